Background: an optimization exercise with open tools, aiming at small area. Do not read the settings as production practice. Where RTL was checked, it was by simulation tests only, not by an equivalence proof against the original. Runs are listed by start time; runs that overlapped did not see each other's results, and the first one shown may already differ from the original design. Not every run is shown, and edits may drop behaviour that the tests do not exercise. Only the layout flow was run in runs 7 and 8; the RTL was not checked for function there. Power is estimated from default activity; no workload was simulated.

<file path="flow/config.mk">
export PLATFORM = sky130hd
export DESIGN_NAME = fft_core
export DESIGN_NICKNAME = fft_core
export VERILOG_FILES = /design/flow/design.v
export SDC_FILE = /design/flow/constraint.sdc
export NUM_CORES = 4
export LEC_CHECK = 0
export CAP_MARGIN = 20
export CORE_MARGIN = 2
export CORE_UTILIZATION = 40
export SLEW_MARGIN = 20
export SYNTH_MEMORY_MAX_BITS = 65536
</file>
<file path="flow/constraint.sdc">
create_clock -name core_clock -period 20.0 [get_ports {clk}]
set_input_delay 4.0000 -clock core_clock [delete_from_list [all_inputs] [get_ports {clk}]]
set_output_delay 4.0000 -clock core_clock [all_outputs]
set_load 0.01 [all_outputs]
</file>
<file path="flow/design.v">
typedef struct packed {
   logic signed  [16 - 1 : 0] data_r;
   logic signed  [16 - 1 : 0] data_i;
} DATA_SAMPLE;
typedef struct packed {
   DATA_SAMPLE                  data;
   logic                        valid;
} DATA_BUS;
typedef struct packed {
   logic                        valid;
} RX_TO_CONT;
typedef struct packed {
   logic                        valid;
} TX_TO_CONT;
typedef struct packed {
   logic  [3:0]                 point;
   logic  [17:0]                scaling;
   logic                        ifft;
} CONT_TO_COMP;
typedef struct packed {
   logic  [3:0]                 point;
   logic  [4:0]                final_shift;
   logic                        ifft;
} CONT_TO_TX;
module sat_16(
   input         [16     : 0]  result_pre,
   output logic  [16 - 1 : 0]  result
);
  logic trigger;
   assign trigger = result_pre[16] ^ result_pre[16 - 1];
   always_comb begin
      if (trigger == 1) begin
         if (result_pre[16] == 0) begin
            result = 16'h7fff;
         end
         else begin
            result = 16'h8000;
         end
      end
      else begin
         result = result_pre;
      end
   end
endmodule
module sat_32 (
   input [32   : 0] in,
   output logic [16 - 1 : 0] out
);
   logic trig_0;
   assign trig_0 = (in[32 - 1 : 16 - 1] == 0) || (in[32 - 1 : 16 - 1] == 17'h1ffff);
   always_comb begin
      if (in == 33'h100000000) begin
         out = 16'h7fff;
      end
      else begin
      if (trig_0 == 1) begin
         out = in[15:0];
      end
      else begin
         if (in[31] == 0) begin
            out = 16'h7fff;
         end
         else begin
            out = 16'h8000;
         end
      end
      end
   end
endmodule
module cadd(
    input  DATA_SAMPLE              opa,
    input  DATA_SAMPLE              opb,
    output DATA_SAMPLE              out
    );
    logic signed [16  - 1  : 0] aR, bR, aI, bI;
    logic signed [16     : 0] result_pre_R, result_pre_I;
    assign  aR = opa.data_r;
    assign  aI = opa.data_i;
    assign  bR = opb.data_r;
    assign  bI = opb.data_i;
    assign  result_pre_R = aR + bR;
    assign  result_pre_I = aI + bI;
   sat_16 sr(
      .result_pre(result_pre_R),
      .result(out.data_r)
   );
   sat_16 si(
      .result_pre(result_pre_I),
      .result(out.data_i)
   );
endmodule
module csub (
    input  DATA_SAMPLE              opa,
    input  DATA_SAMPLE              opb,
    output DATA_SAMPLE              out
    );
    logic signed [16  - 1  : 0] aR, bR, aI, bI;
    logic signed [16     : 0] result_pre_R, result_pre_I;
    assign  aR = opa.data_r;
    assign  aI = opa.data_i;
    assign  bR = opb.data_r;
    assign  bI = opb.data_i;
    assign  result_pre_R = aR - bR;
    assign  result_pre_I = aI - bI;
   sat_16 sr(
      .result_pre(result_pre_R),
      .result(out.data_r)
   );
   sat_16 si(
      .result_pre(result_pre_I),
      .result(out.data_i)
   );
endmodule
module cmult(
    input  DATA_SAMPLE              opa,
    input  DATA_SAMPLE              opb,
    output DATA_SAMPLE              out
    );
    logic signed [16  - 1  : 0] aR, bR, aI, bI;
    logic signed [2*16 - 1 : 0] aRbR, aRbI, aIbR, aIbI;
    logic signed [2*16     : 0] result_pre_R, result_pre_I;
    logic signed [2*16     : 0] result_pre_R_t, result_pre_I_t;
    assign  aR = opa.data_r;
    assign  aI = opa.data_i;
    assign  bR = opb.data_r;
    assign  bI = opb.data_i;
    assign  result_pre_R_t = result_pre_R >>> 14;
    assign  result_pre_I_t = result_pre_I >>> 14;
    assign  aRbR = aR * bR;
    assign  aRbI = aR * bI;
    assign  aIbR = aI * bR;
    assign  aIbI = aI * bI;
    assign  result_pre_R = aRbR - aIbI;
    assign  result_pre_I = aIbR + aRbI;
   sat_32 sr(
      .in(result_pre_R_t),
      .out(out.data_r)
   );
   sat_32 si(
      .in(result_pre_I_t),
      .out(out.data_i)
   );
endmodule
module butterfly (
   input   DATA_BUS      add_up,
   input   DATA_BUS      add_down,
   input   DATA_BUS      sub_up,
   input   DATA_BUS      sub_down,
   input   DATA_BUS      twiddle,
   input                 clk,
   input                 rst_n,
   output  DATA_BUS   add_out,
   output  DATA_BUS   mult_out
);
   DATA_SAMPLE add_opa, add_opb, sub_opa, sub_opb, mult_opa, mult_opb;
   DATA_SAMPLE add_out_pre, sub_out_pre, mult_out_pre, sub_out;
   logic mult_valid;
   assign add_opa = (add_up.valid == 1) ? add_up.data   : 0;
   assign add_opb = (add_down.valid == 1) ? add_down.data : 0;
   assign sub_opa = (sub_up.valid == 1) ? sub_up.data   : 0;
   assign sub_opb = (sub_down.valid == 1) ? sub_down.data : 0;
   assign mult_opa = (mult_valid == 1)? sub_out : 0;
   assign mult_opb = (twiddle.valid == 1)? twiddle.data : 0;
   cmult m1 (
      .opa(mult_opa),
      .opb(mult_opb),
      .out(mult_out_pre)
   ); 
   cadd a1 (
      .opa(add_opa),
      .opb(add_opb),
      .out(add_out_pre)
   ); 
   csub s1 (
      .opa(sub_opa),
      .opb(sub_opb),
      .out(sub_out_pre)
   ); 
   always_ff @(posedge clk) begin
      if (rst_n == 0) begin
         mult_out.data <= 0;
         sub_out  <= 0;
         add_out.data  <= 0;
         add_out.valid <= 0;
         mult_out.valid <= 0;
         mult_valid <= 0;
      end
      else begin
         mult_out.data <= mult_out_pre;
         sub_out  <= sub_out_pre;
         add_out.data  <= add_out_pre;
         add_out.valid <= (add_up.valid && add_down.valid);
         mult_out.valid <= (mult_valid && twiddle.valid);
         mult_valid <= (sub_up.valid && sub_down.valid);
      end
   end 
endmodule
module lut (
   input       clk,
   input       rst_n,
   input  [$clog2(512) - 1 - 1 : 0] index,
   input               valid,
   output  DATA_BUS twiddle
);
   logic [7:0] idx;
   assign idx = index;
   logic [15:0] twidI, twidQ;
   logic  [31:0] twiddle_w;
   assign  twiddle_w = (valid == 0) ? {1'b0,1'b1, 14'b0, 16'b0} : {twidI, twidQ};
	always_comb begin
		case (idx)
			8'd0: begin
				twidI = 16'd16384;
				twidQ = 16'd0;
			end
			8'd1: begin
				twidI = 16'd16382;
				twidQ = -16'd202;
			end
			8'd2: begin
				twidI = 16'd16379;
				twidQ = -16'd403;
			end
			8'd3: begin
				twidI = 16'd16372;
				twidQ = -16'd604;
			end
			8'd4: begin
				twidI = 16'd16364;
				twidQ = -16'd804;
			end
			8'd5: begin
				twidI = 16'd16353;
				twidQ = -16'd1005;
			end
			8'd6: begin
				twidI = 16'd16339;
				twidQ = -16'd1206;
			end
			8'd7: begin
				twidI = 16'd16323;
				twidQ = -16'd1406;
			end
			8'd8: begin
				twidI = 16'd16305;
				twidQ = -16'd1606;
			end
			8'd9: begin
				twidI = 16'd16284;
				twidQ = -16'd1806;
			end
			8'd10: begin
				twidI = 16'd16260;
				twidQ = -16'd2006;
			end
			8'd11: begin
				twidI = 16'd16234;
				twidQ = -16'd2205;
			end
			8'd12: begin
				twidI = 16'd16206;
				twidQ = -16'd2405;
			end
			8'd13: begin
				twidI = 16'd16175;
				twidQ = -16'd2603;
			end
			8'd14: begin
				twidI = 16'd16142;
				twidQ = -16'd2802;
			end
			8'd15: begin
				twidI = 16'd16107;
				twidQ = -16'd2999;
			end
			8'd16: begin
				twidI = 16'd16069;
				twidQ = -16'd3197;
			end
			8'd17: begin
				twidI = 16'd16028;
				twidQ = -16'd3394;
			end
			8'd18: begin
				twidI = 16'd15985;
				twidQ = -16'd3590;
			end
			8'd19: begin
				twidI = 16'd15940;
				twidQ = -16'd3786;
			end
			8'd20: begin
				twidI = 16'd15892;
				twidQ = -16'd3981;
			end
			8'd21: begin
				twidI = 16'd15842;
				twidQ = -16'd4176;
			end
			8'd22: begin
				twidI = 16'd15790;
				twidQ = -16'd4370;
			end
			8'd23: begin
				twidI = 16'd15735;
				twidQ = -16'd4564;
			end
			8'd24: begin
				twidI = 16'd15678;
				twidQ = -16'd4757;
			end
			8'd25: begin
				twidI = 16'd15618;
				twidQ = -16'd4949;
			end
			8'd26: begin
				twidI = 16'd15557;
				twidQ = -16'd5140;
			end
			8'd27: begin
				twidI = 16'd15492;
				twidQ = -16'd5330;
			end
			8'd28: begin
				twidI = 16'd15426;
				twidQ = -16'd5520;
			end
			8'd29: begin
				twidI = 16'd15357;
				twidQ = -16'd5709;
			end
			8'd30: begin
				twidI = 16'd15286;
				twidQ = -16'd5897;
			end
			8'd31: begin
				twidI = 16'd15212;
				twidQ = -16'd6084;
			end
			8'd32: begin
				twidI = 16'd15136;
				twidQ = -16'd6270;
			end
			8'd33: begin
				twidI = 16'd15058;
				twidQ = -16'd6456;
			end
			8'd34: begin
				twidI = 16'd14978;
				twidQ = -16'd6640;
			end
			8'd35: begin
				twidI = 16'd14895;
				twidQ = -16'd6823;
			end
			8'd36: begin
				twidI = 16'd14810;
				twidQ = -16'd7006;
			end
			8'd37: begin
				twidI = 16'd14723;
				twidQ = -16'd7187;
			end
			8'd38: begin
				twidI = 16'd14634;
				twidQ = -16'd7367;
			end
			8'd39: begin
				twidI = 16'd14543;
				twidQ = -16'd7546;
			end
			8'd40: begin
				twidI = 16'd14449;
				twidQ = -16'd7724;
			end
			8'd41: begin
				twidI = 16'd14353;
				twidQ = -16'd7901;
			end
			8'd42: begin
				twidI = 16'd14255;
				twidQ = -16'd8076;
			end
			8'd43: begin
				twidI = 16'd14155;
				twidQ = -16'd8250;
			end
			8'd44: begin
				twidI = 16'd14053;
				twidQ = -16'd8424;
			end
			8'd45: begin
				twidI = 16'd13948;
				twidQ = -16'd8595;
			end
			8'd46: begin
				twidI = 16'd13842;
				twidQ = -16'd8766;
			end
			8'd47: begin
				twidI = 16'd13733;
				twidQ = -16'd8935;
			end
			8'd48: begin
				twidI = 16'd13622;
				twidQ = -16'd9103;
			end
			8'd49: begin
				twidI = 16'd13510;
				twidQ = -16'd9269;
			end
			8'd50: begin
				twidI = 16'd13395;
				twidQ = -16'd9435;
			end
			8'd51: begin
				twidI = 16'd13278;
				twidQ = -16'd9598;
			end
			8'd52: begin
				twidI = 16'd13159;
				twidQ = -16'd9760;
			end
			8'd53: begin
				twidI = 16'd13038;
				twidQ = -16'd9921;
			end
			8'd54: begin
				twidI = 16'd12916;
				twidQ = -16'd10080;
			end
			8'd55: begin
				twidI = 16'd12791;
				twidQ = -16'd10238;
			end
			8'd56: begin
				twidI = 16'd12665;
				twidQ = -16'd10394;
			end
			8'd57: begin
				twidI = 16'd12536;
				twidQ = -16'd10549;
			end
			8'd58: begin
				twidI = 16'd12406;
				twidQ = -16'd10702;
			end
			8'd59: begin
				twidI = 16'd12273;
				twidQ = -16'd10854;
			end
			8'd60: begin
				twidI = 16'd12139;
				twidQ = -16'd11003;
			end
			8'd61: begin
				twidI = 16'd12003;
				twidQ = -16'd11151;
			end
			8'd62: begin
				twidI = 16'd11866;
				twidQ = -16'd11298;
			end
			8'd63: begin
				twidI = 16'd11726;
				twidQ = -16'd11443;
			end
			8'd64: begin
				twidI = 16'd11585;
				twidQ = -16'd11586;
			end
			8'd65: begin
				twidI = 16'd11442;
				twidQ = -16'd11727;
			end
			8'd66: begin
				twidI = 16'd11297;
				twidQ = -16'd11867;
			end
			8'd67: begin
				twidI = 16'd11150;
				twidQ = -16'd12004;
			end
			8'd68: begin
				twidI = 16'd11002;
				twidQ = -16'd12140;
			end
			8'd69: begin
				twidI = 16'd10853;
				twidQ = -16'd12274;
			end
			8'd70: begin
				twidI = 16'd10701;
				twidQ = -16'd12407;
			end
			8'd71: begin
				twidI = 16'd10548;
				twidQ = -16'd12537;
			end
			8'd72: begin
				twidI = 16'd10393;
				twidQ = -16'd12666;
			end
			8'd73: begin
				twidI = 16'd10237;
				twidQ = -16'd12792;
			end
			8'd74: begin
				twidI = 16'd10079;
				twidQ = -16'd12917;
			end
			8'd75: begin
				twidI = 16'd9920;
				twidQ = -16'd13039;
			end
			8'd76: begin
				twidI = 16'd9759;
				twidQ = -16'd13160;
			end
			8'd77: begin
				twidI = 16'd9597;
				twidQ = -16'd13279;
			end
			8'd78: begin
				twidI = 16'd9434;
				twidQ = -16'd13396;
			end
			8'd79: begin
				twidI = 16'd9268;
				twidQ = -16'd13511;
			end
			8'd80: begin
				twidI = 16'd9102;
				twidQ = -16'd13623;
			end
			8'd81: begin
				twidI = 16'd8934;
				twidQ = -16'd13734;
			end
			8'd82: begin
				twidI = 16'd8765;
				twidQ = -16'd13843;
			end
			8'd83: begin
				twidI = 16'd8594;
				twidQ = -16'd13949;
			end
			8'd84: begin
				twidI = 16'd8423;
				twidQ = -16'd14054;
			end
			8'd85: begin
				twidI = 16'd8249;
				twidQ = -16'd14156;
			end
			8'd86: begin
				twidI = 16'd8075;
				twidQ = -16'd14256;
			end
			8'd87: begin
				twidI = 16'd7900;
				twidQ = -16'd14354;
			end
			8'd88: begin
				twidI = 16'd7723;
				twidQ = -16'd14450;
			end
			8'd89: begin
				twidI = 16'd7545;
				twidQ = -16'd14544;
			end
			8'd90: begin
				twidI = 16'd7366;
				twidQ = -16'd14635;
			end
			8'd91: begin
				twidI = 16'd7186;
				twidQ = -16'd14724;
			end
			8'd92: begin
				twidI = 16'd7005;
				twidQ = -16'd14811;
			end
			8'd93: begin
				twidI = 16'd6822;
				twidQ = -16'd14896;
			end
			8'd94: begin
				twidI = 16'd6639;
				twidQ = -16'd14979;
			end
			8'd95: begin
				twidI = 16'd6455;
				twidQ = -16'd15059;
			end
			8'd96: begin
				twidI = 16'd6269;
				twidQ = -16'd15137;
			end
			8'd97: begin
				twidI = 16'd6083;
				twidQ = -16'd15213;
			end
			8'd98: begin
				twidI = 16'd5896;
				twidQ = -16'd15287;
			end
			8'd99: begin
				twidI = 16'd5708;
				twidQ = -16'd15358;
			end
			8'd100: begin
				twidI = 16'd5519;
				twidQ = -16'd15427;
			end
			8'd101: begin
				twidI = 16'd5329;
				twidQ = -16'd15493;
			end
			8'd102: begin
				twidI = 16'd5139;
				twidQ = -16'd15558;
			end
			8'd103: begin
				twidI = 16'd4948;
				twidQ = -16'd15619;
			end
			8'd104: begin
				twidI = 16'd4756;
				twidQ = -16'd15679;
			end
			8'd105: begin
				twidI = 16'd4563;
				twidQ = -16'd15736;
			end
			8'd106: begin
				twidI = 16'd4369;
				twidQ = -16'd15791;
			end
			8'd107: begin
				twidI = 16'd4175;
				twidQ = -16'd15843;
			end
			8'd108: begin
				twidI = 16'd3980;
				twidQ = -16'd15893;
			end
			8'd109: begin
				twidI = 16'd3785;
				twidQ = -16'd15941;
			end
			8'd110: begin
				twidI = 16'd3589;
				twidQ = -16'd15986;
			end
			8'd111: begin
				twidI = 16'd3393;
				twidQ = -16'd16029;
			end
			8'd112: begin
				twidI = 16'd3196;
				twidQ = -16'd16070;
			end
			8'd113: begin
				twidI = 16'd2998;
				twidQ = -16'd16108;
			end
			8'd114: begin
				twidI = 16'd2801;
				twidQ = -16'd16143;
			end
			8'd115: begin
				twidI = 16'd2602;
				twidQ = -16'd16176;
			end
			8'd116: begin
				twidI = 16'd2404;
				twidQ = -16'd16207;
			end
			8'd117: begin
				twidI = 16'd2204;
				twidQ = -16'd16235;
			end
			8'd118: begin
				twidI = 16'd2005;
				twidQ = -16'd16261;
			end
			8'd119: begin
				twidI = 16'd1805;
				twidQ = -16'd16285;
			end
			8'd120: begin
				twidI = 16'd1605;
				twidQ = -16'd16306;
			end
			8'd121: begin
				twidI = 16'd1405;
				twidQ = -16'd16324;
			end
			8'd122: begin
				twidI = 16'd1205;
				twidQ = -16'd16340;
			end
			8'd123: begin
				twidI = 16'd1004;
				twidQ = -16'd16354;
			end
			8'd124: begin
				twidI = 16'd803;
				twidQ = -16'd16365;
			end
			8'd125: begin
				twidI = 16'd603;
				twidQ = -16'd16373;
			end
			8'd126: begin
				twidI = 16'd402;
				twidQ = -16'd16380;
			end
			8'd127: begin
				twidI = 16'd201;
				twidQ = -16'd16383;
			end
			8'd128: begin
				twidI = 16'd0;
				twidQ = -16'd16384;
			end
			8'd129: begin
				twidI = -16'd202;
				twidQ = -16'd16383;
			end
			8'd130: begin
				twidI = -16'd403;
				twidQ = -16'd16380;
			end
			8'd131: begin
				twidI = -16'd604;
				twidQ = -16'd16373;
			end
			8'd132: begin
				twidI = -16'd804;
				twidQ = -16'd16365;
			end
			8'd133: begin
				twidI = -16'd1005;
				twidQ = -16'd16354;
			end
			8'd134: begin
				twidI = -16'd1206;
				twidQ = -16'd16340;
			end
			8'd135: begin
				twidI = -16'd1406;
				twidQ = -16'd16324;
			end
			8'd136: begin
				twidI = -16'd1606;
				twidQ = -16'd16306;
			end
			8'd137: begin
				twidI = -16'd1806;
				twidQ = -16'd16285;
			end
			8'd138: begin
				twidI = -16'd2006;
				twidQ = -16'd16261;
			end
			8'd139: begin
				twidI = -16'd2205;
				twidQ = -16'd16235;
			end
			8'd140: begin
				twidI = -16'd2405;
				twidQ = -16'd16207;
			end
			8'd141: begin
				twidI = -16'd2603;
				twidQ = -16'd16176;
			end
			8'd142: begin
				twidI = -16'd2802;
				twidQ = -16'd16143;
			end
			8'd143: begin
				twidI = -16'd2999;
				twidQ = -16'd16108;
			end
			8'd144: begin
				twidI = -16'd3197;
				twidQ = -16'd16070;
			end
			8'd145: begin
				twidI = -16'd3394;
				twidQ = -16'd16029;
			end
			8'd146: begin
				twidI = -16'd3590;
				twidQ = -16'd15986;
			end
			8'd147: begin
				twidI = -16'd3786;
				twidQ = -16'd15941;
			end
			8'd148: begin
				twidI = -16'd3981;
				twidQ = -16'd15893;
			end
			8'd149: begin
				twidI = -16'd4176;
				twidQ = -16'd15843;
			end
			8'd150: begin
				twidI = -16'd4370;
				twidQ = -16'd15791;
			end
			8'd151: begin
				twidI = -16'd4564;
				twidQ = -16'd15736;
			end
			8'd152: begin
				twidI = -16'd4757;
				twidQ = -16'd15679;
			end
			8'd153: begin
				twidI = -16'd4949;
				twidQ = -16'd15619;
			end
			8'd154: begin
				twidI = -16'd5140;
				twidQ = -16'd15558;
			end
			8'd155: begin
				twidI = -16'd5330;
				twidQ = -16'd15493;
			end
			8'd156: begin
				twidI = -16'd5520;
				twidQ = -16'd15427;
			end
			8'd157: begin
				twidI = -16'd5709;
				twidQ = -16'd15358;
			end
			8'd158: begin
				twidI = -16'd5897;
				twidQ = -16'd15287;
			end
			8'd159: begin
				twidI = -16'd6084;
				twidQ = -16'd15213;
			end
			8'd160: begin
				twidI = -16'd6270;
				twidQ = -16'd15137;
			end
			8'd161: begin
				twidI = -16'd6456;
				twidQ = -16'd15059;
			end
			8'd162: begin
				twidI = -16'd6640;
				twidQ = -16'd14979;
			end
			8'd163: begin
				twidI = -16'd6823;
				twidQ = -16'd14896;
			end
			8'd164: begin
				twidI = -16'd7006;
				twidQ = -16'd14811;
			end
			8'd165: begin
				twidI = -16'd7187;
				twidQ = -16'd14724;
			end
			8'd166: begin
				twidI = -16'd7367;
				twidQ = -16'd14635;
			end
			8'd167: begin
				twidI = -16'd7546;
				twidQ = -16'd14544;
			end
			8'd168: begin
				twidI = -16'd7724;
				twidQ = -16'd14450;
			end
			8'd169: begin
				twidI = -16'd7901;
				twidQ = -16'd14354;
			end
			8'd170: begin
				twidI = -16'd8076;
				twidQ = -16'd14256;
			end
			8'd171: begin
				twidI = -16'd8250;
				twidQ = -16'd14156;
			end
			8'd172: begin
				twidI = -16'd8424;
				twidQ = -16'd14054;
			end
			8'd173: begin
				twidI = -16'd8595;
				twidQ = -16'd13949;
			end
			8'd174: begin
				twidI = -16'd8766;
				twidQ = -16'd13843;
			end
			8'd175: begin
				twidI = -16'd8935;
				twidQ = -16'd13734;
			end
			8'd176: begin
				twidI = -16'd9103;
				twidQ = -16'd13623;
			end
			8'd177: begin
				twidI = -16'd9269;
				twidQ = -16'd13511;
			end
			8'd178: begin
				twidI = -16'd9435;
				twidQ = -16'd13396;
			end
			8'd179: begin
				twidI = -16'd9598;
				twidQ = -16'd13279;
			end
			8'd180: begin
				twidI = -16'd9760;
				twidQ = -16'd13160;
			end
			8'd181: begin
				twidI = -16'd9921;
				twidQ = -16'd13039;
			end
			8'd182: begin
				twidI = -16'd10080;
				twidQ = -16'd12917;
			end
			8'd183: begin
				twidI = -16'd10238;
				twidQ = -16'd12792;
			end
			8'd184: begin
				twidI = -16'd10394;
				twidQ = -16'd12666;
			end
			8'd185: begin
				twidI = -16'd10549;
				twidQ = -16'd12537;
			end
			8'd186: begin
				twidI = -16'd10702;
				twidQ = -16'd12407;
			end
			8'd187: begin
				twidI = -16'd10854;
				twidQ = -16'd12274;
			end
			8'd188: begin
				twidI = -16'd11003;
				twidQ = -16'd12140;
			end
			8'd189: begin
				twidI = -16'd11151;
				twidQ = -16'd12004;
			end
			8'd190: begin
				twidI = -16'd11298;
				twidQ = -16'd11867;
			end
			8'd191: begin
				twidI = -16'd11443;
				twidQ = -16'd11727;
			end
			8'd192: begin
				twidI = -16'd11586;
				twidQ = -16'd11586;
			end
			8'd193: begin
				twidI = -16'd11727;
				twidQ = -16'd11443;
			end
			8'd194: begin
				twidI = -16'd11867;
				twidQ = -16'd11298;
			end
			8'd195: begin
				twidI = -16'd12004;
				twidQ = -16'd11151;
			end
			8'd196: begin
				twidI = -16'd12140;
				twidQ = -16'd11003;
			end
			8'd197: begin
				twidI = -16'd12274;
				twidQ = -16'd10854;
			end
			8'd198: begin
				twidI = -16'd12407;
				twidQ = -16'd10702;
			end
			8'd199: begin
				twidI = -16'd12537;
				twidQ = -16'd10549;
			end
			8'd200: begin
				twidI = -16'd12666;
				twidQ = -16'd10394;
			end
			8'd201: begin
				twidI = -16'd12792;
				twidQ = -16'd10238;
			end
			8'd202: begin
				twidI = -16'd12917;
				twidQ = -16'd10080;
			end
			8'd203: begin
				twidI = -16'd13039;
				twidQ = -16'd9921;
			end
			8'd204: begin
				twidI = -16'd13160;
				twidQ = -16'd9760;
			end
			8'd205: begin
				twidI = -16'd13279;
				twidQ = -16'd9598;
			end
			8'd206: begin
				twidI = -16'd13396;
				twidQ = -16'd9435;
			end
			8'd207: begin
				twidI = -16'd13511;
				twidQ = -16'd9269;
			end
			8'd208: begin
				twidI = -16'd13623;
				twidQ = -16'd9103;
			end
			8'd209: begin
				twidI = -16'd13734;
				twidQ = -16'd8935;
			end
			8'd210: begin
				twidI = -16'd13843;
				twidQ = -16'd8766;
			end
			8'd211: begin
				twidI = -16'd13949;
				twidQ = -16'd8595;
			end
			8'd212: begin
				twidI = -16'd14054;
				twidQ = -16'd8424;
			end
			8'd213: begin
				twidI = -16'd14156;
				twidQ = -16'd8250;
			end
			8'd214: begin
				twidI = -16'd14256;
				twidQ = -16'd8076;
			end
			8'd215: begin
				twidI = -16'd14354;
				twidQ = -16'd7901;
			end
			8'd216: begin
				twidI = -16'd14450;
				twidQ = -16'd7724;
			end
			8'd217: begin
				twidI = -16'd14544;
				twidQ = -16'd7546;
			end
			8'd218: begin
				twidI = -16'd14635;
				twidQ = -16'd7367;
			end
			8'd219: begin
				twidI = -16'd14724;
				twidQ = -16'd7187;
			end
			8'd220: begin
				twidI = -16'd14811;
				twidQ = -16'd7006;
			end
			8'd221: begin
				twidI = -16'd14896;
				twidQ = -16'd6823;
			end
			8'd222: begin
				twidI = -16'd14979;
				twidQ = -16'd6640;
			end
			8'd223: begin
				twidI = -16'd15059;
				twidQ = -16'd6456;
			end
			8'd224: begin
				twidI = -16'd15137;
				twidQ = -16'd6270;
			end
			8'd225: begin
				twidI = -16'd15213;
				twidQ = -16'd6084;
			end
			8'd226: begin
				twidI = -16'd15287;
				twidQ = -16'd5897;
			end
			8'd227: begin
				twidI = -16'd15358;
				twidQ = -16'd5709;
			end
			8'd228: begin
				twidI = -16'd15427;
				twidQ = -16'd5520;
			end
			8'd229: begin
				twidI = -16'd15493;
				twidQ = -16'd5330;
			end
			8'd230: begin
				twidI = -16'd15558;
				twidQ = -16'd5140;
			end
			8'd231: begin
				twidI = -16'd15619;
				twidQ = -16'd4949;
			end
			8'd232: begin
				twidI = -16'd15679;
				twidQ = -16'd4757;
			end
			8'd233: begin
				twidI = -16'd15736;
				twidQ = -16'd4564;
			end
			8'd234: begin
				twidI = -16'd15791;
				twidQ = -16'd4370;
			end
			8'd235: begin
				twidI = -16'd15843;
				twidQ = -16'd4176;
			end
			8'd236: begin
				twidI = -16'd15893;
				twidQ = -16'd3981;
			end
			8'd237: begin
				twidI = -16'd15941;
				twidQ = -16'd3786;
			end
			8'd238: begin
				twidI = -16'd15986;
				twidQ = -16'd3590;
			end
			8'd239: begin
				twidI = -16'd16029;
				twidQ = -16'd3394;
			end
			8'd240: begin
				twidI = -16'd16070;
				twidQ = -16'd3197;
			end
			8'd241: begin
				twidI = -16'd16108;
				twidQ = -16'd2999;
			end
			8'd242: begin
				twidI = -16'd16143;
				twidQ = -16'd2802;
			end
			8'd243: begin
				twidI = -16'd16176;
				twidQ = -16'd2603;
			end
			8'd244: begin
				twidI = -16'd16207;
				twidQ = -16'd2405;
			end
			8'd245: begin
				twidI = -16'd16235;
				twidQ = -16'd2205;
			end
			8'd246: begin
				twidI = -16'd16261;
				twidQ = -16'd2006;
			end
			8'd247: begin
				twidI = -16'd16285;
				twidQ = -16'd1806;
			end
			8'd248: begin
				twidI = -16'd16306;
				twidQ = -16'd1606;
			end
			8'd249: begin
				twidI = -16'd16324;
				twidQ = -16'd1406;
			end
			8'd250: begin
				twidI = -16'd16340;
				twidQ = -16'd1206;
			end
			8'd251: begin
				twidI = -16'd16354;
				twidQ = -16'd1005;
			end
			8'd252: begin
				twidI = -16'd16365;
				twidQ = -16'd804;
			end
			8'd253: begin
				twidI = -16'd16373;
				twidQ = -16'd604;
			end
			8'd254: begin
				twidI = -16'd16380;
				twidQ = -16'd403;
			end
			8'd255: begin
				twidI = -16'd16383;
				twidQ = -16'd202;
			end
			default: begin
				twidI = 16'd0;
				twidQ = 16'd0;
			end
		endcase
	end
always_ff @(posedge clk) begin
   if (rst_n == 0) begin
      twiddle <= 0;
   end
   else begin
      twiddle.data <= twiddle_w;
      twiddle.valid <= valid;
   end
end
endmodule
module ram
#(
   parameter DATA_WIDTH  = 16, 
   parameter MEM_SIZE    = 1024,
   parameter ADDR_WIDTH = (MEM_SIZE==1)? 1 : $clog2(MEM_SIZE)
)
(
   input                                        clk,
   input                                        enable_write,
   input                                        enable_read,
   input                                        ctrl_write,
   input                  [ADDR_WIDTH - 1 : 0]  addr,
   input          [DATA_WIDTH - 1 : 0]  data_write,
   output logic   [DATA_WIDTH - 1 : 0]  data_read
);
   logic  [DATA_WIDTH - 1 : 0] mem [MEM_SIZE - 1 : 0];
   always @(posedge clk) begin
      if (enable_write && ctrl_write) begin
               mem[addr] <= data_write;
      end
      else begin
        mem[addr] <=  'd0;
      end
   end
   always @(posedge clk) begin
      if (enable_read) begin
         data_read <=   mem[addr];
      end
        else begin
           data_read <= 'd0; 
        end
   end
endmodule
module PE #(parameter POINT = 4) (
   input              clk,
   input              rst_n,
   input DATA_BUS  par,
   input DATA_BUS  in,
   output DATA_BUS out,
   input              select,  
   input  [1:0]       scaling
);
   localparam STEP = 512/POINT;
   DATA_BUS real_in, out_pre, out_w;
   assign real_in = (select == 1) ? par : in;
   DATA_BUS temp, temp_w;
   logic flag, flag_w;
   logic mem_flag, mem_flag_w;
   DATA_BUS add_up, add_down, sub_up, sub_down, twiddle, add_out, mult_out;
   logic ctrl_write_in, ctrl_read_in, ctrl_write_out, ctrl_read_out;
   DATA_SAMPLE data_write_in, data_write_out;
   logic [$clog2(POINT) - 2 : 0] addr_in, addr_in_w, addr_out, addr_out_w;
   logic [31:0] data_read_in, data_read_out; 
   logic [7:0] index, index_w, index_p;
   logic ctrl_read_in_p, ctrl_read_out_p;
   DATA_BUS in_p;
   logic lut_valid;
   butterfly b1 ( 
      .add_up(add_up),
      .add_down(add_down),
      .sub_up(sub_up),
      .sub_down(sub_down),
      .twiddle(twiddle),
      .clk(clk),
      .rst_n(rst_n),
      .add_out(add_out),
      .mult_out(mult_out)
   ); 
   lut l1 (
      .clk(clk),
      .rst_n(rst_n),
      .index(index_p),
      .valid(lut_valid),
      .twiddle(twiddle)
   );  
   ram #(.DATA_WIDTH(32), .MEM_SIZE(POINT/2)) input_buffer (
      .clk(clk),
      .enable_write(ctrl_write_in),
      .enable_read (ctrl_read_in),
      .ctrl_write(ctrl_write_in),
      .addr(addr_in),
      .data_write(data_write_in),
      .data_read(data_read_in)
    );
   ram #(.DATA_WIDTH(32), .MEM_SIZE(POINT/2)) output_buffer (
      .clk(clk),
      .enable_write(ctrl_write_out),
      .enable_read (ctrl_read_out),
      .ctrl_write(ctrl_write_out),
      .addr(addr_out),
      .data_write(data_write_out),
      .data_read(data_read_out)
    );
    DATA_BUS in_p_p, in_p_p_p;
    logic [31:0] data_read_in_p, data_read_in_p_p;
    logic ctrl_read_in_p_p, ctrl_read_in_p_p_p;
   always_comb begin
      temp_w = temp;
      flag_w = flag;
      data_write_out = mult_out.data;
      add_up.data = data_read_in_p_p;
      add_up.valid = ctrl_read_in_p_p_p;
      add_down = in_p_p_p;
      sub_up.valid = ctrl_read_in_p;
      sub_up.data = data_read_in;
      sub_down = in_p;
      lut_valid = ctrl_read_in_p;
      ctrl_write_in = 0;
      ctrl_read_in = 0;
      ctrl_read_out = 0;
      ctrl_write_out = 0;
      index_w = index; 
      addr_in_w = addr_in;
      addr_out_w = addr_out;
      mem_flag_w = mem_flag;
      data_write_in = real_in.data;
      if (real_in.valid == 1) begin
         if (flag == 0) begin
            ctrl_write_in = 1;
            if(addr_in == POINT/2 - 1) begin
               addr_in_w = 0;
               flag_w = 1;
            end
            else begin
               addr_in_w = addr_in + 1;
            end
         end
         else begin
            ctrl_read_in = 1;
            if(addr_in == POINT/2 - 1) begin
               addr_in_w = 0;
               flag_w = 0;
               index_w = 0;
            end
            else begin
               addr_in_w = addr_in + 1;
               index_w = index + STEP;
            end
         end
      end
      if (add_out.valid == 1) begin
         out_pre = add_out;
      end
      else if (ctrl_read_out_p == 1) begin
         out_pre.data = data_read_out;
         out_pre.valid = ctrl_read_out_p;
      end
      else begin
         out_pre = 0;
      end
      if (mem_flag == 0) begin
         if (mult_out.valid == 1) begin
            ctrl_write_out = 1;
            if (addr_out == POINT/2 - 1) begin
               addr_out_w = 0;
               mem_flag_w = 1;
            end
            else begin
               addr_out_w = addr_out + 1;
            end
         end
      end
      else begin
         ctrl_read_out = 1;
         if (addr_out == POINT/2 - 1) begin
            addr_out_w = 0;
            mem_flag_w = 0;
         end
         else begin
            addr_out_w = addr_out + 1;
         end
      end
   end
  assign    out_w.valid = out_pre.valid;
  assign    out_w.data.data_r = out_pre.data.data_r >>> scaling;    
  assign    out_w.data.data_i = out_pre.data.data_i >>> scaling;   
  always_ff @(posedge clk) begin
      if (rst_n == 0) begin
         out <= 0;
         temp <= 0;
         flag <= 0;
         ctrl_read_in_p <= 0;
         ctrl_read_in_p_p <= 0;
         ctrl_read_out_p <= 0;
         in_p <= 0;
         in_p_p <= 0;
         data_read_in_p <= 0;
         addr_in <= 0;
         addr_out <= 0;
         index <= 0;
         index_p <= 0;
         mem_flag <= 0;
         ctrl_read_in_p_p_p <= 0;
         in_p_p_p <= 0;
         data_read_in_p_p <= 0;
      end
      else begin
         out <= out_w;
         temp <= temp_w;
         flag <= flag_w;
         ctrl_read_in_p <= ctrl_read_in;
         ctrl_read_out_p <= ctrl_read_out;
         in_p <= real_in;
         addr_in <= addr_in_w;
         addr_out <= addr_out_w;
         index <= index_w;
         index_p <= index;
         mem_flag <= mem_flag_w;
         ctrl_read_in_p_p <= ctrl_read_in_p;
         in_p_p <= in_p;
         data_read_in_p <= data_read_in;
         ctrl_read_in_p_p_p <= ctrl_read_in_p_p;
         in_p_p_p <= in_p_p;
         data_read_in_p_p <= data_read_in_p;
      end
   end
endmodule 
module PE_2_point (
   input              clk,
   input              rst_n,
   input DATA_BUS  par,
   input DATA_BUS  in,
   output DATA_BUS out,
   input              select,  
   input  [1:0]       scaling
);
   DATA_BUS real_in, out_pre, out_w;
   assign real_in = (select == 1) ? par : in;
   DATA_BUS temp, temp_w;
   logic flag, flag_w;
   DATA_BUS add_up, add_down, sub_up, sub_down, twiddle, add_out, mult_out;
   butterfly b1 ( 
      .add_up(add_up),
      .add_down(add_down),
      .sub_up(sub_up),
      .sub_down(sub_down),
      .twiddle(twiddle),
      .clk(clk),
      .rst_n(rst_n),
      .add_out(add_out),
      .mult_out(mult_out)
   ); 
   always_comb begin
      temp_w = temp;
      flag_w = flag;
      twiddle.valid = 1;
      twiddle.data.data_r = {1'b0, 1'b1, 14'b0};
      twiddle.data.data_i = 0;
      add_up = 0;
      add_down = 0;
      sub_up = 0;
      sub_down = 0;
      if (real_in.valid == 1) begin
         if (flag == 0) begin
            temp_w = real_in;
            flag_w = 1;
         end
         else begin
            temp_w = 0;
            flag_w = 0;
            add_up = temp;
            add_down = real_in;    
            sub_up = temp;
            sub_down = real_in;
         end
      end
   end
   always_comb begin 
      if (add_out.valid == 1) begin
         out_pre = add_out;
      end
      else if (mult_out.valid == 1) begin
         out_pre = mult_out;
      end
      else begin
         out_pre = 0;
      end   
   end
  assign    out_w.valid = out_pre.valid;
  assign    out_w.data.data_r = out_pre.data.data_r >>> scaling;    
  assign    out_w.data.data_i = out_pre.data.data_i >>> scaling;   
  always_ff @(posedge clk) begin
      if (rst_n == 0) begin
         out <= 0;
         temp <= 0;
         flag <= 0;
      end
      else begin
         out <= out_w;
         temp <= temp_w;
         flag <= flag_w;
      end
   end
endmodule 
module FFT_compute #(parameter LOG_MAX = 9) (
   input  DATA_BUS   in,
   output DATA_BUS   out,
   input  CONT_TO_COMP cont_to_comp,
   input             clk,
   input             rst_n
);
   logic [10*33-1:0]  par;   
   localparam W = 33;
   DATA_BUS  real_in, real_in_w;
   assign  out = par[9*W +: W];
   assign  real_in_w.valid = in.valid;
   assign  real_in_w.data  = (cont_to_comp.ifft == 1) ? {in.data.data_i, in.data.data_r} : in.data;
   always_ff @ (posedge clk) begin
      if (rst_n == 0) begin
         real_in <= 0;
      end
      else begin
         real_in <= real_in_w;
      end
   end
   logic [8:0] select;
   always_comb begin
      case (cont_to_comp.point)
         1: select = 9'b011111111;
         2: select = 9'b101111111;
         3: select = 9'b110111111;
         4: select = 9'b111011111;
         5: select = 9'b111101111;
         6: select = 9'b111110111;
         7: select = 9'b111111011;
         8: select = 9'b111111101;
         9: select = 9'b111111110;
         default: select = 0;  
      endcase
   end
   genvar i;
   generate 
      PE_2_point PE_2 (
         .clk(clk),
         .rst_n(rst_n),
         .par(par[8*W +: W]),
         .in(real_in),
         .out(par[9*W +: W]),
         .select(select[8]),
         .scaling(cont_to_comp.scaling[17:16])
      );
      for (i = 0; i <= 9 - LOG_MAX; i = i + 1) begin : unused
         assign par[i*W +: W] = 0;
      end
      for (i = 9 - LOG_MAX; i < 8; i = i + 1) begin
      PE #(.POINT(512/(2**i)))  pp (
         .clk(clk),
         .rst_n(rst_n),
         .par(par[i*W +: W]),
         .in(real_in),
         .out(par[(i+1)*W +: W]),
         .select(select[i]),
         .scaling(cont_to_comp.scaling[2*i + 1: 2*i])
      );
      end 
   endgenerate
endmodule
module fft_core (
   input               clk,
   input               rst_n,
   input        [3:0]  cfg_point,
   input               cfg_ifft,
   input        [5:0]  cfg_scaling,
   input               in_valid,
   input        [31:0] in_data,
   output logic        out_valid,
   output logic [31:0] out_data
);
   DATA_BUS     in_bus, out_bus;
   CONT_TO_COMP cont_to_comp;
   assign in_bus.valid = in_valid;
   assign in_bus.data  = in_data;
   assign cont_to_comp.point   = cfg_point;
   assign cont_to_comp.ifft    = cfg_ifft;
   assign cont_to_comp.scaling = {cfg_scaling, 12'b0};
   FFT_compute #(.LOG_MAX(3)) Fcm (
      .in(in_bus),
      .out(out_bus),
      .cont_to_comp(cont_to_comp),
      .clk(clk),
      .rst_n(rst_n)
   );
   assign out_valid = out_bus.valid;
   assign out_data  = out_bus.data;
endmodule
</file>
<file path="flow/run.sh">
#!/bin/bash
# synth_recipe.tcl (not shown) runs the flow's synth.tcl, then flattens the netlist and writes it again
# the make line also repeats each setting of config.mk as NAME=value (left out here)
make -C /OpenROAD-flow-scripts/flow DESIGN_CONFIG=/design/flow/config.mk WORK_HOME=/design/flow/orfs CLKGATE_MAP_FILE= SYNTH_SCRIPT=/design/flow/synth_recipe.tcl finish
</file>
==> summary.txt, run 1 <==
Clock network:
- Clock-pin slew was measured on the worst setup and hold paths at 0.06 ns.
- The maximum level of the CTS H-tree is 4.
- Once the clock tree was built, the resizer swapped 0 gates to a different size.
- Buffers added to address setup during post-CTS repair amount to 0.
- The CTS buffer count is 137.
- The TritonCTS clock tree is yes.
- In this run, post-CTS hold repair placed 0 buffers.
- The clock network latency to the later pin of the worst-skew pair is 0.80 ns.
- CTS saw 1370 sinks.
- The maximum count of clock buffers along a single path is 3.
- The library cell used as clock root buffer is sky130_fd_sc_hd__clkbuf_16.

Synthesis:
- The number of enable-type register cells in the synthesized netlist is 384.
- By area the synthesized netlist is led by sky130_fd_sc_hd__fa_1, sky130_fd_sc_hd__dfxtp_1, sky130_fd_sc_hd__edfxtp_1.
- The synthesized area is 0.128 sq mm.
- After synthesis, the netlist uses 91 different library cells.
- The average cell area after synthesis is 10.3 sq um.
- Of the post-synthesis cell area, the dominant cell type holds 35.6%.
- The flip-flop and latch count after synthesis is 1370.
- The largest total area in the synthesized netlist belongs to sky130_fd_sc_hd__fa_1.
- Of all flip-flops after synthesis, the portion carrying an async set or reset was 0%.
- Of the synthesized area, sequential elements account for 24.5%.
- The most instantiated flip-flop cell in the synthesis netlist is sky130_fd_sc_hd__dfxtp_1.
- The Yosys warning count is 10.
- The cell count after synthesis came out at 12402.

Global route:
- Global routing consumed, on the met1 layer, 29.2% of the routing resources.
- The global routing usage on met3 is 3.79%.
- The overflow left after global routing is 0.
- The busiest layer in global routing is met2.
- The largest net degree at the start of global routing is 117.
- The first-pass GRT wire length is 520000 um.
- The initial antenna violation count is 21.
- The number of global-route vias before repair came to 85775.
- Global routing used 34.3% of the available met2 tracks.
- Global routing used 21.3% of the available tracks across all layers.

Setup path:
- Of all nets on the critical path, the largest fanout is 66.
- For the worst setup path, the data arrival time is 10.72 ns.
- The endpoint class of the critical path is a flop.
- The slowest stage of the critical path belongs to the cell sky130_fd_sc_hd__and2_1.
- On the worst path, the slowest cell contributes a delay of 0.79 ns.
- STA classifies the critical path startpoint as a flop.
- At the worst endpoint, the required time is 20.61 ns.
- The critical path is of the reg2reg type.
- Counting stages on the worst path, the most repeated cell is sky130_fd_sc_hd__fa_1.

Die:
- The I/O pin count is 79.
- After floorplanning, the core was divided into 207 placement rows.
- The floorplan step defined a die boundary enclosing 0.324 sq mm.
- The effective utilization at floorplan is 40.2%.
- After floorplanning, the core was sized to cover 0.318 sq mm.
- The die outline width is 569 um.
- The height of the chip is 569 um.

Drt:
- The detail route stage leaves a number of antenna-violating nets equal to 0.
- The DRC violation count after routing is 0.
- The first detailed-routing pass ran for 8 iterations.
- Summed over all layers, the routed wires come to 337000 um.
- The detailed-route via count is 82851.
- The mean number of vias per cell is 4.77.
- The number of DRC violations after detailed-routing iteration 0 is 5955.
- In the final routed layout, each cell accounts on average for 19.4 um.

STA:
- The hold violation count in the final report is 0.
- The transition time at the pin with the least slew margin is 1.21 ns.
- The final count of pins violating max slew is 0.
- The maximum clock skew at final layout is 0.0440 ns.
- The final critical-path share of the clock period is 50.5%.
- The sum of negative setup slack is 0 ns.
- The worst path in the final design needs a cycle of 10.11 ns, including I/O delays and setup.
- Setup repair after global routing left no endpoint under its margin.
- Static timing analysis puts the maximum clock frequency at 99.0 MHz.
- The worst slew margin relative to its limit is 19.0%.
- The total of endpoints with negative setup slack in the final report is 0.
- The tightest hold path in the finished design has a slack of 0.414 ns.

Layout:
- The number of fill cells is 30492.
- The area taken by flip-flops and latches is 0.0313 sq mm.
- The final layout contains 16258 nets.
- The area of combinational cells with multiple inputs is 0.0872 sq mm.
- The post-route netlist has 3.95% of its cells at a drive strength greater than 1.
- The area growth from synthesis to layout is 10.3%.

Job:
- The total of max-cap violations is 0.

Hold path:
- The kind of path behind the tightest hold check is reg2reg.

Placement:
- The congestion estimate from routability-driven global placement came to 0.910.
- The number of buffer cells added on primary ports is 78.
- The placed wire-length estimate is 271000 um.

Run status:
- The flow ran to the end and the layout has no timing, DRC or antenna violations.
critical path, delay by kind of cell (launching register included):
family,cells,cell delay [ns]
XOR/XNOR,1,0.19
AO/OA/AOI/OAI,8,2.16
AND/OR/NAND/NOR,2,1.24
adder cells (fa/ha/maj),9,4.31
flip-flops,1,0.31
buffers and inverters,8,1.69
layer usage:
| metal | vias to the layer above | routed length [um] |
|---|---|---|
| li1 | 38422 | - |
| met1 | 41754 | 145000 |
| met2 | 2201 | 158000 |
| met3 | 456 | 22700 |
| met4 | 18 | 11600 |
| met5 | - | 182 |
cell usage after synthesis (all sizes together) (34+ instances only):
library cell  count
buf              47
edfxtp          384
xor2             89
nor2b            84
a21o             82
o22ai            38
inv            2812
ha              869
o21ai           206
clkbuf          417
a21oi           320
fa             2269
a22oi            90
and2            690
o31ai            34
nand2           727
nand3            78
nor3             83
mux4             64
a211oi           60
mux2i           307
xnor2           189
and3            142
or2              34
dfxtp           986
nand2b           71
nor2            906
sequential cells by signal, indices dropped and copies added, names as in the netlist, 12 cells and up:
register                                count
Fcm.genblk2.pp.input_buffer.mem           192
Fcm.genblk2.pp.output_buffer.mem          192
Fcm.genblk2.pp.b1.add_out                  66
Fcm.genblk2.pp.b1.mult_out                 66
Fcm.genblk2.pp.in_p                        66
Fcm.genblk2.pp.in_p_p                      66
Fcm.genblk2.pp.in_p_p_p                    66
Fcm.genblk2.pp.out                         66
Fcm.genblk2.pp.b1.sub_out                  64
Fcm.genblk2.pp.data_read_in_p              64
Fcm.genblk2.pp.data_read_in_p_p            64
Fcm.genblk2.pp.input_buffer.data_read      64
Fcm.genblk2.pp.output_buffer.data_read     64
Fcm.PE_2.b1.add_out                        33
Fcm.PE_2.b1.mult_out                       33
Fcm.PE_2.out                               33
Fcm.PE_2.temp                              33
Fcm.real_in                                33
Fcm.PE_2.b1.sub_out                        32
Fcm.genblk2.pp.l1.twiddle                  27
Fcm.genblk2.pp.l1.twidI                    13
Fcm.genblk2.pp.l1.twidQ                    12
cells by family after synthesis:
group | count (synthesis) | share of synthesized area, %
compound gates | 1055 | 5.31
simple gates | 2898 | 10.9
other cells | 2 | 0.00588
fa+ha+maj | 3138 | 44.1
buf+inv | 3280 | 9.67
flops | 1370 | 24.5
mux | 380 | 3.61
xor+xnor | 279 | 1.94
through the flow:
stage	worst slack, ns	utilization, %	cells	area [sq um]
after floorplan	11.23	-	13199	131000
after global placement	9.97	42.8	17111	136000
after detailed placement	9.80	42.8	17112	136000
after CTS	9.78	44.3	17366	141000
after global routing	9.43	44.3	17369	141000
final	9.89	44.3	17378	141000
worst paths after layout:
| check | start | endpoint | slack, ns | cells after the start |
|---|---|---|---|---|
| worst min-delay path | Fcm.genblk2[6].pp.data_read_in_p[31] | Fcm.genblk2[6].pp.data_read_in_p_p[31] | 0.41 | 1 |
| worst max register to register | Fcm.genblk2[6].pp.b1.mult_valid | Fcm.genblk2[6].pp.b1.mult_out[21] | 9.89 | 28 |
| worst max-delay path | Fcm.genblk2[6].pp.b1.mult_valid | Fcm.genblk2[6].pp.b1.mult_out[21] | 9.89 | 28 |
| worst min register to register | Fcm.genblk2[6].pp.data_read_in_p[31] | Fcm.genblk2[6].pp.data_read_in_p_p[31] | 0.41 | 1 |
cell type report:
| class | count | share of cell area (%) |
|---|---|---|
| clock inverter | 61 | 0.629 |
| multi-input combinational | 8549 | 61.9 |
| timing repair buffer | 200 | 1.21 |
| sequential | 1370 | 22.2 |
| tap | 4180 | 3.71 |
| antenna | 9 | 0.0160 |
| inverter | 2816 | 7.51 |
| clock buffer | 193 | 2.78 |
cells in the final DEF (no fill, tap or decap), types with 83 or more instances in the layout:
cell and count:
sky130_fd_sc_hd__fa_1 2269, sky130_fd_sc_hd__edfxtp_1 384, sky130_fd_sc_hd__ha_1 868, sky130_fd_sc_hd__and3_1 142, sky130_fd_sc_hd__conb_1 799, sky130_fd_sc_hd__nand2_1 726
sky130_fd_sc_hd__a22oi_1 90, sky130_fd_sc_hd__inv_1 2810, sky130_fd_sc_hd__xor2_1 89, sky130_fd_sc_hd__nor3_1 83, sky130_fd_sc_hd__and2_1 685, sky130_fd_sc_hd__xnor2_1 186
sky130_fd_sc_hd__a21oi_1 318, sky130_fd_sc_hd__mux2i_1 306, sky130_fd_sc_hd__nor2_1 905, sky130_fd_sc_hd__dfxtp_1 978, sky130_fd_sc_hd__buf_4 119, sky130_fd_sc_hd__clkbuf_16 142
sky130_fd_sc_hd__o21ai_0 194
Power of run 1 is not shown: default switching activity piles up to over one toggle a cycle in this logic, so the estimate is an artifact.
==> inputs of run 2 (changes only) <==
==> flow/design.v (replaced) <==
module sdf_stage #(parameter L = 4, parameter TW = 0) (
   input               clk,
   input               rst_n,
   input               act,       
   input        [1:0]  shift,
   input               iv,
   input        [31:0] id,
   output              ov,
   output       [31:0] od
);
   localparam CW = $clog2(2*L);
   function automatic [15:0] sat17(input [16:0] x);
      sat17 = (x[16] ^ x[15]) ? (x[16] ? 16'h8000 : 16'h7fff) : x[15:0];
   endfunction
   function automatic [15:0] satp(input signed [32:0] p);
      logic signed [18:0] q;
      q = p[32:14];
      satp = (q[18:15] == 4'b0000 || q[18:15] == 4'b1111) ? q[15:0]
           : (q[18] ? 16'h8000 : 16'h7fff);
   endfunction
   logic [CW-1:0] cnt;
   logic [31:0]   dl [0:L-1];
   logic [L-1:0]  tag;
   wire second = act & cnt[CW-1];
   wire bf     = iv & second;
   wire signed [15:0] ar = dl[L-1][31:16], ai = dl[L-1][15:0];
   wire signed [15:0] br = id[31:16],      bi = id[15:0];
   wire [15:0] sr = sat17({ar[15], ar} + {br[15], br});
   wire [15:0] si = sat17({ai[15], ai} + {bi[15], bi});
   wire signed [15:0] dr = sat17({ar[15], ar} - {br[15], br});
   wire signed [15:0] di = sat17({ai[15], ai} - {bi[15], bi});
   logic [31:0] tw;
   generate
      if (TW == 0) begin : g_none
         always_comb tw = {dr, di};
      end else begin : g_tw
         wire [1:0] n = (TW == 1) ? {cnt[0], 1'b0} : cnt[1:0];
         wire [15:0] ndr = (dr == 16'sh8000) ? 16'h7fff : -dr;
         wire signed [32:0] p1r = 33'sd11585 * dr + 33'sd11586 * di;
         wire signed [32:0] p1i = 33'sd11585 * di - 33'sd11586 * dr;
         wire signed [32:0] p3r = 33'sd11586 * di - 33'sd11586 * dr;
         wire signed [32:0] p3i = -(33'sd11586 * di) - 33'sd11586 * dr;
         always_comb begin
            case (n)
               2'd0: tw = {dr, di};
               2'd1: tw = {satp(p1r), satp(p1i)};
               2'd2: tw = {di, ndr};
               default: tw = {satp(p3r), satp(p3i)};
            endcase
         end
      end
   endgenerate
   wire [31:0] dl_in = bf ? tw : id;
   always_ff @(posedge clk) begin
      dl[0] <= dl_in;
      for (int k = 1; k < L; k++) dl[k] <= dl[k-1];
   end
   always_ff @(posedge clk) begin
      if (!rst_n) begin
         cnt <= 0;
         tag <= 0;
      end else begin
         if (iv) cnt <= cnt + 1'b1;
         tag <= {tag, act ? bf : iv} ;
      end
   end
   wire [31:0] o  = bf ? {sr, si} : dl[L-1];
   wire [1:0]  sh = act ? shift : 2'd0;
   assign ov = bf | tag[L-1];
   wire signed [15:0] o_r = o[31:16], o_i = o[15:0];
   wire signed [15:0] sh_r = o_r >>> sh, sh_i = o_i >>> sh;
   assign od = {sh_r, sh_i};
endmodule
module fft_core (
   input               clk,
   input               rst_n,
   input        [3:0]  cfg_point,
   input               cfg_ifft,
   input        [5:0]  cfg_scaling,
   input               in_valid,
   input        [31:0] in_data,
   output logic        out_valid,
   output logic [31:0] out_data
);
   wire ok  = (cfg_point[3:2] == 2'b00);
   wire a8  = (cfg_point == 4'd3);
   wire a4  = (cfg_point == 4'd3) || (cfg_point == 4'd2);
   wire [31:0] x = cfg_ifft ? {in_data[15:0], in_data[31:16]} : in_data;
   wire        v1, v2, v3;
   wire [31:0] d1, d2, d3;
   sdf_stage #(.L(4), .TW(2)) s8 (.clk(clk), .rst_n(rst_n), .act(a8), .shift(cfg_scaling[1:0]),
      .iv(in_valid & ok), .id(x), .ov(v1), .od(d1));
   sdf_stage #(.L(2), .TW(1)) s4 (.clk(clk), .rst_n(rst_n), .act(a4), .shift(cfg_scaling[3:2]),
      .iv(v1), .id(d1), .ov(v2), .od(d2));
   sdf_stage #(.L(1), .TW(0)) s2 (.clk(clk), .rst_n(rst_n), .act(1'b1), .shift(cfg_scaling[5:4]),
      .iv(v2), .id(d2), .ov(v3), .od(d3));
   always_ff @(posedge clk) begin
      if (!rst_n) out_valid <= 1'b0;
      else        out_valid <= v3;
      out_data <= d3;
   end
endmodule
==> run 2 against run 1 <==
Net effect: still clean on timing, DRC and antenna; clock skew increased by 0.0085 ns; sequential share of layout area decreased by 10 points; via count fell by 54%; setup slack got worse by 8.1 ns; first-iteration DRC count fell by 36%; non-clock buffer count fell by 73; critical path type is now in2reg; largest cell class unchanged.
==> summary.txt, run 2 <==
Clock network:
- The post-CTS clock slew at the launch and capture registers of the worst setup and hold paths was 0.07 ns (was 0.06 ns).
- The CTS buffer count is 30 (was 137).
- The total of hold buffers inserted after clock tree synthesis is 0 (unchanged).
- The TritonCTS clock tree is yes (unchanged).
- The maximum count of clock buffers along a single path came to 3 (unchanged).
- The post-cts resize count is 0 (unchanged).
- The clock network latency to the later pin of the worst-skew pair is 0.62 ns (was 0.80 ns).
- The library cell used as clock root buffer is sky130_fd_sc_hd__clkbuf_16 (unchanged).
- The maximum level of the CTS H-tree is 1 (was 4).
- The setup fix buffers added after clock tree synthesis is 0 (unchanged).
- The CTS sink count is 270 (was 1370).

Drt:
- The DRC violation count after routing is 0 (unchanged).
- The routed wire length is 140000 um (was 337000 um).
- The mean number of vias per cell came to 5.81 (was 4.77).
- The detailed-route via count is 38163 (was 82851).
- The number of search-and-repair iterations in the first detailed-routing pass is 6 (was 8).
- The post-detailed-route count of antenna-violating nets was 0 (unchanged).
- The per-cell routed wire length is 21.3 um (was 19.4 um).
- The number of DRC violations after detailed-routing iteration 0 is 3828 (was 5955).

Synthesis:
- The flip-flop and latch count after synthesis is 270 (was 1370).
- The async set or reset register ratio after synthesis is 0% (unchanged).
- Most frequent cells after synthesis: sky130_fd_sc_hd__ha_1, sky130_fd_sc_hd__inv_1, sky130_fd_sc_hd__a21oi_1 (was sky130_fd_sc_hd__inv_1, sky130_fd_sc_hd__fa_1, sky130_fd_sc_hd__dfxtp_1).
- The most instantiated flip-flop cell in the synthesis netlist is sky130_fd_sc_hd__dfxtp_1 (unchanged).
- The number of enable-type register cells in the synthesized netlist is 0 (was 384).
- Synth area leaders: sky130_fd_sc_hd__ha_1, sky130_fd_sc_hd__dfxtp_1, sky130_fd_sc_hd__fa_1 (was sky130_fd_sc_hd__fa_1, sky130_fd_sc_hd__dfxtp_1, sky130_fd_sc_hd__edfxtp_1).
- The synthesized instance count was 5198 (was 12402).
- The fraction of post-synthesis cell area in the top cell type by area was 21.5% (was 35.6%).
- The distinct cell type count of the synthesized netlist is 113 (was 91).
- The largest area contributor in the synthesized netlist is sky130_fd_sc_hd__ha_1 (was sky130_fd_sc_hd__fa_1).
- The synthesized area is 0.0417 sq mm (was 0.128 sq mm).
- The cell with the most instances after synthesis was sky130_fd_sc_hd__ha_1 (was sky130_fd_sc_hd__inv_1).
- The share of the yosys chip area belonging to registers is 13.0% (was 24.5%).
- The Yosys warning count is 7 (was 10).
- The average cell area after synthesis was 8.02 sq um (was 10.3 sq um).

Layout:
- Commonest cells after routing, fill and taps aside: sky130_fd_sc_hd__ha_1, sky130_fd_sc_hd__inv_1, sky130_fd_sc_hd__a21oi_1 (was sky130_fd_sc_hd__inv_1, sky130_fd_sc_hd__fa_1, sky130_fd_sc_hd__dfxtp_1).
- The register ranked first by flip-flop count is s8.dl.
- The most common library cell in the layout ignoring fill and taps was sky130_fd_sc_hd__ha_1 (was sky130_fd_sc_hd__inv_1).
- The layout-stage area growth over the synthesis result is 8.08% (was 10.3%).
- The fraction of layout instances using a drive strength above 1 is 4.47% (was 3.95%).
- The register with the most flip-flops in the layout has 128 of them.
- Regs by FF count: s8.dl: 128 flops, s4.dl: 64 flops (was Fcm.genblk2.pp.input_buffer.mem: 192 flops, Fcm.genblk2.pp.output_buffer.mem: 192 flops).
- The net total in the final layout is 6129 (was 16258).
- The number of inserted diodes was 0 (was 9).

Setup path:
- The startpoint kind of the worst setup timing path is an input port (was flop).
- The endpoint class of the critical path is a flop (unchanged).
- The required time at the endpoint of the critical path is 20.48 ns (was 20.61 ns).
- The critical path arrival was 18.70 ns (was 10.72 ns).
- The class of the most critical setup path is in2reg (was reg2reg).
- The reg-to-reg setup timing slack came to 5.80 ns (was 9.89 ns).
- The cell at the slowest stage of the critical path is sky130_fd_sc_hd__ha_1 (was sky130_fd_sc_hd__and2_1).
- The largest stage delay on the critical path is 0.63 ns (was 0.79 ns).
- The most numerous cell on the critical path is sky130_fd_sc_hd__ha_1 (was sky130_fd_sc_hd__fa_1).
- The highest fanout seen on the critical path is 32 (was 66).

Global route:
- The first-pass GRT wire length came to 215000 um (was 520000 um).
- The overflow left after global routing is 0 (unchanged).
- The global-route usage over all layers is 25.5% (was 21.3%).
- The number of global-route vias before repair is 35941 (was 85775).
- The largest net degree at the start of global routing was 51 (was 117).
- The initial antenna violation count is 1 (was 21).

Run status:
- Result of the run: timing/DRC/antenna clean (unchanged).

Die:
- The full die area was 0.107 sq mm (was 0.324 sq mm).
- The height of the chip is 327 um (was 569 um).
- The number of cell rows is 118 (was 207).
- The die outline width is 327 um (was 569 um).
- The effective utilization at floorplan came to 40.3% (was 40.2%).
- The core outline area is 0.103 sq mm (was 0.318 sq mm).
- The I/O pin count is 79 (unchanged).

STA:
- The achievable clock frequency was 54.9 MHz (was 99.0 MHz).
- The total of endpoints with negative setup slack in the final report is 0 (unchanged).
- The final count of pins violating max slew is 0 (unchanged).
- Unrepaired setup endpoints after global routing: false (unchanged).
- The hold violation count in the final report came to 0 (unchanged).
- The maximum clock skew at final layout is 0.0525 ns (was 0.0440 ns).
- The transition time at the pin with the least slew margin is 1.20 ns (was 1.21 ns).
- The worst-case setup margin in the final layout is 1.79 ns (was 9.89 ns).
- The time the worst path needs with I/O delays and setup is 18.21 ns (was 10.11 ns).
- The sum of negative setup slack is 0 ns (unchanged).
- The worst slew margin relative to its limit came to 19.5% (was 19.0%).
- The final critical-path share of the clock period came to 91.1% (was 50.5%).

Placement:
- The placer's final routability congestion estimate is 0.995 (was 0.910).
- The placed wire-length estimate is 116000 um (was 271000 um).
- The number of buffer cells added on primary ports is 78 (unchanged).
- The pre-CTS worst setup slack is 1.27 ns (was 9.80 ns).

Hold path:
- The kind of path behind the tightest hold check is reg2reg (unchanged).

Job:
- The total of max-cap violations is 0 (unchanged).
## run 2: cell types whose count changed in the layout (fill, tap and decap cells not counted), sizes merged, moves of 77 or more
cell | before | now
conb | 799 | 0
inv | 2820 | 683
dfxtp | 986 | 270
and3 | 142 | 41
fa | 2269 | 198
ha | 869 | 717
a22oi | 90 | 8
and2 | 690 | 38
nand2 | 727 | 307
clkbuf | 194 | 34
nor2 | 906 | 316
buf | 126 | 49
edfxtp | 384 | 0
mux2i | 307 | 91
## run 2: path summary, 6_finish.rpt
check / start / to / depth (start not counted)
hold / removal: s8.dl[2][26] / s8.dl[3][26] / 0
hold reg to reg: s8.dl[2][26] / s8.dl[3][26] / 0
setup / recovery: cfg_ifft / out_data[9] / 56
setup reg to reg: s8.dl[3][1] / out_data[9] / 53
## run 2: cell type report
class | count | area [sq um]
Clock buffer | 33 | 772
Inverter | 683 | 2560
Timing Repair Buffer | 127 | 1140
Tap cell | 1380 | 1730
Sequential cell | 270 | 5410
Fill cell | 10426 | 58400
Clock inverter | 23 | 405
Multi-Input combinational cell | 4056 | 33100
## run 2: per-stage QoR
step | area, sq um | cells | hold WS, ns | util [%]
final | 45100 | 6572 | 0.296 | 43.6
after detailed placement | 43900 | 6515 | 0.312 | 42.4
after global routing | 45100 | 6572 | 0.298 | 43.6
after global placement | 43900 | 6515 | 0.310 | 42.4
after floorplan | 41700 | 5198 | 0.310 | -
after CTS | 45100 | 6571 | 0.287 | 43.5
## run 2: routing by layer
layer | track usage (%) | vias to the layer above | part of all wire, %
li1 | - | 18281 | -
met1 | 39.2 | 18388 | 49
met2 | 37.2 | 1349 | 41
met3 | 4.13 | 143 | 8.2
met4 | 4.35 | 2 | 1.6
met5 | 0 | - | 0.0093
## run 2: worst max-delay path: cells and delay by family
family	cells	cell delay, ns
fa+ha+maj	6	2.51
mux	4	1.12
xor+xnor	2	0.25
compound gates	32	7.89
simple gates	7	1.46
buf+inv	5	1.43
## run 2: kinds of logic after synthesis
group           count (synthesis)  synth area share [%]
fa+ha+maj                     921                  31.2
simple gates                 1207                  14.1
buf+inv                       872                  7.93
xor+xnor                      287                  6.16
flops                         270                  13.0
compound gates               1510                  24.3
mux                           131                  3.35
Power of run 2 is left out for the same reason.
## Run 3: large edit since run 2, in outline
flow/design.v: 102 -> 2304 lines; modules unchanged: 0
  fft_core: edited, 29 -> 2304 lines, shown in part
  removed: sdf_stage
==> module fft_core, changes in run 3, first 44 of 2307 lines <==
@@ -12,18 +12,2293 @@
    wire ok  = (cfg_point[3:2] == 2'b00);
    wire a8  = (cfg_point == 4'd3);
    wire a4  = (cfg_point == 4'd3) || (cfg_point == 4'd2);
-   wire [31:0] x = cfg_ifft ? {in_data[15:0], in_data[31:16]} : in_data;
-   wire        v1, v2, v3;
-   wire [31:0] d1, d2, d3;
-   sdf_stage #(.L(4), .TW(2)) s8 (.clk(clk), .rst_n(rst_n), .act(a8), .shift(cfg_scaling[1:0]),
-      .iv(in_valid & ok), .id(x), .ov(v1), .od(d1));
-   sdf_stage #(.L(2), .TW(1)) s4 (.clk(clk), .rst_n(rst_n), .act(a4), .shift(cfg_scaling[3:2]),
-      .iv(v1), .id(d1), .ov(v2), .od(d2));
-   sdf_stage #(.L(1), .TW(0)) s2 (.clk(clk), .rst_n(rst_n), .act(1'b1), .shift(cfg_scaling[5:4]),
-      .iv(v2), .id(d2), .ov(v3), .od(d3));
-   always_ff @(posedge clk) begin
-      if (!rst_n) out_valid <= 1'b0;
-      else        out_valid <= v3;
-      out_data <= d3;
+   wire        iv8 = in_valid & ok;
+   wire [31:0] x8  = cfg_ifft ? {in_data[15:0], in_data[31:16]} : in_data;
+   logic [2:0]  cnt8;
+   logic [32:0] dl8 [0:3];
+   logic [3:0]  tag8;
+   logic [1:0]  k8;           
+   wire         bf8 = iv8 & a8 & cnt8[2];
+   wire [15:0]  a8r = dl8[3][31:16], a8i = dl8[3][15:0];
+   wire [15:0]  b8r = x8[31:16],     b8i = x8[15:0];
+   wire hs_1;
+   wire hc_2;
+   assign hs_1 = a8r[0] ^ b8r[0];
+   assign hc_2 = a8r[0] & b8r[0];
+   wire fs_3;
+   wire fc_4;
+   assign fs_3 = a8r[1] ^ b8r[1] ^ hc_2;
+   assign fc_4 = (a8r[1] & b8r[1]) | (hc_2 & (a8r[1] ^ b8r[1]));
+   wire fs_5;
+   wire fc_6;
+   assign fs_5 = a8r[2] ^ b8r[2] ^ fc_4;
+   assign fc_6 = (a8r[2] & b8r[2]) | (fc_4 & (a8r[2] ^ b8r[2]));
+   wire fs_7;
+   wire fc_8;
+   assign fs_7 = a8r[3] ^ b8r[3] ^ fc_6;
+   assign fc_8 = (a8r[3] & b8r[3]) | (fc_6 & (a8r[3] ^ b8r[3]));
+   wire fs_9;
+   wire fc_10;
==> run 3 against run 2 <==
Net effect: still clean on timing, DRC and antenna; synthesized area shrank 39%; die area is 39% lower; clock-buffer cell count up 3; cell count is 46% lower; first-iteration DRC count down 61%; setup slack lost 1.1 ns; synthesized cell count fell by 49%; critical endpoint is now out_data[22].
==> summary.txt, run 3 <==
Layout:
- The area of combinational cells with multiple inputs was 0.0179 sq mm (was 0.0331 sq mm).
- The fraction of layout instances using a drive strength above 1 is 7.46% (was 4.47%).
- The number of fill cells came to 6052 (was 10426).
- The number of flip-flops in the largest register is 132 (was 128).
- The net total in the final layout was 3278 (was 6129).
- The most common library cell in the layout ignoring fill and taps is sky130_fd_sc_hd__inv_1 (was sky130_fd_sc_hd__ha_1).
- The area taken by flip-flops and latches is 0.00555 sq mm (was 0.00541 sq mm).
- The layout-stage area growth over the synthesis result is 11.6% (was 8.08%).
- The number of inserted diodes is 0 (unchanged).
- The design area is 0.0284 sq mm (was 0.0451 sq mm).
- Commonest cells after routing, fill and taps aside: sky130_fd_sc_hd__inv_1, sky130_fd_sc_hd__fa_1, sky130_fd_sc_hd__dfxtp_1 (was sky130_fd_sc_hd__ha_1, sky130_fd_sc_hd__inv_1, sky130_fd_sc_hd__a21oi_1).
- Regs by FF count: dl8: 132 flops, dl4: 64 flops (was s8.dl: 128 flops, s4.dl: 64 flops).
- The non-filler instance count after layout is 3566 (was 6572).
- The register ranked first by flip-flop count is dl8 (was s8.dl).

Synthesis:
- The number of enable-type register cells in the synthesized netlist was 2 (was 0).
- The synthesized-area fraction occupied by and/or/nand/nor cells came to 7.78% (was 14.1%).
- The largest family of logic cells by synthesized area is adder cells (unchanged).
- Synth area leaders: sky130_fd_sc_hd__fa_1, sky130_fd_sc_hd__dfxtp_1, sky130_fd_sc_hd__ha_1 (was sky130_fd_sc_hd__ha_1, sky130_fd_sc_hd__dfxtp_1, sky130_fd_sc_hd__fa_1).
- The largest area contributor in the synthesized netlist was sky130_fd_sc_hd__fa_1 (was sky130_fd_sc_hd__ha_1).
- The synthesized-area fraction occupied by adder cells came to 38.3% (was 31.2%).
- The average cell area after synthesis is 9.56 sq um (was 8.02 sq um).
- Most frequent cells after synthesis: sky130_fd_sc_hd__inv_1, sky130_fd_sc_hd__fa_1, sky130_fd_sc_hd__dfxtp_1 (was sky130_fd_sc_hd__ha_1, sky130_fd_sc_hd__inv_1, sky130_fd_sc_hd__a21oi_1).
- The cell with the most instances after synthesis was sky130_fd_sc_hd__inv_1 (was sky130_fd_sc_hd__ha_1).
- The compound-cell area share of the yosys netlist was 16.0% (was 24.3%).
- The synthesized instance count is 2661 (was 5198).
- The share of the yosys chip area belonging to registers came to 21.8% (was 13.0%).
- The distinct cell type count of the synthesized netlist is 69 (was 113).
- The Yosys warning count came to 3 (was 7).
- The async set or reset register ratio after synthesis is 0% (unchanged).
- The synthesized-area fraction occupied by xor and xnor cells was 0.826% (was 6.16%).
- The synthesized area is 0.0254 sq mm (was 0.0417 sq mm).
- The flip-flop and latch count after synthesis came to 276 (was 270).
- The fraction of post-synthesis cell area in the top cell type by area is 32.0% (was 21.5%).
- The most instantiated flip-flop cell in the synthesis netlist is sky130_fd_sc_hd__dfxtp_1 (unchanged).
- The multiplexer share of the synthesized area is 6.90% (was 3.35%).

Global route:
- The largest net degree at the start of global routing is 84 (was 51).
- The first-pass GRT wire length was 116000 um (was 215000 um).
- The met2 capacity usage during global routing is 38.0% (was 37.2%).
- The initial antenna violation count is 0 (was 1).
- The overflow left after global routing is 0 (unchanged).
- The met1 track demand over resource in global routing came to 30.3% (was 39.2%).
- The busiest layer in global routing is met2 (was met1).
- The number of global-route vias before repair came to 19938 (was 35941).
- The global routing usage on met3 is 2.49% (was 4.13%).
- The global-route usage over all layers came to 22.6% (was 25.5%).

Setup path:
- The highest fanout seen on the critical path is 15 (was 32).
- The cell at the slowest stage of the critical path is sky130_fd_sc_hd__clkdlybuf4s50_1 (was sky130_fd_sc_hd__ha_1).
- The critical path arrival is 15.36 ns (was 18.70 ns).
- The required time at the endpoint of the critical path came to 16.00 ns (was 20.48 ns).
- The beginning of the critical path was dl4[1][16] (was cfg_ifft).
- The end of the worst register-to-register path is dl8[0][14] (was out_data[9]).
- The reg-to-reg setup timing slack is 4.25 ns (was 5.80 ns).
- The worst flop-to-flop path startpoint is dl8[3][0] (was s8.dl[3][1]).
- The endpoint class of the critical path is a primary output (was flop).
- The worst reg2reg path depth came to 45 (was 53).
- The largest stage delay on the critical path came to 0.48 ns (was 0.63 ns).
- The class of the most critical setup path is reg2out (was in2reg).
- The most numerous cell on the critical path is sky130_fd_sc_hd__fa_1 (was sky130_fd_sc_hd__ha_1).
- The startpoint kind of the worst setup timing path is a flop (was input port).

Placement:
- The placed wire-length estimate was 57900 um (was 116000 um).
- The number of buffer cells added on primary ports was 78 (unchanged).
- The placer's final routability congestion estimate is 0.986 (was 0.995).
- The standard cell area after detailed placement is 0.0272 sq mm (was 0.0439 sq mm).
- The cell count after placement came to 3501 (was 6515).

Job:
- The total of max-cap violations is 0 (unchanged).

Hold path:
- The terminating pin of the worst hold path is dl8[3][12] (was s8.dl[3][26]).
- The worst hold path stage count is 0 (unchanged).
- The hold path startpoint is dl8[2][12] (was s8.dl[2][26]).
- The kind of path behind the tightest hold check is reg2reg (unchanged).

STA:
- The total of endpoints with negative setup slack in the final report came to 0 (unchanged).
- The final count of pins violating max slew was 0 (unchanged).
- The transition time at the pin with the least slew margin was 1.05 ns (was 1.20 ns).
- The time the worst path needs with I/O delays and setup was 19.36 ns (was 18.21 ns).
- The maximum clock skew at final layout is 0.0143 ns (was 0.0525 ns).
- The hold violation count in the final report is 0 (unchanged).
- The final critical-path share of the clock period was 96.8% (was 91.1%).
- The worst slew margin relative to its limit is 29.3% (was 19.5%).
- The achievable clock frequency was 51.7 MHz (was 54.9 MHz).

Clock network:
- The CTS buffer count was 28 (was 30).
- The TritonCTS clock tree is yes (unchanged).
- The clock network latency to the later pin of the worst-skew pair is 0.57 ns (was 0.62 ns).
- The maximum count of clock buffers along a single path is 3 (unchanged).
- The total of hold buffers inserted after clock tree synthesis is 0 (unchanged).
- The library cell used as clock root buffer is sky130_fd_sc_hd__clkbuf_16 (unchanged).
- The maximum level of the CTS H-tree is 1 (unchanged).
- The post-CTS clock slew at the launch and capture registers of the worst setup and hold paths came to 0.06 ns (was 0.07 ns).
- The CTS sink count is 276 (was 270).

Die:
- The full die area is 0.0657 sq mm (was 0.107 sq mm).
- The effective utilization at floorplan is 40.4% (was 40.3%).
- The core outline area is 0.0630 sq mm (was 0.103 sq mm).
- The number of cell rows came to 92 (was 118).
- The height of the chip is 256 um (was 327 um).
- The I/O pin count is 79 (unchanged).
- The die outline width is 256 um (was 327 um).

Run status:
- Result of the run: timing/DRC/antenna clean (unchanged).

Drt:
- The mean number of vias per cell is 5.36 (was 5.81).
- The number of search-and-repair iterations in the first detailed-routing pass came to 9 (was 6).
- The post-detailed-route count of antenna-violating nets is 0 (unchanged).
- The DRC violation count after routing was 0 (unchanged).
- The detailed-route via count is 19131 (was 38163).
- The per-cell routed wire length came to 20.5 um (was 21.3 um).
- The routed wire length is 73000 um (was 140000 um).
- The number of DRC violations after detailed-routing iteration 0 is 1495 (was 3828).

Power and ir drop:
- The worst vdd rail ir drop is 0.0000732 V.
- The power density over the cells is 106 mW/mm^2.
- Summed over all cells, the static leakage comes to 13.0 nW.
==> run 3: timing repair <==
action,CTS,global route
setup endpoints to repair,0,30
gates resized for setup,0,33
setup buffers,0,11
==> run 3: final cells by class <==
class,count,area share [%]
well taps,846,3.73
repair buffers,151,4.82
multi-input cells,1823,63.0
clock buffers,36,2.79
flip-flops and latches,276,19.5
inverters,418,5.52
clock inverters,16,0.639
==> run 3: stage by stage <==
step	setup WS, ns	utilization [%]	power (mW)	TNS [ns]	hold slack (ns)
2_1_floorplan	0.650	-	1.88	0	0.310
3_3_place_gp	0.711	43.2	2.41	0	0.310
3_5_place_dp	0.543	43.2	2.44	0	0.312
4_1_cts	0.0155	44.7	3.01	0	0.321
5_1_grt	-0.0599	45.1	3.29	-0.222	0.326
6_report	0.644	45.1	3.00	0	0.322
==> run 3: worst max path at each step <==
| stage | end | slack, ns | cells after the start |
|---|---|---|---|
| finish | out_data[22] | 0.64 | 55 |
| global route | out_data[22] | -0.06 | 55 |
| CTS | out_data[20] | 0.02 | 55 |
| detailed placement | dl8[0][14] | 0.54 | 46 |
| global placement | dl8[0][14] | 0.71 | 46 |
| floorplan | dl8[0][14] | 0.65 | 48 |
==> run 3: kinds of logic after synthesis <==
family,after synthesis
adders and majority gates,534
xor gates and xnor gates,24
and+or+nand+nor,473
DFF,276
AOI/OAI and AO/OA,624
muxes,168
buffers and inverters,562
==> run 3: report_power, final <==
part	internal, mW	switching (mW)
Combinational	0.773	1.04
Clock	0.320	0.228
Sequential	0.599	0.0408
==> run 3: critical path, delay by kind of cell (launching register included) <==
family	cells	cell delay, ns
AOI/OAI and AO/OA	5	0.84
xor gates and xnor gates	2	0.34
adders and majority gates	32	10.86
buffers and inverters	12	1.48
DFF	1	0.36
muxes	3	0.74
and+or+nand+nor	1	0.09
==> run 3: per-layer routing <==
metal | up-vias | part of all wire, %
met5 | - | 0
met4 | 0 | 4.2
met3 | 151 | 4.9
met2 | 591 | 48
met1 | 9497 | 43
li1 | 8892 | -
==> run 4: too many edits to list; what changed since run 3 <==
flow/design.v: 2304 -> 1743 lines; modules unchanged: 0
  fft_core: edited, 2304 -> 1743 lines, shown in part
==> module fft_core, changes in run 4, first 46 of 2529 lines <==
@@ -17,7 +17,11 @@
    logic [2:0]  cnt8;
    logic [32:0] dl8 [0:3];
    logic [3:0]  tag8;
-   logic [1:0]  k8;           
+   logic [1:0]  j8;           
+   logic        mB, nB3;      
+   logic [15:0] uh;           
+   wire         mA  = a8 & tag8[2] & j8[0];
+   wire         nA3 = j8[1];
    wire         bf8 = iv8 & a8 & cnt8[2];
    wire [15:0]  a8r = dl8[3][31:16], a8i = dl8[3][15:0];
    wire [15:0]  b8r = x8[31:16],     b8i = x8[15:0];
@@ -492,479 +496,494 @@
    assign fs_227 = ~dr8[15] ^ 1'b0 ^ fc_226;
    assign fc_228 = (~dr8[15] & 1'b0) | (fc_226 & (~dr8[15] ^ 1'b0));
    wire [15:0] nd8 = (dr8 == 16'h8000) ? 16'h7fff : {fs_227, fs_225, fs_223, fs_221, fs_219, fs_217, fs_215, fs_213, fs_211, fs_209, fs_207, fs_205, fs_203, fs_201, fs_199, fs_197};
-   wire [16:0] ws = dl8[3][32:16];
-   wire [16:0] wt = {dl8[3][15:0], dl8[3][16]};
-   wire k3 = k8[1];
-   wire [16:0] wa = k3 ? ws : wt;
-   wire [16:0] wb = k3 ? wt : ~ws;
+   wire [16:0] s2 = dl8[2][32:16], t2 = {dl8[2][15:0], dl8[2][16]};
+   wire [16:0] s3 = dl8[3][32:16], t3 = {dl8[3][15:0], dl8[3][16]};
+   wire [16:0] ux = mB ? t3 : s2;
+   wire [16:0] uw = mB ? (nB3 ? t3 : ~s3) : (nA3 ? s2 : t2);
+   wire ue = mB & ~nB3;
+   wire uz = ~mB & nA3 & (s2[12:0] == 13'd0);
+   logic [16:0] ucorr;
+   always_comb begin
+      case ({ux[16], uw[16], uz})
+         3'd0: ucorr = 17'd0;
+         3'd1: ucorr = 17'd131071;
+         3'd2: ucorr = 17'd131070;
+         3'd3: ucorr = 17'd131069;
+         3'd4: ucorr = 17'd84730;
+         3'd5: ucorr = 17'd84729;
+         3'd6: ucorr = 17'd84728;
+         3'd7: ucorr = 17'd84727;
+         default: ucorr = 17'd0;
+      endcase
+   end
    wire hs_229;
    wire hc_230;
-   assign hs_229 = ws[11] ^ ws[10];
-   assign hc_230 = ws[11] & ws[10];
==> run 4 against run 3 <==
Net effect: still clean; worst hold slack got worse by 0.0067 ns; cell area down 5.1%; synthesized area down 6.2%; total power increased by 14%; combinational power grew 8%; maximum frequency decreased by 0.56%; critical path type unchanged; largest power group unchanged.
==> summary.txt, run 4 <==
Layout:
- The number of inserted diodes came to 0 (unchanged).
- The design area was 0.0270 sq mm (was 0.0284 sq mm).
- Commonest cells after routing, fill and taps aside: sky130_fd_sc_hd__inv_1, sky130_fd_sc_hd__fa_1, sky130_fd_sc_hd__dfxtp_1 (unchanged).
- The most common library cell in the layout ignoring fill and taps was sky130_fd_sc_hd__inv_1 (unchanged).
- The number of fill cells is 5634 (was 6052).
- Regs by FF count: dl8: 132 flops, dl4: 64 flops (unchanged).
- The fraction of layout instances using a drive strength above 1 is 9.91% (was 7.46%).
- The area taken by flip-flops and latches was 0.00591 sq mm (was 0.00555 sq mm).
- The area of combinational cells with multiple inputs is 0.0163 sq mm (was 0.0179 sq mm).
- The layout-stage area growth over the synthesis result was 12.9% (was 11.6%).
- The number of flip-flops in the largest register came to 132 (unchanged).
- The register ranked first by flip-flop count is dl8 (unchanged).
- The net total in the final layout came to 2962 (was 3278).

Clock network:
- The total of hold buffers inserted after clock tree synthesis is 0 (unchanged).
- The library cell used as clock root buffer is sky130_fd_sc_hd__clkbuf_16 (unchanged).
- The clock network latency to the later pin of the worst-skew pair was 0.56 ns (was 0.57 ns).
- The TritonCTS clock tree is yes (unchanged).
- The CTS buffer count came to 34 (was 28).
- The CTS sink count is 294 (was 276).
- The maximum count of clock buffers along a single path is 3 (unchanged).
- The maximum level of the CTS H-tree came to 2 (was 1).
- The post-CTS clock slew at the launch and capture registers of the worst setup and hold paths is 0.06 ns (about the same).

STA:
- The total of endpoints with negative setup slack in the final report is 0 (unchanged).
- The maximum clock skew at final layout is 0.0179 ns (was 0.0143 ns).
- The final critical-path share of the clock period is 97.3% (was 96.8%).
- The transition time at the pin with the least slew margin is 1.16 ns (was 1.05 ns).
- The worst slew margin relative to its limit is 22.7% (was 29.3%).
- The time the worst path needs with I/O delays and setup was 19.47 ns (was 19.36 ns).
- The final count of pins violating max slew came to 0 (unchanged).
- The hold violation count in the final report was 0 (unchanged).
- The achievable clock frequency was 51.4 MHz (was 51.7 MHz).
- The worst-case setup margin in the final layout came to 0.534 ns (was 0.644 ns).

Setup path:
- The reg-to-reg setup timing slack is 4.35 ns (was 4.25 ns).
- The critical path arrival is 15.47 ns (was 15.36 ns).
- The largest stage delay on the critical path is 0.48 ns (about the same).
- The worst reg2reg path depth came to 43 (was 45).
- The startpoint kind of the worst setup timing path is a flop (unchanged).
- The cell at the slowest stage of the critical path is sky130_fd_sc_hd__clkdlybuf4s50_1 (unchanged).
- The highest fanout seen on the critical path is 17 (was 15).
- The class of the most critical setup path is reg2out (unchanged).
- The required time at the endpoint of the critical path is 16.00 ns (about the same).
- The end of the worst register-to-register path is dl8[0][15] (was dl8[0][14]).
- The beginning of the critical path is dl4[1][16] (unchanged).
- The most numerous cell on the critical path was sky130_fd_sc_hd__fa_1 (unchanged).
- The endpoint class of the critical path is a primary output (unchanged).
- The worst flop-to-flop path startpoint is dl8[3][0] (unchanged).

Hold path:
- The worst hold path stage count came to 0 (unchanged).
- The kind of path behind the tightest hold check is reg2reg (unchanged).
- The hold path startpoint is dl8[0][0] (was dl8[2][12]).
- The terminating pin of the worst hold path is dl8[1][0] (was dl8[3][12]).

Synthesis:
- The synthesized instance count is 2479 (was 2661).
- The Yosys warning count is 3 (unchanged).
- The async set or reset register ratio after synthesis came to 0% (unchanged).
- The fraction of post-synthesis cell area in the top cell type by area is 26.7% (was 32.0%).
- The number of enable-type register cells in the synthesized netlist is 2 (unchanged).
- The flip-flop and latch count after synthesis is 294 (was 276).
- Synth area leaders: sky130_fd_sc_hd__fa_1, sky130_fd_sc_hd__dfxtp_1, sky130_fd_sc_hd__mux2i_1 (was sky130_fd_sc_hd__fa_1, sky130_fd_sc_hd__dfxtp_1, sky130_fd_sc_hd__ha_1).
- The most instantiated flip-flop cell in the synthesis netlist is sky130_fd_sc_hd__dfxtp_1 (unchanged).
- The distinct cell type count of the synthesized netlist is 69 (unchanged).
- Most frequent cells after synthesis: sky130_fd_sc_hd__inv_1, sky130_fd_sc_hd__fa_1, sky130_fd_sc_hd__dfxtp_1 (unchanged).
- The cell with the most instances after synthesis was sky130_fd_sc_hd__inv_1 (unchanged).
- The synthesized area was 0.0239 sq mm (was 0.0254 sq mm).
- The average cell area after synthesis came to 9.63 sq um (was 9.56 sq um).
- The share of the yosys chip area belonging to registers is 24.7% (was 21.8%).
- The largest area contributor in the synthesized netlist was sky130_fd_sc_hd__fa_1 (unchanged).

Power and ir drop:
- The power density over the cells is 127 mW/mm^2 (was 106 mW/mm^2).
- The standby leakage power is 11.9 nW (was 13.0 nW).
- The worst vdd rail ir drop is 0.0000729 V (was 0.0000732 V).

Placement:
- The standard cell area after detailed placement is 0.0254 sq mm (was 0.0272 sq mm).
- The pre-CTS worst setup slack is 0.235 ns (was 0.543 ns).
- The number of buffer cells added on primary ports is 78 (unchanged).
- The placer's final routability congestion estimate came to 0.968 (was 0.986).
- The placed wire-length estimate is 56800 um (was 57900 um).

Die:
- The effective utilization at floorplan was 40.5% (was 40.4%).
- The I/O pin count is 79 (unchanged).
- The height of the chip is 248 um (was 256 um).
- The die outline width is 248 um (was 256 um).
- The number of cell rows is 89 (was 92).
- The full die area is 0.0617 sq mm (was 0.0657 sq mm).
- The core outline area is 0.0590 sq mm (was 0.0630 sq mm).

Global route:
- The first-pass GRT wire length is 112000 um (was 116000 um).
- The global routing usage on met3 is 3.17% (was 2.49%).
- The busiest layer in global routing is met2 (unchanged).
- The overflow left after global routing is 0 (unchanged).
- The met1 track demand over resource in global routing came to 29.3% (was 30.3%).
- The met2 capacity usage during global routing is 40.9% (was 38.0%).
- The number of global-route vias before repair is 18987 (was 19938).
- The global-route usage over all layers is 23.7% (was 22.6%).
- The largest net degree at the start of global routing was 85 (was 84).
- The initial antenna violation count is 1 (was 0).

Drt:
- The detailed-route via count is 18277 (was 19131).
- The number of DRC violations after detailed-routing iteration 0 is 1336 (was 1495).
- The routed wire length is 71700 um (was 73000 um).
- The number of search-and-repair iterations in the first detailed-routing pass is 6 (was 9).
- The post-detailed-route count of antenna-violating nets is 0 (unchanged).
- The DRC violation count after routing was 0 (unchanged).
- The mean number of vias per cell is 5.51 (was 5.36).
- The per-cell routed wire length is 21.6 um (was 20.5 um).

Job:
- The total of max-cap violations is 0 (unchanged).

Run status:
- Result of the run: timing/DRC/antenna clean (unchanged).
-- run 4: worst max-delay path by stage --
stage,end,slack [ns],cells past startpoint
floorplan,dl8[0][14],0.23,46
global placement,dl8[0][14],0.45,44
detailed placement,out_data[3],0.23,53
CTS,out_data[2],0.007,53
global route,out_data[21],-0.03,55
finish,out_data[23],0.53,55
-- run 4: what timing repair did --
item	4_1_cts	5_1_grt
setup endpoints to repair	16	29
cloned	0	2
endpoints found under the hold margin	0	0
pin swaps	1	9
resized for setup	7	47
setup buffers	1	18
-- run 4: logic make-up after synthesis --
| kind of cell | count (synthesis) | share of synthesized area (%) |
|---|---|---|
| XOR/XNOR | 25 | 0.980 |
| buffers and inverters | 474 | 7.77 |
| adder cells (fa/ha/maj) | 400 | 31.0 |
| multiplexers | 257 | 11.3 |
| AND/OR/NAND/NOR | 447 | 8.44 |
| AO/OA/AOI/OAI | 582 | 15.9 |
| flip-flops | 294 | 24.7 |
-- run 4: power breakdown --
group          total [mW]  switching, mW  internal [mW]
Clock               0.661          0.276          0.385
Combinational        1.96           1.15          0.811
Sequential          0.795         0.0995          0.696
-- run 4: metal layers --
layer	share of wire, %	routed length [um]	vias up
li1	-	-	8456
met1	41	29300	9104
met2	49	35300	551
met3	5.0	3560	164
met4	4.9	3520	2
met5	0.018	13	-
-- run 4: through the flow --
stage	util (%)	hold slack [ns]	power (mW)	cells	TNS [ns]
after floorplan	-	0.310	2.10	2479	0
after global placement	43.1	0.310	2.67	3232	0
after detailed placement	43.1	0.312	2.72	3232	0
after CTS	45.2	0.315	3.40	3295	0
after global routing	45.7	0.312	3.71	3315	-0.109
final	45.7	0.315	3.41	3315	0
-- run 4: critical path, delay by kind of cell (launching register included) --
family | cells | cell delay, ns
XOR/XNOR | 2 | 0.33
flip-flops | 1 | 0.37
buffers and inverters | 12 | 1.59
multiplexers | 3 | 0.72
adder cells (fa/ha/maj) | 32 | 10.96
AND/OR/NAND/NOR | 1 | 0.13
AO/OA/AOI/OAI | 5 | 0.79
-- run 4: cell type report --
type,instances,share of cell area [%]
Timing Repair Buffer,149,5.02
Sequential cell,294,21.9
Multi-Input combinational cell,1711,60.6
Clock buffer,43,3.54
Clock inverter,19,0.830
Tap cell,773,3.59
Inverter,326,4.54
==> inputs of run 5 (changes only) <==
==> flow/config.mk (replaced) <==
export PLATFORM = sky130hd
export DESIGN_NAME = fft_core
export DESIGN_NICKNAME = fft_core
export VERILOG_FILES = /design/flow/design.v
export SDC_FILE = /design/flow/constraint.sdc
export NUM_CORES = 4
export LEC_CHECK = 0
export ABC_AREA = 1
export CAP_MARGIN = 0
export CORE_MARGIN = 2
export CORE_UTILIZATION = 60
export SLEW_MARGIN = 0
export SYNTH_MEMORY_MAX_BITS = 65536
==> run 5 against run 4 <==
Net effect: clock-buffer cell count increased by 3; sequential power decreased by 11%; global-route usage increased by 10 points; cell area decreased by 7.8%; sequential share of layout area increased by 1.9 points; total power decreased by 25%; wire length decreased by 11%; largest power group unchanged; highest routed layer is now met4.
==> summary.txt, run 5 <==
Synthesis:
- The synthesized instance count came to 2618 (was 2479).
- Synth area leaders: sky130_fd_sc_hd__fa_1, sky130_fd_sc_hd__dfxtp_1, sky130_fd_sc_hd__o21ai_0 (was sky130_fd_sc_hd__fa_1, sky130_fd_sc_hd__dfxtp_1, sky130_fd_sc_hd__mux2i_1).
- The fraction of post-synthesis cell area in the top cell type by area is 28.5% (was 26.7%).
- The largest area contributor in the synthesized netlist is sky130_fd_sc_hd__fa_1 (unchanged).
- The Yosys warning count is 3 (unchanged).
- The async set or reset register ratio after synthesis is 0% (unchanged).
- The synthesized area came to 0.0223 sq mm (was 0.0239 sq mm).
- The most instantiated flip-flop cell in the synthesis netlist is sky130_fd_sc_hd__dfxtp_1 (unchanged).
- The average cell area after synthesis is 8.53 sq um (was 9.63 sq um).
- Most frequent cells after synthesis: sky130_fd_sc_hd__inv_1, sky130_fd_sc_hd__nand2_1, sky130_fd_sc_hd__o21ai_0 (was sky130_fd_sc_hd__inv_1, sky130_fd_sc_hd__fa_1, sky130_fd_sc_hd__dfxtp_1).
- The cell with the most instances after synthesis is sky130_fd_sc_hd__inv_1 (unchanged).
- The share of the yosys chip area belonging to registers was 26.4% (was 24.7%).
- The flip-flop and latch count after synthesis is 294 (unchanged).
- The number of enable-type register cells in the synthesized netlist is 2 (unchanged).
- The distinct cell type count of the synthesized netlist is 44 (was 69).

Die:
- The full die area is 0.0388 sq mm (was 0.0617 sq mm).
- The core outline area is 0.0366 sq mm (was 0.0590 sq mm).
- The height of the chip is 197 um (was 248 um).
- The effective utilization at floorplan is 61.0% (was 40.5%).
- The number of cell rows is 70 (was 89).
- The die outline width came to 197 um (was 248 um).
- The I/O pin count is 79 (unchanged).

Setup path:
- The largest stage delay on the critical path is 0.58 ns (was 0.48 ns).
- The cell at the slowest stage of the critical path is sky130_fd_sc_hd__clkdlybuf4s50_1 (unchanged).
- The startpoint kind of the worst setup timing path is a flop (unchanged).
- The worst reg2reg path depth is 52 (was 43).
- The highest fanout seen on the critical path is 7 (was 17).
- The worst flop-to-flop path startpoint is cd[16] (was dl8[3][0]).
- The most numerous cell on the critical path is sky130_fd_sc_hd__fa_1 (unchanged).
- The end of the worst register-to-register path is dl2[29] (was dl8[0][15]).
- The critical path arrival is 15.43 ns (was 15.47 ns).
- The required time at the endpoint of the critical path came to 16.00 ns (about the same).
- The class of the most critical setup path is reg2out (unchanged).
- The endpoint class of the critical path is a primary output (unchanged).
- The reg-to-reg setup timing slack is 3.89 ns (was 4.35 ns).

Power and ir drop:
- The standby leakage power is 11.7 nW (was 11.9 nW).
- The power density over the cells is 104 mW/mm^2 (was 127 mW/mm^2).
- The worst vdd rail ir drop was 0.0000845 V (was 0.0000729 V).
- The final total power is 2.58 mW (was 3.41 mW).

Global route:
- The global-route usage over all layers is 34.0% (was 23.7%).
- The initial antenna violation count is 0 (was 1).
- The largest net degree at the start of global routing was 57 (was 85).
- The number of global-route vias before repair is 18557 (was 18987).
- The overflow left after global routing is 0 (unchanged).
- The first-pass GRT wire length is 101000 um (was 112000 um).

Layout:
- The area of combinational cells with multiple inputs is 0.0142 sq mm (was 0.0163 sq mm).
- The number of fill cells is 3032 (was 5634).
- Commonest cells after routing, fill and taps aside: sky130_fd_sc_hd__inv_1, sky130_fd_sc_hd__nand2_1, sky130_fd_sc_hd__o21ai_0 (was sky130_fd_sc_hd__inv_1, sky130_fd_sc_hd__fa_1, sky130_fd_sc_hd__dfxtp_1).
- The most common library cell in the layout ignoring fill and taps is sky130_fd_sc_hd__inv_1 (unchanged).
- Regs by FF count: dl8: 132 flops, dl4: 64 flops (unchanged).
- The non-filler instance count after layout came to 3148 (was 3315).
- The register ranked first by flip-flop count was dl8 (unchanged).
- The area taken by flip-flops and latches is 0.00591 sq mm (about the same).
- The number of inserted diodes is 0 (unchanged).
- The number of flip-flops in the largest register is 132 (unchanged).
- The fraction of layout instances using a drive strength above 1 is 6.01% (was 9.91%).
- The layout-stage area growth over the synthesis result is 11.3% (was 12.9%).
- The net total in the final layout is 3100 (was 2962).

Clock network:
- The total of hold buffers inserted after clock tree synthesis is 0 (unchanged).
- The post-CTS clock slew at the launch and capture registers of the worst setup and hold paths is 0.06 ns (about the same).
- The TritonCTS clock tree is yes (unchanged).
- The CTS buffer count is 34 (unchanged).
- The maximum level of the CTS H-tree came to 2 (unchanged).
- The CTS sink count is 294 (unchanged).
- The maximum count of clock buffers along a single path is 3 (unchanged).
- The clock network latency to the later pin of the worst-skew pair is 0.55 ns (was 0.56 ns).
- The library cell used as clock root buffer is sky130_fd_sc_hd__clkbuf_16 (unchanged).

Placement:
- The placer's final routability congestion estimate was 0.958 (was 0.968).
- The placed wire-length estimate is 50100 um (was 56800 um).
- The number of buffer cells added on primary ports was 78 (unchanged).
- The cell count after placement came to 3068 (was 3232).
- The pre-CTS worst setup slack was 0.156 ns (was 0.235 ns).

Hold path:
- The kind of path behind the tightest hold check is reg2reg (unchanged).
- The terminating pin of the worst hold path is dl8[2][13] (was dl8[1][0]).
- The worst hold path stage count is 0 (unchanged).
- The hold path startpoint is dl8[1][13] (was dl8[0][0]).

STA:
- The total of endpoints with negative setup slack in the final report was 0 (unchanged).
- The achievable clock frequency was 51.5 MHz (was 51.4 MHz).
- The final critical-path share of the clock period was 97.1% (was 97.3%).
- The time the worst path needs with I/O delays and setup came to 19.43 ns (was 19.47 ns).
- The final hold slack is 0.312 ns (was 0.315 ns).
- The transition time at the pin with the least slew margin was 1.25 ns (was 1.16 ns).
- The worst-case setup margin in the final layout is 0.573 ns (was 0.534 ns).
- The maximum clock skew at final layout was 0.0219 ns (was 0.0179 ns).
- The final count of pins violating max slew is 0 (unchanged).
- The worst slew margin relative to its limit is 16.8% (was 22.7%).
- The hold violation count in the final report came to 0 (unchanged).

Drt:
- The per-cell routed wire length is 20.3 um (was 21.6 um).
- The mean number of vias per cell was 5.72 (was 5.51).
- The number of DRC violations after detailed-routing iteration 0 is 1197 (was 1336).
- The DRC violation count after routing is 0 (unchanged).
- The number of search-and-repair iterations in the first detailed-routing pass is 8 (was 6).
- The post-detailed-route count of antenna-violating nets was 0 (unchanged).
- The detailed-route via count is 18019 (was 18277).
- The routed wire length is 63800 um (was 71700 um).

Run status:
- Result of the run: timing/DRC/antenna clean (unchanged).

Job:
- The total of max-cap violations is 0 (unchanged).
==> run 5: cell count changes after synthesis, moves of 22 or more <==
cell and change:
sky130_fd_sc_hd__a211oi_1 -95, sky130_fd_sc_hd__a21o_1 -40, sky130_fd_sc_hd__a21oi_1 -64, sky130_fd_sc_hd__a31oi_1 -32, sky130_fd_sc_hd__inv_1 +148, sky130_fd_sc_hd__mux2_2 -58, sky130_fd_sc_hd__mux2i_1 -150, sky130_fd_sc_hd__nand2_1 +279
sky130_fd_sc_hd__nand3_1 -26, sky130_fd_sc_hd__nor2_1 -91, sky130_fd_sc_hd__nor2b_1 -22, sky130_fd_sc_hd__o21ai_0 +345
==> run 5: area by class of cell <==
type / count / share of cell area, %
well taps: 468 / 2.36
clock buffers: 46 / 3.89
inverters: 487 / 7.37
clock inverters: 16 / 0.846
flip-flops and latches: 294 / 23.8
repair buffers: 128 / 4.81
multi-input cells: 1709 / 57.0
==> run 5: repair_timing <==
item,4_1_cts,5_1_grt
pin swaps,2,9
gates resized for setup,10,56
setup endpoints to repair,27,30
gates cloned,1,1
buffers inserted,3,13
==> run 5: power by group <==
| group | leakage [nW] | switching [mW] | internal, mW | total [mW] |
|---|---|---|---|---|
| sequential | 2.48 | 0.0503 | 0.660 | 0.710 |
| combinational | 8.62 | 0.754 | 0.457 | 1.21 |
| clock | 0.584 | 0.261 | 0.394 | 0.655 |
| total | 11.7 | 1.07 | 1.51 | 2.58 |
==> run 5: through the flow <==
| step | util, % | setup TNS, ns | cell area [sq um] |
|---|---|---|---|
| 2_1_floorplan | - | 0 | 22300 |
| 3_3_place_gp | 64.0 | 0 | 23400 |
| 3_5_place_dp | 64.0 | 0 | 23400 |
| 4_1_cts | 67.3 | 0 | 24700 |
| 5_1_grt | 67.9 | -0.0737 | 24900 |
| 6_report | 67.9 | 0 | 24900 |
==> run 5: how the worst max path moves through the flow <==
stage               start      endpoint  slack (ns)  cells past startpoint
3_5_place_dp        cd[0]  out_data[10]        0.16                     58
2_1_floorplan    cfg_ifft    dl8[0][14]        0.73                     47
5_1_grt             cd[0]  out_data[13]       -0.03                     57
6_report           cd[16]  out_data[22]        0.57                     57
4_1_cts             cd[0]  out_data[10]        0.01                     58
3_3_place_gp   in_data[0]    dl8[0][14]        0.41                     46
==> run 5: per-layer routing <==
layer	global-route usage [%]	vias to the layer above	wire (um)
met4	18.7	0	3830
met1	40.0	8802	24300
met5	0	-	0
li1	-	8441	-
met2	61.0	589	32800
met3	3.71	187	2900
==> run 5: cell families (layout without fill, tap and decap cells) <==
family | Yosys count | count (layout) | synth area share, %
AO/OA/AOI/OAI | 706 | 706 | 17.7
XOR/XNOR | 10 | 10 | 0.426
flip-flops | 294 | 294 | 26.4
AND/OR/NAND/NOR | 548 | 550 | 9.94
buffers and inverters | 617 | 677 | 10.5
adder cells (fa/ha/maj) | 400 | 400 | 33.1
multiplexers | 43 | 43 | 1.93
==> run 5: worst max-delay path, delay by kind of cell, from the launching register on <==
family	cells	cell delay (ns)
compound gates	5	0.77
xor+xnor	1	0.20
fa+ha+maj	32	11.02
buf+inv	11	1.38
flops	1	0.37
mux	2	0.34
simple gates	6	0.76
==> inputs of run 6 (changes only) <==
--- a/flow/config.mk
+++ b/flow/config.mk
@@ -9,5 +9,8 @@
 export CAP_MARGIN = 0
 export CORE_MARGIN = 2
 export CORE_UTILIZATION = 60
+export CTS_BUF_LIST = sky130_fd_sc_hd__clkbuf_2 sky130_fd_sc_hd__clkbuf_4 sky130_fd_sc_hd__clkbuf_8
+export CTS_CLUSTER_DIAMETER = 60
+export CTS_CLUSTER_SIZE = 20
 export SLEW_MARGIN = 0
 export SYNTH_MEMORY_MAX_BITS = 65536
==> run 6 against run 5 <==
Net effect: still clean; critical path depth shrank 1; non-clock buffer count grew 3; clock skew grew 0.0070 ns; wire length shrank 1.2%.
==> summary.txt, run 6 <==
Setup path:
- The reg-to-reg setup timing slack came to 3.97 ns (was 3.89 ns).
- The endpoint class of the critical path was a primary output (unchanged).
- The highest fanout seen on the critical path is 15 (was 7).
- The critical path arrival came to 15.57 ns (was 15.43 ns).
- The beginning of the critical path is cd[16] (unchanged).
- The cell at the slowest stage of the critical path is sky130_fd_sc_hd__clkdlybuf4s50_1 (unchanged).
- The class of the most critical setup path is reg2out (unchanged).
- The largest stage delay on the critical path came to 0.53 ns (was 0.58 ns).
- The required time at the endpoint of the critical path is 16.00 ns (about the same).
- The startpoint kind of the worst setup timing path is a flop (unchanged).
- The most numerous cell on the critical path is sky130_fd_sc_hd__fa_1 (unchanged).
- The worst reg2reg path depth is 52 (unchanged).
- The worst flop-to-flop path startpoint was cd[16] (unchanged).

Synthesis:
- The distinct cell type count of the synthesized netlist is 44 (unchanged).
- The fraction of post-synthesis cell area in the top cell type by area is 28.5% (unchanged).
- Most frequent cells after synthesis: sky130_fd_sc_hd__inv_1, sky130_fd_sc_hd__nand2_1, sky130_fd_sc_hd__o21ai_0 (unchanged).
- The cell with the most instances after synthesis is sky130_fd_sc_hd__inv_1 (unchanged).
- The async set or reset register ratio after synthesis is 0% (unchanged).
- The number of enable-type register cells in the synthesized netlist is 2 (unchanged).
- The most instantiated flip-flop cell in the synthesis netlist was sky130_fd_sc_hd__dfxtp_1 (unchanged).
- The share of the yosys chip area belonging to registers was 26.4% (unchanged).
- The Yosys warning count was 3 (unchanged).
- Synth area leaders: sky130_fd_sc_hd__fa_1, sky130_fd_sc_hd__dfxtp_1, sky130_fd_sc_hd__o21ai_0 (unchanged).
- The largest area contributor in the synthesized netlist is sky130_fd_sc_hd__fa_1 (unchanged).
- The synthesized instance count came to 2618 (unchanged).
- The synthesized area is 0.0223 sq mm (unchanged).
- The average cell area after synthesis is 8.53 sq um (unchanged).
- The flip-flop and latch count after synthesis was 294 (unchanged).

Drt:
- The post-detailed-route count of antenna-violating nets was 0 (unchanged).
- The number of search-and-repair iterations in the first detailed-routing pass is 6 (was 8).
- The routed wire length came to 63000 um (was 63800 um).
- The detailed-route via count is 17887 (was 18019).
- The number of DRC violations after detailed-routing iteration 0 is 1250 (was 1197).
- The DRC violation count after routing is 0 (unchanged).
- The mean number of vias per cell is 5.70 (was 5.72).
- The per-cell routed wire length is 20.1 um (was 20.3 um).

Hold path:
- The hold path startpoint is dl8[0][2] (was dl8[1][13]).
- The worst hold path stage count came to 0 (unchanged).
- The kind of path behind the tightest hold check is reg2reg (unchanged).

Layout:
- The fraction of layout instances using a drive strength above 1 is 6.40% (was 6.01%).
- The number of flip-flops in the largest register is 132 (unchanged).
- The net total in the final layout was 3096 (was 3100).
- The number of fill cells came to 3123 (was 3032).
- Regs by FF count: dl8: 132 flops, dl4: 64 flops (unchanged).
- The layout-stage area growth over the synthesis result is 8.71% (was 11.3%).
- Commonest cells after routing, fill and taps aside: sky130_fd_sc_hd__inv_1, sky130_fd_sc_hd__nand2_1, sky130_fd_sc_hd__o21ai_0 (unchanged).
- The number of inserted diodes is 0 (unchanged).
- The most common library cell in the layout ignoring fill and taps is sky130_fd_sc_hd__inv_1 (unchanged).
- The register ranked first by flip-flop count was dl8 (unchanged).

Clock network:
- The CTS buffer count is 27 (was 34).
- The total of hold buffers inserted after clock tree synthesis was 0 (unchanged).
- The TritonCTS clock tree is yes (unchanged).
- The CTS sink count came to 294 (unchanged).
- The post-CTS clock slew at the launch and capture registers of the worst setup and hold paths is 0.11 ns (was 0.06 ns).
- The maximum level of the CTS H-tree was 1 (was 2).
- The library cell used as clock root buffer is sky130_fd_sc_hd__clkbuf_8 (was sky130_fd_sc_hd__clkbuf_16).
- The maximum count of clock buffers along a single path is 3 (unchanged).
- The clock network latency to the later pin of the worst-skew pair is 0.65 ns (was 0.55 ns).

STA:
- The transition time at the pin with the least slew margin is 1.25 ns (about the same).
- The hold violation count in the final report came to 0 (unchanged).
- The maximum clock skew at final layout was 0.0289 ns (was 0.0219 ns).
- The achievable clock frequency is 51.1 MHz (was 51.5 MHz).
- The final count of pins violating max slew is 0 (unchanged).
- The worst slew margin relative to its limit came to 17.0% (was 16.8%).
- The final critical-path share of the clock period was 97.9% (was 97.1%).
- The time the worst path needs with I/O delays and setup is 19.57 ns (was 19.43 ns).
- The total of endpoints with negative setup slack in the final report is 0 (unchanged).
- Setup repair after global routing could not meet its margin everywhere.
- The sum of negative setup slack is 0 ns (unchanged).

Die:
- The die outline width is 197 um (unchanged).
- The I/O pin count is 79 (unchanged).
- The height of the chip is 197 um (unchanged).
- The effective utilization at floorplan is 61.0% (unchanged).
- The full die area is 0.0388 sq mm (unchanged).
- The number of cell rows is 70 (unchanged).
- The core outline area came to 0.0366 sq mm (unchanged).

Power and ir drop:
- The worst vdd rail ir drop came to 0.0000691 V (was 0.0000845 V).
- The final total power is 2.33 mW (was 2.58 mW).
- The power density over the cells is 96.1 mW/mm^2 (was 104 mW/mm^2).
- The standby leakage power is 11.3 nW (was 11.7 nW).

Global route:
- The met2 capacity usage during global routing is 60.8% (was 61.0%).
- The initial antenna violation count is 0 (unchanged).
- The global routing usage on met3 is 3.52% (was 3.71%).
- The first-pass GRT wire length is 99800 um (was 101000 um).
- The overflow left after global routing was 0 (unchanged).
- The global-route usage over all layers came to 33.4% (was 34.0%).
- The largest net degree at the start of global routing is 57 (unchanged).
- The busiest layer in global routing was met2 (unchanged).
- The number of global-route vias before repair is 18348 (was 18557).
- The met1 track demand over resource in global routing is 39.8% (was 40.0%).

Job:
- The total of max-cap violations is 0 (unchanged).

Placement:
- The number of buffer cells added on primary ports is 78 (unchanged).
- The placed wire-length estimate was 50100 um (unchanged).
- The placer's final routability congestion estimate is 0.958 (unchanged).

Run status:
- Result of the run: timing/DRC/antenna clean (unchanged).
==> run 6: cell types whose count changed in the layout (fill, tap and decap cells not counted), sizes merged <==
cell,before,now
inv,483,494
clkinvlp,1,2
dlygate4sd2,2,1
dlymetal6s2s,20,9
clkbuf,48,40
buf,51,54
clkdlybuf4s50,53,55
bufinv,4,0
clkdlybuf4s15,0,1
clkinv,15,12
==> run 6: path summary, 6_finish.rpt <==
check | end
hold / removal | dl8[1][2]
setup / recovery | out_data[16]
hold reg to reg | dl8[1][2]
setup reg to reg | dl2[29]
==> run 6: what timing repair did <==
item / CTS / global route
setup buffers: 3 / 15
pin swaps: 3 / 8
setup endpoints to repair: 28 / 30
resized for setup: 22 / 67
cloned: 1 / 2
==> run 6: metrics by stage <==
step / utilization (%) / setup WS, ns / instances / instance area [sq um] / hold slack (ns)
after detailed placement: 64.0 / 0.156 / 3068 / 23400 / 0.312
after CTS: 65.9 / 0.0230 / 3122 / 24100 / 0.290
after global placement: 64.0 / 0.409 / 3068 / 23400 / 0.310
after global routing: 66.3 / -0.216 / 3139 / 24300 / 0.290
after floorplan: - / 0.727 / 2618 / 22300 / 0.310
final: 66.3 / 0.426 / 3139 / 24300 / 0.307
==> run 6: final cells by class <==
cell class | count | area, sq um | share of cell area, %
inverters | 487 | 1830 | 7.55
multi-input cells | 1709 | 14200 | 58.4
repair buffers | 131 | 1140 | 4.70
well taps | 468 | 586 | 2.41
clock inverters | 21 | 240 | 0.990
clock buffers | 29 | 399 | 1.64
flip-flops and latches | 294 | 5910 | 24.3
==> run 6: cells by family after synthesis <==
| group | count (synthesis) | synth area share (%) |
|---|---|---|
| AOI/OAI and AO/OA | 706 | 17.7 |
| buffers and inverters | 617 | 10.5 |
| and+or+nand+nor | 548 | 9.94 |
| adders and majority gates | 400 | 33.1 |
| DFF | 294 | 26.4 |
| muxes | 43 | 1.93 |
| xor gates and xnor gates | 10 | 0.426 |
==> run 6: report_power, final <==
part	internal, mW	leakage, nW	switching (mW)
logic	0.456	8.55	0.755
registers	0.659	2.48	0.0503
clock network	0.158	0.327	0.256
total	1.27	11.3	1.06
==> run 6: layer usage <==
| layer | wire [um] | share of wire (%) |
|---|---|---|
| met2 | 32600 | 52 |
| met4 | 3500 | 5.6 |
| met5 | 0 | 0 |
| met1 | 24000 | 38 |
| met3 | 2870 | 4.6 |
==> run 6: worst max-delay path, delay by kind of cell (launching register included) <==
kind	cells	cell delay [ns]
adder cells (fa/ha/maj)	32	11.00
buffers and inverters	11	1.43
AO/OA/AOI/OAI	8	1.24
AND/OR/NAND/NOR	4	0.60
flip-flops	1	0.36
XOR/XNOR	1	0.29
==> inputs of run 7 (changes only) <==
==> flow/design.v (replaced) <==
module fft_core (
   input               clk,
   input               rst_n,
   input        [3:0]  cfg_point,
   input               cfg_ifft,
   input        [5:0]  cfg_scaling,
   input               in_valid,
   input        [31:0] in_data,
   output logic        out_valid,
   output logic [31:0] out_data
);
   wire ok  = (cfg_point[3:2] == 2'b00);
   wire a8  = (cfg_point == 4'd3);
   wire a4  = (cfg_point == 4'd3) || (cfg_point == 4'd2);
   wire        iv8 = in_valid & ok;
   wire [31:0] x8  = cfg_ifft ? {in_data[15:0], in_data[31:16]} : in_data;
   logic [2:0]  cnt8;
   logic [32:0] dl8 [0:3];
   logic [3:0]  tag8;
   logic [1:0]  j8;           
   logic        mB, nB3;      
   logic [15:0] uh;           
   wire         mA  = a8 & tag8[2] & j8[0];
   wire         nA3 = j8[1];
   wire         bf8 = iv8 & a8 & cnt8[2];
   wire [15:0]  a8r = dl8[3][31:16], a8i = dl8[3][15:0];
   wire [15:0]  b8r = x8[31:16],     b8i = x8[15:0];
   wire         cin8 = ~(cnt8[1:0] == 2'd2);
   wire hs_1;
   wire hc_2;
   assign hs_1 = a8r[0] ^ b8r[0];
   assign hc_2 = a8r[0] & b8r[0];
   wire fs_3;
   wire fc_4;
   assign fs_3 = a8r[1] ^ b8r[1] ^ hc_2;
   assign fc_4 = (a8r[1] & b8r[1]) | (hc_2 & (a8r[1] ^ b8r[1]));
   wire fs_5;
   wire fc_6;
   assign fs_5 = a8r[2] ^ b8r[2] ^ fc_4;
   assign fc_6 = (a8r[2] & b8r[2]) | (fc_4 & (a8r[2] ^ b8r[2]));
   wire fs_7;
   wire fc_8;
   assign fs_7 = a8r[3] ^ b8r[3] ^ fc_6;
   assign fc_8 = (a8r[3] & b8r[3]) | (fc_6 & (a8r[3] ^ b8r[3]));
   wire fs_9;
   wire fc_10;
   assign fs_9 = a8r[4] ^ b8r[4] ^ fc_8;
   assign fc_10 = (a8r[4] & b8r[4]) | (fc_8 & (a8r[4] ^ b8r[4]));
   wire fs_11;
   wire fc_12;
   assign fs_11 = a8r[5] ^ b8r[5] ^ fc_10;
   assign fc_12 = (a8r[5] & b8r[5]) | (fc_10 & (a8r[5] ^ b8r[5]));
   wire fs_13;
   wire fc_14;
   assign fs_13 = a8r[6] ^ b8r[6] ^ fc_12;
   assign fc_14 = (a8r[6] & b8r[6]) | (fc_12 & (a8r[6] ^ b8r[6]));
   wire fs_15;
   wire fc_16;
   assign fs_15 = a8r[7] ^ b8r[7] ^ fc_14;
   assign fc_16 = (a8r[7] & b8r[7]) | (fc_14 & (a8r[7] ^ b8r[7]));
   wire fs_17;
   wire fc_18;
   assign fs_17 = a8r[8] ^ b8r[8] ^ fc_16;
   assign fc_18 = (a8r[8] & b8r[8]) | (fc_16 & (a8r[8] ^ b8r[8]));
   wire fs_19;
   wire fc_20;
   assign fs_19 = a8r[9] ^ b8r[9] ^ fc_18;
   assign fc_20 = (a8r[9] & b8r[9]) | (fc_18 & (a8r[9] ^ b8r[9]));
   wire fs_21;
   wire fc_22;
   assign fs_21 = a8r[10] ^ b8r[10] ^ fc_20;
   assign fc_22 = (a8r[10] & b8r[10]) | (fc_20 & (a8r[10] ^ b8r[10]));
   wire fs_23;
   wire fc_24;
   assign fs_23 = a8r[11] ^ b8r[11] ^ fc_22;
   assign fc_24 = (a8r[11] & b8r[11]) | (fc_22 & (a8r[11] ^ b8r[11]));
   wire fs_25;
   wire fc_26;
   assign fs_25 = a8r[12] ^ b8r[12] ^ fc_24;
   assign fc_26 = (a8r[12] & b8r[12]) | (fc_24 & (a8r[12] ^ b8r[12]));
   wire fs_27;
   wire fc_28;
   assign fs_27 = a8r[13] ^ b8r[13] ^ fc_26;
   assign fc_28 = (a8r[13] & b8r[13]) | (fc_26 & (a8r[13] ^ b8r[13]));
   wire fs_29;
   wire fc_30;
   assign fs_29 = a8r[14] ^ b8r[14] ^ fc_28;
   assign fc_30 = (a8r[14] & b8r[14]) | (fc_28 & (a8r[14] ^ b8r[14]));
   wire fs_31;
   wire fc_32;
   assign fs_31 = a8r[15] ^ b8r[15] ^ fc_30;
   assign fc_32 = (a8r[15] & b8r[15]) | (fc_30 & (a8r[15] ^ b8r[15]));
   wire [15:0] sr8;
   wire sr8_ov = fc_32 ^ fc_30;
   assign sr8 = sr8_ov ? {a8r[15], {15{~a8r[15]}}} : {fs_31, fs_29, fs_27, fs_25, fs_23, fs_21, fs_19, fs_17, fs_15, fs_13, fs_11, fs_9, fs_7, fs_5, fs_3, hs_1};
   wire hs_33;
   wire hc_34;
   assign hs_33 = a8i[0] ^ b8i[0];
   assign hc_34 = a8i[0] & b8i[0];
   wire fs_35;
   wire fc_36;
   assign fs_35 = a8i[1] ^ b8i[1] ^ hc_34;
   assign fc_36 = (a8i[1] & b8i[1]) | (hc_34 & (a8i[1] ^ b8i[1]));
   wire fs_37;
   wire fc_38;
   assign fs_37 = a8i[2] ^ b8i[2] ^ fc_36;
   assign fc_38 = (a8i[2] & b8i[2]) | (fc_36 & (a8i[2] ^ b8i[2]));
   wire fs_39;
   wire fc_40;
   assign fs_39 = a8i[3] ^ b8i[3] ^ fc_38;
   assign fc_40 = (a8i[3] & b8i[3]) | (fc_38 & (a8i[3] ^ b8i[3]));
   wire fs_41;
   wire fc_42;
   assign fs_41 = a8i[4] ^ b8i[4] ^ fc_40;
   assign fc_42 = (a8i[4] & b8i[4]) | (fc_40 & (a8i[4] ^ b8i[4]));
   wire fs_43;
   wire fc_44;
   assign fs_43 = a8i[5] ^ b8i[5] ^ fc_42;
   assign fc_44 = (a8i[5] & b8i[5]) | (fc_42 & (a8i[5] ^ b8i[5]));
   wire fs_45;
   wire fc_46;
   assign fs_45 = a8i[6] ^ b8i[6] ^ fc_44;
   assign fc_46 = (a8i[6] & b8i[6]) | (fc_44 & (a8i[6] ^ b8i[6]));
   wire fs_47;
   wire fc_48;
   assign fs_47 = a8i[7] ^ b8i[7] ^ fc_46;
   assign fc_48 = (a8i[7] & b8i[7]) | (fc_46 & (a8i[7] ^ b8i[7]));
   wire fs_49;
   wire fc_50;
   assign fs_49 = a8i[8] ^ b8i[8] ^ fc_48;
   assign fc_50 = (a8i[8] & b8i[8]) | (fc_48 & (a8i[8] ^ b8i[8]));
   wire fs_51;
   wire fc_52;
   assign fs_51 = a8i[9] ^ b8i[9] ^ fc_50;
   assign fc_52 = (a8i[9] & b8i[9]) | (fc_50 & (a8i[9] ^ b8i[9]));
   wire fs_53;
   wire fc_54;
   assign fs_53 = a8i[10] ^ b8i[10] ^ fc_52;
   assign fc_54 = (a8i[10] & b8i[10]) | (fc_52 & (a8i[10] ^ b8i[10]));
   wire fs_55;
   wire fc_56;
   assign fs_55 = a8i[11] ^ b8i[11] ^ fc_54;
   assign fc_56 = (a8i[11] & b8i[11]) | (fc_54 & (a8i[11] ^ b8i[11]));
   wire fs_57;
   wire fc_58;
   assign fs_57 = a8i[12] ^ b8i[12] ^ fc_56;
   assign fc_58 = (a8i[12] & b8i[12]) | (fc_56 & (a8i[12] ^ b8i[12]));
   wire fs_59;
   wire fc_60;
   assign fs_59 = a8i[13] ^ b8i[13] ^ fc_58;
   assign fc_60 = (a8i[13] & b8i[13]) | (fc_58 & (a8i[13] ^ b8i[13]));
   wire fs_61;
   wire fc_62;
   assign fs_61 = a8i[14] ^ b8i[14] ^ fc_60;
   assign fc_62 = (a8i[14] & b8i[14]) | (fc_60 & (a8i[14] ^ b8i[14]));
   wire fs_63;
   wire fc_64;
   assign fs_63 = a8i[15] ^ b8i[15] ^ fc_62;
   assign fc_64 = (a8i[15] & b8i[15]) | (fc_62 & (a8i[15] ^ b8i[15]));
   wire [15:0] si8;
   wire si8_ov = fc_64 ^ fc_62;
   assign si8 = si8_ov ? {a8i[15], {15{~a8i[15]}}} : {fs_63, fs_61, fs_59, fs_57, fs_55, fs_53, fs_51, fs_49, fs_47, fs_45, fs_43, fs_41, fs_39, fs_37, fs_35, hs_33};
   wire fs_65;
   wire fc_66;
   assign fs_65 = a8r[0] ^ ~b8r[0] ^ cin8;
   assign fc_66 = (a8r[0] & ~b8r[0]) | (cin8 & (a8r[0] ^ ~b8r[0]));
   wire fs_67;
   wire fc_68;
   assign fs_67 = a8r[1] ^ ~b8r[1] ^ fc_66;
   assign fc_68 = (a8r[1] & ~b8r[1]) | (fc_66 & (a8r[1] ^ ~b8r[1]));
   wire fs_69;
   wire fc_70;
   assign fs_69 = a8r[2] ^ ~b8r[2] ^ fc_68;
   assign fc_70 = (a8r[2] & ~b8r[2]) | (fc_68 & (a8r[2] ^ ~b8r[2]));
   wire fs_71;
   wire fc_72;
   assign fs_71 = a8r[3] ^ ~b8r[3] ^ fc_70;
   assign fc_72 = (a8r[3] & ~b8r[3]) | (fc_70 & (a8r[3] ^ ~b8r[3]));
   wire fs_73;
   wire fc_74;
   assign fs_73 = a8r[4] ^ ~b8r[4] ^ fc_72;
   assign fc_74 = (a8r[4] & ~b8r[4]) | (fc_72 & (a8r[4] ^ ~b8r[4]));
   wire fs_75;
   wire fc_76;
   assign fs_75 = a8r[5] ^ ~b8r[5] ^ fc_74;
   assign fc_76 = (a8r[5] & ~b8r[5]) | (fc_74 & (a8r[5] ^ ~b8r[5]));
   wire fs_77;
   wire fc_78;
   assign fs_77 = a8r[6] ^ ~b8r[6] ^ fc_76;
   assign fc_78 = (a8r[6] & ~b8r[6]) | (fc_76 & (a8r[6] ^ ~b8r[6]));
   wire fs_79;
   wire fc_80;
   assign fs_79 = a8r[7] ^ ~b8r[7] ^ fc_78;
   assign fc_80 = (a8r[7] & ~b8r[7]) | (fc_78 & (a8r[7] ^ ~b8r[7]));
   wire fs_81;
   wire fc_82;
   assign fs_81 = a8r[8] ^ ~b8r[8] ^ fc_80;
   assign fc_82 = (a8r[8] & ~b8r[8]) | (fc_80 & (a8r[8] ^ ~b8r[8]));
   wire fs_83;
   wire fc_84;
   assign fs_83 = a8r[9] ^ ~b8r[9] ^ fc_82;
   assign fc_84 = (a8r[9] & ~b8r[9]) | (fc_82 & (a8r[9] ^ ~b8r[9]));
   wire fs_85;
   wire fc_86;
   assign fs_85 = a8r[10] ^ ~b8r[10] ^ fc_84;
   assign fc_86 = (a8r[10] & ~b8r[10]) | (fc_84 & (a8r[10] ^ ~b8r[10]));
   wire fs_87;
   wire fc_88;
   assign fs_87 = a8r[11] ^ ~b8r[11] ^ fc_86;
   assign fc_88 = (a8r[11] & ~b8r[11]) | (fc_86 & (a8r[11] ^ ~b8r[11]));
   wire fs_89;
   wire fc_90;
   assign fs_89 = a8r[12] ^ ~b8r[12] ^ fc_88;
   assign fc_90 = (a8r[12] & ~b8r[12]) | (fc_88 & (a8r[12] ^ ~b8r[12]));
   wire fs_91;
   wire fc_92;
   assign fs_91 = a8r[13] ^ ~b8r[13] ^ fc_90;
   assign fc_92 = (a8r[13] & ~b8r[13]) | (fc_90 & (a8r[13] ^ ~b8r[13]));
   wire fs_93;
   wire fc_94;
   assign fs_93 = a8r[14] ^ ~b8r[14] ^ fc_92;
   assign fc_94 = (a8r[14] & ~b8r[14]) | (fc_92 & (a8r[14] ^ ~b8r[14]));
   wire fs_95;
   wire fc_96;
   assign fs_95 = a8r[15] ^ ~b8r[15] ^ fc_94;
   assign fc_96 = (a8r[15] & ~b8r[15]) | (fc_94 & (a8r[15] ^ ~b8r[15]));
   wire [15:0] dr8;
   wire dr8_ov = fc_96 ^ fc_94;
   assign dr8 = dr8_ov ? {a8r[15], {15{~a8r[15]}}} : {fs_95, fs_93, fs_91, fs_89, fs_87, fs_85, fs_83, fs_81, fs_79, fs_77, fs_75, fs_73, fs_71, fs_69, fs_67, fs_65};
   wire fs_97;
   wire fc_98;
   assign fs_97 = ~(a8i[0] ^ ~b8i[0]);
   assign fc_98 = a8i[0] | ~b8i[0];
   wire fs_99;
   wire fc_100;
   assign fs_99 = a8i[1] ^ ~b8i[1] ^ fc_98;
   assign fc_100 = (a8i[1] & ~b8i[1]) | (fc_98 & (a8i[1] ^ ~b8i[1]));
   wire fs_101;
   wire fc_102;
   assign fs_101 = a8i[2] ^ ~b8i[2] ^ fc_100;
   assign fc_102 = (a8i[2] & ~b8i[2]) | (fc_100 & (a8i[2] ^ ~b8i[2]));
   wire fs_103;
   wire fc_104;
   assign fs_103 = a8i[3] ^ ~b8i[3] ^ fc_102;
   assign fc_104 = (a8i[3] & ~b8i[3]) | (fc_102 & (a8i[3] ^ ~b8i[3]));
   wire fs_105;
   wire fc_106;
   assign fs_105 = a8i[4] ^ ~b8i[4] ^ fc_104;
   assign fc_106 = (a8i[4] & ~b8i[4]) | (fc_104 & (a8i[4] ^ ~b8i[4]));
   wire fs_107;
   wire fc_108;
   assign fs_107 = a8i[5] ^ ~b8i[5] ^ fc_106;
   assign fc_108 = (a8i[5] & ~b8i[5]) | (fc_106 & (a8i[5] ^ ~b8i[5]));
   wire fs_109;
   wire fc_110;
   assign fs_109 = a8i[6] ^ ~b8i[6] ^ fc_108;
   assign fc_110 = (a8i[6] & ~b8i[6]) | (fc_108 & (a8i[6] ^ ~b8i[6]));
   wire fs_111;
   wire fc_112;
   assign fs_111 = a8i[7] ^ ~b8i[7] ^ fc_110;
   assign fc_112 = (a8i[7] & ~b8i[7]) | (fc_110 & (a8i[7] ^ ~b8i[7]));
   wire fs_113;
   wire fc_114;
   assign fs_113 = a8i[8] ^ ~b8i[8] ^ fc_112;
   assign fc_114 = (a8i[8] & ~b8i[8]) | (fc_112 & (a8i[8] ^ ~b8i[8]));
   wire fs_115;
   wire fc_116;
   assign fs_115 = a8i[9] ^ ~b8i[9] ^ fc_114;
   assign fc_116 = (a8i[9] & ~b8i[9]) | (fc_114 & (a8i[9] ^ ~b8i[9]));
   wire fs_117;
   wire fc_118;
   assign fs_117 = a8i[10] ^ ~b8i[10] ^ fc_116;
   assign fc_118 = (a8i[10] & ~b8i[10]) | (fc_116 & (a8i[10] ^ ~b8i[10]));
   wire fs_119;
   wire fc_120;
   assign fs_119 = a8i[11] ^ ~b8i[11] ^ fc_118;
   assign fc_120 = (a8i[11] & ~b8i[11]) | (fc_118 & (a8i[11] ^ ~b8i[11]));
   wire fs_121;
   wire fc_122;
   assign fs_121 = a8i[12] ^ ~b8i[12] ^ fc_120;
   assign fc_122 = (a8i[12] & ~b8i[12]) | (fc_120 & (a8i[12] ^ ~b8i[12]));
   wire fs_123;
   wire fc_124;
   assign fs_123 = a8i[13] ^ ~b8i[13] ^ fc_122;
   assign fc_124 = (a8i[13] & ~b8i[13]) | (fc_122 & (a8i[13] ^ ~b8i[13]));
   wire fs_125;
   wire fc_126;
   assign fs_125 = a8i[14] ^ ~b8i[14] ^ fc_124;
   assign fc_126 = (a8i[14] & ~b8i[14]) | (fc_124 & (a8i[14] ^ ~b8i[14]));
   wire fs_127;
   wire fc_128;
   assign fs_127 = a8i[15] ^ ~b8i[15] ^ fc_126;
   assign fc_128 = (a8i[15] & ~b8i[15]) | (fc_126 & (a8i[15] ^ ~b8i[15]));
   wire [15:0] di8;
   wire di8_ov = fc_128 ^ fc_126;
   assign di8 = di8_ov ? {a8i[15], {15{~a8i[15]}}} : {fs_127, fs_125, fs_123, fs_121, fs_119, fs_117, fs_115, fs_113, fs_111, fs_109, fs_107, fs_105, fs_103, fs_101, fs_99, fs_97};
   wire hs_129;
   wire hc_130;
   assign hs_129 = dr8[0] ^ di8[0];
   assign hc_130 = dr8[0] & di8[0];
   wire fs_131;
   wire fc_132;
   assign fs_131 = dr8[1] ^ di8[1] ^ hc_130;
   assign fc_132 = (dr8[1] & di8[1]) | (hc_130 & (dr8[1] ^ di8[1]));
   wire fs_133;
   wire fc_134;
   assign fs_133 = dr8[2] ^ di8[2] ^ fc_132;
   assign fc_134 = (dr8[2] & di8[2]) | (fc_132 & (dr8[2] ^ di8[2]));
   wire fs_135;
   wire fc_136;
   assign fs_135 = dr8[3] ^ di8[3] ^ fc_134;
   assign fc_136 = (dr8[3] & di8[3]) | (fc_134 & (dr8[3] ^ di8[3]));
   wire fs_137;
   wire fc_138;
   assign fs_137 = dr8[4] ^ di8[4] ^ fc_136;
   assign fc_138 = (dr8[4] & di8[4]) | (fc_136 & (dr8[4] ^ di8[4]));
   wire fs_139;
   wire fc_140;
   assign fs_139 = dr8[5] ^ di8[5] ^ fc_138;
   assign fc_140 = (dr8[5] & di8[5]) | (fc_138 & (dr8[5] ^ di8[5]));
   wire fs_141;
   wire fc_142;
   assign fs_141 = dr8[6] ^ di8[6] ^ fc_140;
   assign fc_142 = (dr8[6] & di8[6]) | (fc_140 & (dr8[6] ^ di8[6]));
   wire fs_143;
   wire fc_144;
   assign fs_143 = dr8[7] ^ di8[7] ^ fc_142;
   assign fc_144 = (dr8[7] & di8[7]) | (fc_142 & (dr8[7] ^ di8[7]));
   wire fs_145;
   wire fc_146;
   assign fs_145 = dr8[8] ^ di8[8] ^ fc_144;
   assign fc_146 = (dr8[8] & di8[8]) | (fc_144 & (dr8[8] ^ di8[8]));
   wire fs_147;
   wire fc_148;
   assign fs_147 = dr8[9] ^ di8[9] ^ fc_146;
   assign fc_148 = (dr8[9] & di8[9]) | (fc_146 & (dr8[9] ^ di8[9]));
   wire fs_149;
   wire fc_150;
   assign fs_149 = dr8[10] ^ di8[10] ^ fc_148;
   assign fc_150 = (dr8[10] & di8[10]) | (fc_148 & (dr8[10] ^ di8[10]));
   wire fs_151;
   wire fc_152;
   assign fs_151 = dr8[11] ^ di8[11] ^ fc_150;
   assign fc_152 = (dr8[11] & di8[11]) | (fc_150 & (dr8[11] ^ di8[11]));
   wire fs_153;
   wire fc_154;
   assign fs_153 = dr8[12] ^ di8[12] ^ fc_152;
   assign fc_154 = (dr8[12] & di8[12]) | (fc_152 & (dr8[12] ^ di8[12]));
   wire fs_155;
   wire fc_156;
   assign fs_155 = dr8[13] ^ di8[13] ^ fc_154;
   assign fc_156 = (dr8[13] & di8[13]) | (fc_154 & (dr8[13] ^ di8[13]));
   wire fs_157;
   wire fc_158;
   assign fs_157 = dr8[14] ^ di8[14] ^ fc_156;
   assign fc_158 = (dr8[14] & di8[14]) | (fc_156 & (dr8[14] ^ di8[14]));
   wire fs_159;
   wire fc_160;
   assign fs_159 = dr8[15] ^ di8[15] ^ fc_158;
   assign fc_160 = (dr8[15] & di8[15]) | (fc_158 & (dr8[15] ^ di8[15]));
   wire fs_161;
   wire fc_162;
   assign fs_161 = dr8[15] ^ di8[15] ^ fc_160;
   assign fc_162 = (dr8[15] & di8[15]) | (fc_160 & (dr8[15] ^ di8[15]));
   wire [16:0] s8 = {fs_161, fs_159, fs_157, fs_155, fs_153, fs_151, fs_149, fs_147, fs_145, fs_143, fs_141, fs_139, fs_137, fs_135, fs_133, fs_131, hs_129};
   wire fs_163;
   wire fc_164;
   assign fs_163 = ~(di8[0] ^ ~dr8[0]);
   assign fc_164 = di8[0] | ~dr8[0];
   wire fs_165;
   wire fc_166;
   assign fs_165 = di8[1] ^ ~dr8[1] ^ fc_164;
   assign fc_166 = (di8[1] & ~dr8[1]) | (fc_164 & (di8[1] ^ ~dr8[1]));
   wire fs_167;
   wire fc_168;
   assign fs_167 = di8[2] ^ ~dr8[2] ^ fc_166;
   assign fc_168 = (di8[2] & ~dr8[2]) | (fc_166 & (di8[2] ^ ~dr8[2]));
   wire fs_169;
   wire fc_170;
   assign fs_169 = di8[3] ^ ~dr8[3] ^ fc_168;
   assign fc_170 = (di8[3] & ~dr8[3]) | (fc_168 & (di8[3] ^ ~dr8[3]));
   wire fs_171;
   wire fc_172;
   assign fs_171 = di8[4] ^ ~dr8[4] ^ fc_170;
   assign fc_172 = (di8[4] & ~dr8[4]) | (fc_170 & (di8[4] ^ ~dr8[4]));
   wire fs_173;
   wire fc_174;
   assign fs_173 = di8[5] ^ ~dr8[5] ^ fc_172;
   assign fc_174 = (di8[5] & ~dr8[5]) | (fc_172 & (di8[5] ^ ~dr8[5]));
   wire fs_175;
   wire fc_176;
   assign fs_175 = di8[6] ^ ~dr8[6] ^ fc_174;
   assign fc_176 = (di8[6] & ~dr8[6]) | (fc_174 & (di8[6] ^ ~dr8[6]));
   wire fs_177;
   wire fc_178;
   assign fs_177 = di8[7] ^ ~dr8[7] ^ fc_176;
   assign fc_178 = (di8[7] & ~dr8[7]) | (fc_176 & (di8[7] ^ ~dr8[7]));
   wire fs_179;
   wire fc_180;
   assign fs_179 = di8[8] ^ ~dr8[8] ^ fc_178;
   assign fc_180 = (di8[8] & ~dr8[8]) | (fc_178 & (di8[8] ^ ~dr8[8]));
   wire fs_181;
   wire fc_182;
   assign fs_181 = di8[9] ^ ~dr8[9] ^ fc_180;
   assign fc_182 = (di8[9] & ~dr8[9]) | (fc_180 & (di8[9] ^ ~dr8[9]));
   wire fs_183;
   wire fc_184;
   assign fs_183 = di8[10] ^ ~dr8[10] ^ fc_182;
   assign fc_184 = (di8[10] & ~dr8[10]) | (fc_182 & (di8[10] ^ ~dr8[10]));
   wire fs_185;
   wire fc_186;
   assign fs_185 = di8[11] ^ ~dr8[11] ^ fc_184;
   assign fc_186 = (di8[11] & ~dr8[11]) | (fc_184 & (di8[11] ^ ~dr8[11]));
   wire fs_187;
   wire fc_188;
   assign fs_187 = di8[12] ^ ~dr8[12] ^ fc_186;
   assign fc_188 = (di8[12] & ~dr8[12]) | (fc_186 & (di8[12] ^ ~dr8[12]));
   wire fs_189;
   wire fc_190;
   assign fs_189 = di8[13] ^ ~dr8[13] ^ fc_188;
   assign fc_190 = (di8[13] & ~dr8[13]) | (fc_188 & (di8[13] ^ ~dr8[13]));
   wire fs_191;
   wire fc_192;
   assign fs_191 = di8[14] ^ ~dr8[14] ^ fc_190;
   assign fc_192 = (di8[14] & ~dr8[14]) | (fc_190 & (di8[14] ^ ~dr8[14]));
   wire fs_193;
   wire fc_194;
   assign fs_193 = di8[15] ^ ~dr8[15] ^ fc_192;
   assign fc_194 = (di8[15] & ~dr8[15]) | (fc_192 & (di8[15] ^ ~dr8[15]));
   wire fs_195;
   wire fc_196;
   assign fs_195 = di8[15] ^ ~dr8[15] ^ fc_194;
   assign fc_196 = (di8[15] & ~dr8[15]) | (fc_194 & (di8[15] ^ ~dr8[15]));
   wire [16:0] t8 = {fs_195, fs_193, fs_191, fs_189, fs_187, fs_185, fs_183, fs_181, fs_179, fs_177, fs_175, fs_173, fs_171, fs_169, fs_167, fs_165, fs_163};
   wire [15:0] nd8 = (dr8 == 16'h7fff) ? 16'h8001 : ~dr8;
   wire [16:0] s2 = dl8[2][32:16], t2 = {dl8[2][15:0], dl8[2][16]};
   wire [16:0] s3 = dl8[3][32:16], t3 = {dl8[3][15:0], dl8[3][16]};
   wire [16:0] ux = mB ? t3 : s2;
   wire [16:0] uw = mB ? (nB3 ? t3 : ~s3) : (nA3 ? s2 : t2);
   wire ue = mB & ~nB3;
   wire uz = ~mB & nA3 & (s2[12:0] == 13'd0);
   logic [16:0] ucorr;
   always_comb begin
      case ({ux[16], uw[16], uz})
         3'd0: ucorr = 17'd0;
         3'd1: ucorr = 17'd131071;
         3'd2: ucorr = 17'd131070;
         3'd3: ucorr = 17'd131069;
         3'd4: ucorr = 17'd84730;
         3'd5: ucorr = 17'd84729;
         3'd6: ucorr = 17'd84728;
         3'd7: ucorr = 17'd84727;
         default: ucorr = 17'd0;
      endcase
   end
   wire hs_197;
   wire hc_198;
   assign hs_197 = ux[12] ^ ux[11];
   assign hc_198 = ux[12] & ux[11];
   wire fs_199;
   wire fc_200;
   assign fs_199 = ux[13] ^ ux[12] ^ ux[6];
   assign fc_200 = (ux[13] & ux[12]) | (ux[6] & (ux[13] ^ ux[12]));
   wire fs_201;
   wire fc_202;
   assign fs_201 = ux[14] ^ ux[13] ^ ux[7];
   assign fc_202 = (ux[14] & ux[13]) | (ux[7] & (ux[14] ^ ux[13]));
   wire hs_203;
   wire hc_204;
   assign hs_203 = ux[5] ^ ux[3];
   assign hc_204 = ux[5] & ux[3];
   wire fs_205;
   wire fc_206;
   assign fs_205 = ux[15] ^ ux[14] ^ ux[8];
   assign fc_206 = (ux[15] & ux[14]) | (ux[8] & (ux[15] ^ ux[14]));
   wire fs_207;
   wire fc_208;
   assign fs_207 = ux[6] ^ ux[4] ^ ux[3];
   assign fc_208 = (ux[6] & ux[4]) | (ux[3] & (ux[6] ^ ux[4]));
   wire hs_209;
   wire hc_210;
   assign hs_209 = ux[1] ^ uw[15];
   assign hc_210 = ux[1] & uw[15];
   wire fs_211;
   wire fc_212;
   assign fs_211 = ux[15] ^ ux[9] ^ ux[7];
   assign fc_212 = (ux[15] & ux[9]) | (ux[7] & (ux[15] ^ ux[9]));
   wire fs_213;
   wire fc_214;
   assign fs_213 = ux[5] ^ ux[4] ^ ux[2];
   assign fc_214 = (ux[5] & ux[4]) | (ux[2] & (ux[5] ^ ux[4]));
   wire fs_215;
   wire fc_216;
   assign fs_215 = ux[10] ^ ux[8] ^ ux[6];
   assign fc_216 = (ux[10] & ux[8]) | (ux[6] & (ux[10] ^ ux[8]));
   wire hs_217;
   wire hc_218;
   assign hs_217 = ux[11] ^ ux[9];
   assign hc_218 = ux[11] & ux[9];
   wire hs_219;
   wire hc_220;
   assign hs_219 = ux[12] ^ ux[10];
   assign hc_220 = ux[12] & ux[10];
   wire hs_221;
   wire hc_222;
   assign hs_221 = ux[13] ^ ux[11];
   assign hc_222 = ux[13] & ux[11];
   wire hs_223;
   wire hc_224;
   assign hs_223 = ux[14] ^ ux[12];
   assign hc_224 = ux[14] & ux[12];
   wire hs_225;
   wire hc_226;
   assign hs_225 = ux[15] ^ ux[13];
   assign hc_226 = ux[15] & ux[13];
   wire hs_227;
   wire hc_228;
   assign hs_227 = ux[9] ^ ux[8];
   assign hc_228 = ux[9] & ux[8];
   wire fs_229;
   wire fc_230;
   assign fs_229 = ux[10] ^ ux[9] ^ ux[3];
   assign fc_230 = (ux[10] & ux[9]) | (ux[3] & (ux[10] ^ ux[9]));
   wire fs_231;
   wire fc_232;
   assign fs_231 = ux[11] ^ ux[10] ^ ux[4];
   assign fc_232 = (ux[11] & ux[10]) | (ux[4] & (ux[11] ^ ux[10]));
   wire hs_233;
   wire hc_234;
   assign hs_233 = ux[2] ^ ux[0];
   assign hc_234 = ux[2] & ux[0];
   wire fs_235;
   wire fc_236;
   assign fs_235 = hs_197 ^ ux[5] ^ ux[3];
   assign fc_236 = (hs_197 & ux[5]) | (ux[3] & (hs_197 ^ ux[5]));
   wire fs_237;
   wire fc_238;
   assign fs_237 = ux[1] ^ ux[0] ^ uw[12];
   assign fc_238 = (ux[1] & ux[0]) | (uw[12] & (ux[1] ^ ux[0]));
   wire fs_239;
   wire fc_240;
   assign fs_239 = hc_198 ^ fs_199 ^ ux[4];
   assign fc_240 = (hc_198 & fs_199) | (ux[4] & (hc_198 ^ fs_199));
   wire fs_241;
   wire fc_242;
   assign fs_241 = ux[2] ^ ux[1] ^ uw[13];
   assign fc_242 = (ux[2] & ux[1]) | (uw[13] & (ux[2] ^ ux[1]));
   wire fs_243;
   wire fc_244;
   assign fs_243 = fc_200 ^ fs_201 ^ hs_203;
   assign fc_244 = (fc_200 & fs_201) | (hs_203 & (fc_200 ^ fs_201));
   wire fs_245;
   wire fc_246;
   assign fs_245 = ux[2] ^ ux[0] ^ uw[14];
   assign fc_246 = (ux[2] & ux[0]) | (uw[14] & (ux[2] ^ ux[0]));
   wire fs_247;
   wire fc_248;
   assign fs_247 = fc_202 ^ hc_204 ^ fs_205;
   assign fc_248 = (fc_202 & hc_204) | (fs_205 & (fc_202 ^ hc_204));
   wire fs_249;
   wire fc_250;
   assign fs_249 = fs_207 ^ hs_209 ^ ucorr[0];
   assign fc_250 = (fs_207 & hs_209) | (ucorr[0] & (fs_207 ^ hs_209));
   wire fs_251;
   wire fc_252;
   assign fs_251 = fc_206 ^ fc_208 ^ hc_210;
   assign fc_252 = (fc_206 & fc_208) | (hc_210 & (fc_206 ^ fc_208));
   wire fs_253;
   wire fc_254;
   assign fs_253 = fs_211 ^ fs_213 ^ ucorr[1];
   assign fc_254 = (fs_211 & fs_213) | (ucorr[1] & (fs_211 ^ fs_213));
   wire fs_255;
   wire fc_256;
   assign fs_255 = fc_212 ^ fc_214 ^ fs_215;
   assign fc_256 = (fc_212 & fc_214) | (fs_215 & (fc_212 ^ fc_214));
   wire fs_257;
   wire fc_258;
   assign fs_257 = ux[5] ^ ux[3] ^ ucorr[2];
   assign fc_258 = (ux[5] & ux[3]) | (ucorr[2] & (ux[5] ^ ux[3]));
   wire fs_259;
   wire fc_260;
   assign fs_259 = fc_216 ^ hs_217 ^ ux[7];
   assign fc_260 = (fc_216 & hs_217) | (ux[7] & (fc_216 ^ hs_217));
   wire fs_261;
   wire fc_262;
   assign fs_261 = ux[6] ^ ux[4] ^ ucorr[3];
   assign fc_262 = (ux[6] & ux[4]) | (ucorr[3] & (ux[6] ^ ux[4]));
   wire fs_263;
   wire fc_264;
   assign fs_263 = hc_218 ^ hs_219 ^ ux[8];
   assign fc_264 = (hc_218 & hs_219) | (ux[8] & (hc_218 ^ hs_219));
   wire fs_265;
   wire fc_266;
   assign fs_265 = ux[7] ^ ux[5] ^ ucorr[4];
   assign fc_266 = (ux[7] & ux[5]) | (ucorr[4] & (ux[7] ^ ux[5]));
   wire fs_267;
   wire fc_268;
   assign fs_267 = hc_220 ^ hs_221 ^ ux[9];
   assign fc_268 = (hc_220 & hs_221) | (ux[9] & (hc_220 ^ hs_221));
   wire fs_269;
   wire fc_270;
   assign fs_269 = ux[8] ^ ux[6] ^ ucorr[5];
   assign fc_270 = (ux[8] & ux[6]) | (ucorr[5] & (ux[8] ^ ux[6]));
   wire fs_271;
   wire fc_272;
   assign fs_271 = hc_222 ^ hs_223 ^ ux[10];
   assign fc_272 = (hc_222 & hs_223) | (ux[10] & (hc_222 ^ hs_223));
   wire fs_273;
   wire fc_274;
   assign fs_273 = ux[9] ^ ux[7] ^ ucorr[6];
   assign fc_274 = (ux[9] & ux[7]) | (ucorr[6] & (ux[9] ^ ux[7]));
   wire fs_275;
   wire fc_276;
   assign fs_275 = hc_224 ^ hs_225 ^ ux[11];
   assign fc_276 = (hc_224 & hs_225) | (ux[11] & (hc_224 ^ hs_225));
   wire fs_277;
   wire fc_278;
   assign fs_277 = ux[10] ^ ux[8] ^ ucorr[7];
   assign fc_278 = (ux[10] & ux[8]) | (ucorr[7] & (ux[10] ^ ux[8]));
   wire fs_279;
   wire fc_280;
   assign fs_279 = hc_226 ^ ux[14] ^ ux[12];
   assign fc_280 = (hc_226 & ux[14]) | (ux[12] & (hc_226 ^ ux[14]));
   wire fs_281;
   wire fc_282;
   assign fs_281 = ux[11] ^ ux[9] ^ ucorr[8];
   assign fc_282 = (ux[11] & ux[9]) | (ucorr[8] & (ux[11] ^ ux[9]));
   wire fs_283;
   wire fc_284;
   assign fs_283 = ux[15] ^ ux[13] ^ ux[12];
   assign fc_284 = (ux[15] & ux[13]) | (ux[12] & (ux[15] ^ ux[13]));
   wire hs_285;
   wire hc_286;
   assign hs_285 = ux[10] ^ ucorr[9];
   assign hc_286 = ux[10] & ucorr[9];
   wire fs_287;
   wire fc_288;
   assign fs_287 = ux[14] ^ ux[13] ^ ux[11];
   assign fc_288 = (ux[14] & ux[13]) | (ux[11] & (ux[14] ^ ux[13]));
   wire hs_289;
   wire hc_290;
   assign hs_289 = ux[15] ^ ux[14];
   assign hc_290 = ux[15] & ux[14];
   wire hs_291;
   wire hc_292;
   assign hs_291 = ux[7] ^ ux[6];
   assign hc_292 = ux[7] & ux[6];
   wire fs_293;
   wire fc_294;
   assign fs_293 = ux[8] ^ ux[7] ^ ux[1];
   assign fc_294 = (ux[8] & ux[7]) | (ux[1] & (ux[8] ^ ux[7]));
   wire fs_295;
   wire fc_296;
   assign fs_295 = hs_227 ^ ux[2] ^ ux[0];
   assign fc_296 = (hs_227 & ux[2]) | (ux[0] & (hs_227 ^ ux[2]));
   wire fs_297;
   wire fc_298;
   assign fs_297 = hc_228 ^ fs_229 ^ ux[1];
   assign fc_298 = (hc_228 & fs_229) | (ux[1] & (hc_228 ^ fs_229));
   wire fs_299;
   wire fc_300;
   assign fs_299 = fc_230 ^ fs_231 ^ hs_233;
   assign fc_300 = (fc_230 & fs_231) | (hs_233 & (fc_230 ^ fs_231));
   wire fs_301;
   wire fc_302;
   assign fs_301 = fc_232 ^ hc_234 ^ fs_235;
   assign fc_302 = (fc_232 & hc_234) | (fs_235 & (fc_232 ^ hc_234));
   wire fs_303;
   wire fc_304;
   assign fs_303 = fc_236 ^ fc_238 ^ fs_239;
   assign fc_304 = (fc_236 & fc_238) | (fs_239 & (fc_236 ^ fc_238));
   wire fs_305;
   wire fc_306;
   assign fs_305 = fc_240 ^ fc_242 ^ fs_243;
   assign fc_306 = (fc_240 & fc_242) | (fs_243 & (fc_240 ^ fc_242));
   wire fs_307;
   wire fc_308;
   assign fs_307 = fc_244 ^ fc_246 ^ fs_247;
   assign fc_308 = (fc_244 & fc_246) | (fs_247 & (fc_244 ^ fc_246));
   wire fs_309;
   wire fc_310;
   assign fs_309 = fc_248 ^ fc_250 ^ fs_251;
   assign fc_310 = (fc_248 & fc_250) | (fs_251 & (fc_248 ^ fc_250));
   wire fs_311;
   wire fc_312;
   assign fs_311 = fc_252 ^ fc_254 ^ fs_255;
   assign fc_312 = (fc_252 & fc_254) | (fs_255 & (fc_252 ^ fc_254));
   wire fs_313;
   wire fc_314;
   assign fs_313 = fc_256 ^ fc_258 ^ fs_259;
   assign fc_314 = (fc_256 & fc_258) | (fs_259 & (fc_256 ^ fc_258));
   wire fs_315;
   wire fc_316;
   assign fs_315 = fc_260 ^ fc_262 ^ fs_263;
   assign fc_316 = (fc_260 & fc_262) | (fs_263 & (fc_260 ^ fc_262));
   wire fs_317;
   wire fc_318;
   assign fs_317 = fc_264 ^ fc_266 ^ fs_267;
   assign fc_318 = (fc_264 & fc_266) | (fs_267 & (fc_264 ^ fc_266));
   wire fs_319;
   wire fc_320;
   assign fs_319 = fc_268 ^ fc_270 ^ fs_271;
   assign fc_320 = (fc_268 & fc_270) | (fs_271 & (fc_268 ^ fc_270));
   wire fs_321;
   wire fc_322;
   assign fs_321 = fc_272 ^ fc_274 ^ fs_275;
   assign fc_322 = (fc_272 & fc_274) | (fs_275 & (fc_272 ^ fc_274));
   wire fs_323;
   wire fc_324;
   assign fs_323 = fc_276 ^ fc_278 ^ fs_279;
   assign fc_324 = (fc_276 & fc_278) | (fs_279 & (fc_276 ^ fc_278));
   wire fs_325;
   wire fc_326;
   assign fs_325 = fc_280 ^ fc_282 ^ fs_283;
   assign fc_326 = (fc_280 & fc_282) | (fs_283 & (fc_280 ^ fc_282));
   wire fs_327;
   wire fc_328;
   assign fs_327 = fc_284 ^ hc_286 ^ fs_287;
   assign fc_328 = (fc_284 & hc_286) | (fs_287 & (fc_284 ^ hc_286));
   wire fs_329;
   wire fc_330;
   assign fs_329 = fc_288 ^ hs_289 ^ ux[12];
   assign fc_330 = (fc_288 & hs_289) | (ux[12] & (fc_288 ^ hs_289));
   wire fs_331;
   wire fc_332;
   assign fs_331 = hc_290 ^ ux[15] ^ ux[13];
   assign fc_332 = (hc_290 & ux[15]) | (ux[13] & (hc_290 ^ ux[15]));
   wire hs_333;
   wire hc_334;
   assign hs_333 = ux[0] ^ uw[0];
   assign hc_334 = ux[0] & uw[0];
   wire fs_335;
   wire fc_336;
   assign fs_335 = ux[1] ^ ux[0] ^ uw[1];
   assign fc_336 = (ux[1] & ux[0]) | (uw[1] & (ux[1] ^ ux[0]));
   wire fs_337;
   wire fc_338;
   assign fs_337 = ux[2] ^ ux[1] ^ uw[2];
   assign fc_338 = (ux[2] & ux[1]) | (uw[2] & (ux[2] ^ ux[1]));
   wire fs_339;
   wire fc_340;
   assign fs_339 = ux[3] ^ ux[2] ^ uw[3];
   assign fc_340 = (ux[3] & ux[2]) | (uw[3] & (ux[3] ^ ux[2]));
   wire fs_341;
   wire fc_342;
   assign fs_341 = ux[4] ^ ux[3] ^ uw[4];
   assign fc_342 = (ux[4] & ux[3]) | (uw[4] & (ux[4] ^ ux[3]));
   wire fs_343;
   wire fc_344;
   assign fs_343 = ux[5] ^ ux[4] ^ uw[5];
   assign fc_344 = (ux[5] & ux[4]) | (uw[5] & (ux[5] ^ ux[4]));
   wire fs_345;
   wire fc_346;
   assign fs_345 = ux[6] ^ ux[5] ^ uw[6];
   assign fc_346 = (ux[6] & ux[5]) | (uw[6] & (ux[6] ^ ux[5]));
   wire fs_347;
   wire fc_348;
   assign fs_347 = hs_291 ^ ux[0] ^ uw[7];
   assign fc_348 = (hs_291 & ux[0]) | (uw[7] & (hs_291 ^ ux[0]));
   wire fs_349;
   wire fc_350;
   assign fs_349 = hc_292 ^ fs_293 ^ uw[8];
   assign fc_350 = (hc_292 & fs_293) | (uw[8] & (hc_292 ^ fs_293));
   wire fs_351;
   wire fc_352;
   assign fs_351 = fc_294 ^ fs_295 ^ uw[9];
   assign fc_352 = (fc_294 & fs_295) | (uw[9] & (fc_294 ^ fs_295));
   wire fs_353;
   wire fc_354;
   assign fs_353 = fc_296 ^ fs_297 ^ uw[10];
   assign fc_354 = (fc_296 & fs_297) | (uw[10] & (fc_296 ^ fs_297));
   wire fs_355;
   wire fc_356;
   assign fs_355 = fc_298 ^ fs_299 ^ uw[11];
   assign fc_356 = (fc_298 & fs_299) | (uw[11] & (fc_298 ^ fs_299));
   wire fs_357;
   wire fc_358;
   assign fs_357 = fc_300 ^ fs_301 ^ fs_237;
   assign fc_358 = (fc_300 & fs_301) | (fs_237 & (fc_300 ^ fs_301));
   wire fs_359;
   wire fc_360;
   assign fs_359 = fc_302 ^ fs_303 ^ fs_241;
   assign fc_360 = (fc_302 & fs_303) | (fs_241 & (fc_302 ^ fs_303));
   wire fs_361;
   wire fc_362;
   assign fs_361 = fc_304 ^ fs_305 ^ fs_245;
   assign fc_362 = (fc_304 & fs_305) | (fs_245 & (fc_304 ^ fs_305));
   wire fs_363;
   wire fc_364;
   assign fs_363 = fc_306 ^ fs_307 ^ fs_249;
   assign fc_364 = (fc_306 & fs_307) | (fs_249 & (fc_306 ^ fs_307));
   wire fs_365;
   wire fc_366;
   assign fs_365 = fc_308 ^ fs_309 ^ fs_253;
   assign fc_366 = (fc_308 & fs_309) | (fs_253 & (fc_308 ^ fs_309));
   wire fs_367;
   wire fc_368;
   assign fs_367 = fc_310 ^ fs_311 ^ fs_257;
   assign fc_368 = (fc_310 & fs_311) | (fs_257 & (fc_310 ^ fs_311));
   wire fs_369;
   wire fc_370;
   assign fs_369 = fc_312 ^ fs_313 ^ fs_261;
   assign fc_370 = (fc_312 & fs_313) | (fs_261 & (fc_312 ^ fs_313));
   wire fs_371;
   wire fc_372;
   assign fs_371 = fc_314 ^ fs_315 ^ fs_265;
   assign fc_372 = (fc_314 & fs_315) | (fs_265 & (fc_314 ^ fs_315));
   wire fs_373;
   wire fc_374;
   assign fs_373 = fc_316 ^ fs_317 ^ fs_269;
   assign fc_374 = (fc_316 & fs_317) | (fs_269 & (fc_316 ^ fs_317));
   wire fs_375;
   wire fc_376;
   assign fs_375 = fc_318 ^ fs_319 ^ fs_273;
   assign fc_376 = (fc_318 & fs_319) | (fs_273 & (fc_318 ^ fs_319));
   wire fs_377;
   wire fc_378;
   assign fs_377 = fc_320 ^ fs_321 ^ fs_277;
   assign fc_378 = (fc_320 & fs_321) | (fs_277 & (fc_320 ^ fs_321));
   wire fs_379;
   wire fc_380;
   assign fs_379 = fc_322 ^ fs_323 ^ fs_281;
   assign fc_380 = (fc_322 & fs_323) | (fs_281 & (fc_322 ^ fs_323));
   wire fs_381;
   wire fc_382;
   assign fs_381 = fc_324 ^ fs_325 ^ hs_285;
   assign fc_382 = (fc_324 & fs_325) | (hs_285 & (fc_324 ^ fs_325));
   wire fs_383;
   wire fc_384;
   assign fs_383 = fc_326 ^ fs_327 ^ ucorr[10];
   assign fc_384 = (fc_326 & fs_327) | (ucorr[10] & (fc_326 ^ fs_327));
   wire fs_385;
   wire fc_386;
   assign fs_385 = fc_328 ^ fs_329 ^ ucorr[11];
   assign fc_386 = (fc_328 & fs_329) | (ucorr[11] & (fc_328 ^ fs_329));
   wire fs_387;
   wire fc_388;
   assign fs_387 = fc_330 ^ fs_331 ^ ucorr[12];
   assign fc_388 = (fc_330 & fs_331) | (ucorr[12] & (fc_330 ^ fs_331));
   wire fs_389;
   wire fc_390;
   assign fs_389 = fc_332 ^ ux[14] ^ ucorr[13];
   assign fc_390 = (fc_332 & ux[14]) | (ucorr[13] & (fc_332 ^ ux[14]));
   wire hs_391;
   wire hc_392;
   assign hs_391 = ux[15] ^ ucorr[14];
   assign hc_392 = ux[15] & ucorr[14];
   wire lc_393;
   assign lc_393 = hs_333 & ue;
   wire lc_394;
   assign lc_394 = (hc_334 & fs_335) | (lc_393 & (hc_334 | fs_335));
   wire lc_395;
   assign lc_395 = (fc_336 & fs_337) | (lc_394 & (fc_336 | fs_337));
   wire lc_396;
   assign lc_396 = (fc_338 & fs_339) | (lc_395 & (fc_338 | fs_339));
   wire lc_397;
   assign lc_397 = (fc_340 & fs_341) | (lc_396 & (fc_340 | fs_341));
   wire lc_398;
   assign lc_398 = (fc_342 & fs_343) | (lc_397 & (fc_342 | fs_343));
   wire lc_399;
   assign lc_399 = (fc_344 & fs_345) | (lc_398 & (fc_344 | fs_345));
   wire lc_400;
   assign lc_400 = (fc_346 & fs_347) | (lc_399 & (fc_346 | fs_347));
   wire lc_401;
   assign lc_401 = (fc_348 & fs_349) | (lc_400 & (fc_348 | fs_349));
   wire lc_402;
   assign lc_402 = (fc_350 & fs_351) | (lc_401 & (fc_350 | fs_351));
   wire lc_403;
   assign lc_403 = (fc_352 & fs_353) | (lc_402 & (fc_352 | fs_353));
   wire lc_404;
   assign lc_404 = (fc_354 & fs_355) | (lc_403 & (fc_354 | fs_355));
   wire lc_405;
   assign lc_405 = (fc_356 & fs_357) | (lc_404 & (fc_356 | fs_357));
   wire lc_406;
   assign lc_406 = (fc_358 & fs_359) | (lc_405 & (fc_358 | fs_359));
   wire lc_407;
   assign lc_407 = (fc_360 & fs_361) | (lc_406 & (fc_360 | fs_361));
   wire fs_408;
   wire fc_409;
   assign fs_408 = fc_362 ^ fs_363 ^ lc_407;
   assign fc_409 = (fc_362 & fs_363) | (lc_407 & (fc_362 ^ fs_363));
   wire fs_410;
   wire fc_411;
   assign fs_410 = fc_364 ^ fs_365 ^ fc_409;
   assign fc_411 = (fc_364 & fs_365) | (fc_409 & (fc_364 ^ fs_365));
   wire fs_412;
   wire fc_413;
   assign fs_412 = fc_366 ^ fs_367 ^ fc_411;
   assign fc_413 = (fc_366 & fs_367) | (fc_411 & (fc_366 ^ fs_367));
   wire fs_414;
   wire fc_415;
   assign fs_414 = fc_368 ^ fs_369 ^ fc_413;
   assign fc_415 = (fc_368 & fs_369) | (fc_413 & (fc_368 ^ fs_369));
   wire fs_416;
   wire fc_417;
   assign fs_416 = fc_370 ^ fs_371 ^ fc_415;
   assign fc_417 = (fc_370 & fs_371) | (fc_415 & (fc_370 ^ fs_371));
   wire fs_418;
   wire fc_419;
   assign fs_418 = fc_372 ^ fs_373 ^ fc_417;
   assign fc_419 = (fc_372 & fs_373) | (fc_417 & (fc_372 ^ fs_373));
   wire fs_420;
   wire fc_421;
   assign fs_420 = fc_374 ^ fs_375 ^ fc_419;
   assign fc_421 = (fc_374 & fs_375) | (fc_419 & (fc_374 ^ fs_375));
   wire fs_422;
   wire fc_423;
   assign fs_422 = fc_376 ^ fs_377 ^ fc_421;
   assign fc_423 = (fc_376 & fs_377) | (fc_421 & (fc_376 ^ fs_377));
   wire fs_424;
   wire fc_425;
   assign fs_424 = fc_378 ^ fs_379 ^ fc_423;
   assign fc_425 = (fc_378 & fs_379) | (fc_423 & (fc_378 ^ fs_379));
   wire fs_426;
   wire fc_427;
   assign fs_426 = fc_380 ^ fs_381 ^ fc_425;
   assign fc_427 = (fc_380 & fs_381) | (fc_425 & (fc_380 ^ fs_381));
   wire fs_428;
   wire fc_429;
   assign fs_428 = fc_382 ^ fs_383 ^ fc_427;
   assign fc_429 = (fc_382 & fs_383) | (fc_427 & (fc_382 ^ fs_383));
   wire fs_430;
   wire fc_431;
   assign fs_430 = fc_384 ^ fs_385 ^ fc_429;
   assign fc_431 = (fc_384 & fs_385) | (fc_429 & (fc_384 ^ fs_385));
   wire fs_432;
   wire fc_433;
   assign fs_432 = fc_386 ^ fs_387 ^ fc_431;
   assign fc_433 = (fc_386 & fs_387) | (fc_431 & (fc_386 ^ fs_387));
   wire fs_434;
   wire fc_435;
   assign fs_434 = fc_388 ^ fs_389 ^ fc_433;
   assign fc_435 = (fc_388 & fs_389) | (fc_433 & (fc_388 ^ fs_389));
   wire fs_436;
   wire fc_437;
   assign fs_436 = fc_390 ^ hs_391 ^ fc_435;
   assign fc_437 = (fc_390 & hs_391) | (fc_435 & (fc_390 ^ hs_391));
   wire fs_438;
   wire fc_439;
   assign fs_438 = hc_392 ^ ucorr[15] ^ fc_437;
   assign fc_439 = (hc_392 & ucorr[15]) | (fc_437 & (hc_392 ^ ucorr[15]));
   wire hs_440;
   wire hc_441;
   assign hs_440 = ucorr[16] ^ fc_439;
   assign hc_441 = ucorr[16] & fc_439;
   wire [16:0] uq_q = {hs_440, fs_438, fs_436, fs_434, fs_432, fs_430, fs_428, fs_426, fs_424, fs_422, fs_420, fs_418, fs_416, fs_414, fs_412, fs_410, fs_408};
   wire [15:0] uq = (uq_q[16] ^ uq_q[15]) ? {uq_q[16], {15{~uq_q[16]}}} : uq_q[15:0];
   logic [32:0] dl8_in;
   always_comb begin
      if (bf8) begin
         case (cnt8[1:0])
            2'd0: dl8_in = {1'b0, dr8, di8};
            2'd2: dl8_in = {1'b0, di8, nd8};
            default: dl8_in = {s8, t8[16:1]};
         endcase
      end else begin
         dl8_in = {1'b0, x8};
      end
   end
   always_ff @(posedge clk) begin
      dl8[0] <= dl8_in;
      dl8[1] <= dl8[0];
      dl8[2] <= dl8[1];
      dl8[3] <= dl8[2];
   end
   always_ff @(posedge clk) begin
      if (!rst_n) begin
         cnt8 <= 3'd0;
         tag8 <= 4'd0;
         j8   <= 2'd0;
         mB   <= 1'b0;
      end else begin
         if (iv8) cnt8 <= cnt8 + 3'd1;
         tag8 <= {tag8[2:0], a8 ? bf8 : iv8};
         if (a8 & tag8[2]) j8 <= j8 + 2'd1;
         mB <= mA;
      end
   end
   always_ff @(posedge clk) begin
      nB3 <= nA3;
      uh  <= uq;
   end
   logic [31:0] o8;
   always_comb begin
      if (bf8)                 o8 = {sr8, si8};
      else if (mB)             o8 = nB3 ? {uq, ~uh} : {uh, uq};
      else                     o8 = dl8[3][31:0];
   end
   wire        v8  = bf8 | tag8[3];
   wire [1:0]  sh8 = a8 ? cfg_scaling[1:0] : 2'd0;
   wire signed [15:0] o8r = o8[31:16], o8i = o8[15:0];
   wire signed [15:0] q8r = o8r >>> sh8, q8i = o8i >>> sh8;
   logic        cv;
   logic [31:0] cd;
   always_ff @(posedge clk) begin
      if (!rst_n) cv <= 1'b0;
      else        cv <= v8;
      cd <= {q8r, q8i};
   end
   logic [1:0]  cnt4;
   logic [31:0] dl4 [0:1];
   logic [1:0]  tag4;
   wire         bf4 = cv & a4 & cnt4[1];
   wire [15:0]  a4r = dl4[1][31:16], a4i = dl4[1][15:0];
   wire [15:0]  b4r = cd[31:16],     b4i = cd[15:0];
   wire         cin4 = ~cnt4[0];
   wire hs_442;
   wire hc_443;
   assign hs_442 = a4r[0] ^ b4r[0];
   assign hc_443 = a4r[0] & b4r[0];
   wire fs_444;
   wire fc_445;
   assign fs_444 = a4r[1] ^ b4r[1] ^ hc_443;
   assign fc_445 = (a4r[1] & b4r[1]) | (hc_443 & (a4r[1] ^ b4r[1]));
   wire fs_446;
   wire fc_447;
   assign fs_446 = a4r[2] ^ b4r[2] ^ fc_445;
   assign fc_447 = (a4r[2] & b4r[2]) | (fc_445 & (a4r[2] ^ b4r[2]));
   wire fs_448;
   wire fc_449;
   assign fs_448 = a4r[3] ^ b4r[3] ^ fc_447;
   assign fc_449 = (a4r[3] & b4r[3]) | (fc_447 & (a4r[3] ^ b4r[3]));
   wire fs_450;
   wire fc_451;
   assign fs_450 = a4r[4] ^ b4r[4] ^ fc_449;
   assign fc_451 = (a4r[4] & b4r[4]) | (fc_449 & (a4r[4] ^ b4r[4]));
   wire fs_452;
   wire fc_453;
   assign fs_452 = a4r[5] ^ b4r[5] ^ fc_451;
   assign fc_453 = (a4r[5] & b4r[5]) | (fc_451 & (a4r[5] ^ b4r[5]));
   wire fs_454;
   wire fc_455;
   assign fs_454 = a4r[6] ^ b4r[6] ^ fc_453;
   assign fc_455 = (a4r[6] & b4r[6]) | (fc_453 & (a4r[6] ^ b4r[6]));
   wire fs_456;
   wire fc_457;
   assign fs_456 = a4r[7] ^ b4r[7] ^ fc_455;
   assign fc_457 = (a4r[7] & b4r[7]) | (fc_455 & (a4r[7] ^ b4r[7]));
   wire fs_458;
   wire fc_459;
   assign fs_458 = a4r[8] ^ b4r[8] ^ fc_457;
   assign fc_459 = (a4r[8] & b4r[8]) | (fc_457 & (a4r[8] ^ b4r[8]));
   wire fs_460;
   wire fc_461;
   assign fs_460 = a4r[9] ^ b4r[9] ^ fc_459;
   assign fc_461 = (a4r[9] & b4r[9]) | (fc_459 & (a4r[9] ^ b4r[9]));
   wire fs_462;
   wire fc_463;
   assign fs_462 = a4r[10] ^ b4r[10] ^ fc_461;
   assign fc_463 = (a4r[10] & b4r[10]) | (fc_461 & (a4r[10] ^ b4r[10]));
   wire fs_464;
   wire fc_465;
   assign fs_464 = a4r[11] ^ b4r[11] ^ fc_463;
   assign fc_465 = (a4r[11] & b4r[11]) | (fc_463 & (a4r[11] ^ b4r[11]));
   wire fs_466;
   wire fc_467;
   assign fs_466 = a4r[12] ^ b4r[12] ^ fc_465;
   assign fc_467 = (a4r[12] & b4r[12]) | (fc_465 & (a4r[12] ^ b4r[12]));
   wire fs_468;
   wire fc_469;
   assign fs_468 = a4r[13] ^ b4r[13] ^ fc_467;
   assign fc_469 = (a4r[13] & b4r[13]) | (fc_467 & (a4r[13] ^ b4r[13]));
   wire fs_470;
   wire fc_471;
   assign fs_470 = a4r[14] ^ b4r[14] ^ fc_469;
   assign fc_471 = (a4r[14] & b4r[14]) | (fc_469 & (a4r[14] ^ b4r[14]));
   wire fs_472;
   wire fc_473;
   assign fs_472 = a4r[15] ^ b4r[15] ^ fc_471;
   assign fc_473 = (a4r[15] & b4r[15]) | (fc_471 & (a4r[15] ^ b4r[15]));
   wire [15:0] sr4;
   wire sr4_ov = fc_473 ^ fc_471;
   assign sr4 = sr4_ov ? {a4r[15], {15{~a4r[15]}}} : {fs_472, fs_470, fs_468, fs_466, fs_464, fs_462, fs_460, fs_458, fs_456, fs_454, fs_452, fs_450, fs_448, fs_446, fs_444, hs_442};
   wire hs_474;
   wire hc_475;
   assign hs_474 = a4i[0] ^ b4i[0];
   assign hc_475 = a4i[0] & b4i[0];
   wire fs_476;
   wire fc_477;
   assign fs_476 = a4i[1] ^ b4i[1] ^ hc_475;
   assign fc_477 = (a4i[1] & b4i[1]) | (hc_475 & (a4i[1] ^ b4i[1]));
   wire fs_478;
   wire fc_479;
   assign fs_478 = a4i[2] ^ b4i[2] ^ fc_477;
   assign fc_479 = (a4i[2] & b4i[2]) | (fc_477 & (a4i[2] ^ b4i[2]));
   wire fs_480;
   wire fc_481;
   assign fs_480 = a4i[3] ^ b4i[3] ^ fc_479;
   assign fc_481 = (a4i[3] & b4i[3]) | (fc_479 & (a4i[3] ^ b4i[3]));
   wire fs_482;
   wire fc_483;
   assign fs_482 = a4i[4] ^ b4i[4] ^ fc_481;
   assign fc_483 = (a4i[4] & b4i[4]) | (fc_481 & (a4i[4] ^ b4i[4]));
   wire fs_484;
   wire fc_485;
   assign fs_484 = a4i[5] ^ b4i[5] ^ fc_483;
   assign fc_485 = (a4i[5] & b4i[5]) | (fc_483 & (a4i[5] ^ b4i[5]));
   wire fs_486;
   wire fc_487;
   assign fs_486 = a4i[6] ^ b4i[6] ^ fc_485;
   assign fc_487 = (a4i[6] & b4i[6]) | (fc_485 & (a4i[6] ^ b4i[6]));
   wire fs_488;
   wire fc_489;
   assign fs_488 = a4i[7] ^ b4i[7] ^ fc_487;
   assign fc_489 = (a4i[7] & b4i[7]) | (fc_487 & (a4i[7] ^ b4i[7]));
   wire fs_490;
   wire fc_491;
   assign fs_490 = a4i[8] ^ b4i[8] ^ fc_489;
   assign fc_491 = (a4i[8] & b4i[8]) | (fc_489 & (a4i[8] ^ b4i[8]));
   wire fs_492;
   wire fc_493;
   assign fs_492 = a4i[9] ^ b4i[9] ^ fc_491;
   assign fc_493 = (a4i[9] & b4i[9]) | (fc_491 & (a4i[9] ^ b4i[9]));
   wire fs_494;
   wire fc_495;
   assign fs_494 = a4i[10] ^ b4i[10] ^ fc_493;
   assign fc_495 = (a4i[10] & b4i[10]) | (fc_493 & (a4i[10] ^ b4i[10]));
   wire fs_496;
   wire fc_497;
   assign fs_496 = a4i[11] ^ b4i[11] ^ fc_495;
   assign fc_497 = (a4i[11] & b4i[11]) | (fc_495 & (a4i[11] ^ b4i[11]));
   wire fs_498;
   wire fc_499;
   assign fs_498 = a4i[12] ^ b4i[12] ^ fc_497;
   assign fc_499 = (a4i[12] & b4i[12]) | (fc_497 & (a4i[12] ^ b4i[12]));
   wire fs_500;
   wire fc_501;
   assign fs_500 = a4i[13] ^ b4i[13] ^ fc_499;
   assign fc_501 = (a4i[13] & b4i[13]) | (fc_499 & (a4i[13] ^ b4i[13]));
   wire fs_502;
   wire fc_503;
   assign fs_502 = a4i[14] ^ b4i[14] ^ fc_501;
   assign fc_503 = (a4i[14] & b4i[14]) | (fc_501 & (a4i[14] ^ b4i[14]));
   wire fs_504;
   wire fc_505;
   assign fs_504 = a4i[15] ^ b4i[15] ^ fc_503;
   assign fc_505 = (a4i[15] & b4i[15]) | (fc_503 & (a4i[15] ^ b4i[15]));
   wire [15:0] si4;
   wire si4_ov = fc_505 ^ fc_503;
   assign si4 = si4_ov ? {a4i[15], {15{~a4i[15]}}} : {fs_504, fs_502, fs_500, fs_498, fs_496, fs_494, fs_492, fs_490, fs_488, fs_486, fs_484, fs_482, fs_480, fs_478, fs_476, hs_474};
   wire fs_506;
   wire fc_507;
   assign fs_506 = a4r[0] ^ ~b4r[0] ^ cin4;
   assign fc_507 = (a4r[0] & ~b4r[0]) | (cin4 & (a4r[0] ^ ~b4r[0]));
   wire fs_508;
   wire fc_509;
   assign fs_508 = a4r[1] ^ ~b4r[1] ^ fc_507;
   assign fc_509 = (a4r[1] & ~b4r[1]) | (fc_507 & (a4r[1] ^ ~b4r[1]));
   wire fs_510;
   wire fc_511;
   assign fs_510 = a4r[2] ^ ~b4r[2] ^ fc_509;
   assign fc_511 = (a4r[2] & ~b4r[2]) | (fc_509 & (a4r[2] ^ ~b4r[2]));
   wire fs_512;
   wire fc_513;
   assign fs_512 = a4r[3] ^ ~b4r[3] ^ fc_511;
   assign fc_513 = (a4r[3] & ~b4r[3]) | (fc_511 & (a4r[3] ^ ~b4r[3]));
   wire fs_514;
   wire fc_515;
   assign fs_514 = a4r[4] ^ ~b4r[4] ^ fc_513;
   assign fc_515 = (a4r[4] & ~b4r[4]) | (fc_513 & (a4r[4] ^ ~b4r[4]));
   wire fs_516;
   wire fc_517;
   assign fs_516 = a4r[5] ^ ~b4r[5] ^ fc_515;
   assign fc_517 = (a4r[5] & ~b4r[5]) | (fc_515 & (a4r[5] ^ ~b4r[5]));
   wire fs_518;
   wire fc_519;
   assign fs_518 = a4r[6] ^ ~b4r[6] ^ fc_517;
   assign fc_519 = (a4r[6] & ~b4r[6]) | (fc_517 & (a4r[6] ^ ~b4r[6]));
   wire fs_520;
   wire fc_521;
   assign fs_520 = a4r[7] ^ ~b4r[7] ^ fc_519;
   assign fc_521 = (a4r[7] & ~b4r[7]) | (fc_519 & (a4r[7] ^ ~b4r[7]));
   wire fs_522;
   wire fc_523;
   assign fs_522 = a4r[8] ^ ~b4r[8] ^ fc_521;
   assign fc_523 = (a4r[8] & ~b4r[8]) | (fc_521 & (a4r[8] ^ ~b4r[8]));
   wire fs_524;
   wire fc_525;
   assign fs_524 = a4r[9] ^ ~b4r[9] ^ fc_523;
   assign fc_525 = (a4r[9] & ~b4r[9]) | (fc_523 & (a4r[9] ^ ~b4r[9]));
   wire fs_526;
   wire fc_527;
   assign fs_526 = a4r[10] ^ ~b4r[10] ^ fc_525;
   assign fc_527 = (a4r[10] & ~b4r[10]) | (fc_525 & (a4r[10] ^ ~b4r[10]));
   wire fs_528;
   wire fc_529;
   assign fs_528 = a4r[11] ^ ~b4r[11] ^ fc_527;
   assign fc_529 = (a4r[11] & ~b4r[11]) | (fc_527 & (a4r[11] ^ ~b4r[11]));
   wire fs_530;
   wire fc_531;
   assign fs_530 = a4r[12] ^ ~b4r[12] ^ fc_529;
   assign fc_531 = (a4r[12] & ~b4r[12]) | (fc_529 & (a4r[12] ^ ~b4r[12]));
   wire fs_532;
   wire fc_533;
   assign fs_532 = a4r[13] ^ ~b4r[13] ^ fc_531;
   assign fc_533 = (a4r[13] & ~b4r[13]) | (fc_531 & (a4r[13] ^ ~b4r[13]));
   wire fs_534;
   wire fc_535;
   assign fs_534 = a4r[14] ^ ~b4r[14] ^ fc_533;
   assign fc_535 = (a4r[14] & ~b4r[14]) | (fc_533 & (a4r[14] ^ ~b4r[14]));
   wire fs_536;
   wire fc_537;
   assign fs_536 = a4r[15] ^ ~b4r[15] ^ fc_535;
   assign fc_537 = (a4r[15] & ~b4r[15]) | (fc_535 & (a4r[15] ^ ~b4r[15]));
   wire [15:0] dr4;
   wire dr4_ov = fc_537 ^ fc_535;
   assign dr4 = dr4_ov ? {a4r[15], {15{~a4r[15]}}} : {fs_536, fs_534, fs_532, fs_530, fs_528, fs_526, fs_524, fs_522, fs_520, fs_518, fs_516, fs_514, fs_512, fs_510, fs_508, fs_506};
   wire fs_538;
   wire fc_539;
   assign fs_538 = ~(a4i[0] ^ ~b4i[0]);
   assign fc_539 = a4i[0] | ~b4i[0];
   wire fs_540;
   wire fc_541;
   assign fs_540 = a4i[1] ^ ~b4i[1] ^ fc_539;
   assign fc_541 = (a4i[1] & ~b4i[1]) | (fc_539 & (a4i[1] ^ ~b4i[1]));
   wire fs_542;
   wire fc_543;
   assign fs_542 = a4i[2] ^ ~b4i[2] ^ fc_541;
   assign fc_543 = (a4i[2] & ~b4i[2]) | (fc_541 & (a4i[2] ^ ~b4i[2]));
   wire fs_544;
   wire fc_545;
   assign fs_544 = a4i[3] ^ ~b4i[3] ^ fc_543;
   assign fc_545 = (a4i[3] & ~b4i[3]) | (fc_543 & (a4i[3] ^ ~b4i[3]));
   wire fs_546;
   wire fc_547;
   assign fs_546 = a4i[4] ^ ~b4i[4] ^ fc_545;
   assign fc_547 = (a4i[4] & ~b4i[4]) | (fc_545 & (a4i[4] ^ ~b4i[4]));
   wire fs_548;
   wire fc_549;
   assign fs_548 = a4i[5] ^ ~b4i[5] ^ fc_547;
   assign fc_549 = (a4i[5] & ~b4i[5]) | (fc_547 & (a4i[5] ^ ~b4i[5]));
   wire fs_550;
   wire fc_551;
   assign fs_550 = a4i[6] ^ ~b4i[6] ^ fc_549;
   assign fc_551 = (a4i[6] & ~b4i[6]) | (fc_549 & (a4i[6] ^ ~b4i[6]));
   wire fs_552;
   wire fc_553;
   assign fs_552 = a4i[7] ^ ~b4i[7] ^ fc_551;
   assign fc_553 = (a4i[7] & ~b4i[7]) | (fc_551 & (a4i[7] ^ ~b4i[7]));
   wire fs_554;
   wire fc_555;
   assign fs_554 = a4i[8] ^ ~b4i[8] ^ fc_553;
   assign fc_555 = (a4i[8] & ~b4i[8]) | (fc_553 & (a4i[8] ^ ~b4i[8]));
   wire fs_556;
   wire fc_557;
   assign fs_556 = a4i[9] ^ ~b4i[9] ^ fc_555;
   assign fc_557 = (a4i[9] & ~b4i[9]) | (fc_555 & (a4i[9] ^ ~b4i[9]));
   wire fs_558;
   wire fc_559;
   assign fs_558 = a4i[10] ^ ~b4i[10] ^ fc_557;
   assign fc_559 = (a4i[10] & ~b4i[10]) | (fc_557 & (a4i[10] ^ ~b4i[10]));
   wire fs_560;
   wire fc_561;
   assign fs_560 = a4i[11] ^ ~b4i[11] ^ fc_559;
   assign fc_561 = (a4i[11] & ~b4i[11]) | (fc_559 & (a4i[11] ^ ~b4i[11]));
   wire fs_562;
   wire fc_563;
   assign fs_562 = a4i[12] ^ ~b4i[12] ^ fc_561;
   assign fc_563 = (a4i[12] & ~b4i[12]) | (fc_561 & (a4i[12] ^ ~b4i[12]));
   wire fs_564;
   wire fc_565;
   assign fs_564 = a4i[13] ^ ~b4i[13] ^ fc_563;
   assign fc_565 = (a4i[13] & ~b4i[13]) | (fc_563 & (a4i[13] ^ ~b4i[13]));
   wire fs_566;
   wire fc_567;
   assign fs_566 = a4i[14] ^ ~b4i[14] ^ fc_565;
   assign fc_567 = (a4i[14] & ~b4i[14]) | (fc_565 & (a4i[14] ^ ~b4i[14]));
   wire fs_568;
   wire fc_569;
   assign fs_568 = a4i[15] ^ ~b4i[15] ^ fc_567;
   assign fc_569 = (a4i[15] & ~b4i[15]) | (fc_567 & (a4i[15] ^ ~b4i[15]));
   wire [15:0] di4;
   wire di4_ov = fc_569 ^ fc_567;
   assign di4 = di4_ov ? {a4i[15], {15{~a4i[15]}}} : {fs_568, fs_566, fs_564, fs_562, fs_560, fs_558, fs_556, fs_554, fs_552, fs_550, fs_548, fs_546, fs_544, fs_542, fs_540, fs_538};
   wire [15:0] nd4 = (dr4 == 16'h7fff) ? 16'h8001 : ~dr4;
   wire [31:0] dl4_in = bf4 ? (cnt4[0] ? {di4, nd4} : {dr4, di4}) : cd;
   always_ff @(posedge clk) begin
      dl4[0] <= dl4_in;
      dl4[1] <= dl4[0];
   end
   always_ff @(posedge clk) begin
      if (!rst_n) begin
         cnt4 <= 2'd0;
         tag4 <= 2'd0;
      end else begin
         if (cv) cnt4 <= cnt4 + 2'd1;
         tag4 <= {tag4[0], a4 ? bf4 : cv};
      end
   end
   wire [31:0] o4  = bf4 ? {sr4, si4} : dl4[1];
   wire        v4  = bf4 | tag4[1];
   wire [1:0]  sh4 = a4 ? cfg_scaling[3:2] : 2'd0;
   wire signed [15:0] o4r = o4[31:16], o4i = o4[15:0];
   wire signed [15:0] q4r = o4r >>> sh4, q4i = o4i >>> sh4;
   wire [31:0] d4 = {q4r, q4i};
   logic        cnt2;
   logic [31:0] dl2;
   logic        tag2;
   wire         bf2 = v4 & cnt2;
   wire [15:0]  a2r = dl2[31:16], a2i = dl2[15:0];
   wire [15:0]  b2r = d4[31:16],  b2i = d4[15:0];
   wire hs_570;
   wire hc_571;
   assign hs_570 = a2r[0] ^ b2r[0];
   assign hc_571 = a2r[0] & b2r[0];
   wire fs_572;
   wire fc_573;
   assign fs_572 = a2r[1] ^ b2r[1] ^ hc_571;
   assign fc_573 = (a2r[1] & b2r[1]) | (hc_571 & (a2r[1] ^ b2r[1]));
   wire fs_574;
   wire fc_575;
   assign fs_574 = a2r[2] ^ b2r[2] ^ fc_573;
   assign fc_575 = (a2r[2] & b2r[2]) | (fc_573 & (a2r[2] ^ b2r[2]));
   wire fs_576;
   wire fc_577;
   assign fs_576 = a2r[3] ^ b2r[3] ^ fc_575;
   assign fc_577 = (a2r[3] & b2r[3]) | (fc_575 & (a2r[3] ^ b2r[3]));
   wire fs_578;
   wire fc_579;
   assign fs_578 = a2r[4] ^ b2r[4] ^ fc_577;
   assign fc_579 = (a2r[4] & b2r[4]) | (fc_577 & (a2r[4] ^ b2r[4]));
   wire fs_580;
   wire fc_581;
   assign fs_580 = a2r[5] ^ b2r[5] ^ fc_579;
   assign fc_581 = (a2r[5] & b2r[5]) | (fc_579 & (a2r[5] ^ b2r[5]));
   wire fs_582;
   wire fc_583;
   assign fs_582 = a2r[6] ^ b2r[6] ^ fc_581;
   assign fc_583 = (a2r[6] & b2r[6]) | (fc_581 & (a2r[6] ^ b2r[6]));
   wire fs_584;
   wire fc_585;
   assign fs_584 = a2r[7] ^ b2r[7] ^ fc_583;
   assign fc_585 = (a2r[7] & b2r[7]) | (fc_583 & (a2r[7] ^ b2r[7]));
   wire fs_586;
   wire fc_587;
   assign fs_586 = a2r[8] ^ b2r[8] ^ fc_585;
   assign fc_587 = (a2r[8] & b2r[8]) | (fc_585 & (a2r[8] ^ b2r[8]));
   wire fs_588;
   wire fc_589;
   assign fs_588 = a2r[9] ^ b2r[9] ^ fc_587;
   assign fc_589 = (a2r[9] & b2r[9]) | (fc_587 & (a2r[9] ^ b2r[9]));
   wire fs_590;
   wire fc_591;
   assign fs_590 = a2r[10] ^ b2r[10] ^ fc_589;
   assign fc_591 = (a2r[10] & b2r[10]) | (fc_589 & (a2r[10] ^ b2r[10]));
   wire fs_592;
   wire fc_593;
   assign fs_592 = a2r[11] ^ b2r[11] ^ fc_591;
   assign fc_593 = (a2r[11] & b2r[11]) | (fc_591 & (a2r[11] ^ b2r[11]));
   wire fs_594;
   wire fc_595;
   assign fs_594 = a2r[12] ^ b2r[12] ^ fc_593;
   assign fc_595 = (a2r[12] & b2r[12]) | (fc_593 & (a2r[12] ^ b2r[12]));
   wire fs_596;
   wire fc_597;
   assign fs_596 = a2r[13] ^ b2r[13] ^ fc_595;
   assign fc_597 = (a2r[13] & b2r[13]) | (fc_595 & (a2r[13] ^ b2r[13]));
   wire fs_598;
   wire fc_599;
   assign fs_598 = a2r[14] ^ b2r[14] ^ fc_597;
   assign fc_599 = (a2r[14] & b2r[14]) | (fc_597 & (a2r[14] ^ b2r[14]));
   wire fs_600;
   wire fc_601;
   assign fs_600 = a2r[15] ^ b2r[15] ^ fc_599;
   assign fc_601 = (a2r[15] & b2r[15]) | (fc_599 & (a2r[15] ^ b2r[15]));
   wire [15:0] sr2;
   wire sr2_ov = fc_601 ^ fc_599;
   assign sr2 = sr2_ov ? {a2r[15], {15{~a2r[15]}}} : {fs_600, fs_598, fs_596, fs_594, fs_592, fs_590, fs_588, fs_586, fs_584, fs_582, fs_580, fs_578, fs_576, fs_574, fs_572, hs_570};
   wire hs_602;
   wire hc_603;
   assign hs_602 = a2i[0] ^ b2i[0];
   assign hc_603 = a2i[0] & b2i[0];
   wire fs_604;
   wire fc_605;
   assign fs_604 = a2i[1] ^ b2i[1] ^ hc_603;
   assign fc_605 = (a2i[1] & b2i[1]) | (hc_603 & (a2i[1] ^ b2i[1]));
   wire fs_606;
   wire fc_607;
   assign fs_606 = a2i[2] ^ b2i[2] ^ fc_605;
   assign fc_607 = (a2i[2] & b2i[2]) | (fc_605 & (a2i[2] ^ b2i[2]));
   wire fs_608;
   wire fc_609;
   assign fs_608 = a2i[3] ^ b2i[3] ^ fc_607;
   assign fc_609 = (a2i[3] & b2i[3]) | (fc_607 & (a2i[3] ^ b2i[3]));
   wire fs_610;
   wire fc_611;
   assign fs_610 = a2i[4] ^ b2i[4] ^ fc_609;
   assign fc_611 = (a2i[4] & b2i[4]) | (fc_609 & (a2i[4] ^ b2i[4]));
   wire fs_612;
   wire fc_613;
   assign fs_612 = a2i[5] ^ b2i[5] ^ fc_611;
   assign fc_613 = (a2i[5] & b2i[5]) | (fc_611 & (a2i[5] ^ b2i[5]));
   wire fs_614;
   wire fc_615;
   assign fs_614 = a2i[6] ^ b2i[6] ^ fc_613;
   assign fc_615 = (a2i[6] & b2i[6]) | (fc_613 & (a2i[6] ^ b2i[6]));
   wire fs_616;
   wire fc_617;
   assign fs_616 = a2i[7] ^ b2i[7] ^ fc_615;
   assign fc_617 = (a2i[7] & b2i[7]) | (fc_615 & (a2i[7] ^ b2i[7]));
   wire fs_618;
   wire fc_619;
   assign fs_618 = a2i[8] ^ b2i[8] ^ fc_617;
   assign fc_619 = (a2i[8] & b2i[8]) | (fc_617 & (a2i[8] ^ b2i[8]));
   wire fs_620;
   wire fc_621;
   assign fs_620 = a2i[9] ^ b2i[9] ^ fc_619;
   assign fc_621 = (a2i[9] & b2i[9]) | (fc_619 & (a2i[9] ^ b2i[9]));
   wire fs_622;
   wire fc_623;
   assign fs_622 = a2i[10] ^ b2i[10] ^ fc_621;
   assign fc_623 = (a2i[10] & b2i[10]) | (fc_621 & (a2i[10] ^ b2i[10]));
   wire fs_624;
   wire fc_625;
   assign fs_624 = a2i[11] ^ b2i[11] ^ fc_623;
   assign fc_625 = (a2i[11] & b2i[11]) | (fc_623 & (a2i[11] ^ b2i[11]));
   wire fs_626;
   wire fc_627;
   assign fs_626 = a2i[12] ^ b2i[12] ^ fc_625;
   assign fc_627 = (a2i[12] & b2i[12]) | (fc_625 & (a2i[12] ^ b2i[12]));
   wire fs_628;
   wire fc_629;
   assign fs_628 = a2i[13] ^ b2i[13] ^ fc_627;
   assign fc_629 = (a2i[13] & b2i[13]) | (fc_627 & (a2i[13] ^ b2i[13]));
   wire fs_630;
   wire fc_631;
   assign fs_630 = a2i[14] ^ b2i[14] ^ fc_629;
   assign fc_631 = (a2i[14] & b2i[14]) | (fc_629 & (a2i[14] ^ b2i[14]));
   wire fs_632;
   wire fc_633;
   assign fs_632 = a2i[15] ^ b2i[15] ^ fc_631;
   assign fc_633 = (a2i[15] & b2i[15]) | (fc_631 & (a2i[15] ^ b2i[15]));
   wire [15:0] si2;
   wire si2_ov = fc_633 ^ fc_631;
   assign si2 = si2_ov ? {a2i[15], {15{~a2i[15]}}} : {fs_632, fs_630, fs_628, fs_626, fs_624, fs_622, fs_620, fs_618, fs_616, fs_614, fs_612, fs_610, fs_608, fs_606, fs_604, hs_602};
   wire fs_634;
   wire fc_635;
   assign fs_634 = ~(a2r[0] ^ ~b2r[0]);
   assign fc_635 = a2r[0] | ~b2r[0];
   wire fs_636;
   wire fc_637;
   assign fs_636 = a2r[1] ^ ~b2r[1] ^ fc_635;
   assign fc_637 = (a2r[1] & ~b2r[1]) | (fc_635 & (a2r[1] ^ ~b2r[1]));
   wire fs_638;
   wire fc_639;
   assign fs_638 = a2r[2] ^ ~b2r[2] ^ fc_637;
   assign fc_639 = (a2r[2] & ~b2r[2]) | (fc_637 & (a2r[2] ^ ~b2r[2]));
   wire fs_640;
   wire fc_641;
   assign fs_640 = a2r[3] ^ ~b2r[3] ^ fc_639;
   assign fc_641 = (a2r[3] & ~b2r[3]) | (fc_639 & (a2r[3] ^ ~b2r[3]));
   wire fs_642;
   wire fc_643;
   assign fs_642 = a2r[4] ^ ~b2r[4] ^ fc_641;
   assign fc_643 = (a2r[4] & ~b2r[4]) | (fc_641 & (a2r[4] ^ ~b2r[4]));
   wire fs_644;
   wire fc_645;
   assign fs_644 = a2r[5] ^ ~b2r[5] ^ fc_643;
   assign fc_645 = (a2r[5] & ~b2r[5]) | (fc_643 & (a2r[5] ^ ~b2r[5]));
   wire fs_646;
   wire fc_647;
   assign fs_646 = a2r[6] ^ ~b2r[6] ^ fc_645;
   assign fc_647 = (a2r[6] & ~b2r[6]) | (fc_645 & (a2r[6] ^ ~b2r[6]));
   wire fs_648;
   wire fc_649;
   assign fs_648 = a2r[7] ^ ~b2r[7] ^ fc_647;
   assign fc_649 = (a2r[7] & ~b2r[7]) | (fc_647 & (a2r[7] ^ ~b2r[7]));
   wire fs_650;
   wire fc_651;
   assign fs_650 = a2r[8] ^ ~b2r[8] ^ fc_649;
   assign fc_651 = (a2r[8] & ~b2r[8]) | (fc_649 & (a2r[8] ^ ~b2r[8]));
   wire fs_652;
   wire fc_653;
   assign fs_652 = a2r[9] ^ ~b2r[9] ^ fc_651;
   assign fc_653 = (a2r[9] & ~b2r[9]) | (fc_651 & (a2r[9] ^ ~b2r[9]));
   wire fs_654;
   wire fc_655;
   assign fs_654 = a2r[10] ^ ~b2r[10] ^ fc_653;
   assign fc_655 = (a2r[10] & ~b2r[10]) | (fc_653 & (a2r[10] ^ ~b2r[10]));
   wire fs_656;
   wire fc_657;
   assign fs_656 = a2r[11] ^ ~b2r[11] ^ fc_655;
   assign fc_657 = (a2r[11] & ~b2r[11]) | (fc_655 & (a2r[11] ^ ~b2r[11]));
   wire fs_658;
   wire fc_659;
   assign fs_658 = a2r[12] ^ ~b2r[12] ^ fc_657;
   assign fc_659 = (a2r[12] & ~b2r[12]) | (fc_657 & (a2r[12] ^ ~b2r[12]));
   wire fs_660;
   wire fc_661;
   assign fs_660 = a2r[13] ^ ~b2r[13] ^ fc_659;
   assign fc_661 = (a2r[13] & ~b2r[13]) | (fc_659 & (a2r[13] ^ ~b2r[13]));
   wire fs_662;
   wire fc_663;
   assign fs_662 = a2r[14] ^ ~b2r[14] ^ fc_661;
   assign fc_663 = (a2r[14] & ~b2r[14]) | (fc_661 & (a2r[14] ^ ~b2r[14]));
   wire fs_664;
   wire fc_665;
   assign fs_664 = a2r[15] ^ ~b2r[15] ^ fc_663;
   assign fc_665 = (a2r[15] & ~b2r[15]) | (fc_663 & (a2r[15] ^ ~b2r[15]));
   wire [15:0] dr2;
   wire dr2_ov = fc_665 ^ fc_663;
   assign dr2 = dr2_ov ? {a2r[15], {15{~a2r[15]}}} : {fs_664, fs_662, fs_660, fs_658, fs_656, fs_654, fs_652, fs_650, fs_648, fs_646, fs_644, fs_642, fs_640, fs_638, fs_636, fs_634};
   wire fs_666;
   wire fc_667;
   assign fs_666 = ~(a2i[0] ^ ~b2i[0]);
   assign fc_667 = a2i[0] | ~b2i[0];
   wire fs_668;
   wire fc_669;
   assign fs_668 = a2i[1] ^ ~b2i[1] ^ fc_667;
   assign fc_669 = (a2i[1] & ~b2i[1]) | (fc_667 & (a2i[1] ^ ~b2i[1]));
   wire fs_670;
   wire fc_671;
   assign fs_670 = a2i[2] ^ ~b2i[2] ^ fc_669;
   assign fc_671 = (a2i[2] & ~b2i[2]) | (fc_669 & (a2i[2] ^ ~b2i[2]));
   wire fs_672;
   wire fc_673;
   assign fs_672 = a2i[3] ^ ~b2i[3] ^ fc_671;
   assign fc_673 = (a2i[3] & ~b2i[3]) | (fc_671 & (a2i[3] ^ ~b2i[3]));
   wire fs_674;
   wire fc_675;
   assign fs_674 = a2i[4] ^ ~b2i[4] ^ fc_673;
   assign fc_675 = (a2i[4] & ~b2i[4]) | (fc_673 & (a2i[4] ^ ~b2i[4]));
   wire fs_676;
   wire fc_677;
   assign fs_676 = a2i[5] ^ ~b2i[5] ^ fc_675;
   assign fc_677 = (a2i[5] & ~b2i[5]) | (fc_675 & (a2i[5] ^ ~b2i[5]));
   wire fs_678;
   wire fc_679;
   assign fs_678 = a2i[6] ^ ~b2i[6] ^ fc_677;
   assign fc_679 = (a2i[6] & ~b2i[6]) | (fc_677 & (a2i[6] ^ ~b2i[6]));
   wire fs_680;
   wire fc_681;
   assign fs_680 = a2i[7] ^ ~b2i[7] ^ fc_679;
   assign fc_681 = (a2i[7] & ~b2i[7]) | (fc_679 & (a2i[7] ^ ~b2i[7]));
   wire fs_682;
   wire fc_683;
   assign fs_682 = a2i[8] ^ ~b2i[8] ^ fc_681;
   assign fc_683 = (a2i[8] & ~b2i[8]) | (fc_681 & (a2i[8] ^ ~b2i[8]));
   wire fs_684;
   wire fc_685;
   assign fs_684 = a2i[9] ^ ~b2i[9] ^ fc_683;
   assign fc_685 = (a2i[9] & ~b2i[9]) | (fc_683 & (a2i[9] ^ ~b2i[9]));
   wire fs_686;
   wire fc_687;
   assign fs_686 = a2i[10] ^ ~b2i[10] ^ fc_685;
   assign fc_687 = (a2i[10] & ~b2i[10]) | (fc_685 & (a2i[10] ^ ~b2i[10]));
   wire fs_688;
   wire fc_689;
   assign fs_688 = a2i[11] ^ ~b2i[11] ^ fc_687;
   assign fc_689 = (a2i[11] & ~b2i[11]) | (fc_687 & (a2i[11] ^ ~b2i[11]));
   wire fs_690;
   wire fc_691;
   assign fs_690 = a2i[12] ^ ~b2i[12] ^ fc_689;
   assign fc_691 = (a2i[12] & ~b2i[12]) | (fc_689 & (a2i[12] ^ ~b2i[12]));
   wire fs_692;
   wire fc_693;
   assign fs_692 = a2i[13] ^ ~b2i[13] ^ fc_691;
   assign fc_693 = (a2i[13] & ~b2i[13]) | (fc_691 & (a2i[13] ^ ~b2i[13]));
   wire fs_694;
   wire fc_695;
   assign fs_694 = a2i[14] ^ ~b2i[14] ^ fc_693;
   assign fc_695 = (a2i[14] & ~b2i[14]) | (fc_693 & (a2i[14] ^ ~b2i[14]));
   wire fs_696;
   wire fc_697;
   assign fs_696 = a2i[15] ^ ~b2i[15] ^ fc_695;
   assign fc_697 = (a2i[15] & ~b2i[15]) | (fc_695 & (a2i[15] ^ ~b2i[15]));
   wire [15:0] di2;
   wire di2_ov = fc_697 ^ fc_695;
   assign di2 = di2_ov ? {a2i[15], {15{~a2i[15]}}} : {fs_696, fs_694, fs_692, fs_690, fs_688, fs_686, fs_684, fs_682, fs_680, fs_678, fs_676, fs_674, fs_672, fs_670, fs_668, fs_666};
   always_ff @(posedge clk) begin
      dl2 <= bf2 ? {dr2, di2} : d4;
   end
   always_ff @(posedge clk) begin
      if (!rst_n) begin
         cnt2 <= 1'b0;
         tag2 <= 1'b0;
      end else begin
         if (v4) cnt2 <= ~cnt2;
         tag2 <= bf2;
      end
   end
   wire [31:0] o2 = bf2 ? {sr2, si2} : dl2;
   wire signed [15:0] o2r = o2[31:16], o2i = o2[15:0];
   wire signed [15:0] q2r = o2r >>> cfg_scaling[5:4], q2i = o2i >>> cfg_scaling[5:4];
   assign out_valid = bf2 | tag2;
   assign out_data  = {q2r, q2i};
endmodule
module fa (input a, input b, input c, output s, output co);
   assign s  = a ^ b ^ c;
   assign co = (a & b) | (c & (a ^ b));
endmodule
module ha (input a, input b, output s, output co);
   assign s  = a ^ b;
   assign co = a & b;
endmodule
==> run 7 against run 6 <==
Net effect: still clean; via count rose by 2.1%; die area decreased by 1.1%; synthesized area shrank 1.1%; maximum frequency rose by 1.2%; non-clock buffer count decreased by 8; first-iteration DRC count is 22% higher; wire length rose by 2.5%.
==> summary.txt, run 7 <==
Run status:
- Result of the run: timing/DRC/antenna clean (unchanged).

Setup path:
- The number of buffer and inverter stages on the critical path is 12 (was 11).
- The startpoint kind of the worst setup timing path is a flop (unchanged).
- The total stage count of the critical path is 59 (was 56).
- The endpoint class of the critical path is a primary output (unchanged).
- The most numerous cell on the critical path is sky130_fd_sc_hd__fa_1 (unchanged).
- The largest stage delay on the critical path is 0.43 ns (was 0.53 ns).
- The class of the most critical setup path is reg2out (unchanged).
- The required time at the endpoint of the critical path is 16.00 ns (about the same).
- The highest fanout seen on the critical path was 6 (was 15).
- The worst reg2reg path depth is 51 (was 52).
- The cell family contributing the most delay on the critical path was adder cells (unchanged).
- The critical path arrival came to 15.34 ns (was 15.57 ns).
- The cell at the slowest stage of the critical path is sky130_fd_sc_hd__fa_2 (was sky130_fd_sc_hd__clkdlybuf4s50_1).

Layout:
- The layout-stage area growth over the synthesis result is 9.44% (was 8.71%).
- The area taken by flip-flops and latches came to 0.00591 sq mm (about the same).
- Commonest cells after routing, fill and taps aside: sky130_fd_sc_hd__nand2_1, sky130_fd_sc_hd__inv_1, sky130_fd_sc_hd__o21ai_0, sky130_fd_sc_hd__fa_1, sky130_fd_sc_hd__dfxtp_1 (was sky130_fd_sc_hd__inv_1, sky130_fd_sc_hd__nand2_1, sky130_fd_sc_hd__o21ai_0).
- The fraction of layout instances using a drive strength above 1 is 7.47% (was 6.40%).
- The most common library cell in the layout ignoring fill and taps is sky130_fd_sc_hd__nand2_1 (was sky130_fd_sc_hd__inv_1).
- The number of fill cells was 3147 (was 3123).
- The number of flip-flops in the largest register is 132 (unchanged).
- The register ranked first by flip-flop count is dl8 (unchanged).
- The number of inserted diodes is 0 (unchanged).
- The net total in the final layout was 3102 (was 3096).
- The design area came to 0.0242 sq mm (was 0.0243 sq mm).
- Regs by FF count: dl8: 132 flops, dl4: 64 flops (unchanged).
- The area of combinational cells with multiple inputs is 0.0140 sq mm (was 0.0142 sq mm).

Die:
- The height of the chip was 196 um (was 197 um).
- The number of cell rows is 70 (unchanged).
- The I/O pin count is 79 (unchanged).
- The core outline area is 0.0364 sq mm (was 0.0366 sq mm).
- The die outline width came to 196 um (was 197 um).
- The effective utilization at floorplan was 60.6% (was 61.0%).
- The full die area was 0.0384 sq mm (was 0.0388 sq mm).

Synthesis:
- The synthesized instance count is 2675 (was 2618).
- The async set or reset register ratio after synthesis is 0% (unchanged).
- The synthesized-area fraction occupied by adder cells was 31.3% (was 33.1%).
- Most frequent cells after synthesis: sky130_fd_sc_hd__nand2_1, sky130_fd_sc_hd__inv_1, sky130_fd_sc_hd__o21ai_0 (was sky130_fd_sc_hd__inv_1, sky130_fd_sc_hd__nand2_1, sky130_fd_sc_hd__o21ai_0).
- The share of the yosys chip area belonging to registers came to 26.7% (was 26.4%).
- The synthesized-area fraction occupied by xor and xnor cells is 0.317% (was 0.426%).
- The multiplexer share of the synthesized area is 0.861% (was 1.93%).
- The synthesized area is 0.0221 sq mm (was 0.0223 sq mm).
- The largest area contributor in the synthesized netlist is sky130_fd_sc_hd__fa_1 (unchanged).
- Synth area leaders: sky130_fd_sc_hd__fa_1, sky130_fd_sc_hd__dfxtp_1, sky130_fd_sc_hd__nand2_1 (was sky130_fd_sc_hd__fa_1, sky130_fd_sc_hd__dfxtp_1, sky130_fd_sc_hd__o21ai_0).
- The fraction of post-synthesis cell area in the top cell type by area is 29.0% (was 28.5%).
- The largest family of logic cells by synthesized area is adder cells (unchanged).
- The synthesized-area fraction occupied by and/or/nand/nor cells is 13.5% (was 9.94%).
- The cell with the most instances after synthesis was sky130_fd_sc_hd__nand2_1 (was sky130_fd_sc_hd__inv_1).
- The distinct cell type count of the synthesized netlist is 47 (was 44).
- The average cell area after synthesis is 8.26 sq um (was 8.53 sq um).
- The Yosys warning count is 3 (unchanged).
- The most instantiated flip-flop cell in the synthesis netlist was sky130_fd_sc_hd__dfxtp_1 (unchanged).
- The flip-flop and latch count after synthesis was 294 (unchanged).
- The compound-cell area share of the yosys netlist is 16.8% (was 17.7%).
- The number of enable-type register cells in the synthesized netlist is 2 (unchanged).

STA:
- The final count of pins violating max slew is 0 (unchanged).
- The maximum clock skew at final layout is 0.0398 ns (was 0.0289 ns).
- Unrepaired setup endpoints after global routing: true (unchanged).
- The total of endpoints with negative setup slack in the final report was 0 (unchanged).
- The hold violation count in the final report is 0 (unchanged).
- The worst-case setup margin in the final layout is 0.660 ns (was 0.426 ns).
- The achievable clock frequency is 51.7 MHz (was 51.1 MHz).
- The worst slew margin relative to its limit is 14.2% (was 17.0%).
- The sum of negative setup slack is 0 ns (unchanged).
- The time the worst path needs with I/O delays and setup is 19.34 ns (was 19.57 ns).
- The transition time at the pin with the least slew margin is 1.29 ns (was 1.25 ns).
- The final critical-path share of the clock period is 96.7% (was 97.9%).

Power and ir drop:
- The power density over the cells came to 101 mW/mm^2 (was 96.1 mW/mm^2).
- The cell internal power dissipation came to 1.32 mW (was 1.27 mW).
- The power dissipated by switching net loads was 1.13 mW (was 1.06 mW).
- The final total power is 2.45 mW (was 2.33 mW).
- The fraction of power consumed by sequential logic is 29.2% (was 30.4%).
- The fraction of power consumed by the clock network is 18.6% (was 17.7%).
- The proportion of total power due to net switching is 46.1% (was 45.5%).
- The standby leakage power is 11.4 nW (was 11.3 nW).
- The combinational group share of total power was 52.3% (was 51.9%).
- The worst vdd rail ir drop is 0.0000920 V (was 0.0000691 V).

Global route:
- The number of global-route vias before repair is 18228 (was 18348).
- The initial antenna violation count is 0 (unchanged).
- The global-route usage over all layers is 34.4% (was 33.4%).
- The first-pass GRT wire length is 101000 um (was 99800 um).
- The largest net degree at the start of global routing is 86 (was 57).
- The overflow left after global routing is 0 (unchanged).

Drt:
- The mean number of vias per cell was 5.73 (was 5.70).
- The per-cell routed wire length was 20.2 um (was 20.1 um).
- The number of search-and-repair iterations in the first detailed-routing pass is 6 (unchanged).
- The detailed-route via count came to 18268 (was 17887).
- The number of DRC violations after detailed-routing iteration 0 was 1527 (was 1250).
- The post-detailed-route count of antenna-violating nets is 0 (unchanged).
- The DRC violation count after routing is 0 (unchanged).
- The routed wire length is 64500 um (was 63000 um).

Clock network:
- The maximum count of clock buffers along a single path is 3 (unchanged).
- The library cell used as clock root buffer is sky130_fd_sc_hd__clkbuf_8 (unchanged).
- The total of hold buffers inserted after clock tree synthesis came to 0 (unchanged).
- The post-CTS clock slew at the launch and capture registers of the worst setup and hold paths was 0.12 ns (was 0.11 ns).
- The CTS sink count came to 294 (unchanged).
- The CTS buffer count was 30 (was 27).
- The TritonCTS clock tree is yes (unchanged).
- The clock network latency to the later pin of the worst-skew pair is 0.67 ns (was 0.65 ns).
- The maximum level of the CTS H-tree is 1 (unchanged).

Placement:
- The placed wire-length estimate is 51200 um (was 50100 um).
- The pre-CTS worst setup slack came to 0.126 ns (was 0.156 ns).
- The standard cell area after detailed placement was 0.0232 sq mm (was 0.0234 sq mm).
- The number of buffer cells added on primary ports is 78 (unchanged).
- The placer's final routability congestion estimate is 1.01 (was 0.958).

Job:
- The total of max-cap violations came to 0 (unchanged).

Hold path:
- The kind of path behind the tightest hold check is reg2reg (unchanged).
- The worst hold path stage count is 0 (unchanged).
[run 7: worst paths after layout]
check / startpoint / end / slack, ns
worst max-delay path: cd[16] / out_data[17] / 0.66
worst min-delay path: dl8[0][1] / dl8[1][1] / 0.30
worst max register to register: cd[16] / dl2[16] / 3.66
worst min register to register: dl8[0][1] / dl8[1][1] / 0.30
[run 7: what timing repair did]
action                     in CTS  in global routing
setup buffers                   5                  7
pin swaps                       4                 14
setup endpoints to repair      30                 31
gates resized for setup        18                 99
cloned                          1                  0
[run 7: per-stage QoR]
step / hold WS, ns / instances / utilization, %
after floorplan: 0.310 / 2675 / -
after global placement: 0.310 / 3119 / 63.6
after detailed placement: 0.312 / 3119 / 63.6
after CTS: 0.294 / 3180 / 65.8
after global routing: 0.307 / 3187 / 66.3
final: 0.302 / 3187 / 66.3
[run 7: logic make-up after synthesis]
group                    after synthesis
adder cells (fa/ha/maj)              360
multiplexers                          19
buffers and inverters                613
XOR/XNOR                               8
AO/OA/AOI/OAI                        646
AND/OR/NAND/NOR                      735
flip-flops                           294
[run 7: worst register-to-register path: cells and delay by family (launching register included)]
| family | cells | cell delay [ns] |
|---|---|---|
| flops | 1 | 0.38 |
| buf+inv | 8 | 0.87 |
| compound gates | 5 | 1.72 |
| simple gates | 4 | 0.57 |
| xor+xnor | 2 | 0.99 |
| fa+ha+maj | 32 | 11.71 |
[run 7: area by class of cell]
| type | instances | share of cell area [%] |
|---|---|---|
| clock inverters | 23 | 1.24 |
| inverters | 478 | 7.42 |
| clock buffers | 32 | 1.80 |
| multi-input cells | 1769 | 58.0 |
| flip-flops and latches | 294 | 24.5 |
| repair buffers | 123 | 4.68 |
| well taps | 468 | 2.42 |
[run 7: metal layers]
layer / share of wire, % / wire [um] / track usage (%)
met3: 5.5 / 3520 / 4.11
met1: 39 / 24900 / 42.2
met5: 0 / 0 / 0
met4: 5.4 / 3470 / 15.9
met2: 51 / 32700 / 60.7
[run 7: power by group through the flow]
stage	registers (mW)	logic, mW	clock network (mW)
2_1_floorplan	0.704	0.894	0
3_3_place_gp	0.724	1.22	0
3_5_place_dp	0.726	1.25	0
4_1_cts	0.713	1.27	0.465
5_1_grt	0.720	1.45	0.486
6_report	0.714	1.28	0.455
==> inputs of run 8 (changes only) <==
--- a/flow/config.mk
+++ b/flow/config.mk
@@ -8,9 +8,10 @@
 export ABC_AREA = 1
 export CAP_MARGIN = 0
 export CORE_MARGIN = 2
-export CORE_UTILIZATION = 60
+export CORE_UTILIZATION = 75
 export CTS_BUF_LIST = sky130_fd_sc_hd__clkbuf_2 sky130_fd_sc_hd__clkbuf_4 sky130_fd_sc_hd__clkbuf_8
 export CTS_CLUSTER_DIAMETER = 60
 export CTS_CLUSTER_SIZE = 20
+export PLACE_DENSITY = 0.85
 export SLEW_MARGIN = 0
 export SYNTH_MEMORY_MAX_BITS = 65536
==> run 8 against run 7 <==
Net effect: synthesized area did not move; critical path depth fell by 3; clock-buffer cell count fell by 6; maximum frequency is 1.7% lower; worst hold slack improved by 0.012 ns; flip-flop and latch count unchanged; first-iteration DRC count rose by 81%; total power fell by 2.7%; critical endpoint is now out_data[3].
==> summary.txt, run 8 <==
Die:
- The height of the chip is 176 um (was 196 um).
- The die outline width is 176 um (was 196 um).
- The number of cell rows was 62 (was 70).
- The effective utilization at floorplan is 76.5% (was 60.6%).
- The core outline area is 0.0289 sq mm (was 0.0364 sq mm).
- The full die area was 0.0308 sq mm (was 0.0384 sq mm).
- The I/O pin count was 79 (unchanged).

Drt:
- The routed wire length came to 68000 um (was 64500 um).
- The met2 wire length is 32200 um (was 32700 um).
- The sum of routed wire segments on met1 is 22300 um (was 24900 um).
- The per-cell routed wire length was 22.0 um (was 20.2 um).
- The number of search-and-repair iterations in the first detailed-routing pass came to 9 (was 6).
- The met3 routed wirelength came to 6690 um (was 3520 um).
- The top layer reached by signal wires is met4 (unchanged).
- The detailed-route via count came to 19615 (was 18268).
- The mean number of vias per cell is 6.36 (was 5.73).
- The DRC violation count after routing was 0 (unchanged).
- The number of DRC violations after detailed-routing iteration 0 came to 2763 (was 1527).
- The post-detailed-route count of antenna-violating nets is 0 (unchanged).

Placement:
- The number of buffer cells added on primary ports is 78 (unchanged).
- The placed wire-length estimate was 51500 um (was 51200 um).
- The placer's final routability congestion estimate is 1.03 (was 1.01).
- The standard cell area after detailed placement is 0.0231 sq mm (was 0.0232 sq mm).

Synthesis:
- The distinct cell type count of the synthesized netlist is 47 (unchanged).
- The async set or reset register ratio after synthesis was 0% (unchanged).
- The synthesized area came to 0.0221 sq mm (unchanged).
- The synthesized instance count is 2675 (unchanged).
- The number of enable-type register cells in the synthesized netlist is 2 (unchanged).
- Synth area leaders: sky130_fd_sc_hd__fa_1, sky130_fd_sc_hd__dfxtp_1, sky130_fd_sc_hd__nand2_1 (unchanged).
- The average cell area after synthesis is 8.26 sq um (unchanged).
- Most frequent cells after synthesis: sky130_fd_sc_hd__nand2_1, sky130_fd_sc_hd__inv_1, sky130_fd_sc_hd__o21ai_0 (unchanged).
- The cell with the most instances after synthesis is sky130_fd_sc_hd__nand2_1 (unchanged).
- The share of the yosys chip area belonging to registers is 26.7% (unchanged).
- The Yosys warning count is 3 (unchanged).
- The most instantiated flip-flop cell in the synthesis netlist is sky130_fd_sc_hd__dfxtp_1 (unchanged).
- The largest area contributor in the synthesized netlist is sky130_fd_sc_hd__fa_1 (unchanged).
- The flip-flop and latch count after synthesis is 294 (unchanged).
- The fraction of post-synthesis cell area in the top cell type by area is 29.0% (unchanged).

Power and ir drop:
- The fraction of power consumed by the clock network is 15.0% (was 18.6%).
- The proportion of total power due to net switching is 46.6% (was 46.1%).
- The cell internal power dissipation is 1.27 mW (was 1.32 mW).
- The power density over the cells came to 100 mW/mm^2 (was 101 mW/mm^2).
- The standby leakage power is 11.3 nW (was 11.4 nW).
- The fraction of power consumed by sequential logic is 30.1% (was 29.2%).
- The combinational group share of total power was 55.0% (was 52.3%).
- The worst vdd rail ir drop is 0.0000959 V (was 0.0000920 V).
- The power dissipated by switching net loads is 1.11 mW (was 1.13 mW).

Layout:
- Commonest cells after routing, fill and taps aside: sky130_fd_sc_hd__nand2_1, sky130_fd_sc_hd__inv_1, sky130_fd_sc_hd__o21ai_0 (was sky130_fd_sc_hd__nand2_1, sky130_fd_sc_hd__inv_1, sky130_fd_sc_hd__o21ai_0, sky130_fd_sc_hd__fa_1, sky130_fd_sc_hd__dfxtp_1).
- The net total in the final layout is 3092 (was 3102).
- The register ranked first by flip-flop count is dl8 (unchanged).
- The fraction of layout instances using a drive strength above 1 was 6.92% (was 7.47%).
- Regs by FF count: dl8: 132 flops, dl4: 64 flops (unchanged).
- The layout-stage area growth over the synthesis result is 7.76% (was 9.44%).
- The number of inserted diodes is 0 (unchanged).
- The design area is 0.0238 sq mm (was 0.0242 sq mm).
- The number of flip-flops in the largest register was 132 (unchanged).
- The share of the core filled with cells is 82.5% (was 66.3%).
- The most common library cell in the layout ignoring fill and taps is sky130_fd_sc_hd__nand2_1 (unchanged).

Global route:
- The global-route usage over all layers is 45.0% (was 34.4%).
- The overflow left after global routing is 0 (unchanged).
- The first-pass GRT wire length is 106000 um (was 101000 um).
- The largest net degree at the start of global routing is 86 (unchanged).
- The number of global-route vias before repair is 19927 (was 18228).
- The initial antenna violation count was 0 (unchanged).

STA:
- The achievable clock frequency was 50.8 MHz (was 51.7 MHz).
- The final count of pins violating max slew is 0 (unchanged).
- The sum of negative setup slack is 0 ns (unchanged).
- The total of endpoints with negative setup slack in the final report came to 0 (unchanged).
- The final hold slack is 0.314 ns (was 0.302 ns).
- The worst slew margin relative to its limit was 15.0% (was 14.2%).
- The hold violation count in the final report is 0 (unchanged).
- The transition time at the pin with the least slew margin came to 1.26 ns (was 1.29 ns).
- The time the worst path needs with I/O delays and setup is 19.67 ns (was 19.34 ns).
- The final critical-path share of the clock period is 98.4% (was 96.7%).
- The maximum clock skew at final layout is 0.0401 ns (was 0.0398 ns).

Clock network:
- The CTS sink count was 294 (unchanged).
- The clock network latency to the later pin of the worst-skew pair is 0.62 ns (was 0.67 ns).
- The TritonCTS clock tree is yes (unchanged).
- The post-CTS clock slew at the launch and capture registers of the worst setup and hold paths is 0.12 ns (about the same).
- The maximum count of clock buffers along a single path was 3 (unchanged).
- The CTS buffer count is 23 (was 30).
- The total of hold buffers inserted after clock tree synthesis is 0 (unchanged).
- The maximum level of the CTS H-tree is 1 (unchanged).
- The library cell used as clock root buffer is sky130_fd_sc_hd__clkbuf_8 (unchanged).

Setup path:
- The reg-to-reg setup timing slack came to 3.53 ns (was 3.66 ns).
- The worst reg2reg path depth is 50 (was 51).
- The worst flop-to-flop path startpoint was cd[16] (unchanged).
- The largest stage delay on the critical path was 0.51 ns (was 0.43 ns).
- The required time at the endpoint of the critical path is 16.00 ns (about the same).
- The beginning of the critical path was dl4[1][0] (was cd[16]).
- The class of the most critical setup path is reg2out (unchanged).
- The end of the worst register-to-register path is dl2[16] (unchanged).
- The endpoint class of the critical path is a primary output (unchanged).
- The capturing instance or port of the critical path is out_data[3] (was out_data[17]).
- The highest fanout seen on the critical path is 8 (was 6).
- The critical path arrival is 15.67 ns (was 15.34 ns).
- The cell at the slowest stage of the critical path is sky130_fd_sc_hd__fa_1 (was sky130_fd_sc_hd__fa_2).
- The startpoint kind of the worst setup timing path is a flop (unchanged).

Hold path:
- The worst hold path stage count is 0 (unchanged).
- The kind of path behind the tightest hold check was reg2reg (unchanged).

Job:
- The total of max-cap violations came to 0 (unchanged).

Run status:
- Result of the run: timing/DRC/antenna clean (unchanged).
run 8: how the worst min path moves through the flow:
stage	startpoint	end	slack, ns
after floorplan	dl4[0][0]	dl4[1][0]	0.31
after global placement	dl4[0][9]	dl4[1][9]	0.31
after detailed placement	dl4[0][10]	dl4[1][10]	0.31
after CTS	dl8[0][2]	dl8[1][2]	0.31
after global routing	dl8[0][2]	dl8[1][2]	0.32
final	dl8[1][0]	dl8[2][0]	0.31
run 8: power by group through the flow:
stage / registers, mW / clock network, mW / logic (mW)
2_1_floorplan: 0.704 / 0 / 0.894
3_3_place_gp: 0.722 / 0 / 1.16
3_5_place_dp: 0.726 / 0 / 1.24
4_1_cts: 0.712 / 0.352 / 1.26
5_1_grt: 0.721 / 0.374 / 1.47
6_report: 0.716 / 0.356 / 1.31
run 8: layout make-up:
type	instances	area, sq um
inverter	478	1790
timing repair buffer	121	1100
clock buffer	26	345
tap	384	480
fill	1720	5060
clock inverter	15	139
multi-input combinational	1768	14000
sequential	294	5910
run 8: kinds of logic after synthesis:
logic type,Yosys count,synth area share [%]
xor gates and xnor gates,8,0.317
muxes,19,0.861
and+or+nand+nor,735,13.5
DFF,294,26.7
AOI/OAI and AO/OA,646,16.8
adders and majority gates,360,31.3
buffers and inverters,613,10.6
run 8: through the flow:
step / instances / setup slack (ns) / total power, mW
4_1_cts: 3085 / -0.0108 / 2.33
2_1_floorplan: 2675 / 1.13 / 1.60
5_1_grt: 3086 / -0.0654 / 2.56
3_5_place_dp: 3037 / -0.0235 / 1.97
3_3_place_gp: 3037 / 0.362 / 1.88
6_report: 3086 / 0.330 / 2.38
run 8: worst max-delay path: cells and delay by family, from the launching register on:
family | cells | cell delay, ns
buffers and inverters | 12 | 1.46
xor gates and xnor gates | 2 | 0.33
AOI/OAI and AO/OA | 7 | 1.36
DFF | 1 | 0.36
adders and majority gates | 31 | 11.13
muxes | 1 | 0.18
and+or+nand+nor | 3 | 0.23
run 8: layer usage:
layer | up-vias | track usage, %
met5 | - | 0
met4 | 0 | 34.2
li1 | 8494 | -
met3 | 489 | 10.1
met1 | 9215 | 51.1
met2 | 1417 | 74.5
run 8: timing repair:
action / 4_1_cts / 5_1_grt
cloned: 0 / 0
endpoints found under the hold margin: 0 / 0
setup buffers: 7 / 1
gates resized for setup: 29 / 78
pin swaps: 6 / 10
endpoints found under the setup margin: 30 / 30
==> inputs of run 9 (changes only) <==
==> flow/design.v (replaced) <==
module fft_core (
   input               clk,
   input               rst_n,
   input        [3:0]  cfg_point,
   input               cfg_ifft,
   input        [5:0]  cfg_scaling,
   input               in_valid,
   input        [31:0] in_data,
   output logic        out_valid,
   output logic [31:0] out_data
);
   wire ok  = (cfg_point[3:2] == 2'b00);
   wire a8  = (cfg_point == 4'd3);
   wire a4  = (cfg_point == 4'd3) || (cfg_point == 4'd2);
   wire        iv8 = in_valid & ok;
   wire [31:0] x8  = cfg_ifft ? {in_data[15:0], in_data[31:16]} : in_data;
   logic [2:0]  cnt8;
   logic [32:0] dl8 [0:3];
   logic [3:0]  tag8;
   logic [1:0]  j8;           
   logic        mB, nB3;      
   logic [15:0] uh;           
   wire         mA  = a8 & tag8[2] & j8[0];
   wire         nA3 = j8[1];
   wire         bf8 = iv8 & a8 & cnt8[2];
   wire [15:0]  a8r = dl8[3][31:16], a8i = dl8[3][15:0];
   wire [15:0]  b8r = x8[31:16],     b8i = x8[15:0];
   wire         cin8 = ~(cnt8[1:0] == 2'd2);
   wire hs_1;
   wire hc_2;
   ha u_hs_1 (.a(a8r[0]), .b(b8r[0]), .s(hs_1), .co(hc_2));
   wire fs_3;
   wire fc_4;
   fa u_fs_3 (.a(a8r[1]), .b(b8r[1]), .c(hc_2), .s(fs_3), .co(fc_4));
   wire fs_5;
   wire fc_6;
   fa u_fs_5 (.a(a8r[2]), .b(b8r[2]), .c(fc_4), .s(fs_5), .co(fc_6));
   wire fs_7;
   wire fc_8;
   fa u_fs_7 (.a(a8r[3]), .b(b8r[3]), .c(fc_6), .s(fs_7), .co(fc_8));
   wire fs_9;
   wire fc_10;
   fa u_fs_9 (.a(a8r[4]), .b(b8r[4]), .c(fc_8), .s(fs_9), .co(fc_10));
   wire fs_11;
   wire fc_12;
   fa u_fs_11 (.a(a8r[5]), .b(b8r[5]), .c(fc_10), .s(fs_11), .co(fc_12));
   wire fs_13;
   wire fc_14;
   fa u_fs_13 (.a(a8r[6]), .b(b8r[6]), .c(fc_12), .s(fs_13), .co(fc_14));
   wire fs_15;
   wire fc_16;
   fa u_fs_15 (.a(a8r[7]), .b(b8r[7]), .c(fc_14), .s(fs_15), .co(fc_16));
   wire fs_17;
   wire fc_18;
   fa u_fs_17 (.a(a8r[8]), .b(b8r[8]), .c(fc_16), .s(fs_17), .co(fc_18));
   wire fs_19;
   wire fc_20;
   fa u_fs_19 (.a(a8r[9]), .b(b8r[9]), .c(fc_18), .s(fs_19), .co(fc_20));
   wire fs_21;
   wire fc_22;
   fa u_fs_21 (.a(a8r[10]), .b(b8r[10]), .c(fc_20), .s(fs_21), .co(fc_22));
   wire fs_23;
   wire fc_24;
   fa u_fs_23 (.a(a8r[11]), .b(b8r[11]), .c(fc_22), .s(fs_23), .co(fc_24));
   wire fs_25;
   wire fc_26;
   fa u_fs_25 (.a(a8r[12]), .b(b8r[12]), .c(fc_24), .s(fs_25), .co(fc_26));
   wire fs_27;
   wire fc_28;
   fa u_fs_27 (.a(a8r[13]), .b(b8r[13]), .c(fc_26), .s(fs_27), .co(fc_28));
   wire fs_29;
   wire fc_30;
   fa u_fs_29 (.a(a8r[14]), .b(b8r[14]), .c(fc_28), .s(fs_29), .co(fc_30));
   wire fs_31;
   wire fc_32;
   fa u_fs_31 (.a(a8r[15]), .b(b8r[15]), .c(fc_30), .s(fs_31), .co(fc_32));
   wire [15:0] sr8;
   wire sr8_ov = fc_32 ^ fc_30;
   assign sr8 = sr8_ov ? {a8r[15], {15{~a8r[15]}}} : {fs_31, fs_29, fs_27, fs_25, fs_23, fs_21, fs_19, fs_17, fs_15, fs_13, fs_11, fs_9, fs_7, fs_5, fs_3, hs_1};
   wire hs_33;
   wire hc_34;
   ha u_hs_33 (.a(a8i[0]), .b(b8i[0]), .s(hs_33), .co(hc_34));
   wire fs_35;
   wire fc_36;
   fa u_fs_35 (.a(a8i[1]), .b(b8i[1]), .c(hc_34), .s(fs_35), .co(fc_36));
   wire fs_37;
   wire fc_38;
   fa u_fs_37 (.a(a8i[2]), .b(b8i[2]), .c(fc_36), .s(fs_37), .co(fc_38));
   wire fs_39;
   wire fc_40;
   fa u_fs_39 (.a(a8i[3]), .b(b8i[3]), .c(fc_38), .s(fs_39), .co(fc_40));
   wire fs_41;
   wire fc_42;
   fa u_fs_41 (.a(a8i[4]), .b(b8i[4]), .c(fc_40), .s(fs_41), .co(fc_42));
   wire fs_43;
   wire fc_44;
   fa u_fs_43 (.a(a8i[5]), .b(b8i[5]), .c(fc_42), .s(fs_43), .co(fc_44));
   wire fs_45;
   wire fc_46;
   fa u_fs_45 (.a(a8i[6]), .b(b8i[6]), .c(fc_44), .s(fs_45), .co(fc_46));
   wire fs_47;
   wire fc_48;
   fa u_fs_47 (.a(a8i[7]), .b(b8i[7]), .c(fc_46), .s(fs_47), .co(fc_48));
   wire fs_49;
   wire fc_50;
   fa u_fs_49 (.a(a8i[8]), .b(b8i[8]), .c(fc_48), .s(fs_49), .co(fc_50));
   wire fs_51;
   wire fc_52;
   fa u_fs_51 (.a(a8i[9]), .b(b8i[9]), .c(fc_50), .s(fs_51), .co(fc_52));
   wire fs_53;
   wire fc_54;
   fa u_fs_53 (.a(a8i[10]), .b(b8i[10]), .c(fc_52), .s(fs_53), .co(fc_54));
   wire fs_55;
   wire fc_56;
   fa u_fs_55 (.a(a8i[11]), .b(b8i[11]), .c(fc_54), .s(fs_55), .co(fc_56));
   wire fs_57;
   wire fc_58;
   fa u_fs_57 (.a(a8i[12]), .b(b8i[12]), .c(fc_56), .s(fs_57), .co(fc_58));
   wire fs_59;
   wire fc_60;
   fa u_fs_59 (.a(a8i[13]), .b(b8i[13]), .c(fc_58), .s(fs_59), .co(fc_60));
   wire fs_61;
   wire fc_62;
   fa u_fs_61 (.a(a8i[14]), .b(b8i[14]), .c(fc_60), .s(fs_61), .co(fc_62));
   wire fs_63;
   wire fc_64;
   fa u_fs_63 (.a(a8i[15]), .b(b8i[15]), .c(fc_62), .s(fs_63), .co(fc_64));
   wire [15:0] si8;
   wire si8_ov = fc_64 ^ fc_62;
   assign si8 = si8_ov ? {a8i[15], {15{~a8i[15]}}} : {fs_63, fs_61, fs_59, fs_57, fs_55, fs_53, fs_51, fs_49, fs_47, fs_45, fs_43, fs_41, fs_39, fs_37, fs_35, hs_33};
   wire fs_65;
   wire fc_66;
   fa u_fs_65 (.a(a8r[0]), .b(~b8r[0]), .c(cin8), .s(fs_65), .co(fc_66));
   wire fs_67;
   wire fc_68;
   fa u_fs_67 (.a(a8r[1]), .b(~b8r[1]), .c(fc_66), .s(fs_67), .co(fc_68));
   wire fs_69;
   wire fc_70;
   fa u_fs_69 (.a(a8r[2]), .b(~b8r[2]), .c(fc_68), .s(fs_69), .co(fc_70));
   wire fs_71;
   wire fc_72;
   fa u_fs_71 (.a(a8r[3]), .b(~b8r[3]), .c(fc_70), .s(fs_71), .co(fc_72));
   wire fs_73;
   wire fc_74;
   fa u_fs_73 (.a(a8r[4]), .b(~b8r[4]), .c(fc_72), .s(fs_73), .co(fc_74));
   wire fs_75;
   wire fc_76;
   fa u_fs_75 (.a(a8r[5]), .b(~b8r[5]), .c(fc_74), .s(fs_75), .co(fc_76));
   wire fs_77;
   wire fc_78;
   fa u_fs_77 (.a(a8r[6]), .b(~b8r[6]), .c(fc_76), .s(fs_77), .co(fc_78));
   wire fs_79;
   wire fc_80;
   fa u_fs_79 (.a(a8r[7]), .b(~b8r[7]), .c(fc_78), .s(fs_79), .co(fc_80));
   wire fs_81;
   wire fc_82;
   fa u_fs_81 (.a(a8r[8]), .b(~b8r[8]), .c(fc_80), .s(fs_81), .co(fc_82));
   wire fs_83;
   wire fc_84;
   fa u_fs_83 (.a(a8r[9]), .b(~b8r[9]), .c(fc_82), .s(fs_83), .co(fc_84));
   wire fs_85;
   wire fc_86;
   fa u_fs_85 (.a(a8r[10]), .b(~b8r[10]), .c(fc_84), .s(fs_85), .co(fc_86));
   wire fs_87;
   wire fc_88;
   fa u_fs_87 (.a(a8r[11]), .b(~b8r[11]), .c(fc_86), .s(fs_87), .co(fc_88));
   wire fs_89;
   wire fc_90;
   fa u_fs_89 (.a(a8r[12]), .b(~b8r[12]), .c(fc_88), .s(fs_89), .co(fc_90));
   wire fs_91;
   wire fc_92;
   fa u_fs_91 (.a(a8r[13]), .b(~b8r[13]), .c(fc_90), .s(fs_91), .co(fc_92));
   wire fs_93;
   wire fc_94;
   fa u_fs_93 (.a(a8r[14]), .b(~b8r[14]), .c(fc_92), .s(fs_93), .co(fc_94));
   wire fs_95;
   wire fc_96;
   fa u_fs_95 (.a(a8r[15]), .b(~b8r[15]), .c(fc_94), .s(fs_95), .co(fc_96));
   wire [15:0] dr8;
   wire dr8_ov = fc_96 ^ fc_94;
   assign dr8 = dr8_ov ? {a8r[15], {15{~a8r[15]}}} : {fs_95, fs_93, fs_91, fs_89, fs_87, fs_85, fs_83, fs_81, fs_79, fs_77, fs_75, fs_73, fs_71, fs_69, fs_67, fs_65};
   wire fs_97;
   wire fc_98;
   assign fs_97 = ~(a8i[0] ^ ~b8i[0]);
   assign fc_98 = a8i[0] | ~b8i[0];
   wire fs_99;
   wire fc_100;
   fa u_fs_99 (.a(a8i[1]), .b(~b8i[1]), .c(fc_98), .s(fs_99), .co(fc_100));
   wire fs_101;
   wire fc_102;
   fa u_fs_101 (.a(a8i[2]), .b(~b8i[2]), .c(fc_100), .s(fs_101), .co(fc_102));
   wire fs_103;
   wire fc_104;
   fa u_fs_103 (.a(a8i[3]), .b(~b8i[3]), .c(fc_102), .s(fs_103), .co(fc_104));
   wire fs_105;
   wire fc_106;
   fa u_fs_105 (.a(a8i[4]), .b(~b8i[4]), .c(fc_104), .s(fs_105), .co(fc_106));
   wire fs_107;
   wire fc_108;
   fa u_fs_107 (.a(a8i[5]), .b(~b8i[5]), .c(fc_106), .s(fs_107), .co(fc_108));
   wire fs_109;
   wire fc_110;
   fa u_fs_109 (.a(a8i[6]), .b(~b8i[6]), .c(fc_108), .s(fs_109), .co(fc_110));
   wire fs_111;
   wire fc_112;
   fa u_fs_111 (.a(a8i[7]), .b(~b8i[7]), .c(fc_110), .s(fs_111), .co(fc_112));
   wire fs_113;
   wire fc_114;
   fa u_fs_113 (.a(a8i[8]), .b(~b8i[8]), .c(fc_112), .s(fs_113), .co(fc_114));
   wire fs_115;
   wire fc_116;
   fa u_fs_115 (.a(a8i[9]), .b(~b8i[9]), .c(fc_114), .s(fs_115), .co(fc_116));
   wire fs_117;
   wire fc_118;
   fa u_fs_117 (.a(a8i[10]), .b(~b8i[10]), .c(fc_116), .s(fs_117), .co(fc_118));
   wire fs_119;
   wire fc_120;
   fa u_fs_119 (.a(a8i[11]), .b(~b8i[11]), .c(fc_118), .s(fs_119), .co(fc_120));
   wire fs_121;
   wire fc_122;
   fa u_fs_121 (.a(a8i[12]), .b(~b8i[12]), .c(fc_120), .s(fs_121), .co(fc_122));
   wire fs_123;
   wire fc_124;
   fa u_fs_123 (.a(a8i[13]), .b(~b8i[13]), .c(fc_122), .s(fs_123), .co(fc_124));
   wire fs_125;
   wire fc_126;
   fa u_fs_125 (.a(a8i[14]), .b(~b8i[14]), .c(fc_124), .s(fs_125), .co(fc_126));
   wire fs_127;
   wire fc_128;
   fa u_fs_127 (.a(a8i[15]), .b(~b8i[15]), .c(fc_126), .s(fs_127), .co(fc_128));
   wire [15:0] di8;
   wire di8_ov = fc_128 ^ fc_126;
   assign di8 = di8_ov ? {a8i[15], {15{~a8i[15]}}} : {fs_127, fs_125, fs_123, fs_121, fs_119, fs_117, fs_115, fs_113, fs_111, fs_109, fs_107, fs_105, fs_103, fs_101, fs_99, fs_97};
   wire hs_129;
   wire hc_130;
   ha u_hs_129 (.a(dr8[0]), .b(di8[0]), .s(hs_129), .co(hc_130));
   wire fs_131;
   wire fc_132;
   fa u_fs_131 (.a(dr8[1]), .b(di8[1]), .c(hc_130), .s(fs_131), .co(fc_132));
   wire fs_133;
   wire fc_134;
   fa u_fs_133 (.a(dr8[2]), .b(di8[2]), .c(fc_132), .s(fs_133), .co(fc_134));
   wire fs_135;
   wire fc_136;
   fa u_fs_135 (.a(dr8[3]), .b(di8[3]), .c(fc_134), .s(fs_135), .co(fc_136));
   wire fs_137;
   wire fc_138;
   fa u_fs_137 (.a(dr8[4]), .b(di8[4]), .c(fc_136), .s(fs_137), .co(fc_138));
   wire fs_139;
   wire fc_140;
   fa u_fs_139 (.a(dr8[5]), .b(di8[5]), .c(fc_138), .s(fs_139), .co(fc_140));
   wire fs_141;
   wire fc_142;
   fa u_fs_141 (.a(dr8[6]), .b(di8[6]), .c(fc_140), .s(fs_141), .co(fc_142));
   wire fs_143;
   wire fc_144;
   fa u_fs_143 (.a(dr8[7]), .b(di8[7]), .c(fc_142), .s(fs_143), .co(fc_144));
   wire fs_145;
   wire fc_146;
   fa u_fs_145 (.a(dr8[8]), .b(di8[8]), .c(fc_144), .s(fs_145), .co(fc_146));
   wire fs_147;
   wire fc_148;
   fa u_fs_147 (.a(dr8[9]), .b(di8[9]), .c(fc_146), .s(fs_147), .co(fc_148));
   wire fs_149;
   wire fc_150;
   fa u_fs_149 (.a(dr8[10]), .b(di8[10]), .c(fc_148), .s(fs_149), .co(fc_150));
   wire fs_151;
   wire fc_152;
   fa u_fs_151 (.a(dr8[11]), .b(di8[11]), .c(fc_150), .s(fs_151), .co(fc_152));
   wire fs_153;
   wire fc_154;
   fa u_fs_153 (.a(dr8[12]), .b(di8[12]), .c(fc_152), .s(fs_153), .co(fc_154));
   wire fs_155;
   wire fc_156;
   fa u_fs_155 (.a(dr8[13]), .b(di8[13]), .c(fc_154), .s(fs_155), .co(fc_156));
   wire fs_157;
   wire fc_158;
   fa u_fs_157 (.a(dr8[14]), .b(di8[14]), .c(fc_156), .s(fs_157), .co(fc_158));
   wire fs_159;
   wire fc_160;
   fa u_fs_159 (.a(dr8[15]), .b(di8[15]), .c(fc_158), .s(fs_159), .co(fc_160));
   wire fs_161;
   wire fc_162;
   fa u_fs_161 (.a(dr8[15]), .b(di8[15]), .c(fc_160), .s(fs_161), .co(fc_162));
   wire [16:0] s8 = {fs_161, fs_159, fs_157, fs_155, fs_153, fs_151, fs_149, fs_147, fs_145, fs_143, fs_141, fs_139, fs_137, fs_135, fs_133, fs_131, hs_129};
   wire fs_163;
   wire fc_164;
   assign fs_163 = ~(di8[0] ^ ~dr8[0]);
   assign fc_164 = di8[0] | ~dr8[0];
   wire fs_165;
   wire fc_166;
   fa u_fs_165 (.a(di8[1]), .b(~dr8[1]), .c(fc_164), .s(fs_165), .co(fc_166));
   wire fs_167;
   wire fc_168;
   fa u_fs_167 (.a(di8[2]), .b(~dr8[2]), .c(fc_166), .s(fs_167), .co(fc_168));
   wire fs_169;
   wire fc_170;
   fa u_fs_169 (.a(di8[3]), .b(~dr8[3]), .c(fc_168), .s(fs_169), .co(fc_170));
   wire fs_171;
   wire fc_172;
   fa u_fs_171 (.a(di8[4]), .b(~dr8[4]), .c(fc_170), .s(fs_171), .co(fc_172));
   wire fs_173;
   wire fc_174;
   fa u_fs_173 (.a(di8[5]), .b(~dr8[5]), .c(fc_172), .s(fs_173), .co(fc_174));
   wire fs_175;
   wire fc_176;
   fa u_fs_175 (.a(di8[6]), .b(~dr8[6]), .c(fc_174), .s(fs_175), .co(fc_176));
   wire fs_177;
   wire fc_178;
   fa u_fs_177 (.a(di8[7]), .b(~dr8[7]), .c(fc_176), .s(fs_177), .co(fc_178));
   wire fs_179;
   wire fc_180;
   fa u_fs_179 (.a(di8[8]), .b(~dr8[8]), .c(fc_178), .s(fs_179), .co(fc_180));
   wire fs_181;
   wire fc_182;
   fa u_fs_181 (.a(di8[9]), .b(~dr8[9]), .c(fc_180), .s(fs_181), .co(fc_182));
   wire fs_183;
   wire fc_184;
   fa u_fs_183 (.a(di8[10]), .b(~dr8[10]), .c(fc_182), .s(fs_183), .co(fc_184));
   wire fs_185;
   wire fc_186;
   fa u_fs_185 (.a(di8[11]), .b(~dr8[11]), .c(fc_184), .s(fs_185), .co(fc_186));
   wire fs_187;
   wire fc_188;
   fa u_fs_187 (.a(di8[12]), .b(~dr8[12]), .c(fc_186), .s(fs_187), .co(fc_188));
   wire fs_189;
   wire fc_190;
   fa u_fs_189 (.a(di8[13]), .b(~dr8[13]), .c(fc_188), .s(fs_189), .co(fc_190));
   wire fs_191;
   wire fc_192;
   fa u_fs_191 (.a(di8[14]), .b(~dr8[14]), .c(fc_190), .s(fs_191), .co(fc_192));
   wire fs_193;
   wire fc_194;
   fa u_fs_193 (.a(di8[15]), .b(~dr8[15]), .c(fc_192), .s(fs_193), .co(fc_194));
   wire fs_195;
   wire fc_196;
   fa u_fs_195 (.a(di8[15]), .b(~dr8[15]), .c(fc_194), .s(fs_195), .co(fc_196));
   wire [16:0] t8 = {fs_195, fs_193, fs_191, fs_189, fs_187, fs_185, fs_183, fs_181, fs_179, fs_177, fs_175, fs_173, fs_171, fs_169, fs_167, fs_165, fs_163};
   wire [15:0] nd8 = (dr8 == 16'h7fff) ? 16'h8001 : ~dr8;
   wire [16:0] s2 = dl8[2][32:16], t2 = {dl8[2][15:0], dl8[2][16]};
   wire [16:0] s3 = dl8[3][32:16], t3 = {dl8[3][15:0], dl8[3][16]};
   wire [16:0] ux = mB ? t3 : s2;
   wire [16:0] uw = mB ? (nB3 ? t3 : ~s3) : (nA3 ? s2 : t2);
   wire ue = mB & ~nB3;
   wire uz = ~mB & nA3 & (s2[12:0] == 13'd0);
   logic [16:0] ucorr;
   always_comb begin
      case ({ux[16], uw[16], uz})
         3'd0: ucorr = 17'd0;
         3'd1: ucorr = 17'd131071;
         3'd2: ucorr = 17'd131070;
         3'd3: ucorr = 17'd131069;
         3'd4: ucorr = 17'd84730;
         3'd5: ucorr = 17'd84729;
         3'd6: ucorr = 17'd84728;
         3'd7: ucorr = 17'd84727;
         default: ucorr = 17'd0;
      endcase
   end
   wire hs_197;
   wire hc_198;
   ha u_hs_197 (.a(ux[12]), .b(ux[11]), .s(hs_197), .co(hc_198));
   wire fs_199;
   wire fc_200;
   fa u_fs_199 (.a(ux[13]), .b(ux[12]), .c(ux[6]), .s(fs_199), .co(fc_200));
   wire fs_201;
   wire fc_202;
   fa u_fs_201 (.a(ux[14]), .b(ux[13]), .c(ux[7]), .s(fs_201), .co(fc_202));
   wire hs_203;
   wire hc_204;
   ha u_hs_203 (.a(ux[5]), .b(ux[3]), .s(hs_203), .co(hc_204));
   wire fs_205;
   wire fc_206;
   fa u_fs_205 (.a(ux[15]), .b(ux[14]), .c(ux[8]), .s(fs_205), .co(fc_206));
   wire fs_207;
   wire fc_208;
   fa u_fs_207 (.a(ux[6]), .b(ux[4]), .c(ux[3]), .s(fs_207), .co(fc_208));
   wire hs_209;
   wire hc_210;
   ha u_hs_209 (.a(ux[1]), .b(uw[15]), .s(hs_209), .co(hc_210));
   wire fs_211;
   wire fc_212;
   fa u_fs_211 (.a(ux[15]), .b(ux[9]), .c(ux[7]), .s(fs_211), .co(fc_212));
   wire fs_213;
   wire fc_214;
   fa u_fs_213 (.a(ux[5]), .b(ux[4]), .c(ux[2]), .s(fs_213), .co(fc_214));
   wire fs_215;
   wire fc_216;
   fa u_fs_215 (.a(ux[10]), .b(ux[8]), .c(ux[6]), .s(fs_215), .co(fc_216));
   wire hs_217;
   wire hc_218;
   ha u_hs_217 (.a(ux[11]), .b(ux[9]), .s(hs_217), .co(hc_218));
   wire hs_219;
   wire hc_220;
   ha u_hs_219 (.a(ux[12]), .b(ux[10]), .s(hs_219), .co(hc_220));
   wire hs_221;
   wire hc_222;
   ha u_hs_221 (.a(ux[13]), .b(ux[11]), .s(hs_221), .co(hc_222));
   wire hs_223;
   wire hc_224;
   ha u_hs_223 (.a(ux[14]), .b(ux[12]), .s(hs_223), .co(hc_224));
   wire hs_225;
   wire hc_226;
   ha u_hs_225 (.a(ux[15]), .b(ux[13]), .s(hs_225), .co(hc_226));
   wire hs_227;
   wire hc_228;
   ha u_hs_227 (.a(ux[9]), .b(ux[8]), .s(hs_227), .co(hc_228));
   wire fs_229;
   wire fc_230;
   fa u_fs_229 (.a(ux[10]), .b(ux[9]), .c(ux[3]), .s(fs_229), .co(fc_230));
   wire fs_231;
   wire fc_232;
   fa u_fs_231 (.a(ux[11]), .b(ux[10]), .c(ux[4]), .s(fs_231), .co(fc_232));
   wire hs_233;
   wire hc_234;
   ha u_hs_233 (.a(ux[2]), .b(ux[0]), .s(hs_233), .co(hc_234));
   wire fs_235;
   wire fc_236;
   fa u_fs_235 (.a(hs_197), .b(ux[5]), .c(ux[3]), .s(fs_235), .co(fc_236));
   wire fs_237;
   wire fc_238;
   fa u_fs_237 (.a(ux[1]), .b(ux[0]), .c(uw[12]), .s(fs_237), .co(fc_238));
   wire fs_239;
   wire fc_240;
   fa u_fs_239 (.a(hc_198), .b(fs_199), .c(ux[4]), .s(fs_239), .co(fc_240));
   wire fs_241;
   wire fc_242;
   fa u_fs_241 (.a(ux[2]), .b(ux[1]), .c(uw[13]), .s(fs_241), .co(fc_242));
   wire fs_243;
   wire fc_244;
   fa u_fs_243 (.a(fc_200), .b(fs_201), .c(hs_203), .s(fs_243), .co(fc_244));
   wire fs_245;
   wire fc_246;
   fa u_fs_245 (.a(ux[2]), .b(ux[0]), .c(uw[14]), .s(fs_245), .co(fc_246));
   wire fs_247;
   wire fc_248;
   fa u_fs_247 (.a(fc_202), .b(hc_204), .c(fs_205), .s(fs_247), .co(fc_248));
   wire fs_249;
   wire fc_250;
   fa u_fs_249 (.a(fs_207), .b(hs_209), .c(ucorr[0]), .s(fs_249), .co(fc_250));
   wire fs_251;
   wire fc_252;
   fa u_fs_251 (.a(fc_206), .b(fc_208), .c(hc_210), .s(fs_251), .co(fc_252));
   wire fs_253;
   wire fc_254;
   fa u_fs_253 (.a(fs_211), .b(fs_213), .c(ucorr[1]), .s(fs_253), .co(fc_254));
   wire fs_255;
   wire fc_256;
   fa u_fs_255 (.a(fc_212), .b(fc_214), .c(fs_215), .s(fs_255), .co(fc_256));
   wire fs_257;
   wire fc_258;
   fa u_fs_257 (.a(ux[5]), .b(ux[3]), .c(ucorr[2]), .s(fs_257), .co(fc_258));
   wire fs_259;
   wire fc_260;
   fa u_fs_259 (.a(fc_216), .b(hs_217), .c(ux[7]), .s(fs_259), .co(fc_260));
   wire fs_261;
   wire fc_262;
   fa u_fs_261 (.a(ux[6]), .b(ux[4]), .c(ucorr[3]), .s(fs_261), .co(fc_262));
   wire fs_263;
   wire fc_264;
   fa u_fs_263 (.a(hc_218), .b(hs_219), .c(ux[8]), .s(fs_263), .co(fc_264));
   wire fs_265;
   wire fc_266;
   fa u_fs_265 (.a(ux[7]), .b(ux[5]), .c(ucorr[4]), .s(fs_265), .co(fc_266));
   wire fs_267;
   wire fc_268;
   fa u_fs_267 (.a(hc_220), .b(hs_221), .c(ux[9]), .s(fs_267), .co(fc_268));
   wire fs_269;
   wire fc_270;
   fa u_fs_269 (.a(ux[8]), .b(ux[6]), .c(ucorr[5]), .s(fs_269), .co(fc_270));
   wire fs_271;
   wire fc_272;
   fa u_fs_271 (.a(hc_222), .b(hs_223), .c(ux[10]), .s(fs_271), .co(fc_272));
   wire fs_273;
   wire fc_274;
   fa u_fs_273 (.a(ux[9]), .b(ux[7]), .c(ucorr[6]), .s(fs_273), .co(fc_274));
   wire fs_275;
   wire fc_276;
   fa u_fs_275 (.a(hc_224), .b(hs_225), .c(ux[11]), .s(fs_275), .co(fc_276));
   wire fs_277;
   wire fc_278;
   fa u_fs_277 (.a(ux[10]), .b(ux[8]), .c(ucorr[7]), .s(fs_277), .co(fc_278));
   wire fs_279;
   wire fc_280;
   fa u_fs_279 (.a(hc_226), .b(ux[14]), .c(ux[12]), .s(fs_279), .co(fc_280));
   wire fs_281;
   wire fc_282;
   fa u_fs_281 (.a(ux[11]), .b(ux[9]), .c(ucorr[8]), .s(fs_281), .co(fc_282));
   wire fs_283;
   wire fc_284;
   fa u_fs_283 (.a(ux[15]), .b(ux[13]), .c(ux[12]), .s(fs_283), .co(fc_284));
   wire hs_285;
   wire hc_286;
   ha u_hs_285 (.a(ux[10]), .b(ucorr[9]), .s(hs_285), .co(hc_286));
   wire fs_287;
   wire fc_288;
   fa u_fs_287 (.a(ux[14]), .b(ux[13]), .c(ux[11]), .s(fs_287), .co(fc_288));
   wire hs_289;
   wire hc_290;
   ha u_hs_289 (.a(ux[15]), .b(ux[14]), .s(hs_289), .co(hc_290));
   wire hs_291;
   wire hc_292;
   ha u_hs_291 (.a(ux[7]), .b(ux[6]), .s(hs_291), .co(hc_292));
   wire fs_293;
   wire fc_294;
   fa u_fs_293 (.a(ux[8]), .b(ux[7]), .c(ux[1]), .s(fs_293), .co(fc_294));
   wire fs_295;
   wire fc_296;
   fa u_fs_295 (.a(hs_227), .b(ux[2]), .c(ux[0]), .s(fs_295), .co(fc_296));
   wire fs_297;
   wire fc_298;
   fa u_fs_297 (.a(hc_228), .b(fs_229), .c(ux[1]), .s(fs_297), .co(fc_298));
   wire fs_299;
   wire fc_300;
   fa u_fs_299 (.a(fc_230), .b(fs_231), .c(hs_233), .s(fs_299), .co(fc_300));
   wire fs_301;
   wire fc_302;
   fa u_fs_301 (.a(fc_232), .b(hc_234), .c(fs_235), .s(fs_301), .co(fc_302));
   wire fs_303;
   wire fc_304;
   fa u_fs_303 (.a(fc_236), .b(fc_238), .c(fs_239), .s(fs_303), .co(fc_304));
   wire fs_305;
   wire fc_306;
   fa u_fs_305 (.a(fc_240), .b(fc_242), .c(fs_243), .s(fs_305), .co(fc_306));
   wire fs_307;
   wire fc_308;
   fa u_fs_307 (.a(fc_244), .b(fc_246), .c(fs_247), .s(fs_307), .co(fc_308));
   wire fs_309;
   wire fc_310;
   fa u_fs_309 (.a(fc_248), .b(fc_250), .c(fs_251), .s(fs_309), .co(fc_310));
   wire fs_311;
   wire fc_312;
   fa u_fs_311 (.a(fc_252), .b(fc_254), .c(fs_255), .s(fs_311), .co(fc_312));
   wire fs_313;
   wire fc_314;
   fa u_fs_313 (.a(fc_256), .b(fc_258), .c(fs_259), .s(fs_313), .co(fc_314));
   wire fs_315;
   wire fc_316;
   fa u_fs_315 (.a(fc_260), .b(fc_262), .c(fs_263), .s(fs_315), .co(fc_316));
   wire fs_317;
   wire fc_318;
   fa u_fs_317 (.a(fc_264), .b(fc_266), .c(fs_267), .s(fs_317), .co(fc_318));
   wire fs_319;
   wire fc_320;
   fa u_fs_319 (.a(fc_268), .b(fc_270), .c(fs_271), .s(fs_319), .co(fc_320));
   wire fs_321;
   wire fc_322;
   fa u_fs_321 (.a(fc_272), .b(fc_274), .c(fs_275), .s(fs_321), .co(fc_322));
   wire fs_323;
   wire fc_324;
   fa u_fs_323 (.a(fc_276), .b(fc_278), .c(fs_279), .s(fs_323), .co(fc_324));
   wire fs_325;
   wire fc_326;
   fa u_fs_325 (.a(fc_280), .b(fc_282), .c(fs_283), .s(fs_325), .co(fc_326));
   wire fs_327;
   wire fc_328;
   fa u_fs_327 (.a(fc_284), .b(hc_286), .c(fs_287), .s(fs_327), .co(fc_328));
   wire fs_329;
   wire fc_330;
   fa u_fs_329 (.a(fc_288), .b(hs_289), .c(ux[12]), .s(fs_329), .co(fc_330));
   wire fs_331;
   wire fc_332;
   fa u_fs_331 (.a(hc_290), .b(ux[15]), .c(ux[13]), .s(fs_331), .co(fc_332));
   wire hs_333;
   wire hc_334;
   ha u_hs_333 (.a(ux[0]), .b(uw[0]), .s(hs_333), .co(hc_334));
   wire fs_335;
   wire fc_336;
   fa u_fs_335 (.a(ux[1]), .b(ux[0]), .c(uw[1]), .s(fs_335), .co(fc_336));
   wire fs_337;
   wire fc_338;
   fa u_fs_337 (.a(ux[2]), .b(ux[1]), .c(uw[2]), .s(fs_337), .co(fc_338));
   wire fs_339;
   wire fc_340;
   fa u_fs_339 (.a(ux[3]), .b(ux[2]), .c(uw[3]), .s(fs_339), .co(fc_340));
   wire fs_341;
   wire fc_342;
   fa u_fs_341 (.a(ux[4]), .b(ux[3]), .c(uw[4]), .s(fs_341), .co(fc_342));
   wire fs_343;
   wire fc_344;
   fa u_fs_343 (.a(ux[5]), .b(ux[4]), .c(uw[5]), .s(fs_343), .co(fc_344));
   wire fs_345;
   wire fc_346;
   fa u_fs_345 (.a(ux[6]), .b(ux[5]), .c(uw[6]), .s(fs_345), .co(fc_346));
   wire fs_347;
   wire fc_348;
   fa u_fs_347 (.a(hs_291), .b(ux[0]), .c(uw[7]), .s(fs_347), .co(fc_348));
   wire fs_349;
   wire fc_350;
   fa u_fs_349 (.a(hc_292), .b(fs_293), .c(uw[8]), .s(fs_349), .co(fc_350));
   wire fs_351;
   wire fc_352;
   fa u_fs_351 (.a(fc_294), .b(fs_295), .c(uw[9]), .s(fs_351), .co(fc_352));
   wire fs_353;
   wire fc_354;
   fa u_fs_353 (.a(fc_296), .b(fs_297), .c(uw[10]), .s(fs_353), .co(fc_354));
   wire fs_355;
   wire fc_356;
   fa u_fs_355 (.a(fc_298), .b(fs_299), .c(uw[11]), .s(fs_355), .co(fc_356));
   wire fs_357;
   wire fc_358;
   fa u_fs_357 (.a(fc_300), .b(fs_301), .c(fs_237), .s(fs_357), .co(fc_358));
   wire fs_359;
   wire fc_360;
   fa u_fs_359 (.a(fc_302), .b(fs_303), .c(fs_241), .s(fs_359), .co(fc_360));
   wire fs_361;
   wire fc_362;
   fa u_fs_361 (.a(fc_304), .b(fs_305), .c(fs_245), .s(fs_361), .co(fc_362));
   wire fs_363;
   wire fc_364;
   fa u_fs_363 (.a(fc_306), .b(fs_307), .c(fs_249), .s(fs_363), .co(fc_364));
   wire fs_365;
   wire fc_366;
   fa u_fs_365 (.a(fc_308), .b(fs_309), .c(fs_253), .s(fs_365), .co(fc_366));
   wire fs_367;
   wire fc_368;
   fa u_fs_367 (.a(fc_310), .b(fs_311), .c(fs_257), .s(fs_367), .co(fc_368));
   wire fs_369;
   wire fc_370;
   fa u_fs_369 (.a(fc_312), .b(fs_313), .c(fs_261), .s(fs_369), .co(fc_370));
   wire fs_371;
   wire fc_372;
   fa u_fs_371 (.a(fc_314), .b(fs_315), .c(fs_265), .s(fs_371), .co(fc_372));
   wire fs_373;
   wire fc_374;
   fa u_fs_373 (.a(fc_316), .b(fs_317), .c(fs_269), .s(fs_373), .co(fc_374));
   wire fs_375;
   wire fc_376;
   fa u_fs_375 (.a(fc_318), .b(fs_319), .c(fs_273), .s(fs_375), .co(fc_376));
   wire fs_377;
   wire fc_378;
   fa u_fs_377 (.a(fc_320), .b(fs_321), .c(fs_277), .s(fs_377), .co(fc_378));
   wire fs_379;
   wire fc_380;
   fa u_fs_379 (.a(fc_322), .b(fs_323), .c(fs_281), .s(fs_379), .co(fc_380));
   wire fs_381;
   wire fc_382;
   fa u_fs_381 (.a(fc_324), .b(fs_325), .c(hs_285), .s(fs_381), .co(fc_382));
   wire fs_383;
   wire fc_384;
   fa u_fs_383 (.a(fc_326), .b(fs_327), .c(ucorr[10]), .s(fs_383), .co(fc_384));
   wire fs_385;
   wire fc_386;
   fa u_fs_385 (.a(fc_328), .b(fs_329), .c(ucorr[11]), .s(fs_385), .co(fc_386));
   wire fs_387;
   wire fc_388;
   fa u_fs_387 (.a(fc_330), .b(fs_331), .c(ucorr[12]), .s(fs_387), .co(fc_388));
   wire fs_389;
   wire fc_390;
   fa u_fs_389 (.a(fc_332), .b(ux[14]), .c(ucorr[13]), .s(fs_389), .co(fc_390));
   wire hs_391;
   wire hc_392;
   ha u_hs_391 (.a(ux[15]), .b(ucorr[14]), .s(hs_391), .co(hc_392));
   wire lc_393;
   assign lc_393 = hs_333 & ue;
   wire lc_394;
   assign lc_394 = (hc_334 & fs_335) | (lc_393 & (hc_334 | fs_335));
   wire lc_395;
   assign lc_395 = (fc_336 & fs_337) | (lc_394 & (fc_336 | fs_337));
   wire lc_396;
   assign lc_396 = (fc_338 & fs_339) | (lc_395 & (fc_338 | fs_339));
   wire lc_397;
   assign lc_397 = (fc_340 & fs_341) | (lc_396 & (fc_340 | fs_341));
   wire lc_398;
   assign lc_398 = (fc_342 & fs_343) | (lc_397 & (fc_342 | fs_343));
   wire lc_399;
   assign lc_399 = (fc_344 & fs_345) | (lc_398 & (fc_344 | fs_345));
   wire lc_400;
   assign lc_400 = (fc_346 & fs_347) | (lc_399 & (fc_346 | fs_347));
   wire lc_401;
   assign lc_401 = (fc_348 & fs_349) | (lc_400 & (fc_348 | fs_349));
   wire lc_402;
   assign lc_402 = (fc_350 & fs_351) | (lc_401 & (fc_350 | fs_351));
   wire lc_403;
   assign lc_403 = (fc_352 & fs_353) | (lc_402 & (fc_352 | fs_353));
   wire lc_404;
   assign lc_404 = (fc_354 & fs_355) | (lc_403 & (fc_354 | fs_355));
   wire lc_405;
   assign lc_405 = (fc_356 & fs_357) | (lc_404 & (fc_356 | fs_357));
   wire lc_406;
   assign lc_406 = (fc_358 & fs_359) | (lc_405 & (fc_358 | fs_359));
   wire lc_407;
   assign lc_407 = (fc_360 & fs_361) | (lc_406 & (fc_360 | fs_361));
   wire fs_408;
   wire fc_409;
   fa u_fs_408 (.a(fc_362), .b(fs_363), .c(lc_407), .s(fs_408), .co(fc_409));
   wire fs_410;
   wire fc_411;
   fa u_fs_410 (.a(fc_364), .b(fs_365), .c(fc_409), .s(fs_410), .co(fc_411));
   wire fs_412;
   wire fc_413;
   fa u_fs_412 (.a(fc_366), .b(fs_367), .c(fc_411), .s(fs_412), .co(fc_413));
   wire fs_414;
   wire fc_415;
   fa u_fs_414 (.a(fc_368), .b(fs_369), .c(fc_413), .s(fs_414), .co(fc_415));
   wire fs_416;
   wire fc_417;
   fa u_fs_416 (.a(fc_370), .b(fs_371), .c(fc_415), .s(fs_416), .co(fc_417));
   wire fs_418;
   wire fc_419;
   fa u_fs_418 (.a(fc_372), .b(fs_373), .c(fc_417), .s(fs_418), .co(fc_419));
   wire fs_420;
   wire fc_421;
   fa u_fs_420 (.a(fc_374), .b(fs_375), .c(fc_419), .s(fs_420), .co(fc_421));
   wire fs_422;
   wire fc_423;
   fa u_fs_422 (.a(fc_376), .b(fs_377), .c(fc_421), .s(fs_422), .co(fc_423));
   wire fs_424;
   wire fc_425;
   fa u_fs_424 (.a(fc_378), .b(fs_379), .c(fc_423), .s(fs_424), .co(fc_425));
   wire fs_426;
   wire fc_427;
   fa u_fs_426 (.a(fc_380), .b(fs_381), .c(fc_425), .s(fs_426), .co(fc_427));
   wire fs_428;
   wire fc_429;
   fa u_fs_428 (.a(fc_382), .b(fs_383), .c(fc_427), .s(fs_428), .co(fc_429));
   wire fs_430;
   wire fc_431;
   fa u_fs_430 (.a(fc_384), .b(fs_385), .c(fc_429), .s(fs_430), .co(fc_431));
   wire fs_432;
   wire fc_433;
   fa u_fs_432 (.a(fc_386), .b(fs_387), .c(fc_431), .s(fs_432), .co(fc_433));
   wire fs_434;
   wire fc_435;
   fa u_fs_434 (.a(fc_388), .b(fs_389), .c(fc_433), .s(fs_434), .co(fc_435));
   wire fs_436;
   wire fc_437;
   fa u_fs_436 (.a(fc_390), .b(hs_391), .c(fc_435), .s(fs_436), .co(fc_437));
   wire fs_438;
   wire fc_439;
   fa u_fs_438 (.a(hc_392), .b(ucorr[15]), .c(fc_437), .s(fs_438), .co(fc_439));
   wire hs_440;
   wire hc_441;
   ha u_hs_440 (.a(ucorr[16]), .b(fc_439), .s(hs_440), .co(hc_441));
   wire [16:0] uq_q = {hs_440, fs_438, fs_436, fs_434, fs_432, fs_430, fs_428, fs_426, fs_424, fs_422, fs_420, fs_418, fs_416, fs_414, fs_412, fs_410, fs_408};
   wire [15:0] uq = (uq_q[16] ^ uq_q[15]) ? {uq_q[16], {15{~uq_q[16]}}} : uq_q[15:0];
   logic [32:0] dl8_in;
   always_comb begin
      if (bf8) begin
         case (cnt8[1:0])
            2'd0: dl8_in = {1'b0, dr8, di8};
            2'd2: dl8_in = {1'b0, di8, nd8};
            default: dl8_in = {s8, t8[16:1]};
         endcase
      end else begin
         dl8_in = {1'b0, x8};
      end
   end
   always_ff @(posedge clk) begin
      dl8[0] <= dl8_in;
      dl8[1] <= dl8[0];
      dl8[2] <= dl8[1];
      dl8[3] <= dl8[2];
   end
   always_ff @(posedge clk) begin
      if (!rst_n) begin
         cnt8 <= 3'd0;
         tag8 <= 4'd0;
         j8   <= 2'd0;
         mB   <= 1'b0;
      end else begin
         if (iv8) cnt8 <= cnt8 + 3'd1;
         tag8 <= {tag8[2:0], a8 ? bf8 : iv8};
         if (a8 & tag8[2]) j8 <= j8 + 2'd1;
         mB <= mA;
      end
   end
   always_ff @(posedge clk) begin
      nB3 <= nA3;
      uh  <= uq;
   end
   logic [31:0] o8;
   always_comb begin
      if (bf8)                 o8 = {sr8, si8};
      else if (mB)             o8 = nB3 ? {uq, ~uh} : {uh, uq};
      else                     o8 = dl8[3][31:0];
   end
   wire        v8  = bf8 | tag8[3];
   wire [1:0]  sh8 = a8 ? cfg_scaling[1:0] : 2'd0;
   wire signed [15:0] o8r = o8[31:16], o8i = o8[15:0];
   wire signed [15:0] q8r = o8r >>> sh8, q8i = o8i >>> sh8;
   logic        cv;
   logic [31:0] cd;
   always_ff @(posedge clk) begin
      if (!rst_n) cv <= 1'b0;
      else        cv <= v8;
      cd <= {q8r, q8i};
   end
   logic [1:0]  cnt4;
   logic [31:0] dl4 [0:1];
   logic [1:0]  tag4;
   wire         bf4 = cv & a4 & cnt4[1];
   wire [15:0]  a4r = dl4[1][31:16], a4i = dl4[1][15:0];
   wire [15:0]  b4r = cd[31:16],     b4i = cd[15:0];
   wire         cin4 = ~cnt4[0];
   wire hs_442;
   wire hc_443;
   ha u_hs_442 (.a(a4r[0]), .b(b4r[0]), .s(hs_442), .co(hc_443));
   wire fs_444;
   wire fc_445;
   fa u_fs_444 (.a(a4r[1]), .b(b4r[1]), .c(hc_443), .s(fs_444), .co(fc_445));
   wire fs_446;
   wire fc_447;
   fa u_fs_446 (.a(a4r[2]), .b(b4r[2]), .c(fc_445), .s(fs_446), .co(fc_447));
   wire fs_448;
   wire fc_449;
   fa u_fs_448 (.a(a4r[3]), .b(b4r[3]), .c(fc_447), .s(fs_448), .co(fc_449));
   wire fs_450;
   wire fc_451;
   fa u_fs_450 (.a(a4r[4]), .b(b4r[4]), .c(fc_449), .s(fs_450), .co(fc_451));
   wire fs_452;
   wire fc_453;
   fa u_fs_452 (.a(a4r[5]), .b(b4r[5]), .c(fc_451), .s(fs_452), .co(fc_453));
   wire fs_454;
   wire fc_455;
   fa u_fs_454 (.a(a4r[6]), .b(b4r[6]), .c(fc_453), .s(fs_454), .co(fc_455));
   wire fs_456;
   wire fc_457;
   fa u_fs_456 (.a(a4r[7]), .b(b4r[7]), .c(fc_455), .s(fs_456), .co(fc_457));
   wire fs_458;
   wire fc_459;
   fa u_fs_458 (.a(a4r[8]), .b(b4r[8]), .c(fc_457), .s(fs_458), .co(fc_459));
   wire fs_460;
   wire fc_461;
   fa u_fs_460 (.a(a4r[9]), .b(b4r[9]), .c(fc_459), .s(fs_460), .co(fc_461));
   wire fs_462;
   wire fc_463;
   fa u_fs_462 (.a(a4r[10]), .b(b4r[10]), .c(fc_461), .s(fs_462), .co(fc_463));
   wire fs_464;
   wire fc_465;
   fa u_fs_464 (.a(a4r[11]), .b(b4r[11]), .c(fc_463), .s(fs_464), .co(fc_465));
   wire fs_466;
   wire fc_467;
   fa u_fs_466 (.a(a4r[12]), .b(b4r[12]), .c(fc_465), .s(fs_466), .co(fc_467));
   wire fs_468;
   wire fc_469;
   fa u_fs_468 (.a(a4r[13]), .b(b4r[13]), .c(fc_467), .s(fs_468), .co(fc_469));
   wire fs_470;
   wire fc_471;
   fa u_fs_470 (.a(a4r[14]), .b(b4r[14]), .c(fc_469), .s(fs_470), .co(fc_471));
   wire fs_472;
   wire fc_473;
   fa u_fs_472 (.a(a4r[15]), .b(b4r[15]), .c(fc_471), .s(fs_472), .co(fc_473));
   wire [15:0] sr4;
   wire sr4_ov = fc_473 ^ fc_471;
   assign sr4 = sr4_ov ? {a4r[15], {15{~a4r[15]}}} : {fs_472, fs_470, fs_468, fs_466, fs_464, fs_462, fs_460, fs_458, fs_456, fs_454, fs_452, fs_450, fs_448, fs_446, fs_444, hs_442};
   wire hs_474;
   wire hc_475;
   ha u_hs_474 (.a(a4i[0]), .b(b4i[0]), .s(hs_474), .co(hc_475));
   wire fs_476;
   wire fc_477;
   fa u_fs_476 (.a(a4i[1]), .b(b4i[1]), .c(hc_475), .s(fs_476), .co(fc_477));
   wire fs_478;
   wire fc_479;
   fa u_fs_478 (.a(a4i[2]), .b(b4i[2]), .c(fc_477), .s(fs_478), .co(fc_479));
   wire fs_480;
   wire fc_481;
   fa u_fs_480 (.a(a4i[3]), .b(b4i[3]), .c(fc_479), .s(fs_480), .co(fc_481));
   wire fs_482;
   wire fc_483;
   fa u_fs_482 (.a(a4i[4]), .b(b4i[4]), .c(fc_481), .s(fs_482), .co(fc_483));
   wire fs_484;
   wire fc_485;
   fa u_fs_484 (.a(a4i[5]), .b(b4i[5]), .c(fc_483), .s(fs_484), .co(fc_485));
   wire fs_486;
   wire fc_487;
   fa u_fs_486 (.a(a4i[6]), .b(b4i[6]), .c(fc_485), .s(fs_486), .co(fc_487));
   wire fs_488;
   wire fc_489;
   fa u_fs_488 (.a(a4i[7]), .b(b4i[7]), .c(fc_487), .s(fs_488), .co(fc_489));
   wire fs_490;
   wire fc_491;
   fa u_fs_490 (.a(a4i[8]), .b(b4i[8]), .c(fc_489), .s(fs_490), .co(fc_491));
   wire fs_492;
   wire fc_493;
   fa u_fs_492 (.a(a4i[9]), .b(b4i[9]), .c(fc_491), .s(fs_492), .co(fc_493));
   wire fs_494;
   wire fc_495;
   fa u_fs_494 (.a(a4i[10]), .b(b4i[10]), .c(fc_493), .s(fs_494), .co(fc_495));
   wire fs_496;
   wire fc_497;
   fa u_fs_496 (.a(a4i[11]), .b(b4i[11]), .c(fc_495), .s(fs_496), .co(fc_497));
   wire fs_498;
   wire fc_499;
   fa u_fs_498 (.a(a4i[12]), .b(b4i[12]), .c(fc_497), .s(fs_498), .co(fc_499));
   wire fs_500;
   wire fc_501;
   fa u_fs_500 (.a(a4i[13]), .b(b4i[13]), .c(fc_499), .s(fs_500), .co(fc_501));
   wire fs_502;
   wire fc_503;
   fa u_fs_502 (.a(a4i[14]), .b(b4i[14]), .c(fc_501), .s(fs_502), .co(fc_503));
   wire fs_504;
   wire fc_505;
   fa u_fs_504 (.a(a4i[15]), .b(b4i[15]), .c(fc_503), .s(fs_504), .co(fc_505));
   wire [15:0] si4;
   wire si4_ov = fc_505 ^ fc_503;
   assign si4 = si4_ov ? {a4i[15], {15{~a4i[15]}}} : {fs_504, fs_502, fs_500, fs_498, fs_496, fs_494, fs_492, fs_490, fs_488, fs_486, fs_484, fs_482, fs_480, fs_478, fs_476, hs_474};
   wire fs_506;
   wire fc_507;
   fa u_fs_506 (.a(a4r[0]), .b(~b4r[0]), .c(cin4), .s(fs_506), .co(fc_507));
   wire fs_508;
   wire fc_509;
   fa u_fs_508 (.a(a4r[1]), .b(~b4r[1]), .c(fc_507), .s(fs_508), .co(fc_509));
   wire fs_510;
   wire fc_511;
   fa u_fs_510 (.a(a4r[2]), .b(~b4r[2]), .c(fc_509), .s(fs_510), .co(fc_511));
   wire fs_512;
   wire fc_513;
   fa u_fs_512 (.a(a4r[3]), .b(~b4r[3]), .c(fc_511), .s(fs_512), .co(fc_513));
   wire fs_514;
   wire fc_515;
   fa u_fs_514 (.a(a4r[4]), .b(~b4r[4]), .c(fc_513), .s(fs_514), .co(fc_515));
   wire fs_516;
   wire fc_517;
   fa u_fs_516 (.a(a4r[5]), .b(~b4r[5]), .c(fc_515), .s(fs_516), .co(fc_517));
   wire fs_518;
   wire fc_519;
   fa u_fs_518 (.a(a4r[6]), .b(~b4r[6]), .c(fc_517), .s(fs_518), .co(fc_519));
   wire fs_520;
   wire fc_521;
   fa u_fs_520 (.a(a4r[7]), .b(~b4r[7]), .c(fc_519), .s(fs_520), .co(fc_521));
   wire fs_522;
   wire fc_523;
   fa u_fs_522 (.a(a4r[8]), .b(~b4r[8]), .c(fc_521), .s(fs_522), .co(fc_523));
   wire fs_524;
   wire fc_525;
   fa u_fs_524 (.a(a4r[9]), .b(~b4r[9]), .c(fc_523), .s(fs_524), .co(fc_525));
   wire fs_526;
   wire fc_527;
   fa u_fs_526 (.a(a4r[10]), .b(~b4r[10]), .c(fc_525), .s(fs_526), .co(fc_527));
   wire fs_528;
   wire fc_529;
   fa u_fs_528 (.a(a4r[11]), .b(~b4r[11]), .c(fc_527), .s(fs_528), .co(fc_529));
   wire fs_530;
   wire fc_531;
   fa u_fs_530 (.a(a4r[12]), .b(~b4r[12]), .c(fc_529), .s(fs_530), .co(fc_531));
   wire fs_532;
   wire fc_533;
   fa u_fs_532 (.a(a4r[13]), .b(~b4r[13]), .c(fc_531), .s(fs_532), .co(fc_533));
   wire fs_534;
   wire fc_535;
   fa u_fs_534 (.a(a4r[14]), .b(~b4r[14]), .c(fc_533), .s(fs_534), .co(fc_535));
   wire fs_536;
   wire fc_537;
   fa u_fs_536 (.a(a4r[15]), .b(~b4r[15]), .c(fc_535), .s(fs_536), .co(fc_537));
   wire [15:0] dr4;
   wire dr4_ov = fc_537 ^ fc_535;
   assign dr4 = dr4_ov ? {a4r[15], {15{~a4r[15]}}} : {fs_536, fs_534, fs_532, fs_530, fs_528, fs_526, fs_524, fs_522, fs_520, fs_518, fs_516, fs_514, fs_512, fs_510, fs_508, fs_506};
   wire fs_538;
   wire fc_539;
   assign fs_538 = ~(a4i[0] ^ ~b4i[0]);
   assign fc_539 = a4i[0] | ~b4i[0];
   wire fs_540;
   wire fc_541;
   fa u_fs_540 (.a(a4i[1]), .b(~b4i[1]), .c(fc_539), .s(fs_540), .co(fc_541));
   wire fs_542;
   wire fc_543;
   fa u_fs_542 (.a(a4i[2]), .b(~b4i[2]), .c(fc_541), .s(fs_542), .co(fc_543));
   wire fs_544;
   wire fc_545;
   fa u_fs_544 (.a(a4i[3]), .b(~b4i[3]), .c(fc_543), .s(fs_544), .co(fc_545));
   wire fs_546;
   wire fc_547;
   fa u_fs_546 (.a(a4i[4]), .b(~b4i[4]), .c(fc_545), .s(fs_546), .co(fc_547));
   wire fs_548;
   wire fc_549;
   fa u_fs_548 (.a(a4i[5]), .b(~b4i[5]), .c(fc_547), .s(fs_548), .co(fc_549));
   wire fs_550;
   wire fc_551;
   fa u_fs_550 (.a(a4i[6]), .b(~b4i[6]), .c(fc_549), .s(fs_550), .co(fc_551));
   wire fs_552;
   wire fc_553;
   fa u_fs_552 (.a(a4i[7]), .b(~b4i[7]), .c(fc_551), .s(fs_552), .co(fc_553));
   wire fs_554;
   wire fc_555;
   fa u_fs_554 (.a(a4i[8]), .b(~b4i[8]), .c(fc_553), .s(fs_554), .co(fc_555));
   wire fs_556;
   wire fc_557;
   fa u_fs_556 (.a(a4i[9]), .b(~b4i[9]), .c(fc_555), .s(fs_556), .co(fc_557));
   wire fs_558;
   wire fc_559;
   fa u_fs_558 (.a(a4i[10]), .b(~b4i[10]), .c(fc_557), .s(fs_558), .co(fc_559));
   wire fs_560;
   wire fc_561;
   fa u_fs_560 (.a(a4i[11]), .b(~b4i[11]), .c(fc_559), .s(fs_560), .co(fc_561));
   wire fs_562;
   wire fc_563;
   fa u_fs_562 (.a(a4i[12]), .b(~b4i[12]), .c(fc_561), .s(fs_562), .co(fc_563));
   wire fs_564;
   wire fc_565;
   fa u_fs_564 (.a(a4i[13]), .b(~b4i[13]), .c(fc_563), .s(fs_564), .co(fc_565));
   wire fs_566;
   wire fc_567;
   fa u_fs_566 (.a(a4i[14]), .b(~b4i[14]), .c(fc_565), .s(fs_566), .co(fc_567));
   wire fs_568;
   wire fc_569;
   fa u_fs_568 (.a(a4i[15]), .b(~b4i[15]), .c(fc_567), .s(fs_568), .co(fc_569));
   wire [15:0] di4;
   wire di4_ov = fc_569 ^ fc_567;
   assign di4 = di4_ov ? {a4i[15], {15{~a4i[15]}}} : {fs_568, fs_566, fs_564, fs_562, fs_560, fs_558, fs_556, fs_554, fs_552, fs_550, fs_548, fs_546, fs_544, fs_542, fs_540, fs_538};
   wire [15:0] nd4 = (dr4 == 16'h7fff) ? 16'h8001 : ~dr4;
   wire [31:0] dl4_in = bf4 ? (cnt4[0] ? {di4, nd4} : {dr4, di4}) : cd;
   always_ff @(posedge clk) begin
      dl4[0] <= dl4_in;
      dl4[1] <= dl4[0];
   end
   always_ff @(posedge clk) begin
      if (!rst_n) begin
         cnt4 <= 2'd0;
         tag4 <= 2'd0;
      end else begin
         if (cv) cnt4 <= cnt4 + 2'd1;
         tag4 <= {tag4[0], a4 ? bf4 : cv};
      end
   end
   wire [31:0] o4  = bf4 ? {sr4, si4} : dl4[1];
   wire        v4  = bf4 | tag4[1];
   wire [1:0]  sh4 = a4 ? cfg_scaling[3:2] : 2'd0;
   wire signed [15:0] o4r = o4[31:16], o4i = o4[15:0];
   wire signed [15:0] q4r = o4r >>> sh4, q4i = o4i >>> sh4;
   wire [31:0] d4 = {q4r, q4i};
   logic        cnt2;
   logic [31:0] dl2;
   logic        tag2;
   wire         bf2 = v4 & cnt2;
   wire [15:0]  a2r = dl2[31:16], a2i = dl2[15:0];
   wire [15:0]  b2r = d4[31:16],  b2i = d4[15:0];
   wire hs_570;
   wire hc_571;
   ha u_hs_570 (.a(a2r[0]), .b(b2r[0]), .s(hs_570), .co(hc_571));
   wire fs_572;
   wire fc_573;
   fa u_fs_572 (.a(a2r[1]), .b(b2r[1]), .c(hc_571), .s(fs_572), .co(fc_573));
   wire fs_574;
   wire fc_575;
   fa u_fs_574 (.a(a2r[2]), .b(b2r[2]), .c(fc_573), .s(fs_574), .co(fc_575));
   wire fs_576;
   wire fc_577;
   fa u_fs_576 (.a(a2r[3]), .b(b2r[3]), .c(fc_575), .s(fs_576), .co(fc_577));
   wire fs_578;
   wire fc_579;
   fa u_fs_578 (.a(a2r[4]), .b(b2r[4]), .c(fc_577), .s(fs_578), .co(fc_579));
   wire fs_580;
   wire fc_581;
   fa u_fs_580 (.a(a2r[5]), .b(b2r[5]), .c(fc_579), .s(fs_580), .co(fc_581));
   wire fs_582;
   wire fc_583;
   fa u_fs_582 (.a(a2r[6]), .b(b2r[6]), .c(fc_581), .s(fs_582), .co(fc_583));
   wire fs_584;
   wire fc_585;
   fa u_fs_584 (.a(a2r[7]), .b(b2r[7]), .c(fc_583), .s(fs_584), .co(fc_585));
   wire fs_586;
   wire fc_587;
   fa u_fs_586 (.a(a2r[8]), .b(b2r[8]), .c(fc_585), .s(fs_586), .co(fc_587));
   wire fs_588;
   wire fc_589;
   fa u_fs_588 (.a(a2r[9]), .b(b2r[9]), .c(fc_587), .s(fs_588), .co(fc_589));
   wire fs_590;
   wire fc_591;
   fa u_fs_590 (.a(a2r[10]), .b(b2r[10]), .c(fc_589), .s(fs_590), .co(fc_591));
   wire fs_592;
   wire fc_593;
   fa u_fs_592 (.a(a2r[11]), .b(b2r[11]), .c(fc_591), .s(fs_592), .co(fc_593));
   wire fs_594;
   wire fc_595;
   fa u_fs_594 (.a(a2r[12]), .b(b2r[12]), .c(fc_593), .s(fs_594), .co(fc_595));
   wire fs_596;
   wire fc_597;
   fa u_fs_596 (.a(a2r[13]), .b(b2r[13]), .c(fc_595), .s(fs_596), .co(fc_597));
   wire fs_598;
   wire fc_599;
   fa u_fs_598 (.a(a2r[14]), .b(b2r[14]), .c(fc_597), .s(fs_598), .co(fc_599));
   wire fs_600;
   wire fc_601;
   fa u_fs_600 (.a(a2r[15]), .b(b2r[15]), .c(fc_599), .s(fs_600), .co(fc_601));
   wire [15:0] sr2;
   wire sr2_ov = fc_601 ^ fc_599;
   assign sr2 = sr2_ov ? {a2r[15], {15{~a2r[15]}}} : {fs_600, fs_598, fs_596, fs_594, fs_592, fs_590, fs_588, fs_586, fs_584, fs_582, fs_580, fs_578, fs_576, fs_574, fs_572, hs_570};
   wire hs_602;
   wire hc_603;
   ha u_hs_602 (.a(a2i[0]), .b(b2i[0]), .s(hs_602), .co(hc_603));
   wire fs_604;
   wire fc_605;
   fa u_fs_604 (.a(a2i[1]), .b(b2i[1]), .c(hc_603), .s(fs_604), .co(fc_605));
   wire fs_606;
   wire fc_607;
   fa u_fs_606 (.a(a2i[2]), .b(b2i[2]), .c(fc_605), .s(fs_606), .co(fc_607));
   wire fs_608;
   wire fc_609;
   fa u_fs_608 (.a(a2i[3]), .b(b2i[3]), .c(fc_607), .s(fs_608), .co(fc_609));
   wire fs_610;
   wire fc_611;
   fa u_fs_610 (.a(a2i[4]), .b(b2i[4]), .c(fc_609), .s(fs_610), .co(fc_611));
   wire fs_612;
   wire fc_613;
   fa u_fs_612 (.a(a2i[5]), .b(b2i[5]), .c(fc_611), .s(fs_612), .co(fc_613));
   wire fs_614;
   wire fc_615;
   fa u_fs_614 (.a(a2i[6]), .b(b2i[6]), .c(fc_613), .s(fs_614), .co(fc_615));
   wire fs_616;
   wire fc_617;
   fa u_fs_616 (.a(a2i[7]), .b(b2i[7]), .c(fc_615), .s(fs_616), .co(fc_617));
   wire fs_618;
   wire fc_619;
   fa u_fs_618 (.a(a2i[8]), .b(b2i[8]), .c(fc_617), .s(fs_618), .co(fc_619));
   wire fs_620;
   wire fc_621;
   fa u_fs_620 (.a(a2i[9]), .b(b2i[9]), .c(fc_619), .s(fs_620), .co(fc_621));
   wire fs_622;
   wire fc_623;
   fa u_fs_622 (.a(a2i[10]), .b(b2i[10]), .c(fc_621), .s(fs_622), .co(fc_623));
   wire fs_624;
   wire fc_625;
   fa u_fs_624 (.a(a2i[11]), .b(b2i[11]), .c(fc_623), .s(fs_624), .co(fc_625));
   wire fs_626;
   wire fc_627;
   fa u_fs_626 (.a(a2i[12]), .b(b2i[12]), .c(fc_625), .s(fs_626), .co(fc_627));
   wire fs_628;
   wire fc_629;
   fa u_fs_628 (.a(a2i[13]), .b(b2i[13]), .c(fc_627), .s(fs_628), .co(fc_629));
   wire fs_630;
   wire fc_631;
   fa u_fs_630 (.a(a2i[14]), .b(b2i[14]), .c(fc_629), .s(fs_630), .co(fc_631));
   wire fs_632;
   wire fc_633;
   fa u_fs_632 (.a(a2i[15]), .b(b2i[15]), .c(fc_631), .s(fs_632), .co(fc_633));
   wire [15:0] si2;
   wire si2_ov = fc_633 ^ fc_631;
   assign si2 = si2_ov ? {a2i[15], {15{~a2i[15]}}} : {fs_632, fs_630, fs_628, fs_626, fs_624, fs_622, fs_620, fs_618, fs_616, fs_614, fs_612, fs_610, fs_608, fs_606, fs_604, hs_602};
   wire fs_634;
   wire fc_635;
   assign fs_634 = ~(a2r[0] ^ ~b2r[0]);
   assign fc_635 = a2r[0] | ~b2r[0];
   wire fs_636;
   wire fc_637;
   fa u_fs_636 (.a(a2r[1]), .b(~b2r[1]), .c(fc_635), .s(fs_636), .co(fc_637));
   wire fs_638;
   wire fc_639;
   fa u_fs_638 (.a(a2r[2]), .b(~b2r[2]), .c(fc_637), .s(fs_638), .co(fc_639));
   wire fs_640;
   wire fc_641;
   fa u_fs_640 (.a(a2r[3]), .b(~b2r[3]), .c(fc_639), .s(fs_640), .co(fc_641));
   wire fs_642;
   wire fc_643;
   fa u_fs_642 (.a(a2r[4]), .b(~b2r[4]), .c(fc_641), .s(fs_642), .co(fc_643));
   wire fs_644;
   wire fc_645;
   fa u_fs_644 (.a(a2r[5]), .b(~b2r[5]), .c(fc_643), .s(fs_644), .co(fc_645));
   wire fs_646;
   wire fc_647;
   fa u_fs_646 (.a(a2r[6]), .b(~b2r[6]), .c(fc_645), .s(fs_646), .co(fc_647));
   wire fs_648;
   wire fc_649;
   fa u_fs_648 (.a(a2r[7]), .b(~b2r[7]), .c(fc_647), .s(fs_648), .co(fc_649));
   wire fs_650;
   wire fc_651;
   fa u_fs_650 (.a(a2r[8]), .b(~b2r[8]), .c(fc_649), .s(fs_650), .co(fc_651));
   wire fs_652;
   wire fc_653;
   fa u_fs_652 (.a(a2r[9]), .b(~b2r[9]), .c(fc_651), .s(fs_652), .co(fc_653));
   wire fs_654;
   wire fc_655;
   fa u_fs_654 (.a(a2r[10]), .b(~b2r[10]), .c(fc_653), .s(fs_654), .co(fc_655));
   wire fs_656;
   wire fc_657;
   fa u_fs_656 (.a(a2r[11]), .b(~b2r[11]), .c(fc_655), .s(fs_656), .co(fc_657));
   wire fs_658;
   wire fc_659;
   fa u_fs_658 (.a(a2r[12]), .b(~b2r[12]), .c(fc_657), .s(fs_658), .co(fc_659));
   wire fs_660;
   wire fc_661;
   fa u_fs_660 (.a(a2r[13]), .b(~b2r[13]), .c(fc_659), .s(fs_660), .co(fc_661));
   wire fs_662;
   wire fc_663;
   fa u_fs_662 (.a(a2r[14]), .b(~b2r[14]), .c(fc_661), .s(fs_662), .co(fc_663));
   wire fs_664;
   wire fc_665;
   fa u_fs_664 (.a(a2r[15]), .b(~b2r[15]), .c(fc_663), .s(fs_664), .co(fc_665));
   wire [15:0] dr2;
   wire dr2_ov = fc_665 ^ fc_663;
   assign dr2 = dr2_ov ? {a2r[15], {15{~a2r[15]}}} : {fs_664, fs_662, fs_660, fs_658, fs_656, fs_654, fs_652, fs_650, fs_648, fs_646, fs_644, fs_642, fs_640, fs_638, fs_636, fs_634};
   wire fs_666;
   wire fc_667;
   assign fs_666 = ~(a2i[0] ^ ~b2i[0]);
   assign fc_667 = a2i[0] | ~b2i[0];
   wire fs_668;
   wire fc_669;
   fa u_fs_668 (.a(a2i[1]), .b(~b2i[1]), .c(fc_667), .s(fs_668), .co(fc_669));
   wire fs_670;
   wire fc_671;
   fa u_fs_670 (.a(a2i[2]), .b(~b2i[2]), .c(fc_669), .s(fs_670), .co(fc_671));
   wire fs_672;
   wire fc_673;
   fa u_fs_672 (.a(a2i[3]), .b(~b2i[3]), .c(fc_671), .s(fs_672), .co(fc_673));
   wire fs_674;
   wire fc_675;
   fa u_fs_674 (.a(a2i[4]), .b(~b2i[4]), .c(fc_673), .s(fs_674), .co(fc_675));
   wire fs_676;
   wire fc_677;
   fa u_fs_676 (.a(a2i[5]), .b(~b2i[5]), .c(fc_675), .s(fs_676), .co(fc_677));
   wire fs_678;
   wire fc_679;
   fa u_fs_678 (.a(a2i[6]), .b(~b2i[6]), .c(fc_677), .s(fs_678), .co(fc_679));
   wire fs_680;
   wire fc_681;
   fa u_fs_680 (.a(a2i[7]), .b(~b2i[7]), .c(fc_679), .s(fs_680), .co(fc_681));
   wire fs_682;
   wire fc_683;
   fa u_fs_682 (.a(a2i[8]), .b(~b2i[8]), .c(fc_681), .s(fs_682), .co(fc_683));
   wire fs_684;
   wire fc_685;
   fa u_fs_684 (.a(a2i[9]), .b(~b2i[9]), .c(fc_683), .s(fs_684), .co(fc_685));
   wire fs_686;
   wire fc_687;
   fa u_fs_686 (.a(a2i[10]), .b(~b2i[10]), .c(fc_685), .s(fs_686), .co(fc_687));
   wire fs_688;
   wire fc_689;
   fa u_fs_688 (.a(a2i[11]), .b(~b2i[11]), .c(fc_687), .s(fs_688), .co(fc_689));
   wire fs_690;
   wire fc_691;
   fa u_fs_690 (.a(a2i[12]), .b(~b2i[12]), .c(fc_689), .s(fs_690), .co(fc_691));
   wire fs_692;
   wire fc_693;
   fa u_fs_692 (.a(a2i[13]), .b(~b2i[13]), .c(fc_691), .s(fs_692), .co(fc_693));
   wire fs_694;
   wire fc_695;
   fa u_fs_694 (.a(a2i[14]), .b(~b2i[14]), .c(fc_693), .s(fs_694), .co(fc_695));
   wire fs_696;
   wire fc_697;
   fa u_fs_696 (.a(a2i[15]), .b(~b2i[15]), .c(fc_695), .s(fs_696), .co(fc_697));
   wire [15:0] di2;
   wire di2_ov = fc_697 ^ fc_695;
   assign di2 = di2_ov ? {a2i[15], {15{~a2i[15]}}} : {fs_696, fs_694, fs_692, fs_690, fs_688, fs_686, fs_684, fs_682, fs_680, fs_678, fs_676, fs_674, fs_672, fs_670, fs_668, fs_666};
   always_ff @(posedge clk) begin
      dl2 <= bf2 ? {dr2, di2} : d4;
   end
   always_ff @(posedge clk) begin
      if (!rst_n) begin
         cnt2 <= 1'b0;
         tag2 <= 1'b0;
      end else begin
         if (v4) cnt2 <= ~cnt2;
         tag2 <= bf2;
      end
   end
   wire [31:0] o2 = bf2 ? {sr2, si2} : dl2;
   wire signed [15:0] o2r = o2[31:16], o2i = o2[15:0];
   wire signed [15:0] q2r = o2r >>> cfg_scaling[5:4], q2i = o2i >>> cfg_scaling[5:4];
   assign out_valid = bf2 | tag2;
   assign out_data  = {q2r, q2i};
endmodule
module fa (input a, input b, input c, output s, output co);
   assign s  = a ^ b ^ c;
   assign co = (a & b) | (c & (a ^ b));
endmodule
module ha (input a, input b, output s, output co);
   assign s  = a ^ b;
   assign co = a & b;
endmodule
==> flow/config.mk (replaced) <==
export PLATFORM = sky130hd
export DESIGN_NAME = fft_core
export DESIGN_NICKNAME = fft_core
export VERILOG_FILES = /design/flow/design.v
export SDC_FILE = /design/flow/constraint.sdc
export NUM_CORES = 4
export LEC_CHECK = 0
export CAP_MARGIN = 0
export CORE_MARGIN = 2
export CORE_UTILIZATION = 60
export CTS_BUF_LIST = sky130_fd_sc_hd__clkbuf_2 sky130_fd_sc_hd__clkbuf_4 sky130_fd_sc_hd__clkbuf_8
export CTS_CLUSTER_DIAMETER = 60
export CTS_CLUSTER_SIZE = 20
export SLEW_MARGIN = 0
export SYNTH_HIERARCHICAL = 1
export SYNTH_MEMORY_MAX_BITS = 65536
==> run 9 against run 8 <==
Net effect: still clean; setup slack improved by 0.16 ns; clock power rose by about 20%; first-iteration DRC count fell by 65%; worst hold slack improved by 0.011 ns; synthesized area fell by 1.1%; total power rose by 1.5%; via count fell by 21%; flip-flop and latch count did not move; critical endpoint is now out_data[10]; largest power group unchanged.
==> summary.txt, run 9 <==
Placement:
- The standard cell area after detailed placement is 0.0230 sq mm (was 0.0231 sq mm).
- The placer's final routability congestion estimate is 0.911 (was 1.03).
- The number of buffer cells added on primary ports is 78 (unchanged).
- The placed wire-length estimate is 46600 um (was 51500 um).

Power and ir drop:
- The final total power is 2.42 mW (was 2.38 mW).
- The worst vdd rail ir drop is 0.0000875 V (was 0.0000959 V).
- The power dissipated by switching net loads is 1.04 mW (was 1.11 mW).
- The proportion of total power due to net switching came to 42.9% (was 46.6%).
- The fraction of power consumed by the clock network is 17.6% (was 15.0%).
- The power density over the cells is 101 mW/mm^2 (was 100 mW/mm^2).
- The cell internal power dissipation came to 1.38 mW (was 1.27 mW).
- The fraction of power consumed by sequential logic is 29.9% (was 30.1%).
- The standby leakage power was 10.4 nW (was 11.3 nW).
- The combinational group share of total power is 52.5% (was 55.0%).

Layout:
- The most common library cell in the layout ignoring fill and taps was sky130_fd_sc_hd__dfxtp_1 (was sky130_fd_sc_hd__nand2_1).
- Commonest cells after routing, fill and taps aside: sky130_fd_sc_hd__dfxtp_1, sky130_fd_sc_hd__fa_1, sky130_fd_sc_hd__mux2i_1 (was sky130_fd_sc_hd__nand2_1, sky130_fd_sc_hd__inv_1, sky130_fd_sc_hd__o21ai_0).
- The number of inserted diodes is 0 (unchanged).
- The design area is 0.0240 sq mm (was 0.0238 sq mm).
- The layout-stage area growth over the synthesis result is 9.90% (was 7.76%).
- The net total in the final layout is 2472 (was 3092).
- The number of flip-flops in the largest register is 132 (unchanged).
- The fraction of layout instances using a drive strength above 1 is 12.4% (was 6.92%).
- The share of the core filled with cells is 67.1% (was 82.5%).
- The register ranked first by flip-flop count is dl8 (unchanged).
- Regs by FF count: dl8: 132 flops, dl4: 64 flops (unchanged).

Setup path:
- The largest stage delay on the critical path is 0.41 ns (was 0.51 ns).
- The critical path arrival was 15.51 ns (was 15.67 ns).
- The most numerous cell on the critical path is sky130_fd_sc_hd__fa_2.
- The required time at the endpoint of the critical path came to 16.00 ns (about the same).
- The startpoint kind of the worst setup timing path was a flop (unchanged).
- The highest fanout seen on the critical path came to 15 (was 8).
- The class of the most critical setup path is reg2out (unchanged).
- The cell at the slowest stage of the critical path is sky130_fd_sc_hd__fa_2 (was sky130_fd_sc_hd__fa_1).
- The endpoint class of the critical path is a primary output (unchanged).

Drt:
- The DRC violation count after routing is 0 (unchanged).
- The detailed-route via count is 15537 (was 19615).
- The routed wire length is 59300 um (was 68000 um).
- The number of DRC violations after detailed-routing iteration 0 is 976 (was 2763).
- The mean number of vias per cell came to 6.08 (was 6.36).
- The post-detailed-route count of antenna-violating nets is 0 (unchanged).
- The per-cell routed wire length came to 23.2 um (was 22.0 um).
- The number of search-and-repair iterations in the first detailed-routing pass is 6 (was 9).

Run status:
- Result of the run: timing/DRC/antenna clean (unchanged).

Die:
- The die outline width was 195 um (was 176 um).
- The full die area is 0.0379 sq mm (was 0.0308 sq mm).
- The core outline area is 0.0357 sq mm (was 0.0289 sq mm).
- The number of cell rows is 69 (was 62).
- The effective utilization at floorplan is 61.1% (was 76.5%).
- The height of the chip is 195 um (was 176 um).
- The I/O pin count came to 79 (unchanged).

Synthesis:
- The synthesized-area fraction occupied by adder cells is 30.8% (was 31.3%).
- The average cell area after synthesis is 10.7 sq um (was 8.26 sq um).
- The flip-flop and latch count after synthesis is 294 (unchanged).
- The synthesized area is 0.0218 sq mm (was 0.0221 sq mm).
- The async set or reset register ratio after synthesis is 0% (unchanged).
- The synthesized-area fraction occupied by xor and xnor cells was 0.871% (was 0.317%).
- The cell with the most instances after synthesis is sky130_fd_sc_hd__fa_1 (was sky130_fd_sc_hd__nand2_1).
- The Yosys warning count is 9 (was 3).
- The multiplexer share of the synthesized area is 15.8% (was 0.861%).
- The distinct cell type count of the synthesized netlist is 65 (was 47).
- The fraction of post-synthesis cell area in the top cell type by area is 28.7% (was 29.0%).
- Most frequent cells after synthesis: sky130_fd_sc_hd__fa_1, sky130_fd_sc_hd__dfxtp_1, sky130_fd_sc_hd__mux2i_1 (was sky130_fd_sc_hd__nand2_1, sky130_fd_sc_hd__inv_1, sky130_fd_sc_hd__o21ai_0).
- The largest area contributor in the synthesized netlist is sky130_fd_sc_hd__fa_1 (unchanged).
- The synthesized-area fraction occupied by and/or/nand/nor cells is 5.43% (was 13.5%).
- The synthesized instance count is 2045 (was 2675).
- The number of enable-type register cells in the synthesized netlist came to 2 (unchanged).
- The largest family of logic cells by synthesized area is adder cells (unchanged).
- Synth area leaders: sky130_fd_sc_hd__fa_1, sky130_fd_sc_hd__dfxtp_1, sky130_fd_sc_hd__mux2i_1 (was sky130_fd_sc_hd__fa_1, sky130_fd_sc_hd__dfxtp_1, sky130_fd_sc_hd__nand2_1).
- The share of the yosys chip area belonging to registers came to 27.0% (was 26.7%).
- The compound-cell area share of the yosys netlist is 15.2% (was 16.8%).
- The most instantiated flip-flop cell in the synthesis netlist is sky130_fd_sc_hd__dfxtp_1 (unchanged).

Global route:
- The initial antenna violation count is 0 (unchanged).
- The largest net degree at the start of global routing is 85 (was 86).
- The overflow left after global routing was 0 (unchanged).
- The first-pass GRT wire length is 93900 um (was 106000 um).
- The number of global-route vias before repair is 16489 (was 19927).
- The global-route usage over all layers was 32.2% (was 45.0%).

STA:
- The final critical-path share of the clock period is 97.6% (was 98.4%).
- The total of endpoints with negative setup slack in the final report is 0 (unchanged).
- The transition time at the pin with the least slew margin is 1.23 ns (was 1.26 ns).
- The maximum clock skew at final layout is 0.0433 ns (was 0.0401 ns).
- The achievable clock frequency is 51.3 MHz (was 50.8 MHz).
- The time the worst path needs with I/O delays and setup is 19.51 ns (was 19.67 ns).
- The final count of pins violating max slew is 0 (unchanged).
- The worst slew margin relative to its limit was 17.9% (was 15.0%).
- The final hold slack is 0.325 ns (was 0.314 ns).
- The hold violation count in the final report came to 0 (unchanged).

Job:
- The total of max-cap violations came to 0 (unchanged).

Clock network:
- The CTS sink count is 294 (unchanged).
- The library cell used as clock root buffer is sky130_fd_sc_hd__clkbuf_8 (unchanged).
- The clock network latency to the later pin of the worst-skew pair came to 0.63 ns (was 0.62 ns).
- The post-CTS clock slew at the launch and capture registers of the worst setup and hold paths is 0.11 ns (was 0.12 ns).
- The CTS buffer count is 27 (was 23).
- The TritonCTS clock tree is yes (unchanged).
- The total of hold buffers inserted after clock tree synthesis came to 0 (unchanged).
- The maximum level of the CTS H-tree is 1 (unchanged).
- The maximum count of clock buffers along a single path is 3 (unchanged).

Hold path:
- The kind of path behind the tightest hold check is reg2reg (unchanged).
run 9: cell types whose count changed in the layout (fill, tap and decap cells not counted), moves of 30 or more:
cell / delta
sky130_fd_sc_hd__nand3_1: -95
sky130_fd_sc_hd__mux2_2: +74
sky130_fd_sc_hd__a22oi_1: -47
sky130_fd_sc_hd__o21ai_1: -46
sky130_fd_sc_hd__a211oi_1: +51
sky130_fd_sc_hd__a21o_1: +57
sky130_fd_sc_hd__nand2_1: -407
sky130_fd_sc_hd__mux2i_1: +212
sky130_fd_sc_hd__o22ai_1: -30
sky130_fd_sc_hd__a21oi_1: +95
sky130_fd_sc_hd__o21ai_0: -252
sky130_fd_sc_hd__inv_1: -320
run 9: power by group through the flow:
stage / logic [mW] / registers [mW] / clock network (mW)
3_5_place_dp: 1.24 / 0.735 / 0
6_report: 1.27 / 0.722 / 0.426
2_1_floorplan: 0.889 / 0.709 / 0
3_3_place_gp: 1.20 / 0.733 / 0
4_1_cts: 1.26 / 0.722 / 0.436
5_1_grt: 1.44 / 0.732 / 0.458
run 9: path summary, 6_finish.rpt:
kind / startpoint / endpoint / slack (ns) / cells after the start
min reg2reg: dl4[0][22] / dl4[1][22] / 0.32 / 0
max reg2reg: cnt8[0] / dl8[0][15] / 4.77 / 41
min: dl4[0][22] / dl4[1][22] / 0.32 / 0
max: dl4[1][0] / out_data[10] / 0.49 / 47
run 9: cell families (layout without fill, tap and decap cells):
kind of cell	after synthesis	count (layout)
AOI/OAI and AO/OA	515	515
xor gates and xnor gates	20	20
adders and majority gates	350	350
buffers and inverters	274	324
DFF	294	294
muxes	332	332
and+or+nand+nor	260	260
run 9: through the flow:
step                      setup WS (ns)  TNS [ns]  std cells
final                             0.490         0       2556
after global routing            -0.0784    -0.131       2556
after CTS                        0.0233         0       2546
after detailed placement          0.226         0       2494
after global placement            0.535         0       2494
after floorplan                   0.986         0       2045
run 9: critical path, delay by kind of cell (launching register included):
kind                     cells  cell delay (ns)
AND/OR/NAND/NOR              1             0.07
flip-flops                   1             0.34
AO/OA/AOI/OAI                1             0.16
buffers and inverters        4             0.77
adder cells (fa/ha/maj)     32            11.69
multiplexers                 7             1.55
XOR/XNOR                     2             0.34
run 9: repair_timing:
action,4_1_cts,5_1_grt
pin swaps,6,5
buffers inserted,5,10
setup endpoints to repair,31,32
gates cloned,1,0
gates resized for setup,38,56
run 9: Yosys stat by module (local to each module, per instance):
module	cell area [sq um]	flops+latches	cells
fft_core	15300	294	1709
ha	12.5	0	1
fa	20.0	0	1
run 9: routing by layer:
layer	track usage, %	up-vias	share of wire [%]
met1	39.1	7758	39
met3	3.59	169	4.2
met5	0	-	0
li1	-	7159	-
met2	56.6	451	50
met4	17.0	0	6.4
run 9: final cells by class:
type                       instances  area (sq um)
inverter                         145           544
multi-input combinational       1477         15100
timing repair buffer             133          1220
clock buffer                      28           385
sequential                       294          5910
fill                            2884         11700
tap                              461           577
clock inverter                    18           272
==> inputs of run 10 (changes only) <==
==> flow/flow/run.sh (new file) <==
#!/bin/bash
# Layout flow: the standard flow (standard.sh, all ORFS steps from the
# standard synthesis to finish) with two settings changed:
#  - the port buffers that global placement inserts are buf_2 cells;
#  - clock tree synthesis inserts no dummy loads.
# make's full output goes to flow_make.log in the work folder; ORFS keeps
# each step's log under orfs/logs/.
set -euo pipefail
bash standard.sh \
  "BUFFER_PORTS_ARGS=-buffer_cell sky130_fd_sc_hd__buf_2" \
  "CTS_ARGS=-sink_clustering_enable -repair_clock_nets -dont_use_dummy_load -buf_list {sky130_fd_sc_hd__clkbuf_2 sky130_fd_sc_hd__clkbuf_4 sky130_fd_sc_hd__clkbuf_8} -sink_clustering_size 20 -sink_clustering_max_diameter 60" \
  finish > flow_make.log 2>&1
==> flow/standard.sh (new file) <==
#!/bin/bash
# synth_recipe.tcl (not shown) runs the flow's synth.tcl, then flattens the netlist and writes it again
# the make line also repeats each setting of config.mk as NAME=value (left out here)
make -C /OpenROAD-flow-scripts/flow DESIGN_CONFIG=/design/flow/config.mk WORK_HOME=/design/flow/orfs CLKGATE_MAP_FILE= SYNTH_SCRIPT=/design/flow/synth_recipe.tcl "${@:-finish}"
--- a/flow/config.mk
+++ b/flow/config.mk
@@ -7,10 +7,11 @@
 export LEC_CHECK = 0
 export CAP_MARGIN = 0
 export CORE_MARGIN = 2
-export CORE_UTILIZATION = 60
+export CORE_UTILIZATION = 75
 export CTS_BUF_LIST = sky130_fd_sc_hd__clkbuf_2 sky130_fd_sc_hd__clkbuf_4 sky130_fd_sc_hd__clkbuf_8
 export CTS_CLUSTER_DIAMETER = 60
 export CTS_CLUSTER_SIZE = 20
+export PLACE_DENSITY = 0.85
 export SLEW_MARGIN = 0
 export SYNTH_HIERARCHICAL = 1
 export SYNTH_MEMORY_MAX_BITS = 65536
removed: flow/run.sh
==> run 10 against run 9 <==
Net effect: clock power down 28%; synthesized cell count unchanged; register-to-register slack lost 0.14 ns; total power is 5.7% lower; die area shrank 20%; non-clock buffer count is 14 lower; setup slack got worse by 0.099 ns; critical endpoint is now out_data[11].
==> summary.txt, run 10 <==
Synthesis:
- The fraction of post-synthesis cell area in the top cell type by area is 28.7% (unchanged).
- The share of the yosys chip area belonging to registers is 27.0% (unchanged).
- The number of enable-type register cells in the synthesized netlist is 2 (unchanged).
- The most instantiated flip-flop cell in the synthesis netlist is sky130_fd_sc_hd__dfxtp_1 (unchanged).
- The distinct cell type count of the synthesized netlist is 65 (unchanged).
- Most frequent cells after synthesis: sky130_fd_sc_hd__fa_1, sky130_fd_sc_hd__dfxtp_1, sky130_fd_sc_hd__mux2i_1 (unchanged).
- The largest area contributor in the synthesized netlist is sky130_fd_sc_hd__fa_1 (unchanged).
- The flip-flop and latch count after synthesis is 294 (unchanged).
- The async set or reset register ratio after synthesis is 0% (unchanged).
- The average cell area after synthesis is 10.7 sq um (unchanged).
- The synthesized instance count was 2045 (unchanged).
- The cell with the most instances after synthesis was sky130_fd_sc_hd__fa_1 (unchanged).
- The synthesized area came to 0.0218 sq mm (unchanged).
- The Yosys warning count came to 9 (unchanged).
- Synth area leaders: sky130_fd_sc_hd__fa_1, sky130_fd_sc_hd__dfxtp_1, sky130_fd_sc_hd__mux2i_1 (unchanged).

Setup path:
- The cell family contributing the most delay on the critical path is adder cells (unchanged).
- The worst reg2reg path depth was 41 (unchanged).
- The reg-to-reg setup timing slack came to 4.63 ns (was 4.77 ns).
- The worst flop-to-flop path startpoint is cnt8[0] (unchanged).
- The most numerous cell on the critical path was sky130_fd_sc_hd__fa_1 (was sky130_fd_sc_hd__fa_2).
- The beginning of the critical path is dl4[1][0] (unchanged).
- The cell at the slowest stage of the critical path was sky130_fd_sc_hd__fa_2 (unchanged).
- The required time at the endpoint of the critical path is 16.00 ns (about the same).
- The largest stage delay on the critical path is 0.42 ns (was 0.41 ns).
- The end of the worst register-to-register path was dl8[0][15] (unchanged).
- The class of the most critical setup path is reg2out (unchanged).
- The critical path arrival is 15.61 ns (was 15.51 ns).
- The total stage count of the critical path is 46 (was 47).
- The highest fanout seen on the critical path is 15 (unchanged).
- The number of buffer and inverter stages on the critical path is 3 (was 4).
- The endpoint class of the critical path is a primary output (unchanged).
- The startpoint kind of the worst setup timing path is a flop (unchanged).

Hold path:
- The kind of path behind the tightest hold check is reg2reg (unchanged).
- The terminating pin of the worst hold path was dl8[1][0] (was dl4[1][22]).
- The hold path startpoint is dl8[0][0] (was dl4[0][22]).
- The worst hold path stage count was 0 (unchanged).

STA:
- The final hold slack is 0.262 ns (was 0.325 ns).
- The worst-case setup margin in the final layout is 0.391 ns (was 0.490 ns).
- The transition time at the pin with the least slew margin is 1.16 ns (was 1.23 ns).
- The hold violation count in the final report was 0 (unchanged).
- The final critical-path share of the clock period is 98.0% (was 97.6%).
- The worst slew margin relative to its limit is 22.4% (was 17.9%).
- The time the worst path needs with I/O delays and setup was 19.61 ns (was 19.51 ns).
- The achievable clock frequency is 51.0 MHz (was 51.3 MHz).
- The final count of pins violating max slew is 0 (unchanged).
- The sum of negative setup slack is 0 ns (unchanged).
- The maximum clock skew at final layout came to 0.111 ns (was 0.0433 ns).
- The total of endpoints with negative setup slack in the final report is 0 (unchanged).

Placement:
- The pre-CTS worst setup slack is 0.465 ns (was 0.226 ns).
- The placed wire-length estimate is 43200 um (was 46600 um).
- The placer's final routability congestion estimate is 1.02 (was 0.911).
- The number of buffer cells added on primary ports is 78 (unchanged).

Die:
- The height of the chip is 175 um (was 195 um).
- The core outline area is 0.0287 sq mm (was 0.0357 sq mm).
- The number of cell rows is 62 (was 69).
- The effective utilization at floorplan is 76.1% (was 61.1%).
- The I/O pin count was 79 (unchanged).
- The die outline width is 175 um (was 195 um).
- The full die area is 0.0305 sq mm (was 0.0379 sq mm).

Clock network:
- The CTS sink count is 294 (unchanged).
- The maximum level of the CTS H-tree is 1 (unchanged).
- The total of hold buffers inserted after clock tree synthesis is 0 (unchanged).
- The maximum count of clock buffers along a single path was 3 (unchanged).
- The CTS buffer count is 26 (was 27).
- The post-CTS clock slew at the launch and capture registers of the worst setup and hold paths is 0.11 ns (about the same).
- The clock network latency to the later pin of the worst-skew pair is 0.63 ns (about the same).
- The TritonCTS clock tree is yes (unchanged).
- The library cell used as clock root buffer is sky130_fd_sc_hd__clkbuf_8 (unchanged).

Power and ir drop:
- The fraction of power consumed by sequential logic is 31.6% (was 29.9%).
- The proportion of total power due to net switching came to 42.9% (about the same).
- The power density over the cells is 98.9 mW/mm^2 (was 101 mW/mm^2).
- The worst vdd rail ir drop is 0.0000925 V (was 0.0000875 V).
- The combinational group share of total power came to 54.9% (was 52.5%).
- The standby leakage power came to 10.0 nW (was 10.4 nW).
- The power dissipated by switching net loads was 0.978 mW (was 1.04 mW).
- The fraction of power consumed by the clock network is 13.5% (was 17.6%).
- The final total power was 2.28 mW (was 2.42 mW).
- The cell internal power dissipation is 1.30 mW (was 1.38 mW).

Global route:
- The number of global-route vias before repair is 16606 (was 16489).
- The first-pass GRT wire length came to 88100 um (was 93900 um).
- The overflow left after global routing is 0 (unchanged).
- The initial antenna violation count came to 0 (unchanged).
- The global-route usage over all layers came to 37.1% (was 32.2%).
- The largest net degree at the start of global routing is 63 (was 85).

Run status:
- Result of the run: timing/DRC/antenna clean (unchanged).

Drt:
- The number of DRC violations after detailed-routing iteration 0 is 1245 (was 976).
- The DRC violation count after routing came to 0 (unchanged).
- The mean number of vias per cell is 6.52 (was 6.08).
- The per-cell routed wire length is 22.6 um (was 23.2 um).
- The number of search-and-repair iterations in the first detailed-routing pass is 7 (was 6).
- The post-detailed-route count of antenna-violating nets is 0 (unchanged).
- The detailed-route via count came to 15942 (was 15537).
- The routed wire length is 55200 um (was 59300 um).

Job:
- The total of max-cap violations was 0 (unchanged).

Layout:
- The register ranked first by flip-flop count is dl8 (unchanged).
- The number of inserted diodes is 0 (unchanged).
- Regs by FF count: dl8: 132 flops, dl4: 64 flops (unchanged).
- Commonest cells after routing, fill and taps aside: sky130_fd_sc_hd__fa_1, sky130_fd_sc_hd__dfxtp_1, sky130_fd_sc_hd__mux2i_1 (was sky130_fd_sc_hd__dfxtp_1, sky130_fd_sc_hd__fa_1, sky130_fd_sc_hd__mux2i_1).
- The net total in the final layout came to 2457 (was 2472).
- The fraction of layout instances using a drive strength above 1 is 13.9% (was 12.4%).
- The layout-stage area growth over the synthesis result is 5.42% (was 9.90%).
- The number of flip-flops in the largest register came to 132 (unchanged).
- The share of the core filled with cells is 80.2% (was 67.1%).
- The most common library cell in the layout ignoring fill and taps was sky130_fd_sc_hd__fa_1 (was sky130_fd_sc_hd__dfxtp_1).
==> run 10: final cells by class <==
cell class	instances	area (sq um)
well taps	384	480
fillers	1825	5680
clock buffers	26	358
multi-input cells	1477	15000
flip-flops and latches	294	5910
repair buffers	119	706
inverters	145	544
==> run 10: how the worst max path moves through the flow <==
stage | slack [ns] | to
after floorplan | 0.99 | out_data[10]
after global placement | 0.70 | out_data[11]
after detailed placement | 0.47 | out_data[26]
after CTS | 0.01 | out_data[10]
after global routing | -0.02 | out_data[29]
final | 0.39 | out_data[11]
==> run 10: per-module statistics from Yosys, one instance, submodules excluded <==
module	cells inside	times used	flip-flops and latches	area [sq um]
fft_core	1709	1	294	15300
fa	1	313	0	20.0
ha	1	23	0	12.5
==> run 10: cells by family after synthesis <==
logic type | count (synthesis) | synth area share [%]
buffers and inverters | 274 | 4.91
muxes | 332 | 15.8
adders and majority gates | 350 | 30.8
and+or+nand+nor | 260 | 5.43
xor gates and xnor gates | 20 | 0.871
DFF | 294 | 27.0
AOI/OAI and AO/OA | 515 | 15.2
==> run 10: power by group through the flow <==
stage                     registers (mW)  clock network [mW]  logic [mW]
after floorplan                    0.709                   0       0.889
after detailed placement           0.732                   0        1.21
final                              0.719               0.307        1.25
after global routing               0.728               0.330        1.40
after CTS                          0.719               0.311        1.22
after global placement             0.728                   0        1.14
==> run 10: repair_timing <==
action | 4_1_cts | 5_1_grt
setup buffers | 4 | 4
pin swaps | 2 | 11
gates cloned | 0 | 1
resized for setup | 10 | 36
setup endpoints to repair | 28 | 32
==> run 10: routing by layer <==
layer	vias up	wire length (um)	share of wire, %	GRT usage (%)
li1	7104	-	-	-
met1	7871	20100	36	44.3
met2	734	27600	50	65.1
met3	233	3020	5.5	3.44
met4	0	4370	7.9	23.0
met5	-	0	0	0
==> run 10: metrics by stage <==
step / area (sq um) / std cells
final: 23000 / 2445
after global routing: 23000 / 2445
after CTS: 22900 / 2441
after detailed placement: 22400 / 2411
after floorplan: 21800 / 2045
after global placement: 22400 / 2411
==> run 10: worst register-to-register path, delay by kind of cell, from the launching register on <==
kind	cells	cell delay [ns]
AOI/OAI and AO/OA	2	0.42
adders and majority gates	33	13.05
and+or+nand+nor	2	0.75
DFF	1	0.33
buffers and inverters	3	0.56
xor gates and xnor gates	1	0.16
==> inputs of run 11 (changes only) <==
--- a/flow/flow/run.sh
+++ b/flow/flow/run.sh
@@ -7,6 +7,6 @@
 # each step's log under orfs/logs/.
 set -euo pipefail
 bash standard.sh \
-  "BUFFER_PORTS_ARGS=-buffer_cell sky130_fd_sc_hd__buf_2" \
+  "BUFFER_PORTS_ARGS=-buffer_cell sky130_fd_sc_hd__buf_1" \
   "CTS_ARGS=-sink_clustering_enable -repair_clock_nets -dont_use_dummy_load -buf_list {sky130_fd_sc_hd__clkbuf_2 sky130_fd_sc_hd__clkbuf_4 sky130_fd_sc_hd__clkbuf_8} -sink_clustering_size 20 -sink_clustering_max_diameter 60" \
   finish > flow_make.log 2>&1
--- a/flow/config.mk
+++ b/flow/config.mk
@@ -7,11 +7,11 @@
 export LEC_CHECK = 0
 export CAP_MARGIN = 0
 export CORE_MARGIN = 2
-export CORE_UTILIZATION = 75
+export CORE_UTILIZATION = 85
 export CTS_BUF_LIST = sky130_fd_sc_hd__clkbuf_2 sky130_fd_sc_hd__clkbuf_4 sky130_fd_sc_hd__clkbuf_8
 export CTS_CLUSTER_DIAMETER = 60
 export CTS_CLUSTER_SIZE = 20
-export PLACE_DENSITY = 0.85
+export PLACE_DENSITY = 0.92
 export SLEW_MARGIN = 0
 export SYNTH_HIERARCHICAL = 1
 export SYNTH_MEMORY_MAX_BITS = 65536
==> run 11 against run 10 <==
Net effect: the layout now fails its checks (negative setup slack); wire length up 29%; sequential power up 2%; flip-flop and latch count unchanged; register-to-register slack worse by 0.80 ns; maximum frequency down 4.1%; setup slack worse by 0.84 ns; synthesized cell count unchanged.
==> summary.txt, run 11 <==
Setup path:
- The class of the most critical setup path is reg2out (unchanged).
- The highest fanout seen on the critical path is 7 (was 15).
- The most numerous cell on the critical path is sky130_fd_sc_hd__fa_2 (was sky130_fd_sc_hd__fa_1).
- The worst reg2reg path depth is 45 (was 41).
- The beginning of the critical path is cd[0] (was dl4[1][0]).
- The worst flop-to-flop path startpoint is cd[0] (was cnt8[0]).
- The endpoint class of the critical path is a primary output (unchanged).
- The critical path arrival was 16.45 ns (was 15.61 ns).
- The reg-to-reg setup timing slack is 3.83 ns (was 4.63 ns).
- The cell at the slowest stage of the critical path is sky130_fd_sc_hd__fa_2 (unchanged).
- The required time at the endpoint of the critical path is 16.00 ns (about the same).
- The startpoint kind of the worst setup timing path is a flop (unchanged).
- The largest stage delay on the critical path came to 0.49 ns (was 0.42 ns).
- The end of the worst register-to-register path is dl2[1] (was dl8[0][15]).

Hold path:
- The hold path startpoint is dl8[0][7] (was dl8[0][0]).
- The worst hold path stage count is 0 (unchanged).
- The kind of path behind the tightest hold check was reg2reg (unchanged).
- The terminating pin of the worst hold path is dl8[1][7] (was dl8[1][0]).

Drt:
- The post-detailed-route count of antenna-violating nets is 0 (unchanged).
- The number of search-and-repair iterations in the first detailed-routing pass is 6 (was 7).
- The detailed-route via count is 18312 (was 15942).
- The routed wire length is 71100 um (was 55200 um).
- The mean number of vias per cell was 7.60 (was 6.52).
- The per-cell routed wire length came to 29.5 um (was 22.6 um).
- The DRC violation count after routing is 0 (unchanged).
- The number of DRC violations after detailed-routing iteration 0 is 2751 (was 1245).

Global route:
- The initial antenna violation count was 7 (was 0).
- The first-pass GRT wire length came to 99900 um (was 88100 um).
- The global-route usage over all layers came to 49.5% (was 37.1%).
- The largest net degree at the start of global routing is 63 (unchanged).
- The overflow left after global routing is 0 (unchanged).
- The number of global-route vias before repair was 18233 (was 16606).

STA:
- The final critical-path share of the clock period is 102% (was 98.0%).
- The worst slew margin relative to its limit is 12.3% (was 22.4%).
- The time the worst path needs with I/O delays and setup is 20.45 ns (was 19.61 ns).
- The worst-case setup margin in the final layout is -0.454 ns (was 0.391 ns).
- The achievable clock frequency is 48.9 MHz (was 51.0 MHz).
- The sum of negative setup slack came to -5.69 ns (was 0 ns).
- The final count of pins violating max slew is 0 (unchanged).
- The hold violation count in the final report was 0 (unchanged).
- The maximum clock skew at final layout is 0.0827 ns (was 0.111 ns).
- The total of endpoints with negative setup slack in the final report is 15 (was 0).
- The transition time at the pin with the least slew margin came to 1.32 ns (was 1.16 ns).

Die:
- The die outline width is 164 um (was 175 um).
- The full die area came to 0.0270 sq mm (was 0.0305 sq mm).
- The number of cell rows is 58 (was 62).
- The height of the chip is 164 um (was 175 um).
- The core outline area is 0.0252 sq mm (was 0.0287 sq mm).
- The effective utilization at floorplan came to 86.7% (was 76.1%).
- The I/O pin count is 79 (unchanged).

Power and ir drop:
- The final total power is 2.45 mW (was 2.28 mW).
- The standby leakage power was 9.90 nW (was 10.0 nW).
- The power density over the cells is 106 mW/mm^2 (was 98.9 mW/mm^2).
- The worst vdd rail ir drop was 0.000130 V (was 0.0000925 V).

Layout:
- The register ranked first by flip-flop count is dl8 (unchanged).
- The number of flip-flops in the largest register is 132 (unchanged).
- The layout-stage area growth over the synthesis result was 5.77% (was 5.42%).
- The most common library cell in the layout ignoring fill and taps is sky130_fd_sc_hd__dfxtp_1 (was sky130_fd_sc_hd__fa_1).
- The non-filler instance count after layout came to 2411 (was 2445).
- The fraction of layout instances using a drive strength above 1 is 11.6% (was 13.9%).
- The number of fill cells is 940 (was 1825).
- The net total in the final layout is 2472 (was 2457).
- Regs by FF count: dl8: 132 flops, dl4: 64 flops (unchanged).
- Commonest cells after routing, fill and taps aside: sky130_fd_sc_hd__dfxtp_1, sky130_fd_sc_hd__fa_1, sky130_fd_sc_hd__mux2i_1 (was sky130_fd_sc_hd__fa_1, sky130_fd_sc_hd__dfxtp_1, sky130_fd_sc_hd__mux2i_1).

Synthesis:
- The Yosys warning count is 9 (unchanged).
- The fraction of post-synthesis cell area in the top cell type by area is 28.7% (unchanged).
- The number of enable-type register cells in the synthesized netlist came to 2 (unchanged).
- The async set or reset register ratio after synthesis is 0% (unchanged).
- The compound-cell area share of the yosys netlist came to 15.2% (unchanged).
- The synthesized-area fraction occupied by adder cells came to 30.8% (unchanged).
- Synth area leaders: sky130_fd_sc_hd__fa_1, sky130_fd_sc_hd__dfxtp_1, sky130_fd_sc_hd__mux2i_1 (unchanged).
- The average cell area after synthesis is 10.7 sq um (unchanged).
- The largest family of logic cells by synthesized area is adder cells (unchanged).
- The synthesized-area fraction occupied by and/or/nand/nor cells was 5.43% (unchanged).
- The flip-flop and latch count after synthesis is 294 (unchanged).
- The multiplexer share of the synthesized area is 15.8% (unchanged).
- The synthesized-area fraction occupied by xor and xnor cells is 0.871% (unchanged).
- Most frequent cells after synthesis: sky130_fd_sc_hd__fa_1, sky130_fd_sc_hd__dfxtp_1, sky130_fd_sc_hd__mux2i_1 (unchanged).
- The distinct cell type count of the synthesized netlist is 65 (unchanged).
- The synthesized area is 0.0218 sq mm (unchanged).
- The synthesized instance count is 2045 (unchanged).
- The share of the yosys chip area belonging to registers is 27.0% (unchanged).
- The most instantiated flip-flop cell in the synthesis netlist is sky130_fd_sc_hd__dfxtp_1 (unchanged).
- The largest area contributor in the synthesized netlist is sky130_fd_sc_hd__fa_1 (unchanged).
- The cell with the most instances after synthesis is sky130_fd_sc_hd__fa_1 (unchanged).

Run status:
- Result of the run: complete, but fails checks (was timing/DRC/antenna clean).
- The checks that failed were negative setup slack.

Placement:
- The placer's final routability congestion estimate came to 1.03 (was 1.02).
- The placed wire-length estimate came to 47500 um (was 43200 um).
- The number of buffer cells added on primary ports came to 78 (unchanged).
- The cell count after placement came to 2362 (was 2411).

Clock network:
- The post-CTS clock slew at the launch and capture registers of the worst setup and hold paths is 0.11 ns (about the same).
- The CTS sink count came to 294 (unchanged).
- The maximum level of the CTS H-tree is 1 (unchanged).
- The maximum count of clock buffers along a single path is 3 (unchanged).
- The clock network latency to the later pin of the worst-skew pair came to 0.63 ns (about the same).
- The CTS buffer count is 25 (was 26).
- The library cell used as clock root buffer is sky130_fd_sc_hd__clkbuf_8 (unchanged).
- The TritonCTS clock tree is yes (unchanged).

Job:
- The total of max-cap violations is 0 (unchanged).
run 11: changes by cell type in the layout (fill, tap and decap cells not counted), moves of 3 or more:
cell	delta
sky130_fd_sc_hd__mux2_2	-4
sky130_fd_sc_hd__diode_2	+5
sky130_fd_sc_hd__mux2i_1	-3
sky130_fd_sc_hd__fa_1	-7
sky130_fd_sc_hd__mux2i_4	+4
sky130_fd_sc_hd__fa_2	+7
sky130_fd_sc_hd__buf_2	-77
sky130_fd_sc_hd__buf_1	+76
sky130_fd_sc_hd__buf_4	+13
sky130_fd_sc_hd__mux2_4	+4
run 11: logic make-up after synthesis:
logic type / Yosys count
AOI/OAI and AO/OA: 515
xor gates and xnor gates: 20
adders and majority gates: 350
buffers and inverters: 274
DFF: 294
muxes: 332
and+or+nand+nor: 260
run 11: report_power, final:
group          switching, mW  internal [mW]  leakage (nW)
combinational          0.846          0.565          7.24
sequential            0.0744          0.657          2.48
clock                  0.196          0.111         0.180
total                   1.12           1.33          9.90
run 11: stage by stage:
stage               setup slack [ns]  instance area, sq um  hold slack (ns)  util (%)
floorplan                      0.986                 21800            0.310         -
global placement               0.563                 22300            0.310      88.6
detailed placement            -0.107                 22300            0.312      88.6
CTS                          0.00362                 22800            0.280      90.6
global route                  -0.888                 23100            0.282      91.7
finish                        -0.454                 23100            0.273      91.7
run 11: worst max-delay path by stage:
stage	endpoint
5_1_grt	out_data[3]
4_1_cts	out_data[7]
3_3_place_gp	out_data[1]
2_1_floorplan	out_data[10]
3_5_place_dp	out_data[4]
6_report	out_data[11]
run 11: per-module statistics from Yosys (local to each module, per instance):
module / cells / copies in the design
ha: 1 / 23
fft_core: 1709 / 1
fa: 1 / 313
run 11: worst max-delay path: cells and delay by family, from the launching register on:
family,cells,cell delay (ns)
adders and majority gates,32,12.34
muxes,7,1.78
buffers and inverters,4,0.63
xor gates and xnor gates,2,0.46
DFF,1,0.37
AOI/OAI and AO/OA,1,0.16
and+or+nand+nor,1,0.05
run 11: cell type report:
| cell class | instances | area (sq um) | share of cell area (%) |
|---|---|---|---|
| Inverter | 145 | 544 | 2.36 |
| Multi-Input combinational cell | 1477 | 15100 | 65.5 |
| Timing Repair Buffer | 135 | 736 | 3.19 |
| Antenna cell | 5 | 12.5 | 0.0542 |
| Tap cell | 330 | 413 | 1.79 |
| Clock buffer | 25 | 344 | 1.49 |
| Sequential cell | 294 | 5910 | 25.6 |
run 11: per-layer routing:
metal	global-route usage, %	share of wire, %	vias up
met5	0	0.20	-
met4	41.4	12	8
li1	-	-	7132
met1	55.7	31	8602
met3	12.3	13	747
met2	79.6	44	1823
run 11: repair_timing:
item / CTS / global route
resized for setup: 20 / 52
buffers inserted: 10 / 7
hold buffers: 0 / 0
cloned: 0 / 2
pin swaps: 3 / 12
endpoints found under the setup margin: 27 / 32
==> inputs of run 12 (changes only) <==
--- a/flow/design.v
+++ b/flow/design.v
@@ -9,7 +9,7 @@
    output logic        out_valid,
    output logic [31:0] out_data
 );
-   wire ok  = (cfg_point[3:2] == 2'b00);
+   wire ok  = ~((cfg_point >= 4'd4) && (cfg_point <= 4'd9));
    wire a8  = (cfg_point == 4'd3);
    wire a4  = (cfg_point == 4'd3) || (cfg_point == 4'd2);
    wire        iv8 = in_valid & ok;
==> flow/flow/run.sh (replaced) <==
#!/bin/bash
# Layout flow: the standard flow (standard.sh: ORFS from the standard
# synthesis script to finish) with these settings changed:
#  - ABC maps the logic between registers with an area-oriented script
#    (flow/abc_speed.script, used in place of ORFS's script of that name;
#    registers are mapped before ABC runs, so they are unchanged);
#  - the port buffers that global placement inserts are buf_2 cells;
#  - clock tree synthesis inserts no dummy loads.
# make's full output goes to flow_make.log in the work folder; ORFS keeps
# each step's log under orfs/logs/.
set -euo pipefail
rm -rf scripts_abc
cp -r "$FLOW_HOME/scripts" scripts_abc
cp flow/abc_speed.script scripts_abc/abc_speed.script
bash standard.sh \
  "SCRIPTS_DIR=$PWD/scripts_abc" \
  "BUFFER_PORTS_ARGS=-buffer_cell sky130_fd_sc_hd__buf_2" \
  "CTS_ARGS=-sink_clustering_enable -repair_clock_nets -dont_use_dummy_load -buf_list {sky130_fd_sc_hd__clkbuf_2 sky130_fd_sc_hd__clkbuf_4 sky130_fd_sc_hd__clkbuf_8} -sink_clustering_size 20 -sink_clustering_max_diameter 60" \
  finish > flow_make.log 2>&1
==> flow/flow/abc_speed.script (new file) <==
&get -n
&st
&dch
&nf -a -R 1000
&put
buffer -c
topo
stime -c
upsize -c
dnsize -c
--- a/flow/config.mk
+++ b/flow/config.mk
@@ -7,11 +7,11 @@
 export LEC_CHECK = 0
 export CAP_MARGIN = 0
 export CORE_MARGIN = 2
-export CORE_UTILIZATION = 85
+export CORE_UTILIZATION = 75
 export CTS_BUF_LIST = sky130_fd_sc_hd__clkbuf_2 sky130_fd_sc_hd__clkbuf_4 sky130_fd_sc_hd__clkbuf_8
 export CTS_CLUSTER_DIAMETER = 60
 export CTS_CLUSTER_SIZE = 20
-export PLACE_DENSITY = 0.92
+export PLACE_DENSITY = 0.85
 export SLEW_MARGIN = 0
 export SYNTH_HIERARCHICAL = 1
 export SYNTH_MEMORY_MAX_BITS = 65536
==> run 12 against run 11 <==
Net effect: critical path depth fell by 4; synthesized area fell by 5.0%; cell count fell by 4.6%; largest cell class unchanged; now clean on timing, DRC and antenna; register-to-register slack improved by 0.28 ns; clock power rose by 1%; global-route usage fell by 11 points; first-iteration DRC count fell by 44%; clock-buffer cell count rose by 2; maximum frequency rose by 4.1%.
==> summary.txt, run 12 <==
Die:
- The I/O pin count is 79 (unchanged).
- The number of cell rows was 60 (was 58).
- The die outline width came to 170 um (was 164 um).
- The full die area is 0.0290 sq mm (was 0.0270 sq mm).
- The height of the chip is 170 um (was 164 um).
- The core outline area is 0.0270 sq mm (was 0.0252 sq mm).
- The effective utilization at floorplan is 76.8% (was 86.7%).

Clock network:
- The post-CTS clock slew at the launch and capture registers of the worst setup and hold paths is 0.11 ns (about the same).
- The maximum count of clock buffers along a single path is 3 (unchanged).
- The CTS buffer count is 27 (was 25).
- The TritonCTS clock tree is yes (unchanged).
- The CTS sink count is 294 (unchanged).
- The clock network latency to the later pin of the worst-skew pair is 0.62 ns (was 0.63 ns).
- The maximum level of the CTS H-tree is 1 (unchanged).
- The library cell used as clock root buffer was sky130_fd_sc_hd__clkbuf_8 (unchanged).
- The total of hold buffers inserted after clock tree synthesis was 0 (unchanged).

Power and ir drop:
- The fraction of power consumed by the clock network is 14.2% (was 12.6%).
- The power density over the cells is 101 mW/mm^2 (was 106 mW/mm^2).
- The standby leakage power is 9.55 nW (was 9.90 nW).
- The cell internal power dissipation is 1.26 mW (was 1.33 mW).
- The worst vdd rail ir drop is 0.0000876 V (was 0.000130 V).
- The fraction of power consumed by sequential logic is 32.7% (was 29.8%).
- The proportion of total power due to net switching is 43.1% (was 45.6%).
- The final total power was 2.21 mW (was 2.45 mW).
- The power dissipated by switching net loads is 0.950 mW (was 1.12 mW).
- The combinational group share of total power is 53.1% (was 57.6%).

STA:
- The time the worst path needs with I/O delays and setup came to 19.65 ns (was 20.45 ns).
- The hold violation count in the final report is 0 (unchanged).
- The total of endpoints with negative setup slack in the final report is 0 (was 15).
- The maximum clock skew at final layout is 0.0767 ns (was 0.0827 ns).
- The transition time at the pin with the least slew margin is 1.27 ns (was 1.32 ns).
- The achievable clock frequency is 50.9 MHz (was 48.9 MHz).
- The final critical-path share of the clock period came to 98.2% (was 102%).
- The sum of negative setup slack is 0 ns (was -5.69 ns).
- The final hold slack is 0.296 ns (was 0.273 ns).
- The final count of pins violating max slew was 0 (unchanged).
- The worst slew margin relative to its limit came to 14.6% (was 12.3%).

Layout:
- The number of flip-flops in the largest register came to 132 (unchanged).
- The most common library cell in the layout ignoring fill and taps is sky130_fd_sc_hd__fa_1 (was sky130_fd_sc_hd__dfxtp_1).
- Commonest cells after routing, fill and taps aside: sky130_fd_sc_hd__fa_1, sky130_fd_sc_hd__dfxtp_1, sky130_fd_sc_hd__a21oi_1 (was sky130_fd_sc_hd__dfxtp_1, sky130_fd_sc_hd__fa_1, sky130_fd_sc_hd__mux2i_1).
- The design area is 0.0219 sq mm (was 0.0231 sq mm).
- The fraction of layout instances using a drive strength above 1 is 12.0% (was 11.6%).
- Regs by FF count: dl8: 132 flops, dl4: 64 flops (unchanged).
- The share of the core filled with cells is 81.0% (was 91.7%).
- The number of inserted diodes was 0 (was 5).
- The net total in the final layout is 2357 (was 2472).
- The register ranked first by flip-flop count was dl8 (unchanged).
- The layout-stage area growth over the synthesis result was 5.55% (was 5.77%).

Placement:
- The standard cell area after detailed placement is 0.0212 sq mm (was 0.0223 sq mm).
- The placer's final routability congestion estimate is 0.994 (was 1.03).
- The placed wire-length estimate is 41800 um (was 47500 um).
- The number of buffer cells added on primary ports is 78 (unchanged).

Drt:
- The mean number of vias per cell is 6.77 (was 7.60).
- The per-cell routed wire length was 23.7 um (was 29.5 um).
- The routed wire length was 54500 um (was 71100 um).
- The number of search-and-repair iterations in the first detailed-routing pass was 5 (was 6).
- The post-detailed-route count of antenna-violating nets is 0 (unchanged).
- The DRC violation count after routing is 0 (unchanged).
- The detailed-route via count is 15586 (was 18312).
- The number of DRC violations after detailed-routing iteration 0 was 1529 (was 2751).

Setup path:
- The reg-to-reg setup timing slack is 4.11 ns (was 3.83 ns).
- The worst flop-to-flop path startpoint is dl4[1][16] (was cd[0]).
- The class of the most critical setup path is reg2out (unchanged).
- The capturing instance or port of the critical path is out_data[28] (was out_data[11]).
- The startpoint kind of the worst setup timing path is a flop (unchanged).
- The critical path arrival is 15.65 ns (was 16.45 ns).
- The required time at the endpoint of the critical path is 16.00 ns (about the same).
- The highest fanout seen on the critical path was 15 (was 7).
- The worst reg2reg path depth came to 44 (was 45).
- The beginning of the critical path is dl4[1][16] (was cd[0]).
- The largest stage delay on the critical path is 0.42 ns (was 0.49 ns).
- The cell at the slowest stage of the critical path is sky130_fd_sc_hd__fa_1 (was sky130_fd_sc_hd__fa_2).
- The most numerous cell on the critical path was sky130_fd_sc_hd__fa_1 (was sky130_fd_sc_hd__fa_2).
- The endpoint class of the critical path is a primary output (unchanged).
- The end of the worst register-to-register path is dl2[21] (was dl2[1]).

Synthesis:
- The async set or reset register ratio after synthesis is 0% (unchanged).
- The number of enable-type register cells in the synthesized netlist is 2 (unchanged).
- The average cell area after synthesis is 10.7 sq um (about the same).
- The fraction of post-synthesis cell area in the top cell type by area is 30.2% (was 28.7%).
- The synthesized area is 0.0208 sq mm (was 0.0218 sq mm).
- The most instantiated flip-flop cell in the synthesis netlist is sky130_fd_sc_hd__dfxtp_1 (unchanged).
- The cell with the most instances after synthesis is sky130_fd_sc_hd__fa_1 (unchanged).
- The synthesized instance count is 1935 (was 2045).
- Most frequent cells after synthesis: sky130_fd_sc_hd__fa_1, sky130_fd_sc_hd__dfxtp_1, sky130_fd_sc_hd__a21oi_1 (was sky130_fd_sc_hd__fa_1, sky130_fd_sc_hd__dfxtp_1, sky130_fd_sc_hd__mux2i_1).
- The largest area contributor in the synthesized netlist is sky130_fd_sc_hd__fa_1 (unchanged).
- The Yosys warning count is 9 (unchanged).
- The distinct cell type count of the synthesized netlist is 59 (was 65).
- Synth area leaders: sky130_fd_sc_hd__fa_1, sky130_fd_sc_hd__dfxtp_1, sky130_fd_sc_hd__mux2i_1 (unchanged).
- The flip-flop and latch count after synthesis is 294 (unchanged).
- The share of the yosys chip area belonging to registers came to 28.5% (was 27.0%).

Job:
- The total of max-cap violations is 0 (unchanged).

Global route:
- The initial antenna violation count was 0 (was 7).
- The overflow left after global routing is 0 (unchanged).
- The first-pass GRT wire length came to 85900 um (was 99900 um).
- The largest net degree at the start of global routing came to 94 (was 63).
- The global-route usage over all layers came to 38.5% (was 49.5%).
- The number of global-route vias before repair is 15965 (was 18233).

Run status:
- Result of the run: timing/DRC/antenna clean (was complete, but fails checks).

Hold path:
- The kind of path behind the tightest hold check is reg2reg (unchanged).
==> run 12: cell count changes in the layout (fill, tap and decap cells not counted), moves of 27 or more <==
cell,change
sky130_fd_sc_hd__buf_2,+78
sky130_fd_sc_hd__mux2i_1,-78
sky130_fd_sc_hd__buf_1,-76
sky130_fd_sc_hd__a22oi_1,+75
sky130_fd_sc_hd__a211oi_1,-61
sky130_fd_sc_hd__a221o_1,+57
sky130_fd_sc_hd__mux2_2,-53
sky130_fd_sc_hd__nand2_1,+49
sky130_fd_sc_hd__o221ai_1,+31
sky130_fd_sc_hd__a311oi_1,-27
==> run 12: layout make-up <==
class / instances / area [sq um]
Sequential cell: 294 / 5910
Multi-Input combinational cell: 1382 / 13900
Inverter: 131 / 492
Timing Repair Buffer: 126 / 781
Clock buffer: 27 / 372
Fill cell: 1692 / 5120
Tap cell: 341 / 427
==> run 12: kinds of logic after synthesis <==
logic type / synth area share (%)
buffers and inverters: 5.10
xor gates and xnor gates: 0.506
DFF: 28.5
adders and majority gates: 32.4
and+or+nand+nor: 6.61
muxes: 8.70
AOI/OAI and AO/OA: 18.3
==> run 12: how the worst min path moves through the flow <==
| stage | slack [ns] | cells after the start | endpoint | start |
|---|---|---|---|---|
| detailed placement | 0.31 | 0 | dl4[1][14] | dl4[0][14] |
| finish | 0.30 | 0 | dl8[2][16] | dl8[1][16] |
| floorplan | 0.31 | 0 | dl4[1][0] | dl4[0][0] |
| global placement | 0.31 | 0 | dl8[1][16] | dl8[0][16] |
| global route | 0.29 | 0 | dl8[2][16] | dl8[1][16] |
| CTS | 0.29 | 0 | dl8[2][16] | dl8[1][16] |
==> run 12: modules after synthesis (local to each module, per instance) <==
module | area, sq um | flip-flops and latches | cells | times used
fft_core | 14200 | 294 | 1599 | 1
ha | 12.5 | 0 | 1 | 23
fa | 20.0 | 0 | 1 | 313
==> run 12: critical path: cells and delay by family, from the launching register on <==
family	cells	cell delay [ns]
multiplexers	2	0.66
AO/OA/AOI/OAI	4	0.81
AND/OR/NAND/NOR	2	0.49
XOR/XNOR	2	0.41
buffers and inverters	1	0.18
flip-flops	1	0.36
adder cells (fa/ha/maj)	32	12.14
==> run 12: metal layers <==
layer / up-vias / share of wire [%] / GRT usage [%]
met3: 204 / 7.3 / 5.88
met2: 818 / 50 / 66.8
li1: 6814 / - / -
met4: 0 / 5.7 / 17.1
met1: 7750 / 37 / 48.2
met5: - / 0 / 0
==> run 12: repair_timing <==
item                       4_1_cts  5_1_grt
setup endpoints to repair       23       32
buffers inserted                 4       18
pin swaps                        0       11
gates cloned                     0        1
resized for setup                0       33
==> run 12: stage by stage <==
stage,cells,setup WS [ns]
after detailed placement,2251,0.491
after global placement,2251,0.803
after CTS,2282,0.0508
after floorplan,1935,1.33
after global routing,2301,-0.0380
final,2301,0.355
==> run 12: power by group through the flow <==
stage                     clock, mW  combinational [mW]  sequential, mW
after floorplan                   0               0.780           0.711
after global placement            0                1.08           0.730
after detailed placement          0                1.12           0.733
after CTS                     0.314                1.13           0.720
after global routing          0.337                1.28           0.731
final                         0.312                1.17           0.722
==> inputs of run 13 (changes only) <==
--- a/flow/flow/run.sh
+++ b/flow/flow/run.sh
@@ -15,5 +15,5 @@
 bash standard.sh \
   "SCRIPTS_DIR=$PWD/scripts_abc" \
   "BUFFER_PORTS_ARGS=-buffer_cell sky130_fd_sc_hd__buf_2" \
-  "CTS_ARGS=-sink_clustering_enable -repair_clock_nets -dont_use_dummy_load -buf_list {sky130_fd_sc_hd__clkbuf_2 sky130_fd_sc_hd__clkbuf_4 sky130_fd_sc_hd__clkbuf_8} -sink_clustering_size 20 -sink_clustering_max_diameter 60" \
+  "CTS_ARGS=-sink_clustering_enable -repair_clock_nets -dont_use_dummy_load -buf_list {sky130_fd_sc_hd__clkbuf_2 sky130_fd_sc_hd__clkbuf_4 sky130_fd_sc_hd__clkbuf_8} -sink_clustering_size 12 -sink_clustering_max_diameter 40" \
   finish > flow_make.log 2>&1
==> flow/flow/abc_speed.script (replaced) <==
&get -n
&st
&dch
&nf -a -R 1000 -E 100 -F 8 -A 6
&put
topo
stime -c
--- a/flow/config.mk
+++ b/flow/config.mk
@@ -9,8 +9,8 @@
 export CORE_MARGIN = 2
 export CORE_UTILIZATION = 75
 export CTS_BUF_LIST = sky130_fd_sc_hd__clkbuf_2 sky130_fd_sc_hd__clkbuf_4 sky130_fd_sc_hd__clkbuf_8
-export CTS_CLUSTER_DIAMETER = 60
-export CTS_CLUSTER_SIZE = 20
+export CTS_CLUSTER_DIAMETER = 40
+export CTS_CLUSTER_SIZE = 12
 export PLACE_DENSITY = 0.85
 export SLEW_MARGIN = 0
 export SYNTH_HIERARCHICAL = 1
==> run 13 against run 12 <==
Net effect: synthesized area decreased by 4.5%; first-iteration DRC count shrank 3.9%; clock power increased by 23%; die area shrank 4.3%; synthesized cell count fell by 9.0%; critical path type unchanged; largest cell class unchanged.
==> summary.txt, run 13 <==
Run status:
- Result of the run: timing/DRC/antenna clean (unchanged).

STA:
- The worst slew margin relative to its limit is 9.66% (was 14.6%).
- The total of endpoints with negative setup slack in the final report came to 0 (unchanged).
- The hold violation count in the final report was 0 (unchanged).
- The final critical-path share of the clock period is 98.2% (about the same).
- The maximum clock skew at final layout was 0.0602 ns (was 0.0767 ns).
- The worst-case setup margin in the final layout is 0.369 ns (was 0.355 ns).
- The time the worst path needs with I/O delays and setup was 19.63 ns (was 19.65 ns).
- The final count of pins violating max slew is 0 (unchanged).
- The achievable clock frequency is 50.9 MHz (about the same).
- The transition time at the pin with the least slew margin came to 1.35 ns (was 1.27 ns).

Setup path:
- The cell at the slowest stage of the critical path is sky130_fd_sc_hd__fa_1 (unchanged).
- The largest stage delay on the critical path is 0.41 ns (was 0.42 ns).
- The worst reg2reg path depth is 44 (unchanged).
- The highest fanout seen on the critical path is 8 (was 15).
- The critical path arrival is 15.63 ns (was 15.65 ns).
- The endpoint class of the critical path is a primary output (unchanged).
- The class of the most critical setup path is reg2out (unchanged).
- The end of the worst register-to-register path is dl2[23] (was dl2[21]).
- The beginning of the critical path is dl4[1][16] (unchanged).
- The most numerous cell on the critical path was sky130_fd_sc_hd__fa_1 (unchanged).
- The startpoint kind of the worst setup timing path was a flop (unchanged).
- The reg-to-reg setup timing slack is 4.26 ns (was 4.11 ns).
- The worst flop-to-flop path startpoint was dl4[1][16] (unchanged).
- The required time at the endpoint of the critical path is 16.00 ns (about the same).

Global route:
- The overflow left after global routing is 0 (unchanged).
- The number of global-route vias before repair is 15946 (was 15965).
- The first-pass GRT wire length is 82700 um (was 85900 um).
- The initial antenna violation count is 0 (unchanged).
- The global-route usage over all layers was 37.3% (was 38.5%).
- The largest net degree at the start of global routing came to 95 (was 94).

Synthesis:
- The cell with the most instances after synthesis is sky130_fd_sc_hd__fa_1 (unchanged).
- The Yosys warning count is 9 (unchanged).
- The average cell area after synthesis is 11.3 sq um (was 10.7 sq um).
- The synthesized area is 0.0198 sq mm (was 0.0208 sq mm).
- The number of enable-type register cells in the synthesized netlist is 2 (unchanged).
- The fraction of post-synthesis cell area in the top cell type by area is 31.6% (was 30.2%).
- The most instantiated flip-flop cell in the synthesis netlist is sky130_fd_sc_hd__dfxtp_1 (unchanged).
- Most frequent cells after synthesis: sky130_fd_sc_hd__fa_1, sky130_fd_sc_hd__dfxtp_1, sky130_fd_sc_hd__a21oi_1 (unchanged).
- The share of the yosys chip area belonging to registers is 29.8% (was 28.5%).
- The largest area contributor in the synthesized netlist is sky130_fd_sc_hd__fa_1 (unchanged).
- The synthesized instance count came to 1761 (was 1935).
- The flip-flop and latch count after synthesis is 294 (unchanged).
- The distinct cell type count of the synthesized netlist is 46 (was 59).
- The async set or reset register ratio after synthesis is 0% (unchanged).
- Synth area leaders: sky130_fd_sc_hd__fa_1, sky130_fd_sc_hd__dfxtp_1, sky130_fd_sc_hd__mux2i_1 (unchanged).

Die:
- The die outline width is 167 um (was 170 um).
- The core outline area came to 0.0260 sq mm (was 0.0270 sq mm).
- The height of the chip is 167 um (was 170 um).
- The number of cell rows was 59 (was 60).
- The full die area came to 0.0278 sq mm (was 0.0290 sq mm).
- The I/O pin count came to 79 (unchanged).
- The effective utilization at floorplan is 76.3% (was 76.8%).

Drt:
- The top layer reached by signal wires is met4 (unchanged).
- The met2 wire length is 25800 um (was 27100 um).
- The DRC violation count after routing was 0 (unchanged).
- The number of search-and-repair iterations in the first detailed-routing pass is 8 (was 5).
- The post-detailed-route count of antenna-violating nets came to 0 (unchanged).
- The mean number of vias per cell came to 6.80 (was 6.77).
- The number of DRC violations after detailed-routing iteration 0 was 1470 (was 1529).
- The per-cell routed wire length was 22.6 um (was 23.7 um).
- The sum of routed wire segments on met1 came to 19200 um (was 20300 um).
- The met3 routed wirelength came to 3640 um (was 3990 um).
- The routed wire length came to 51200 um (was 54500 um).
- The detailed-route via count was 15400 (was 15586).

Layout:
- Commonest cells after routing, fill and taps aside: sky130_fd_sc_hd__fa_1, sky130_fd_sc_hd__dfxtp_1, sky130_fd_sc_hd__a21oi_1 (unchanged).
- The most common library cell in the layout ignoring fill and taps is sky130_fd_sc_hd__fa_1 (unchanged).
- The register ranked first by flip-flop count is dl8 (unchanged).
- The fraction of layout instances using a drive strength above 1 came to 11.4% (was 12.0%).
- The net total in the final layout is 2326 (was 2357).
- The layout-stage area growth over the synthesis result is 10.2% (was 5.55%).
- The number of inserted diodes is 0 (unchanged).
- The number of flip-flops in the largest register is 132 (unchanged).
- Regs by FF count: dl8: 132 flops, dl4: 64 flops (unchanged).

Hold path:
- The hold path startpoint is dl8[0][27] (was dl8[1][16]).
- The kind of path behind the tightest hold check is reg2reg (unchanged).
- The worst hold path stage count is 0 (unchanged).
- The terminating pin of the worst hold path is dl8[1][27] (was dl8[2][16]).

Clock network:
- The maximum count of clock buffers along a single path is 3 (unchanged).
- The CTS buffer count was 41 (was 27).
- The maximum level of the CTS H-tree came to 2 (was 1).
- The TritonCTS clock tree was yes (unchanged).
- The library cell used as clock root buffer is sky130_fd_sc_hd__clkbuf_8 (unchanged).
- The CTS sink count came to 294 (unchanged).
- The post-CTS clock slew at the launch and capture registers of the worst setup and hold paths is 0.07 ns (was 0.11 ns).
- The clock network latency to the later pin of the worst-skew pair is 0.55 ns (was 0.62 ns).

Placement:
- The number of buffer cells added on primary ports was 78 (unchanged).
- The placer's final routability congestion estimate is 0.986 (was 0.994).
- The placed wire-length estimate is 38400 um (was 41800 um).
- The pre-CTS worst setup slack is 0.595 ns (was 0.491 ns).

Power and ir drop:
- The worst vdd rail ir drop was 0.0000893 V (was 0.0000876 V).
- The power density over the cells came to 104 mW/mm^2 (was 101 mW/mm^2).
- The standby leakage power was 8.81 nW (was 9.55 nW).
- The final total power came to 2.27 mW (was 2.21 mW).

Job:
- The total of max-cap violations is 0 (unchanged).
run 13: cell types whose count changed after synthesis, sizes merged, moves of 38 or more:
cell	before	now
clkbuf	75	0
clkinv	1	137
a21oi	178	216
nand2	158	101
inv	130	0
buf	53	0
run 13: modules after synthesis (local to each module, per instance):
module | area, sq um | copies in the design | cells | flip-flops and latches
ha | 12.5 | 23 | 1 | 0
fa | 20.0 | 313 | 1 | 0
fft_core | 13300 | 1 | 1425 | 294
run 13: worst max-delay path by stage:
| stage | to | depth (start not counted) |
|---|---|---|
| after CTS | out_data[5] | 47 |
| after floorplan | out_data[23] | 43 |
| after detailed placement | out_data[22] | 45 |
| final | out_data[18] | 47 |
| after global placement | out_data[18] | 47 |
| after global routing | out_data[18] | 47 |
run 13: cell families (layout without fill, tap and decap cells):
group	after synthesis	count (layout)	synth area share, %
simple gates	222	222	4.92
fa+ha+maj	350	350	33.9
mux	181	181	9.39
xor+xnor	12	12	0.530
compound gates	565	565	18.9
flops	294	294	29.8
buf+inv	137	305	2.59
run 13: what timing repair did:
action	4_1_cts	5_1_grt
setup endpoints to repair	3	32
hold buffers	0	0
resized for setup	1	63
cloned	0	4
setup buffers	0	10
pin swaps	0	6
run 13: stage by stage:
step                      instances  setup TNS, ns  utilization, %  cell area, sq um  hold WS [ns]
final                          2264              0            84.1             21800         0.303
after global routing           2264         -0.321            84.1             21800         0.298
after CTS                      2250              0            82.7             21500         0.302
after detailed placement       2209              0            80.6             20900         0.312
after global placement         2209              0            80.6             20900         0.310
after floorplan                1761              0               -             19800         0.310
run 13: critical path: cells and delay by family, from the launching register on:
kind                     cells  cell delay, ns
XOR/XNOR                     2            0.35
multiplexers                 1            0.31
flip-flops                   1            0.34
buffers and inverters        3            0.58
adder cells (fa/ha/maj)     32           12.00
AO/OA/AOI/OAI                5            0.94
AND/OR/NAND/NOR              4            0.54
run 13: power by group:
group          leakage [nW]  switching [mW]  internal [mW]
Combinational          6.04           0.689          0.474
Clock                 0.295           0.203          0.181
Sequential             2.48          0.0641          0.659
Total                  8.81           0.956           1.31
run 13: layout make-up:
type / count / area [sq um]
Inverter: 137 / 514
Tap cell: 335 / 419
Timing Repair Buffer: 127 / 774
Clock buffer: 41 / 564
Fill cell: 1464 / 4140
Multi-Input combinational cell: 1330 / 13700
Sequential cell: 294 / 5910
run 13: layer usage:
layer,vias up,global-route usage (%)
li1,6751,-
met1,7672,47.2
met2,794,64.2
met3,183,6.01
met4,0,16.2
met5,-,0
==> inputs of run 14 (changes only) <==
--- a/flow/flow/run.sh
+++ b/flow/flow/run.sh
@@ -15,5 +15,5 @@
 bash standard.sh \
   "SCRIPTS_DIR=$PWD/scripts_abc" \
   "BUFFER_PORTS_ARGS=-buffer_cell sky130_fd_sc_hd__buf_2" \
-  "CTS_ARGS=-sink_clustering_enable -repair_clock_nets -dont_use_dummy_load -buf_list {sky130_fd_sc_hd__clkbuf_2 sky130_fd_sc_hd__clkbuf_4 sky130_fd_sc_hd__clkbuf_8} -sink_clustering_size 12 -sink_clustering_max_diameter 40" \
+  "CTS_ARGS=-sink_clustering_enable -repair_clock_nets -dont_use_dummy_load -buf_list {sky130_fd_sc_hd__clkbuf_4 sky130_fd_sc_hd__clkbuf_8} -sink_clustering_size 20 -sink_clustering_max_diameter 60" \
   finish > flow_make.log 2>&1
--- a/flow/config.mk
+++ b/flow/config.mk
@@ -8,9 +8,9 @@
 export CAP_MARGIN = 0
 export CORE_MARGIN = 2
 export CORE_UTILIZATION = 75
-export CTS_BUF_LIST = sky130_fd_sc_hd__clkbuf_2 sky130_fd_sc_hd__clkbuf_4 sky130_fd_sc_hd__clkbuf_8
-export CTS_CLUSTER_DIAMETER = 40
-export CTS_CLUSTER_SIZE = 12
+export CTS_BUF_LIST = sky130_fd_sc_hd__clkbuf_4 sky130_fd_sc_hd__clkbuf_8
+export CTS_CLUSTER_DIAMETER = 60
+export CTS_CLUSTER_SIZE = 20
 export PLACE_DENSITY = 0.85
 export SLEW_MARGIN = 0
 export SYNTH_HIERARCHICAL = 1
==> run 14 against run 13 <==
Net effect: clock skew grew 0.00057 ns; die area is the same; via count shrank 0.87%; maximum frequency shrank 0.11%; critical path depth is the same; non-clock buffer count is the same; critical path type unchanged; critical endpoint unchanged.
==> summary.txt, run 14 <==
Run status:
- Result of the run: timing/DRC/antenna clean (unchanged).

Die:
- The number of cell rows is 59 (unchanged).
- The effective utilization at floorplan is 76.3% (unchanged).
- The I/O pin count came to 79 (unchanged).
- The die outline width is 167 um (unchanged).
- The core outline area is 0.0260 sq mm (unchanged).
- The full die area was 0.0278 sq mm (unchanged).
- The height of the chip is 167 um (unchanged).

Layout:
- The fraction of layout instances using a drive strength above 1 is 10.7% (was 11.4%).
- The area taken by flip-flops and latches is 0.00591 sq mm (about the same).
- The number of flip-flops in the largest register is 132 (unchanged).
- The number of fill cells came to 1515 (was 1464).
- The register ranked first by flip-flop count is dl8 (unchanged).
- The number of inserted diodes is 0 (unchanged).
- Commonest cells after routing, fill and taps aside: sky130_fd_sc_hd__fa_1, sky130_fd_sc_hd__dfxtp_1, sky130_fd_sc_hd__a21oi_1 (unchanged).
- Regs by FF count: dl8: 132 flops, dl4: 64 flops (unchanged).
- The area of combinational cells with multiple inputs came to 0.0137 sq mm (about the same).
- The most common library cell in the layout ignoring fill and taps is sky130_fd_sc_hd__fa_1 (unchanged).
- The non-filler instance count after layout is 2248 (was 2264).
- The layout-stage area growth over the synthesis result came to 9.06% (was 10.2%).
- The net total in the final layout is 2310 (was 2326).

STA:
- The final critical-path share of the clock period is 98.3% (was 98.2%).
- The total of endpoints with negative setup slack in the final report is 0 (unchanged).
- The time the worst path needs with I/O delays and setup is 19.65 ns (was 19.63 ns).
- The final count of pins violating max slew is 0 (unchanged).
- The sum of negative setup slack came to 0 ns (unchanged).
- The worst slew margin relative to its limit came to 13.2% (was 9.66%).
- The achievable clock frequency is 50.9 MHz (about the same).
- The maximum clock skew at final layout is 0.0608 ns (was 0.0602 ns).
- The transition time at the pin with the least slew margin is 1.30 ns (was 1.35 ns).
- The hold violation count in the final report is 0 (unchanged).

Synthesis:
- The synthesized area is 0.0198 sq mm (unchanged).
- The largest area contributor in the synthesized netlist is sky130_fd_sc_hd__fa_1 (unchanged).
- Most frequent cells after synthesis: sky130_fd_sc_hd__fa_1, sky130_fd_sc_hd__dfxtp_1, sky130_fd_sc_hd__a21oi_1 (unchanged).
- The flip-flop and latch count after synthesis was 294 (unchanged).
- The share of the yosys chip area belonging to registers was 29.8% (unchanged).
- The most instantiated flip-flop cell in the synthesis netlist is sky130_fd_sc_hd__dfxtp_1 (unchanged).
- The number of enable-type register cells in the synthesized netlist is 2 (unchanged).
- Synth area leaders: sky130_fd_sc_hd__fa_1, sky130_fd_sc_hd__dfxtp_1, sky130_fd_sc_hd__mux2i_1 (unchanged).
- The async set or reset register ratio after synthesis was 0% (unchanged).
- The Yosys warning count is 9 (unchanged).
- The distinct cell type count of the synthesized netlist is 46 (unchanged).
- The fraction of post-synthesis cell area in the top cell type by area is 31.6% (unchanged).
- The average cell area after synthesis is 11.3 sq um (unchanged).
- The synthesized instance count is 1761 (unchanged).
- The cell with the most instances after synthesis is sky130_fd_sc_hd__fa_1 (unchanged).

Power and ir drop:
- The standby leakage power was 8.70 nW (was 8.81 nW).
- The worst vdd rail ir drop is 0.0000881 V (was 0.0000893 V).
- The final total power came to 2.18 mW (was 2.27 mW).
- The power density over the cells came to 101 mW/mm^2 (was 104 mW/mm^2).

Drt:
- The mean number of vias per cell came to 6.79 (was 6.80).
- The number of DRC violations after detailed-routing iteration 0 is 1432 (was 1470).
- The top layer reached by signal wires is met4 (unchanged).
- The post-detailed-route count of antenna-violating nets is 0 (unchanged).
- The DRC violation count after routing is 0 (unchanged).
- The number of search-and-repair iterations in the first detailed-routing pass came to 6 (was 8).
- The routed wire length was 50500 um (was 51200 um).
- The detailed-route via count came to 15266 (was 15400).
- The sum of routed wire segments on met1 is 19100 um (was 19200 um).
- The per-cell routed wire length came to 22.5 um (was 22.6 um).
- The met2 wire length is 25500 um (was 25800 um).
- The met3 routed wirelength is 3170 um (was 3640 um).

Clock network:
- The TritonCTS clock tree is yes (unchanged).
- The CTS buffer count is 25 (was 41).
- The post-CTS clock slew at the launch and capture registers of the worst setup and hold paths came to 0.12 ns (was 0.07 ns).
- The clock network latency to the later pin of the worst-skew pair was 0.60 ns (was 0.55 ns).
- The library cell used as clock root buffer is sky130_fd_sc_hd__clkbuf_8 (unchanged).
- The maximum level of the CTS H-tree is 1 (was 2).
- The maximum count of clock buffers along a single path came to 3 (unchanged).
- The CTS sink count is 294 (unchanged).

Global route:
- The first-pass GRT wire length is 81400 um (was 82700 um).
- The largest net degree at the start of global routing is 95 (unchanged).
- The overflow left after global routing is 0 (unchanged).
- The initial antenna violation count is 0 (unchanged).
- The number of global-route vias before repair was 15734 (was 15946).
- The global-route usage over all layers is 36.6% (was 37.3%).

Placement:
- The cell count after placement is 2209 (unchanged).
- The number of buffer cells added on primary ports is 78 (unchanged).
- The placer's final routability congestion estimate came to 0.986 (unchanged).
- The placed wire-length estimate came to 38400 um (unchanged).

Setup path:
- The endpoint class of the critical path was a primary output (unchanged).
- The cell at the slowest stage of the critical path is sky130_fd_sc_hd__fa_1 (unchanged).
- The reg-to-reg setup timing slack is 4.35 ns (was 4.26 ns).
- The largest stage delay on the critical path is 0.40 ns (was 0.41 ns).
- The class of the most critical setup path was reg2out (unchanged).
- The highest fanout seen on the critical path is 8 (unchanged).
- The most numerous cell on the critical path was sky130_fd_sc_hd__fa_1 (unchanged).
- The critical path arrival is 15.65 ns (was 15.63 ns).
- The required time at the endpoint of the critical path came to 16.00 ns (about the same).
- The startpoint kind of the worst setup timing path is a flop (unchanged).

Hold path:
- The kind of path behind the tightest hold check is reg2reg (unchanged).

Job:
- The total of max-cap violations is 0 (unchanged).
[run 14: metal layers]
metal | vias up | track usage [%]
met1 | 7652 | 47.1
met5 | - | 0
li1 | 6738 | -
met2 | 705 | 61.9
met3 | 171 | 4.66
met4 | 0 | 18.1
[run 14: final timing paths]
kind | start | endpoint | cells after the start
max | dl4[1][16] | out_data[18] | 47
min reg2reg | dl4[0][27] | dl4[1][27] | 0
min | dl4[0][27] | dl4[1][27] | 0
max reg2reg | dl4[1][16] | dl2[21] | 45
[run 14: report_power, final]
| part | internal, mW | switching (mW) | total [mW] | leakage [nW] |
|---|---|---|---|---|
| combinational | 0.474 | 0.680 | 1.15 | 6.04 |
| clock | 0.111 | 0.187 | 0.299 | 0.180 |
| sequential | 0.659 | 0.0639 | 0.723 | 2.48 |
[run 14: per-module statistics from Yosys (local to each module, per instance)]
module,times used,cell area [sq um],cells inside,flops+latches
fft_core,1,13300,1425,294
fa,313,20.0,1,0
ha,23,12.5,1,0
[run 14: final cells by class]
type	count	area share (%)
Multi-Input combinational cell	1330	63.2
Sequential cell	294	27.3
Timing Repair Buffer	127	3.56
Inverter	137	2.38
Tap cell	335	1.94
Clock buffer	25	1.59
[run 14: cell families after synthesis]
group / synth area share [%]
AOI/OAI and AO/OA: 18.9
adders and majority gates: 33.9
DFF: 29.8
and+or+nand+nor: 4.92
muxes: 9.39
buffers and inverters: 2.59
xor gates and xnor gates: 0.530
[run 14: what timing repair did]
item,in CTS,in global routing
resized for setup,6,56
hold buffers,0,0
pin swaps,0,6
cloned,0,4
setup endpoints to repair,4,32
hold endpoints to repair,0,0
buffers inserted,0,10
[run 14: per-stage QoR]
stage	utilization (%)	setup WS, ns	hold WS, ns	cell area [sq um]
after CTS	82.0	0.00631	0.305	21300
after global routing	83.2	-0.0358	0.308	21600
after floorplan	-	0.543	0.310	19800
after detailed placement	80.6	0.595	0.312	20900
after global placement	80.6	1.07	0.310	20900
final	83.2	0.347	0.307	21600
[run 14: worst max-delay path: cells and delay by family, from the launching register on]
kind	cells	cell delay (ns)
XOR/XNOR	2	0.35
multiplexers	1	0.33
AND/OR/NAND/NOR	4	0.54
buffers and inverters	3	0.58
AO/OA/AOI/OAI	5	0.90
flip-flops	1	0.36
adder cells (fa/ha/maj)	32	11.98
==> inputs of run 15 (changes only) <==
==> flow/design.v (replaced) <==
module fft_core (
   input               clk,
   input               rst_n,
   input        [3:0]  cfg_point,
   input               cfg_ifft,
   input        [5:0]  cfg_scaling,
   input               in_valid,
   input        [31:0] in_data,
   output logic        out_valid,
   output logic [31:0] out_data
);
   wire ok  = ~((cfg_point >= 4'd4) && (cfg_point <= 4'd9));
   wire a8  = (cfg_point == 4'd3);
   wire a4  = (cfg_point == 4'd3) || (cfg_point == 4'd2);
   wire        iv8 = in_valid & ok;
   wire [31:0] x8  = cfg_ifft ? {in_data[15:0], in_data[31:16]} : in_data;
   logic [2:0]  cnt8;
   logic [32:0] dl8 [0:3];
   logic [3:0]  tag8;
   logic [1:0]  j8;           
   logic        mB, nB3;      
   logic [15:0] uh;           
   wire         mA  = a8 & tag8[2] & j8[0];
   wire         nA3 = j8[1];
   wire         bf8 = iv8 & a8 & cnt8[2];
   wire [15:0]  a8r = dl8[3][31:16], a8i = dl8[3][15:0];
   wire [15:0]  b8r = x8[31:16],     b8i = x8[15:0];
   wire         cin8 = ~(cnt8[1:0] == 2'd2);
   wire hs_1;
   wire hc_2;
   ha u_hs_1 (.a(a8r[0]), .b(b8r[0]), .s(hs_1), .co(hc_2));
   wire fs_3;
   wire fc_4;
   fa u_fs_3 (.a(a8r[1]), .b(b8r[1]), .c(hc_2), .s(fs_3), .co(fc_4));
   wire fs_5;
   wire fc_6;
   fa u_fs_5 (.a(a8r[2]), .b(b8r[2]), .c(fc_4), .s(fs_5), .co(fc_6));
   wire fs_7;
   wire fc_8;
   fa u_fs_7 (.a(a8r[3]), .b(b8r[3]), .c(fc_6), .s(fs_7), .co(fc_8));
   wire fs_9;
   wire fc_10;
   fa u_fs_9 (.a(a8r[4]), .b(b8r[4]), .c(fc_8), .s(fs_9), .co(fc_10));
   wire fs_11;
   wire fc_12;
   fa u_fs_11 (.a(a8r[5]), .b(b8r[5]), .c(fc_10), .s(fs_11), .co(fc_12));
   wire fs_13;
   wire fc_14;
   fa u_fs_13 (.a(a8r[6]), .b(b8r[6]), .c(fc_12), .s(fs_13), .co(fc_14));
   wire fs_15;
   wire fc_16;
   fa u_fs_15 (.a(a8r[7]), .b(b8r[7]), .c(fc_14), .s(fs_15), .co(fc_16));
   wire fs_17;
   wire fc_18;
   fa u_fs_17 (.a(a8r[8]), .b(b8r[8]), .c(fc_16), .s(fs_17), .co(fc_18));
   wire fs_19;
   wire fc_20;
   fa u_fs_19 (.a(a8r[9]), .b(b8r[9]), .c(fc_18), .s(fs_19), .co(fc_20));
   wire fs_21;
   wire fc_22;
   fa u_fs_21 (.a(a8r[10]), .b(b8r[10]), .c(fc_20), .s(fs_21), .co(fc_22));
   wire fs_23;
   wire fc_24;
   fa u_fs_23 (.a(a8r[11]), .b(b8r[11]), .c(fc_22), .s(fs_23), .co(fc_24));
   wire fs_25;
   wire fc_26;
   fa u_fs_25 (.a(a8r[12]), .b(b8r[12]), .c(fc_24), .s(fs_25), .co(fc_26));
   wire fs_27;
   wire fc_28;
   fa u_fs_27 (.a(a8r[13]), .b(b8r[13]), .c(fc_26), .s(fs_27), .co(fc_28));
   wire fs_29;
   wire fc_30;
   fa u_fs_29 (.a(a8r[14]), .b(b8r[14]), .c(fc_28), .s(fs_29), .co(fc_30));
   wire fs_31;
   wire fc_32;
   fa u_fs_31 (.a(a8r[15]), .b(b8r[15]), .c(fc_30), .s(fs_31), .co(fc_32));
   wire [15:0] sr8;
   wire sr8_ov = fc_32 ^ fc_30;
   assign sr8 = sr8_ov ? {a8r[15], {15{~a8r[15]}}} : {fs_31, fs_29, fs_27, fs_25, fs_23, fs_21, fs_19, fs_17, fs_15, fs_13, fs_11, fs_9, fs_7, fs_5, fs_3, hs_1};
   wire hs_33;
   wire hc_34;
   ha u_hs_33 (.a(a8i[0]), .b(b8i[0]), .s(hs_33), .co(hc_34));
   wire fs_35;
   wire fc_36;
   fa u_fs_35 (.a(a8i[1]), .b(b8i[1]), .c(hc_34), .s(fs_35), .co(fc_36));
   wire fs_37;
   wire fc_38;
   fa u_fs_37 (.a(a8i[2]), .b(b8i[2]), .c(fc_36), .s(fs_37), .co(fc_38));
   wire fs_39;
   wire fc_40;
   fa u_fs_39 (.a(a8i[3]), .b(b8i[3]), .c(fc_38), .s(fs_39), .co(fc_40));
   wire fs_41;
   wire fc_42;
   fa u_fs_41 (.a(a8i[4]), .b(b8i[4]), .c(fc_40), .s(fs_41), .co(fc_42));
   wire fs_43;
   wire fc_44;
   fa u_fs_43 (.a(a8i[5]), .b(b8i[5]), .c(fc_42), .s(fs_43), .co(fc_44));
   wire fs_45;
   wire fc_46;
   fa u_fs_45 (.a(a8i[6]), .b(b8i[6]), .c(fc_44), .s(fs_45), .co(fc_46));
   wire fs_47;
   wire fc_48;
   fa u_fs_47 (.a(a8i[7]), .b(b8i[7]), .c(fc_46), .s(fs_47), .co(fc_48));
   wire fs_49;
   wire fc_50;
   fa u_fs_49 (.a(a8i[8]), .b(b8i[8]), .c(fc_48), .s(fs_49), .co(fc_50));
   wire fs_51;
   wire fc_52;
   fa u_fs_51 (.a(a8i[9]), .b(b8i[9]), .c(fc_50), .s(fs_51), .co(fc_52));
   wire fs_53;
   wire fc_54;
   fa u_fs_53 (.a(a8i[10]), .b(b8i[10]), .c(fc_52), .s(fs_53), .co(fc_54));
   wire fs_55;
   wire fc_56;
   fa u_fs_55 (.a(a8i[11]), .b(b8i[11]), .c(fc_54), .s(fs_55), .co(fc_56));
   wire fs_57;
   wire fc_58;
   fa u_fs_57 (.a(a8i[12]), .b(b8i[12]), .c(fc_56), .s(fs_57), .co(fc_58));
   wire fs_59;
   wire fc_60;
   fa u_fs_59 (.a(a8i[13]), .b(b8i[13]), .c(fc_58), .s(fs_59), .co(fc_60));
   wire fs_61;
   wire fc_62;
   fa u_fs_61 (.a(a8i[14]), .b(b8i[14]), .c(fc_60), .s(fs_61), .co(fc_62));
   wire fs_63;
   wire fc_64;
   fa u_fs_63 (.a(a8i[15]), .b(b8i[15]), .c(fc_62), .s(fs_63), .co(fc_64));
   wire [15:0] si8;
   wire si8_ov = fc_64 ^ fc_62;
   assign si8 = si8_ov ? {a8i[15], {15{~a8i[15]}}} : {fs_63, fs_61, fs_59, fs_57, fs_55, fs_53, fs_51, fs_49, fs_47, fs_45, fs_43, fs_41, fs_39, fs_37, fs_35, hs_33};
   wire fs_65;
   wire fc_66;
   fa u_fs_65 (.a(a8r[0]), .b(~b8r[0]), .c(cin8), .s(fs_65), .co(fc_66));
   wire fs_67;
   wire fc_68;
   fa u_fs_67 (.a(a8r[1]), .b(~b8r[1]), .c(fc_66), .s(fs_67), .co(fc_68));
   wire fs_69;
   wire fc_70;
   fa u_fs_69 (.a(a8r[2]), .b(~b8r[2]), .c(fc_68), .s(fs_69), .co(fc_70));
   wire fs_71;
   wire fc_72;
   fa u_fs_71 (.a(a8r[3]), .b(~b8r[3]), .c(fc_70), .s(fs_71), .co(fc_72));
   wire fs_73;
   wire fc_74;
   fa u_fs_73 (.a(a8r[4]), .b(~b8r[4]), .c(fc_72), .s(fs_73), .co(fc_74));
   wire fs_75;
   wire fc_76;
   fa u_fs_75 (.a(a8r[5]), .b(~b8r[5]), .c(fc_74), .s(fs_75), .co(fc_76));
   wire fs_77;
   wire fc_78;
   fa u_fs_77 (.a(a8r[6]), .b(~b8r[6]), .c(fc_76), .s(fs_77), .co(fc_78));
   wire fs_79;
   wire fc_80;
   fa u_fs_79 (.a(a8r[7]), .b(~b8r[7]), .c(fc_78), .s(fs_79), .co(fc_80));
   wire fs_81;
   wire fc_82;
   fa u_fs_81 (.a(a8r[8]), .b(~b8r[8]), .c(fc_80), .s(fs_81), .co(fc_82));
   wire fs_83;
   wire fc_84;
   fa u_fs_83 (.a(a8r[9]), .b(~b8r[9]), .c(fc_82), .s(fs_83), .co(fc_84));
   wire fs_85;
   wire fc_86;
   fa u_fs_85 (.a(a8r[10]), .b(~b8r[10]), .c(fc_84), .s(fs_85), .co(fc_86));
   wire fs_87;
   wire fc_88;
   fa u_fs_87 (.a(a8r[11]), .b(~b8r[11]), .c(fc_86), .s(fs_87), .co(fc_88));
   wire fs_89;
   wire fc_90;
   fa u_fs_89 (.a(a8r[12]), .b(~b8r[12]), .c(fc_88), .s(fs_89), .co(fc_90));
   wire fs_91;
   wire fc_92;
   fa u_fs_91 (.a(a8r[13]), .b(~b8r[13]), .c(fc_90), .s(fs_91), .co(fc_92));
   wire fs_93;
   wire fc_94;
   fa u_fs_93 (.a(a8r[14]), .b(~b8r[14]), .c(fc_92), .s(fs_93), .co(fc_94));
   wire fs_95;
   wire fc_96;
   fa u_fs_95 (.a(a8r[15]), .b(~b8r[15]), .c(fc_94), .s(fs_95), .co(fc_96));
   wire [15:0] dr8;
   wire dr8_ov = fc_96 ^ fc_94;
   assign dr8 = dr8_ov ? {a8r[15], {15{~a8r[15]}}} : {fs_95, fs_93, fs_91, fs_89, fs_87, fs_85, fs_83, fs_81, fs_79, fs_77, fs_75, fs_73, fs_71, fs_69, fs_67, fs_65};
   wire fs_97;
   wire fc_98;
   assign fs_97 = ~(a8i[0] ^ ~b8i[0]);
   assign fc_98 = a8i[0] | ~b8i[0];
   wire fs_99;
   wire fc_100;
   fa u_fs_99 (.a(a8i[1]), .b(~b8i[1]), .c(fc_98), .s(fs_99), .co(fc_100));
   wire fs_101;
   wire fc_102;
   fa u_fs_101 (.a(a8i[2]), .b(~b8i[2]), .c(fc_100), .s(fs_101), .co(fc_102));
   wire fs_103;
   wire fc_104;
   fa u_fs_103 (.a(a8i[3]), .b(~b8i[3]), .c(fc_102), .s(fs_103), .co(fc_104));
   wire fs_105;
   wire fc_106;
   fa u_fs_105 (.a(a8i[4]), .b(~b8i[4]), .c(fc_104), .s(fs_105), .co(fc_106));
   wire fs_107;
   wire fc_108;
   fa u_fs_107 (.a(a8i[5]), .b(~b8i[5]), .c(fc_106), .s(fs_107), .co(fc_108));
   wire fs_109;
   wire fc_110;
   fa u_fs_109 (.a(a8i[6]), .b(~b8i[6]), .c(fc_108), .s(fs_109), .co(fc_110));
   wire fs_111;
   wire fc_112;
   fa u_fs_111 (.a(a8i[7]), .b(~b8i[7]), .c(fc_110), .s(fs_111), .co(fc_112));
   wire fs_113;
   wire fc_114;
   fa u_fs_113 (.a(a8i[8]), .b(~b8i[8]), .c(fc_112), .s(fs_113), .co(fc_114));
   wire fs_115;
   wire fc_116;
   fa u_fs_115 (.a(a8i[9]), .b(~b8i[9]), .c(fc_114), .s(fs_115), .co(fc_116));
   wire fs_117;
   wire fc_118;
   fa u_fs_117 (.a(a8i[10]), .b(~b8i[10]), .c(fc_116), .s(fs_117), .co(fc_118));
   wire fs_119;
   wire fc_120;
   fa u_fs_119 (.a(a8i[11]), .b(~b8i[11]), .c(fc_118), .s(fs_119), .co(fc_120));
   wire fs_121;
   wire fc_122;
   fa u_fs_121 (.a(a8i[12]), .b(~b8i[12]), .c(fc_120), .s(fs_121), .co(fc_122));
   wire fs_123;
   wire fc_124;
   fa u_fs_123 (.a(a8i[13]), .b(~b8i[13]), .c(fc_122), .s(fs_123), .co(fc_124));
   wire fs_125;
   wire fc_126;
   fa u_fs_125 (.a(a8i[14]), .b(~b8i[14]), .c(fc_124), .s(fs_125), .co(fc_126));
   wire fs_127;
   wire fc_128;
   fa u_fs_127 (.a(a8i[15]), .b(~b8i[15]), .c(fc_126), .s(fs_127), .co(fc_128));
   wire [15:0] di8;
   wire di8_ov = fc_128 ^ fc_126;
   assign di8 = di8_ov ? {a8i[15], {15{~a8i[15]}}} : {fs_127, fs_125, fs_123, fs_121, fs_119, fs_117, fs_115, fs_113, fs_111, fs_109, fs_107, fs_105, fs_103, fs_101, fs_99, fs_97};
   wire hs_129;
   wire hc_130;
   ha u_hs_129 (.a(dr8[0]), .b(di8[0]), .s(hs_129), .co(hc_130));
   wire fs_131;
   wire fc_132;
   fa u_fs_131 (.a(dr8[1]), .b(di8[1]), .c(hc_130), .s(fs_131), .co(fc_132));
   wire fs_133;
   wire fc_134;
   fa u_fs_133 (.a(dr8[2]), .b(di8[2]), .c(fc_132), .s(fs_133), .co(fc_134));
   wire fs_135;
   wire fc_136;
   fa u_fs_135 (.a(dr8[3]), .b(di8[3]), .c(fc_134), .s(fs_135), .co(fc_136));
   wire fs_137;
   wire fc_138;
   fa u_fs_137 (.a(dr8[4]), .b(di8[4]), .c(fc_136), .s(fs_137), .co(fc_138));
   wire fs_139;
   wire fc_140;
   fa u_fs_139 (.a(dr8[5]), .b(di8[5]), .c(fc_138), .s(fs_139), .co(fc_140));
   wire fs_141;
   wire fc_142;
   fa u_fs_141 (.a(dr8[6]), .b(di8[6]), .c(fc_140), .s(fs_141), .co(fc_142));
   wire fs_143;
   wire fc_144;
   fa u_fs_143 (.a(dr8[7]), .b(di8[7]), .c(fc_142), .s(fs_143), .co(fc_144));
   wire fs_145;
   wire fc_146;
   fa u_fs_145 (.a(dr8[8]), .b(di8[8]), .c(fc_144), .s(fs_145), .co(fc_146));
   wire fs_147;
   wire fc_148;
   fa u_fs_147 (.a(dr8[9]), .b(di8[9]), .c(fc_146), .s(fs_147), .co(fc_148));
   wire fs_149;
   wire fc_150;
   fa u_fs_149 (.a(dr8[10]), .b(di8[10]), .c(fc_148), .s(fs_149), .co(fc_150));
   wire fs_151;
   wire fc_152;
   fa u_fs_151 (.a(dr8[11]), .b(di8[11]), .c(fc_150), .s(fs_151), .co(fc_152));
   wire fs_153;
   wire fc_154;
   fa u_fs_153 (.a(dr8[12]), .b(di8[12]), .c(fc_152), .s(fs_153), .co(fc_154));
   wire fs_155;
   wire fc_156;
   fa u_fs_155 (.a(dr8[13]), .b(di8[13]), .c(fc_154), .s(fs_155), .co(fc_156));
   wire fs_157;
   wire fc_158;
   fa u_fs_157 (.a(dr8[14]), .b(di8[14]), .c(fc_156), .s(fs_157), .co(fc_158));
   wire fs_159;
   wire fc_160;
   fa u_fs_159 (.a(dr8[15]), .b(di8[15]), .c(fc_158), .s(fs_159), .co(fc_160));
   wire fs_161;
   wire fc_162;
   fa u_fs_161 (.a(dr8[15]), .b(di8[15]), .c(fc_160), .s(fs_161), .co(fc_162));
   wire [16:0] s8 = {fs_161, fs_159, fs_157, fs_155, fs_153, fs_151, fs_149, fs_147, fs_145, fs_143, fs_141, fs_139, fs_137, fs_135, fs_133, fs_131, hs_129};
   wire fs_163;
   wire fc_164;
   assign fs_163 = ~(di8[0] ^ ~dr8[0]);
   assign fc_164 = di8[0] | ~dr8[0];
   wire fs_165;
   wire fc_166;
   fa u_fs_165 (.a(di8[1]), .b(~dr8[1]), .c(fc_164), .s(fs_165), .co(fc_166));
   wire fs_167;
   wire fc_168;
   fa u_fs_167 (.a(di8[2]), .b(~dr8[2]), .c(fc_166), .s(fs_167), .co(fc_168));
   wire fs_169;
   wire fc_170;
   fa u_fs_169 (.a(di8[3]), .b(~dr8[3]), .c(fc_168), .s(fs_169), .co(fc_170));
   wire fs_171;
   wire fc_172;
   fa u_fs_171 (.a(di8[4]), .b(~dr8[4]), .c(fc_170), .s(fs_171), .co(fc_172));
   wire fs_173;
   wire fc_174;
   fa u_fs_173 (.a(di8[5]), .b(~dr8[5]), .c(fc_172), .s(fs_173), .co(fc_174));
   wire fs_175;
   wire fc_176;
   fa u_fs_175 (.a(di8[6]), .b(~dr8[6]), .c(fc_174), .s(fs_175), .co(fc_176));
   wire fs_177;
   wire fc_178;
   fa u_fs_177 (.a(di8[7]), .b(~dr8[7]), .c(fc_176), .s(fs_177), .co(fc_178));
   wire fs_179;
   wire fc_180;
   fa u_fs_179 (.a(di8[8]), .b(~dr8[8]), .c(fc_178), .s(fs_179), .co(fc_180));
   wire fs_181;
   wire fc_182;
   fa u_fs_181 (.a(di8[9]), .b(~dr8[9]), .c(fc_180), .s(fs_181), .co(fc_182));
   wire fs_183;
   wire fc_184;
   fa u_fs_183 (.a(di8[10]), .b(~dr8[10]), .c(fc_182), .s(fs_183), .co(fc_184));
   wire fs_185;
   wire fc_186;
   fa u_fs_185 (.a(di8[11]), .b(~dr8[11]), .c(fc_184), .s(fs_185), .co(fc_186));
   wire fs_187;
   wire fc_188;
   fa u_fs_187 (.a(di8[12]), .b(~dr8[12]), .c(fc_186), .s(fs_187), .co(fc_188));
   wire fs_189;
   wire fc_190;
   fa u_fs_189 (.a(di8[13]), .b(~dr8[13]), .c(fc_188), .s(fs_189), .co(fc_190));
   wire fs_191;
   wire fc_192;
   fa u_fs_191 (.a(di8[14]), .b(~dr8[14]), .c(fc_190), .s(fs_191), .co(fc_192));
   wire fs_193;
   wire fc_194;
   fa u_fs_193 (.a(di8[15]), .b(~dr8[15]), .c(fc_192), .s(fs_193), .co(fc_194));
   wire fs_195;
   wire fc_196;
   fa u_fs_195 (.a(di8[15]), .b(~dr8[15]), .c(fc_194), .s(fs_195), .co(fc_196));
   wire [16:0] t8 = {fs_195, fs_193, fs_191, fs_189, fs_187, fs_185, fs_183, fs_181, fs_179, fs_177, fs_175, fs_173, fs_171, fs_169, fs_167, fs_165, fs_163};
   wire [15:0] nd8 = (dr8 == 16'h7fff) ? 16'h8001 : ~dr8;
   wire [16:0] s2 = dl8[2][32:16], t2 = {dl8[2][15:0], dl8[2][16]};
   wire [16:0] s3 = dl8[3][32:16], t3 = {dl8[3][15:0], dl8[3][16]};
   wire [16:0] ux = mB ? t3 : s2;
   wire [16:0] uw = mB ? (nB3 ? t3 : ~s3) : (nA3 ? s2 : t2);
   wire ue = mB & ~nB3;
   wire uz = ~mB & nA3 & (s2[12:0] == 13'd0);
   wire hs_197;
   wire hc_198;
   ha u_hs_197 (.a(ux[1]), .b(ux[0]), .s(hs_197), .co(hc_198));
   wire fs_199;
   wire fc_200;
   fa u_fs_199 (.a(ux[2]), .b(ux[1]), .c(hc_198), .s(fs_199), .co(fc_200));
   wire fs_201;
   wire fc_202;
   fa u_fs_201 (.a(ux[3]), .b(ux[2]), .c(fc_200), .s(fs_201), .co(fc_202));
   wire fs_203;
   wire fc_204;
   fa u_fs_203 (.a(ux[4]), .b(ux[3]), .c(fc_202), .s(fs_203), .co(fc_204));
   wire fs_205;
   wire fc_206;
   fa u_fs_205 (.a(ux[5]), .b(ux[4]), .c(fc_204), .s(fs_205), .co(fc_206));
   wire fs_207;
   wire fc_208;
   fa u_fs_207 (.a(ux[6]), .b(ux[5]), .c(fc_206), .s(fs_207), .co(fc_208));
   wire fs_209;
   wire fc_210;
   fa u_fs_209 (.a(ux[7]), .b(ux[6]), .c(fc_208), .s(fs_209), .co(fc_210));
   wire fs_211;
   wire fc_212;
   fa u_fs_211 (.a(ux[8]), .b(ux[7]), .c(fc_210), .s(fs_211), .co(fc_212));
   wire fs_213;
   wire fc_214;
   fa u_fs_213 (.a(ux[9]), .b(ux[8]), .c(fc_212), .s(fs_213), .co(fc_214));
   wire fs_215;
   wire fc_216;
   fa u_fs_215 (.a(ux[10]), .b(ux[9]), .c(fc_214), .s(fs_215), .co(fc_216));
   wire fs_217;
   wire fc_218;
   fa u_fs_217 (.a(ux[11]), .b(ux[10]), .c(fc_216), .s(fs_217), .co(fc_218));
   wire fs_219;
   wire fc_220;
   fa u_fs_219 (.a(ux[12]), .b(ux[11]), .c(fc_218), .s(fs_219), .co(fc_220));
   wire fs_221;
   wire fc_222;
   fa u_fs_221 (.a(ux[13]), .b(ux[12]), .c(fc_220), .s(fs_221), .co(fc_222));
   wire fs_223;
   wire fc_224;
   fa u_fs_223 (.a(ux[14]), .b(ux[13]), .c(fc_222), .s(fs_223), .co(fc_224));
   wire fs_225;
   wire fc_226;
   fa u_fs_225 (.a(ux[15]), .b(ux[14]), .c(fc_224), .s(fs_225), .co(fc_226));
   wire fs_227;
   wire fc_228;
   fa u_fs_227 (.a(ux[16]), .b(ux[15]), .c(fc_226), .s(fs_227), .co(fc_228));
   wire fs_229;
   wire fc_230;
   fa u_fs_229 (.a(ux[16]), .b(ux[16]), .c(fc_228), .s(fs_229), .co(fc_230));
   wire fs_231;
   wire fc_232;
   fa u_fs_231 (.a(ux[16]), .b(ux[16]), .c(fc_230), .s(fs_231), .co(fc_232));
   wire [18:0] uy = {fs_231, fs_229, fs_227, fs_225, fs_223, fs_221, fs_219, fs_217, fs_215, fs_213, fs_211, fs_209, fs_207, fs_205, fs_203, fs_201, fs_199, hs_197, ux[0]};
   logic [22:0] ucorr;
   always_comb begin
      case ({ux[16], uw[16], uz})
         3'd0: ucorr = 23'd8126465;
         3'd1: ucorr = 23'd8126401;
         3'd2: ucorr = 23'd8126337;
         3'd3: ucorr = 23'd8126273;
         3'd4: ucorr = 23'd4177409;
         3'd5: ucorr = 23'd4177345;
         3'd6: ucorr = 23'd4177281;
         3'd7: ucorr = 23'd4177217;
         default: ucorr = 23'd0;
      endcase
   end
   wire hs_233;
   wire hc_234;
   ha u_hs_233 (.a(~uy[0]), .b(uy[9]), .s(hs_233), .co(hc_234));
   wire hs_235;
   wire hc_236;
   ha u_hs_235 (.a(~uy[1]), .b(uy[10]), .s(hs_235), .co(hc_236));
   wire hs_237;
   wire hc_238;
   ha u_hs_237 (.a(~uy[2]), .b(uy[11]), .s(hs_237), .co(hc_238));
   wire hs_239;
   wire hc_240;
   ha u_hs_239 (.a(~uy[3]), .b(uy[12]), .s(hs_239), .co(hc_240));
   wire fs_241;
   wire fc_242;
   fa u_fs_241 (.a(uy[0]), .b(~uy[4]), .c(uy[13]), .s(fs_241), .co(fc_242));
   wire fs_243;
   wire fc_244;
   fa u_fs_243 (.a(uy[1]), .b(~uy[5]), .c(uy[14]), .s(fs_243), .co(fc_244));
   wire fs_245;
   wire fc_246;
   fa u_fs_245 (.a(uy[2]), .b(~uy[6]), .c(uy[15]), .s(fs_245), .co(fc_246));
   wire hs_247;
   wire hc_248;
   ha u_hs_247 (.a(ux[8]), .b(uw[15]), .s(hs_247), .co(hc_248));
   wire fs_249;
   wire fc_250;
   fa u_fs_249 (.a(uy[3]), .b(~uy[7]), .c(uy[16]), .s(fs_249), .co(fc_250));
   wire hs_251;
   wire hc_252;
   ha u_hs_251 (.a(ux[9]), .b(ucorr[7]), .s(hs_251), .co(hc_252));
   wire fs_253;
   wire fc_254;
   fa u_fs_253 (.a(uy[4]), .b(~uy[8]), .c(uy[17]), .s(fs_253), .co(fc_254));
   wire hs_255;
   wire hc_256;
   ha u_hs_255 (.a(ux[10]), .b(ucorr[8]), .s(hs_255), .co(hc_256));
   wire fs_257;
   wire fc_258;
   fa u_fs_257 (.a(uy[5]), .b(~uy[9]), .c(ux[11]), .s(fs_257), .co(fc_258));
   wire hs_259;
   wire hc_260;
   ha u_hs_259 (.a(uy[6]), .b(~uy[10]), .s(hs_259), .co(hc_260));
   wire hs_261;
   wire hc_262;
   ha u_hs_261 (.a(uy[7]), .b(~uy[11]), .s(hs_261), .co(hc_262));
   wire hs_263;
   wire hc_264;
   ha u_hs_263 (.a(uy[8]), .b(~uy[12]), .s(hs_263), .co(hc_264));
   wire hs_265;
   wire hc_266;
   ha u_hs_265 (.a(uy[9]), .b(~uy[13]), .s(hs_265), .co(hc_266));
   wire hs_267;
   wire hc_268;
   ha u_hs_267 (.a(hs_233), .b(ux[2]), .s(hs_267), .co(hc_268));
   wire fs_269;
   wire fc_270;
   fa u_fs_269 (.a(hc_234), .b(hs_235), .c(ux[3]), .s(fs_269), .co(fc_270));
   wire fs_271;
   wire fc_272;
   fa u_fs_271 (.a(hc_236), .b(hs_237), .c(ux[4]), .s(fs_271), .co(fc_272));
   wire fs_273;
   wire fc_274;
   fa u_fs_273 (.a(hc_238), .b(hs_239), .c(ux[5]), .s(fs_273), .co(fc_274));
   wire fs_275;
   wire fc_276;
   fa u_fs_275 (.a(hc_240), .b(fs_241), .c(ux[6]), .s(fs_275), .co(fc_276));
   wire fs_277;
   wire fc_278;
   fa u_fs_277 (.a(fc_242), .b(fs_243), .c(ux[7]), .s(fs_277), .co(fc_278));
   wire fs_279;
   wire fc_280;
   fa u_fs_279 (.a(fc_244), .b(fs_245), .c(hs_247), .s(fs_279), .co(fc_280));
   wire fs_281;
   wire fc_282;
   fa u_fs_281 (.a(fc_246), .b(hc_248), .c(fs_249), .s(fs_281), .co(fc_282));
   wire fs_283;
   wire fc_284;
   fa u_fs_283 (.a(fc_250), .b(hc_252), .c(fs_253), .s(fs_283), .co(fc_284));
   wire fs_285;
   wire fc_286;
   fa u_fs_285 (.a(fc_254), .b(hc_256), .c(fs_257), .s(fs_285), .co(fc_286));
   wire fs_287;
   wire fc_288;
   fa u_fs_287 (.a(fc_258), .b(hs_259), .c(ux[12]), .s(fs_287), .co(fc_288));
   wire fs_289;
   wire fc_290;
   fa u_fs_289 (.a(hc_260), .b(hs_261), .c(ux[13]), .s(fs_289), .co(fc_290));
   wire fs_291;
   wire fc_292;
   fa u_fs_291 (.a(hc_262), .b(hs_263), .c(ux[14]), .s(fs_291), .co(fc_292));
   wire fs_293;
   wire fc_294;
   fa u_fs_293 (.a(hc_264), .b(hs_265), .c(ux[15]), .s(fs_293), .co(fc_294));
   wire fs_295;
   wire fc_296;
   fa u_fs_295 (.a(hc_266), .b(uy[10]), .c(~uy[14]), .s(fs_295), .co(fc_296));
   wire hs_297;
   wire hc_298;
   ha u_hs_297 (.a(uy[11]), .b(~uy[15]), .s(hs_297), .co(hc_298));
   wire hs_299;
   wire hc_300;
   ha u_hs_299 (.a(uy[12]), .b(~uy[16]), .s(hs_299), .co(hc_300));
   wire hs_301;
   wire hc_302;
   ha u_hs_301 (.a(uy[13]), .b(~uy[17]), .s(hs_301), .co(hc_302));
   wire hs_303;
   wire hc_304;
   ha u_hs_303 (.a(uy[0]), .b(uw[0]), .s(hs_303), .co(hc_304));
   wire hs_305;
   wire hc_306;
   ha u_hs_305 (.a(uy[1]), .b(uw[1]), .s(hs_305), .co(hc_306));
   wire hs_307;
   wire hc_308;
   ha u_hs_307 (.a(uy[2]), .b(uw[2]), .s(hs_307), .co(hc_308));
   wire hs_309;
   wire hc_310;
   ha u_hs_309 (.a(uy[3]), .b(uw[3]), .s(hs_309), .co(hc_310));
   wire hs_311;
   wire hc_312;
   ha u_hs_311 (.a(uy[4]), .b(uw[4]), .s(hs_311), .co(hc_312));
   wire hs_313;
   wire hc_314;
   ha u_hs_313 (.a(uy[5]), .b(uw[5]), .s(hs_313), .co(hc_314));
   wire hs_315;
   wire hc_316;
   ha u_hs_315 (.a(uy[6]), .b(uw[6]), .s(hs_315), .co(hc_316));
   wire fs_317;
   wire fc_318;
   fa u_fs_317 (.a(uy[7]), .b(ux[0]), .c(uw[7]), .s(fs_317), .co(fc_318));
   wire fs_319;
   wire fc_320;
   fa u_fs_319 (.a(uy[8]), .b(ux[1]), .c(uw[8]), .s(fs_319), .co(fc_320));
   wire fs_321;
   wire fc_322;
   assign fs_321 = ~(hs_267 ^ uw[9]);
   assign fc_322 = hs_267 | uw[9];
   wire fs_323;
   wire fc_324;
   fa u_fs_323 (.a(hc_268), .b(fs_269), .c(uw[10]), .s(fs_323), .co(fc_324));
   wire fs_325;
   wire fc_326;
   fa u_fs_325 (.a(fc_270), .b(fs_271), .c(uw[11]), .s(fs_325), .co(fc_326));
   wire fs_327;
   wire fc_328;
   fa u_fs_327 (.a(fc_272), .b(fs_273), .c(uw[12]), .s(fs_327), .co(fc_328));
   wire fs_329;
   wire fc_330;
   fa u_fs_329 (.a(fc_274), .b(fs_275), .c(uw[13]), .s(fs_329), .co(fc_330));
   wire fs_331;
   wire fc_332;
   fa u_fs_331 (.a(fc_276), .b(fs_277), .c(uw[14]), .s(fs_331), .co(fc_332));
   wire fs_333;
   wire fc_334;
   fa u_fs_333 (.a(fc_278), .b(fs_279), .c(ucorr[6]), .s(fs_333), .co(fc_334));
   wire fs_335;
   wire fc_336;
   fa u_fs_335 (.a(fc_280), .b(fs_281), .c(hs_251), .s(fs_335), .co(fc_336));
   wire fs_337;
   wire fc_338;
   fa u_fs_337 (.a(fc_282), .b(fs_283), .c(hs_255), .s(fs_337), .co(fc_338));
   wire fs_339;
   wire fc_340;
   fa u_fs_339 (.a(fc_284), .b(fs_285), .c(ucorr[9]), .s(fs_339), .co(fc_340));
   wire fs_341;
   wire fc_342;
   fa u_fs_341 (.a(fc_286), .b(fs_287), .c(ucorr[10]), .s(fs_341), .co(fc_342));
   wire fs_343;
   wire fc_344;
   fa u_fs_343 (.a(fc_288), .b(fs_289), .c(ucorr[11]), .s(fs_343), .co(fc_344));
   wire fs_345;
   wire fc_346;
   fa u_fs_345 (.a(fc_290), .b(fs_291), .c(ucorr[12]), .s(fs_345), .co(fc_346));
   wire fs_347;
   wire fc_348;
   fa u_fs_347 (.a(fc_292), .b(fs_293), .c(ucorr[13]), .s(fs_347), .co(fc_348));
   wire fs_349;
   wire fc_350;
   fa u_fs_349 (.a(fc_294), .b(fs_295), .c(ucorr[14]), .s(fs_349), .co(fc_350));
   wire fs_351;
   wire fc_352;
   fa u_fs_351 (.a(fc_296), .b(hs_297), .c(ucorr[15]), .s(fs_351), .co(fc_352));
   wire fs_353;
   wire fc_354;
   fa u_fs_353 (.a(hc_298), .b(hs_299), .c(ucorr[16]), .s(fs_353), .co(fc_354));
   wire fs_355;
   wire fc_356;
   fa u_fs_355 (.a(hc_300), .b(hs_301), .c(ucorr[17]), .s(fs_355), .co(fc_356));
   wire fs_357;
   wire fc_358;
   fa u_fs_357 (.a(hc_302), .b(uy[14]), .c(ucorr[18]), .s(fs_357), .co(fc_358));
   wire lc_359;
   assign lc_359 = hs_303 & ue;
   wire lc_360;
   assign lc_360 = (hc_304 & hs_305) | (lc_359 & (hc_304 | hs_305));
   wire lc_361;
   assign lc_361 = (hc_306 & hs_307) | (lc_360 & (hc_306 | hs_307));
   wire lc_362;
   assign lc_362 = (hc_308 & hs_309) | (lc_361 & (hc_308 | hs_309));
   wire lc_363;
   assign lc_363 = (hc_310 & hs_311) | (lc_362 & (hc_310 | hs_311));
   wire lc_364;
   assign lc_364 = (hc_312 & hs_313) | (lc_363 & (hc_312 | hs_313));
   wire lc_365;
   assign lc_365 = (hc_314 & hs_315) | (lc_364 & (hc_314 | hs_315));
   wire lc_366;
   assign lc_366 = (hc_316 & fs_317) | (lc_365 & (hc_316 | fs_317));
   wire lc_367;
   assign lc_367 = (fc_318 & fs_319) | (lc_366 & (fc_318 | fs_319));
   wire lc_368;
   assign lc_368 = (fc_320 & fs_321) | (lc_367 & (fc_320 | fs_321));
   wire lc_369;
   assign lc_369 = (fc_322 & fs_323) | (lc_368 & (fc_322 | fs_323));
   wire lc_370;
   assign lc_370 = (fc_324 & fs_325) | (lc_369 & (fc_324 | fs_325));
   wire lc_371;
   assign lc_371 = (fc_326 & fs_327) | (lc_370 & (fc_326 | fs_327));
   wire lc_372;
   assign lc_372 = (fc_328 & fs_329) | (lc_371 & (fc_328 | fs_329));
   wire lc_373;
   assign lc_373 = (fc_330 & fs_331) | (lc_372 & (fc_330 | fs_331));
   wire fs_374;
   wire fc_375;
   fa u_fs_374 (.a(fc_332), .b(fs_333), .c(lc_373), .s(fs_374), .co(fc_375));
   wire fs_376;
   wire fc_377;
   fa u_fs_376 (.a(fc_334), .b(fs_335), .c(fc_375), .s(fs_376), .co(fc_377));
   wire fs_378;
   wire fc_379;
   fa u_fs_378 (.a(fc_336), .b(fs_337), .c(fc_377), .s(fs_378), .co(fc_379));
   wire fs_380;
   wire fc_381;
   fa u_fs_380 (.a(fc_338), .b(fs_339), .c(fc_379), .s(fs_380), .co(fc_381));
   wire fs_382;
   wire fc_383;
   fa u_fs_382 (.a(fc_340), .b(fs_341), .c(fc_381), .s(fs_382), .co(fc_383));
   wire fs_384;
   wire fc_385;
   fa u_fs_384 (.a(fc_342), .b(fs_343), .c(fc_383), .s(fs_384), .co(fc_385));
   wire fs_386;
   wire fc_387;
   fa u_fs_386 (.a(fc_344), .b(fs_345), .c(fc_385), .s(fs_386), .co(fc_387));
   wire fs_388;
   wire fc_389;
   fa u_fs_388 (.a(fc_346), .b(fs_347), .c(fc_387), .s(fs_388), .co(fc_389));
   wire fs_390;
   wire fc_391;
   fa u_fs_390 (.a(fc_348), .b(fs_349), .c(fc_389), .s(fs_390), .co(fc_391));
   wire fs_392;
   wire fc_393;
   fa u_fs_392 (.a(fc_350), .b(fs_351), .c(fc_391), .s(fs_392), .co(fc_393));
   wire fs_394;
   wire fc_395;
   fa u_fs_394 (.a(fc_352), .b(fs_353), .c(fc_393), .s(fs_394), .co(fc_395));
   wire fs_396;
   wire fc_397;
   fa u_fs_396 (.a(fc_354), .b(fs_355), .c(fc_395), .s(fs_396), .co(fc_397));
   wire fs_398;
   wire fc_399;
   fa u_fs_398 (.a(fc_356), .b(fs_357), .c(fc_397), .s(fs_398), .co(fc_399));
   wire fs_400;
   wire fc_401;
   fa u_fs_400 (.a(fc_358), .b(~uy[15]), .c(fc_399), .s(fs_400), .co(fc_401));
   wire fs_402;
   wire fc_403;
   fa u_fs_402 (.a(uy[15]), .b(~uy[16]), .c(fc_401), .s(fs_402), .co(fc_403));
   wire fs_404;
   wire fc_405;
   fa u_fs_404 (.a(uy[16]), .b(~uy[17]), .c(fc_403), .s(fs_404), .co(fc_405));
   wire fs_406;
   wire fc_407;
   fa u_fs_406 (.a(uy[17]), .b(ucorr[22]), .c(fc_405), .s(fs_406), .co(fc_407));
   wire [16:0] uq_q = {fs_406, fs_404, fs_402, fs_400, fs_398, fs_396, fs_394, fs_392, fs_390, fs_388, fs_386, fs_384, fs_382, fs_380, fs_378, fs_376, fs_374};
   wire [15:0] uq = (uq_q[16] ^ uq_q[15]) ? {uq_q[16], {15{~uq_q[16]}}} : uq_q[15:0];
   logic [32:0] dl8_in;
   always_comb begin
      if (bf8) begin
         case (cnt8[1:0])
            2'd0: dl8_in = {1'b0, dr8, di8};
            2'd2: dl8_in = {1'b0, di8, nd8};
            default: dl8_in = {s8, t8[16:1]};
         endcase
      end else begin
         dl8_in = {1'b0, x8};
      end
   end
   always_ff @(posedge clk) begin
      dl8[0] <= dl8_in;
      dl8[1] <= dl8[0];
      dl8[2] <= dl8[1];
      dl8[3] <= dl8[2];
   end
   always_ff @(posedge clk) begin
      if (!rst_n) begin
         cnt8 <= 3'd0;
         tag8 <= 4'd0;
         j8   <= 2'd0;
         mB   <= 1'b0;
      end else begin
         if (iv8) cnt8 <= cnt8 + 3'd1;
         tag8 <= {tag8[2:0], a8 ? bf8 : iv8};
         if (a8 & tag8[2]) j8 <= j8 + 2'd1;
         mB <= mA;
      end
   end
   always_ff @(posedge clk) begin
      nB3 <= nA3;
      uh  <= uq;
   end
   logic [31:0] o8;
   always_comb begin
      if (bf8)                 o8 = {sr8, si8};
      else if (mB)             o8 = nB3 ? {uq, ~uh} : {uh, uq};
      else                     o8 = dl8[3][31:0];
   end
   wire        v8  = bf8 | tag8[3];
   wire [1:0]  sh8 = a8 ? cfg_scaling[1:0] : 2'd0;
   wire signed [15:0] o8r = o8[31:16], o8i = o8[15:0];
   wire signed [15:0] q8r = o8r >>> sh8, q8i = o8i >>> sh8;
   logic        cv;
   logic [31:0] cd;
   always_ff @(posedge clk) begin
      if (!rst_n) cv <= 1'b0;
      else        cv <= v8;
      cd <= {q8r, q8i};
   end
   logic [1:0]  cnt4;
   logic [31:0] dl4 [0:1];
   logic [1:0]  tag4;
   wire         bf4 = cv & a4 & cnt4[1];
   wire [15:0]  a4r = dl4[1][31:16], a4i = dl4[1][15:0];
   wire [15:0]  b4r = cd[31:16],     b4i = cd[15:0];
   wire         cin4 = ~cnt4[0];
   wire hs_408;
   wire hc_409;
   ha u_hs_408 (.a(a4r[0]), .b(b4r[0]), .s(hs_408), .co(hc_409));
   wire fs_410;
   wire fc_411;
   fa u_fs_410 (.a(a4r[1]), .b(b4r[1]), .c(hc_409), .s(fs_410), .co(fc_411));
   wire fs_412;
   wire fc_413;
   fa u_fs_412 (.a(a4r[2]), .b(b4r[2]), .c(fc_411), .s(fs_412), .co(fc_413));
   wire fs_414;
   wire fc_415;
   fa u_fs_414 (.a(a4r[3]), .b(b4r[3]), .c(fc_413), .s(fs_414), .co(fc_415));
   wire fs_416;
   wire fc_417;
   fa u_fs_416 (.a(a4r[4]), .b(b4r[4]), .c(fc_415), .s(fs_416), .co(fc_417));
   wire fs_418;
   wire fc_419;
   fa u_fs_418 (.a(a4r[5]), .b(b4r[5]), .c(fc_417), .s(fs_418), .co(fc_419));
   wire fs_420;
   wire fc_421;
   fa u_fs_420 (.a(a4r[6]), .b(b4r[6]), .c(fc_419), .s(fs_420), .co(fc_421));
   wire fs_422;
   wire fc_423;
   fa u_fs_422 (.a(a4r[7]), .b(b4r[7]), .c(fc_421), .s(fs_422), .co(fc_423));
   wire fs_424;
   wire fc_425;
   fa u_fs_424 (.a(a4r[8]), .b(b4r[8]), .c(fc_423), .s(fs_424), .co(fc_425));
   wire fs_426;
   wire fc_427;
   fa u_fs_426 (.a(a4r[9]), .b(b4r[9]), .c(fc_425), .s(fs_426), .co(fc_427));
   wire fs_428;
   wire fc_429;
   fa u_fs_428 (.a(a4r[10]), .b(b4r[10]), .c(fc_427), .s(fs_428), .co(fc_429));
   wire fs_430;
   wire fc_431;
   fa u_fs_430 (.a(a4r[11]), .b(b4r[11]), .c(fc_429), .s(fs_430), .co(fc_431));
   wire fs_432;
   wire fc_433;
   fa u_fs_432 (.a(a4r[12]), .b(b4r[12]), .c(fc_431), .s(fs_432), .co(fc_433));
   wire fs_434;
   wire fc_435;
   fa u_fs_434 (.a(a4r[13]), .b(b4r[13]), .c(fc_433), .s(fs_434), .co(fc_435));
   wire fs_436;
   wire fc_437;
   fa u_fs_436 (.a(a4r[14]), .b(b4r[14]), .c(fc_435), .s(fs_436), .co(fc_437));
   wire fs_438;
   wire fc_439;
   fa u_fs_438 (.a(a4r[15]), .b(b4r[15]), .c(fc_437), .s(fs_438), .co(fc_439));
   wire [15:0] sr4;
   wire sr4_ov = fc_439 ^ fc_437;
   assign sr4 = sr4_ov ? {a4r[15], {15{~a4r[15]}}} : {fs_438, fs_436, fs_434, fs_432, fs_430, fs_428, fs_426, fs_424, fs_422, fs_420, fs_418, fs_416, fs_414, fs_412, fs_410, hs_408};
   wire hs_440;
   wire hc_441;
   ha u_hs_440 (.a(a4i[0]), .b(b4i[0]), .s(hs_440), .co(hc_441));
   wire fs_442;
   wire fc_443;
   fa u_fs_442 (.a(a4i[1]), .b(b4i[1]), .c(hc_441), .s(fs_442), .co(fc_443));
   wire fs_444;
   wire fc_445;
   fa u_fs_444 (.a(a4i[2]), .b(b4i[2]), .c(fc_443), .s(fs_444), .co(fc_445));
   wire fs_446;
   wire fc_447;
   fa u_fs_446 (.a(a4i[3]), .b(b4i[3]), .c(fc_445), .s(fs_446), .co(fc_447));
   wire fs_448;
   wire fc_449;
   fa u_fs_448 (.a(a4i[4]), .b(b4i[4]), .c(fc_447), .s(fs_448), .co(fc_449));
   wire fs_450;
   wire fc_451;
   fa u_fs_450 (.a(a4i[5]), .b(b4i[5]), .c(fc_449), .s(fs_450), .co(fc_451));
   wire fs_452;
   wire fc_453;
   fa u_fs_452 (.a(a4i[6]), .b(b4i[6]), .c(fc_451), .s(fs_452), .co(fc_453));
   wire fs_454;
   wire fc_455;
   fa u_fs_454 (.a(a4i[7]), .b(b4i[7]), .c(fc_453), .s(fs_454), .co(fc_455));
   wire fs_456;
   wire fc_457;
   fa u_fs_456 (.a(a4i[8]), .b(b4i[8]), .c(fc_455), .s(fs_456), .co(fc_457));
   wire fs_458;
   wire fc_459;
   fa u_fs_458 (.a(a4i[9]), .b(b4i[9]), .c(fc_457), .s(fs_458), .co(fc_459));
   wire fs_460;
   wire fc_461;
   fa u_fs_460 (.a(a4i[10]), .b(b4i[10]), .c(fc_459), .s(fs_460), .co(fc_461));
   wire fs_462;
   wire fc_463;
   fa u_fs_462 (.a(a4i[11]), .b(b4i[11]), .c(fc_461), .s(fs_462), .co(fc_463));
   wire fs_464;
   wire fc_465;
   fa u_fs_464 (.a(a4i[12]), .b(b4i[12]), .c(fc_463), .s(fs_464), .co(fc_465));
   wire fs_466;
   wire fc_467;
   fa u_fs_466 (.a(a4i[13]), .b(b4i[13]), .c(fc_465), .s(fs_466), .co(fc_467));
   wire fs_468;
   wire fc_469;
   fa u_fs_468 (.a(a4i[14]), .b(b4i[14]), .c(fc_467), .s(fs_468), .co(fc_469));
   wire fs_470;
   wire fc_471;
   fa u_fs_470 (.a(a4i[15]), .b(b4i[15]), .c(fc_469), .s(fs_470), .co(fc_471));
   wire [15:0] si4;
   wire si4_ov = fc_471 ^ fc_469;
   assign si4 = si4_ov ? {a4i[15], {15{~a4i[15]}}} : {fs_470, fs_468, fs_466, fs_464, fs_462, fs_460, fs_458, fs_456, fs_454, fs_452, fs_450, fs_448, fs_446, fs_444, fs_442, hs_440};
   wire fs_472;
   wire fc_473;
   fa u_fs_472 (.a(a4r[0]), .b(~b4r[0]), .c(cin4), .s(fs_472), .co(fc_473));
   wire fs_474;
   wire fc_475;
   fa u_fs_474 (.a(a4r[1]), .b(~b4r[1]), .c(fc_473), .s(fs_474), .co(fc_475));
   wire fs_476;
   wire fc_477;
   fa u_fs_476 (.a(a4r[2]), .b(~b4r[2]), .c(fc_475), .s(fs_476), .co(fc_477));
   wire fs_478;
   wire fc_479;
   fa u_fs_478 (.a(a4r[3]), .b(~b4r[3]), .c(fc_477), .s(fs_478), .co(fc_479));
   wire fs_480;
   wire fc_481;
   fa u_fs_480 (.a(a4r[4]), .b(~b4r[4]), .c(fc_479), .s(fs_480), .co(fc_481));
   wire fs_482;
   wire fc_483;
   fa u_fs_482 (.a(a4r[5]), .b(~b4r[5]), .c(fc_481), .s(fs_482), .co(fc_483));
   wire fs_484;
   wire fc_485;
   fa u_fs_484 (.a(a4r[6]), .b(~b4r[6]), .c(fc_483), .s(fs_484), .co(fc_485));
   wire fs_486;
   wire fc_487;
   fa u_fs_486 (.a(a4r[7]), .b(~b4r[7]), .c(fc_485), .s(fs_486), .co(fc_487));
   wire fs_488;
   wire fc_489;
   fa u_fs_488 (.a(a4r[8]), .b(~b4r[8]), .c(fc_487), .s(fs_488), .co(fc_489));
   wire fs_490;
   wire fc_491;
   fa u_fs_490 (.a(a4r[9]), .b(~b4r[9]), .c(fc_489), .s(fs_490), .co(fc_491));
   wire fs_492;
   wire fc_493;
   fa u_fs_492 (.a(a4r[10]), .b(~b4r[10]), .c(fc_491), .s(fs_492), .co(fc_493));
   wire fs_494;
   wire fc_495;
   fa u_fs_494 (.a(a4r[11]), .b(~b4r[11]), .c(fc_493), .s(fs_494), .co(fc_495));
   wire fs_496;
   wire fc_497;
   fa u_fs_496 (.a(a4r[12]), .b(~b4r[12]), .c(fc_495), .s(fs_496), .co(fc_497));
   wire fs_498;
   wire fc_499;
   fa u_fs_498 (.a(a4r[13]), .b(~b4r[13]), .c(fc_497), .s(fs_498), .co(fc_499));
   wire fs_500;
   wire fc_501;
   fa u_fs_500 (.a(a4r[14]), .b(~b4r[14]), .c(fc_499), .s(fs_500), .co(fc_501));
   wire fs_502;
   wire fc_503;
   fa u_fs_502 (.a(a4r[15]), .b(~b4r[15]), .c(fc_501), .s(fs_502), .co(fc_503));
   wire [15:0] dr4;
   wire dr4_ov = fc_503 ^ fc_501;
   assign dr4 = dr4_ov ? {a4r[15], {15{~a4r[15]}}} : {fs_502, fs_500, fs_498, fs_496, fs_494, fs_492, fs_490, fs_488, fs_486, fs_484, fs_482, fs_480, fs_478, fs_476, fs_474, fs_472};
   wire fs_504;
   wire fc_505;
   assign fs_504 = ~(a4i[0] ^ ~b4i[0]);
   assign fc_505 = a4i[0] | ~b4i[0];
   wire fs_506;
   wire fc_507;
   fa u_fs_506 (.a(a4i[1]), .b(~b4i[1]), .c(fc_505), .s(fs_506), .co(fc_507));
   wire fs_508;
   wire fc_509;
   fa u_fs_508 (.a(a4i[2]), .b(~b4i[2]), .c(fc_507), .s(fs_508), .co(fc_509));
   wire fs_510;
   wire fc_511;
   fa u_fs_510 (.a(a4i[3]), .b(~b4i[3]), .c(fc_509), .s(fs_510), .co(fc_511));
   wire fs_512;
   wire fc_513;
   fa u_fs_512 (.a(a4i[4]), .b(~b4i[4]), .c(fc_511), .s(fs_512), .co(fc_513));
   wire fs_514;
   wire fc_515;
   fa u_fs_514 (.a(a4i[5]), .b(~b4i[5]), .c(fc_513), .s(fs_514), .co(fc_515));
   wire fs_516;
   wire fc_517;
   fa u_fs_516 (.a(a4i[6]), .b(~b4i[6]), .c(fc_515), .s(fs_516), .co(fc_517));
   wire fs_518;
   wire fc_519;
   fa u_fs_518 (.a(a4i[7]), .b(~b4i[7]), .c(fc_517), .s(fs_518), .co(fc_519));
   wire fs_520;
   wire fc_521;
   fa u_fs_520 (.a(a4i[8]), .b(~b4i[8]), .c(fc_519), .s(fs_520), .co(fc_521));
   wire fs_522;
   wire fc_523;
   fa u_fs_522 (.a(a4i[9]), .b(~b4i[9]), .c(fc_521), .s(fs_522), .co(fc_523));
   wire fs_524;
   wire fc_525;
   fa u_fs_524 (.a(a4i[10]), .b(~b4i[10]), .c(fc_523), .s(fs_524), .co(fc_525));
   wire fs_526;
   wire fc_527;
   fa u_fs_526 (.a(a4i[11]), .b(~b4i[11]), .c(fc_525), .s(fs_526), .co(fc_527));
   wire fs_528;
   wire fc_529;
   fa u_fs_528 (.a(a4i[12]), .b(~b4i[12]), .c(fc_527), .s(fs_528), .co(fc_529));
   wire fs_530;
   wire fc_531;
   fa u_fs_530 (.a(a4i[13]), .b(~b4i[13]), .c(fc_529), .s(fs_530), .co(fc_531));
   wire fs_532;
   wire fc_533;
   fa u_fs_532 (.a(a4i[14]), .b(~b4i[14]), .c(fc_531), .s(fs_532), .co(fc_533));
   wire fs_534;
   wire fc_535;
   fa u_fs_534 (.a(a4i[15]), .b(~b4i[15]), .c(fc_533), .s(fs_534), .co(fc_535));
   wire [15:0] di4;
   wire di4_ov = fc_535 ^ fc_533;
   assign di4 = di4_ov ? {a4i[15], {15{~a4i[15]}}} : {fs_534, fs_532, fs_530, fs_528, fs_526, fs_524, fs_522, fs_520, fs_518, fs_516, fs_514, fs_512, fs_510, fs_508, fs_506, fs_504};
   wire [15:0] nd4 = (dr4 == 16'h7fff) ? 16'h8001 : ~dr4;
   wire [31:0] dl4_in = bf4 ? (cnt4[0] ? {di4, nd4} : {dr4, di4}) : cd;
   always_ff @(posedge clk) begin
      dl4[0] <= dl4_in;
      dl4[1] <= dl4[0];
   end
   always_ff @(posedge clk) begin
      if (!rst_n) begin
         cnt4 <= 2'd0;
         tag4 <= 2'd0;
      end else begin
         if (cv) cnt4 <= cnt4 + 2'd1;
         tag4 <= {tag4[0], a4 ? bf4 : cv};
      end
   end
   wire [31:0] o4  = bf4 ? {sr4, si4} : dl4[1];
   wire        v4  = bf4 | tag4[1];
   wire [1:0]  sh4 = a4 ? cfg_scaling[3:2] : 2'd0;
   wire signed [15:0] o4r = o4[31:16], o4i = o4[15:0];
   wire signed [15:0] q4r = o4r >>> sh4, q4i = o4i >>> sh4;
   wire [31:0] d4 = {q4r, q4i};
   logic        cnt2;
   logic [31:0] dl2;
   logic        tag2;
   wire         bf2 = v4 & cnt2;
   wire [15:0]  a2r = dl2[31:16], a2i = dl2[15:0];
   wire [15:0]  b2r = d4[31:16],  b2i = d4[15:0];
   wire hs_536;
   wire hc_537;
   ha u_hs_536 (.a(a2r[0]), .b(b2r[0]), .s(hs_536), .co(hc_537));
   wire fs_538;
   wire fc_539;
   fa u_fs_538 (.a(a2r[1]), .b(b2r[1]), .c(hc_537), .s(fs_538), .co(fc_539));
   wire fs_540;
   wire fc_541;
   fa u_fs_540 (.a(a2r[2]), .b(b2r[2]), .c(fc_539), .s(fs_540), .co(fc_541));
   wire fs_542;
   wire fc_543;
   fa u_fs_542 (.a(a2r[3]), .b(b2r[3]), .c(fc_541), .s(fs_542), .co(fc_543));
   wire fs_544;
   wire fc_545;
   fa u_fs_544 (.a(a2r[4]), .b(b2r[4]), .c(fc_543), .s(fs_544), .co(fc_545));
   wire fs_546;
   wire fc_547;
   fa u_fs_546 (.a(a2r[5]), .b(b2r[5]), .c(fc_545), .s(fs_546), .co(fc_547));
   wire fs_548;
   wire fc_549;
   fa u_fs_548 (.a(a2r[6]), .b(b2r[6]), .c(fc_547), .s(fs_548), .co(fc_549));
   wire fs_550;
   wire fc_551;
   fa u_fs_550 (.a(a2r[7]), .b(b2r[7]), .c(fc_549), .s(fs_550), .co(fc_551));
   wire fs_552;
   wire fc_553;
   fa u_fs_552 (.a(a2r[8]), .b(b2r[8]), .c(fc_551), .s(fs_552), .co(fc_553));
   wire fs_554;
   wire fc_555;
   fa u_fs_554 (.a(a2r[9]), .b(b2r[9]), .c(fc_553), .s(fs_554), .co(fc_555));
   wire fs_556;
   wire fc_557;
   fa u_fs_556 (.a(a2r[10]), .b(b2r[10]), .c(fc_555), .s(fs_556), .co(fc_557));
   wire fs_558;
   wire fc_559;
   fa u_fs_558 (.a(a2r[11]), .b(b2r[11]), .c(fc_557), .s(fs_558), .co(fc_559));
   wire fs_560;
   wire fc_561;
   fa u_fs_560 (.a(a2r[12]), .b(b2r[12]), .c(fc_559), .s(fs_560), .co(fc_561));
   wire fs_562;
   wire fc_563;
   fa u_fs_562 (.a(a2r[13]), .b(b2r[13]), .c(fc_561), .s(fs_562), .co(fc_563));
   wire fs_564;
   wire fc_565;
   fa u_fs_564 (.a(a2r[14]), .b(b2r[14]), .c(fc_563), .s(fs_564), .co(fc_565));
   wire fs_566;
   wire fc_567;
   fa u_fs_566 (.a(a2r[15]), .b(b2r[15]), .c(fc_565), .s(fs_566), .co(fc_567));
   wire [15:0] sr2;
   wire sr2_ov = fc_567 ^ fc_565;
   assign sr2 = sr2_ov ? {a2r[15], {15{~a2r[15]}}} : {fs_566, fs_564, fs_562, fs_560, fs_558, fs_556, fs_554, fs_552, fs_550, fs_548, fs_546, fs_544, fs_542, fs_540, fs_538, hs_536};
   wire hs_568;
   wire hc_569;
   ha u_hs_568 (.a(a2i[0]), .b(b2i[0]), .s(hs_568), .co(hc_569));
   wire fs_570;
   wire fc_571;
   fa u_fs_570 (.a(a2i[1]), .b(b2i[1]), .c(hc_569), .s(fs_570), .co(fc_571));
   wire fs_572;
   wire fc_573;
   fa u_fs_572 (.a(a2i[2]), .b(b2i[2]), .c(fc_571), .s(fs_572), .co(fc_573));
   wire fs_574;
   wire fc_575;
   fa u_fs_574 (.a(a2i[3]), .b(b2i[3]), .c(fc_573), .s(fs_574), .co(fc_575));
   wire fs_576;
   wire fc_577;
   fa u_fs_576 (.a(a2i[4]), .b(b2i[4]), .c(fc_575), .s(fs_576), .co(fc_577));
   wire fs_578;
   wire fc_579;
   fa u_fs_578 (.a(a2i[5]), .b(b2i[5]), .c(fc_577), .s(fs_578), .co(fc_579));
   wire fs_580;
   wire fc_581;
   fa u_fs_580 (.a(a2i[6]), .b(b2i[6]), .c(fc_579), .s(fs_580), .co(fc_581));
   wire fs_582;
   wire fc_583;
   fa u_fs_582 (.a(a2i[7]), .b(b2i[7]), .c(fc_581), .s(fs_582), .co(fc_583));
   wire fs_584;
   wire fc_585;
   fa u_fs_584 (.a(a2i[8]), .b(b2i[8]), .c(fc_583), .s(fs_584), .co(fc_585));
   wire fs_586;
   wire fc_587;
   fa u_fs_586 (.a(a2i[9]), .b(b2i[9]), .c(fc_585), .s(fs_586), .co(fc_587));
   wire fs_588;
   wire fc_589;
   fa u_fs_588 (.a(a2i[10]), .b(b2i[10]), .c(fc_587), .s(fs_588), .co(fc_589));
   wire fs_590;
   wire fc_591;
   fa u_fs_590 (.a(a2i[11]), .b(b2i[11]), .c(fc_589), .s(fs_590), .co(fc_591));
   wire fs_592;
   wire fc_593;
   fa u_fs_592 (.a(a2i[12]), .b(b2i[12]), .c(fc_591), .s(fs_592), .co(fc_593));
   wire fs_594;
   wire fc_595;
   fa u_fs_594 (.a(a2i[13]), .b(b2i[13]), .c(fc_593), .s(fs_594), .co(fc_595));
   wire fs_596;
   wire fc_597;
   fa u_fs_596 (.a(a2i[14]), .b(b2i[14]), .c(fc_595), .s(fs_596), .co(fc_597));
   wire fs_598;
   wire fc_599;
   fa u_fs_598 (.a(a2i[15]), .b(b2i[15]), .c(fc_597), .s(fs_598), .co(fc_599));
   wire [15:0] si2;
   wire si2_ov = fc_599 ^ fc_597;
   assign si2 = si2_ov ? {a2i[15], {15{~a2i[15]}}} : {fs_598, fs_596, fs_594, fs_592, fs_590, fs_588, fs_586, fs_584, fs_582, fs_580, fs_578, fs_576, fs_574, fs_572, fs_570, hs_568};
   wire fs_600;
   wire fc_601;
   assign fs_600 = ~(a2r[0] ^ ~b2r[0]);
   assign fc_601 = a2r[0] | ~b2r[0];
   wire fs_602;
   wire fc_603;
   fa u_fs_602 (.a(a2r[1]), .b(~b2r[1]), .c(fc_601), .s(fs_602), .co(fc_603));
   wire fs_604;
   wire fc_605;
   fa u_fs_604 (.a(a2r[2]), .b(~b2r[2]), .c(fc_603), .s(fs_604), .co(fc_605));
   wire fs_606;
   wire fc_607;
   fa u_fs_606 (.a(a2r[3]), .b(~b2r[3]), .c(fc_605), .s(fs_606), .co(fc_607));
   wire fs_608;
   wire fc_609;
   fa u_fs_608 (.a(a2r[4]), .b(~b2r[4]), .c(fc_607), .s(fs_608), .co(fc_609));
   wire fs_610;
   wire fc_611;
   fa u_fs_610 (.a(a2r[5]), .b(~b2r[5]), .c(fc_609), .s(fs_610), .co(fc_611));
   wire fs_612;
   wire fc_613;
   fa u_fs_612 (.a(a2r[6]), .b(~b2r[6]), .c(fc_611), .s(fs_612), .co(fc_613));
   wire fs_614;
   wire fc_615;
   fa u_fs_614 (.a(a2r[7]), .b(~b2r[7]), .c(fc_613), .s(fs_614), .co(fc_615));
   wire fs_616;
   wire fc_617;
   fa u_fs_616 (.a(a2r[8]), .b(~b2r[8]), .c(fc_615), .s(fs_616), .co(fc_617));
   wire fs_618;
   wire fc_619;
   fa u_fs_618 (.a(a2r[9]), .b(~b2r[9]), .c(fc_617), .s(fs_618), .co(fc_619));
   wire fs_620;
   wire fc_621;
   fa u_fs_620 (.a(a2r[10]), .b(~b2r[10]), .c(fc_619), .s(fs_620), .co(fc_621));
   wire fs_622;
   wire fc_623;
   fa u_fs_622 (.a(a2r[11]), .b(~b2r[11]), .c(fc_621), .s(fs_622), .co(fc_623));
   wire fs_624;
   wire fc_625;
   fa u_fs_624 (.a(a2r[12]), .b(~b2r[12]), .c(fc_623), .s(fs_624), .co(fc_625));
   wire fs_626;
   wire fc_627;
   fa u_fs_626 (.a(a2r[13]), .b(~b2r[13]), .c(fc_625), .s(fs_626), .co(fc_627));
   wire fs_628;
   wire fc_629;
   fa u_fs_628 (.a(a2r[14]), .b(~b2r[14]), .c(fc_627), .s(fs_628), .co(fc_629));
   wire fs_630;
   wire fc_631;
   fa u_fs_630 (.a(a2r[15]), .b(~b2r[15]), .c(fc_629), .s(fs_630), .co(fc_631));
   wire [15:0] dr2;
   wire dr2_ov = fc_631 ^ fc_629;
   assign dr2 = dr2_ov ? {a2r[15], {15{~a2r[15]}}} : {fs_630, fs_628, fs_626, fs_624, fs_622, fs_620, fs_618, fs_616, fs_614, fs_612, fs_610, fs_608, fs_606, fs_604, fs_602, fs_600};
   wire fs_632;
   wire fc_633;
   assign fs_632 = ~(a2i[0] ^ ~b2i[0]);
   assign fc_633 = a2i[0] | ~b2i[0];
   wire fs_634;
   wire fc_635;
   fa u_fs_634 (.a(a2i[1]), .b(~b2i[1]), .c(fc_633), .s(fs_634), .co(fc_635));
   wire fs_636;
   wire fc_637;
   fa u_fs_636 (.a(a2i[2]), .b(~b2i[2]), .c(fc_635), .s(fs_636), .co(fc_637));
   wire fs_638;
   wire fc_639;
   fa u_fs_638 (.a(a2i[3]), .b(~b2i[3]), .c(fc_637), .s(fs_638), .co(fc_639));
   wire fs_640;
   wire fc_641;
   fa u_fs_640 (.a(a2i[4]), .b(~b2i[4]), .c(fc_639), .s(fs_640), .co(fc_641));
   wire fs_642;
   wire fc_643;
   fa u_fs_642 (.a(a2i[5]), .b(~b2i[5]), .c(fc_641), .s(fs_642), .co(fc_643));
   wire fs_644;
   wire fc_645;
   fa u_fs_644 (.a(a2i[6]), .b(~b2i[6]), .c(fc_643), .s(fs_644), .co(fc_645));
   wire fs_646;
   wire fc_647;
   fa u_fs_646 (.a(a2i[7]), .b(~b2i[7]), .c(fc_645), .s(fs_646), .co(fc_647));
   wire fs_648;
   wire fc_649;
   fa u_fs_648 (.a(a2i[8]), .b(~b2i[8]), .c(fc_647), .s(fs_648), .co(fc_649));
   wire fs_650;
   wire fc_651;
   fa u_fs_650 (.a(a2i[9]), .b(~b2i[9]), .c(fc_649), .s(fs_650), .co(fc_651));
   wire fs_652;
   wire fc_653;
   fa u_fs_652 (.a(a2i[10]), .b(~b2i[10]), .c(fc_651), .s(fs_652), .co(fc_653));
   wire fs_654;
   wire fc_655;
   fa u_fs_654 (.a(a2i[11]), .b(~b2i[11]), .c(fc_653), .s(fs_654), .co(fc_655));
   wire fs_656;
   wire fc_657;
   fa u_fs_656 (.a(a2i[12]), .b(~b2i[12]), .c(fc_655), .s(fs_656), .co(fc_657));
   wire fs_658;
   wire fc_659;
   fa u_fs_658 (.a(a2i[13]), .b(~b2i[13]), .c(fc_657), .s(fs_658), .co(fc_659));
   wire fs_660;
   wire fc_661;
   fa u_fs_660 (.a(a2i[14]), .b(~b2i[14]), .c(fc_659), .s(fs_660), .co(fc_661));
   wire fs_662;
   wire fc_663;
   fa u_fs_662 (.a(a2i[15]), .b(~b2i[15]), .c(fc_661), .s(fs_662), .co(fc_663));
   wire [15:0] di2;
   wire di2_ov = fc_663 ^ fc_661;
   assign di2 = di2_ov ? {a2i[15], {15{~a2i[15]}}} : {fs_662, fs_660, fs_658, fs_656, fs_654, fs_652, fs_650, fs_648, fs_646, fs_644, fs_642, fs_640, fs_638, fs_636, fs_634, fs_632};
   always_ff @(posedge clk) begin
      dl2 <= bf2 ? {dr2, di2} : d4;
   end
   always_ff @(posedge clk) begin
      if (!rst_n) begin
         cnt2 <= 1'b0;
         tag2 <= 1'b0;
      end else begin
         if (v4) cnt2 <= ~cnt2;
         tag2 <= bf2;
      end
   end
   wire [31:0] o2 = bf2 ? {sr2, si2} : dl2;
   wire signed [15:0] o2r = o2[31:16], o2i = o2[15:0];
   wire signed [15:0] q2r = o2r >>> cfg_scaling[5:4], q2i = o2i >>> cfg_scaling[5:4];
   assign out_valid = bf2 | tag2;
   assign out_data  = {q2r, q2i};
endmodule
module fa (input a, input b, input c, output s, output co);
   assign s  = a ^ b ^ c;
   assign co = (a & b) | (c & (a ^ b));
endmodule
module ha (input a, input b, output s, output co);
   assign s  = a ^ b;
   assign co = a & b;
endmodule
==> run 15 against run 14 <==
Net effect: via count shrank 0.70%; die area shrank 1.8%; cell count shrank 0.67%; non-clock buffer count shrank 1; setup slack gained 0.043 ns; clock skew grew 0.0024 ns; still clean on timing, DRC and antenna; register-to-register slack lost 2.5 ns; first-iteration DRC count grew 2.4%; core utilization grew 0.32 points; largest power group unchanged.
==> summary.txt, run 15 <==
Synthesis:
- The synthesized area came to 0.0195 sq mm (was 0.0198 sq mm).
- The synthesized instance count is 1753 (was 1761).
- The share of the yosys chip area belonging to registers is 30.4% (was 29.8%).
- The fraction of post-synthesis cell area in the top cell type by area is 30.0% (was 31.6%).
- Synth area leaders: sky130_fd_sc_hd__dfxtp_1, sky130_fd_sc_hd__fa_1, sky130_fd_sc_hd__mux2i_1 (was sky130_fd_sc_hd__fa_1, sky130_fd_sc_hd__dfxtp_1, sky130_fd_sc_hd__mux2i_1).
- The async set or reset register ratio after synthesis is 0% (unchanged).
- The average cell area after synthesis is 11.1 sq um (was 11.3 sq um).
- The Yosys warning count is 9 (unchanged).
- The number of enable-type register cells in the synthesized netlist is 2 (unchanged).
- The cell with the most instances after synthesis is sky130_fd_sc_hd__dfxtp_1 (was sky130_fd_sc_hd__fa_1).
- The largest area contributor in the synthesized netlist is sky130_fd_sc_hd__dfxtp_1 (was sky130_fd_sc_hd__fa_1).
- The distinct cell type count of the synthesized netlist is 44 (was 46).
- Most frequent cells after synthesis: sky130_fd_sc_hd__dfxtp_1, sky130_fd_sc_hd__fa_1, sky130_fd_sc_hd__a21oi_1 (was sky130_fd_sc_hd__fa_1, sky130_fd_sc_hd__dfxtp_1, sky130_fd_sc_hd__a21oi_1).
- The flip-flop and latch count after synthesis was 294 (unchanged).
- The most instantiated flip-flop cell in the synthesis netlist is sky130_fd_sc_hd__dfxtp_1 (unchanged).

STA:
- The final hold slack is 0.306 ns (was 0.307 ns).
- The transition time at the pin with the least slew margin came to 1.13 ns (was 1.30 ns).
- The worst slew margin relative to its limit is 24.3% (was 13.2%).
- The total of endpoints with negative setup slack in the final report is 0 (unchanged).
- The final critical-path share of the clock period is 98.1% (was 98.3%).
- The sum of negative setup slack is 0 ns (unchanged).
- The maximum clock skew at final layout is 0.0633 ns (was 0.0608 ns).
- The final count of pins violating max slew is 0 (unchanged).
- The hold violation count in the final report came to 0 (unchanged).
- The time the worst path needs with I/O delays and setup came to 19.61 ns (was 19.65 ns).
- The achievable clock frequency was 51.0 MHz (was 50.9 MHz).

Setup path:
- The beginning of the critical path is dl4[1][16] (unchanged).
- The critical path arrival is 15.61 ns (was 15.65 ns).
- The capturing instance or port of the critical path is out_data[18] (unchanged).
- The reg-to-reg setup timing slack was 1.82 ns (was 4.35 ns).
- The cell at the slowest stage of the critical path is sky130_fd_sc_hd__fa_1 (unchanged).
- The startpoint kind of the worst setup timing path is a flop (unchanged).
- The class of the most critical setup path was reg2out (unchanged).
- The worst reg2reg path depth was 43 (was 45).
- The required time at the endpoint of the critical path is 16.00 ns (about the same).
- The largest stage delay on the critical path is 0.41 ns (was 0.40 ns).
- The endpoint class of the critical path is a primary output (unchanged).
- The number of buffer and inverter stages on the critical path is 3 (unchanged).
- The end of the worst register-to-register path is cd[17] (was dl2[21]).
- The cell family contributing the most delay on the critical path is adder cells (unchanged).
- The worst flop-to-flop path startpoint was mB (was dl4[1][16]).
- The most numerous cell on the critical path is sky130_fd_sc_hd__fa_1 (unchanged).
- The highest fanout seen on the critical path came to 7 (was 8).
- The total stage count of the critical path is 47 (unchanged).

Power and ir drop:
- The worst vdd rail ir drop is 0.0000949 V (was 0.0000881 V).
- The standby leakage power is 8.59 nW (was 8.70 nW).
- The power density over the cells is 109 mW/mm^2 (was 101 mW/mm^2).

Layout:
- The number of fill cells was 1458 (was 1515).
- The net total in the final layout is 2280 (was 2310).
- The non-filler instance count after layout is 2233 (was 2248).
- Regs by FF count: dl8: 132 flops, dl4: 64 flops (unchanged).
- The layout-stage area growth over the synthesis result is 8.75% (was 9.06%).
- The most common library cell in the layout ignoring fill and taps was sky130_fd_sc_hd__dfxtp_1 (was sky130_fd_sc_hd__fa_1).
- The fraction of layout instances using a drive strength above 1 came to 9.93% (was 10.7%).
- The register ranked first by flip-flop count is dl8 (unchanged).
- Commonest cells after routing, fill and taps aside: sky130_fd_sc_hd__dfxtp_1, sky130_fd_sc_hd__fa_1, sky130_fd_sc_hd__a21oi_1 (was sky130_fd_sc_hd__fa_1, sky130_fd_sc_hd__dfxtp_1, sky130_fd_sc_hd__a21oi_1).
- The number of flip-flops in the largest register was 132 (unchanged).
- The number of inserted diodes is 0 (unchanged).
- The share of the core filled with cells was 83.5% (was 83.2%).

Die:
- The full die area is 0.0272 sq mm (was 0.0278 sq mm).
- The die outline width is 165 um (was 167 um).
- The effective utilization at floorplan is 76.8% (was 76.3%).
- The number of cell rows came to 58 (was 59).
- The I/O pin count is 79 (unchanged).
- The core outline area is 0.0253 sq mm (was 0.0260 sq mm).
- The height of the chip is 165 um (was 167 um).

Drt:
- The DRC violation count after routing was 0 (unchanged).
- The number of search-and-repair iterations in the first detailed-routing pass is 8 (was 6).
- The post-detailed-route count of antenna-violating nets is 0 (unchanged).
- The per-cell routed wire length came to 23.1 um (was 22.5 um).
- The number of DRC violations after detailed-routing iteration 0 is 1467 (was 1432).
- The routed wire length was 51500 um (was 50500 um).
- The detailed-route via count is 15159 (was 15266).
- The mean number of vias per cell was 6.79 (about the same).

Clock network:
- The total of hold buffers inserted after clock tree synthesis is 0 (unchanged).
- The clock network latency to the later pin of the worst-skew pair is 0.60 ns (about the same).
- The maximum count of clock buffers along a single path is 3 (unchanged).
- The post-CTS clock slew at the launch and capture registers of the worst setup and hold paths is 0.09 ns (was 0.12 ns).
- The CTS buffer count is 24 (was 25).
- The maximum level of the CTS H-tree is 1 (unchanged).
- The TritonCTS clock tree is yes (unchanged).
- The CTS sink count is 294 (unchanged).
- The library cell used as clock root buffer is sky130_fd_sc_hd__clkbuf_8 (unchanged).

Global route:
- The largest net degree at the start of global routing is 58 (was 95).
- The global-route usage over all layers came to 38.6% (was 36.6%).
- The overflow left after global routing is 0 (unchanged).
- The initial antenna violation count is 0 (unchanged).
- The number of global-route vias before repair is 15430 (was 15734).
- The first-pass GRT wire length is 81100 um (was 81400 um).

Run status:
- Result of the run: timing/DRC/antenna clean (unchanged).

Placement:
- The placed wire-length estimate is 39000 um (was 38400 um).
- The number of buffer cells added on primary ports is 78 (unchanged).
- The cell count after placement came to 2197 (was 2209).
- The placer's final routability congestion estimate is 0.978 (was 0.986).

Job:
- The total of max-cap violations is 0 (unchanged).

Hold path:
- The kind of path behind the tightest hold check is reg2reg (unchanged).
run 15: cell count changes after synthesis, sizes merged, moves of 2 or more:
cell | before | now
a21oi | 216 | 212
nor2 | 58 | 56
fa | 313 | 287
nand2 | 101 | 97
a221oi | 53 | 51
nand2b | 5 | 7
o22ai | 8 | 5
mux2 | 40 | 43
maj3 | 1 | 7
clkinv | 137 | 158
o21ai | 76 | 74
ha | 36 | 42
run 15: cell families after synthesis:
family                   count (synthesis)  share of synthesized area (%)
buffers and inverters                  158                           3.05
AO/OA/AOI/OAI                          552                           18.8
multiplexers                           184                           9.74
AND/OR/NAND/NOR                        217                           4.93
adder cells (fa/ha/maj)                336                           32.6
flip-flops                             294                           30.4
XOR/XNOR                                12                          0.540
run 15: Yosys stat by module, one instance, submodules excluded:
module,cell area (sq um),copies in the design,flip-flops and latches
fa,20.0,287,0
fft_core,13300,1,294
ha,12.5,30,0
run 15: worst register-to-register path, delay by kind of cell, from the launching register on:
family                     cells  cell delay (ns)
adders and majority gates     36            15.06
and+or+nand+nor                1             0.86
AOI/OAI and AO/OA              5             1.43
DFF                            1             0.54
muxes                          1             0.19
run 15: layer usage:
layer | vias up | track usage (%) | part of all wire, %
li1 | 6676 | - | -
met1 | 7514 | 48.7 | 37
met2 | 785 | 66.2 | 50
met3 | 184 | 6.57 | 8.0
met4 | 0 | 16.2 | 4.6
met5 | - | 0 | 0
run 15: layout make-up:
cell class                 instances  area, sq um  area share (%)
multi-input combinational       1301        13200            62.2
sequential                       294         5910            27.9
timing repair buffer             126          759            3.59
inverter                         158          593            2.80
tap                              330          413            1.95
clock buffer                      24          330            1.56
run 15: stage by stage:
stage | power (mW) | setup WS [ns] | cell area, sq um
3_3_place_gp | 1.91 | 1.07 | 20600
2_1_floorplan | 1.59 | 0.605 | 19500
6_report | 2.30 | 0.390 | 21200
3_5_place_dp | 1.97 | 0.502 | 20600
4_1_cts | 2.27 | 0.00160 | 20900
5_1_grt | 2.47 | -0.0136 | 21200
run 15: power by group:
part           internal, mW  switching [mW]  leakage [nW]
clock                 0.107           0.189         0.173
combinational         0.537           0.741          5.94
sequential            0.661          0.0610          2.48
run 15: how the worst min path moves through the flow:
stage                          start    endpoint  slack, ns  cells past startpoint
final                      dl8[0][9]   dl8[1][9]       0.31                      0
after global routing      dl4[0][30]  dl4[1][30]       0.31                      0
after CTS                  dl8[0][9]   dl8[1][9]       0.31                      0
after detailed placement  dl4[0][24]  dl4[1][24]       0.31                      0
after global placement     dl8[1][0]   dl8[2][0]       0.31                      0
after floorplan            dl4[0][0]   dl4[1][0]       0.31                      0
run 15: what timing repair did:
action | 4_1_cts | 5_1_grt
buffers inserted | 0 | 9
pin swaps | 0 | 6
setup endpoints to repair | 12 | 31
cloned | 0 | 3
gates resized for setup | 4 | 42
==> inputs of run 16 (changes only) <==
--- a/flow/config.mk
+++ b/flow/config.mk
@@ -11,6 +11,7 @@
 export CTS_BUF_LIST = sky130_fd_sc_hd__clkbuf_4 sky130_fd_sc_hd__clkbuf_8
 export CTS_CLUSTER_DIAMETER = 60
 export CTS_CLUSTER_SIZE = 20
+export GPL_TIMING_DRIVEN = 0
 export PLACE_DENSITY = 0.85
 export SLEW_MARGIN = 0
 export SYNTH_HIERARCHICAL = 1
==> run 16 against run 15 <==
Net effect: setup slack better by 0.0018 ns; synthesized area stayed put; via count is 0.20% higher; still clean on timing, DRC and antenna; core utilization is 0.69 points higher; combinational power hardly changed.
==> summary.txt, run 16 <==
Clock network:
- The clock network latency to the later pin of the worst-skew pair is 0.60 ns (about the same).
- The maximum count of clock buffers along a single path is 3 (unchanged).
- The CTS buffer count is 23 (was 24).
- The maximum level of the CTS H-tree is 1 (unchanged).
- The post-CTS clock slew at the launch and capture registers of the worst setup and hold paths was 0.11 ns (was 0.09 ns).
- The TritonCTS clock tree is yes (unchanged).
- The library cell used as clock root buffer is sky130_fd_sc_hd__clkbuf_8 (unchanged).
- The total of hold buffers inserted after clock tree synthesis came to 0 (unchanged).
- The CTS sink count is 294 (unchanged).

Setup path:
- The endpoint class of the critical path is a primary output (unchanged).
- The required time at the endpoint of the critical path is 16.00 ns (about the same).
- The highest fanout seen on the critical path is 15 (was 7).
- The largest stage delay on the critical path came to 0.42 ns (was 0.41 ns).
- The worst reg2reg path depth is 43 (unchanged).
- The reg-to-reg setup timing slack came to 1.31 ns (was 1.82 ns).
- The cell family contributing the most delay on the critical path is adder cells (unchanged).
- The critical path arrival is 15.61 ns (about the same).
- The end of the worst register-to-register path was cd[18] (was cd[17]).
- The beginning of the critical path is cd[0] (was dl4[1][16]).
- The class of the most critical setup path is reg2out (unchanged).
- The most numerous cell on the critical path is sky130_fd_sc_hd__fa_1 (unchanged).
- The cell at the slowest stage of the critical path is sky130_fd_sc_hd__fa_1 (unchanged).
- The number of buffer and inverter stages on the critical path came to 2 (was 3).
- The startpoint kind of the worst setup timing path was a flop (unchanged).
- The worst flop-to-flop path startpoint is mB (unchanged).
- The total stage count of the critical path came to 46 (was 47).
- The capturing instance or port of the critical path was out_data[2] (was out_data[18]).

Drt:
- The routed wire length was 50800 um (was 51500 um).
- The mean number of vias per cell is 6.87 (was 6.79).
- The number of DRC violations after detailed-routing iteration 0 came to 1602 (was 1467).
- The per-cell routed wire length is 23.0 um (was 23.1 um).
- The number of search-and-repair iterations in the first detailed-routing pass came to 8 (unchanged).
- The detailed-route via count is 15190 (was 15159).
- The post-detailed-route count of antenna-violating nets is 0 (unchanged).
- The DRC violation count after routing was 0 (unchanged).

Layout:
- The fraction of layout instances using a drive strength above 1 is 10.7% (was 9.93%).
- The net total in the final layout is 2258 (was 2280).
- The number of fill cells is 1446 (was 1458).
- The most common library cell in the layout ignoring fill and taps is sky130_fd_sc_hd__dfxtp_1 (unchanged).
- The register ranked first by flip-flop count is dl8 (unchanged).
- The number of inserted diodes was 0 (unchanged).
- The number of flip-flops in the largest register was 132 (unchanged).
- Regs by FF count: dl8: 132 flops, dl4: 64 flops (unchanged).
- The layout-stage area growth over the synthesis result is 9.65% (was 8.75%).
- Commonest cells after routing, fill and taps aside: sky130_fd_sc_hd__dfxtp_1, sky130_fd_sc_hd__fa_1, sky130_fd_sc_hd__a21oi_1 (unchanged).

Synthesis:
- The number of enable-type register cells in the synthesized netlist is 2 (unchanged).
- The synthesized area was 0.0195 sq mm (unchanged).
- Most frequent cells after synthesis: sky130_fd_sc_hd__dfxtp_1, sky130_fd_sc_hd__fa_1, sky130_fd_sc_hd__a21oi_1 (unchanged).
- The async set or reset register ratio after synthesis is 0% (unchanged).
- The share of the yosys chip area belonging to registers is 30.4% (unchanged).
- The fraction of post-synthesis cell area in the top cell type by area is 30.0% (unchanged).
- The average cell area after synthesis came to 11.1 sq um (unchanged).
- The flip-flop and latch count after synthesis is 294 (unchanged).
- The cell with the most instances after synthesis is sky130_fd_sc_hd__dfxtp_1 (unchanged).
- The distinct cell type count of the synthesized netlist is 44 (unchanged).
- The synthesized instance count was 1753 (unchanged).
- The largest area contributor in the synthesized netlist is sky130_fd_sc_hd__dfxtp_1 (unchanged).
- The Yosys warning count is 9 (unchanged).
- Synth area leaders: sky130_fd_sc_hd__dfxtp_1, sky130_fd_sc_hd__fa_1, sky130_fd_sc_hd__mux2i_1 (unchanged).
- The most instantiated flip-flop cell in the synthesis netlist is sky130_fd_sc_hd__dfxtp_1 (unchanged).

Hold path:
- The kind of path behind the tightest hold check is reg2reg (unchanged).

Die:
- The die outline width came to 165 um (unchanged).
- The effective utilization at floorplan came to 76.8% (unchanged).
- The core outline area is 0.0253 sq mm (unchanged).
- The I/O pin count is 79 (unchanged).
- The full die area came to 0.0272 sq mm (unchanged).
- The height of the chip is 165 um (unchanged).
- The number of cell rows is 58 (unchanged).

STA:
- The hold violation count in the final report is 0 (unchanged).
- The final critical-path share of the clock period is 98.0% (was 98.1%).
- The maximum clock skew at final layout is 0.0484 ns (was 0.0633 ns).
- The final count of pins violating max slew is 0 (unchanged).
- The worst slew margin relative to its limit is 9.80% (was 24.3%).
- The total of endpoints with negative setup slack in the final report was 0 (unchanged).
- The time the worst path needs with I/O delays and setup came to 19.61 ns (about the same).
- The achievable clock frequency is 51.0 MHz (about the same).
- The transition time at the pin with the least slew margin is 1.35 ns (was 1.13 ns).
- The sum of negative setup slack is 0 ns (unchanged).

Global route:
- The number of global-route vias before repair is 15233 (was 15430).
- The global-route usage over all layers is 37.3% (was 38.6%).
- The first-pass GRT wire length is 78800 um (was 81100 um).
- The initial antenna violation count is 0 (unchanged).
- The largest net degree at the start of global routing is 56 (was 58).
- The overflow left after global routing is 0 (unchanged).

Run status:
- Result of the run: timing/DRC/antenna clean (unchanged).

Placement:
- The placed wire-length estimate is 37300 um (was 39000 um).
- The placer's final routability congestion estimate is 0.983 (was 0.978).
- The number of buffer cells added on primary ports was 78 (unchanged).

Job:
- The total of max-cap violations is 0 (unchanged).

Power and ir drop:
- The power density over the cells came to 108 mW/mm^2 (was 109 mW/mm^2).
- The standby leakage power was 8.58 nW (was 8.59 nW).
- The worst vdd rail ir drop is 0.000101 V (was 0.0000949 V).
- The final total power is 2.31 mW (was 2.30 mW).
==> run 16: cell types whose count changed in the layout (fill, tap and decap cells not counted), sizes merged <==
cell	previous run	this run
buf	124	104
clkbuf	25	24
clkdlybuf4s15	1	0
clkinv	158	157
inv	0	1
==> run 16: power by group <==
| part | total [mW] | switching [mW] | leakage (nW) | internal (mW) |
|---|---|---|---|---|
| sequential | 0.722 | 0.0614 | 2.48 | 0.661 |
| combinational | 1.29 | 0.748 | 5.94 | 0.540 |
| clock | 0.294 | 0.191 | 0.165 | 0.103 |
| total | 2.31 | 1.00 | 8.58 | 1.30 |
==> run 16: routing by layer <==
layer	up-vias	part of all wire [%]	global-route usage, %
met2	820	51	64.5
met3	203	8.1	6.39
met4	0	4.7	15.9
met5	-	0	0
met1	7539	36	46.6
li1	6628	-	-
==> run 16: logic make-up after synthesis <==
kind of cell | after synthesis | share of synthesized area, %
and+or+nand+nor | 217 | 4.93
AOI/OAI and AO/OA | 552 | 18.8
buffers and inverters | 158 | 3.05
muxes | 184 | 9.74
adders and majority gates | 336 | 32.6
xor gates and xnor gates | 12 | 0.540
DFF | 294 | 30.4
==> run 16: cell type report <==
type | count | area [sq um] | area share (%)
Tap cell | 330 | 413 | 1.94
Inverter | 158 | 593 | 2.78
Multi-Input combinational cell | 1301 | 13400 | 62.7
Sequential cell | 294 | 5910 | 27.7
Clock buffer | 23 | 317 | 1.48
Timing Repair Buffer | 105 | 728 | 3.41
==> run 16: metrics by stage <==
stage	std cells	hold WS, ns	util [%]	setup WS [ns]	area (sq um)
2_1_floorplan	1753	0.310	-	0.605	19500
3_3_place_gp	2161	0.310	80.0	-1.40	20300
3_5_place_dp	2172	0.312	81.0	-0.888	20500
4_1_cts	2200	0.302	83.0	0.000938	21000
5_1_grt	2211	0.309	84.2	-0.0794	21300
6_report	2211	0.299	84.2	0.392	21300
==> run 16: worst min path at each step <==
stage                  to  depth (start not counted)  slack (ns)  startpoint
5_1_grt         dl4[1][8]                          0        0.31   dl4[0][8]
3_3_place_gp   dl8[1][31]                          0        0.31  dl8[0][31]
2_1_floorplan   dl4[1][0]                          0        0.31   dl4[0][0]
3_5_place_dp   dl4[1][23]                          0        0.31  dl4[0][23]
4_1_cts        dl4[1][30]                          0        0.30  dl4[0][30]
6_report        dl4[1][8]                          0        0.30   dl4[0][8]
==> run 16: timing repair <==
| action | in CTS | in global routing |
|---|---|---|
| pin swaps | 2 | 9 |
| buffers inserted | 5 | 10 |
| gates resized for setup | 25 | 45 |
| cloned | 0 | 0 |
| setup endpoints to repair | 33 | 36 |
==> run 16: modules after synthesis (local to each module, per instance) <==
module | copies in the design | area (sq um) | flops+latches | cells
fa | 287 | 20.0 | 0 | 1
ha | 30 | 12.5 | 0 | 1
fft_core | 1 | 13300 | 294 | 1436
==> run 16: worst register-to-register path, delay by kind of cell (launching register included) <==
kind | cells | cell delay (ns)
simple gates | 1 | 1.00
buf+inv | 1 | 0.29
flops | 1 | 0.56
mux | 3 | 0.99
fa+ha+maj | 35 | 14.99
compound gates | 3 | 0.77
==> inputs of run 17 (changes only) <==
--- a/flow/flow/run.sh
+++ b/flow/flow/run.sh
@@ -14,6 +14,6 @@
 cp flow/abc_speed.script scripts_abc/abc_speed.script
 bash standard.sh \
   "SCRIPTS_DIR=$PWD/scripts_abc" \
-  "BUFFER_PORTS_ARGS=-buffer_cell sky130_fd_sc_hd__buf_2" \
+  "BUFFER_PORTS_ARGS=-buffer_cell sky130_fd_sc_hd__buf_1" \
   "CTS_ARGS=-sink_clustering_enable -repair_clock_nets -dont_use_dummy_load -buf_list {sky130_fd_sc_hd__clkbuf_4 sky130_fd_sc_hd__clkbuf_8} -sink_clustering_size 20 -sink_clustering_max_diameter 60" \
   finish > flow_make.log 2>&1
--- a/flow/config.mk
+++ b/flow/config.mk
@@ -11,7 +11,6 @@
 export CTS_BUF_LIST = sky130_fd_sc_hd__clkbuf_4 sky130_fd_sc_hd__clkbuf_8
 export CTS_CLUSTER_DIAMETER = 60
 export CTS_CLUSTER_SIZE = 20
-export GPL_TIMING_DRIVEN = 0
 export PLACE_DENSITY = 0.85
 export SLEW_MARGIN = 0
 export SYNTH_HIERARCHICAL = 1
==> run 17 against run 16 <==
Net effect: clock power is 4% lower; cell area is 1.0% lower; setup slack worse by 0.057 ns; die area stayed put; register-to-register slack better by 0.66 ns; highest routed layer unchanged; non-clock buffer count is 19 higher; still clean; flip-flop and latch count stayed put.
==> summary.txt, run 17 <==
Run status:
- Result of the run: timing/DRC/antenna clean (unchanged).

Clock network:
- The post-CTS clock slew at the launch and capture registers of the worst setup and hold paths was 0.11 ns (about the same).
- The CTS buffer count came to 22 (was 23).
- The maximum level of the CTS H-tree came to 1 (unchanged).
- The clock network latency to the later pin of the worst-skew pair was 0.58 ns (was 0.60 ns).
- The CTS sink count is 294 (unchanged).
- The TritonCTS clock tree was yes (unchanged).
- The maximum count of clock buffers along a single path is 3 (unchanged).
- The library cell used as clock root buffer is sky130_fd_sc_hd__clkbuf_8 (unchanged).
- The total of hold buffers inserted after clock tree synthesis is 0 (unchanged).

STA:
- The final count of pins violating max slew was 0 (unchanged).
- The achievable clock frequency is 50.9 MHz (was 51.0 MHz).
- The worst slew margin relative to its limit was 22.6% (was 9.80%).
- The final hold slack is 0.303 ns (was 0.299 ns).
- The final critical-path share of the clock period is 98.3% (was 98.0%).
- The total of endpoints with negative setup slack in the final report was 0 (unchanged).
- The sum of negative setup slack is 0 ns (unchanged).
- The worst-case setup margin in the final layout came to 0.335 ns (was 0.392 ns).
- The transition time at the pin with the least slew margin is 1.16 ns (was 1.35 ns).
- The maximum clock skew at final layout was 0.0464 ns (was 0.0484 ns).
- The time the worst path needs with I/O delays and setup is 19.66 ns (was 19.61 ns).
- The hold violation count in the final report is 0 (unchanged).

Setup path:
- The class of the most critical setup path was reg2out (unchanged).
- The required time at the endpoint of the critical path is 16.00 ns (about the same).
- The most numerous cell on the critical path is sky130_fd_sc_hd__fa_1 (unchanged).
- The critical path arrival came to 15.66 ns (was 15.61 ns).
- The endpoint class of the critical path is a primary output (unchanged).
- The largest stage delay on the critical path was 0.43 ns (was 0.42 ns).
- The cell at the slowest stage of the critical path was sky130_fd_sc_hd__fa_1 (unchanged).
- The startpoint kind of the worst setup timing path is a flop (unchanged).
- The highest fanout seen on the critical path is 10 (was 15).

Global route:
- The number of global-route vias before repair is 15338 (was 15233).
- The first-pass GRT wire length is 79500 um (was 78800 um).
- The initial antenna violation count was 0 (unchanged).
- The global-route usage over all layers is 37.8% (was 37.3%).
- The overflow left after global routing is 0 (unchanged).
- The largest net degree at the start of global routing is 56 (unchanged).

Synthesis:
- The Yosys warning count is 9 (unchanged).
- The average cell area after synthesis was 11.1 sq um (unchanged).
- The synthesized-area fraction occupied by adder cells was 32.6% (unchanged).
- The number of enable-type register cells in the synthesized netlist is 2 (unchanged).
- The flip-flop and latch count after synthesis is 294 (unchanged).
- The synthesized area is 0.0195 sq mm (unchanged).
- The synthesized-area fraction occupied by xor and xnor cells came to 0.540% (unchanged).
- Synth area leaders: sky130_fd_sc_hd__dfxtp_1, sky130_fd_sc_hd__fa_1, sky130_fd_sc_hd__mux2i_1 (unchanged).
- The distinct cell type count of the synthesized netlist is 44 (unchanged).
- The most instantiated flip-flop cell in the synthesis netlist is sky130_fd_sc_hd__dfxtp_1 (unchanged).
- The cell with the most instances after synthesis is sky130_fd_sc_hd__dfxtp_1 (unchanged).
- The share of the yosys chip area belonging to registers is 30.4% (unchanged).
- The multiplexer share of the synthesized area is 9.74% (unchanged).
- The fraction of post-synthesis cell area in the top cell type by area was 30.0% (unchanged).
- The synthesized-area fraction occupied by and/or/nand/nor cells was 4.93% (unchanged).
- The synthesized instance count is 1753 (unchanged).
- The compound-cell area share of the yosys netlist is 18.8% (unchanged).
- The largest area contributor in the synthesized netlist is sky130_fd_sc_hd__dfxtp_1 (unchanged).
- Most frequent cells after synthesis: sky130_fd_sc_hd__dfxtp_1, sky130_fd_sc_hd__fa_1, sky130_fd_sc_hd__a21oi_1 (unchanged).
- The async set or reset register ratio after synthesis is 0% (unchanged).
- The largest family of logic cells by synthesized area is adder cells (unchanged).

Power and ir drop:
- The proportion of total power due to net switching is 43.2% (was 43.4%).
- The final total power is 2.28 mW (was 2.31 mW).
- The worst vdd rail ir drop is 0.000111 V (was 0.000101 V).
- The power dissipated by switching net loads is 0.985 mW (was 1.00 mW).
- The power density over the cells was 108 mW/mm^2 (about the same).
- The cell internal power dissipation is 1.30 mW (about the same).
- The standby leakage power is 8.38 nW (was 8.58 nW).
- The combinational group share of total power came to 55.9% (about the same).
- The fraction of power consumed by the clock network was 12.4% (was 12.7%).
- The fraction of power consumed by sequential logic is 31.7% (was 31.3%).

Job:
- The total of max-cap violations is 0 (unchanged).

Die:
- The core outline area is 0.0253 sq mm (unchanged).
- The height of the chip was 165 um (unchanged).
- The number of cell rows is 58 (unchanged).
- The I/O pin count is 79 (unchanged).
- The full die area is 0.0272 sq mm (unchanged).
- The die outline width was 165 um (unchanged).
- The effective utilization at floorplan is 76.8% (unchanged).

Drt:
- The routed wire length is 50800 um (about the same).
- The DRC violation count after routing is 0 (unchanged).
- The detailed-route via count is 15204 (was 15190).
- The number of search-and-repair iterations in the first detailed-routing pass was 8 (unchanged).
- The mean number of vias per cell came to 6.82 (was 6.87).
- The per-cell routed wire length came to 22.8 um (was 23.0 um).
- The number of DRC violations after detailed-routing iteration 0 is 1623 (was 1602).
- The post-detailed-route count of antenna-violating nets is 0 (unchanged).

Layout:
- The net total in the final layout is 2276 (was 2258).
- The fraction of layout instances using a drive strength above 1 is 6.58% (was 10.7%).
- The register ranked first by flip-flop count is dl8 (unchanged).
- The number of inserted diodes came to 0 (unchanged).
- The layout-stage area growth over the synthesis result is 8.55% (was 9.65%).
- Regs by FF count: dl8: 132 flops, dl4: 64 flops (unchanged).
- The most common library cell in the layout ignoring fill and taps is sky130_fd_sc_hd__dfxtp_1 (unchanged).
- Commonest cells after routing, fill and taps aside: sky130_fd_sc_hd__dfxtp_1, sky130_fd_sc_hd__fa_1, sky130_fd_sc_hd__a21oi_1 (unchanged).
- The non-filler instance count after layout is 2229 (was 2211).
- The number of flip-flops in the largest register is 132 (unchanged).

Placement:
- The placer's final routability congestion estimate came to 0.981 (was 0.983).
- The number of buffer cells added on primary ports is 78 (unchanged).
- The pre-CTS worst setup slack is 0.552 ns (was -0.888 ns).
- The placed wire-length estimate is 38500 um (was 37300 um).
- The cell count after placement is 2197 (was 2172).

Hold path:
- The kind of path behind the tightest hold check is reg2reg (unchanged).
[run 17: cell counts after synthesis]
No cell type changed its count.
[run 17: cell type report]
class	count	area [sq um]
Sequential cell	294	5910
Clock buffer	22	303
Fill cell	1532	4210
Multi-Input combinational cell	1301	13200
Tap cell	330	413
Timing Repair Buffer	124	662
Inverter	158	593
[run 17: metrics by stage]
stage          utilization, %  instance area [sq um]
2_1_floorplan               -                  19500
3_3_place_gp             80.8                  20500
3_5_place_dp             80.8                  20500
4_1_cts                  82.1                  20800
5_1_grt                  83.4                  21100
6_report                 83.4                  21100
[run 17: kinds of logic (layout without fill, tap and decap cells)]
logic type / after synthesis / in the layout
AO/OA/AOI/OAI: 552 / 552
adder cells (fa/ha/maj): 336 / 336
flip-flops: 294 / 294
AND/OR/NAND/NOR: 217 / 217
multiplexers: 184 / 184
buffers and inverters: 158 / 304
XOR/XNOR: 12 / 12
[run 17: repair_timing]
item / CTS / global route
gates resized for setup: 2 / 67
setup buffers: 0 / 8
hold endpoints to repair: 0 / 0
pin swaps: 0 / 5
setup endpoints to repair: 11 / 31
gates cloned: 0 / 2
[run 17: per-layer routing]
metal | up-vias | share of wire (%) | track usage [%] | wire length, um
met2 | 764 | 51 | 66.1 | 25900
met1 | 7607 | 37 | 47.7 | 19000
met5 | - | 0 | 0 | 0
met3 | 169 | 7.2 | 5.69 | 3660
li1 | 6664 | - | - | -
met4 | 0 | 4.5 | 14.7 | 2260
[run 17: final timing paths]
check | slack [ns] | to | startpoint | cells past startpoint
hold reg to reg | 0.30 | dl8[2][10] | dl8[1][10] | 0
setup reg to reg | 1.97 | cd[26] | mB | 44
hold / removal | 0.30 | dl8[2][10] | dl8[1][10] | 0
setup / recovery | 0.34 | out_data[2] | dl4[1][0] | 47
[run 17: power groups by stage]
stage	registers [mW]	clock network [mW]	logic, mW
after CTS	0.720	0.287	1.23
after global placement	0.730	0	1.17
after global routing	0.731	0.304	1.41
after floorplan	0.715	0	0.874
final	0.722	0.283	1.28
after detailed placement	0.734	0	1.22
[run 17: worst max-delay path, delay by kind of cell (launching register included)]
family,cells,cell delay [ns]
adder cells (fa/ha/maj),31,11.95
AO/OA/AOI/OAI,4,0.75
buffers and inverters,4,0.71
AND/OR/NAND/NOR,4,0.53
multiplexers,2,0.48
flip-flops,1,0.34
XOR/XNOR,2,0.33
[run 17: per-module statistics from Yosys, one instance, submodules excluded]
module	cells inside	cell area (sq um)
fa	1	20.0
ha	1	12.5
fft_core	1436	13300
==> inputs of run 18 (changes only) <==
--- a/flow/flow/run.sh
+++ b/flow/flow/run.sh
@@ -4,7 +4,7 @@
 #  - ABC maps the logic between registers with an area-oriented script
 #    (flow/abc_speed.script, used in place of ORFS's script of that name;
 #    registers are mapped before ABC runs, so they are unchanged);
-#  - the port buffers that global placement inserts are buf_2 cells;
+#  - the port buffers that global placement inserts are buf_1 cells;
 #  - clock tree synthesis inserts no dummy loads.
 # make's full output goes to flow_make.log in the work folder; ORFS keeps
 # each step's log under orfs/logs/.
==> flow/flow/abc_speed.script (replaced) <==
&get -n
&st
&dch
&nf -a -R 1000 -E 100 -F 8 -A 6
&st
&dch
&nf -a -R 1000 -E 100 -F 8 -A 6
&put
topo
stime -c
==> run 18 against run 17 <==
Net effect: still clean on timing, DRC and antenna; sequential power barely moved; core utilization fell by 0.27 points; wire length rose by 0.57%; first-iteration DRC count fell by 19%; worst hold slack got worse by 0.0084 ns; total power fell by 0.30%; critical path depth fell by 1; critical endpoint is now out_data[26].
==> summary.txt, run 18 <==
Setup path:
- The class of the most critical setup path is reg2out (unchanged).
- The worst flop-to-flop path startpoint is mB (unchanged).
- The reg-to-reg setup timing slack is 1.39 ns (was 1.97 ns).
- The endpoint class of the critical path is a primary output (unchanged).
- The end of the worst register-to-register path was cd[0] (was cd[26]).
- The worst reg2reg path depth is 45 (was 44).
- The required time at the endpoint of the critical path is 16.00 ns (about the same).
- The startpoint kind of the worst setup timing path is a flop (unchanged).
- The cell family contributing the most delay on the critical path is adder cells (unchanged).
- The cell at the slowest stage of the critical path was sky130_fd_sc_hd__fa_1 (unchanged).
- The critical path arrival is 15.70 ns (was 15.66 ns).
- The highest fanout seen on the critical path is 16 (was 10).
- The number of buffer and inverter stages on the critical path is 2 (was 4).
- The largest stage delay on the critical path is 0.40 ns (was 0.43 ns).
- The most numerous cell on the critical path is sky130_fd_sc_hd__fa_1 (unchanged).

Synthesis:
- The number of enable-type register cells in the synthesized netlist is 2 (unchanged).
- The synthesized area is 0.0193 sq mm (was 0.0195 sq mm).
- The share of the yosys chip area belonging to registers is 30.5% (was 30.4%).
- The most instantiated flip-flop cell in the synthesis netlist is sky130_fd_sc_hd__dfxtp_1 (unchanged).
- The synthesized instance count is 1761 (was 1753).
- Most frequent cells after synthesis: sky130_fd_sc_hd__dfxtp_1, sky130_fd_sc_hd__fa_1, sky130_fd_sc_hd__a21oi_1 (unchanged).
- The fraction of post-synthesis cell area in the top cell type by area is 30.2% (was 30.0%).
- The cell with the most instances after synthesis is sky130_fd_sc_hd__dfxtp_1 (unchanged).
- The average cell area after synthesis is 11.0 sq um (was 11.1 sq um).
- Synth area leaders: sky130_fd_sc_hd__dfxtp_1, sky130_fd_sc_hd__fa_1, sky130_fd_sc_hd__mux2i_1 (unchanged).
- The distinct cell type count of the synthesized netlist is 38 (was 44).
- The largest area contributor in the synthesized netlist is sky130_fd_sc_hd__dfxtp_1 (unchanged).
- The Yosys warning count is 9 (unchanged).
- The flip-flop and latch count after synthesis is 294 (unchanged).
- The async set or reset register ratio after synthesis was 0% (unchanged).

Layout:
- The number of flip-flops in the largest register is 132 (unchanged).
- The fraction of layout instances using a drive strength above 1 is 6.13% (was 6.58%).
- Commonest cells after routing, fill and taps aside: sky130_fd_sc_hd__dfxtp_1, sky130_fd_sc_hd__fa_1, sky130_fd_sc_hd__a21oi_1 (unchanged).
- The non-filler instance count after layout is 2240 (was 2229).
- Regs by FF count: dl8: 132 flops, dl4: 64 flops (unchanged).
- The register ranked first by flip-flop count is dl8 (unchanged).
- The most common library cell in the layout ignoring fill and taps was sky130_fd_sc_hd__dfxtp_1 (unchanged).
- The net total in the final layout is 2286 (was 2276).
- The layout-stage area growth over the synthesis result is 8.48% (was 8.55%).
- The area taken by flip-flops and latches is 0.00591 sq mm (unchanged).
- The number of fill cells is 1521 (was 1532).
- The area of combinational cells with multiple inputs came to 0.0131 sq mm (was 0.0132 sq mm).

Global route:
- The met1 track demand over resource in global routing is 46.3% (was 47.7%).
- The busiest layer in global routing is met2 (unchanged).
- The number of global-route vias before repair is 15130 (was 15338).
- The met2 capacity usage during global routing is 65.7% (was 66.1%).
- The largest net degree at the start of global routing came to 89 (was 56).
- The global routing usage on met3 came to 7.08% (was 5.69%).
- The initial antenna violation count was 1 (was 0).
- The global-route usage over all layers is 37.9% (was 37.8%).
- The overflow left after global routing is 0 (unchanged).
- The first-pass GRT wire length was 78900 um (was 79500 um).

STA:
- The final critical-path share of the clock period is 98.5% (was 98.3%).
- The achievable clock frequency is 50.8 MHz (was 50.9 MHz).
- The transition time at the pin with the least slew margin is 1.12 ns (was 1.16 ns).
- The hold violation count in the final report is 0 (unchanged).
- The sum of negative setup slack is 0 ns (unchanged).
- The final count of pins violating max slew is 0 (unchanged).
- The maximum clock skew at final layout is 0.0497 ns (was 0.0464 ns).
- The time the worst path needs with I/O delays and setup is 19.70 ns (was 19.66 ns).
- The total of endpoints with negative setup slack in the final report is 0 (unchanged).
- The worst slew margin relative to its limit is 25.1% (was 22.6%).

Clock network:
- The CTS buffer count is 22 (unchanged).
- The total of hold buffers inserted after clock tree synthesis came to 0 (unchanged).
- The post-CTS clock slew at the launch and capture registers of the worst setup and hold paths is 0.12 ns (was 0.11 ns).
- The library cell used as clock root buffer is sky130_fd_sc_hd__clkbuf_8 (unchanged).
- The clock network latency to the later pin of the worst-skew pair came to 0.59 ns (was 0.58 ns).
- The maximum level of the CTS H-tree is 1 (unchanged).
- The CTS sink count is 294 (unchanged).
- The maximum count of clock buffers along a single path is 3 (unchanged).
- The TritonCTS clock tree is yes (unchanged).

Placement:
- The placed wire-length estimate is 38600 um (was 38500 um).
- The cell count after placement is 2209 (was 2197).
- The number of buffer cells added on primary ports is 78 (unchanged).
- The placer's final routability congestion estimate came to 1.00 (was 0.981).

Die:
- The core outline area came to 0.0253 sq mm (about the same).
- The full die area is 0.0271 sq mm (was 0.0272 sq mm).
- The effective utilization at floorplan is 76.6% (was 76.8%).
- The die outline width is 165 um (about the same).
- The height of the chip came to 165 um (about the same).
- The I/O pin count is 79 (unchanged).
- The number of cell rows is 58 (unchanged).

Drt:
- The per-cell routed wire length is 22.8 um (about the same).
- The detailed-route via count came to 15191 (was 15204).
- The post-detailed-route count of antenna-violating nets is 0 (unchanged).
- The mean number of vias per cell is 6.78 (was 6.82).
- The routed wire length came to 51100 um (was 50800 um).
- The number of search-and-repair iterations in the first detailed-routing pass is 10 (was 8).
- The DRC violation count after routing was 0 (unchanged).
- The number of DRC violations after detailed-routing iteration 0 is 1310 (was 1623).

Hold path:
- The kind of path behind the tightest hold check was reg2reg (unchanged).
- The terminating pin of the worst hold path is dl8[1][12] (was dl8[2][10]).
- The hold path startpoint is dl8[0][12] (was dl8[1][10]).
- The worst hold path stage count is 0 (unchanged).

Power and ir drop:
- The power density over the cells is 108 mW/mm^2 (about the same).
- The worst vdd rail ir drop is 0.0000927 V (was 0.000111 V).
- The standby leakage power came to 8.35 nW (was 8.38 nW).

Run status:
- Result of the run: timing/DRC/antenna clean (unchanged).

Job:
- The total of max-cap violations is 0 (unchanged).
## run 18: cell count changes in the layout (fill, tap and decap cells not counted), sizes merged, moves of 12 or more
cell | previous run | this run
mux2 | 43 | 26
o22ai | 5 | 26
nand3 | 17 | 4
nand2 | 97 | 75
a22o | 15 | 1
a22oi | 63 | 41
o21ai | 74 | 102
a21o | 38 | 50
a21oi | 212 | 245
## run 18: power by group
group	internal, mW	switching, mW
Combinational	0.532	0.741
Sequential	0.661	0.0614
Clock	0.0988	0.181
## run 18: cell type report
cell class | count | area share, %
inverter | 157 | 2.81
sequential | 294 | 28.1
antenna | 1 | 0.0119
timing repair buffer | 126 | 3.18
multi-input combinational | 1310 | 62.5
tap | 330 | 1.97
clock buffer | 22 | 1.44
## run 18: cell families after synthesis
group           count (synthesis)  synth area share [%]
mux                           177                  9.32
xor+xnor                       12                 0.543
simple gates                  188                  4.27
fa+ha+maj                     329                  32.4
buf+inv                       157                  3.05
flops                         294                  30.5
compound gates                604                  19.9
## run 18: metrics by stage
step                      setup slack, ns  area (sq um)  util (%)  hold WS [ns]  power, mW
after floorplan                     0.643         19300         -         0.310       1.59
after global placement               1.08         20400      80.8         0.310       1.90
after detailed placement            0.529         20400      80.8         0.312       1.95
after CTS                          0.0526         20700      82.0         0.299       2.23
after global routing               -0.124         21000      83.1         0.302       2.44
final                               0.299         21000      83.1         0.295       2.27
## run 18: repair_timing
item / 4_1_cts / 5_1_grt
gates cloned: 0 / 3
endpoints found under the setup margin: 5 / 31
resized for setup: 2 / 49
hold endpoints to repair: 0 / 0
setup buffers: 0 / 5
pin swaps: 0 / 3
## run 18: metal layers
metal	wire length, um	vias to the layer above
met3	4120	177
met1	18600	7526
met2	25500	801
li1	-	6687
met5	0	-
met4	2880	0
## run 18: how the worst max path moves through the flow
stage,cells after the start,endpoint,start
3_5_place_dp,45,out_data[10],dl4[1][0]
6_report,46,out_data[26],dl4[1][16]
3_3_place_gp,45,out_data[10],dl4[1][0]
2_1_floorplan,42,out_data[13],dl4[1][0]
5_1_grt,45,out_data[26],dl4[1][16]
4_1_cts,45,out_data[26],dl4[1][16]
## run 18: Yosys stat by module, one instance, submodules excluded
module    flip-flops and latches  area, sq um  cells
fa                             0         20.0      1
fft_core                     294        13200   1444
ha                             0         12.5      1

-- what the ideal ports hide --
In the flow no input, the clock included, has a driving cell. The finished layouts below were timed again as built, in two steps. Step 1 assumes that a clkbuf_16 drives the clock port and a buf_2 every other input. Step 2 adds t to the input delays and takes it off the output delays; t is the mean of the earliest and latest rising clock arrival at the registers after step 1. Input paths then give back, and output paths get back, about the clock's delay inside the block. a / b / c = ideal ports / drivers / drivers and shift; a / b = the first two.
run	t (ns)	slack for setup (ns)	hold slack, ns
run 1	0.846	9.895 / 9.895 / 9.891	0.414 / 0.414 / 0.414
run 2	0.665	1.786 / 1.832 / 1.167	0.296 / 0.296 / 0.296
run 3	0.617	0.644 / 0.588 / 0.517	0.322 / 0.322 / 0.322
run 4	0.611	0.534 / 0.478 / 0.304	0.315 / 0.315 / 0.315
run 5	0.594	0.573 / 0.518 / 0.164	0.312 / 0.312 / 0.312
run 6	0.684	0.426 / 0.373 / 0.183	0.307 / 0.307 / 0.307
run 7	0.706	0.660 / 0.605 / 0.212	0.302 / 0.302 / 0.302
run 8	0.651	0.330 / 0.278 / 0.227	0.314 / 0.314 / 0.314
run 9	0.666	0.490 / 0.432 / 1.069	0.325 / 0.325 / 0.325
run 10	0.625	0.391 / 0.343 / 0.967	0.262 / 0.262 / 0.262
run 11	0.637	-0.454 / -0.501 / 0.136	0.273 / 0.273 / 0.273
run 12	0.633	0.355 / 0.305 / 0.937	0.296 / 0.296 / 0.296
run 13	0.568	0.369 / 0.324 / 0.892	0.303 / 0.303 / 0.303
run 14	0.615	0.347 / 0.297 / 0.912	0.307 / 0.307 / 0.307
run 15	0.619	0.390 / 0.343 / 0.962	0.306 / 0.306 / 0.306
run 16	0.619	0.392 / 0.346 / 0.012	0.299 / 0.299 / 0.299
run 17	0.603	0.335 / 0.289 / 0.892	0.303 / 0.303 / 0.303
run 18	0.611	0.299 / 0.250 / 0.861	0.295 / 0.295 / 0.295
For run 2, which loses most, drivers alone change the setup slack by +0.046 ns; drivers and shift together by -0.619 ns.
